Source: an optimization exercise on an open RTL-to-GDS flow (aim: small area, a short achievable clock period and few clock cycles per item). Production flows keep margins and buffers that such runs may drop.
Where RTL was checked, it was by simulation tests only, not by an equivalence proof against the original.
Runs are listed by start time; runs that overlapped did not see each other's results, and the first one shown may already differ from the original design.
Not every run is shown, and edits may drop behaviour that the tests do not exercise.
Only the layout flow was run in runs 6 and 12 to 14; the RTL was not checked for function there.
The flow treats the clock pin as an ideal source, which a real chip does not have.
Power and IR drop assume default switching activity.

==> run.sh <==
#!/bin/bash
# synth_recipe.tcl (not shown) runs the flow's synth.tcl, then flattens the netlist and writes it again
# the make line also repeats each setting of config.mk as NAME=value (left out here)
make -C /OpenROAD-flow-scripts/flow DESIGN_CONFIG=/design/flow/config.mk WORK_HOME=/design/flow/orfs CLKGATE_MAP_FILE= SYNTH_SCRIPT=/design/flow/synth_recipe.tcl finish
==> config.mk <==
export PLATFORM = sky130hd
export DESIGN_NAME = sobel_gx_gy
export DESIGN_NICKNAME = sobel_gx_gy
export VERILOG_FILES = /design/flow/design.v
export SDC_FILE = /design/flow/constraint.sdc
export NUM_CORES = 4
export LEC_CHECK = 0
export CAP_MARGIN = 20
export CORE_MARGIN = 2
export CORE_UTILIZATION = 40
export SLEW_MARGIN = 20
==> constraint.sdc <==
create_clock -name core_clock -period 4.2 [get_ports {i_clk}]
set_input_delay 0.8400 -clock core_clock [delete_from_list [all_inputs] [get_ports {i_clk}]]
set_output_delay 0.8400 -clock core_clock [all_outputs]
set_load 0.01 [all_outputs]
==> design.v <==
module sobel_gx_gy#(
    parameter p_data_bits = 8
) (
    input wire i_clk,
    input wire i_rst,
    output wire busy_out,
    input wire valid_in,
    input wire [9*p_data_bits-1:0] data_in,
    output reg valid_out,
    output reg [p_data_bits-1:0] data_out_gx,
    output reg [p_data_bits-1:0] data_out_gy
);
wire [7:0] a00 = data_in[71:64];
wire [7:0] a10 = data_in[63:56];
wire [7:0] a20 = data_in[55:48];
wire [7:0] a01 = data_in[47:40];
wire [7:0] a21 = data_in[31:24];
wire [7:0] a02 = data_in[23:16];
wire [7:0] a12 = data_in[15:8];
wire [7:0] a22 = data_in[7:0];
wire [10:0] sx = a00 + a02 + {3'b000, ~a20} + {3'b000, ~a22} + {2'b00, a01, 1'b0} + {2'b00, ~a21, 1'b0};
wire [10:0] sy = a00 + a20 + {3'b000, ~a02} + {3'b000, ~a22} + {2'b00, a10, 1'b0} + {2'b00, ~a12, 1'b0};
assign busy_out = 1'b0;
always @(posedge i_clk) begin
    valid_out   <= valid_in & ~i_rst;
    data_out_gx <= sx[10:3];
    data_out_gy <= sy[10:3];
end
endmodule
==> results of run 1 <==
[cells by family (layout without fill, tap and decap cells)]
family / Yosys count / count (layout) / synth area share [%]
other: 1 / 1 / 0.129
flip-flops: 17 / 17 / 11.7
XOR/XNOR: 12 / 12 / 3.60
AND/OR/NAND/NOR: 24 / 24 / 5.92
AO/OA/AOI/OAI: 30 / 30 / 7.59
adder cells (fa/ha/maj): 82 / 82 / 51.1
buffers and inverters: 154 / 266 / 19.9
[how the worst min path moves through the flow]
stage	to	slack, ns	cells after the start
floorplan	valid_out$_DFF_P_	0.91	1
global placement	valid_out$_DFF_P_	1.36	2
detailed placement	valid_out$_DFF_P_	1.37	2
CTS	valid_out$_DFF_P_	1.11	2
global route	valid_out$_DFF_P_	1.14	2
finish	valid_out$_DFF_P_	1.11	2
[worst max-delay path, cell delays in order]
cell	delay, ns
clkdlybuf4s50_1	0.45
inv_1	0.07
fa_1	0.54
inv_1	0.06
fa_1	0.49
fa_1	0.51
and4bb_2	0.27
fa_2	0.22
a21oi_2	0.06
o21a_1	0.19
or4_1	0.52
nand3_1	0.08
[metal layers]
| layer | part of all wire, % | vias to the layer above | GRT usage [%] | wire length [um] |
|---|---|---|---|---|
| met5 | 0 | - | 0 | 0 |
| met4 | 1.9 | 0 | 4.21 | 100 |
| met3 | 4.2 | 8 | 1.29 | 221 |
| met2 | 54 | 61 | 29.1 | 2830 |
| met1 | 40 | 1064 | 16.8 | 2110 |
| li1 | - | 1121 | - | - |
[final cells by class]
cell class / count / area (um2)
sequential: 17 / 340
fill: 659 / 2930
clock buffer: 3 / 41.3
clock inverter: 1 / 5.00
timing repair buffer: 109 / 1030
multi-input combinational: 149 / 2100
inverter: 153 / 574
tap: 99 / 124
[registers in the layout (all words and copies together) (netlist names)]
register,count
data_out_gx,8
data_out_gy,8
valid_out,1
[through the flow]
stage | std cells | utilization, %
CTS | 528 | 57.6
detailed placement | 524 | 56.6
global placement | 524 | 56.6
floorplan | 320 | -
global route | 531 | 59.0
finish | 531 | 59.0
[synth_stat cells (2+ instances only)]
cell type	n	share of area, %
fa_1	62	43
or3_1	2	0.43
o21ai_0	7	1.2
and4_1	2	0.60
nand3b_1	2	0.51
o21a_1	2	0.51
inv_1	153	20
a211o_1	2	0.60
ha_1	20	8.6
nand2_1	2	0.26
nor2b_1	2	0.43
a21o_1	3	0.77
a21oi_1	5	0.86
dfxtp_1	17	12
nor2_1	3	0.39
xor2_1	5	1.5
and3_1	2	0.43
xnor2_1	7	2.1
a311oi_1	2	0.60
o21bai_1	2	0.51
[power by group through the flow]
stage / clock network [W] / logic [W] / registers [W]
floorplan: 0 / 0.000927 / 0.000330
global placement: 0 / 0.00153 / 0.000290
detailed placement: 0 / 0.00155 / 0.000290
CTS: 0.000128 / 0.00159 / 0.000287
global route: 0.000130 / 0.00193 / 0.000294
finish: 0.000123 / 0.00169 / 0.000285
[what timing repair did]
| action | 4_1_cts | 5_1_grt |
|---|---|---|
| pin swaps | 1 | 21 |
| hold buffers | 0 | 0 |
| resized for setup | 4 | 16 |
| endpoints found under the setup margin | 3 | 8 |
| setup buffers | 0 | 3 |
==> impl_metrics.csv, run 1 <==
group,metric,value,unit
setup_path,cp.required,4.40,ns
finish,final_common_cell,"inv_1",
synthesis,syn_area_per_cell,9.11,um2
floorplan,ioPinCount,93,
timing,setup_viol,0,
floorplan,dieArea,7990,um2
clocking,clkTransAtPathRegs,0.07,ns
routing,avgRoutedWirePerCell,9.92,um
synthesis,synth-edff-count,0,
power,power_leakage,2.23,nW
grt,track_usage,14.8,%
finish,drive_above_1_share,12.5,%
synthesis,yosysSeqAreaShare,11.7,%
setup_path,critPathCapture,"data_out_gx[7]$_DFF_P_",
routing,final_antenna_net_count,0,
setup_path,cp-start-kind,"input port",
finish,nets,590,
power,powerDensity,498,nW/um2
power,clkPwrFrac,5.8,%
placed_design,post-place-ws,-0.362,ns
finish,synthToLayoutAreaGrowth,44.4,%
setup_path,criticalPathCategory,"input port to flop",
routing,drt_iter0_drc,35,
grt,grt_pass1_vias,2438,
run,maxCapViolations,0,
synthesis,synthCells,320,
timing,hold_violations,0,
placed_design,gp_congestion,0.812,
floorplan,core.rowCount,31,
power,seq_power_share,13.6,%
synthesis,synth_area,2920,um2
floorplan,core,7140,um2
timing,post-route-period-util,97.7,%
setup_path,critPathCaptureType,"flop",
power,internal-power,0.00123,W
finish,final_cell_mix,"inv_1, clkdlybuf4s50_1, fa_1, buf_4, dfxtp_1",
setup_path,startpoint,"data_in[18]",
clocking,cts.htree.levels,1,
placed_design,place_area,4040,um2
synthesis,synth_cell_types,38,
routing,vias,2254,
timing,post-route-worst-setup-slack,0.0951,ns
clocking,clockRootBuffer,"clkbuf_8",
placed_design,dp_hpwl,4830,um
synthesis,synth-main-ff-cell,"dfxtp_1",
setup_path,worstPathArrival,4.30,ns
timing,fmax,244,MHz
finish,diodes,0,
grt,grt-ovfl-total,0,
clocking,cts_tree,"yes",
grt,grt_max_degree,11,
power,vdd_drop_max,0.000235,V
grt,antenna_found_initial,0,
synthesis,syn_nets,477,
routing,remaining_drc_errors,0,
routing,routed_wirelength,5270,um
power,total_power,0.00210,W
power,combPwrFrac,80.5,%
clocking,clockBufferDepth,2,
synthesis,ys_ff_latch,17,
min_path,hold_path.startpoint,"i_rst",
timing,slew_violations,0,
clocking,clock_sinks,17,
finish,design_area,4210,um2
status,outcome,"no timing/DRC/antenna violations",
timing,finalSetupTns,0,ns
power,p_sw_share,41.4,%
clocking,cts_buffers,3,
synthesis,yosysWarningCount,1,
setup_path,crit_fanout,3,
routing,dr.pass1.iters,4,
floorplan,start_util,40.9,%
timing,min_period,4.10,ns
floorplan,die_w,89.4,um
floorplan,die_h,89.4,um
placed_design,port_buffers,83,
power,power.switching,0.000868,W
grt,grt_pass1_wl,9460,um
timing,hold-worst-slack,1.11,ns
routing,routed_via_density,4.24,
min_path,hold_path.class,"input port to flop",
synthesis,postSynth.asyncResetShare,0,%
Testbench counts, summed over its fixed seeds: cycles 3,208, items 3,200.
==> run 2: changes to the inputs <==
--- a/design.v
+++ b/design.v
@@ -19,9 +19,18 @@
 wire [7:0] a12 = data_in[15:8];
 wire [7:0] a22 = data_in[7:0];
-wire [10:0] sx = a00 + a02 + {3'b000, ~a20} + {3'b000, ~a22} + {2'b00, a01, 1'b0} + {2'b00, ~a21, 1'b0};
-wire [10:0] sy = a00 + a20 + {3'b000, ~a02} + {3'b000, ~a22} + {2'b00, a10, 1'b0} + {2'b00, ~a12, 1'b0};
 assign busy_out = 1'b0;
+reg [8:0] e_r, f_r, g_r, h_r;
+reg       valid_r;
 always @(posedge i_clk) begin
-    valid_out   <= valid_in & ~i_rst;
+    e_r     <= a00 + {1'b0, ~a22};
+    f_r     <= a02 + {1'b0, ~a20};
+    g_r     <= a01 + {1'b0, ~a21};
+    h_r     <= a10 + {1'b0, ~a12};
+    valid_r <= valid_in & ~i_rst;
+end
+wire [10:0] sx = e_r + f_r + {g_r, 1'b0};
+wire [10:0] sy = e_r + {2'b00, ~f_r} + {h_r, 1'b0} - 11'd1;
+always @(posedge i_clk) begin
+    valid_out   <= valid_r & ~i_rst;
     data_out_gx <= sx[10:3];
     data_out_gy <= sy[10:3];
--- a/config.mk
+++ b/config.mk
@@ -9,3 +9,4 @@
 export CORE_MARGIN = 2
 export CORE_UTILIZATION = 40
+export SETUP_SLACK_MARGIN = 2.4
 export SLEW_MARGIN = 20
==> run 2 against run 1 <==
- fmax increased by 62%
- cell count increased by 24%
- synthesized area increased by 29%
- highest routed layer unchanged
- worst setup slack improved by 1.6 ns
- core utilization increased by 9.1 points
- first-iteration DRC count increased by 29%
- sequential share of layout area increased by 9.5 points
- critical path depth decreased by 3
- clock-buffer cell count increased by 3
- combinational power increased by 39%
- still clean
- non-clock buffer count increased by 37
==> impl_metrics.csv, run 2 <==
group,metric,value,unit
clocking,cts_buffers,5,
routing,routed_wirelength,8620,um
synthesis,synthCells,392,
setup_path,cp-start-kind,"flop",
routing,dr.pass1.iters,4,
floorplan,dieArea,10200,um2
finish,final_common_cell,"buf_4",
floorplan,start_util,41.0,%
grt,grt_pass1_vias,3297,
floorplan,die_w,101,um
synthesis,synth-main-ff-cell,"dfxtp_1",
synthesis,synth-edff-count,0,
timing,post-route-period-util,60.4,%
routing,final_antenna_net_count,0,
placed_design,gp_congestion,0.807,
finish,final_cell_mix,"buf_4, dlygate4sd2_1, dfxtp_1, inv_1, ha_4",
power,p_sw_share,37.6,%
floorplan,die_h,101,um
power,clkPwrFrac,11.9,%
setup_path,criticalPathCategory,"flop to flop",
finish,diodes,0,
synthesis,ys_top_cells_by_count,"inv_1, ha_1, dfxtp_1, fa_1, xnor2_1",
synthesis,ys_ff_latch,54,
clocking,clockBufferDepth,2,
grt,grt_max_degree,17,
synthesis,synth_cell_types,44,
grt,track_usage,17.1,%
setup_path,crit_chain,"inv_2, ha_4, fa_1, o21ba_4, fa_2, a21o_1, a221oi_4, nand3_1, o311ai_2",
clocking,hold_buffers,0,
timing,final.setup_skew,0.00390,ns
timing,finalSetupTns,0,ns
routing,routed_via_density,4.92,
synthesis,synth_area,3770,um2
synthesis,syn_area_per_cell,9.62,um2
run,maxCapViolations,0,
timing,rsz0062_at_grt,"true",
clocking,clockRootBuffer,"clkbuf_8",
clocking,clkTransAtPathRegs,0.09,ns
power,seq_power_share,21.2,%
synthesis,synth_area_leaders,"dfxtp_1, ha_1, fa_1",
routing,avgRoutedWirePerCell,13.1,um
finish,synthToLayoutAreaGrowth,66.1,%
timing,hold_violations,0,
synthesis,yosys.area.top_type_share,28.7,%
power,powerDensity,562,nW/um2
power,power.switching,0.00132,W
setup_path,critPathCaptureType,"flop",
status,outcome,"no timing/DRC/antenna violations",
clocking,clk_latency,0.29,ns
synthesis,yosysTopAreaCell,"dfxtp_1",
placed_design,dp_hpwl,6370,um
setup_path,cp.required,4.40,ns
synthesis,postSynth.asyncResetShare,0,%
synthesis,syn_nets,544,
finish,nets,696,
grt,grt-ovfl-total,0,
power,power_leakage,2.81,nW
power,internal-power,0.00220,W
routing,vias,3229,
synthesis,yosysWarningCount,1,
clocking,cts_tree,"yes",
floorplan,core.rowCount,35,
setup_path,worstPathArrival,2.74,ns
synthesis,yosysSeqAreaShare,28.7,%
setup_path,slowest_delay,0.49,ns
power,vdd_drop_max,0.000348,V
floorplan,ioPinCount,93,
timing,setup_viol,0,
clocking,cts.htree.levels,2,
min_path,hold_path.class,"flop to flop",
placed_design,port_buffers,83,
synthesis,synth.most_common_cell,"inv_1",
finish,drive_above_1_share,44.0,%
finish,finalNonFillerCells,656,
timing,slew_violations,0,
clocking,clock_sinks,54,
grt,antenna_found_initial,0,
placed_design,place_inst,585,
setup_path,critPathSlowestCell,"fa_1",
setup_path,crit_fanout,3,
power,combPwrFrac,66.9,%
floorplan,core,9200,um2
grt,grt_pass1_wl,14100,um
finish,design_area,6260,um2
routing,drt_iter0_drc,45,
finish,nFillCells,753,
placed_design,place_area,5200,um2
routing,remaining_drc_errors,0,
timing,min_period,2.54,ns
timing,fmax,394,MHz
==> run 2: final cells by class <==
class	count	area, um2	area share, %
timing repair buffer	146	1320	21.1
multi-input combinational	259	3220	51.4
inverter	78	342	5.45
sequential	54	1100	17.5
clock inverter	2	60.1	0.959
tap	111	139	2.22
clock buffer	6	82.6	1.32
==> run 2: worst max-delay path: cells and delay by family (launching register included) <==
kind,cells,cell delay (ns)
AOI/OAI and AO/OA,4,0.87
and+or+nand+nor,1,0.15
buffers and inverters,1,0.04
DFF,1,0.34
adders and majority gates,3,1.05
==> run 2: timing repair <==
action,4_1_cts,5_1_grt
gates resized for setup,211,36
endpoints found under the setup margin,64,36
setup buffers,43,20
pin swaps,77,47
==> run 2: cells by family after synthesis <==
| logic type | share of synthesized area (%) |
|---|---|
| xor+xnor | 6.50 |
| simple gates | 8.20 |
| other cells | 0.0994 |
| flops | 28.7 |
| fa+ha+maj | 29.5 |
| buf+inv | 7.96 |
| compound gates | 19.0 |
==> run 2: path summary, 6_finish.rpt <==
check | end | from | depth (start not counted) | slack, ns
setup / recovery | data_out_gy[7]$_DFF_P_ | h_r[1]$_DFF_P_ | 9 | 1.66
hold / removal | valid_out$_DFF_P_ | valid_r$_DFF_P_ | 1 | 0.46
setup reg to reg | data_out_gy[7]$_DFF_P_ | h_r[1]$_DFF_P_ | 9 | 1.66
hold reg to reg | valid_out$_DFF_P_ | valid_r$_DFF_P_ | 1 | 0.46
==> run 2: metrics by stage <==
| stage | setup WS, ns | utilization, % | hold WS, ns | total power [W] |
|---|---|---|---|---|
| after floorplan | 1.81 | - | 0.414 | 0.00218 |
| after global placement | 1.22 | 56.5 | 0.431 | 0.00265 |
| after detailed placement | 1.20 | 56.5 | 0.441 | 0.00270 |
| after CTS | 1.69 | 64.8 | 0.463 | 0.00333 |
| after global routing | 1.56 | 68.1 | 0.489 | 0.00384 |
| final | 1.66 | 68.1 | 0.462 | 0.00352 |
==> run 2: metal layers <==
| metal | wire [um] | vias to the layer above | share of wire (%) | track usage (%) |
|---|---|---|---|---|
| li1 | - | 1642 | - | - |
| met1 | 3760 | 1530 | 44 | 20.7 |
| met2 | 4500 | 49 | 52 | 31.9 |
| met3 | 263 | 8 | 3.1 | 2.84 |
| met4 | 93 | 0 | 1.1 | 3.12 |
| met5 | 0 | - | 0 | 0 |
==> run 2: power by group through the flow <==
stage	clock network (W)	logic [W]	registers, W
after floorplan	0	0.00138	0.000792
final	0.000418	0.00235	0.000747
after detailed placement	0	0.00193	0.000767
after CTS	0.000428	0.00215	0.000754
after global placement	0	0.00189	0.000766
after global routing	0.000451	0.00263	0.000761
Testbench counts for the RTL of run 2, summed over its fixed seeds: cycles 3,216, items 3,200.
==> run 3: changes to the inputs <==
--- a/config.mk
+++ b/config.mk
@@ -9,4 +9,3 @@
 export CORE_MARGIN = 2
 export CORE_UTILIZATION = 40
-export SETUP_SLACK_MARGIN = 2.4
 export SLEW_MARGIN = 20
==> run 3 against run 2 <==
- via count decreased by 9.5%
- worst setup slack got worse by 0.19 ns
- still clean on timing, DRC and antenna
- hold slack worse by 0.014 ns
- first-iteration DRC count grew 6.7%
- synthesized cell count is the same
- non-clock buffer count fell by 63
- clock-buffer cell count unchanged
- register-to-register slack worse by 0.15 ns
==> impl_metrics.csv, run 3 <==
group,metric,value,unit
clocking,clockRootBuffer,"clkbuf_8",
run,maxCapViolations,0,
synthesis,synth-main-ff-cell,"dfxtp_1",
synthesis,yosysTopAreaCell,"dfxtp_1",
synthesis,ys_top_cells_by_count,"inv_1, ha_1, dfxtp_1, fa_1, xnor2_1",
timing,final.setup_skew,0.0125,ns
setup_path,crit_fanout,4,
synthesis,synth_top_family_by_area,"adder cells",
floorplan,ioPinCount,93,
synthesis,synthCells,392,
routing,drt_iter0_drc,48,
grt,grt_pass1_vias,2842,
grt,antenna_found_initial,0,
grt,gr-usage-met3,2.64,%
setup_path,r2r_setup_slack,1.51,ns
setup_path,cp-start-kind,"input port",
timing,finalSetupTns,0,ns
finish,final_cell_mix,"clkdlybuf4s50_1, inv_1, ha_1, dfxtp_1, fa_1",
grt,grt_max_degree,18,
power,power_leakage,2.32,nW
grt,grt_pass1_wl,12400,um
finish,seqCellArea,1080,um2
clocking,clockBufferDepth,2,
clocking,cts_buffers,5,
finish,multiInputGateArea,2390,um2
synthesis,syn_area_per_cell,9.62,um2
grt,grt.busiest_layer,"met2",
timing,fmax,367,MHz
timing,post-route-period-util,64.9,%
floorplan,die_w,101,um
grt,use_met2,26.0,%
setup_path,worstRegToRegCells,9,
placed_design,gp_congestion,0.800,
finish,synthToLayoutAreaGrowth,28.2,%
timing,rsz0062_at_grt,"false",
setup_path,critPathCaptureType,"flop",
clocking,clk_latency,0.31,ns
routing,final_antenna_net_count,0,
finish,nets,633,
grt,grt-ovfl-total,0,
synthesis,postSynth.asyncResetShare,0,%
routing,avgRoutedWirePerCell,12.0,um
setup_path,cp.required,4.39,ns
synthesis,synth-edff-count,0,
placed_design,post-place-ws,1.13,ns
clocking,hold_buffers,0,
setup_path,worstPathArrival,2.92,ns
placed_design,dp_hpwl,6110,um
routing,dr.pass1.iters,4,
finish,diodes,0,
setup_path,criticalPathCategory,"input port to flop",
synthesis,ys_ff_latch,54,
synthesis,synth_xor_area_share,6.50,%
min_path,whs_path_depth,1,
grt,met1_usage,19.3,%
synthesis,yosys.area.top_type_share,28.7,%
clocking,ctsResizeCount,0,
timing,min_period,2.72,ns
min_path,hold_path.class,"flop to flop",
floorplan,dieArea,10200,um2
synthesis,synthMuxAreaShare,0,%
synthesis,syn_nets,544,
clocking,cts_tree,"yes",
synthesis,synth.most_common_cell,"inv_1",
routing,remaining_drc_errors,0,
floorplan,start_util,41.0,%
clocking,clkTransAtPathRegs,0.10,ns
synthesis,yosys.area_share.adder,29.5,%
routing,routed_wirelength,7140,um
placed_design,port_buffers,83,
synthesis,yosysSeqAreaShare,28.7,%
synthesis,yosysWarningCount,1,
grt,track_usage,15.1,%
routing,vias,2923,
power,vdd_drop_max,0.000236,V
finish,final_common_cell,"clkdlybuf4s50_1",
finish,drive_above_1_share,2.90,%
floorplan,core,9200,um2
timing,hold_violations,0,
clocking,cts_setup_buffers,0,
timing,post-route-worst-setup-slack,1.48,ns
power,powerDensity,564,nW/um2
timing,slew_violations,0,
floorplan,die_h,101,um
clocking,cts.htree.levels,2,
floorplan,core.rowCount,35,
synthesis,synth_area,3770,um2
synthesis,yosys.area_share.simple,8.20,%
synthesis,synth_cell_types,44,
timing,setup_viol,0,
status,outcome,"no timing/DRC/antenna violations",
synthesis,synth_compound_area_share,19.0,%
clocking,clock_sinks,54,
synthesis,synth_area_leaders,"dfxtp_1, ha_1, fa_1",
routing,routed_via_density,4.93,
finish,nFillCells,882,
power,total_power,0.00273,W
-- run 3: cell count changes in the layout (fill, tap and decap cells not counted), sizes merged, moves of 3 or more --
cell / previous run / this run
clkdlybuf4s15: 8 / 0
clkinvlp: 3 / 0
inv: 75 / 78
buf: 77 / 0
dlygate4sd2: 43 / 0
clkdlybuf4s50: 14 / 83
-- run 3: path summary, 6_finish.rpt --
kind	startpoint	end
worst max-delay path	data_in[24]	g_r[6]$_DFF_P_
worst min-delay path	valid_r$_DFF_P_	valid_out$_DFF_P_
worst max register to register	e_r[3]$_DFF_P_	data_out_gy[7]$_DFF_P_
worst min register to register	valid_r$_DFF_P_	valid_out$_DFF_P_
-- run 3: cell type report --
type,count,share of cell area (%)
inverter,78,6.06
timing repair buffer,83,17.2
clock inverter,2,0.362
sequential,54,22.4
multi-input combinational,259,49.4
clock buffer,6,1.71
tap,111,2.87
-- run 3: cell families (layout without fill, tap and decap cells) --
| kind of cell | Yosys count | in the layout |
|---|---|---|
| adders and majority gates | 77 | 77 |
| buffers and inverters | 79 | 169 |
| AOI/OAI and AO/OA | 96 | 96 |
| xor gates and xnor gates | 28 | 28 |
| other | 1 | 1 |
| DFF | 54 | 54 |
| and+or+nand+nor | 57 | 57 |
-- run 3: critical path, cell delays in order --
cell	delay (ns)
clkdlybuf4s50_1	0.45
inv_1	0.04
ha_1	0.23
fa_1	0.41
a21o_1	0.19
a21oi_1	0.31
nor4b_1	0.10
or3b_1	0.36
-- run 3: report_power, final --
part	switching (W)	internal [W]	leakage [nW]	total (W)
Clock	0.000171	0.000136	0.0514	0.000307
Sequential	0.0000687	0.000681	0.455	0.000750
Combinational	0.000830	0.000839	1.81	0.00167
Total	0.00107	0.00166	2.32	0.00273
-- run 3: routing by layer --
layer | vias to the layer above | routed length, um
met1 | 1322 | 3410
met5 | - | 0
met3 | 9 | 333
li1 | 1526 | -
met2 | 66 | 3310
met4 | 0 | 89
-- run 3: per-stage QoR --
stage / utilization (%) / area, um2 / std cells / hold WS (ns)
floorplan: - / 3770 / 392 / 0.414
global placement: 51.5 / 4730 / 585 / 0.424
detailed placement: 51.5 / 4730 / 585 / 0.433
CTS: 52.6 / 4830 / 593 / 0.457
global route: 52.6 / 4830 / 593 / 0.478
finish: 52.6 / 4830 / 593 / 0.447
==> run 4: changes to the inputs <==
==> flow/run.sh (new file) <==
#!/bin/bash
# Standard ORFS layout, except that the port buffers are plain buf_1 cells
# instead of the resizer's default pick (a 10 um2 delay buffer).
set -euo pipefail
export BUFFER_PORTS_ARGS="-buffer_cell sky130_fd_sc_hd__buf_1"
bash standard.sh finish > orfs_flow.log 2>&1
==> standard.sh (new file) <==
#!/bin/bash
# synth_recipe.tcl (not shown) runs the flow's synth.tcl, then flattens the netlist and writes it again
# the make line also repeats each setting of config.mk as NAME=value (left out here)
make -C /OpenROAD-flow-scripts/flow DESIGN_CONFIG=/design/flow/config.mk WORK_HOME=/design/flow/orfs CLKGATE_MAP_FILE= SYNTH_SCRIPT=/design/flow/synth_recipe.tcl "${@:-finish}"
removed: run.sh
==> run 4 against run 3 <==
- synthesized area unchanged
- largest cell class unchanged
- still clean on timing, DRC and antenna
- worst setup slack better by 0.041 ns
- global-route usage down 0.82 points
- combinational power down 9%
- largest power group unchanged
==> impl_metrics.csv, run 4 <==
group,metric,value,unit
finish,seqCellArea,1080,um2
synthesis,yosysTopAreaCell,"dfxtp_1",
finish,multiInputGateArea,2390,um2
finish,drive_above_1_share,2.90,%
timing,post-route-period-util,63.9,%
grt,gr-usage-met3,2.29,%
grt,grt_pass1_wl,11800,um
synthesis,synth_area,3770,um2
synthesis,yosys.area.top_type_share,28.7,%
routing,routed_via_density,4.80,
synthesis,yosysSeqAreaShare,28.7,%
min_path,hold_path.class,"flop to flop",
setup_path,path_buf_inv,2,
power,clkPwrFrac,12.8,%
setup_path,worstPathArrival,2.88,ns
setup_path,worstRegToRegCells,9,
min_path,hold_path.startpoint,"valid_r$_DFF_P_",
routing,dr.pass1.iters,4,
grt,grt_pass1_vias,2616,
clocking,ctsResizeCount,0,
clocking,clockRootBuffer,"clkbuf_8",
min_path,min_to,"valid_out$_DFF_P_",
synthesis,synth_area_leaders,"dfxtp_1, ha_1, fa_1",
routing,remaining_drc_errors,0,
synthesis,syn_nets,544,
timing,finalSetupTns,0,ns
floorplan,core.rowCount,35,
min_path,whs_path_depth,1,
setup_path,critPathSlowestCell,"fa_1",
finish,final_cell_mix,"buf_1, inv_1, ha_1, dfxtp_1, fa_1",
routing,routed_wirelength,6820,um
setup_path,crit_fanout,3,
setup_path,r2r_start,"e_r[3]$_DFF_P_",
synthesis,yosysWarningCount,1,
routing,final_antenna_net_count,0,
clocking,cts_buffers,5,
synthesis,synth-main-ff-cell,"dfxtp_1",
synthesis,synth-edff-count,0,
setup_path,crit_chain,"inv_1, ha_1, fa_1, inv_1, fa_1, a21o_1, a221oi_2, nand3_1, o311ai_1",
grt,grt_max_degree,17,
grt,use_met2,23.6,%
setup_path,cp-start-kind,"flop",
power,seq_power_share,28.7,%
synthesis,ys_ff_latch,54,
power,combPwrFrac,58.4,%
routing,drt_iter0_drc,68,
finish,nets,633,
synthesis,synth_cell_types,44,
grt,grt-ovfl-total,0,
timing,final.setup_skew,0.00360,ns
finish,fin_util,47.0,%
power,power_leakage,2.10,nW
finish,design_area,4320,um2
floorplan,die_h,101,um
setup_path,cp.required,4.40,ns
synthesis,ys_top_cells_by_count,"inv_1, ha_1, dfxtp_1, fa_1, xnor2_1",
placed_design,port_buffers,83,
setup_path,r2r_setup_slack,1.52,ns
setup_path,path_delay_family,"adder cells",
power,total_power,0.00260,W
timing,min_period,2.68,ns
floorplan,start_util,41.0,%
clocking,clkTransAtPathRegs,0.09,ns
floorplan,ioPinCount,93,
clocking,cts_setup_buffers,0,
timing,slew_violations,0,
synthesis,postSynth.asyncResetShare,0,%
setup_path,rr_endpoint,"data_out_gy[7]$_DFF_P_",
clocking,cts.htree.levels,2,
power,power.switching,0.00104,W
routing,vias,2847,
finish,final_common_cell,"buf_1",
grt,antenna_found_initial,0,
status,outcome,"no timing/DRC/antenna violations",
synthesis,syn_area_per_cell,9.62,um2
finish,diodes,0,
clocking,hold_buffers,0,
setup_path,criticalPathCategory,"flop to flop",
clocking,cts_tree,"yes",
placed_design,gp_congestion,0.803,
timing,fmax,373,MHz
setup_path,slowest_delay,0.53,ns
clocking,clockBufferDepth,2,
grt,track_usage,14.3,%
synthesis,synth.most_common_cell,"inv_1",
power,vdd_drop_max,0.000283,V
placed_design,place_area,4210,um2
timing,rsz0062_at_grt,"false",
timing,post-route-worst-setup-slack,1.52,ns
floorplan,die_w,101,um
setup_path,critPathCaptureType,"flop",
power,powerDensity,600,nW/um2
power,p_sw_share,40.1,%
grt,met1_usage,19.7,%
placed_design,post-place-ws,1.51,ns
clocking,clk_latency,0.29,ns
clocking,clock_sinks,54,
synthesis,synthCells,392,
floorplan,core,9200,um2
timing,setup_viol,0,
floorplan,dieArea,10200,um2
grt,grt.busiest_layer,"met2",
placed_design,dp_hpwl,5900,um
run,maxCapViolations,0,
timing,hold_violations,0,
routing,avgRoutedWirePerCell,11.5,um
finish,synthToLayoutAreaGrowth,14.6,%
power,internal-power,0.00155,W
finish,nFillCells,926,
==> run 4: cell counts after synthesis <==
Identical to the previous run, type by type.
==> run 4: cell type report <==
type	instances	area share, %
multi-input combinational	259	55.3
sequential	54	25.0
timing repair buffer	83	7.21
inverter	78	6.77
tap	111	3.21
clock buffer	5	1.59
clock inverter	3	0.926
==> run 4: per-layer routing <==
metal / wire length [um] / vias to the layer above
li1: - / 1517
met1: 3300 / 1269
met2: 3190 / 59
met3: 303 / 2
met4: 34 / 0
met5: 0 / -
==> run 4: through the flow <==
step,hold slack [ns],cells
after global routing,0.475,593
after global placement,0.425,585
final,0.449,593
after detailed placement,0.435,585
after floorplan,0.414,392
after CTS,0.458,593
==> run 4: power groups by stage <==
stage / clock network (W) / logic (W) / registers (W)
6_report: 0.000333 / 0.00152 / 0.000746
3_5_place_dp: 0 / 0.00152 / 0.000761
5_1_grt: 0.000369 / 0.00174 / 0.000760
3_3_place_gp: 0 / 0.00147 / 0.000765
4_1_cts: 0.000354 / 0.00153 / 0.000749
2_1_floorplan: 0 / 0.00116 / 0.000786
==> run 4: worst reg2reg max path: cells and delay by family (launching register included) <==
family,cells,cell delay (ns)
flops,1,0.38
fa+ha+maj,3,1.29
buf+inv,2,0.13
compound gates,3,0.66
simple gates,1,0.13
==> run 4: kinds of logic after synthesis <==
family,after synthesis,synth area share [%]
compound gates,96,19.0
xor+xnor,28,6.50
fa+ha+maj,77,29.5
buf+inv,79,7.96
flops,54,28.7
other cells,1,0.0994
simple gates,57,8.20
==> run 4: how the worst max path moves through the flow <==
stage,from,to,slack (ns),cells past startpoint
6_report,e_r[3]$_DFF_P_,data_out_gy[7]$_DFF_P_,1.52,9
5_1_grt,e_r[3]$_DFF_P_,data_out_gy[7]$_DFF_P_,1.32,9
4_1_cts,e_r[3]$_DFF_P_,data_out_gy[7]$_DFF_P_,1.47,9
3_5_place_dp,e_r[3]$_DFF_P_,data_out_gy[7]$_DFF_P_,1.51,9
3_3_place_gp,e_r[3]$_DFF_P_,data_out_gy[7]$_DFF_P_,1.53,9
2_1_floorplan,e_r[3]$_DFF_P_,data_out_gy[7]$_DFF_P_,1.70,9
==> run 5: changes to the inputs <==
--- a/config.mk
+++ b/config.mk
@@ -6,4 +6,5 @@
 export NUM_CORES = 4
 export LEC_CHECK = 0
+export ABC_AREA = 1
 export CAP_MARGIN = 20
 export CORE_MARGIN = 2
==> run 5 against run 4 <==
- critical endpoint unchanged
- final area shrank 0.12%
- clock power grew 4%
- first-iteration DRC count grew 8.8%
- largest cell class unchanged
- largest power group unchanged
==> impl_metrics.csv, run 5 <==
group,metric,value,unit
routing,routed_wirelength,6570,um
synthesis,synth-main-ff-cell,"dfxtp_1",
routing,final_antenna_net_count,0,
routing,remaining_drc_errors,0,
power,vdd_drop_max,0.000247,V
synthesis,syn_nets,627,
clocking,clk_latency,0.31,ns
timing,min_period,2.43,ns
clocking,ctsResizeCount,0,
floorplan,die_h,101,um
status,outcome,"no timing/DRC/antenna violations",
synthesis,ys_ff_latch,54,
synthesis,synth_area_leaders,"dfxtp_1, ha_1, inv_1",
setup_path,path_delay_family,"adder cells",
synthesis,synthCells,475,
grt,grt_pass1_vias,2886,
routing,drt_iter0_drc,74,
floorplan,core.rowCount,35,
min_path,min_to,"valid_out$_DFF_P_",
floorplan,dieArea,10200,um2
floorplan,core,9200,um2
setup_path,cp-start-kind,"flop",
grt,grt-ovfl-total,0,
synthesis,synth_area,3760,um2
timing,fmax,412,MHz
routing,dr.pass1.iters,4,
power,combPwrFrac,56.6,%
power,power_leakage,2.42,nW
clocking,clockRootBuffer,"clkbuf_8",
finish,fin_util,47.0,%
routing,avgRoutedWirePerCell,9.72,um
finish,drive_above_1_share,2.12,%
setup_path,r2r_setup_slack,1.77,ns
setup_path,crit_chain,"inv_1, ha_1, fa_1, inv_1, and2_1, fa_1, nand3_1, nand2_1, nand3_1, nand2_1, xor2_1",
floorplan,die_w,101,um
power,seq_power_share,29.6,%
run,maxCapViolations,0,
timing,hold_violations,0,
routing,vias,3001,
min_path,hold_path.class,"flop to flop",
setup_path,crit_fanout,3,
synthesis,yosysSeqAreaShare,28.7,%
setup_path,worstRegToRegCells,11,
clocking,hold_buffers,0,
clocking,cts_setup_buffers,0,
synthesis,synth-edff-count,0,
timing,rsz0062_at_grt,"false",
setup_path,cp.required,4.41,ns
finish,diodes,0,
setup_path,path_buf_inv,2,
synthesis,synth.most_common_cell,"inv_1",
placed_design,place_area,4210,um2
clocking,clockBufferDepth,2,
timing,setup_viol,0,
clocking,clock_sinks,54,
timing,finalSetupTns,0,ns
setup_path,r2r_start,"e_r[2]$_DFF_P_",
placed_design,gp_congestion,0.805,
synthesis,yosysTopAreaCell,"dfxtp_1",
power,power.switching,0.00109,W
setup_path,rr_endpoint,"data_out_gy[7]$_DFF_P_",
timing,final.setup_skew,0.00527,ns
timing,slew_violations,0,
setup_path,critPathSlowestCell,"fa_1",
grt,track_usage,14.4,%
finish,design_area,4320,um2
synthesis,ys_top_cells_by_count,"inv_1, nand2_1, ha_1, dfxtp_1, nand3_1",
clocking,cts_tree,"yes",
finish,final_common_cell,"inv_1",
placed_design,dp_hpwl,5730,um
placed_design,port_buffers,83,
grt,antenna_found_initial,0,
power,clkPwrFrac,13.8,%
setup_path,slowest_delay,0.50,ns
setup_path,critPathCaptureType,"flop",
timing,post-route-period-util,57.8,%
clocking,clkTransAtPathRegs,0.10,ns
clocking,cts.htree.levels,2,
synthesis,synth_cell_types,22,
floorplan,ioPinCount,93,
synthesis,syn_area_per_cell,7.92,um2
clocking,cts_buffers,5,
finish,synthToLayoutAreaGrowth,14.8,%
power,internal-power,0.00142,W
synthesis,yosysWarningCount,1,
setup_path,worstPathArrival,2.64,ns
grt,grt_pass1_wl,11800,um
min_path,whs_path_depth,2,
grt,grt_max_degree,18,
synthesis,postSynth.asyncResetShare,0,%
setup_path,criticalPathCategory,"flop to flop",
finish,nets,716,
power,powerDensity,581,nW/um2
min_path,hold_path.startpoint,"valid_r$_DFF_P_",
routing,routed_via_density,4.44,
power,p_sw_share,43.3,%
synthesis,yosys.area.top_type_share,28.7,%
finish,final_cell_mix,"inv_1, nand2_1, buf_1, ha_1, dfxtp_1",
floorplan,start_util,40.9,%
-- run 5: cell count changes in the layout (fill, tap and decap cells not counted), sizes merged, moves of 6 or more --
| cell | previous run | this run |
|---|---|---|
| a211oi | 7 | 0 |
| xor2 | 10 | 24 |
| a21o | 17 | 1 |
| nand2 | 10 | 106 |
| a21oi | 17 | 27 |
| xnor2 | 18 | 4 |
| nor2b | 10 | 0 |
| nand3 | 6 | 33 |
| inv | 78 | 122 |
| nand4 | 1 | 8 |
| o21a | 8 | 0 |
| o211ai | 6 | 0 |
-- run 5: power by group through the flow --
stage,clock (W),combinational (W),sequential [W]
after floorplan,0,0.00106,0.000785
after global placement,0,0.00138,0.000758
after detailed placement,0,0.00142,0.000761
after CTS,0.000356,0.00143,0.000748
after global routing,0.000379,0.00168,0.000761
final,0.000346,0.00142,0.000744
-- run 5: how the worst max path moves through the flow --
stage                         from                      to  cells past startpoint  slack (ns)
floorplan           e_r[2]$_DFF_P_  data_out_gy[7]$_DFF_P_                     11        1.94
global placement    e_r[2]$_DFF_P_  data_out_gy[7]$_DFF_P_                     11        1.81
detailed placement  e_r[2]$_DFF_P_  data_out_gy[7]$_DFF_P_                     11        1.79
CTS                 e_r[2]$_DFF_P_  data_out_gy[7]$_DFF_P_                     11        1.78
global route        e_r[8]$_DFF_P_  data_out_gy[6]$_DFF_P_                     11        1.60
finish              e_r[2]$_DFF_P_  data_out_gy[7]$_DFF_P_                     11        1.77
-- run 5: worst reg2reg max path, cell delays in order, from the launching register on --
cell     delay, ns
dfxtp_1       0.32
inv_1         0.06
ha_1          0.31
fa_1          0.50
inv_1         0.05
and2_1        0.16
fa_1          0.41
nand3_1       0.09
nand2_1       0.12
nand3_1       0.10
nand2_1       0.07
xor2_1        0.14
-- run 5: metal layers --
layer  vias to the layer above  track usage [%]  share of wire [%]
met5                         -                0                  0
met4                         0             5.61                2.3
met3                        12             1.66                3.7
met2                        65             25.3                 47
met1                      1293             17.8                 47
li1                       1631                -                  -
-- run 5: final cells by class --
class | count | area (um2)
Inverter | 121 | 454
Multi-Input combinational cell | 299 | 2220
Sequential cell | 54 | 1080
Clock inverter | 3 | 43.8
Timing Repair Buffer | 83 | 312
Clock buffer | 5 | 68.8
Fill cell | 953 | 4880
Tap cell | 111 | 139
-- run 5: kinds of logic (layout without fill, tap and decap cells) --
family	after synthesis	count (layout)	share of synthesized area, %
AOI/OAI and AO/OA	35	35	4.99
xor gates and xnor gates	28	28	6.52
adders and majority gates	77	77	29.6
buffers and inverters	122	212	12.3
DFF	54	54	28.7
other	1	1	0.0997
and+or+nand+nor	158	158	17.8
-- run 5: per-stage QoR --
stage	total power, W	std cells	hold slack (ns)	setup WS [ns]
after detailed placement	0.00218	668	0.413	1.79
after global placement	0.00213	668	0.396	1.81
final	0.00251	676	0.415	1.77
after CTS	0.00253	676	0.422	1.78
after global routing	0.00282	676	0.436	1.60
after floorplan	0.00184	475	0.388	1.94
==> run 6: changes to the inputs <==
--- a/design.v
+++ b/design.v
@@ -20,15 +20,218 @@
 wire [7:0] a22 = data_in[7:0];
 assign busy_out = 1'b0;
-reg [8:0] e_r, f_r, g_r, h_r;
-reg       valid_r;
+wire tx1_s1 = a00[1] ^ a02[1] ^ a01[0];
+wire tx1_c2 = (a00[1] & a02[1]) | (a00[1] & a01[0]) | (a02[1] & a01[0]);
+wire tx2_s3 = a00[2] ^ a02[2] ^ a01[1];
+wire tx2_c4 = (a00[2] & a02[2]) | (a00[2] & a01[1]) | (a02[2] & a01[1]);
+wire tx2_s5 = a20[2] ^ a22[2];
+wire tx2_c6 = a20[2] | a22[2];
+wire tx3_s7 = a00[3] ^ a02[3] ^ a01[2];
+wire tx3_c8 = (a00[3] & a02[3]) | (a00[3] & a01[2]) | (a02[3] & a01[2]);
+wire tx3_s9 = a20[3] ^ a22[3] ^ a21[2];
+wire tx3_c10 = (a20[3] & a22[3]) | (a20[3] & a21[2]) | (a22[3] & a21[2]);
+wire tx4_s11 = a00[4] ^ a02[4] ^ a01[3];
+wire tx4_c12 = (a00[4] & a02[4]) | (a00[4] & a01[3]) | (a02[4] & a01[3]);
+wire tx4_s13 = a20[4] ^ a22[4] ^ a21[3];
+wire tx4_c14 = (a20[4] & a22[4]) | (a20[4] & a21[3]) | (a22[4] & a21[3]);
+wire tx5_s15 = a00[5] ^ a02[5] ^ a01[4];
+wire tx5_c16 = (a00[5] & a02[5]) | (a00[5] & a01[4]) | (a02[5] & a01[4]);
+wire tx5_s17 = a20[5] ^ a22[5] ^ a21[4];
+wire tx5_c18 = (a20[5] & a22[5]) | (a20[5] & a21[4]) | (a22[5] & a21[4]);
+wire tx6_s19 = a00[6] ^ a02[6] ^ a01[5];
+wire tx6_c20 = (a00[6] & a02[6]) | (a00[6] & a01[5]) | (a02[6] & a01[5]);
+wire tx6_s21 = a20[6] ^ a22[6] ^ a21[5];
+wire tx6_c22 = (a20[6] & a22[6]) | (a20[6] & a21[5]) | (a22[6] & a21[5]);
+wire tx7_s23 = a00[7] ^ a02[7] ^ a01[6];
+wire tx7_c24 = (a00[7] & a02[7]) | (a00[7] & a01[6]) | (a02[7] & a01[6]);
+wire tx7_s25 = a20[7] ^ a22[7] ^ a21[6];
+wire tx7_c26 = (a20[7] & a22[7]) | (a20[7] & a21[6]) | (a22[7] & a21[6]);
+wire tx0_s27 = a00[0] ^ a02[0];
+wire tx0_c28 = a00[0] & a02[0];
+wire tx1_s29 = a20[1] ^ a22[1] ^ a21[0];
+wire tx1_c30 = (a20[1] & a22[1]) | (a20[1] & a21[0]) | (a22[1] & a21[0]);
+wire tx2_s31 = tx1_c2 ^ tx2_s3 ^ tx2_s5;
+wire tx2_c32 = (tx1_c2 & tx2_s3) | (tx1_c2 & tx2_s5) | (tx2_s3 & tx2_s5);
+wire tx3_s33 = tx2_c4 ^ tx3_s7 ^ ~tx2_c6;
+wire tx3_c34 = (tx2_c4 & tx3_s7) | (tx2_c4 & ~tx2_c6) | (tx3_s7 & ~tx2_c6);
+wire tx4_s35 = tx3_c8 ^ tx4_s11 ^ ~tx3_c10;
+wire tx4_c36 = (tx3_c8 & tx4_s11) | (tx3_c8 & ~tx3_c10) | (tx4_s11 & ~tx3_c10);
+wire tx5_s37 = tx4_c12 ^ tx5_s15 ^ ~tx4_c14;
+wire tx5_c38 = (tx4_c12 & tx5_s15) | (tx4_c12 & ~tx4_c14) | (tx5_s15 & ~tx4_c14);
+wire tx6_s39 = tx5_c16 ^ tx6_s19 ^ ~tx5_c18;
+wire tx6_c40 = (tx5_c16 & tx6_s19) | (tx5_c16 & ~tx5_c18) | (tx6_s19 & ~tx5_c18);
+wire tx7_s41 = tx6_c20 ^ tx7_s23 ^ ~tx6_c22;
+wire tx7_c42 = (tx6_c20 & tx7_s23) | (tx6_c20 & ~tx6_c22) | (tx7_s23 & ~tx6_c22);
+wire tx8_s43 = a01[7] ^ tx7_c24 ^ ~a21[7];
+wire tx8_c44 = (a01[7] & tx7_c24) | (a01[7] & ~a21[7]) | (tx7_c24 & ~a21[7]);
+wire tx0_s45 = a20[0] ^ a22[0];
+wire tx0_c46 = a20[0] | a22[0];
+wire tx1_s47 = tx1_s1 ^ tx0_c28 ^ ~tx1_s29;
+wire tx1_c48 = (tx1_s1 & tx0_c28) | (tx1_s1 & ~tx1_s29) | (tx0_c28 & ~tx1_s29);
+wire tx2_s49 = ~tx2_s31 ^ a21[1] ^ tx1_c30;
+wire tx2_c50 = (~tx2_s31 & a21[1]) | (~tx2_s31 & tx1_c30) | (a21[1] & tx1_c30);
+wire tx3_s51 = tx2_c32 ^ tx3_s33 ^ ~tx3_s9;
+wire tx3_c52 = (tx2_c32 & tx3_s33) | (tx2_c32 & ~tx3_s9) | (tx3_s33 & ~tx3_s9);
+wire tx4_s53 = tx3_c34 ^ tx4_s35 ^ ~tx4_s13;
+wire tx4_c54 = (tx3_c34 & tx4_s35) | (tx3_c34 & ~tx4_s13) | (tx4_s35 & ~tx4_s13);
+wire tx5_s55 = tx4_c36 ^ tx5_s37 ^ ~tx5_s17;
+wire tx5_c56 = (tx4_c36 & tx5_s37) | (tx4_c36 & ~tx5_s17) | (tx5_s37 & ~tx5_s17);
+wire tx6_s57 = tx5_c38 ^ tx6_s39 ^ ~tx6_s21;
+wire tx6_c58 = (tx5_c38 & tx6_s39) | (tx5_c38 & ~tx6_s21) | (tx6_s39 & ~tx6_s21);
+wire tx7_s59 = tx6_c40 ^ tx7_s41 ^ ~tx7_s25;
+wire tx7_c60 = (tx6_c40 & tx7_s41) | (tx6_c40 & ~tx7_s25) | (tx7_s41 & ~tx7_s25);
+wire tx8_s61 = tx7_c42 ^ tx8_s43 ^ ~tx7_c26;
+wire tx8_c62 = (tx7_c42 & tx8_s43) | (tx7_c42 & ~tx7_c26) | (tx8_s43 & ~tx7_c26);
+wire ty1_s63 = a00[1] ^ a20[1] ^ a10[0];
+wire ty1_c64 = (a00[1] & a20[1]) | (a00[1] & a10[0]) | (a20[1] & a10[0]);
+wire ty2_s65 = a00[2] ^ a20[2] ^ a10[1];
+wire ty2_c66 = (a00[2] & a20[2]) | (a00[2] & a10[1]) | (a20[2] & a10[1]);
+wire ty2_s67 = a02[2] ^ a22[2];
+wire ty2_c68 = a02[2] | a22[2];
+wire ty3_s69 = a00[3] ^ a20[3] ^ a10[2];
+wire ty3_c70 = (a00[3] & a20[3]) | (a00[3] & a10[2]) | (a20[3] & a10[2]);
+wire ty3_s71 = a02[3] ^ a22[3] ^ a12[2];
+wire ty3_c72 = (a02[3] & a22[3]) | (a02[3] & a12[2]) | (a22[3] & a12[2]);
+wire ty4_s73 = a00[4] ^ a20[4] ^ a10[3];
+wire ty4_c74 = (a00[4] & a20[4]) | (a00[4] & a10[3]) | (a20[4] & a10[3]);
+wire ty4_s75 = a02[4] ^ a22[4] ^ a12[3];
+wire ty4_c76 = (a02[4] & a22[4]) | (a02[4] & a12[3]) | (a22[4] & a12[3]);
+wire ty5_s77 = a00[5] ^ a20[5] ^ a10[4];
+wire ty5_c78 = (a00[5] & a20[5]) | (a00[5] & a10[4]) | (a20[5] & a10[4]);
+wire ty5_s79 = a02[5] ^ a22[5] ^ a12[4];
+wire ty5_c80 = (a02[5] & a22[5]) | (a02[5] & a12[4]) | (a22[5] & a12[4]);
+wire ty6_s81 = a00[6] ^ a20[6] ^ a10[5];
+wire ty6_c82 = (a00[6] & a20[6]) | (a00[6] & a10[5]) | (a20[6] & a10[5]);
+wire ty6_s83 = a02[6] ^ a22[6] ^ a12[5];
+wire ty6_c84 = (a02[6] & a22[6]) | (a02[6] & a12[5]) | (a22[6] & a12[5]);
+wire ty7_s85 = a00[7] ^ a20[7] ^ a10[6];
+wire ty7_c86 = (a00[7] & a20[7]) | (a00[7] & a10[6]) | (a20[7] & a10[6]);
+wire ty7_s87 = a02[7] ^ a22[7] ^ a12[6];
+wire ty7_c88 = (a02[7] & a22[7]) | (a02[7] & a12[6]) | (a22[7] & a12[6]);
+wire ty0_s89 = a00[0] ^ a20[0];
+wire ty0_c90 = a00[0] & a20[0];
+wire ty1_s91 = a02[1] ^ a22[1] ^ a12[0];
+wire ty1_c92 = (a02[1] & a22[1]) | (a02[1] & a12[0]) | (a22[1] & a12[0]);
+wire ty2_s93 = ty1_c64 ^ ty2_s65 ^ ty2_s67;
+wire ty2_c94 = (ty1_c64 & ty2_s65) | (ty1_c64 & ty2_s67) | (ty2_s65 & ty2_s67);
+wire ty3_s95 = ty2_c66 ^ ty3_s69 ^ ~ty2_c68;
+wire ty3_c96 = (ty2_c66 & ty3_s69) | (ty2_c66 & ~ty2_c68) | (ty3_s69 & ~ty2_c68);
+wire ty4_s97 = ty3_c70 ^ ty4_s73 ^ ~ty3_c72;
+wire ty4_c98 = (ty3_c70 & ty4_s73) | (ty3_c70 & ~ty3_c72) | (ty4_s73 & ~ty3_c72);
+wire ty5_s99 = ty4_c74 ^ ty5_s77 ^ ~ty4_c76;
+wire ty5_c100 = (ty4_c74 & ty5_s77) | (ty4_c74 & ~ty4_c76) | (ty5_s77 & ~ty4_c76);
+wire ty6_s101 = ty5_c78 ^ ty6_s81 ^ ~ty5_c80;
+wire ty6_c102 = (ty5_c78 & ty6_s81) | (ty5_c78 & ~ty5_c80) | (ty6_s81 & ~ty5_c80);
+wire ty7_s103 = ty6_c82 ^ ty7_s85 ^ ~ty6_c84;
+wire ty7_c104 = (ty6_c82 & ty7_s85) | (ty6_c82 & ~ty6_c84) | (ty7_s85 & ~ty6_c84);
+wire ty8_s105 = a10[7] ^ ty7_c86 ^ ~a12[7];
+wire ty8_c106 = (a10[7] & ty7_c86) | (a10[7] & ~a12[7]) | (ty7_c86 & ~a12[7]);
+wire ty0_s107 = a02[0] ^ a22[0];
+wire ty0_c108 = a02[0] | a22[0];
+wire ty1_s109 = ty1_s63 ^ ty0_c90 ^ ~ty1_s91;
+wire ty1_c110 = (ty1_s63 & ty0_c90) | (ty1_s63 & ~ty1_s91) | (ty0_c90 & ~ty1_s91);
+wire ty2_s111 = ~ty2_s93 ^ a12[1] ^ ty1_c92;
+wire ty2_c112 = (~ty2_s93 & a12[1]) | (~ty2_s93 & ty1_c92) | (a12[1] & ty1_c92);
+wire ty3_s113 = ty2_c94 ^ ty3_s95 ^ ~ty3_s71;
+wire ty3_c114 = (ty2_c94 & ty3_s95) | (ty2_c94 & ~ty3_s71) | (ty3_s95 & ~ty3_s71);
+wire ty4_s115 = ty3_c96 ^ ty4_s97 ^ ~ty4_s75;
+wire ty4_c116 = (ty3_c96 & ty4_s97) | (ty3_c96 & ~ty4_s75) | (ty4_s97 & ~ty4_s75);
+wire ty5_s117 = ty4_c98 ^ ty5_s99 ^ ~ty5_s79;
+wire ty5_c118 = (ty4_c98 & ty5_s99) | (ty4_c98 & ~ty5_s79) | (ty5_s99 & ~ty5_s79);
+wire ty6_s119 = ty5_c100 ^ ty6_s101 ^ ~ty6_s83;
+wire ty6_c120 = (ty5_c100 & ty6_s101) | (ty5_c100 & ~ty6_s83) | (ty6_s101 & ~ty6_s83);
+wire ty7_s121 = ty6_c102 ^ ty7_s103 ^ ~ty7_s87;
+wire ty7_c122 = (ty6_c102 & ty7_s103) | (ty6_c102 & ~ty7_s87) | (ty7_s103 & ~ty7_s87);
+wire ty8_s123 = ty7_c104 ^ ty8_s105 ^ ~ty7_c88;
+wire ty8_c124 = (ty7_c104 & ty8_s105) | (ty7_c104 & ~ty7_c88) | (ty8_s105 & ~ty7_c88);
+reg valid_r;
+reg rx_0_0;
+reg rx_0_1;
+reg rx_1_0;
+reg rx_1_1;
+reg rx_2_0;
+reg rx_2_1;
+reg rx_3_0;
+reg rx_3_1;
+reg rx_4_0;
+reg rx_4_1;
+reg rx_5_0;
+reg rx_5_1;
+reg rx_6_0;
+reg rx_6_1;
+reg rx_7_0;
+reg rx_7_1;
+reg rx_8_0;
+reg rx_8_1;
+reg rx_9_0;
+reg rx_9_1;
+reg ry_0_0;
+reg ry_0_1;
+reg ry_1_0;
+reg ry_1_1;
+reg ry_2_0;
+reg ry_2_1;
+reg ry_3_0;
+reg ry_3_1;
+reg ry_4_0;
+reg ry_4_1;
+reg ry_5_0;
+reg ry_5_1;
+reg ry_6_0;
+reg ry_6_1;
+reg ry_7_0;
+reg ry_7_1;
+reg ry_8_0;
+reg ry_8_1;
+reg ry_9_0;
+reg ry_9_1;
 always @(posedge i_clk) begin
-    e_r     <= a00 + {1'b0, ~a22};
-    f_r     <= a02 + {1'b0, ~a20};
-    g_r     <= a01 + {1'b0, ~a21};
-    h_r     <= a10 + {1'b0, ~a12};
     valid_r <= valid_in & ~i_rst;
+    rx_0_0 <= tx0_s45;
+    rx_0_1 <= tx0_s27;
+    rx_1_0 <= tx0_c46;
+    rx_1_1 <= tx1_s47;
+    rx_2_0 <= tx1_c48;
+    rx_2_1 <= tx2_s49;
+    rx_3_0 <= tx2_c50;
+    rx_3_1 <= tx3_s51;
+    rx_4_0 <= tx3_c52;
+    rx_4_1 <= tx4_s53;
+    rx_5_0 <= tx4_c54;
+    rx_5_1 <= tx5_s55;
+    rx_6_0 <= tx5_c56;
+    rx_6_1 <= tx6_s57;
+    rx_7_0 <= tx6_c58;
+    rx_7_1 <= tx7_s59;
+    rx_8_0 <= tx7_c60;
+    rx_8_1 <= tx8_s61;
+    rx_9_0 <= tx8_c62;
+    rx_9_1 <= tx8_c44;
+    ry_0_0 <= ty0_s107;
+    ry_0_1 <= ty0_s89;
+    ry_1_0 <= ty0_c108;
+    ry_1_1 <= ty1_s109;
+    ry_2_0 <= ty1_c110;
+    ry_2_1 <= ty2_s111;
+    ry_3_0 <= ty2_c112;
+    ry_3_1 <= ty3_s113;
+    ry_4_0 <= ty3_c114;
+    ry_4_1 <= ty4_s115;
+    ry_5_0 <= ty4_c116;
+    ry_5_1 <= ty5_s117;
+    ry_6_0 <= ty5_c118;
+    ry_6_1 <= ty6_s119;
+    ry_7_0 <= ty6_c120;
+    ry_7_1 <= ty7_s121;
+    ry_8_0 <= ty7_c122;
+    ry_8_1 <= ty8_s123;
+    ry_9_0 <= ty8_c124;
+    ry_9_1 <= ty8_c106;
 end
-wire [10:0] sx = e_r + f_r + {g_r, 1'b0};
-wire [10:0] sy = e_r + {2'b00, ~f_r} + {h_r, 1'b0} - 11'd1;
+wire [10:0] fx0 = {1'b0, rx_9_0, rx_8_0, rx_7_0, rx_6_0, rx_5_0, rx_4_0, ~rx_3_0, rx_2_0, ~rx_1_0, rx_0_0};
+wire [10:0] fx1 = {1'b0, rx_9_1, rx_8_1, rx_7_1, rx_6_1, rx_5_1, rx_4_1, rx_3_1, ~rx_2_1, rx_1_1, rx_0_1};
+wire [10:0] sx = fx0 + fx1;
+wire [10:0] fy0 = {1'b0, ry_9_0, ry_8_0, ry_7_0, ry_6_0, ry_5_0, ry_4_0, ~ry_3_0, ry_2_0, ~ry_1_0, ry_0_0};
+wire [10:0] fy1 = {1'b0, ry_9_1, ry_8_1, ry_7_1, ry_6_1, ry_5_1, ry_4_1, ry_3_1, ~ry_2_1, ry_1_1, ry_0_1};
+wire [10:0] sy = fy0 + fy1;
 always @(posedge i_clk) begin
     valid_out   <= valid_r & ~i_rst;
==> run 6 against run 5 <==
- still clean on timing, DRC and antenna
- non-clock buffer count unchanged
- hold slack worse by 0.012 ns
- sequential power up 11%
- fmax up 2.5%
- critical path depth down 5
- routed wire length up 2.0%
- clock-buffer cell count up 7
- worst setup slack better by 0.059 ns
- critical path type is now input port to flop
- largest cell class unchanged
- highest routed layer unchanged
==> impl_metrics.csv, run 6 <==
group,metric,value,unit
floorplan,start_util,40.7,%
power,powerDensity,583,nW/um2
timing,rsz0062_at_grt,"false",
min_path,hold_path.startpoint,"valid_r$_DFF_P_",
synthesis,postSynth.asyncResetShare,0,%
power,power_leakage,2.33,nW
grt,grt.busiest_layer,"met2",
clocking,cts_tree,"yes",
timing,finalSetupTns,0,ns
floorplan,die_h,100,um
synthesis,syn_nets,566,
timing,fmax,422,MHz
grt,antenna_found_initial,0,
timing,final.setup_skew,0.00619,ns
finish,top_regs,"data_out_gx: 8 flops, data_out_gy: 8 flops",
routing,dr.pass1.iters,5,
timing,post-route-period-util,56.4,%
status,outcome,"no timing/DRC/antenna violations",
synthesis,synth.most_common_cell,"inv_1",
placed_design,dp_hpwl,5940,um
clocking,clockRootBuffer,"clkbuf_8",
finish,drive_above_1_share,4.53,%
finish,diodes,0,
synthesis,yosysWarningCount,1,
finish,design_area,4330,um2
finish,final_common_cell,"inv_1",
floorplan,dieArea,10100,um2
routing,remaining_drc_errors,0,
clocking,cts_buffers,9,
synthesis,yosys.area.top_type_share,31.2,%
synthesis,synth_area,3720,um2
setup_path,worstPathArrival,2.58,ns
synthesis,synth-edff-count,0,
grt,grt_pass1_wl,11800,um
synthesis,ys_top_cells_by_count,"inv_1, nand2_1, dfxtp_1, fa_1, ha_1",
setup_path,startpoint,"data_in[19]",
run,maxCapViolations,0,
clocking,cts_setup_buffers,0,
synthesis,synthCells,411,
placed_design,port_buffers,83,
timing,slew_violations,0,
clocking,hold_buffers,0,
routing,routed_wirelength,6710,um
synthesis,yosysSeqAreaShare,31.2,%
grt,grt_max_degree,10,
clocking,cts.htree.levels,3,
clocking,clock_sinks,58,
routing,avgRoutedWirePerCell,10.8,um
setup_path,r2r_setup_slack,2.81,ns
grt,grt_pass1_vias,2792,
setup_path,worstRegToRegCells,8,
setup_path,critPathCapture,"rx_3_1$_DFF_P_",
floorplan,core.rowCount,35,
synthesis,synth_area_leaders,"dfxtp_1, fa_1, inv_1",
grt,met1_usage,17.6,%
power,vdd_drop_max,0.000210,V
setup_path,cp.required,4.41,ns
setup_path,cp-start-kind,"input port",
synthesis,syn_area_per_cell,9.05,um2
clocking,clkTransAtPathRegs,0.07,ns
placed_design,place_area,4160,um2
grt,grt-ovfl-total,0,
clocking,ctsResizeCount,0,
timing,setup_viol,0,
timing,hold_violations,0,
routing,drt_iter0_drc,123,
floorplan,core,9150,um2
floorplan,die_w,100,um
routing,final_antenna_net_count,0,
finish,synthToLayoutAreaGrowth,16.5,%
grt,gr-usage-met3,6.03,%
finish,final_cell_mix,"inv_1, buf_1, nand2_1, dfxtp_1, fa_1",
clocking,clockBufferDepth,2,
routing,vias,2644,
setup_path,rr_endpoint,"data_out_gx[7]$_DFF_P_",
setup_path,criticalPathCategory,"input port to flop",
timing,min_period,2.37,ns
placed_design,gp_congestion,0.845,
routing,routed_via_density,4.27,
synthesis,yosysTopAreaCell,"dfxtp_1",
min_path,hold_path.class,"flop to flop",
synthesis,synth_cell_types,18,
setup_path,crit_fanout,2,
grt,track_usage,15.4,%
clocking,clk_latency,0.33,ns
setup_path,r2r_start,"rx_3_0$_DFF_P_",
synthesis,synth-main-ff-cell,"dfxtp_1",
finish,nets,659,
synthesis,ys_ff_latch,58,
floorplan,ioPinCount,93,
setup_path,critPathCaptureType,"flop",
grt,use_met2,26.4,%
[run 6: cell types whose count changed in the layout (fill, tap and decap cells not counted), sizes merged, moves of 8 or more]
cell   before  now
nand2     106   84
ha         57   24
inv       122  135
nor2        6   14
a21oi      27   10
nand3      33   12
xor2       24    4
fa         20   56
[run 6: final cells by class]
class	instances	area, um2
clock buffers	12	155
fillers	920	4820
clock inverters	3	15.0
repair buffers	83	312
inverters	135	507
multi-input cells	217	2050
flip-flops and latches	58	1160
well taps	111	139
[run 6: where the power goes]
group | leakage (nW) | switching [W] | internal, W
clock network | 0.0920 | 0.000204 | 0.000240
logic | 1.75 | 0.000772 | 0.000482
registers | 0.489 | 0.0000558 | 0.000772
total | 2.33 | 0.00103 | 0.00149
[run 6: stage by stage]
stage	instances	hold WS, ns	util [%]	worst slack (ns)	total power [W]
global route	619	0.446	47.4	1.79	0.00283
global placement	604	0.396	45.5	1.48	0.00207
finish	619	0.403	47.4	1.83	0.00253
detailed placement	604	0.397	45.5	1.47	0.00211
CTS	619	0.405	47.4	1.83	0.00257
floorplan	411	0.388	-	1.70	0.00179
[run 6: per-layer routing]
layer	vias up	wire (um)	part of all wire, %
li1	1346	-	-
met1	1207	2920	44
met2	85	3190	48
met3	6	504	7.5
met4	0	88	1.3
met5	-	0	0
[run 6: kinds of logic (layout without fill, tap and decap cells)]
kind of cell / after synthesis / in the layout / synth area share (%)
other cells: 1 / 1 / 0.101
fa+ha+maj: 80 / 80 / 38.2
flops: 58 / 58 / 31.2
simple gates: 116 / 116 / 13.0
xor+xnor: 4 / 4 / 0.941
buf+inv: 136 / 233 / 13.8
compound gates: 16 / 16 / 2.76
[run 6: how the worst min path moves through the flow]
| stage | end | slack, ns | depth (start not counted) |
|---|---|---|---|
| 2_1_floorplan | valid_out$_DFF_P_ | 0.39 | 2 |
| 3_3_place_gp | valid_out$_DFF_P_ | 0.40 | 2 |
| 3_5_place_dp | valid_out$_DFF_P_ | 0.40 | 2 |
| 4_1_cts | valid_out$_DFF_P_ | 0.40 | 2 |
| 5_1_grt | valid_out$_DFF_P_ | 0.45 | 2 |
| 6_report | valid_out$_DFF_P_ | 0.40 | 2 |
[run 6: worst max-delay path, stage by stage]
cell	delay, ns
buf_1	0.15
inv_1	0.08
fa_1	0.50
fa_1	0.52
inv_1	0.05
fa_1	0.43
==> run 7: changes to the inputs <==
--- a/design.v
+++ b/design.v
@@ -64,22 +64,22 @@
 wire tx8_s43 = a01[7] ^ tx7_c24 ^ ~a21[7];
 wire tx8_c44 = (a01[7] & tx7_c24) | (a01[7] & ~a21[7]) | (tx7_c24 & ~a21[7]);
-wire tx0_s45 = a20[0] ^ a22[0];
-wire tx0_c46 = a20[0] | a22[0];
-wire tx1_s47 = tx1_s1 ^ tx0_c28 ^ ~tx1_s29;
-wire tx1_c48 = (tx1_s1 & tx0_c28) | (tx1_s1 & ~tx1_s29) | (tx0_c28 & ~tx1_s29);
-wire tx2_s49 = ~tx2_s31 ^ a21[1] ^ tx1_c30;
-wire tx2_c50 = (~tx2_s31 & a21[1]) | (~tx2_s31 & tx1_c30) | (a21[1] & tx1_c30);
-wire tx3_s51 = tx2_c32 ^ tx3_s33 ^ ~tx3_s9;
-wire tx3_c52 = (tx2_c32 & tx3_s33) | (tx2_c32 & ~tx3_s9) | (tx3_s33 & ~tx3_s9);
-wire tx4_s53 = tx3_c34 ^ tx4_s35 ^ ~tx4_s13;
-wire tx4_c54 = (tx3_c34 & tx4_s35) | (tx3_c34 & ~tx4_s13) | (tx4_s35 & ~tx4_s13);
-wire tx5_s55 = tx4_c36 ^ tx5_s37 ^ ~tx5_s17;
-wire tx5_c56 = (tx4_c36 & tx5_s37) | (tx4_c36 & ~tx5_s17) | (tx5_s37 & ~tx5_s17);
-wire tx6_s57 = tx5_c38 ^ tx6_s39 ^ ~tx6_s21;
-wire tx6_c58 = (tx5_c38 & tx6_s39) | (tx5_c38 & ~tx6_s21) | (tx6_s39 & ~tx6_s21);
-wire tx7_s59 = tx6_c40 ^ tx7_s41 ^ ~tx7_s25;
-wire tx7_c60 = (tx6_c40 & tx7_s41) | (tx6_c40 & ~tx7_s25) | (tx7_s41 & ~tx7_s25);
-wire tx8_s61 = tx7_c42 ^ tx8_s43 ^ ~tx7_c26;
-wire tx8_c62 = (tx7_c42 & tx8_s43) | (tx7_c42 & ~tx7_c26) | (tx8_s43 & ~tx7_c26);
+wire ux0_s45 = rx_0_1 ^ rx_0_2;
+wire ux0_c46 = rx_0_1 | rx_0_2;
+wire ux1_s47 = rx_1_0 ^ rx_1_2 ^ ~rx_1_1;
+wire ux1_c48 = (rx_1_0 & rx_1_2) | (rx_1_0 & ~rx_1_1) | (rx_1_2 & ~rx_1_1);
+wire ux2_s49 = ~rx_2_1 ^ rx_2_0 ^ rx_2_2;
+wire ux2_c50 = (~rx_2_1 & rx_2_0) | (~rx_2_1 & rx_2_2) | (rx_2_0 & rx_2_2);
+wire ux3_s51 = rx_3_0 ^ rx_3_1 ^ ~rx_3_2;
+wire ux3_c52 = (rx_3_0 & rx_3_1) | (rx_3_0 & ~rx_3_2) | (rx_3_1 & ~rx_3_2);
+wire ux4_s53 = rx_4_0 ^ rx_4_1 ^ ~rx_4_2;
+wire ux4_c54 = (rx_4_0 & rx_4_1) | (rx_4_0 & ~rx_4_2) | (rx_4_1 & ~rx_4_2);
+wire ux5_s55 = rx_5_0 ^ rx_5_1 ^ ~rx_5_2;
+wire ux5_c56 = (rx_5_0 & rx_5_1) | (rx_5_0 & ~rx_5_2) | (rx_5_1 & ~rx_5_2);
+wire ux6_s57 = rx_6_0 ^ rx_6_1 ^ ~rx_6_2;
+wire ux6_c58 = (rx_6_0 & rx_6_1) | (rx_6_0 & ~rx_6_2) | (rx_6_1 & ~rx_6_2);
+wire ux7_s59 = rx_7_0 ^ rx_7_1 ^ ~rx_7_2;
+wire ux7_c60 = (rx_7_0 & rx_7_1) | (rx_7_0 & ~rx_7_2) | (rx_7_1 & ~rx_7_2);
+wire ux8_s61 = rx_8_0 ^ rx_8_1 ^ ~rx_8_2;
+wire ux8_c62 = (rx_8_0 & rx_8_1) | (rx_8_0 & ~rx_8_2) | (rx_8_1 & ~rx_8_2);
 wire ty1_s63 = a00[1] ^ a20[1] ^ a10[0];
 wire ty1_c64 = (a00[1] & a20[1]) | (a00[1] & a10[0]) | (a20[1] & a10[0]);
@@ -126,111 +126,143 @@
 wire ty8_s105 = a10[7] ^ ty7_c86 ^ ~a12[7];
 wire ty8_c106 = (a10[7] & ty7_c86) | (a10[7] & ~a12[7]) | (ty7_c86 & ~a12[7]);
-wire ty0_s107 = a02[0] ^ a22[0];
-wire ty0_c108 = a02[0] | a22[0];
-wire ty1_s109 = ty1_s63 ^ ty0_c90 ^ ~ty1_s91;
-wire ty1_c110 = (ty1_s63 & ty0_c90) | (ty1_s63 & ~ty1_s91) | (ty0_c90 & ~ty1_s91);
-wire ty2_s111 = ~ty2_s93 ^ a12[1] ^ ty1_c92;
-wire ty2_c112 = (~ty2_s93 & a12[1]) | (~ty2_s93 & ty1_c92) | (a12[1] & ty1_c92);
-wire ty3_s113 = ty2_c94 ^ ty3_s95 ^ ~ty3_s71;
-wire ty3_c114 = (ty2_c94 & ty3_s95) | (ty2_c94 & ~ty3_s71) | (ty3_s95 & ~ty3_s71);
-wire ty4_s115 = ty3_c96 ^ ty4_s97 ^ ~ty4_s75;
-wire ty4_c116 = (ty3_c96 & ty4_s97) | (ty3_c96 & ~ty4_s75) | (ty4_s97 & ~ty4_s75);
-wire ty5_s117 = ty4_c98 ^ ty5_s99 ^ ~ty5_s79;
-wire ty5_c118 = (ty4_c98 & ty5_s99) | (ty4_c98 & ~ty5_s79) | (ty5_s99 & ~ty5_s79);
-wire ty6_s119 = ty5_c100 ^ ty6_s101 ^ ~ty6_s83;
-wire ty6_c120 = (ty5_c100 & ty6_s101) | (ty5_c100 & ~ty6_s83) | (ty6_s101 & ~ty6_s83);
-wire ty7_s121 = ty6_c102 ^ ty7_s103 ^ ~ty7_s87;
-wire ty7_c122 = (ty6_c102 & ty7_s103) | (ty6_c102 & ~ty7_s87) | (ty7_s103 & ~ty7_s87);
-wire ty8_s123 = ty7_c104 ^ ty8_s105 ^ ~ty7_c88;
-wire ty8_c124 = (ty7_c104 & ty8_s105) | (ty7_c104 & ~ty7_c88) | (ty8_s105 & ~ty7_c88);
+wire uy0_s107 = ry_0_1 ^ ry_0_2;
+wire uy0_c108 = ry_0_1 | ry_0_2;
+wire uy1_s109 = ry_1_0 ^ ry_1_2 ^ ~ry_1_1;
+wire uy1_c110 = (ry_1_0 & ry_1_2) | (ry_1_0 & ~ry_1_1) | (ry_1_2 & ~ry_1_1);
+wire uy2_s111 = ~ry_2_1 ^ ry_2_0 ^ ry_2_2;
+wire uy2_c112 = (~ry_2_1 & ry_2_0) | (~ry_2_1 & ry_2_2) | (ry_2_0 & ry_2_2);
+wire uy3_s113 = ry_3_0 ^ ry_3_1 ^ ~ry_3_2;
+wire uy3_c114 = (ry_3_0 & ry_3_1) | (ry_3_0 & ~ry_3_2) | (ry_3_1 & ~ry_3_2);
+wire uy4_s115 = ry_4_0 ^ ry_4_1 ^ ~ry_4_2;
+wire uy4_c116 = (ry_4_0 & ry_4_1) | (ry_4_0 & ~ry_4_2) | (ry_4_1 & ~ry_4_2);
+wire uy5_s117 = ry_5_0 ^ ry_5_1 ^ ~ry_5_2;
+wire uy5_c118 = (ry_5_0 & ry_5_1) | (ry_5_0 & ~ry_5_2) | (ry_5_1 & ~ry_5_2);
+wire uy6_s119 = ry_6_0 ^ ry_6_1 ^ ~ry_6_2;
+wire uy6_c120 = (ry_6_0 & ry_6_1) | (ry_6_0 & ~ry_6_2) | (ry_6_1 & ~ry_6_2);
+wire uy7_s121 = ry_7_0 ^ ry_7_1 ^ ~ry_7_2;
+wire uy7_c122 = (ry_7_0 & ry_7_1) | (ry_7_0 & ~ry_7_2) | (ry_7_1 & ~ry_7_2);
+wire uy8_s123 = ry_8_0 ^ ry_8_1 ^ ~ry_8_2;
+wire uy8_c124 = (ry_8_0 & ry_8_1) | (ry_8_0 & ~ry_8_2) | (ry_8_1 & ~ry_8_2);
 reg valid_r;
 reg rx_0_0;
 reg rx_0_1;
+reg rx_0_2;
 reg rx_1_0;
 reg rx_1_1;
+reg rx_1_2;
 reg rx_2_0;
 reg rx_2_1;
+reg rx_2_2;
 reg rx_3_0;
 reg rx_3_1;
+reg rx_3_2;
 reg rx_4_0;
 reg rx_4_1;
+reg rx_4_2;
 reg rx_5_0;
 reg rx_5_1;
+reg rx_5_2;
 reg rx_6_0;
 reg rx_6_1;
+reg rx_6_2;
 reg rx_7_0;
 reg rx_7_1;
+reg rx_7_2;
 reg rx_8_0;
 reg rx_8_1;
+reg rx_8_2;
 reg rx_9_0;
-reg rx_9_1;
 reg ry_0_0;
 reg ry_0_1;
+reg ry_0_2;
 reg ry_1_0;
 reg ry_1_1;
+reg ry_1_2;
 reg ry_2_0;
 reg ry_2_1;
+reg ry_2_2;
 reg ry_3_0;
 reg ry_3_1;
+reg ry_3_2;
 reg ry_4_0;
 reg ry_4_1;
+reg ry_4_2;
 reg ry_5_0;
 reg ry_5_1;
+reg ry_5_2;
 reg ry_6_0;
 reg ry_6_1;
+reg ry_6_2;
 reg ry_7_0;
 reg ry_7_1;
+reg ry_7_2;
 reg ry_8_0;
 reg ry_8_1;
+reg ry_8_2;
 reg ry_9_0;
-reg ry_9_1;
 always @(posedge i_clk) begin
     valid_r <= valid_in & ~i_rst;
-    rx_0_0 <= tx0_s45;
-    rx_0_1 <= tx0_s27;
-    rx_1_0 <= tx0_c46;
-    rx_1_1 <= tx1_s47;
-    rx_2_0 <= tx1_c48;
-    rx_2_1 <= tx2_s49;
-    rx_3_0 <= tx2_c50;
-    rx_3_1 <= tx3_s51;
-    rx_4_0 <= tx3_c52;
-    rx_4_1 <= tx4_s53;
-    rx_5_0 <= tx4_c54;
-    rx_5_1 <= tx5_s55;
-    rx_6_0 <= tx5_c56;
-    rx_6_1 <= tx6_s57;
-    rx_7_0 <= tx6_c58;
-    rx_7_1 <= tx7_s59;
-    rx_8_0 <= tx7_c60;
-    rx_8_1 <= tx8_s61;
-    rx_9_0 <= tx8_c62;
-    rx_9_1 <= tx8_c44;
-    ry_0_0 <= ty0_s107;
-    ry_0_1 <= ty0_s89;
-    ry_1_0 <= ty0_c108;
-    ry_1_1 <= ty1_s109;
-    ry_2_0 <= ty1_c110;
-    ry_2_1 <= ty2_s111;
-    ry_3_0 <= ty2_c112;
-    ry_3_1 <= ty3_s113;
-    ry_4_0 <= ty3_c114;
-    ry_4_1 <= ty4_s115;
-    ry_5_0 <= ty4_c116;
-    ry_5_1 <= ty5_s117;
-    ry_6_0 <= ty5_c118;
-    ry_6_1 <= ty6_s119;
-    ry_7_0 <= ty6_c120;
-    ry_7_1 <= ty7_s121;
-    ry_8_0 <= ty7_c122;
-    ry_8_1 <= ty8_s123;
-    ry_9_0 <= ty8_c124;
-    ry_9_1 <= ty8_c106;
+    rx_0_0 <= tx0_s27;
+    rx_0_1 <= a20[0];
+    rx_0_2 <= a22[0];
+    rx_1_0 <= tx0_c28;
+    rx_1_1 <= tx1_s29;
+    rx_1_2 <= tx1_s1;
+    rx_2_0 <= tx1_c30;
+    rx_2_1 <= tx2_s31;
+    rx_2_2 <= a21[1];
+    rx_3_0 <= tx2_c32;
+    rx_3_1 <= tx3_s33;
+    rx_3_2 <= tx3_s9;
+    rx_4_0 <= tx3_c34;
+    rx_4_1 <= tx4_s35;
+    rx_4_2 <= tx4_s13;
+    rx_5_0 <= tx4_c36;
+    rx_5_1 <= tx5_s37;
+    rx_5_2 <= tx5_s17;
+    rx_6_0 <= tx5_c38;
+    rx_6_1 <= tx6_s39;
+    rx_6_2 <= tx6_s21;
+    rx_7_0 <= tx6_c40;
+    rx_7_1 <= tx7_s41;
+    rx_7_2 <= tx7_s25;
+    rx_8_0 <= tx7_c42;
+    rx_8_1 <= tx8_s43;
+    rx_8_2 <= tx7_c26;
+    rx_9_0 <= tx8_c44;
+    ry_0_0 <= ty0_s89;
+    ry_0_1 <= a02[0];
+    ry_0_2 <= a22[0];
+    ry_1_0 <= ty0_c90;
+    ry_1_1 <= ty1_s91;
+    ry_1_2 <= ty1_s63;
+    ry_2_0 <= ty1_c92;
+    ry_2_1 <= ty2_s93;
+    ry_2_2 <= a12[1];
+    ry_3_0 <= ty2_c94;
+    ry_3_1 <= ty3_s95;
+    ry_3_2 <= ty3_s71;
+    ry_4_0 <= ty3_c96;
+    ry_4_1 <= ty4_s97;
+    ry_4_2 <= ty4_s75;
+    ry_5_0 <= ty4_c98;
+    ry_5_1 <= ty5_s99;
+    ry_5_2 <= ty5_s79;
+    ry_6_0 <= ty5_c100;
+    ry_6_1 <= ty6_s101;
+    ry_6_2 <= ty6_s83;
+    ry_7_0 <= ty6_c102;
+    ry_7_1 <= ty7_s103;
+    ry_7_2 <= ty7_s87;
+    ry_8_0 <= ty7_c104;
+    ry_8_1 <= ty8_s105;
+    ry_8_2 <= ty7_c88;
+    ry_9_0 <= ty8_c106;
 end
-wire [10:0] fx0 = {1'b0, rx_9_0, rx_8_0, rx_7_0, rx_6_0, rx_5_0, rx_4_0, ~rx_3_0, rx_2_0, ~rx_1_0, rx_0_0};
-wire [10:0] fx1 = {1'b0, rx_9_1, rx_8_1, rx_7_1, rx_6_1, rx_5_1, rx_4_1, rx_3_1, ~rx_2_1, rx_1_1, rx_0_1};
+wire [10:0] fx0 = {1'b0, ux8_c62, ux7_c60, ux6_c58, ux5_c56, ux4_c54, ux3_c52, ~ux2_c50, ux1_c48, ~ux0_c46, ux0_s45};
+wire [10:0] fx1 = {1'b0, rx_9_0, ux8_s61, ux7_s59, ux6_s57, ux5_s55, ux4_s53, ux3_s51, ~ux2_s49, ux1_s47, rx_0_0};
 wire [10:0] sx = fx0 + fx1;
-wire [10:0] fy0 = {1'b0, ry_9_0, ry_8_0, ry_7_0, ry_6_0, ry_5_0, ry_4_0, ~ry_3_0, ry_2_0, ~ry_1_0, ry_0_0};
-wire [10:0] fy1 = {1'b0, ry_9_1, ry_8_1, ry_7_1, ry_6_1, ry_5_1, ry_4_1, ry_3_1, ~ry_2_1, ry_1_1, ry_0_1};
+wire [10:0] fy0 = {1'b0, uy8_c124, uy7_c122, uy6_c120, uy5_c118, uy4_c116, uy3_c114, ~uy2_c112, uy1_c110, ~uy0_c108, uy0_s107};
+wire [10:0] fy1 = {1'b0, ry_9_0, uy8_s123, uy7_s121, uy6_s119, uy5_s117, uy4_s115, uy3_s113, ~uy2_s111, uy1_s109, ry_0_0};
 wire [10:0] sy = fy0 + fy1;
 always @(posedge i_clk) begin
==> run 7 against run 6 <==
- worst setup slack improved by 0.38 ns
- routed wire length up 3.0%
- hold slack improved by 0.0042 ns
- still clean on timing, DRC and antenna
- final area up 10%
==> impl_metrics.csv, run 7 <==
group,metric,value,unit
finish,diodes,0,
grt,grt.busiest_layer,"met2",
synthesis,synthCells,443,
setup_path,path_delay_family,"adder cells",
power,power_leakage,2.56,nW
setup_path,critPathSlowestCell,"fa_1",
setup_path,criticalPathCategory,"flop to flop",
synthesis,synth-edff-count,0,
floorplan,core.rowCount,36,
run,maxCapViolations,0,
synthesis,syn_nets,598,
routing,vias,2737,
setup_path,critPathCaptureType,"flop",
clocking,clockRootBuffer,"clkbuf_8",
floorplan,start_util,41.4,%
floorplan,die_h,105,um
grt,grt_pass1_wl,12500,um
grt,gr-usage-met3,3.18,%
synthesis,synth_xor_area_share,0.858,%
synthesis,syn_area_per_cell,9.22,um2
clocking,ctsResizeCount,0,
finish,finalNonFillerCells,674,
power,seq_power_share,32.2,%
clocking,cts_buffers,9,
setup_path,path_buf_inv,2,
setup_path,crit_fanout,4,
routing,dr.pass1.iters,4,
synthesis,synth_cell_types,18,
clocking,clockBufferDepth,2,
finish,nets,691,
synthesis,yosysTopAreaCell,"dfxtp_1",
power,powerDensity,607,nW/um2
finish,top_regs,"data_out_gx: 8 flops, data_out_gy: 8 flops",
timing,fmax,502,MHz
clocking,clk_latency,0.34,ns
synthesis,synth_compound_area_share,2.51,%
grt,use_met2,24.0,%
grt,grt_max_degree,13,
min_path,hold_path.class,"flop to flop",
timing,final.setup_skew,0.0103,ns
clocking,cts_tree,"yes",
finish,final_cell_mix,"inv_1, buf_1, nand2_1, dfxtp_1, fa_1",
setup_path,slowest_delay,0.55,ns
status,outcome,"no timing/DRC/antenna violations",
routing,routed_via_density,4.06,
timing,hold_violations,0,
routing,avgRoutedWirePerCell,10.2,um
synthesis,synth_area,4090,um2
clocking,hold_buffers,0,
synthesis,synth-main-ff-cell,"dfxtp_1",
finish,multiInputGateArea,2050,um2
finish,nFillCells,994,
routing,remaining_drc_errors,0,
synthesis,ys_top_cells_by_count,"inv_1, nand2_1, dfxtp_1, fa_1, ha_1",
clocking,clock_sinks,73,
floorplan,die_w,105,um
setup_path,crit_chain,"inv_1, fa_1, inv_1, ha_1, a21oi_2, nor2_1, nor2_1, nand2_1, nand2_1, nand2_1",
finish,synthToLayoutAreaGrowth,16.7,%
synthesis,yosysWarningCount,1,
synthesis,synth.most_common_cell,"inv_1",
synthesis,synth_top_family_by_area,"adder cells",
finish,seqCellArea,1460,um2
grt,grt_pass1_vias,2993,
routing,final_antenna_net_count,0,
floorplan,ioPinCount,93,
timing,min_period,1.99,ns
power,internal-power,0.00173,W
routing,routed_wirelength,6910,um
synthesis,synthMuxAreaShare,0,%
setup_path,cp_common_cell,"nand2_1",
placed_design,port_buffers,83,
setup_path,worstPathArrival,2.23,ns
grt,antenna_found_initial,0,
placed_design,dp_hpwl,5930,um
finish,fin_util,48.3,%
power,vdd_drop_max,0.000199,V
routing,drt_iter0_drc,64,
setup_path,cp.required,4.44,ns
setup_path,cp-start-kind,"flop",
timing,rsz0062_at_grt,"false",
clocking,clkTransAtPathRegs,0.07,ns
synthesis,yosysSeqAreaShare,35.8,%
synthesis,yosys.area.top_type_share,35.8,%
finish,drive_above_1_share,4.44,%
synthesis,yosys.area_share.adder,34.8,%
timing,slew_violations,0,
power,power.switching,0.00116,W
timing,finalSetupTns,0,ns
clocking,cts_setup_buffers,0,
floorplan,dieArea,11000,um2
placed_design,place_inst,658,
grt,grt-ovfl-total,0,
floorplan,core,9860,um2
synthesis,postSynth.asyncResetShare,0,%
grt,met1_usage,17.3,%
grt,track_usage,14.2,%
power,combPwrFrac,47.5,%
power,p_sw_share,40.1,%
synthesis,yosys.area_share.simple,11.8,%
synthesis,synth_area_leaders,"dfxtp_1, fa_1, inv_1",
timing,post-route-period-util,47.4,%
clocking,cts.htree.levels,3,
finish,final_common_cell,"inv_1",
placed_design,gp_congestion,0.781,
synthesis,ys_ff_latch,73,
power,clkPwrFrac,20.3,%
timing,setup_viol,0,
## run 7: cell types whose count changed in the layout (fill, tap and decap cells not counted), sizes merged
cell      change
clkinvlp      +1
clkbuf        -2
inv          +17
dfxtp        +15
bufinv        +2
## run 7: path summary, 6_finish.rpt
| kind | end | cells after the start | slack (ns) | from |
|---|---|---|---|---|
| hold / removal | valid_out$_DFF_P_ | 2 | 0.41 | valid_r$_DFF_P_ |
| setup reg to reg | data_out_gy[4]$_DFF_P_ | 10 | 2.21 | ry_4_0$_DFF_P_ |
| setup / recovery | data_out_gy[4]$_DFF_P_ | 10 | 2.21 | ry_4_0$_DFF_P_ |
| hold reg to reg | valid_out$_DFF_P_ | 2 | 0.41 | valid_r$_DFF_P_ |
## run 7: kinds of logic after synthesis
kind of cell	after synthesis
AOI/OAI and AO/OA	16
xor gates and xnor gates	4
adders and majority gates	80
buffers and inverters	153
DFF	73
other	1
and+or+nand+nor	116
## run 7: through the flow
stage	hold WS, ns	power, W	setup WS (ns)	cell area [um2]
finish	0.408	0.00289	2.21	4770
global route	0.440	0.00321	2.07	4770
CTS	0.413	0.00294	2.18	4770
detailed placement	0.400	0.00234	1.97	4560
global placement	0.394	0.00232	2.01	4560
floorplan	0.388	0.00198	2.19	4090
## run 7: area by class of cell
cell class / count / area share (%)
Clock buffer: 10 / 2.68
Clock inverter: 6 / 1.73
Inverter: 152 / 12.0
Multi-Input combinational cell: 217 / 42.9
Sequential cell: 73 / 30.7
Tap cell: 133 / 3.49
Timing Repair Buffer: 83 / 6.54
## run 7: worst min-delay path, delay by kind of cell, from the launching register on
family | cells | cell delay [ns]
and+or+nand+nor | 1 | 0.03
DFF | 1 | 0.30
buffers and inverters | 1 | 0.04
## run 7: layer usage
layer	vias up	share of wire, %
li1	1428	-
met1	1228	47
met2	66	46
met3	15	4.6
met4	0	2.3
met5	-	0
## run 7: power by group through the flow
| stage | sequential (W) | combinational, W | clock, W |
|---|---|---|---|
| floorplan | 0.000979 | 0.00100 | 0 |
| global placement | 0.000947 | 0.00137 | 0 |
| detailed placement | 0.000951 | 0.00139 | 0 |
| CTS | 0.000934 | 0.00140 | 0.000604 |
| global route | 0.000949 | 0.00163 | 0.000631 |
| finish | 0.000932 | 0.00137 | 0.000587 |
Testbench counts for the RTL of run 7, summed over its fixed seeds: cycles 3,216, items 3,200.
==> run 8: changes to the inputs <==
--- a/config.mk
+++ b/config.mk
@@ -10,3 +10,5 @@
 export CORE_MARGIN = 2
 export CORE_UTILIZATION = 40
+export CTS_CLUSTER_DIAMETER = 200
+export CTS_CLUSTER_SIZE = 40
 export SLEW_MARGIN = 20
==> run 8 against run 7 <==
- still clean on timing, DRC and antenna
- worst setup slack is the same
- core utilization did not move
- clock-buffer cell count unchanged
- via count did not move
- die area stayed put
- global-route usage unchanged
- combinational power about the same
- flip-flop and latch count did not move
- critical endpoint unchanged
- largest power group unchanged
- highest routed layer unchanged
==> impl_metrics.csv, run 8 <==
group,metric,value,unit
status,outcome,"no timing/DRC/antenna violations",
grt,grt_pass1_wl,12500,um
setup_path,r2r_setup_slack,2.21,ns
min_path,hold_path.class,"flop to flop",
finish,top_regs,"data_out_gx: 8 flops, data_out_gy: 8 flops",
clocking,cts.htree.levels,3,
run,maxCapViolations,0,
synthesis,synth.most_common_cell,"inv_1",
finish,drive_above_1_share,4.44,%
setup_path,r2r_start,"ry_4_0$_DFF_P_",
power,seq_power_share,32.2,%
synthesis,postSynth.asyncResetShare,0,%
power,combPwrFrac,47.5,%
placed_design,gp_congestion,0.781,
grt,grt-ovfl-total,0,
routing,final_antenna_net_count,0,
placed_design,place_inst,658,
power,power.switching,0.00116,W
clocking,clk_latency,0.34,ns
setup_path,critPathSlowestCell,"fa_1",
timing,post-route-worst-setup-slack,2.21,ns
clocking,clockRootBuffer,"clkbuf_8",
setup_path,startpoint,"ry_4_0$_DFF_P_",
power,power_leakage,2.56,nW
timing,rsz0062_at_grt,"false",
timing,final.setup_skew,0.0103,ns
setup_path,slowest_delay,0.55,ns
synthesis,syn_area_per_cell,9.22,um2
synthesis,synthCells,443,
synthesis,synth_area_leaders,"dfxtp_1, fa_1, inv_1",
timing,post-route-period-util,47.4,%
finish,fin_util,48.3,%
setup_path,crit_fanout,4,
grt,grt_max_degree,13,
timing,slew_violations,0,
finish,synthToLayoutAreaGrowth,16.7,%
floorplan,core,9860,um2
finish,final_common_cell,"inv_1",
clocking,clkTransAtPathRegs,0.07,ns
synthesis,yosys.area.top_type_share,35.8,%
routing,dr.pass1.iters,4,
synthesis,yosysSeqAreaShare,35.8,%
routing,remaining_drc_errors,0,
timing,min_period,1.99,ns
setup_path,cp.required,4.44,ns
placed_design,dp_hpwl,5930,um
synthesis,synth-edff-count,0,
setup_path,crit_chain,"inv_1, fa_1, inv_1, ha_1, a21oi_2, nor2_1, nor2_1, nand2_1, nand2_1, nand2_1",
grt,track_usage,14.2,%
grt,grt_pass1_vias,2993,
finish,final_cell_mix,"inv_1, buf_1, nand2_1, dfxtp_1, fa_1",
power,vdd_drop_max,0.000199,V
setup_path,cp-start-kind,"flop",
routing,avgRoutedWirePerCell,10.2,um
floorplan,start_util,41.4,%
setup_path,critPathCapture,"data_out_gy[4]$_DFF_P_",
floorplan,dieArea,11000,um2
grt,antenna_found_initial,0,
floorplan,ioPinCount,93,
clocking,clockBufferDepth,2,
floorplan,die_w,105,um
synthesis,syn_nets,598,
floorplan,core.rowCount,36,
placed_design,post-place-ws,1.97,ns
power,clkPwrFrac,20.3,%
setup_path,cp_common_cell,"nand2_1",
placed_design,port_buffers,83,
power,p_sw_share,40.1,%
synthesis,synth-main-ff-cell,"dfxtp_1",
setup_path,worstRegToRegCells,10,
synthesis,ys_top_cells_by_count,"inv_1, nand2_1, dfxtp_1, fa_1, ha_1",
finish,diodes,0,
timing,hold_violations,0,
setup_path,criticalPathCategory,"flop to flop",
clocking,cts_tree,"yes",
power,powerDensity,607,nW/um2
clocking,clock_sinks,73,
synthesis,synth_area,4090,um2
timing,fmax,502,MHz
synthesis,yosysWarningCount,1,
synthesis,ys_ff_latch,73,
routing,routed_via_density,4.06,
clocking,cts_buffers,9,
timing,setup_viol,0,
clocking,cts_setup_buffers,0,
synthesis,yosysTopAreaCell,"dfxtp_1",
power,internal-power,0.00173,W
finish,nets,691,
synthesis,synth_cell_types,18,
setup_path,rr_endpoint,"data_out_gy[4]$_DFF_P_",
finish,finalNonFillerCells,674,
routing,vias,2737,
floorplan,die_h,105,um
setup_path,worstPathArrival,2.23,ns
routing,drt_iter0_drc,64,
clocking,ctsResizeCount,0,
timing,finalSetupTns,0,ns
routing,routed_wirelength,6910,um
setup_path,critPathCaptureType,"flop",
finish,nFillCells,994,
clocking,hold_buffers,0,
run 8: cell counts in the layout (fill, tap and decap cells not counted):
Identical to the previous run, type by type.
run 8: final cells by class:
class / instances / area [um2] / share of cell area [%]
multi-input combinational: 217 / 2050 / 42.9
sequential: 73 / 1460 / 30.7
inverter: 152 / 571 / 12.0
timing repair buffer: 83 / 312 / 6.54
tap: 133 / 166 / 3.49
clock buffer: 10 / 128 / 2.68
clock inverter: 6 / 82.6 / 1.73
run 8: cells by family after synthesis:
logic type / count (synthesis) / share of synthesized area (%)
adder cells (fa/ha/maj): 80 / 34.8
XOR/XNOR: 4 / 0.857
buffers and inverters: 153 / 14.2
AO/OA/AOI/OAI: 16 / 2.51
flip-flops: 73 / 35.8
other: 1 / 0.0918
AND/OR/NAND/NOR: 116 / 11.8
run 8: per-layer routing:
layer	track usage [%]	wire, um
met3	3.18	318
met2	24.0	3210
met1	17.3	3220
met4	6.19	157
met5	0	0
run 8: per-stage QoR:
stage / power, W / hold WS [ns] / instance area (um2)
floorplan: 0.00198 / 0.388 / 4090
global placement: 0.00232 / 0.394 / 4560
detailed placement: 0.00234 / 0.400 / 4560
CTS: 0.00294 / 0.413 / 4770
global route: 0.00321 / 0.440 / 4770
finish: 0.00289 / 0.408 / 4770
run 8: power groups by stage:
stage / clock (W) / sequential (W) / combinational (W)
2_1_floorplan: 0 / 0.000979 / 0.00100
3_3_place_gp: 0 / 0.000947 / 0.00137
3_5_place_dp: 0 / 0.000951 / 0.00139
4_1_cts: 0.000604 / 0.000934 / 0.00140
5_1_grt: 0.000631 / 0.000949 / 0.00163
6_report: 0.000587 / 0.000932 / 0.00137
run 8: worst min-delay path by stage:
stage | startpoint | to | slack, ns | cells past startpoint
after floorplan | valid_r$_DFF_P_ | valid_out$_DFF_P_ | 0.39 | 2
after global placement | valid_r$_DFF_P_ | valid_out$_DFF_P_ | 0.39 | 2
after detailed placement | valid_r$_DFF_P_ | valid_out$_DFF_P_ | 0.40 | 2
after CTS | valid_r$_DFF_P_ | valid_out$_DFF_P_ | 0.41 | 2
after global routing | valid_r$_DFF_P_ | valid_out$_DFF_P_ | 0.44 | 2
final | valid_r$_DFF_P_ | valid_out$_DFF_P_ | 0.41 | 2
run 8: critical path, delay by kind of cell, from the launching register on:
kind / cells / cell delay, ns
AOI/OAI and AO/OA: 1 / 0.23
and+or+nand+nor: 5 / 0.35
DFF: 1 / 0.32
adders and majority gates: 2 / 0.91
buffers and inverters: 2 / 0.09
==> run 9: changes to the inputs <==
--- a/config.mk
+++ b/config.mk
@@ -6,9 +6,6 @@
 export NUM_CORES = 4
 export LEC_CHECK = 0
-export ABC_AREA = 1
 export CAP_MARGIN = 20
 export CORE_MARGIN = 2
 export CORE_UTILIZATION = 40
-export CTS_CLUSTER_DIAMETER = 200
-export CTS_CLUSTER_SIZE = 40
 export SLEW_MARGIN = 20
==> run 9 against run 8 <==
- total power fell by 8.7%
- final area fell by 5.9%
- flip-flop and latch count did not move
- register-to-register slack got worse by 0.31 ns
- fmax fell by 13%
- non-clock buffer count did not move
==> impl_metrics.csv, run 9 <==
group,metric,value,unit
timing,rsz0062_at_grt,"false",
floorplan,start_util,41.5,%
floorplan,die_w,102,um
timing,finalSetupTns,0,ns
finish,diodes,0,
floorplan,dieArea,10500,um2
timing,post-route-period-util,54.7,%
run,maxCapViolations,0,
clocking,clock_sinks,73,
routing,remaining_drc_errors,0,
setup_path,cp-start-kind,"flop",
clocking,clkTransAtPathRegs,0.07,ns
finish,drive_above_1_share,5.17,%
routing,final_antenna_net_count,0,
timing,final.setup_skew,0.00675,ns
floorplan,core.rowCount,35,
timing,hold_violations,0,
power,powerDensity,589,nW/um2
grt,grt-ovfl-total,0,
synthesis,postSynth.asyncResetShare,0,%
synthesis,synth_area,3870,um2
synthesis,yosysWarningCount,1,
floorplan,die_h,102,um
synthesis,synth.most_common_cell,"inv_1",
timing,min_period,2.30,ns
setup_path,r2r_start,"ry_4_0$_DFF_P_",
clocking,ctsResizeCount,0,
min_path,hold_path.startpoint,"valid_r$_DFF_P_",
power,vdd_drop_max,0.000194,V
grt,track_usage,12.9,%
synthesis,synth_cell_types,41,
clocking,cts_setup_buffers,0,
grt,grt_pass1_wl,10300,um
grt,grt_max_degree,12,
finish,synthToLayoutAreaGrowth,16.0,%
timing,fmax,435,MHz
routing,routed_via_density,4.13,
synthesis,syn_area_per_cell,11.0,um2
synthesis,ys_top_cells_by_count,"inv_1, dfxtp_1, fa_1, ha_1, nor2_1",
placed_design,port_buffers,83,
routing,dr.pass1.iters,4,
synthesis,synth_area_leaders,"dfxtp_1, fa_1, inv_1",
synthesis,synth-main-ff-cell,"dfxtp_1",
finish,nets,598,
routing,drt_iter0_drc,39,
timing,post-route-worst-setup-slack,1.90,ns
routing,routed_wirelength,6030,um
finish,final_common_cell,"inv_1",
placed_design,post-place-ws,1.90,ns
finish,finalNonFillerCells,574,
synthesis,synthCells,351,
finish,final_cell_mix,"inv_1, buf_1, dfxtp_1, fa_1, ha_1",
placed_design,gp_congestion,0.775,
routing,vias,2370,
grt,grt_pass1_vias,2411,
synthesis,yosysSeqAreaShare,37.8,%
floorplan,ioPinCount,93,
synthesis,yosys.area.top_type_share,37.8,%
placed_design,dp_hpwl,5160,um
synthesis,syn_nets,506,
power,power_leakage,2.24,nW
clocking,hold_buffers,0,
setup_path,startpoint,"ry_4_0$_DFF_P_",
clocking,cts_buffers,9,
synthesis,synth-edff-count,0,
timing,slew_violations,0,
setup_path,critPathCaptureType,"flop",
status,outcome,"no timing/DRC/antenna violations",
synthesis,yosysTopAreaCell,"dfxtp_1",
floorplan,core,9330,um2
setup_path,cp.required,4.43,ns
clocking,clockBufferDepth,2,
grt,antenna_found_initial,0,
setup_path,worstPathArrival,2.53,ns
min_path,hold_path.class,"flop to flop",
timing,setup_viol,0,
setup_path,criticalPathCategory,"flop to flop",
placed_design,place_inst,561,
finish,nFillCells,914,
synthesis,ys_ff_latch,73,
clocking,cts.htree.levels,3,
clocking,clk_latency,0.34,ns
clocking,cts_tree,"yes",
setup_path,crit_fanout,4,
routing,avgRoutedWirePerCell,10.5,um
finish,top_regs,"data_out_gx: 8 flops, data_out_gy: 8 flops",
clocking,clockRootBuffer,"clkbuf_8",
-- run 9: cell types whose count changed after synthesis, moves of 5 or more --
cell     delta
a21o_1      +6
nand2_2     -5
xnor2_1     +6
nand3_1    -11
nand2_1    -72
inv_1      -31
-- run 9: final timing paths --
path / to / slack (ns) / cells after the start
setup / recovery: data_out_gy[7]$_DFF_P_ / 1.90 / 8
hold / removal: valid_out$_DFF_P_ / 0.44 / 1
setup reg to reg: data_out_gy[7]$_DFF_P_ / 1.90 / 8
hold reg to reg: valid_out$_DFF_P_ / 0.44 / 1
-- run 9: final cells by class --
| cell class | count | area (um2) | area share, % |
|---|---|---|---|
| Tap cell | 129 | 161 | 3.60 |
| Sequential cell | 73 | 1460 | 32.6 |
| Multi-Input combinational cell | 155 | 1940 | 43.3 |
| Inverter | 121 | 454 | 10.1 |
| Clock inverter | 3 | 20.0 | 0.446 |
| Timing Repair Buffer | 83 | 312 | 6.94 |
| Clock buffer | 10 | 138 | 3.07 |
-- run 9: routing by layer --
metal,part of all wire (%),up-vias,wire [um],GRT usage [%]
met5,0,-,0,0
met2,47,60,2830,21.4
li1,-,1212,-,-
met1,46,1089,2770,15.8
met4,1.5,0,92,5.54
met3,5.7,9,341,3.42
-- run 9: cells by family after synthesis --
group	share of synthesized area, %
buffers and inverters	12.0
other	0.0970
AOI/OAI and AO/OA	7.60
xor gates and xnor gates	2.04
and+or+nand+nor	3.69
adders and majority gates	36.8
DFF	37.8
-- run 9: through the flow --
stage / hold slack [ns] / cell area [um2] / power (W) / util (%)
final: 0.438 / 4490 / 0.00264 / 48.1
after global routing: 0.459 / 4490 / 0.00292 / 48.1
after CTS: 0.441 / 4490 / 0.00269 / 48.1
after detailed placement: 0.423 / 4330 / 0.00222 / 46.4
after global placement: 0.427 / 4330 / 0.00221 / 46.4
after floorplan: 0.414 / 3870 / 0.00190 / -
-- run 9: worst max-delay path, cell delays in order (launching register included) --
cell	delay, ns
dfxtp_1	0.31
inv_1	0.05
fa_1	0.54
inv_1	0.04
ha_1	0.33
a21o_1	0.21
a21o_1	0.21
or2_4	0.26
a211o_1	0.25
-- run 9: where the power goes --
group          switching [W]  internal [W]  total, W
Sequential         0.0000518      0.000882  0.000934
Clock               0.000232      0.000219  0.000451
Combinational       0.000699      0.000558   0.00126
Total               0.000983       0.00166   0.00264
==> run 10: changes to the inputs <==
--- a/config.mk
+++ b/config.mk
@@ -6,6 +6,7 @@
 export NUM_CORES = 4
 export LEC_CHECK = 0
+export ABC_AREA = 1
 export CAP_MARGIN = 20
 export CORE_MARGIN = 2
-export CORE_UTILIZATION = 40
+export CORE_UTILIZATION = 65
 export SLEW_MARGIN = 20
==> run 10 against run 9 <==
- global-route usage is 10 points higher
- routed wire length increased by 18%
- critical path type unchanged
- sequential power barely moved
- hold slack worse by 0.022 ns
- critical endpoint is now data_out_gy[4]$_DFF_P_
- largest power group unchanged
- sequential share of layout area shrank 1.1 points
- core utilization is 29 points higher
==> impl_metrics.csv, run 10 <==
group,metric,value,unit
placed_design,port_buffers,83,
setup_path,worstPathArrival,2.23,ns
clocking,clockRootBuffer,"clkbuf_8",
finish,synthToLayoutAreaGrowth,13.7,%
synthesis,yosysWarningCount,1,
floorplan,die_h,83.3,um
synthesis,yosysTopAreaCell,"dfxtp_1",
run,maxCapViolations,0,
timing,slew_violations,0,
synthesis,synth.most_common_cell,"inv_1",
finish,drive_above_1_share,4.07,%
setup_path,startpoint,"ry_4_0$_DFF_P_",
timing,fmax,502,MHz
finish,top_regs,"data_out_gx: 8 flops, data_out_gy: 8 flops",
clocking,clk_latency,0.35,ns
synthesis,synth_cell_types,18,
finish,fin_util,77.5,%
synthesis,yosys.area.top_type_share,35.8,%
setup_path,r2r_setup_slack,2.21,ns
grt,grt_pass1_wl,12600,um
routing,vias,2766,
finish,final_common_cell,"inv_1",
synthesis,yosysSeqAreaShare,35.8,%
setup_path,cp-start-kind,"flop",
floorplan,start_util,68.2,%
clocking,cts_buffers,9,
routing,routed_wirelength,7120,um
routing,final_antenna_net_count,0,
clocking,ctsResizeCount,0,
timing,final.setup_skew,0.00889,ns
clocking,cts.htree.levels,3,
clocking,clockBufferDepth,2,
grt,track_usage,23.2,%
routing,drt_iter0_drc,91,
routing,routed_via_density,4.50,
clocking,hold_buffers,0,
timing,finalSetupTns,0,ns
setup_path,critPathCaptureType,"flop",
synthesis,syn_area_per_cell,9.22,um2
grt,antenna_found_initial,0,
synthesis,syn_nets,598,
power,powerDensity,602,nW/um2
power,power_leakage,2.54,nW
placed_design,gp_congestion,0.807,
timing,post-route-period-util,47.4,%
finish,final_cell_mix,"inv_1, buf_1, nand2_1, dfxtp_1, fa_1",
clocking,cts_tree,"yes",
placed_design,dp_hpwl,5900,um
floorplan,core,5990,um2
setup_path,criticalPathCategory,"flop to flop",
clocking,cts_setup_buffers,0,
finish,nets,691,
timing,rsz0062_at_grt,"false",
grt,grt_max_degree,12,
floorplan,core.rowCount,28,
floorplan,dieArea,6930,um2
power,vdd_drop_max,0.000391,V
setup_path,r2r_start,"ry_4_0$_DFF_P_",
floorplan,die_w,83.3,um
timing,hold_violations,0,
synthesis,ys_top_cells_by_count,"inv_1, nand2_1, dfxtp_1, fa_1, ha_1",
synthesis,postSynth.asyncResetShare,0,%
setup_path,crit_fanout,4,
floorplan,ioPinCount,93,
synthesis,ys_ff_latch,73,
status,outcome,"no timing/DRC/antenna violations",
min_path,hold_path.startpoint,"valid_r$_DFF_P_",
timing,setup_viol,0,
routing,remaining_drc_errors,0,
synthesis,synthCells,443,
routing,avgRoutedWirePerCell,11.6,um
synthesis,synth_area,4090,um2
timing,min_period,1.99,ns
grt,grt-ovfl-total,0,
clocking,clkTransAtPathRegs,0.07,ns
synthesis,synth-edff-count,0,
min_path,hold_path.class,"flop to flop",
finish,diodes,0,
synthesis,synth-main-ff-cell,"dfxtp_1",
synthesis,synth_area_leaders,"dfxtp_1, fa_1, inv_1",
grt,grt_pass1_vias,2974,
routing,dr.pass1.iters,4,
clocking,clock_sinks,73,
setup_path,cp.required,4.44,ns
==> run 10: changes by cell type after synthesis, sizes merged, moves of 4 or more <==
cell	previous run	this run
o21bai	2	6
o21ai	4	0
nor2	9	14
a21o	8	0
inv	121	152
xnor2	6	0
nand3	1	12
nand2	7	84
==> run 10: critical path, cell delays in order (launching register included) <==
cell     delay, ns
dfxtp_1       0.32
inv_1         0.05
fa_1          0.54
inv_1         0.05
ha_1          0.35
a21oi_2       0.23
nor2_1        0.06
nor2_1        0.12
nand2_1       0.06
nand2_1       0.05
nand2_1       0.05
==> run 10: kinds of logic (layout without fill, tap and decap cells) <==
group	Yosys count	after routing	synth area share, %
buffers and inverters	153	250	14.2
AND/OR/NAND/NOR	116	116	11.8
flip-flops	73	73	35.8
AO/OA/AOI/OAI	16	16	2.51
XOR/XNOR	4	4	0.857
adder cells (fa/ha/maj)	80	80	34.8
other	1	1	0.0918
==> run 10: power breakdown <==
| part | internal [W] | switching (W) | total [W] |
|---|---|---|---|
| Sequential | 0.000879 | 0.0000554 | 0.000935 |
| Combinational | 0.000528 | 0.000863 | 0.00139 |
| Clock | 0.000226 | 0.000243 | 0.000469 |
==> run 10: path summary, 6_finish.rpt <==
check,to,cells past startpoint
worst max-delay path,data_out_gy[4]$_DFF_P_,10
worst min-delay path,valid_out$_DFF_P_,2
worst max register to register,data_out_gy[4]$_DFF_P_,10
worst min register to register,valid_out$_DFF_P_,2
==> run 10: cell type report <==
class	count	area (um2)
well taps	75	93.8
clock inverters	3	17.5
inverters	152	571
repair buffers	83	312
flip-flops and latches	73	1460
multi-input cells	217	2050
clock buffers	12	145
fillers	434	1350
==> run 10: stage by stage <==
step	std cells	power (W)	setup WS (ns)	area, um2	hold WS (ns)
final	615	0.00279	2.21	4650	0.416
after global placement	600	0.00228	2.02	4480	0.397
after detailed placement	600	0.00233	1.98	4480	0.410
after CTS	615	0.00281	2.21	4650	0.422
after global routing	615	0.00306	2.07	4650	0.449
after floorplan	443	0.00198	2.19	4090	0.388
==> run 10: layer usage <==
layer | up-vias | track usage (%) | share of wire [%]
li1 | 1429 | - | -
met1 | 1267 | 26.2 | 41
met2 | 63 | 43.0 | 54
met3 | 7 | 6.46 | 3.9
met4 | 0 | 5.96 | 1.5
met5 | - | 0 | 0
==> run 11: changes to the inputs <==
==> flow/run.sh (replaced) <==
#!/bin/bash
# Standard ORFS layout with two changes:
#  - the port buffers are plain buf_1 cells instead of the resizer's default
#    pick (a 10 um2 delay buffer);
#  - after clock tree synthesis, flow/skew.tcl puts a clock buffer in front of
#    the output registers, so their clock arrives a little later.  This gives
#    the register-to-register paths that end there more time; the input paths
#    are untouched, and the output paths only lose slack.
set -euo pipefail
export BUFFER_PORTS_ARGS="-buffer_cell sky130_fd_sc_hd__buf_1"
R=orfs/results/sky130hd/sobel_gx_gy/base
bash standard.sh cts > orfs_to_cts.log 2>&1
SKEW_IN=$R/4_cts.odb SKEW_OUT=$R/4_cts_skew.odb SKEW_CELL=sky130_fd_sc_hd__clkbuf_2 \
  openroad -no_init -exit flow/skew.tcl > skew.log 2>&1
mv -f $R/4_cts_skew.odb $R/4_cts.odb
bash standard.sh finish > orfs_finish.log 2>&1
==> flow/skew.tcl (new file) <==
# Delay the clock of the output registers (data_out_*, valid_out) by putting
# one clock buffer between each leaf clock net and the output registers on it.
# These registers end the pipeline's internal register-to-register paths; the
# later clock gives those paths more time and leaves the input paths alone.
set odb_in  $::env(SKEW_IN)
set odb_out $::env(SKEW_OUT)
set cell    $::env(SKEW_CELL)
read_db $odb_in
set db [ord::get_db]
set block [ord::get_db_block]
set master [$db findMaster $cell]
set groups [dict create]
foreach inst [$block getInsts] {
  set n [$inst getName]
  if {[string match {data_out_g*} $n] || [string match {valid_out*} $n]} {
    set it [$inst findITerm CLK]
    if {$it eq "NULL" || $it eq ""} { continue }
    set net [$it getNet]
    dict lappend groups [$net getName] $it
  }
}
set k 0
dict for {netname iterms} $groups {
  set net [$block findNet $netname]
  set nn [odb::dbNet_create $block "skewnet_$k"]
  $nn setSigType CLOCK
  set buf [odb::dbInst_create $block $master "skewbuf_$k"]
  # place at the centroid of the sinks
  set sx 0; set sy 0
  foreach it $iterms {
    set inst [$it getInst]
    set bb [$inst getBBox]
    set sx [expr {$sx + [$bb xMin]}]; set sy [expr {$sy + [$bb yMin]}]
    $it disconnect
    $it connect $nn
  }
  set cnt [llength $iterms]
  $buf setLocation [expr {$sx / $cnt}] [expr {$sy / $cnt}]
  $buf setPlacementStatus PLACED
  [$buf findITerm A] connect $net
  [$buf findITerm X] connect $nn
  puts "skew: buffer skewbuf_$k on $netname drives $cnt output registers"
  incr k
}
detailed_placement
check_placement
write_db $odb_out
--- a/config.mk
+++ b/config.mk
@@ -9,4 +9,4 @@
 export CAP_MARGIN = 20
 export CORE_MARGIN = 2
-export CORE_UTILIZATION = 65
+export CORE_UTILIZATION = 40
 export SLEW_MARGIN = 20
==> run 11 against run 10 <==
- non-clock buffer count is 5 higher
- die area up 59%
- sequential share of layout area down 0.95 points
- critical endpoint is now ry_4_1$_DFF_P_
- cell count increased by 10%
- fmax increased by 6.6%
- routed wire length fell by 1.9%
==> impl_metrics.csv, run 11 <==
group,metric,value,unit
placed_design,dp_hpwl,5930,um
floorplan,core.rowCount,36,
timing,post-route-period-util,44.4,%
grt,track_usage,14.4,%
floorplan,ioPinCount,93,
synthesis,postSynth.asyncResetShare,0,%
grt,antenna_found_initial,0,
routing,drt_iter0_drc,61,
synthesis,syn_area_per_cell,9.22,um2
routing,highest_layer,"met4",
routing,dr_wl_met3,324,um
placed_design,gp_congestion,0.781,
synthesis,ys_top_cells_by_count,"inv_1, nand2_1, dfxtp_1, fa_1, ha_1",
run,maxCapViolations,0,
routing,vias,2754,
timing,rsz0062_at_grt,"false",
floorplan,start_util,41.4,%
setup_path,criticalPathCategory,"input port to flop",
routing,met2WireLength,3230,um
setup_path,crit_chain,"buf_1, inv_1, fa_1, inv_1, fa_1",
clocking,cts_tree,"yes",
setup_path,slowest_delay,0.54,ns
synthesis,synth-main-ff-cell,"dfxtp_1",
setup_path,cp-start-kind,"input port",
synthesis,synth_area_leaders,"dfxtp_1, fa_1, inv_1",
routing,routed_wirelength,6980,um
synthesis,yosysWarningCount,1,
clocking,cts_buffers,9,
clocking,hold_buffers,0,
setup_path,crit_fanout,2,
timing,hold-worst-slack,0.287,ns
setup_path,worstPathArrival,2.08,ns
routing,remaining_drc_errors,0,
synthesis,synth_area,4090,um2
synthesis,synthCells,443,
synthesis,yosys.area.top_type_share,35.8,%
synthesis,ys_ff_latch,73,
synthesis,synth.most_common_cell,"inv_1",
timing,finalSetupTns,0,ns
clocking,clock_sinks,73,
grt,grt_pass1_wl,12700,um
clocking,clk_latency,0.48,ns
finish,nets,696,
clocking,cts.htree.levels,3,
floorplan,die_w,105,um
clocking,ctsResizeCount,0,
finish,final_common_cell,"inv_1",
clocking,clkTransAtPathRegs,0.07,ns
clocking,clockBufferDepth,2,
timing,hold_violations,0,
finish,drive_above_1_share,5.31,%
clocking,cts_setup_buffers,0,
floorplan,dieArea,11000,um2
floorplan,die_h,105,um
routing,final_antenna_net_count,0,
grt,grt-ovfl-total,0,
placed_design,place_area,4560,um2
finish,final_cell_mix,"inv_1, buf_1, nand2_1, dfxtp_1, fa_1",
setup_path,path_buf_inv,3,
routing,routed_via_density,4.06,
status,outcome,"no timing/DRC/antenna violations",
finish,top_regs,"data_out_gx: 8 flops, data_out_gy: 8 flops",
min_path,hold_path.class,"flop to flop",
setup_path,critPathSlowestCell,"fa_1",
routing,avgRoutedWirePerCell,10.3,um
timing,min_period,1.87,ns
synthesis,yosysSeqAreaShare,35.8,%
floorplan,core,9860,um2
grt,grt_pass1_vias,3032,
placed_design,port_buffers,83,
synthesis,synth_cell_types,18,
finish,diodes,0,
setup_path,path_delay_family,"adder cells",
timing,fmax,536,MHz
synthesis,syn_nets,598,
timing,slew_violations,0,
synthesis,yosysTopAreaCell,"dfxtp_1",
grt,grt_max_degree,13,
power,powerDensity,615,nW/um2
synthesis,synth-edff-count,0,
power,vdd_drop_max,0.000199,V
timing,setup_viol,0,
setup_path,r2r_setup_slack,2.35,ns
finish,design_area,4790,um2
clocking,clockRootBuffer,"clkbuf_8",
timing,final.setup_skew,0.145,ns
setup_path,critPathCaptureType,"flop",
setup_path,cp.required,4.41,ns
routing,dr.pass1.iters,4,
routing,met1_length,3270,um
finish,synthToLayoutAreaGrowth,17.3,%
power,power_leakage,2.58,nW
## run 11: cell counts after synthesis
Identical to the previous run, type by type.
## run 11: layout make-up
cell class	instances	area [um2]
well taps	133	166
repair buffers	83	312
fillers	994	5070
clock inverters	6	82.6
flip-flops and latches	73	1460
plain buffers	5	25.0
multi-input cells	217	2050
clock buffers	10	128
inverters	152	571
## run 11: cell families (layout without fill, tap and decap cells)
family | Yosys count | in the layout | synth area share (%)
xor+xnor | 4 | 4 | 0.857
compound gates | 16 | 16 | 2.51
fa+ha+maj | 80 | 80 | 34.8
other cells | 1 | 1 | 0.0918
simple gates | 116 | 116 | 11.8
flops | 73 | 73 | 35.8
buf+inv | 153 | 256 | 14.2
## run 11: path summary, 6_finish.rpt
check,from,end,cells past startpoint
worst max-delay path,data_in[52],ry_4_1$_DFF_P_,5
worst min-delay path,valid_r$_DFF_P_,valid_out$_DFF_P_,2
worst max register to register,rx_3_0$_DFF_P_,data_out_gx[7]$_DFF_P_,10
worst min register to register,valid_r$_DFF_P_,valid_out$_DFF_P_,2
## run 11: power by group
group	internal (W)	switching, W
sequential	0.000879	0.0000536
clock	0.000362	0.000275
combinational	0.000523	0.000852
total	0.00176	0.00118
## run 11: per-layer routing
layer | up-vias | track usage, %
li1 | 1441 | -
met1 | 1230 | 17.6
met2 | 68 | 24.1
met3 | 15 | 3.18
met4 | 0 | 6.57
met5 | - | 0
## run 11: through the flow
| step | power, W | setup slack, ns | instances | utilization, % |
|---|---|---|---|---|
| 4_1_cts | 0.00294 | 2.18 | 674 | 48.3 |
| 5_1_grt | 0.00327 | 2.22 | 679 | 48.6 |
| 2_1_floorplan | 0.00198 | 2.19 | 443 | - |
| 3_3_place_gp | 0.00232 | 2.01 | 658 | 46.2 |
| 6_report | 0.00294 | 2.33 | 679 | 48.6 |
| 3_5_place_dp | 0.00234 | 1.97 | 658 | 46.2 |
## run 11: worst register-to-register path: cells and delay by family (launching register included)
kind,cells,cell delay [ns]
flip-flops,1,0.31
adder cells (fa/ha/maj),2,0.86
AO/OA/AOI/OAI,1,0.18
buffers and inverters,2,0.10
AND/OR/NAND/NOR,5,0.40
==> run 12: changes to the inputs <==
==> design.v (replaced) <==
module sobel_gx_gy#(
    parameter p_data_bits = 8
) (
    input wire i_clk,
    input wire i_rst,
    output wire busy_out,
    input wire valid_in,
    input wire [9*p_data_bits-1:0] data_in,
    output reg valid_out,
    output reg [p_data_bits-1:0] data_out_gx,
    output reg [p_data_bits-1:0] data_out_gy
);
wire [7:0] a00 = data_in[71:64];
wire [7:0] a10 = data_in[63:56];
wire [7:0] a20 = data_in[55:48];
wire [7:0] a01 = data_in[47:40];
wire [7:0] a21 = data_in[31:24];
wire [7:0] a02 = data_in[23:16];
wire [7:0] a12 = data_in[15:8];
wire [7:0] a22 = data_in[7:0];
wire [7:0] n20 = ~a20;
wire [7:0] n21 = ~a21;
wire [7:0] n22 = ~a22;
wire [7:0] n02 = ~a02;
wire [7:0] n12 = ~a12;
assign busy_out = 1'b0;
wire tx1_s1 = a00[1] ^ a02[1] ^ a01[0];
wire tx1_c2 = (a00[1] & a02[1]) | (a00[1] & a01[0]) | (a02[1] & a01[0]);
wire tx2_s3 = a00[2] ^ a02[2] ^ a01[1];
wire tx2_c4 = (a00[2] & a02[2]) | (a00[2] & a01[1]) | (a02[2] & a01[1]);
wire tx2_s5 = n20[2] ^ n22[2];
wire tx2_c6 = n20[2] & n22[2];
wire tx3_s7 = a00[3] ^ a02[3] ^ a01[2];
wire tx3_c8 = (a00[3] & a02[3]) | (a00[3] & a01[2]) | (a02[3] & a01[2]);
wire tx3_s9 = n20[3] ^ n22[3] ^ n21[2];
wire tx3_c10 = (n20[3] & n22[3]) | (n20[3] & n21[2]) | (n22[3] & n21[2]);
wire tx4_s11 = a00[4] ^ a02[4] ^ a01[3];
wire tx4_c12 = (a00[4] & a02[4]) | (a00[4] & a01[3]) | (a02[4] & a01[3]);
wire tx4_s13 = n20[4] ^ n22[4] ^ n21[3];
wire tx4_c14 = (n20[4] & n22[4]) | (n20[4] & n21[3]) | (n22[4] & n21[3]);
wire tx5_s15 = a00[5] ^ a02[5] ^ a01[4];
wire tx5_c16 = (a00[5] & a02[5]) | (a00[5] & a01[4]) | (a02[5] & a01[4]);
wire tx5_s17 = n20[5] ^ n22[5] ^ n21[4];
wire tx5_c18 = (n20[5] & n22[5]) | (n20[5] & n21[4]) | (n22[5] & n21[4]);
wire tx6_s19 = a00[6] ^ a02[6] ^ a01[5];
wire tx6_c20 = (a00[6] & a02[6]) | (a00[6] & a01[5]) | (a02[6] & a01[5]);
wire tx6_s21 = n20[6] ^ n22[6] ^ n21[5];
wire tx6_c22 = (n20[6] & n22[6]) | (n20[6] & n21[5]) | (n22[6] & n21[5]);
wire tx7_s23 = a00[7] ^ a02[7] ^ a01[6];
wire tx7_c24 = (a00[7] & a02[7]) | (a00[7] & a01[6]) | (a02[7] & a01[6]);
wire tx7_s25 = n20[7] ^ n22[7] ^ n21[6];
wire tx7_c26 = (n20[7] & n22[7]) | (n20[7] & n21[6]) | (n22[7] & n21[6]);
wire tx0_s27 = a00[0] ^ a02[0];
wire tx0_c28 = a00[0] & a02[0];
wire tx1_s29 = n20[1] ^ n22[1] ^ n21[0];
wire tx1_c30 = (n20[1] & n22[1]) | (n20[1] & n21[0]) | (n22[1] & n21[0]);
wire tx2_s31 = n21[1] ^ tx1_c2 ^ tx2_s3;
wire tx2_c32 = (n21[1] & tx1_c2) | (n21[1] & tx2_s3) | (tx1_c2 & tx2_s3);
wire tx3_s33 = tx2_c4 ^ tx2_c6 ^ tx3_s7;
wire tx3_c34 = (tx2_c4 & tx2_c6) | (tx2_c4 & tx3_s7) | (tx2_c6 & tx3_s7);
wire tx4_s35 = tx3_c8 ^ tx3_c10 ^ tx4_s11;
wire tx4_c36 = (tx3_c8 & tx3_c10) | (tx3_c8 & tx4_s11) | (tx3_c10 & tx4_s11);
wire tx5_s37 = tx4_c12 ^ tx4_c14 ^ tx5_s15;
wire tx5_c38 = (tx4_c12 & tx4_c14) | (tx4_c12 & tx5_s15) | (tx4_c14 & tx5_s15);
wire tx6_s39 = tx5_c16 ^ tx5_c18 ^ tx6_s19;
wire tx6_c40 = (tx5_c16 & tx5_c18) | (tx5_c16 & tx6_s19) | (tx5_c18 & tx6_s19);
wire tx7_s41 = tx6_c20 ^ tx6_c22 ^ tx7_s23;
wire tx7_c42 = (tx6_c20 & tx6_c22) | (tx6_c20 & tx7_s23) | (tx6_c22 & tx7_s23);
wire tx8_s43 = a01[7] ^ n21[7] ^ tx7_c24;
wire tx8_c44 = (a01[7] & n21[7]) | (a01[7] & tx7_c24) | (n21[7] & tx7_c24);
wire ux0_s45 = rx_0_0 ^ rx_0_1;
wire ux0_c46 = rx_0_0 & rx_0_1;
wire ux1_s47 = rx_1_0 ^ rx_1_1 ^ rx_1_2;
wire ux1_c48 = (rx_1_0 & rx_1_1) | (rx_1_0 & rx_1_2) | (rx_1_1 & rx_1_2);
wire ux2_s49 = rx_2_0 ^ rx_2_1 ^ rx_2_2;
wire ux2_c50 = (rx_2_0 & rx_2_1) | (rx_2_0 & rx_2_2) | (rx_2_1 & rx_2_2);
wire ux3_s51 = rx_3_0 ^ rx_3_1 ^ rx_3_2;
wire ux3_c52 = (rx_3_0 & rx_3_1) | (rx_3_0 & rx_3_2) | (rx_3_1 & rx_3_2);
wire ux4_s53 = rx_4_0 ^ rx_4_1 ^ rx_4_2;
wire ux4_c54 = (rx_4_0 & rx_4_1) | (rx_4_0 & rx_4_2) | (rx_4_1 & rx_4_2);
wire ux5_s55 = rx_5_0 ^ rx_5_1 ^ rx_5_2;
wire ux5_c56 = (rx_5_0 & rx_5_1) | (rx_5_0 & rx_5_2) | (rx_5_1 & rx_5_2);
wire ux6_s57 = rx_6_0 ^ rx_6_1 ^ rx_6_2;
wire ux6_c58 = (rx_6_0 & rx_6_1) | (rx_6_0 & rx_6_2) | (rx_6_1 & rx_6_2);
wire ux7_s59 = rx_7_0 ^ rx_7_1 ^ rx_7_2;
wire ux7_c60 = (rx_7_0 & rx_7_1) | (rx_7_0 & rx_7_2) | (rx_7_1 & rx_7_2);
wire ux8_s61 = rx_8_0 ^ rx_8_1 ^ rx_8_2;
wire ux8_c62 = (rx_8_0 & rx_8_1) | (rx_8_0 & rx_8_2) | (rx_8_1 & rx_8_2);
wire ty1_s63 = a00[1] ^ a20[1] ^ a10[0];
wire ty1_c64 = (a00[1] & a20[1]) | (a00[1] & a10[0]) | (a20[1] & a10[0]);
wire ty2_s65 = a00[2] ^ a20[2] ^ a10[1];
wire ty2_c66 = (a00[2] & a20[2]) | (a00[2] & a10[1]) | (a20[2] & a10[1]);
wire ty2_s67 = n02[2] ^ n22[2];
wire ty2_c68 = n02[2] & n22[2];
wire ty3_s69 = a00[3] ^ a20[3] ^ a10[2];
wire ty3_c70 = (a00[3] & a20[3]) | (a00[3] & a10[2]) | (a20[3] & a10[2]);
wire ty3_s71 = n02[3] ^ n22[3] ^ n12[2];
wire ty3_c72 = (n02[3] & n22[3]) | (n02[3] & n12[2]) | (n22[3] & n12[2]);
wire ty4_s73 = a00[4] ^ a20[4] ^ a10[3];
wire ty4_c74 = (a00[4] & a20[4]) | (a00[4] & a10[3]) | (a20[4] & a10[3]);
wire ty4_s75 = n02[4] ^ n22[4] ^ n12[3];
wire ty4_c76 = (n02[4] & n22[4]) | (n02[4] & n12[3]) | (n22[4] & n12[3]);
wire ty5_s77 = a00[5] ^ a20[5] ^ a10[4];
wire ty5_c78 = (a00[5] & a20[5]) | (a00[5] & a10[4]) | (a20[5] & a10[4]);
wire ty5_s79 = n02[5] ^ n22[5] ^ n12[4];
wire ty5_c80 = (n02[5] & n22[5]) | (n02[5] & n12[4]) | (n22[5] & n12[4]);
wire ty6_s81 = a00[6] ^ a20[6] ^ a10[5];
wire ty6_c82 = (a00[6] & a20[6]) | (a00[6] & a10[5]) | (a20[6] & a10[5]);
wire ty6_s83 = n02[6] ^ n22[6] ^ n12[5];
wire ty6_c84 = (n02[6] & n22[6]) | (n02[6] & n12[5]) | (n22[6] & n12[5]);
wire ty7_s85 = a00[7] ^ a20[7] ^ a10[6];
wire ty7_c86 = (a00[7] & a20[7]) | (a00[7] & a10[6]) | (a20[7] & a10[6]);
wire ty7_s87 = n02[7] ^ n22[7] ^ n12[6];
wire ty7_c88 = (n02[7] & n22[7]) | (n02[7] & n12[6]) | (n22[7] & n12[6]);
wire ty0_s89 = a00[0] ^ a20[0];
wire ty0_c90 = a00[0] & a20[0];
wire ty1_s91 = n02[1] ^ n22[1] ^ n12[0];
wire ty1_c92 = (n02[1] & n22[1]) | (n02[1] & n12[0]) | (n22[1] & n12[0]);
wire ty2_s93 = n12[1] ^ ty1_c64 ^ ty2_s65;
wire ty2_c94 = (n12[1] & ty1_c64) | (n12[1] & ty2_s65) | (ty1_c64 & ty2_s65);
wire ty3_s95 = ty2_c66 ^ ty2_c68 ^ ty3_s69;
wire ty3_c96 = (ty2_c66 & ty2_c68) | (ty2_c66 & ty3_s69) | (ty2_c68 & ty3_s69);
wire ty4_s97 = ty3_c70 ^ ty3_c72 ^ ty4_s73;
wire ty4_c98 = (ty3_c70 & ty3_c72) | (ty3_c70 & ty4_s73) | (ty3_c72 & ty4_s73);
wire ty5_s99 = ty4_c74 ^ ty4_c76 ^ ty5_s77;
wire ty5_c100 = (ty4_c74 & ty4_c76) | (ty4_c74 & ty5_s77) | (ty4_c76 & ty5_s77);
wire ty6_s101 = ty5_c78 ^ ty5_c80 ^ ty6_s81;
wire ty6_c102 = (ty5_c78 & ty5_c80) | (ty5_c78 & ty6_s81) | (ty5_c80 & ty6_s81);
wire ty7_s103 = ty6_c82 ^ ty6_c84 ^ ty7_s85;
wire ty7_c104 = (ty6_c82 & ty6_c84) | (ty6_c82 & ty7_s85) | (ty6_c84 & ty7_s85);
wire ty8_s105 = a10[7] ^ n12[7] ^ ty7_c86;
wire ty8_c106 = (a10[7] & n12[7]) | (a10[7] & ty7_c86) | (n12[7] & ty7_c86);
wire uy0_s107 = ry_0_0 ^ ry_0_1;
wire uy0_c108 = ry_0_0 & ry_0_1;
wire uy1_s109 = ry_1_0 ^ ry_1_1 ^ ry_1_2;
wire uy1_c110 = (ry_1_0 & ry_1_1) | (ry_1_0 & ry_1_2) | (ry_1_1 & ry_1_2);
wire uy2_s111 = ry_2_0 ^ ry_2_1 ^ ry_2_2;
wire uy2_c112 = (ry_2_0 & ry_2_1) | (ry_2_0 & ry_2_2) | (ry_2_1 & ry_2_2);
wire uy3_s113 = ry_3_0 ^ ry_3_1 ^ ry_3_2;
wire uy3_c114 = (ry_3_0 & ry_3_1) | (ry_3_0 & ry_3_2) | (ry_3_1 & ry_3_2);
wire uy4_s115 = ry_4_0 ^ ry_4_1 ^ ry_4_2;
wire uy4_c116 = (ry_4_0 & ry_4_1) | (ry_4_0 & ry_4_2) | (ry_4_1 & ry_4_2);
wire uy5_s117 = ry_5_0 ^ ry_5_1 ^ ry_5_2;
wire uy5_c118 = (ry_5_0 & ry_5_1) | (ry_5_0 & ry_5_2) | (ry_5_1 & ry_5_2);
wire uy6_s119 = ry_6_0 ^ ry_6_1 ^ ry_6_2;
wire uy6_c120 = (ry_6_0 & ry_6_1) | (ry_6_0 & ry_6_2) | (ry_6_1 & ry_6_2);
wire uy7_s121 = ry_7_0 ^ ry_7_1 ^ ry_7_2;
wire uy7_c122 = (ry_7_0 & ry_7_1) | (ry_7_0 & ry_7_2) | (ry_7_1 & ry_7_2);
wire uy8_s123 = ry_8_0 ^ ry_8_1 ^ ry_8_2;
wire uy8_c124 = (ry_8_0 & ry_8_1) | (ry_8_0 & ry_8_2) | (ry_8_1 & ry_8_2);
reg valid_r;
reg rx_0_0;
reg rx_0_1;
reg rx_0_2;
reg rx_1_0;
reg rx_1_1;
reg rx_1_2;
reg rx_2_0;
reg rx_2_1;
reg rx_2_2;
reg rx_3_0;
reg rx_3_1;
reg rx_3_2;
reg rx_4_0;
reg rx_4_1;
reg rx_4_2;
reg rx_5_0;
reg rx_5_1;
reg rx_5_2;
reg rx_6_0;
reg rx_6_1;
reg rx_6_2;
reg rx_7_0;
reg rx_7_1;
reg rx_7_2;
reg rx_8_0;
reg rx_8_1;
reg rx_8_2;
reg rx_9_0;
reg ry_0_0;
reg ry_0_1;
reg ry_0_2;
reg ry_1_0;
reg ry_1_1;
reg ry_1_2;
reg ry_2_0;
reg ry_2_1;
reg ry_2_2;
reg ry_3_0;
reg ry_3_1;
reg ry_3_2;
reg ry_4_0;
reg ry_4_1;
reg ry_4_2;
reg ry_5_0;
reg ry_5_1;
reg ry_5_2;
reg ry_6_0;
reg ry_6_1;
reg ry_6_2;
reg ry_7_0;
reg ry_7_1;
reg ry_7_2;
reg ry_8_0;
reg ry_8_1;
reg ry_8_2;
reg ry_9_0;
always @(posedge i_clk) begin
    valid_r <= valid_in & ~i_rst;
    rx_0_0 <= tx0_s27;
    rx_0_1 <= n20[0];
    rx_0_2 <= n22[0];
    rx_1_0 <= tx0_c28;
    rx_1_1 <= tx1_s29;
    rx_1_2 <= tx1_s1;
    rx_2_0 <= tx1_c30;
    rx_2_1 <= tx2_s31;
    rx_2_2 <= tx2_s5;
    rx_3_0 <= tx2_c32;
    rx_3_1 <= tx3_s33;
    rx_3_2 <= tx3_s9;
    rx_4_0 <= tx3_c34;
    rx_4_1 <= tx4_s35;
    rx_4_2 <= tx4_s13;
    rx_5_0 <= tx4_c36;
    rx_5_1 <= tx5_s37;
    rx_5_2 <= tx5_s17;
    rx_6_0 <= tx5_c38;
    rx_6_1 <= tx6_s39;
    rx_6_2 <= tx6_s21;
    rx_7_0 <= tx6_c40;
    rx_7_1 <= tx7_s41;
    rx_7_2 <= tx7_s25;
    rx_8_0 <= tx7_c42;
    rx_8_1 <= tx8_s43;
    rx_8_2 <= tx7_c26;
    rx_9_0 <= tx8_c44;
    ry_0_0 <= ty0_s89;
    ry_0_1 <= n02[0];
    ry_0_2 <= n22[0];
    ry_1_0 <= ty0_c90;
    ry_1_1 <= ty1_s91;
    ry_1_2 <= ty1_s63;
    ry_2_0 <= ty1_c92;
    ry_2_1 <= ty2_s93;
    ry_2_2 <= ty2_s67;
    ry_3_0 <= ty2_c94;
    ry_3_1 <= ty3_s95;
    ry_3_2 <= ty3_s71;
    ry_4_0 <= ty3_c96;
    ry_4_1 <= ty4_s97;
    ry_4_2 <= ty4_s75;
    ry_5_0 <= ty4_c98;
    ry_5_1 <= ty5_s99;
    ry_5_2 <= ty5_s79;
    ry_6_0 <= ty5_c100;
    ry_6_1 <= ty6_s101;
    ry_6_2 <= ty6_s83;
    ry_7_0 <= ty6_c102;
    ry_7_1 <= ty7_s103;
    ry_7_2 <= ty7_s87;
    ry_8_0 <= ty7_c104;
    ry_8_1 <= ty8_s105;
    ry_8_2 <= ty7_c88;
    ry_9_0 <= ty8_c106;
end
wire [10:0] fx0 = {1'b0, ux8_c62, ux7_c60, ux6_c58, ux5_c56, ux4_c54, ux3_c52, ux2_c50, ux1_c48, ux0_c46, ux0_s45};
wire [10:0] fx1 = {1'b0, rx_9_0, ux8_s61, ux7_s59, ux6_s57, ux5_s55, ux4_s53, ux3_s51, ux2_s49, ux1_s47, rx_0_2};
wire [10:0] sx = fx0 + fx1;
wire [10:0] fy0 = {1'b0, uy8_c124, uy7_c122, uy6_c120, uy5_c118, uy4_c116, uy3_c114, uy2_c112, uy1_c110, uy0_c108, uy0_s107};
wire [10:0] fy1 = {1'b0, ry_9_0, uy8_s123, uy7_s121, uy6_s119, uy5_s117, uy4_s115, uy3_s113, uy2_s111, uy1_s109, ry_0_2};
wire [10:0] sy = fy0 + fy1;
always @(posedge i_clk) begin
    valid_out   <= valid_r & ~i_rst;
    data_out_gx <= sx[10:3];
    data_out_gy <= sy[10:3];
end
endmodule
--- a/flow/run.sh
+++ b/flow/run.sh
@@ -11,5 +11,5 @@
 R=orfs/results/sky130hd/sobel_gx_gy/base
 bash standard.sh cts > orfs_to_cts.log 2>&1
-SKEW_IN=$R/4_cts.odb SKEW_OUT=$R/4_cts_skew.odb SKEW_CELL=sky130_fd_sc_hd__clkbuf_2 \
+SKEW_IN=$R/4_cts.odb SKEW_OUT=$R/4_cts_skew.odb SKEW_CELL=sky130_fd_sc_hd__clkbuf_4 \
   openroad -no_init -exit flow/skew.tcl > skew.log 2>&1
 mv -f $R/4_cts_skew.odb $R/4_cts.odb
--- a/config.mk
+++ b/config.mk
@@ -9,4 +9,4 @@
 export CAP_MARGIN = 20
 export CORE_MARGIN = 2
-export CORE_UTILIZATION = 40
+export CORE_UTILIZATION = 65
 export SLEW_MARGIN = 20
==> run 12 against run 11 <==
- die area down 39%
- total power down 0.33%
- hold slack worse by 0.039 ns
- critical endpoint is now ry_2_1$_DFF_P_
- core utilization up 30 points
- sequential power up 1%
- still clean
- non-clock buffer count unchanged
- combinational power down 5%
- flip-flop and latch count unchanged
- synthesized cell count down 9.3%
- routed wire length down 2.6%
- highest routed layer unchanged
- register-to-register slack better by 0.11 ns
==> impl_metrics.csv, run 12 <==
group,metric,value,unit
floorplan,die_w,81.8,um
setup_path,critPathSlowestCell,"fa_1",
finish,nets,655,
timing,min_period,1.84,ns
grt,track_usage,23.1,%
synthesis,ys_top_cells_by_count,"inv_1, nand2_1, dfxtp_1, fa_1, ha_1",
grt,grt_max_degree,12,
power,powerDensity,638,nW/um2
timing,rsz0062_at_grt,"false",
synthesis,synth_area,3940,um2
power,seq_power_share,32.2,%
routing,vias,2684,
placed_design,place_inst,559,
setup_path,crit_fanout,2,
setup_path,criticalPathCategory,"input port to flop",
setup_path,worstRegToRegCells,8,
timing,slew_violations,0,
synthesis,yosys.area.top_type_share,37.1,%
floorplan,core,5890,um2
grt,grt_pass1_vias,2755,
setup_path,startpoint,"data_in[50]",
routing,remaining_drc_errors,0,
routing,avgRoutedWirePerCell,11.7,um
setup_path,slowest_delay,0.55,ns
synthesis,synth.most_common_cell,"inv_1",
synthesis,synthCells,402,
timing,post-route-period-util,43.7,%
synthesis,syn_area_per_cell,9.80,um2
clocking,cts_tree,"yes",
routing,final_antenna_net_count,0,
synthesis,syn_nets,557,
power,internal-power,0.00181,W
power,total_power,0.00294,W
clocking,clockBufferDepth,2,
power,p_sw_share,38.5,%
synthesis,yosysSeqAreaShare,37.1,%
setup_path,r2r_setup_slack,2.46,ns
synthesis,synth-edff-count,0,
synthesis,yosysWarningCount,1,
floorplan,die_h,81.8,um
min_path,hold_path.class,"flop to flop",
timing,post-route-worst-setup-slack,2.36,ns
clocking,clkTransAtPathRegs,0.07,ns
grt,grt_pass1_wl,11400,um
finish,synthToLayoutAreaGrowth,16.9,%
clocking,ctsResizeCount,0,
finish,final_common_cell,"inv_1",
timing,fmax,544,MHz
routing,routed_via_density,4.63,
finish,finalNonFillerCells,580,
synthesis,synth-main-ff-cell,"dfxtp_1",
setup_path,r2r_start,"rx_6_0$_DFF_P_",
power,vdd_drop_max,0.000442,V
clocking,cts.htree.levels,3,
grt,grt-ovfl-total,0,
setup_path,worstPathArrival,2.08,ns
finish,diodes,0,
placed_design,gp_congestion,0.872,
routing,drt_iter0_drc,75,
setup_path,critPathCapture,"ry_2_1$_DFF_P_",
setup_path,crit_chain,"buf_1, fa_1, inv_1, fa_1, inv_1",
placed_design,port_buffers,83,
power,clkPwrFrac,23.3,%
floorplan,dieArea,6700,um2
power,power.switching,0.00113,W
floorplan,core.rowCount,28,
synthesis,synth_cell_types,19,
setup_path,cp-start-kind,"input port",
setup_path,rr_endpoint,"data_out_gx[6]$_DFF_P_",
floorplan,start_util,66.9,%
power,power_leakage,2.39,nW
run,maxCapViolations,0,
setup_path,cp.required,4.44,ns
status,outcome,"no timing/DRC/antenna violations",
floorplan,ioPinCount,93,
setup_path,critPathCaptureType,"flop",
clocking,clk_latency,0.47,ns
finish,fin_util,78.2,%
finish,top_regs,"data_out_gx: 8 flops, data_out_gy: 8 flops",
synthesis,postSynth.asyncResetShare,0,%
synthesis,ys_ff_latch,73,
routing,dr.pass1.iters,4,
timing,finalSetupTns,0,ns
grt,antenna_found_initial,0,
clocking,hold_buffers,0,
synthesis,yosysTopAreaCell,"dfxtp_1",
timing,hold_violations,0,
routing,routed_wirelength,6800,um
clocking,cts_buffers,9,
timing,setup_viol,0,
finish,drive_above_1_share,6.34,%
finish,final_cell_mix,"inv_1, buf_1, nand2_1, dfxtp_1, fa_1",
power,combPwrFrac,44.5,%
timing,final.setup_skew,0.156,ns
clocking,clockRootBuffer,"clkbuf_8",
clocking,clock_sinks,73,
synthesis,synth_area_leaders,"dfxtp_1, fa_1, inv_1",
placed_design,dp_hpwl,5730,um
clocking,cts_setup_buffers,0,
placed_design,post-place-ws,2.01,ns
[run 12: cell count changes after synthesis]
| cell | previous run | this run |
|---|---|---|
| nor2_1 | 12 | 13 |
| inv_1 | 152 | 111 |
| nand2_1 | 79 | 78 |
| o21bai_2 | 0 | 2 |
| nand2_2 | 5 | 6 |
| nor2_2 | 2 | 1 |
| o21bai_1 | 6 | 4 |
[run 12: metrics by stage]
| stage | hold slack (ns) | instance area, um2 |
|---|---|---|
| after detailed placement | 0.409 | 4340 |
| after CTS | 0.419 | 4570 |
| after floorplan | 0.388 | 3940 |
| after global routing | 0.252 | 4600 |
| after global placement | 0.400 | 4340 |
| final | 0.248 | 4600 |
[run 12: cells by family (layout without fill, tap and decap cells)]
group / Yosys count / in the layout / synth area share [%]
AO/OA/AOI/OAI: 16 / 16 / 2.80
adder cells (fa/ha/maj): 80 / 80 / 36.1
XOR/XNOR: 4 / 4 / 0.889
flip-flops: 73 / 73 / 37.1
buffers and inverters: 112 / 215 / 10.8
other: 1 / 1 / 0.0952
AND/OR/NAND/NOR: 116 / 116 / 12.3
[run 12: power groups by stage]
stage | clock network, W | registers, W | logic [W]
final | 0.000683 | 0.000945 | 0.00131
after detailed placement | 0 | 0.000964 | 0.00130
after CTS | 0.000630 | 0.000948 | 0.00131
after global placement | 0 | 0.000958 | 0.00126
after floorplan | 0 | 0.000999 | 0.000946
after global routing | 0.000723 | 0.000965 | 0.00153
[run 12: routing by layer]
layer | global-route usage, % | part of all wire (%) | vias up
li1 | - | - | 1362
met1 | 27.9 | 43 | 1216
met2 | 40.3 | 49 | 90
met3 | 4.07 | 5.8 | 16
met4 | 10.5 | 2.1 | 0
met5 | 0 | 0 | -
[run 12: how the worst min path moves through the flow]
| stage | startpoint | endpoint | slack (ns) | cells after the start |
|---|---|---|---|---|
| floorplan | valid_r$_DFF_P_ | valid_out$_DFF_P_ | 0.39 | 2 |
| global placement | valid_r$_DFF_P_ | valid_out$_DFF_P_ | 0.40 | 2 |
| detailed placement | valid_r$_DFF_P_ | valid_out$_DFF_P_ | 0.41 | 2 |
| CTS | valid_r$_DFF_P_ | valid_out$_DFF_P_ | 0.42 | 2 |
| global route | valid_r$_DFF_P_ | valid_out$_DFF_P_ | 0.25 | 2 |
| finish | valid_r$_DFF_P_ | valid_out$_DFF_P_ | 0.25 | 2 |
[run 12: cell type report]
class,count,area (um2)
timing repair buffer,83,312
multi-input combinational,217,2050
clock buffer,11,151
sequential,73,1460
fill,413,1280
tap,75,93.8
clock inverter,5,77.6
buffer,5,37.5
inverter,111,417
[run 12: critical path, delay by kind of cell]
family | cells | cell delay (ns)
adder cells (fa/ha/maj) | 2 | 1.03
buffers and inverters | 3 | 0.21
==> run 13: changes to the inputs <==
--- a/flow/run.sh
+++ b/flow/run.sh
@@ -9,4 +9,6 @@
 set -euo pipefail
 export BUFFER_PORTS_ARGS="-buffer_cell sky130_fd_sc_hd__buf_1"
+# ORFS cts.tcl arguments, plus -dont_use_dummy_load (no dummy clock loads)
+export CTS_ARGS="-sink_clustering_enable -repair_clock_nets -dont_use_dummy_load"
 R=orfs/results/sky130hd/sobel_gx_gy/base
 bash standard.sh cts > orfs_to_cts.log 2>&1
==> run 13 against run 12 <==
- still clean
- worst setup slack got worse by 0.013 ns
- die area did not move
- cell count fell by 1.2%
- register-to-register slack barely moved
- synthesized cell count did not move
- clock skew fell by 0.0053 ns
- critical path depth did not move
- critical path type unchanged
- largest cell class unchanged
==> impl_metrics.csv, run 13 <==
group,metric,value,unit
setup_path,critPathSlowestCell,"fa_1",
synthesis,yosysWarningCount,1,
floorplan,ioPinCount,93,
timing,rsz0062_at_grt,"false",
setup_path,crit_chain,"buf_1, fa_1, inv_1, fa_1, inv_1",
setup_path,cp-start-kind,"input port",
timing,final.setup_skew,0.151,ns
floorplan,start_util,66.9,%
timing,min_period,1.85,ns
synthesis,yosys.area_share.simple,12.3,%
placed_design,dp_hpwl,5730,um
synthesis,synth_top_family_by_area,"adder cells",
setup_path,criticalPathCategory,"input port to flop",
finish,nets,655,
clocking,clockBufferDepth,2,
synthesis,synthMuxAreaShare,0,%
routing,routed_wirelength,6710,um
power,power_leakage,2.34,nW
routing,met1_length,2910,um
grt,grt_max_degree,12,
placed_design,place_area,4340,um2
synthesis,synth.most_common_cell,"inv_1",
finish,drive_above_1_share,5.02,%
routing,vias,2675,
synthesis,ys_top_cells_by_count,"inv_1, nand2_1, dfxtp_1, fa_1, ha_1",
routing,routed_via_density,4.67,
min_path,hold_path.class,"flop to flop",
run,maxCapViolations,0,
floorplan,die_h,81.8,um
clocking,cts_buffers,9,
power,vdd_drop_max,0.000436,V
setup_path,r2r_setup_slack,2.47,ns
grt,grt_pass1_wl,11200,um
setup_path,cp.required,4.43,ns
clocking,clkTransAtPathRegs,0.07,ns
synthesis,yosysTopAreaCell,"dfxtp_1",
timing,fmax,541,MHz
placed_design,gp_congestion,0.872,
timing,post-route-period-util,44.0,%
setup_path,worstPathArrival,2.08,ns
routing,final_antenna_net_count,0,
timing,setup_viol,0,
routing,drt_iter0_drc,69,
setup_path,slowest_delay,0.55,ns
routing,dr_wl_met3,376,um
setup_path,crit_fanout,2,
clocking,cts_setup_buffers,0,
status,outcome,"no timing/DRC/antenna violations",
finish,top_regs,"data_out_gx: 8 flops, data_out_gy: 8 flops",
routing,avgRoutedWirePerCell,11.7,um
timing,finalSetupTns,0,ns
clocking,clock_sinks,73,
synthesis,syn_nets,557,
finish,design_area,4500,um2
setup_path,path_delay_family,"adder cells",
finish,diodes,0,
grt,grt_pass1_vias,2685,
synthesis,synth-edff-count,0,
synthesis,synth_xor_area_share,0.889,%
clocking,clk_latency,0.45,ns
synthesis,synth_area,3940,um2
routing,met2WireLength,3300,um
synthesis,synth_area_leaders,"dfxtp_1, fa_1, inv_1",
synthesis,ys_ff_latch,73,
finish,nFillCells,431,
synthesis,postSynth.asyncResetShare,0,%
finish,synthToLayoutAreaGrowth,14.2,%
timing,hold_violations,0,
timing,slew_violations,0,
finish,final_cell_mix,"inv_1, buf_1, nand2_1, dfxtp_1, fa_1",
grt,antenna_found_initial,0,
floorplan,core.rowCount,28,
routing,highest_layer,"met4",
synthesis,synthCells,402,
routing,dr.pass1.iters,4,
synthesis,syn_area_per_cell,9.80,um2
setup_path,path_buf_inv,3,
clocking,cts.htree.levels,3,
clocking,ctsResizeCount,0,
synthesis,yosys.area.top_type_share,37.1,%
floorplan,die_w,81.8,um
floorplan,dieArea,6700,um2
finish,final_common_cell,"inv_1",
clocking,cts_tree,"yes",
grt,grt-ovfl-total,0,
floorplan,core,5890,um2
clocking,clockRootBuffer,"clkbuf_8",
routing,remaining_drc_errors,0,
placed_design,port_buffers,83,
synthesis,synth-main-ff-cell,"dfxtp_1",
power,powerDensity,605,nW/um2
setup_path,critPathCaptureType,"flop",
clocking,hold_buffers,0,
grt,track_usage,22.8,%
synthesis,yosysSeqAreaShare,37.1,%
synthesis,yosys.area_share.adder,36.1,%
synthesis,synth_compound_area_share,2.80,%
synthesis,synth_cell_types,19,
==> run 13: cells by family (layout without fill, tap and decap cells) <==
family                   after synthesis  count (layout)
AO/OA/AOI/OAI                         16              16
buffers and inverters                112             208
flip-flops                            73              73
other                                  1               1
XOR/XNOR                               4               4
adder cells (fa/ha/maj)               80              80
AND/OR/NAND/NOR                      116             116
==> run 13: worst reg2reg max path, delay by kind of cell (launching register included) <==
| family | cells | cell delay [ns] |
|---|---|---|
| adder cells (fa/ha/maj) | 2 | 0.86 |
| AND/OR/NAND/NOR | 4 | 0.33 |
| flip-flops | 1 | 0.31 |
| AO/OA/AOI/OAI | 1 | 0.21 |
| buffers and inverters | 1 | 0.05 |
==> run 13: layer usage <==
metal  up-vias  GRT usage (%)
met3        12           4.29
met1      1226           27.9
met4         0           8.17
met5         -              0
li1       1352              -
met2        85           40.2
==> run 13: final cells by class <==
cell class | instances | area, um2 | area share [%]
inverter | 111 | 417 | 9.26
timing repair buffer | 83 | 312 | 6.93
sequential | 73 | 1460 | 32.5
tap | 75 | 93.8 | 2.09
clock buffer | 9 | 124 | 2.75
buffer | 5 | 37.5 | 0.834
multi-input combinational | 217 | 2050 | 45.6
==> run 13: power breakdown <==
group | total [W] | internal, W | switching, W
registers | 0.000946 | 0.000880 | 0.0000660
logic | 0.00130 | 0.000509 | 0.000793
clock network | 0.000473 | 0.000243 | 0.000230
total | 0.00272 | 0.00163 | 0.00109
==> run 13: path summary, 6_finish.rpt <==
kind	start	to	cells past startpoint
worst max-delay path	data_in[50]	ry_2_1$_DFF_P_	5
worst min-delay path	valid_r$_DFF_P_	valid_out$_DFF_P_	2
worst max register to register	ry_6_0$_DFF_P_	data_out_gy[5]$_DFF_P_	8
worst min register to register	valid_r$_DFF_P_	valid_out$_DFF_P_	2
==> run 13: stage by stage <==
step                utilization [%]  setup WS (ns)  instances  total power, W  hold slack (ns)
global route                   76.4           2.29        573         0.00300            0.255
finish                         76.4           2.35        573         0.00272            0.249
detailed placement             73.7           2.01        559         0.00226            0.409
global placement               73.7           2.03        559         0.00222            0.400
CTS                            75.8           2.34        568         0.00268            0.417
floorplan                         -           2.20        402         0.00194            0.388
==> run 14: changes to the inputs <==
==> design.v (replaced) <==
module sobel_gx_gy#(
    parameter p_data_bits = 8
) (
    input wire i_clk,
    input wire i_rst,
    output wire busy_out,
    input wire valid_in,
    input wire [9*p_data_bits-1:0] data_in,
    output reg valid_out,
    output reg [p_data_bits-1:0] data_out_gx,
    output reg [p_data_bits-1:0] data_out_gy
);
wire [7:0] a00 = data_in[71:64];
wire [7:0] a10 = data_in[63:56];
wire [7:0] a20 = data_in[55:48];
wire [7:0] a01 = data_in[47:40];
wire [7:0] a21 = data_in[31:24];
wire [7:0] a02 = data_in[23:16];
wire [7:0] a12 = data_in[15:8];
wire [7:0] a22 = data_in[7:0];
wire [7:0] n20 = ~a20;
wire [7:0] n21 = ~a21;
wire [7:0] n22 = ~a22;
wire [7:0] n02 = ~a02;
wire [7:0] n12 = ~a12;
assign busy_out = 1'b0;
wire tx0_0__s1 = a00[0] ^ a02[0] ^ n20[0];
wire tx0_0__c2 = (a00[0] & a02[0]) | (a00[0] & n20[0]) | (a02[0] & n20[0]);
wire tx0_1__s3 = a00[1] ^ a02[1] ^ a01[0];
wire tx0_1__c4 = (a00[1] & a02[1]) | (a00[1] & a01[0]) | (a02[1] & a01[0]);
wire tx0_1__s5 = n20[1] ^ n22[1] ^ n21[0];
wire tx0_1__c6 = (n20[1] & n22[1]) | (n20[1] & n21[0]) | (n22[1] & n21[0]);
wire tx0_2__s7 = a00[2] ^ a02[2] ^ a01[1];
wire tx0_2__c8 = (a00[2] & a02[2]) | (a00[2] & a01[1]) | (a02[2] & a01[1]);
wire tx0_2__s9 = n20[2] ^ n22[2] ^ n21[1];
wire tx0_2__c10 = (n20[2] & n22[2]) | (n20[2] & n21[1]) | (n22[2] & n21[1]);
wire tx0_3__s11 = a00[3] ^ a02[3] ^ a01[2];
wire tx0_3__c12 = (a00[3] & a02[3]) | (a00[3] & a01[2]) | (a02[3] & a01[2]);
wire tx0_3__s13 = n20[3] ^ n22[3] ^ n21[2];
wire tx0_3__c14 = (n20[3] & n22[3]) | (n20[3] & n21[2]) | (n22[3] & n21[2]);
wire tx0_4__s15 = a00[4] ^ a02[4] ^ a01[3];
wire tx0_4__c16 = (a00[4] & a02[4]) | (a00[4] & a01[3]) | (a02[4] & a01[3]);
wire tx0_4__s17 = n20[4] ^ n22[4] ^ n21[3];
wire tx0_4__c18 = (n20[4] & n22[4]) | (n20[4] & n21[3]) | (n22[4] & n21[3]);
wire tx0_5__s19 = a00[5] ^ a02[5] ^ a01[4];
wire tx0_5__c20 = (a00[5] & a02[5]) | (a00[5] & a01[4]) | (a02[5] & a01[4]);
wire tx0_5__s21 = n20[5] ^ n22[5] ^ n21[4];
wire tx0_5__c22 = (n20[5] & n22[5]) | (n20[5] & n21[4]) | (n22[5] & n21[4]);
wire tx0_6__s23 = a00[6] ^ a02[6] ^ a01[5];
wire tx0_6__c24 = (a00[6] & a02[6]) | (a00[6] & a01[5]) | (a02[6] & a01[5]);
wire tx0_6__s25 = n20[6] ^ n22[6] ^ n21[5];
wire tx0_6__c26 = (n20[6] & n22[6]) | (n20[6] & n21[5]) | (n22[6] & n21[5]);
wire tx0_7__s27 = a00[7] ^ a02[7] ^ a01[6];
wire tx0_7__c28 = (a00[7] & a02[7]) | (a00[7] & a01[6]) | (a02[7] & a01[6]);
wire tx0_7__s29 = n20[7] ^ n22[7] ^ n21[6];
wire tx0_7__c30 = (n20[7] & n22[7]) | (n20[7] & n21[6]) | (n22[7] & n21[6]);
wire tx1_1__s31 = tx0_0__c2 ^ tx0_1__s3 ^ tx0_1__s5;
wire tx1_1__c32 = (tx0_0__c2 & tx0_1__s3) | (tx0_0__c2 & tx0_1__s5) | (tx0_1__s3 & tx0_1__s5);
wire tx1_2__s33 = tx0_1__c4 ^ tx0_1__c6 ^ tx0_2__s7;
wire tx1_2__c34 = (tx0_1__c4 & tx0_1__c6) | (tx0_1__c4 & tx0_2__s7) | (tx0_1__c6 & tx0_2__s7);
wire tx1_3__s35 = tx0_2__c8 ^ tx0_2__c10 ^ tx0_3__s11;
wire tx1_3__c36 = (tx0_2__c8 & tx0_2__c10) | (tx0_2__c8 & tx0_3__s11) | (tx0_2__c10 & tx0_3__s11);
wire tx1_4__s37 = tx0_3__c12 ^ tx0_3__c14 ^ tx0_4__s15;
wire tx1_4__c38 = (tx0_3__c12 & tx0_3__c14) | (tx0_3__c12 & tx0_4__s15) | (tx0_3__c14 & tx0_4__s15);
wire tx1_5__s39 = tx0_4__c16 ^ tx0_4__c18 ^ tx0_5__s19;
wire tx1_5__c40 = (tx0_4__c16 & tx0_4__c18) | (tx0_4__c16 & tx0_5__s19) | (tx0_4__c18 & tx0_5__s19);
wire tx1_6__s41 = tx0_5__c20 ^ tx0_5__c22 ^ tx0_6__s23;
wire tx1_6__c42 = (tx0_5__c20 & tx0_5__c22) | (tx0_5__c20 & tx0_6__s23) | (tx0_5__c22 & tx0_6__s23);
wire tx1_7__s43 = tx0_6__c24 ^ tx0_6__c26 ^ tx0_7__s27;
wire tx1_7__c44 = (tx0_6__c24 & tx0_6__c26) | (tx0_6__c24 & tx0_7__s27) | (tx0_6__c26 & tx0_7__s27);
wire tx1_8__s45 = tx0_7__c28 ^ tx0_7__c30 ^ a01[7];
wire tx1_8__c46 = (tx0_7__c28 & tx0_7__c30) | (tx0_7__c28 & a01[7]) | (tx0_7__c30 & a01[7]);
wire ux2_s47 = rx_2_0 ^ rx_2_1;
wire ux2_c48 = rx_2_0 & rx_2_1;
wire ux3_s49 = rx_3_0 ^ rx_3_1 ^ rx_3_2;
wire ux3_c50 = (rx_3_0 & rx_3_1) | (rx_3_0 & rx_3_2) | (rx_3_1 & rx_3_2);
wire ux4_s51 = rx_4_0 ^ rx_4_1 ^ rx_4_2;
wire ux4_c52 = (rx_4_0 & rx_4_1) | (rx_4_0 & rx_4_2) | (rx_4_1 & rx_4_2);
wire ux5_s53 = rx_5_0 ^ rx_5_1 ^ rx_5_2;
wire ux5_c54 = (rx_5_0 & rx_5_1) | (rx_5_0 & rx_5_2) | (rx_5_1 & rx_5_2);
wire ux6_s55 = rx_6_0 ^ rx_6_1 ^ rx_6_2;
wire ux6_c56 = (rx_6_0 & rx_6_1) | (rx_6_0 & rx_6_2) | (rx_6_1 & rx_6_2);
wire ux7_s57 = rx_7_0 ^ rx_7_1 ^ rx_7_2;
wire ux7_c58 = (rx_7_0 & rx_7_1) | (rx_7_0 & rx_7_2) | (rx_7_1 & rx_7_2);
wire ux8_s59 = rx_8_0 ^ rx_8_1 ^ rx_8_2;
wire ux8_c60 = (rx_8_0 & rx_8_1) | (rx_8_0 & rx_8_2) | (rx_8_1 & rx_8_2);
wire ty0_0__s61 = a00[0] ^ a20[0] ^ n02[0];
wire ty0_0__c62 = (a00[0] & a20[0]) | (a00[0] & n02[0]) | (a20[0] & n02[0]);
wire ty0_1__s63 = a00[1] ^ a20[1] ^ a10[0];
wire ty0_1__c64 = (a00[1] & a20[1]) | (a00[1] & a10[0]) | (a20[1] & a10[0]);
wire ty0_1__s65 = n02[1] ^ n22[1] ^ n12[0];
wire ty0_1__c66 = (n02[1] & n22[1]) | (n02[1] & n12[0]) | (n22[1] & n12[0]);
wire ty0_2__s67 = a00[2] ^ a20[2] ^ a10[1];
wire ty0_2__c68 = (a00[2] & a20[2]) | (a00[2] & a10[1]) | (a20[2] & a10[1]);
wire ty0_2__s69 = n02[2] ^ n22[2] ^ n12[1];
wire ty0_2__c70 = (n02[2] & n22[2]) | (n02[2] & n12[1]) | (n22[2] & n12[1]);
wire ty0_3__s71 = a00[3] ^ a20[3] ^ a10[2];
wire ty0_3__c72 = (a00[3] & a20[3]) | (a00[3] & a10[2]) | (a20[3] & a10[2]);
wire ty0_3__s73 = n02[3] ^ n22[3] ^ n12[2];
wire ty0_3__c74 = (n02[3] & n22[3]) | (n02[3] & n12[2]) | (n22[3] & n12[2]);
wire ty0_4__s75 = a00[4] ^ a20[4] ^ a10[3];
wire ty0_4__c76 = (a00[4] & a20[4]) | (a00[4] & a10[3]) | (a20[4] & a10[3]);
wire ty0_4__s77 = n02[4] ^ n22[4] ^ n12[3];
wire ty0_4__c78 = (n02[4] & n22[4]) | (n02[4] & n12[3]) | (n22[4] & n12[3]);
wire ty0_5__s79 = a00[5] ^ a20[5] ^ a10[4];
wire ty0_5__c80 = (a00[5] & a20[5]) | (a00[5] & a10[4]) | (a20[5] & a10[4]);
wire ty0_5__s81 = n02[5] ^ n22[5] ^ n12[4];
wire ty0_5__c82 = (n02[5] & n22[5]) | (n02[5] & n12[4]) | (n22[5] & n12[4]);
wire ty0_6__s83 = a00[6] ^ a20[6] ^ a10[5];
wire ty0_6__c84 = (a00[6] & a20[6]) | (a00[6] & a10[5]) | (a20[6] & a10[5]);
wire ty0_6__s85 = n02[6] ^ n22[6] ^ n12[5];
wire ty0_6__c86 = (n02[6] & n22[6]) | (n02[6] & n12[5]) | (n22[6] & n12[5]);
wire ty0_7__s87 = a00[7] ^ a20[7] ^ a10[6];
wire ty0_7__c88 = (a00[7] & a20[7]) | (a00[7] & a10[6]) | (a20[7] & a10[6]);
wire ty0_7__s89 = n02[7] ^ n22[7] ^ n12[6];
wire ty0_7__c90 = (n02[7] & n22[7]) | (n02[7] & n12[6]) | (n22[7] & n12[6]);
wire ty1_1__s91 = ty0_0__c62 ^ ty0_1__s63 ^ ty0_1__s65;
wire ty1_1__c92 = (ty0_0__c62 & ty0_1__s63) | (ty0_0__c62 & ty0_1__s65) | (ty0_1__s63 & ty0_1__s65);
wire ty1_2__s93 = ty0_1__c64 ^ ty0_1__c66 ^ ty0_2__s67;
wire ty1_2__c94 = (ty0_1__c64 & ty0_1__c66) | (ty0_1__c64 & ty0_2__s67) | (ty0_1__c66 & ty0_2__s67);
wire ty1_3__s95 = ty0_2__c68 ^ ty0_2__c70 ^ ty0_3__s71;
wire ty1_3__c96 = (ty0_2__c68 & ty0_2__c70) | (ty0_2__c68 & ty0_3__s71) | (ty0_2__c70 & ty0_3__s71);
wire ty1_4__s97 = ty0_3__c72 ^ ty0_3__c74 ^ ty0_4__s75;
wire ty1_4__c98 = (ty0_3__c72 & ty0_3__c74) | (ty0_3__c72 & ty0_4__s75) | (ty0_3__c74 & ty0_4__s75);
wire ty1_5__s99 = ty0_4__c76 ^ ty0_4__c78 ^ ty0_5__s79;
wire ty1_5__c100 = (ty0_4__c76 & ty0_4__c78) | (ty0_4__c76 & ty0_5__s79) | (ty0_4__c78 & ty0_5__s79);
wire ty1_6__s101 = ty0_5__c80 ^ ty0_5__c82 ^ ty0_6__s83;
wire ty1_6__c102 = (ty0_5__c80 & ty0_5__c82) | (ty0_5__c80 & ty0_6__s83) | (ty0_5__c82 & ty0_6__s83);
wire ty1_7__s103 = ty0_6__c84 ^ ty0_6__c86 ^ ty0_7__s87;
wire ty1_7__c104 = (ty0_6__c84 & ty0_6__c86) | (ty0_6__c84 & ty0_7__s87) | (ty0_6__c86 & ty0_7__s87);
wire ty1_8__s105 = ty0_7__c88 ^ ty0_7__c90 ^ a10[7];
wire ty1_8__c106 = (ty0_7__c88 & ty0_7__c90) | (ty0_7__c88 & a10[7]) | (ty0_7__c90 & a10[7]);
wire uy2_s107 = ry_2_0 ^ ry_2_1;
wire uy2_c108 = ry_2_0 & ry_2_1;
wire uy3_s109 = ry_3_0 ^ ry_3_1 ^ ry_3_2;
wire uy3_c110 = (ry_3_0 & ry_3_1) | (ry_3_0 & ry_3_2) | (ry_3_1 & ry_3_2);
wire uy4_s111 = ry_4_0 ^ ry_4_1 ^ ry_4_2;
wire uy4_c112 = (ry_4_0 & ry_4_1) | (ry_4_0 & ry_4_2) | (ry_4_1 & ry_4_2);
wire uy5_s113 = ry_5_0 ^ ry_5_1 ^ ry_5_2;
wire uy5_c114 = (ry_5_0 & ry_5_1) | (ry_5_0 & ry_5_2) | (ry_5_1 & ry_5_2);
wire uy6_s115 = ry_6_0 ^ ry_6_1 ^ ry_6_2;
wire uy6_c116 = (ry_6_0 & ry_6_1) | (ry_6_0 & ry_6_2) | (ry_6_1 & ry_6_2);
wire uy7_s117 = ry_7_0 ^ ry_7_1 ^ ry_7_2;
wire uy7_c118 = (ry_7_0 & ry_7_1) | (ry_7_0 & ry_7_2) | (ry_7_1 & ry_7_2);
wire uy8_s119 = ry_8_0 ^ ry_8_1 ^ ry_8_2;
wire uy8_c120 = (ry_8_0 & ry_8_1) | (ry_8_0 & ry_8_2) | (ry_8_1 & ry_8_2);
reg valid_r;
reg rx_0_0;
reg rx_0_1;
reg rx_1_0;
reg rx_2_0;
reg rx_2_1;
reg rx_2_2;
reg rx_3_0;
reg rx_3_1;
reg rx_3_2;
reg rx_4_0;
reg rx_4_1;
reg rx_4_2;
reg rx_5_0;
reg rx_5_1;
reg rx_5_2;
reg rx_6_0;
reg rx_6_1;
reg rx_6_2;
reg rx_7_0;
reg rx_7_1;
reg rx_7_2;
reg rx_8_0;
reg rx_8_1;
reg rx_8_2;
reg rx_9_0;
reg ry_0_0;
reg ry_0_1;
reg ry_1_0;
reg ry_2_0;
reg ry_2_1;
reg ry_2_2;
reg ry_3_0;
reg ry_3_1;
reg ry_3_2;
reg ry_4_0;
reg ry_4_1;
reg ry_4_2;
reg ry_5_0;
reg ry_5_1;
reg ry_5_2;
reg ry_6_0;
reg ry_6_1;
reg ry_6_2;
reg ry_7_0;
reg ry_7_1;
reg ry_7_2;
reg ry_8_0;
reg ry_8_1;
reg ry_8_2;
reg ry_9_0;
always @(posedge i_clk) begin
    valid_r <= valid_in & ~i_rst;
    rx_0_0 <= tx0_0__s1;
    rx_0_1 <= n22[0];
    rx_1_0 <= tx1_1__s31;
    rx_2_0 <= tx1_1__c32;
    rx_2_1 <= tx1_2__s33;
    rx_2_2 <= tx0_2__s9;
    rx_3_0 <= tx1_2__c34;
    rx_3_1 <= tx1_3__s35;
    rx_3_2 <= tx0_3__s13;
    rx_4_0 <= tx1_3__c36;
    rx_4_1 <= tx1_4__s37;
    rx_4_2 <= tx0_4__s17;
    rx_5_0 <= tx1_4__c38;
    rx_5_1 <= tx1_5__s39;
    rx_5_2 <= tx0_5__s21;
    rx_6_0 <= tx1_5__c40;
    rx_6_1 <= tx1_6__s41;
    rx_6_2 <= tx0_6__s25;
    rx_7_0 <= tx1_6__c42;
    rx_7_1 <= tx1_7__s43;
    rx_7_2 <= tx0_7__s29;
    rx_8_0 <= tx1_7__c44;
    rx_8_1 <= tx1_8__s45;
    rx_8_2 <= n21[7];
    rx_9_0 <= tx1_8__c46;
    ry_0_0 <= ty0_0__s61;
    ry_0_1 <= n22[0];
    ry_1_0 <= ty1_1__s91;
    ry_2_0 <= ty1_1__c92;
    ry_2_1 <= ty1_2__s93;
    ry_2_2 <= ty0_2__s69;
    ry_3_0 <= ty1_2__c94;
    ry_3_1 <= ty1_3__s95;
    ry_3_2 <= ty0_3__s73;
    ry_4_0 <= ty1_3__c96;
    ry_4_1 <= ty1_4__s97;
    ry_4_2 <= ty0_4__s77;
    ry_5_0 <= ty1_4__c98;
    ry_5_1 <= ty1_5__s99;
    ry_5_2 <= ty0_5__s81;
    ry_6_0 <= ty1_5__c100;
    ry_6_1 <= ty1_6__s101;
    ry_6_2 <= ty0_6__s85;
    ry_7_0 <= ty1_6__c102;
    ry_7_1 <= ty1_7__s103;
    ry_7_2 <= ty0_7__s89;
    ry_8_0 <= ty1_7__c104;
    ry_8_1 <= ty1_8__s105;
    ry_8_2 <= n12[7];
    ry_9_0 <= ty1_8__c106;
end
wire [10:0] fx0 = {1'b0, ux8_c60, ux7_c58, ux6_c56, ux5_c54, ux4_c52, ux3_c50, ux2_c48, ux2_s47, rx_1_0, rx_0_0};
wire [10:0] fx1 = {1'b0, rx_9_0, ux8_s59, ux7_s57, ux6_s55, ux5_s53, ux4_s51, ux3_s49, rx_2_2, 1'b0, rx_0_1};
wire [10:0] sx = fx0 + fx1;
wire [10:0] fy0 = {1'b0, uy8_c120, uy7_c118, uy6_c116, uy5_c114, uy4_c112, uy3_c110, uy2_c108, uy2_s107, ry_1_0, ry_0_0};
wire [10:0] fy1 = {1'b0, ry_9_0, uy8_s119, uy7_s117, uy6_s115, uy5_s113, uy4_s111, uy3_s109, ry_2_2, 1'b0, ry_0_1};
wire [10:0] sy = fy0 + fy1;
always @(posedge i_clk) begin
    valid_out   <= valid_r & ~i_rst;
    data_out_gx <= sx[10:3];
    data_out_gy <= sy[10:3];
end
endmodule
==> run 14 against run 13 <==
- critical path depth did not move
- clock skew rose by 0.0027 ns
- flip-flop and latch count fell by 7
- largest power group unchanged
- highest routed layer unchanged
==> impl_metrics.csv, run 14 <==
group,metric,value,unit
floorplan,dieArea,6400,um2
timing,setup_viol,0,
setup_path,crit_fanout,2,
timing,slew_violations,0,
routing,routed_wirelength,6530,um
timing,fmax,529,MHz
synthesis,yosysTopAreaCell,"dfxtp_1",
synthesis,synth-main-ff-cell,"dfxtp_1",
min_path,hold_path.class,"flop to flop",
setup_path,rr_endpoint,"data_out_gx[6]$_DFF_P_",
setup_path,worstRegToRegCells,9,
clocking,clockRootBuffer,"clkbuf_8",
power,total_power,0.00266,W
grt,grt-ovfl-total,0,
setup_path,r2r_setup_slack,2.39,ns
synthesis,synthCells,393,
placed_design,gp_congestion,0.869,
floorplan,die_w,80.0,um
synthesis,synth.most_common_cell,"inv_1",
floorplan,die_h,80.0,um
timing,hold-worst-slack,0.242,ns
grt,grt_pass1_wl,11000,um
clocking,clock_sinks,66,
routing,remaining_drc_errors,0,
synthesis,synth-edff-count,0,
timing,post-route-period-util,45.0,%
synthesis,yosysWarningCount,1,
timing,min_period,1.89,ns
routing,avgRoutedWirePerCell,11.6,um
finish,final_cell_mix,"inv_1, buf_1, nand2_1, dfxtp_1, fa_1",
synthesis,synth_area,3760,um2
clocking,clockBufferDepth,2,
routing,final_antenna_net_count,0,
routing,routed_via_density,4.62,
floorplan,core.rowCount,27,
routing,drt_iter0_drc,63,
floorplan,start_util,67.8,%
synthesis,synth_area_leaders,"dfxtp_1, fa_1, inv_1",
clocking,hold_buffers,0,
finish,synthToLayoutAreaGrowth,15.2,%
grt,track_usage,23.6,%
floorplan,core,5540,um2
synthesis,syn_nets,544,
finish,nets,644,
clocking,cts_buffers,9,
setup_path,criticalPathCategory,"input port to flop",
setup_path,worstPathArrival,2.10,ns
grt,grt_max_degree,11,
clocking,ctsResizeCount,0,
status,outcome,"no timing/DRC/antenna violations",
routing,vias,2602,
finish,top_regs,"data_out_gx: 8 flops, data_out_gy: 8 flops",
synthesis,postSynth.asyncResetShare,0,%
power,power_leakage,2.25,nW
synthesis,yosys.area.top_type_share,35.2,%
clocking,clkTransAtPathRegs,0.08,ns
clocking,cts.htree.levels,3,
timing,hold_violations,0,
synthesis,ys_ff_latch,66,
synthesis,ys_top_cells_by_count,"inv_1, nand2_1, dfxtp_1, fa_1",
placed_design,dp_hpwl,5550,um
setup_path,critPathCaptureType,"flop",
setup_path,r2r_start,"rx_4_0$_DFF_P_",
clocking,clk_latency,0.46,ns
floorplan,ioPinCount,93,
grt,grt_pass1_vias,2600,
clocking,cts_setup_buffers,0,
power,powerDensity,614,nW/um2
finish,drive_above_1_share,4.48,%
routing,dr.pass1.iters,4,
placed_design,post-place-ws,1.96,ns
placed_design,port_buffers,83,
synthesis,syn_area_per_cell,9.56,um2
power,vdd_drop_max,0.000400,V
finish,diodes,0,
timing,post-route-worst-setup-slack,2.31,ns
run,maxCapViolations,0,
finish,final_common_cell,"inv_1",
grt,antenna_found_initial,0,
setup_path,cp-start-kind,"input port",
synthesis,synth_cell_types,20,
min_path,hold_path.startpoint,"valid_r$_DFF_P_",
synthesis,yosysSeqAreaShare,35.2,%
timing,rsz0062_at_grt,"false",
min_path,min_to,"valid_out$_DFF_P_",
clocking,cts_tree,"yes",
setup_path,cp.required,4.41,ns
timing,final.setup_skew,0.154,ns
timing,finalSetupTns,0,ns
min_path,whs_path_depth,2,
==> run 14: changes by cell type in the layout (fill, tap and decap cells not counted), moves of 3 or more <==
cell and delta:
nand2_2 -3, dfxtp_1 -7, nand2_1 -8, nor2_1 +3, ha_1 -6, inv_1 +6
nand3_1 +6
==> run 14: final cells by class <==
| cell class | instances | area (um2) |
|---|---|---|
| plain buffers | 7 | 52.6 |
| clock buffers | 9 | 124 |
| fillers | 373 | 1210 |
| inverters | 117 | 439 |
| multi-input cells | 209 | 1990 |
| flip-flops and latches | 66 | 1320 |
| well taps | 72 | 90.1 |
| repair buffers | 83 | 312 |
==> run 14: through the flow <==
| stage | cell area [um2] | instances | util (%) |
|---|---|---|---|
| final | 4330 | 563 | 78.1 |
| after global routing | 4330 | 563 | 78.1 |
| after CTS | 4270 | 556 | 77.1 |
| after detailed placement | 4150 | 547 | 74.9 |
| after global placement | 4150 | 547 | 74.9 |
| after floorplan | 3760 | 393 | - |
==> run 14: worst max path at each step <==
stage / start / endpoint / slack (ns)
CTS: rx_4_0$_DFF_P_ / data_out_gx[6]$_DFF_P_ / 2.28
global placement: data_in[49] / ry_1_0$_DFF_P_ / 2.00
global route: data_in[49] / ry_1_0$_DFF_P_ / 2.28
finish: data_in[49] / ry_1_0$_DFF_P_ / 2.31
detailed placement: data_in[49] / ry_1_0$_DFF_P_ / 1.96
floorplan: data_in[17] / rx_1_0$_DFF_P_ / 2.20
==> run 14: logic make-up after synthesis <==
group | after synthesis | share of synthesized area (%)
DFF | 66 | 35.2
and+or+nand+nor | 110 | 12.0
xor gates and xnor gates | 6 | 1.40
buffers and inverters | 118 | 11.9
adders and majority gates | 76 | 36.9
AOI/OAI and AO/OA | 16 | 2.57
other | 1 | 0.0998
==> run 14: per-layer routing <==
layer	up-vias	part of all wire, %	GRT usage (%)
met4	0	2.2	9.83
met1	1200	42	27.6
met5	-	0	0
met2	75	50	40.1
li1	1313	-	-
met3	14	5.6	7.35
==> run 14: worst max-delay path, cell delays in order <==
cell   delay, ns
buf_1       0.13
inv_1       0.08
fa_1        0.55
inv_1       0.06
fa_1        0.44
==> run 14: report_power, final <==
part / internal [W] / total (W) / switching [W]
sequential: 0.000820 / 0.000893 / 0.0000730
clock: 0.000263 / 0.000476 / 0.000213
combinational: 0.000497 / 0.00129 / 0.000794
==> run 15: changes to the inputs <==
--- a/design.v
+++ b/design.v
@@ -85,5 +85,4 @@
 wire ux8_s59 = rx_8_0 ^ rx_8_1 ^ rx_8_2;
 wire ux8_c60 = (rx_8_0 & rx_8_1) | (rx_8_0 & rx_8_2) | (rx_8_1 & rx_8_2);
-wire ty0_0__s61 = a00[0] ^ a20[0] ^ n02[0];
 wire ty0_0__c62 = (a00[0] & a20[0]) | (a00[0] & n02[0]) | (a20[0] & n02[0]);
 wire ty0_1__s63 = a00[1] ^ a20[1] ^ a10[0];
@@ -171,6 +170,4 @@
 reg rx_8_2;
 reg rx_9_0;
-reg ry_0_0;
-reg ry_0_1;
 reg ry_1_0;
 reg ry_2_0;
@@ -223,6 +220,4 @@
     rx_8_2 <= n21[7];
     rx_9_0 <= tx1_8__c46;
-    ry_0_0 <= ty0_0__s61;
-    ry_0_1 <= n22[0];
     ry_1_0 <= ty1_1__s91;
     ry_2_0 <= ty1_1__c92;
@@ -252,6 +247,6 @@
 wire [10:0] fx1 = {1'b0, rx_9_0, ux8_s59, ux7_s57, ux6_s55, ux5_s53, ux4_s51, ux3_s49, rx_2_2, 1'b0, rx_0_1};
 wire [10:0] sx = fx0 + fx1;
-wire [10:0] fy0 = {1'b0, uy8_c120, uy7_c118, uy6_c116, uy5_c114, uy4_c112, uy3_c110, uy2_c108, uy2_s107, ry_1_0, ry_0_0};
-wire [10:0] fy1 = {1'b0, ry_9_0, uy8_s119, uy7_s117, uy6_s115, uy5_s113, uy4_s111, uy3_s109, ry_2_2, 1'b0, ry_0_1};
+wire [10:0] fy0 = {1'b0, uy8_c120, uy7_c118, uy6_c116, uy5_c114, uy4_c112, uy3_c110, uy2_c108, uy2_s107, ry_1_0, rx_0_0};
+wire [10:0] fy1 = {1'b0, ry_9_0, uy8_s119, uy7_s117, uy6_s115, uy5_s113, uy4_s111, uy3_s109, ry_2_2, 1'b0, rx_0_1};
 wire [10:0] sy = fy0 + fy1;
 always @(posedge i_clk) begin
--- a/flow/run.sh
+++ b/flow/run.sh
@@ -1,4 +1,9 @@
 #!/bin/bash
-# Standard ORFS layout with two changes:
+# Standard ORFS layout with these changes:
+#  - Yosys's synth runs with -noabc, so its generic ABC pass does not
+#    restructure the written-out carry-save adders before extract_fa maps them
+#    to full-adder cells (the registers and the final ABC mapping are as in
+#    the standard synthesis);
+#  - clock tree synthesis adds no dummy loads;
 #  - the port buffers are plain buf_1 cells instead of the resizer's default
 #    pick (a 10 um2 delay buffer);
@@ -9,4 +14,5 @@
 set -euo pipefail
 export BUFFER_PORTS_ARGS="-buffer_cell sky130_fd_sc_hd__buf_1"
+export SYNTH_ARGS="-noabc"
 # ORFS cts.tcl arguments, plus -dont_use_dummy_load (no dummy clock loads)
 export CTS_ARGS="-sink_clustering_enable -repair_clock_nets -dont_use_dummy_load"
==> run 15 against run 14 <==
- still clean
- routed wire length fell by 6.7%
- combinational power about the same
- register-to-register slack better by 0.05 ns
- global-route usage about the same
- clock skew down 0.0031 ns
- total power fell by 1.5%
- sequential share of layout area increased by 1.4 points
- non-clock buffer count unchanged
- die area is 4.8% lower
- largest power group unchanged
- highest routed layer unchanged
==> impl_metrics.csv, run 15 <==
group,metric,value,unit
finish,diodes,0,
floorplan,ioPinCount,93,
setup_path,cp-start-kind,"input port",
grt,gr-usage-met3,6.55,%
synthesis,yosysTopAreaCell,"dfxtp_1",
placed_design,post-place-ws,2.08,ns
timing,post-route-worst-setup-slack,2.40,ns
grt,grt_pass1_vias,2627,
setup_path,criticalPathCategory,"input port to flop",
grt,grt_pass1_wl,11000,um
synthesis,synth.most_common_cell,"nand2_1",
placed_design,place_inst,494,
routing,remaining_drc_errors,0,
routing,avgRoutedWirePerCell,12.0,um
synthesis,yosys.area_share.adder,38.9,%
timing,rsz0062_at_grt,"false",
synthesis,syn_nets,493,
synthesis,yosys.area_share.simple,12.8,%
grt,antenna_found_initial,0,
synthesis,yosysWarningCount,1,
synthesis,synth_area_leaders,"dfxtp_1, fa_1, nand2_1",
grt,track_usage,23.5,%
clocking,hold_buffers,0,
power,power.switching,0.00104,W
timing,hold_violations,0,
setup_path,cp.required,4.39,ns
timing,setup_viol,0,
synthesis,ys_ff_latch,66,
power,p_sw_share,39.6,%
grt,grt_max_degree,12,
grt,use_met2,42.0,%
finish,finalNonFillerCells,510,
synthesis,synth_compound_area_share,2.60,%
power,internal-power,0.00158,W
grt,grt-ovfl-total,0,
clocking,clkTransAtPathRegs,0.05,ns
min_path,hold_path.class,"flop to flop",
floorplan,dieArea,6090,um2
power,clkPwrFrac,18.1,%
floorplan,core,5200,um2
grt,met1_usage,29.0,%
routing,vias,2393,
timing,slew_violations,0,
clocking,clockBufferDepth,2,
finish,drive_above_1_share,5.23,%
setup_path,startpoint,"data_in[17]",
floorplan,die_w,78.1,um
clocking,ctsResizeCount,0,
finish,final_common_cell,"buf_1",
synthesis,synthMuxAreaShare,0,%
run,maxCapViolations,0,
routing,dr.pass1.iters,6,
clocking,cts_tree,"yes",
clocking,clockRootBuffer,"clkbuf_8",
power,vdd_drop_max,0.000492,V
clocking,cts_buffers,9,
finish,nets,593,
synthesis,postSynth.asyncResetShare,0,%
finish,top_regs,"data_out_gx: 8 flops, data_out_gy: 8 flops",
floorplan,start_util,68.5,%
power,combPwrFrac,48.1,%
synthesis,yosysSeqAreaShare,37.1,%
synthesis,synth_cell_types,18,
timing,finalSetupTns,0,ns
power,powerDensity,633,nW/um2
power,seq_power_share,33.8,%
clocking,clock_sinks,66,
grt,grt.busiest_layer,"met2",
synthesis,ys_top_cells_by_count,"nand2_1, dfxtp_1, inv_1, fa_1",
synthesis,syn_area_per_cell,10.4,um2
synthesis,synth_top_family_by_area,"adder cells",
floorplan,die_h,78.1,um
synthesis,synthCells,342,
routing,drt_iter0_drc,95,
setup_path,r2r_start,"rx_4_0$_DFF_P_",
status,outcome,"no timing/DRC/antenna violations",
power,power_leakage,1.98,nW
routing,routed_wirelength,6100,um
synthesis,synth-main-ff-cell,"dfxtp_1",
placed_design,dp_hpwl,5180,um
setup_path,crit_fanout,2,
routing,final_antenna_net_count,0,
timing,fmax,557,MHz
placed_design,gp_congestion,0.821,
floorplan,core.rowCount,26,
clocking,cts.htree.levels,3,
clocking,cts_setup_buffers,0,
min_path,hold_path.startpoint,"valid_r$_DFF_P_",
timing,post-route-period-util,42.7,%
timing,min_period,1.80,ns
synthesis,synth_area,3560,um2
finish,final_cell_mix,"buf_1, nand2_1, dfxtp_1, inv_1, fa_1",
timing,final.setup_skew,0.151,ns
synthesis,synth-edff-count,0,
placed_design,port_buffers,83,
synthesis,synth_xor_area_share,1.47,%
setup_path,critPathCaptureType,"flop",
routing,routed_via_density,4.69,
clocking,clk_latency,0.46,ns
finish,synthToLayoutAreaGrowth,15.9,%
synthesis,yosys.area.top_type_share,37.1,%
setup_path,worstPathArrival,1.98,ns
run 15: changes by cell type after synthesis:
cell,before,now
nand2_1,70,73
inv_1,117,65
and2_4,0,1
o21bai_1,2,0
o21ai_1,0,2
a21oi_1,8,10
o21a_1,1,2
o21ai_0,2,0
a31oi_1,1,0
nor2_1,16,14
nor3_1,1,0
nand2_2,3,2
nor2_2,1,2
run 15: stage by stage:
stage / hold slack (ns) / total power (W) / util, % / instance area, um2
6_report: 0.284 / 0.00262 / 79.4 / 4130
5_1_grt: 0.322 / 0.00291 / 79.4 / 4130
4_1_cts: 0.420 / 0.00255 / 78.4 / 4080
3_5_place_dp: 0.410 / 0.00216 / 76.0 / 3960
3_3_place_gp: 0.392 / 0.00212 / 76.0 / 3960
2_1_floorplan: 0.388 / 0.00184 / - / 3560
run 15: cell families (layout without fill, tap and decap cells):
| kind of cell | Yosys count | after routing |
|---|---|---|
| buffers and inverters | 66 | 164 |
| xor gates and xnor gates | 6 | 6 |
| and+or+nand+nor | 111 | 111 |
| adders and majority gates | 76 | 76 |
| AOI/OAI and AO/OA | 16 | 16 |
| other | 1 | 1 |
| DFF | 66 | 66 |
run 15: metal layers:
layer	vias up	part of all wire (%)
met5	-	0
met4	0	1.3
li1	1215	-
met1	1081	43
met2	87	49
met3	10	6.7
run 15: final timing paths:
| check | end | slack, ns | cells past startpoint |
|---|---|---|---|
| max | ry_1_0$_DFF_P_ | 2.40 | 4 |
| min | valid_out$_DFF_P_ | 0.28 | 2 |
| min reg2reg | valid_out$_DFF_P_ | 0.28 | 2 |
| max reg2reg | data_out_gx[6]$_DFF_P_ | 2.44 | 9 |
run 15: cell type report:
| class | instances | area (um2) |
|---|---|---|
| multi-input cells | 210 | 1990 |
| flip-flops and latches | 66 | 1320 |
| fillers | 360 | 1070 |
| repair buffers | 83 | 312 |
| inverters | 65 | 244 |
| clock buffers | 9 | 124 |
| well taps | 70 | 87.6 |
| plain buffers | 7 | 52.6 |
run 15: critical path, cell delays in order:
cell and delay, ns:
buf_1 0.12, fa_1 0.54, inv_1 0.05, fa_1 0.44
run 15: power groups by stage:
stage                     Clock, W  Sequential (W)  Combinational, W
after global placement           0        0.000896           0.00122
after global routing      0.000515        0.000905           0.00149
after detailed placement         0        0.000901           0.00125
final                     0.000474        0.000886           0.00126
after CTS                 0.000397        0.000888           0.00126
after floorplan                  0        0.000935          0.000909
Testbench counts for the RTL of run 15, summed over its fixed seeds: cycles 3,216, items 3,200.
==> run 16: changes to the inputs <==
--- a/config.mk
+++ b/config.mk
@@ -10,3 +10,4 @@
 export CORE_MARGIN = 2
 export CORE_UTILIZATION = 65
+export SETUP_SLACK_MARGIN = 2.45
 export SLEW_MARGIN = 20
==> run 16 against run 15 <==
- still clean on timing, DRC and antenna
- sequential power is 2.6% higher
- clock-buffer cell count did not move
- non-clock buffer count up 2
- worst setup slack got worse by 0.0026 ns
- flip-flop and latch count stayed put
- sequential share of layout area is 2.9 points lower
- largest cell class unchanged
- largest power group unchanged
==> impl_metrics.csv, run 16 <==
group,metric,value,unit
grt,grt_max_degree,12,
status,outcome,"no timing/DRC/antenna violations",
floorplan,dieArea,6090,um2
power,power.switching,0.00132,W
clocking,cts.htree.levels,3,
timing,final.setup_skew,0.148,ns
clocking,clockRootBuffer,"clkbuf_8",
routing,drt_iter0_drc,120,
synthesis,synth_compound_area_share,2.60,%
grt,grt-ovfl-total,0,
synthesis,synth_top_family_by_area,"adder cells",
power,p_sw_share,40.9,%
finish,top_regs,"data_out_gx: 8 flops, data_out_gy: 8 flops",
timing,min_period,1.80,ns
synthesis,synth_xor_area_share,1.47,%
setup_path,crit_chain,"buf_8, fa_1, inv_2, fa_1",
floorplan,die_h,78.1,um
timing,rsz0062_at_grt,"true",
synthesis,synth_cell_types,18,
grt,track_usage,26.6,%
routing,remaining_drc_errors,0,
setup_path,cp-start-kind,"input port",
synthesis,ys_top_cells_by_count,"nand2_1, dfxtp_1, inv_1, fa_1",
floorplan,core,5200,um2
finish,final_cell_mix,"inv_1, nand2_1, dfxtp_1, buf_1, fa_1",
synthesis,yosys.area_share.adder,38.9,%
clocking,hold_buffers,0,
clocking,clockBufferDepth,2,
timing,finalSetupTns,0,ns
grt,grt_pass1_vias,2767,
routing,routed_wirelength,7540,um
setup_path,worstPathArrival,1.99,ns
synthesis,synthCells,342,
timing,setup_viol,0,
placed_design,port_buffers,83,
timing,fmax,556,MHz
clocking,clk_latency,0.47,ns
setup_path,critPathSlowestCell,"fa_1",
synthesis,postSynth.asyncResetShare,0,%
routing,routed_via_density,4.96,
synthesis,synth_area_leaders,"dfxtp_1, fa_1, nand2_1",
grt,antenna_found_initial,0,
finish,diodes,0,
grt,grt_pass1_wl,12200,um
clocking,cts_tree,"yes",
placed_design,dp_hpwl,5200,um
routing,avgRoutedWirePerCell,14.7,um
power,powerDensity,706,nW/um2
timing,slew_violations,0,
setup_path,cp.required,4.40,ns
synthesis,synth-edff-count,0,
clocking,clkTransAtPathRegs,0.07,ns
synthesis,yosysSeqAreaShare,37.1,%
placed_design,place_inst,494,
power,vdd_drop_max,0.000397,V
synthesis,yosys.area_share.simple,12.8,%
setup_path,path_delay_family,"adder cells",
synthesis,synth.most_common_cell,"nand2_1",
clocking,cts_buffers,9,
power,combPwrFrac,57.5,%
routing,vias,2538,
clocking,clock_sinks,66,
power,internal-power,0.00191,W
finish,synthToLayoutAreaGrowth,28.4,%
setup_path,r2r_setup_slack,2.46,ns
synthesis,syn_area_per_cell,10.4,um2
floorplan,ioPinCount,93,
floorplan,die_w,78.1,um
synthesis,yosys.area.top_type_share,37.1,%
setup_path,crit_fanout,2,
synthesis,syn_nets,493,
floorplan,core.rowCount,26,
synthesis,synth-main-ff-cell,"dfxtp_1",
finish,nFillCells,259,
finish,nets,595,
finish,finalNonFillerCells,512,
setup_path,cp_common_cell,"fa_1",
finish,final_common_cell,"inv_1",
timing,hold_violations,0,
power,seq_power_share,28.2,%
floorplan,start_util,68.5,%
setup_path,critPathCaptureType,"flop",
synthesis,ys_ff_latch,66,
setup_path,slowest_delay,0.55,ns
finish,drive_above_1_share,29.9,%
setup_path,path_buf_inv,2,
timing,post-route-period-util,42.8,%
min_path,hold_path.class,"flop to flop",
placed_design,gp_congestion,0.857,
synthesis,yosysTopAreaCell,"dfxtp_1",
setup_path,criticalPathCategory,"input port to flop",
synthesis,yosysWarningCount,1,
routing,dr.pass1.iters,4,
power,power_leakage,2.09,nW
synthesis,synth_area,3560,um2
power,clkPwrFrac,14.3,%
synthesis,synthMuxAreaShare,0,%
routing,final_antenna_net_count,0,
run,maxCapViolations,0,
-- run 16: changes by cell type in the layout (fill, tap and decap cells not counted), sizes merged --
cell and change:
clkbuf +11, buf -9
-- run 16: cells by family (layout without fill, tap and decap cells) --
kind of cell / after synthesis / in the layout
flip-flops: 66 / 66
AO/OA/AOI/OAI: 16 / 16
other: 1 / 1
buffers and inverters: 66 / 166
adder cells (fa/ha/maj): 76 / 76
AND/OR/NAND/NOR: 111 / 111
XOR/XNOR: 6 / 6
-- run 16: power groups by stage --
stage | Sequential [W] | Clock (W) | Combinational, W
after detailed placement | 0.000907 | 0 | 0.00128
after global routing | 0.000924 | 0.000501 | 0.00205
final | 0.000909 | 0.000463 | 0.00186
after CTS | 0.000896 | 0.000393 | 0.00164
after floorplan | 0.000935 | 0 | 0.000916
after global placement | 0.000904 | 0 | 0.00125
-- run 16: path summary, 6_finish.rpt --
check | cells past startpoint | from | endpoint
max | 4 | data_in[49] | rx_1_0$_DFF_P_
min | 2 | valid_r$_DFF_P_ | valid_out$_DFF_P_
max reg2reg | 9 | rx_4_0$_DFF_P_ | data_out_gx[6]$_DFF_P_
min reg2reg | 2 | valid_r$_DFF_P_ | valid_out$_DFF_P_
-- run 16: worst reg2reg max path, delay by kind of cell, from the launching register on --
kind / cells / cell delay, ns
adder cells (fa/ha/maj): 2 / 0.84
AND/OR/NAND/NOR: 7 / 0.56
flip-flops: 1 / 0.33
-- run 16: final cells by class --
class                      count  area (um2)  area share [%]
multi-input combinational    210        2320            50.6
sequential                    66        1330            29.1
timing repair buffer          87         435            9.51
inverter                      65         244            5.33
clock buffer                   9         124            2.71
tap                           70        87.6            1.91
buffer                         5        37.5           0.820
-- run 16: metrics by stage --
step	setup WS, ns	hold WS [ns]	util, %	instance area [um2]	total power [W]
finish	2.40	0.270	87.9	4580	0.00323
global route	2.40	0.282	87.9	4580	0.00348
global placement	2.07	0.392	77.4	4030	0.00216
floorplan	2.26	0.388	-	3630	0.00185
detailed placement	2.06	0.422	77.4	4030	0.00219
CTS	2.41	0.430	84.8	4410	0.00293
-- run 16: layer usage --
layer	part of all wire (%)	global-route usage (%)	wire (um)	vias to the layer above
met5	0	0	0	-
met4	1.5	9.65	113	0
met3	5.5	6.44	412	18
met2	54	49.1	4100	99
met1	39	30.0	2910	1202
li1	-	-	-	1219
-- run 16: repair_timing --
action / 4_1_cts / 5_1_grt
pin swaps: 37 / 19
buffers inserted: 2 / 2
endpoints found under the setup margin: 23 / 34
resized for setup: 45 / 65
==> run 17: changes to the inputs <==
--- a/config.mk
+++ b/config.mk
@@ -10,4 +10,4 @@
 export CORE_MARGIN = 2
 export CORE_UTILIZATION = 65
-export SETUP_SLACK_MARGIN = 2.45
+export SETUP_SLACK_MARGIN = 2.6
 export SLEW_MARGIN = 20
==> run 17 against run 16 <==
- flip-flop and latch count did not move
- sequential power barely moved
- via count rose by 20%
- first-iteration DRC count rose by 73%
- hold slack improved by 0.011 ns
- core utilization rose by 7.3 points
- clock-buffer cell count did not move
==> impl_metrics.csv, run 17 <==
group,metric,value,unit
finish,finalNonFillerCells,518,
finish,top_regs,"data_out_gx: 8 flops, data_out_gy: 8 flops",
finish,multiInputGateArea,2460,um2
setup_path,slowest_delay,0.55,ns
routing,routed_wirelength,12100,um
placed_design,gp_congestion,0.845,
clocking,cts_buffers,9,
finish,final_cell_mix,"dfxtp_1, inv_1, nand2_1, fa_2, buf_1",
synthesis,synth-edff-count,0,
timing,hold-worst-slack,0.281,ns
placed_design,place_inst,494,
floorplan,core.rowCount,26,
synthesis,synth-main-ff-cell,"dfxtp_1",
synthesis,ys_top_cells_by_count,"nand2_1, dfxtp_1, inv_1, fa_1",
synthesis,yosysWarningCount,1,
clocking,cts.htree.levels,3,
synthesis,yosys.area.top_type_share,37.1,%
run,maxCapViolations,0,
routing,remaining_drc_errors,0,
setup_path,cp.required,4.53,ns
synthesis,synth.most_common_cell,"nand2_1",
synthesis,yosysTopAreaCell,"dfxtp_1",
routing,final_antenna_net_count,0,
power,power_leakage,2.24,nW
placed_design,port_buffers,83,
grt,gr-usage-met3,7.93,%
setup_path,crit_fanout,5,
synthesis,postSynth.asyncResetShare,0,%
power,vdd_drop_max,0.000536,V
setup_path,path_delay_family,"adder cells",
clocking,clkTransAtPathRegs,0.06,ns
finish,nets,601,
timing,post-route-period-util,44.2,%
timing,finalSetupTns,0,ns
grt,grt_pass1_wl,14700,um
clocking,clock_sinks,66,
routing,routed_via_density,5.86,
grt,antenna_found_initial,0,
synthesis,synth_area,3560,um2
synthesis,ys_ff_latch,66,
clocking,clk_latency,0.47,ns
floorplan,ioPinCount,93,
grt,use_met2,62.4,%
synthesis,syn_nets,493,
floorplan,core,5200,um2
grt,grt.busiest_layer,"met2",
power,total_power,0.00377,W
floorplan,dieArea,6090,um2
synthesis,syn_area_per_cell,10.4,um2
timing,rsz0062_at_grt,"true",
routing,dr.pass1.iters,5,
finish,diodes,0,
min_path,hold_path.class,"flop to flop",
finish,synthToLayoutAreaGrowth,39.1,%
grt,grt_max_degree,12,
floorplan,die_h,78.1,um
clocking,hold_buffers,0,
grt,met1_usage,33.2,%
synthesis,synth_area_leaders,"dfxtp_1, fa_1, nand2_1",
placed_design,dp_hpwl,6040,um
clocking,cts_tree,"yes",
finish,drive_above_1_share,44.4,%
clocking,clockBufferDepth,2,
finish,final_common_cell,"dfxtp_1",
setup_path,worstPathArrival,2.19,ns
grt,grt-ovfl-total,0,
timing,fmax,538,MHz
timing,min_period,1.86,ns
grt,track_usage,33.6,%
finish,fin_util,95.2,%
synthesis,synthCells,342,
setup_path,critPathCaptureType,"flop",
power,powerDensity,760,nW/um2
setup_path,path_buf_inv,0,
routing,avgRoutedWirePerCell,23.3,um
status,outcome,"no timing/DRC/antenna violations",
finish,seqCellArea,1340,um2
timing,final.setup_skew,0.155,ns
timing,slew_violations,0,
setup_path,criticalPathCategory,"flop to flop",
floorplan,die_w,78.1,um
timing,hold_violations,0,
grt,grt_pass1_vias,3089,
floorplan,start_util,68.5,%
clocking,clockRootBuffer,"clkbuf_8",
setup_path,crit_chain,"fa_1, ha_4, nand2_4, nor2_2, nor2_2, nand2_2, nand2_1, nand3_1, nand2_1",
routing,vias,3035,
setup_path,critPathSlowestCell,"fa_1",
synthesis,yosysSeqAreaShare,37.1,%
setup_path,cp-start-kind,"flop",
finish,nFillCells,133,
timing,setup_viol,0,
synthesis,synth_cell_types,18,
routing,drt_iter0_drc,208,
run 17: cell counts after synthesis:
Identical to the previous run, type by type.
run 17: area by class of cell:
type,instances,share of cell area (%)
plain buffers,8,1.21
clock buffers,9,2.50
inverters,65,4.92
multi-input cells,210,49.6
flip-flops and latches,66,26.9
well taps,70,1.77
repair buffers,90,13.0
run 17: path summary, 6_finish.rpt:
kind,cells after the start,start,endpoint,slack [ns]
worst min-delay path,2,valid_r$_DFF_P_,valid_out$_DFF_P_,0.28
worst min register to register,2,valid_r$_DFF_P_,valid_out$_DFF_P_,0.28
worst max register to register,9,rx_3_0$_DFF_P_,data_out_gx[6]$_DFF_P_,2.34
worst max-delay path,9,rx_3_0$_DFF_P_,data_out_gx[6]$_DFF_P_,2.34
run 17: cell families (layout without fill, tap and decap cells):
group / after synthesis / in the layout / synth area share (%)
buffers and inverters: 66 / 172 / 7.06
adder cells (fa/ha/maj): 76 / 76 / 38.9
AND/OR/NAND/NOR: 111 / 111 / 12.8
other: 1 / 1 / 0.105
AO/OA/AOI/OAI: 16 / 16 / 2.60
flip-flops: 66 / 66 / 37.1
XOR/XNOR: 6 / 6 / 1.47
run 17: repair_timing:
item                       CTS  global route
resized for setup          109            85
buffers inserted             4             3
pin swaps                   40            56
setup endpoints to repair   58            51
run 17: per-stage QoR:
step           instance area, um2  setup WS [ns]
6_report                     4960           2.34
5_1_grt                      4960           2.32
4_1_cts                      4640           2.43
3_5_place_dp                 4220           2.06
3_3_place_gp                 4220           2.07
2_1_floorplan                3820           2.26
run 17: power by group:
part	leakage [nW]	switching (W)	internal, W	total [W]
sequential	0.557	0.0000820	0.000826	0.000908
combinational	1.58	0.00135	0.00100	0.00235
clock	0.102	0.000237	0.000274	0.000512
run 17: tightest hold or removal path: cells and delay by family (launching register included):
family / cells / cell delay (ns)
AND/OR/NAND/NOR: 1 / 0.03
flip-flops: 1 / 0.29
buffers and inverters: 1 / 0.05
run 17: metal layers:
metal / routed length [um] / up-vias
li1: - / 1231
met1: 3780 / 1408
met2: 6150 / 286
met5: 0 / -
met3: 1090 / 110
met4: 1070 / 0
==> run 18: changes to the inputs <==
==> design.v (replaced) <==
module sobel_gx_gy#(
    parameter p_data_bits = 8
) (
    input wire i_clk,
    input wire i_rst,
    output wire busy_out,
    input wire valid_in,
    input wire [9*p_data_bits-1:0] data_in,
    output reg valid_out,
    output reg [p_data_bits-1:0] data_out_gx,
    output reg [p_data_bits-1:0] data_out_gy
);
wire [7:0] a00 = data_in[71:64];
wire [7:0] a10 = data_in[63:56];
wire [7:0] a20 = data_in[55:48];
wire [7:0] a01 = data_in[47:40];
wire [7:0] a21 = data_in[31:24];
wire [7:0] a02 = data_in[23:16];
wire [7:0] a12 = data_in[15:8];
wire [7:0] a22 = data_in[7:0];
wire [7:0] n20 = ~a20;
wire [7:0] n21 = ~a21;
wire [7:0] n22 = ~a22;
wire [7:0] n02 = ~a02;
wire [7:0] n12 = ~a12;
assign busy_out = 1'b0;
wire tx0_0__s1 = a00[0] ^ a02[0] ^ n20[0];
wire tx0_0__c2 = (a00[0] & a02[0]) | (a00[0] & n20[0]) | (a02[0] & n20[0]);
wire tx0_1__s3 = a00[1] ^ a02[1] ^ a01[0];
wire tx0_1__c4 = (a00[1] & a02[1]) | (a00[1] & a01[0]) | (a02[1] & a01[0]);
wire tx0_1__s5 = n20[1] ^ n22[1] ^ n21[0];
wire tx0_1__c6 = (n20[1] & n22[1]) | (n20[1] & n21[0]) | (n22[1] & n21[0]);
wire tx0_2__s7 = a00[2] ^ a02[2] ^ a01[1];
wire tx0_2__c8 = (a00[2] & a02[2]) | (a00[2] & a01[1]) | (a02[2] & a01[1]);
wire tx0_2__s9 = n20[2] ^ n22[2] ^ n21[1];
wire tx0_2__c10 = (n20[2] & n22[2]) | (n20[2] & n21[1]) | (n22[2] & n21[1]);
wire tx0_3__s11 = a00[3] ^ a02[3] ^ a01[2];
wire tx0_3__c12 = (a00[3] & a02[3]) | (a00[3] & a01[2]) | (a02[3] & a01[2]);
wire tx0_3__s13 = n20[3] ^ n22[3] ^ n21[2];
wire tx0_3__c14 = (n20[3] & n22[3]) | (n20[3] & n21[2]) | (n22[3] & n21[2]);
wire tx0_4__s15 = a00[4] ^ a02[4] ^ a01[3];
wire tx0_4__c16 = (a00[4] & a02[4]) | (a00[4] & a01[3]) | (a02[4] & a01[3]);
wire tx0_4__s17 = n20[4] ^ n22[4] ^ n21[3];
wire tx0_4__c18 = (n20[4] & n22[4]) | (n20[4] & n21[3]) | (n22[4] & n21[3]);
wire tx0_5__s19 = a00[5] ^ a02[5] ^ a01[4];
wire tx0_5__c20 = (a00[5] & a02[5]) | (a00[5] & a01[4]) | (a02[5] & a01[4]);
wire tx0_5__s21 = n20[5] ^ n22[5] ^ n21[4];
wire tx0_5__c22 = (n20[5] & n22[5]) | (n20[5] & n21[4]) | (n22[5] & n21[4]);
wire tx0_6__s23 = a00[6] ^ a02[6] ^ a01[5];
wire tx0_6__c24 = (a00[6] & a02[6]) | (a00[6] & a01[5]) | (a02[6] & a01[5]);
wire tx0_6__s25 = n20[6] ^ n22[6] ^ n21[5];
wire tx0_6__c26 = (n20[6] & n22[6]) | (n20[6] & n21[5]) | (n22[6] & n21[5]);
wire tx0_7__s27 = a00[7] ^ a02[7] ^ a01[6];
wire tx0_7__c28 = (a00[7] & a02[7]) | (a00[7] & a01[6]) | (a02[7] & a01[6]);
wire tx0_7__s29 = n20[7] ^ n22[7] ^ n21[6];
wire tx0_7__c30 = (n20[7] & n22[7]) | (n20[7] & n21[6]) | (n22[7] & n21[6]);
wire tx1_1__s31 = tx0_0__c2 ^ tx0_1__s3 ^ tx0_1__s5;
wire tx1_1__c32 = (tx0_0__c2 & tx0_1__s3) | (tx0_0__c2 & tx0_1__s5) | (tx0_1__s3 & tx0_1__s5);
wire tx1_2__s33 = tx0_1__c4 ^ tx0_1__c6 ^ tx0_2__s7;
wire tx1_2__c34 = (tx0_1__c4 & tx0_1__c6) | (tx0_1__c4 & tx0_2__s7) | (tx0_1__c6 & tx0_2__s7);
wire tx1_3__s35 = tx0_2__c8 ^ tx0_2__c10 ^ tx0_3__s11;
wire tx1_3__c36 = (tx0_2__c8 & tx0_2__c10) | (tx0_2__c8 & tx0_3__s11) | (tx0_2__c10 & tx0_3__s11);
wire tx1_4__s37 = tx0_3__c12 ^ tx0_3__c14 ^ tx0_4__s15;
wire tx1_4__c38 = (tx0_3__c12 & tx0_3__c14) | (tx0_3__c12 & tx0_4__s15) | (tx0_3__c14 & tx0_4__s15);
wire tx1_5__s39 = tx0_4__c16 ^ tx0_4__c18 ^ tx0_5__s19;
wire tx1_5__c40 = (tx0_4__c16 & tx0_4__c18) | (tx0_4__c16 & tx0_5__s19) | (tx0_4__c18 & tx0_5__s19);
wire tx1_6__s41 = tx0_5__c20 ^ tx0_5__c22 ^ tx0_6__s23;
wire tx1_6__c42 = (tx0_5__c20 & tx0_5__c22) | (tx0_5__c20 & tx0_6__s23) | (tx0_5__c22 & tx0_6__s23);
wire tx1_7__s43 = tx0_6__c24 ^ tx0_6__c26 ^ tx0_7__s27;
wire tx1_7__c44 = (tx0_6__c24 & tx0_6__c26) | (tx0_6__c24 & tx0_7__s27) | (tx0_6__c26 & tx0_7__s27);
wire tx1_8__s45 = tx0_7__c28 ^ tx0_7__c30 ^ a01[7];
wire tx1_8__c46 = (tx0_7__c28 & tx0_7__c30) | (tx0_7__c28 & a01[7]) | (tx0_7__c30 & a01[7]);
wire c0_47 = n22[0] & tx0_0__s1;
wire ux2_s48 = rx_2_0 ^ rx_2_1;
wire ux2_c49 = rx_2_0 & rx_2_1;
wire ux3_s50 = rx_3_0 ^ rx_3_1 ^ rx_3_2;
wire ux3_c51 = (rx_3_0 & rx_3_1) | (rx_3_0 & rx_3_2) | (rx_3_1 & rx_3_2);
wire ux4_s52 = rx_4_0 ^ rx_4_1 ^ rx_4_2;
wire ux4_c53 = (rx_4_0 & rx_4_1) | (rx_4_0 & rx_4_2) | (rx_4_1 & rx_4_2);
wire ux5_s54 = rx_5_0 ^ rx_5_1 ^ rx_5_2;
wire ux5_c55 = (rx_5_0 & rx_5_1) | (rx_5_0 & rx_5_2) | (rx_5_1 & rx_5_2);
wire ux6_s56 = rx_6_0 ^ rx_6_1 ^ rx_6_2;
wire ux6_c57 = (rx_6_0 & rx_6_1) | (rx_6_0 & rx_6_2) | (rx_6_1 & rx_6_2);
wire ux7_s58 = rx_7_0 ^ rx_7_1 ^ rx_7_2;
wire ux7_c59 = (rx_7_0 & rx_7_1) | (rx_7_0 & rx_7_2) | (rx_7_1 & rx_7_2);
wire ux8_s60 = rx_8_0 ^ rx_8_1 ^ rx_8_2;
wire ux8_c61 = (rx_8_0 & rx_8_1) | (rx_8_0 & rx_8_2) | (rx_8_1 & rx_8_2);
wire ty0_0__c63 = (a00[0] & a20[0]) | (a00[0] & n02[0]) | (a20[0] & n02[0]);
wire ty0_1__s64 = a00[1] ^ a20[1] ^ a10[0];
wire ty0_1__c65 = (a00[1] & a20[1]) | (a00[1] & a10[0]) | (a20[1] & a10[0]);
wire ty0_1__s66 = n02[1] ^ n22[1] ^ n12[0];
wire ty0_1__c67 = (n02[1] & n22[1]) | (n02[1] & n12[0]) | (n22[1] & n12[0]);
wire ty0_2__s68 = a00[2] ^ a20[2] ^ a10[1];
wire ty0_2__c69 = (a00[2] & a20[2]) | (a00[2] & a10[1]) | (a20[2] & a10[1]);
wire ty0_2__s70 = n02[2] ^ n22[2] ^ n12[1];
wire ty0_2__c71 = (n02[2] & n22[2]) | (n02[2] & n12[1]) | (n22[2] & n12[1]);
wire ty0_3__s72 = a00[3] ^ a20[3] ^ a10[2];
wire ty0_3__c73 = (a00[3] & a20[3]) | (a00[3] & a10[2]) | (a20[3] & a10[2]);
wire ty0_3__s74 = n02[3] ^ n22[3] ^ n12[2];
wire ty0_3__c75 = (n02[3] & n22[3]) | (n02[3] & n12[2]) | (n22[3] & n12[2]);
wire ty0_4__s76 = a00[4] ^ a20[4] ^ a10[3];
wire ty0_4__c77 = (a00[4] & a20[4]) | (a00[4] & a10[3]) | (a20[4] & a10[3]);
wire ty0_4__s78 = n02[4] ^ n22[4] ^ n12[3];
wire ty0_4__c79 = (n02[4] & n22[4]) | (n02[4] & n12[3]) | (n22[4] & n12[3]);
wire ty0_5__s80 = a00[5] ^ a20[5] ^ a10[4];
wire ty0_5__c81 = (a00[5] & a20[5]) | (a00[5] & a10[4]) | (a20[5] & a10[4]);
wire ty0_5__s82 = n02[5] ^ n22[5] ^ n12[4];
wire ty0_5__c83 = (n02[5] & n22[5]) | (n02[5] & n12[4]) | (n22[5] & n12[4]);
wire ty0_6__s84 = a00[6] ^ a20[6] ^ a10[5];
wire ty0_6__c85 = (a00[6] & a20[6]) | (a00[6] & a10[5]) | (a20[6] & a10[5]);
wire ty0_6__s86 = n02[6] ^ n22[6] ^ n12[5];
wire ty0_6__c87 = (n02[6] & n22[6]) | (n02[6] & n12[5]) | (n22[6] & n12[5]);
wire ty0_7__s88 = a00[7] ^ a20[7] ^ a10[6];
wire ty0_7__c89 = (a00[7] & a20[7]) | (a00[7] & a10[6]) | (a20[7] & a10[6]);
wire ty0_7__s90 = n02[7] ^ n22[7] ^ n12[6];
wire ty0_7__c91 = (n02[7] & n22[7]) | (n02[7] & n12[6]) | (n22[7] & n12[6]);
wire ty1_1__s92 = ty0_0__c63 ^ ty0_1__s64 ^ ty0_1__s66;
wire ty1_1__c93 = (ty0_0__c63 & ty0_1__s64) | (ty0_0__c63 & ty0_1__s66) | (ty0_1__s64 & ty0_1__s66);
wire ty1_2__s94 = ty0_1__c65 ^ ty0_1__c67 ^ ty0_2__s68;
wire ty1_2__c95 = (ty0_1__c65 & ty0_1__c67) | (ty0_1__c65 & ty0_2__s68) | (ty0_1__c67 & ty0_2__s68);
wire ty1_3__s96 = ty0_2__c69 ^ ty0_2__c71 ^ ty0_3__s72;
wire ty1_3__c97 = (ty0_2__c69 & ty0_2__c71) | (ty0_2__c69 & ty0_3__s72) | (ty0_2__c71 & ty0_3__s72);
wire ty1_4__s98 = ty0_3__c73 ^ ty0_3__c75 ^ ty0_4__s76;
wire ty1_4__c99 = (ty0_3__c73 & ty0_3__c75) | (ty0_3__c73 & ty0_4__s76) | (ty0_3__c75 & ty0_4__s76);
wire ty1_5__s100 = ty0_4__c77 ^ ty0_4__c79 ^ ty0_5__s80;
wire ty1_5__c101 = (ty0_4__c77 & ty0_4__c79) | (ty0_4__c77 & ty0_5__s80) | (ty0_4__c79 & ty0_5__s80);
wire ty1_6__s102 = ty0_5__c81 ^ ty0_5__c83 ^ ty0_6__s84;
wire ty1_6__c103 = (ty0_5__c81 & ty0_5__c83) | (ty0_5__c81 & ty0_6__s84) | (ty0_5__c83 & ty0_6__s84);
wire ty1_7__s104 = ty0_6__c85 ^ ty0_6__c87 ^ ty0_7__s88;
wire ty1_7__c105 = (ty0_6__c85 & ty0_6__c87) | (ty0_6__c85 & ty0_7__s88) | (ty0_6__c87 & ty0_7__s88);
wire ty1_8__s106 = ty0_7__c89 ^ ty0_7__c91 ^ a10[7];
wire ty1_8__c107 = (ty0_7__c89 & ty0_7__c91) | (ty0_7__c89 & a10[7]) | (ty0_7__c91 & a10[7]);
wire uy2_s108 = ry_2_0 ^ ry_2_1;
wire uy2_c109 = ry_2_0 & ry_2_1;
wire uy3_s110 = ry_3_0 ^ ry_3_1 ^ ry_3_2;
wire uy3_c111 = (ry_3_0 & ry_3_1) | (ry_3_0 & ry_3_2) | (ry_3_1 & ry_3_2);
wire uy4_s112 = ry_4_0 ^ ry_4_1 ^ ry_4_2;
wire uy4_c113 = (ry_4_0 & ry_4_1) | (ry_4_0 & ry_4_2) | (ry_4_1 & ry_4_2);
wire uy5_s114 = ry_5_0 ^ ry_5_1 ^ ry_5_2;
wire uy5_c115 = (ry_5_0 & ry_5_1) | (ry_5_0 & ry_5_2) | (ry_5_1 & ry_5_2);
wire uy6_s116 = ry_6_0 ^ ry_6_1 ^ ry_6_2;
wire uy6_c117 = (ry_6_0 & ry_6_1) | (ry_6_0 & ry_6_2) | (ry_6_1 & ry_6_2);
wire uy7_s118 = ry_7_0 ^ ry_7_1 ^ ry_7_2;
wire uy7_c119 = (ry_7_0 & ry_7_1) | (ry_7_0 & ry_7_2) | (ry_7_1 & ry_7_2);
wire uy8_s120 = ry_8_0 ^ ry_8_1 ^ ry_8_2;
wire uy8_c121 = (ry_8_0 & ry_8_1) | (ry_8_0 & ry_8_2) | (ry_8_1 & ry_8_2);
reg valid_r;
reg rx_1_0;
reg rx_1_1;
reg rx_2_0;
reg rx_2_1;
reg rx_2_2;
reg rx_3_0;
reg rx_3_1;
reg rx_3_2;
reg rx_4_0;
reg rx_4_1;
reg rx_4_2;
reg rx_5_0;
reg rx_5_1;
reg rx_5_2;
reg rx_6_0;
reg rx_6_1;
reg rx_6_2;
reg rx_7_0;
reg rx_7_1;
reg rx_7_2;
reg rx_8_0;
reg rx_8_1;
reg rx_8_2;
reg rx_9_0;
reg ry_1_0;
reg ry_2_0;
reg ry_2_1;
reg ry_2_2;
reg ry_3_0;
reg ry_3_1;
reg ry_3_2;
reg ry_4_0;
reg ry_4_1;
reg ry_4_2;
reg ry_5_0;
reg ry_5_1;
reg ry_5_2;
reg ry_6_0;
reg ry_6_1;
reg ry_6_2;
reg ry_7_0;
reg ry_7_1;
reg ry_7_2;
reg ry_8_0;
reg ry_8_1;
reg ry_8_2;
reg ry_9_0;
always @(posedge i_clk) begin
    valid_r <= valid_in & ~i_rst;
    rx_1_0 <= tx1_1__s31;
    rx_1_1 <= c0_47;
    rx_2_0 <= tx1_1__c32;
    rx_2_1 <= tx1_2__s33;
    rx_2_2 <= tx0_2__s9;
    rx_3_0 <= tx1_2__c34;
    rx_3_1 <= tx1_3__s35;
    rx_3_2 <= tx0_3__s13;
    rx_4_0 <= tx1_3__c36;
    rx_4_1 <= tx1_4__s37;
    rx_4_2 <= tx0_4__s17;
    rx_5_0 <= tx1_4__c38;
    rx_5_1 <= tx1_5__s39;
    rx_5_2 <= tx0_5__s21;
    rx_6_0 <= tx1_5__c40;
    rx_6_1 <= tx1_6__s41;
    rx_6_2 <= tx0_6__s25;
    rx_7_0 <= tx1_6__c42;
    rx_7_1 <= tx1_7__s43;
    rx_7_2 <= tx0_7__s29;
    rx_8_0 <= tx1_7__c44;
    rx_8_1 <= tx1_8__s45;
    rx_8_2 <= n21[7];
    rx_9_0 <= tx1_8__c46;
    ry_1_0 <= ty1_1__s92;
    ry_2_0 <= ty1_1__c93;
    ry_2_1 <= ty1_2__s94;
    ry_2_2 <= ty0_2__s70;
    ry_3_0 <= ty1_2__c95;
    ry_3_1 <= ty1_3__s96;
    ry_3_2 <= ty0_3__s74;
    ry_4_0 <= ty1_3__c97;
    ry_4_1 <= ty1_4__s98;
    ry_4_2 <= ty0_4__s78;
    ry_5_0 <= ty1_4__c99;
    ry_5_1 <= ty1_5__s100;
    ry_5_2 <= ty0_5__s82;
    ry_6_0 <= ty1_5__c101;
    ry_6_1 <= ty1_6__s102;
    ry_6_2 <= ty0_6__s86;
    ry_7_0 <= ty1_6__c103;
    ry_7_1 <= ty1_7__s104;
    ry_7_2 <= ty0_7__s90;
    ry_8_0 <= ty1_7__c105;
    ry_8_1 <= ty1_8__s106;
    ry_8_2 <= n12[7];
    ry_9_0 <= ty1_8__c107;
end
wire [10:0] fx0 = {1'b0, ux8_c61, ux7_c59, ux6_c57, ux5_c55, ux4_c53, ux3_c51, ux2_c49, ux2_s48, rx_1_0, 1'b0};
wire [10:0] fx1 = {1'b0, rx_9_0, ux8_s60, ux7_s58, ux6_s56, ux5_s54, ux4_s52, ux3_s50, rx_2_2, rx_1_1, 1'b0};
wire [10:0] sx = fx0 + fx1;
wire [10:0] fy0 = {1'b0, uy8_c121, uy7_c119, uy6_c117, uy5_c115, uy4_c113, uy3_c111, uy2_c109, uy2_s108, ry_1_0, 1'b0};
wire [10:0] fy1 = {1'b0, ry_9_0, uy8_s120, uy7_s118, uy6_s116, uy5_s114, uy4_s112, uy3_s110, ry_2_2, rx_1_1, 1'b0};
wire [10:0] sy = fy0 + fy1;
always @(posedge i_clk) begin
    valid_out   <= valid_r & ~i_rst;
    data_out_gx <= sx[10:3];
    data_out_gy <= sy[10:3];
end
endmodule
--- a/config.mk
+++ b/config.mk
@@ -10,4 +10,3 @@
 export CORE_MARGIN = 2
 export CORE_UTILIZATION = 65
-export SETUP_SLACK_MARGIN = 2.6
 export SLEW_MARGIN = 20
==> run 18 against run 17 <==
- still clean
- clock power fell by 14%
- clock-buffer cell count did not move
- sequential share of layout area rose by 5.7 points
- critical path type is now input port to flop
- largest power group unchanged
- highest routed layer unchanged
==> impl_metrics.csv, run 18 <==
group,metric,value,unit
timing,final.setup_skew,0.157,ns
setup_path,crit_fanout,2,
routing,avgRoutedWirePerCell,12.8,um
setup_path,worstPathArrival,2.01,ns
placed_design,gp_congestion,0.865,
status,outcome,"no timing/DRC/antenna violations",
timing,setup_viol,0,
timing,post-route-worst-setup-slack,2.38,ns
routing,dr.pass1.iters,4,
finish,nets,558,
floorplan,dieArea,5890,um2
synthesis,postSynth.asyncResetShare,0,%
min_path,hold_path.class,"flop to flop",
synthesis,ys_top_cells_by_count,"dfxtp_1, inv_1, fa_1, nand2_1, ha_1",
setup_path,cp.required,4.39,ns
power,powerDensity,620,nW/um2
finish,diodes,0,
synthesis,syn_area_per_cell,11.1,um2
synthesis,ys_ff_latch,65,
routing,final_antenna_net_count,0,
timing,finalSetupTns,0,ns
power,power_leakage,1.89,nW
setup_path,worstRegToRegCells,10,
timing,hold_violations,0,
routing,routed_via_density,4.80,
routing,dr_wl_met3,404,um
synthesis,yosysWarningCount,1,
timing,slew_violations,0,
synthesis,synth_cell_types,21,
clocking,clockRootBuffer,"clkbuf_8",
routing,met2WireLength,3080,um
setup_path,slowest_delay,0.55,ns
finish,fin_util,78.1,%
finish,top_regs,"data_out_gx: 8 flops, data_out_gy: 8 flops",
synthesis,synth_area_leaders,"dfxtp_1, fa_1, inv_1",
synthesis,yosysSeqAreaShare,37.8,%
synthesis,synth-edff-count,0,
synthesis,yosysTopAreaCell,"dfxtp_1",
floorplan,die_w,76.8,um
grt,grt_pass1_wl,10400,um
placed_design,dp_hpwl,5220,um
setup_path,cp-start-kind,"input port",
clocking,clk_latency,0.45,ns
grt,grt-ovfl-total,0,
timing,rsz0062_at_grt,"false",
setup_path,cp_common_cell,"fa_1",
synthesis,synth_area,3440,um2
timing,fmax,549,MHz
clocking,ctsResizeCount,0,
synthesis,synthCells,310,
finish,final_cell_mix,"buf_1, dfxtp_1, inv_1, fa_1, nand2_1",
finish,synthToLayoutAreaGrowth,15.8,%
setup_path,crit_chain,"buf_1, fa_1, inv_1, fa_1",
grt,track_usage,23.1,%
placed_design,port_buffers,83,
run,maxCapViolations,0,
power,vdd_drop_max,0.000443,V
clocking,hold_buffers,0,
floorplan,core.rowCount,26,
clocking,cts_tree,"yes",
min_path,whs_path_depth,2,
setup_path,critPathSlowestCell,"fa_1",
routing,met1_length,2450,um
grt,grt_pass1_vias,2493,
synthesis,synth-main-ff-cell,"dfxtp_1",
clocking,clock_sinks,65,
finish,finalNonFillerCells,475,
clocking,cts_buffers,9,
routing,routed_wirelength,6070,um
floorplan,core,5110,um2
routing,highest_layer,"met4",
synthesis,synth.most_common_cell,"dfxtp_1",
clocking,cts_setup_buffers,0,
timing,min_period,1.82,ns
clocking,clkTransAtPathRegs,0.08,ns
placed_design,post-place-ws,2.06,ns
timing,post-route-period-util,43.4,%
setup_path,critPathCaptureType,"flop",
setup_path,criticalPathCategory,"input port to flop",
floorplan,ioPinCount,93,
grt,grt_max_degree,10,
grt,antenna_found_initial,0,
placed_design,place_inst,462,
synthesis,yosys.area.top_type_share,37.8,%
finish,final_common_cell,"buf_1",
floorplan,die_h,76.8,um
routing,remaining_drc_errors,0,
clocking,clockBufferDepth,2,
routing,drt_iter0_drc,74,
floorplan,start_util,67.4,%
routing,vias,2280,
clocking,cts.htree.levels,3,
synthesis,syn_nets,461,
finish,drive_above_1_share,7.16,%
## run 18: cell count changes after synthesis, sizes merged, moves of 2 or more
cell and change:
nand2 -17, and2 -2, nand3 -7, nor2 -6, a21oi -2, nand4 +2
o21a -2
## run 18: path summary, 6_finish.rpt
check | start | end | slack (ns)
worst min-delay path | valid_r$_DFF_P_ | valid_out$_DFF_P_ | 0.23
worst min register to register | valid_r$_DFF_P_ | valid_out$_DFF_P_ | 0.23
worst max-delay path | data_in[17] | ry_1_0$_DFF_P_ | 2.38
worst max register to register | ry_5_0$_DFF_P_ | data_out_gy[5]$_DFF_P_ | 2.53
## run 18: metrics by stage
step / power [W] / hold slack [ns] / instance area [um2]
after global placement: 0.00200 / 0.392 / 3830
after CTS: 0.00244 / 0.406 / 3960
after floorplan: 0.00175 / 0.388 / 3440
after global routing: 0.00272 / 0.251 / 3990
after detailed placement: 0.00205 / 0.397 / 3830
final: 0.00247 / 0.235 / 3990
## run 18: report_power, final
| part | switching [W] | internal [W] | total, W | leakage, nW |
|---|---|---|---|---|
| Sequential | 0.0000676 | 0.000808 | 0.000876 | 0.548 |
| Combinational | 0.000699 | 0.000460 | 0.00116 | 1.26 |
| Clock | 0.000206 | 0.000232 | 0.000438 | 0.0831 |
## run 18: worst max-delay path, delay by kind of cell
kind	cells	cell delay (ns)
fa+ha+maj	2	0.98
buf+inv	2	0.18
## run 18: layer usage
metal | up-vias | track usage (%)
met3 | 12 | 5.65
met1 | 1080 | 27.1
met2 | 87 | 41.3
met5 | - | 0
li1 | 1101 | -
met4 | 0 | 8.36
## run 18: area by class of cell
type                            instances  area [um2]
Buffer                                  4        30.0
Sequential cell                        65        1300
Fill cell                             358        1120
Timing Repair Buffer                   83         312
Clock buffer                            9         124
Inverter                               65         244
Tap cell                               70        87.6
Multi-Input combinational cell        179        1890
## run 18: cells by family after synthesis
family	after synthesis	share of synthesized area [%]
compound gates	14	2.22
simple gates	82	10.8
fa+ha+maj	76	40.3
flops	65	37.8
xor+xnor	6	1.53
buf+inv	66	7.31
other cells	1	0.109
Testbench counts for the RTL of run 18, summed over its fixed seeds: cycles 3,216, items 3,200.
==> run 19: changes to the inputs <==
--- a/flow/run.sh
+++ b/flow/run.sh
@@ -11,5 +11,7 @@
 #    the output registers, so their clock arrives a little later.  This gives
 #    the register-to-register paths that end there more time; the input paths
-#    are untouched, and the output paths only lose slack.
+#    are untouched, and the output paths only lose slack;
+#  - then flow/swap.tcl lets the resizer swap equivalent input pins (only that)
+#    aiming at a period of about 1.6 ns.
 set -euo pipefail
 export BUFFER_PORTS_ARGS="-buffer_cell sky130_fd_sc_hd__buf_1"
@@ -21,4 +23,7 @@
 SKEW_IN=$R/4_cts.odb SKEW_OUT=$R/4_cts_skew.odb SKEW_CELL=sky130_fd_sc_hd__clkbuf_4 \
   openroad -no_init -exit flow/skew.tcl > skew.log 2>&1
-mv -f $R/4_cts_skew.odb $R/4_cts.odb
+SWAP_IN=$R/4_cts_skew.odb SWAP_SDC=$R/4_cts.sdc SWAP_OUT=$R/4_cts_swap.odb SWAP_MARGIN=2.6 \
+  openroad -no_init -exit flow/swap.tcl > swap.log 2>&1
+mv -f $R/4_cts_swap.odb $R/4_cts.odb
+rm -f $R/4_cts_skew.odb
 bash standard.sh finish > orfs_finish.log 2>&1
==> flow/swap.tcl (new file) <==
# Pin swapping only: let the resizer move critical signals onto the faster
# of a cell's equivalent input pins (no cell is added, removed or resized).
read_liberty $::env(FLOW_HOME)/platforms/sky130hd/lib/sky130_fd_sc_hd__tt_025C_1v80.lib
read_db $::env(SWAP_IN)
read_sdc $::env(SWAP_SDC)
source $::env(FLOW_HOME)/platforms/sky130hd/setRC.tcl
set_propagated_clock [all_clocks]
estimate_parasitics -placement
report_worst_slack -max
repair_timing -setup -setup_margin $::env(SWAP_MARGIN) -sequence swap -skip_last_gasp
report_worst_slack -max
write_db $::env(SWAP_OUT)
==> run 19 against run 18 <==
- fmax is 2.1% higher
- clock power hardly changed
- final area stayed put
- global-route usage hardly changed
- sequential share of layout area stayed put
- clock-buffer cell count stayed put
- flip-flop and latch count stayed put
- register-to-register slack hardly changed
- hold slack hardly changed
- critical path depth stayed put
- critical path type unchanged
- largest cell class unchanged
==> impl_metrics.csv, run 19 <==
group,metric,value,unit
timing,post-route-worst-setup-slack,2.42,ns
clocking,clkTransAtPathRegs,0.08,ns
routing,dr.pass1.iters,6,
power,powerDensity,620,nW/um2
grt,antenna_found_initial,0,
min_path,hold_path.class,"flop to flop",
min_path,min_to,"valid_out$_DFF_P_",
timing,hold-worst-slack,0.235,ns
synthesis,postSynth.asyncResetShare,0,%
floorplan,core.rowCount,26,
floorplan,die_w,76.8,um
timing,final.setup_skew,0.157,ns
synthesis,ys_top_cells_by_count,"dfxtp_1, inv_1, fa_1, nand2_1, ha_1",
setup_path,rr_endpoint,"data_out_gy[5]$_DFF_P_",
run,maxCapViolations,0,
clocking,clk_latency,0.45,ns
setup_path,worstRegToRegCells,10,
synthesis,yosys.area.top_type_share,37.8,%
clocking,clock_sinks,65,
setup_path,r2r_start,"ry_5_0$_DFF_P_",
clocking,cts_buffers,9,
floorplan,ioPinCount,93,
finish,final_common_cell,"buf_1",
grt,grt-ovfl-total,0,
synthesis,synth_area,3440,um2
setup_path,startpoint,"data_in[49]",
setup_path,worstPathArrival,1.97,ns
power,clkPwrFrac,17.7,%
timing,rsz0062_at_grt,"false",
grt,grt_max_degree,10,
finish,final_cell_mix,"buf_1, dfxtp_1, inv_1, fa_1, nand2_1",
finish,synthToLayoutAreaGrowth,15.8,%
timing,finalSetupTns,0,ns
synthesis,syn_area_per_cell,11.1,um2
power,power_leakage,1.89,nW
grt,track_usage,23.2,%
synthesis,syn_nets,461,
synthesis,synthCells,310,
synthesis,yosysWarningCount,1,
synthesis,yosysSeqAreaShare,37.8,%
routing,routed_via_density,4.81,
power,p_sw_share,39.3,%
setup_path,r2r_setup_slack,2.53,ns
finish,drive_above_1_share,7.16,%
clocking,hold_buffers,0,
setup_path,cp.required,4.39,ns
synthesis,yosysTopAreaCell,"dfxtp_1",
clocking,clockRootBuffer,"clkbuf_8",
clocking,ctsResizeCount,0,
floorplan,die_h,76.8,um
grt,grt_pass1_wl,10400,um
routing,drt_iter0_drc,80,
floorplan,start_util,67.4,%
timing,hold_violations,0,
setup_path,cp-start-kind,"input port",
min_path,hold_path.startpoint,"valid_r$_DFF_P_",
routing,avgRoutedWirePerCell,12.8,um
synthesis,synth-edff-count,0,
routing,vias,2283,
placed_design,place_area,3830,um2
timing,fmax,561,MHz
power,seq_power_share,35.4,%
routing,routed_wirelength,6070,um
power,power.switching,0.000973,W
synthesis,synth-main-ff-cell,"dfxtp_1",
finish,nFillCells,358,
timing,setup_viol,0,
min_path,whs_path_depth,2,
floorplan,core,5110,um2
placed_design,post-place-ws,2.06,ns
power,vdd_drop_max,0.000443,V
timing,slew_violations,0,
setup_path,critPathCaptureType,"flop",
power,combPwrFrac,46.9,%
finish,diodes,0,
placed_design,dp_hpwl,5220,um
timing,post-route-period-util,42.5,%
status,outcome,"no timing/DRC/antenna violations",
clocking,cts.htree.levels,3,
synthesis,synth.most_common_cell,"dfxtp_1",
clocking,cts_tree,"yes",
finish,top_regs,"data_out_gx: 8 flops, data_out_gy: 8 flops",
power,internal-power,0.00150,W
placed_design,port_buffers,83,
placed_design,gp_congestion,0.865,
routing,remaining_drc_errors,0,
routing,final_antenna_net_count,0,
grt,grt_pass1_vias,2486,
finish,design_area,3990,um2
synthesis,synth_cell_types,21,
setup_path,criticalPathCategory,"input port to flop",
timing,min_period,1.78,ns
finish,nets,558,
clocking,clockBufferDepth,2,
setup_path,crit_fanout,2,
finish,seqCellArea,1300,um2
synthesis,ys_ff_latch,65,
floorplan,dieArea,5890,um2
finish,multiInputGateArea,1890,um2
clocking,cts_setup_buffers,0,
synthesis,synth_area_leaders,"dfxtp_1, fa_1, inv_1",
==> run 19: cell counts in the layout (fill, tap and decap cells not counted) <==
Identical to the previous run, type by type.
==> run 19: power groups by stage <==
| stage | clock network [W] | registers, W | logic [W] |
|---|---|---|---|
| floorplan | 0 | 0.000924 | 0.000828 |
| global placement | 0 | 0.000884 | 0.00112 |
| detailed placement | 0 | 0.000891 | 0.00116 |
| CTS | 0.000395 | 0.000878 | 0.00117 |
| global route | 0.000478 | 0.000894 | 0.00135 |
| finish | 0.000438 | 0.000876 | 0.00116 |
==> run 19: worst max-delay path: stages <==
cell and delay, ns:
buf_1 0.12, fa_1 0.51, inv_1 0.06, fa_1 0.45
==> run 19: cell type report <==
class | count | area share [%]
repair buffers | 83 | 7.81
clock buffers | 9 | 3.11
multi-input cells | 179 | 47.4
flip-flops and latches | 65 | 32.6
plain buffers | 4 | 0.753
well taps | 70 | 2.20
inverters | 65 | 6.12
==> run 19: how the worst max path moves through the flow <==
stage / endpoint / slack [ns] / cells after the start
3_3_place_gp: rx_1_0$_DFF_P_ / 2.08 / 4
4_1_cts: data_out_gy[5]$_DFF_P_ / 2.39 / 10
3_5_place_dp: ry_1_0$_DFF_P_ / 2.06 / 4
5_1_grt: data_out_gy[3] / 2.38 / 1
6_report: rx_1_0$_DFF_P_ / 2.42 / 4
2_1_floorplan: rx_1_0$_DFF_P_ / 2.26 / 3
==> run 19: cell families after synthesis <==
logic type,Yosys count,synth area share (%)
xor+xnor,6,1.53
buf+inv,66,7.31
flops,65,37.8
simple gates,82,10.8
compound gates,14,2.22
fa+ha+maj,76,40.3
other cells,1,0.109
==> run 19: through the flow <==
stage | util, % | std cells | total power (W)
5_1_grt | 78.1 | 475 | 0.00272
2_1_floorplan | - | 310 | 0.00175
3_3_place_gp | 75.1 | 462 | 0.00200
6_report | 78.1 | 475 | 0.00247
4_1_cts | 77.5 | 471 | 0.00244
3_5_place_dp | 75.1 | 462 | 0.00205
==> run 19: layer usage <==
| metal | vias up | wire length (um) | GRT usage [%] |
|---|---|---|---|
| met5 | - | 0 | 0 |
| met4 | 0 | 138 | 8.36 |
| met3 | 14 | 457 | 5.65 |
| met2 | 93 | 3060 | 41.3 |
| met1 | 1075 | 2410 | 27.2 |
| li1 | 1101 | - | - |
==> run 20: changes to the inputs <==
--- a/flow/run.sh
+++ b/flow/run.sh
@@ -9,5 +9,6 @@
 #    pick (a 10 um2 delay buffer);
 #  - after clock tree synthesis, flow/skew.tcl puts a clock buffer in front of
-#    the output registers, so their clock arrives a little later.  This gives
+#    the output registers (clkbuf_1, _2 or _4 by load), so their clock arrives
+#    a little later.  This gives
 #    the register-to-register paths that end there more time; the input paths
 #    are untouched, and the output paths only lose slack;
@@ -21,5 +22,5 @@
 R=orfs/results/sky130hd/sobel_gx_gy/base
 bash standard.sh cts > orfs_to_cts.log 2>&1
-SKEW_IN=$R/4_cts.odb SKEW_OUT=$R/4_cts_skew.odb SKEW_CELL=sky130_fd_sc_hd__clkbuf_4 \
+SKEW_SMALL=1 SKEW_IN=$R/4_cts.odb SKEW_OUT=$R/4_cts_skew.odb SKEW_CELL=sky130_fd_sc_hd__clkbuf_4 \
   openroad -no_init -exit flow/skew.tcl > skew.log 2>&1
 SWAP_IN=$R/4_cts_skew.odb SWAP_SDC=$R/4_cts.sdc SWAP_OUT=$R/4_cts_swap.odb SWAP_MARGIN=2.6 \
--- a/flow/skew.tcl
+++ b/flow/skew.tcl
@@ -21,9 +21,24 @@
 }
 set k 0
+if {[info exists ::env(SKEW_SINGLE)]} {
+  # one buffer for all output registers, fed from the leaf net that has most of them
+  set best ""; set bn 0; set all {}
+  dict for {netname iterms} $groups {
+    set all [concat $all $iterms]
+    if {[llength $iterms] > $bn} { set bn [llength $iterms]; set best $netname }
+  }
+  set groups [dict create $best $all]
+}
 dict for {netname iterms} $groups {
   set net [$block findNet $netname]
   set nn [odb::dbNet_create $block "skewnet_$k"]
   $nn setSigType CLOCK
-  set buf [odb::dbInst_create $block $master "skewbuf_$k"]
+  set cnt [llength $iterms]
+  set m $master
+  if {[info exists ::env(SKEW_SMALL)]} {
+    # smaller buffers for the small groups
+    if {$cnt <= 2} { set m [$db findMaster sky130_fd_sc_hd__clkbuf_1] } elseif {$cnt <= 5} { set m [$db findMaster sky130_fd_sc_hd__clkbuf_2] }
+  }
+  set buf [odb::dbInst_create $block $m "skewbuf_$k"]
   # place at the centroid of the sinks
   set sx 0; set sy 0
--- a/config.mk
+++ b/config.mk
@@ -9,4 +9,4 @@
 export CAP_MARGIN = 20
 export CORE_MARGIN = 2
-export CORE_UTILIZATION = 65
+export CORE_UTILIZATION = 55
 export SLEW_MARGIN = 20
==> run 20 against run 19 <==
- final area hardly changed
- cell count is 1.3% higher
- worst setup slack better by 0.0090 ns
- synthesized area stayed put
- clock-buffer cell count stayed put
- clock skew is 0.0020 ns lower
- non-clock buffer count is 1 higher
- hold slack worse by 0.0026 ns
- global-route usage is 4.0 points lower
- synthesized cell count stayed put
- combinational power hardly changed
==> impl_metrics.csv, run 20 <==
group,metric,value,unit
status,outcome,"no timing/DRC/antenna violations",
floorplan,core.rowCount,28,
routing,drt_iter0_drc,73,
setup_path,worstPathArrival,1.97,ns
timing,post-route-period-util,42.3,%
setup_path,cp-start-kind,"input port",
setup_path,r2r_start,"ry_8_0$_DFF_P_",
setup_path,rr_endpoint,"data_out_gy[6]$_DFF_P_",
timing,setup_viol,0,
placed_design,post-place-ws,2.08,ns
synthesis,synth_area,3440,um2
timing,slew_violations,0,
floorplan,die_h,83.1,um
power,combPwrFrac,46.5,%
floorplan,start_util,57.5,%
routing,remaining_drc_errors,0,
synthesis,synth_top_family_by_area,"adder cells",
synthesis,synth_compound_area_share,2.22,%
routing,avgRoutedWirePerCell,11.8,um
synthesis,postSynth.asyncResetShare,0,%
timing,min_period,1.77,ns
timing,fmax,563,MHz
routing,routed_via_density,4.58,
routing,routed_wirelength,5670,um
synthesis,yosys.area_share.adder,40.3,%
clocking,clockRootBuffer,"clkbuf_8",
grt,grt_max_degree,11,
placed_design,port_buffers,83,
floorplan,ioPinCount,93,
grt,grt_pass1_wl,10200,um
power,seq_power_share,35.7,%
synthesis,yosys.area.top_type_share,37.8,%
clocking,hold_buffers,0,
power,internal-power,0.00148,W
timing,rsz0062_at_grt,"false",
power,vdd_drop_max,0.000403,V
power,clkPwrFrac,17.8,%
min_path,whs_path_depth,2,
grt,track_usage,19.1,%
grt,antenna_found_initial,0,
synthesis,synth.most_common_cell,"dfxtp_1",
timing,final.setup_skew,0.155,ns
power,p_sw_share,39.3,%
clocking,clockBufferDepth,2,
clocking,cts_buffers,9,
synthesis,synth-main-ff-cell,"dfxtp_1",
power,power.switching,0.000961,W
synthesis,synth_cell_types,21,
synthesis,synthCells,310,
synthesis,ys_top_cells_by_count,"dfxtp_1, inv_1, fa_1, nand2_1, ha_1",
placed_design,gp_congestion,0.868,
grt,grt-ovfl-total,0,
routing,vias,2205,
finish,final_cell_mix,"buf_1, dfxtp_1, inv_1, fa_1, nand2_1",
synthesis,synth_xor_area_share,1.53,%
setup_path,criticalPathCategory,"input port to flop",
clocking,cts.htree.levels,3,
timing,hold_violations,0,
power,powerDensity,613,nW/um2
synthesis,ys_ff_latch,65,
synthesis,yosys.area_share.simple,10.8,%
setup_path,r2r_setup_slack,2.50,ns
run,maxCapViolations,0,
synthesis,synthMuxAreaShare,0,%
clocking,cts_tree,"yes",
finish,nFillCells,501,
timing,post-route-worst-setup-slack,2.43,ns
finish,top_regs,"data_out_gx: 8 flops, data_out_gy: 8 flops",
min_path,hold_path.startpoint,"valid_r$_DFF_P_",
floorplan,core,5990,um2
setup_path,worstRegToRegCells,8,
clocking,clkTransAtPathRegs,0.08,ns
timing,finalSetupTns,0,ns
synthesis,syn_nets,461,
clocking,cts_setup_buffers,0,
setup_path,critPathCaptureType,"flop",
min_path,hold_path.class,"flop to flop",
floorplan,dieArea,6910,um2
finish,nets,559,
grt,grt_pass1_vias,2317,
routing,final_antenna_net_count,0,
floorplan,die_w,83.1,um
routing,dr.pass1.iters,4,
finish,synthToLayoutAreaGrowth,15.9,%
finish,seqCellArea,1300,um2
placed_design,dp_hpwl,4860,um
clocking,clock_sinks,65,
synthesis,yosysTopAreaCell,"dfxtp_1",
synthesis,yosysWarningCount,1,
finish,multiInputGateArea,1890,um2
finish,diodes,0,
clocking,clk_latency,0.45,ns
finish,final_common_cell,"buf_1",
clocking,ctsResizeCount,0,
power,power_leakage,1.89,nW
synthesis,synth-edff-count,0,
setup_path,crit_fanout,2,
setup_path,cp.required,4.39,ns
min_path,min_to,"valid_out$_DFF_P_",
synthesis,yosysSeqAreaShare,37.8,%
finish,drive_above_1_share,6.90,%
synthesis,syn_area_per_cell,11.1,um2
synthesis,synth_area_leaders,"dfxtp_1, fa_1, inv_1",
## run 20: kinds of logic (layout without fill, tap and decap cells)
kind of cell               after synthesis  count (layout)
and+or+nand+nor                         82              82
adders and majority gates               76              76
buffers and inverters                   66             162
DFF                                     65              65
AOI/OAI and AO/OA                       14              14
xor gates and xnor gates                 6               6
other                                    1               1
## run 20: worst max-delay path by stage
stage / slack (ns) / from / to
2_1_floorplan: 2.26 / data_in[1] / rx_1_0$_DFF_P_
3_5_place_dp: 2.08 / data_in[1] / rx_1_0$_DFF_P_
3_3_place_gp: 2.07 / data_in[1] / rx_1_0$_DFF_P_
4_1_cts: 2.37 / rx_3_0$_DFF_P_ / data_out_gx[7]$_DFF_P_
5_1_grt: 2.35 / rx_3_0$_DFF_P_ / data_out_gx[7]$_DFF_P_
6_report: 2.43 / data_in[49] / rx_1_0$_DFF_P_
## run 20: power by group through the flow
stage	combinational (W)	sequential [W]	clock, W
after floorplan	0.000828	0.000924	0
final	0.00114	0.000873	0.000434
after global routing	0.00135	0.000890	0.000485
after detailed placement	0.00115	0.000890	0
after global placement	0.00112	0.000885	0
after CTS	0.00116	0.000877	0.000402
## run 20: through the flow
stage	hold slack [ns]	cell area (um2)	std cells	total power, W	utilization, %
2_1_floorplan	0.388	3440	310	0.00175	-
3_3_place_gp	0.391	3840	467	0.00201	64.1
3_5_place_dp	0.396	3840	467	0.00204	64.1
4_1_cts	0.405	3960	476	0.00243	66.2
5_1_grt	0.244	3990	481	0.00273	66.6
6_report	0.232	3990	481	0.00244	66.6
## run 20: cell type report
cell class	instances	share of cell area, %
multi-input combinational	179	47.4
sequential	65	32.6
timing repair buffer	83	7.81
inverter	65	6.12
clock buffer	9	3.11
tap	75	2.35
buffer	5	0.627
## run 20: routing by layer
layer  global-route usage, %  part of all wire (%)
met1                    25.4                    45
met2                    29.0                    45
met3                    6.16                   7.8
met4                    8.49                   2.1
met5                       0                     0
## run 20: worst max-delay path, cell delays in order
cell and delay [ns]:
buf_1 0.12, fa_1 0.52, inv_1 0.05, fa_1 0.43
==> run 21: changes to the inputs <==
--- a/config.mk
+++ b/config.mk
@@ -9,4 +9,4 @@
 export CAP_MARGIN = 20
 export CORE_MARGIN = 2
-export CORE_UTILIZATION = 55
+export CORE_UTILIZATION = 72
 export SLEW_MARGIN = 20
==> run 21 against run 20 <==
- register-to-register slack got worse by 0.03 ns
- via count increased by 2.3%
- sequential share of layout area increased by 0.13 points
- critical path type unchanged
- critical endpoint unchanged
- largest cell class unchanged
==> impl_metrics.csv, run 21 <==
group,metric,value,unit
finish,synthToLayoutAreaGrowth,15.4,%
synthesis,synth.most_common_cell,"dfxtp_1",
clocking,cts_tree,"yes",
synthesis,yosysTopAreaCell,"dfxtp_1",
grt,antenna_found_initial,0,
synthesis,synth_top_family_by_area,"adder cells",
setup_path,r2r_setup_slack,2.47,ns
grt,grt_pass1_wl,9800,um
grt,grt-ovfl-total,0,
floorplan,start_util,73.9,%
synthesis,synth_area_leaders,"dfxtp_1, fa_1, inv_1",
synthesis,syn_area_per_cell,11.1,um2
setup_path,worstPathArrival,2.00,ns
floorplan,core.rowCount,25,
run,maxCapViolations,0,
routing,final_antenna_net_count,0,
setup_path,cp.required,4.39,ns
floorplan,core,4660,um2
grt,track_usage,25.3,%
clocking,clkTransAtPathRegs,0.07,ns
timing,fmax,553,MHz
timing,hold-worst-slack,0.272,ns
synthesis,postSynth.asyncResetShare,0,%
grt,grt_pass1_vias,2280,
clocking,cts_setup_buffers,0,
routing,avgRoutedWirePerCell,12.6,um
placed_design,dp_hpwl,4940,um
clocking,clockBufferDepth,2,
synthesis,synth_area,3440,um2
setup_path,r2r_start,"ry_6_0$_DFF_P_",
synthesis,synth_xor_area_share,1.53,%
setup_path,critPathCaptureType,"flop",
power,power_leakage,1.89,nW
power,total_power,0.00248,W
timing,setup_viol,0,
min_path,min_to,"valid_out$_DFF_P_",
routing,dr.pass1.iters,4,
timing,post-route-period-util,43.1,%
min_path,hold_path.startpoint,"valid_r$_DFF_P_",
placed_design,port_buffers,83,
timing,hold_violations,0,
synthesis,synthMuxAreaShare,0,%
setup_path,rr_endpoint,"data_out_gy[6]$_DFF_P_",
timing,min_period,1.81,ns
routing,routed_via_density,4.87,
synthesis,yosys.area_share.adder,40.3,%
synthesis,ys_top_cells_by_count,"dfxtp_1, inv_1, fa_1, nand2_1, ha_1",
finish,final_cell_mix,"buf_1, dfxtp_1, inv_1, fa_1, nand2_1",
finish,drive_above_1_share,7.09,%
routing,vias,2256,
placed_design,place_area,3810,um2
timing,slew_violations,0,
finish,top_regs,"data_out_gx: 8 flops, data_out_gy: 8 flops",
timing,finalSetupTns,0,ns
setup_path,cp-start-kind,"input port",
clocking,ctsResizeCount,0,
clocking,clk_latency,0.44,ns
routing,drt_iter0_drc,72,
setup_path,worstRegToRegCells,8,
synthesis,yosysSeqAreaShare,37.8,%
routing,remaining_drc_errors,0,
timing,final.setup_skew,0.139,ns
setup_path,crit_fanout,2,
setup_path,criticalPathCategory,"input port to flop",
finish,diodes,0,
timing,rsz0062_at_grt,"false",
synthesis,synth_compound_area_share,2.22,%
clocking,clockRootBuffer,"clkbuf_8",
finish,nFillCells,268,
routing,routed_wirelength,5840,um
finish,fin_util,85.2,%
synthesis,syn_nets,461,
synthesis,synth-main-ff-cell,"dfxtp_1",
finish,final_common_cell,"buf_1",
clocking,cts.htree.levels,3,
synthesis,ys_ff_latch,65,
floorplan,dieArea,5350,um2
synthesis,synthCells,310,
synthesis,yosys.area.top_type_share,37.8,%
clocking,cts_buffers,9,
finish,nets,562,
floorplan,die_h,73.1,um
synthesis,yosys.area_share.simple,10.8,%
status,outcome,"no timing/DRC/antenna violations",
synthesis,synth_cell_types,21,
finish,design_area,3970,um2
min_path,hold_path.class,"flop to flop",
grt,grt_max_degree,11,
synthesis,yosysWarningCount,1,
placed_design,gp_congestion,0.902,
min_path,whs_path_depth,2,
power,powerDensity,625,nW/um2
floorplan,ioPinCount,93,
clocking,hold_buffers,0,
power,vdd_drop_max,0.000489,V
floorplan,die_w,73.1,um
synthesis,synth-edff-count,0,
clocking,clock_sinks,65,
[run 21: cell counts after synthesis]
Identical to the previous run, type by type.
[run 21: worst max path at each step]
| stage | startpoint | to | slack [ns] | depth (start not counted) |
|---|---|---|---|---|
| 3_5_place_dp | data_in[1] | rx_1_0$_DFF_P_ | 2.04 | 4 |
| 6_report | data_in[49] | rx_1_0$_DFF_P_ | 2.39 | 4 |
| 2_1_floorplan | data_in[1] | rx_1_0$_DFF_P_ | 2.26 | 3 |
| 4_1_cts | data_in[1] | rx_1_0$_DFF_P_ | 2.36 | 4 |
| 5_1_grt | ry_6_0$_DFF_P_ | data_out_gy[6]$_DFF_P_ | 2.35 | 8 |
| 3_3_place_gp | data_in[1] | rx_1_0$_DFF_P_ | 2.06 | 4 |
[run 21: cells by family after synthesis]
family,Yosys count
other,1
AO/OA/AOI/OAI,14
flip-flops,65
XOR/XNOR,6
buffers and inverters,66
adder cells (fa/ha/maj),76
AND/OR/NAND/NOR,82
[run 21: metrics by stage]
step                      std cells  worst slack [ns]
after global routing            463              2.35
after CTS                       455              2.36
after global placement          446              2.06
after detailed placement        446              2.04
after floorplan                 310              2.26
final                           463              2.39
[run 21: report_power, final]
group          leakage (nW)  internal [W]  total [W]  switching [W]
logic                  1.26      0.000459    0.00116       0.000706
clock network        0.0860      0.000230   0.000443       0.000213
registers             0.548      0.000809   0.000874      0.0000650
total                  1.89       0.00150    0.00248       0.000984
[run 21: layout make-up]
| type | count | area (um2) | share of cell area (%) |
|---|---|---|---|
| Buffer | 8 | 35.0 | 0.882 |
| Clock buffer | 9 | 124 | 3.12 |
| Inverter | 65 | 244 | 6.14 |
| Multi-Input combinational cell | 179 | 1890 | 47.6 |
| Sequential cell | 65 | 1300 | 32.8 |
| Tap cell | 54 | 67.6 | 1.70 |
| Timing Repair Buffer | 83 | 312 | 7.84 |
[run 21: critical path: stages]
cell and delay, ns:
buf_1 0.12, fa_1 0.54, inv_1 0.06, fa_1 0.45
[run 21: routing by layer]
layer  global-route usage (%)  vias up  wire length, um
met2                     41.3      100             2900
met4                     10.5        0              127
met3                     7.04       14              450
met1                     31.9     1030             2360
li1                         -     1112                -
met5                        0        -                0
==> run 22: changes to the inputs <==
==> design.v (replaced) <==
module sobel_gx_gy#(
    parameter p_data_bits = 8
) (
    input wire i_clk,
    input wire i_rst,
    output wire busy_out,
    input wire valid_in,
    input wire [9*p_data_bits-1:0] data_in,
    output reg valid_out,
    output reg [p_data_bits-1:0] data_out_gx,
    output reg [p_data_bits-1:0] data_out_gy
);
wire [7:0] a00 = data_in[71:64];
wire [7:0] a10 = data_in[63:56];
wire [7:0] a20 = data_in[55:48];
wire [7:0] a01 = data_in[47:40];
wire [7:0] a21 = data_in[31:24];
wire [7:0] a02 = data_in[23:16];
wire [7:0] a12 = data_in[15:8];
wire [7:0] a22 = data_in[7:0];
wire [7:0] n20 = ~a20;
wire [7:0] n21 = ~a21;
wire [7:0] n22 = ~a22;
wire [7:0] n02 = ~a02;
wire [7:0] n12 = ~a12;
assign busy_out = 1'b0;
wire tx0_0__s1 = a00[0] ^ a02[0] ^ n20[0];
wire tx0_0__c2 = (a00[0] & a02[0]) | (a00[0] & n20[0]) | (a02[0] & n20[0]);
wire tx0_1__s3 = a00[1] ^ a02[1] ^ a01[0];
wire tx0_1__c4 = (a00[1] & a02[1]) | (a00[1] & a01[0]) | (a02[1] & a01[0]);
wire tx0_1__s5 = n20[1] ^ n22[1] ^ n21[0];
wire tx0_1__c6 = (n20[1] & n22[1]) | (n20[1] & n21[0]) | (n22[1] & n21[0]);
wire tx0_2__s7 = a00[2] ^ a02[2] ^ a01[1];
wire tx0_2__c8 = (a00[2] & a02[2]) | (a00[2] & a01[1]) | (a02[2] & a01[1]);
wire tx0_2__s9 = n20[2] ^ n22[2] ^ n21[1];
wire tx0_2__c10 = (n20[2] & n22[2]) | (n20[2] & n21[1]) | (n22[2] & n21[1]);
wire tx0_3__s11 = a00[3] ^ a02[3] ^ a01[2];
wire tx0_3__c12 = (a00[3] & a02[3]) | (a00[3] & a01[2]) | (a02[3] & a01[2]);
wire tx0_3__s13 = n20[3] ^ n22[3] ^ n21[2];
wire tx0_3__c14 = (n20[3] & n22[3]) | (n20[3] & n21[2]) | (n22[3] & n21[2]);
wire tx0_4__s15 = a00[4] ^ a02[4] ^ a01[3];
wire tx0_4__c16 = (a00[4] & a02[4]) | (a00[4] & a01[3]) | (a02[4] & a01[3]);
wire tx0_4__s17 = n20[4] ^ n22[4] ^ n21[3];
wire tx0_4__c18 = (n20[4] & n22[4]) | (n20[4] & n21[3]) | (n22[4] & n21[3]);
wire tx0_5__s19 = a00[5] ^ a02[5] ^ a01[4];
wire tx0_5__c20 = (a00[5] & a02[5]) | (a00[5] & a01[4]) | (a02[5] & a01[4]);
wire tx0_5__s21 = n20[5] ^ n22[5] ^ n21[4];
wire tx0_5__c22 = (n20[5] & n22[5]) | (n20[5] & n21[4]) | (n22[5] & n21[4]);
wire tx0_6__s23 = a00[6] ^ a02[6] ^ a01[5];
wire tx0_6__c24 = (a00[6] & a02[6]) | (a00[6] & a01[5]) | (a02[6] & a01[5]);
wire tx0_6__s25 = n20[6] ^ n22[6] ^ n21[5];
wire tx0_6__c26 = (n20[6] & n22[6]) | (n20[6] & n21[5]) | (n22[6] & n21[5]);
wire tx0_7__s27 = a00[7] ^ a02[7] ^ a01[6];
wire tx0_7__c28 = (a00[7] & a02[7]) | (a00[7] & a01[6]) | (a02[7] & a01[6]);
wire tx0_7__s29 = n20[7] ^ n22[7] ^ n21[6];
wire tx0_7__c30 = (n20[7] & n22[7]) | (n20[7] & n21[6]) | (n22[7] & n21[6]);
wire tx1_1__s31 = tx0_0__c2 ^ tx0_1__s3 ^ tx0_1__s5;
wire tx1_1__c32 = (tx0_0__c2 & tx0_1__s3) | (tx0_0__c2 & tx0_1__s5) | (tx0_1__s3 & tx0_1__s5);
wire tx1_2__s33 = tx0_1__c4 ^ tx0_1__c6 ^ tx0_2__s7;
wire tx1_2__c34 = (tx0_1__c4 & tx0_1__c6) | (tx0_1__c4 & tx0_2__s7) | (tx0_1__c6 & tx0_2__s7);
wire tx1_3__s35 = tx0_2__c8 ^ tx0_2__c10 ^ tx0_3__s11;
wire tx1_3__c36 = (tx0_2__c8 & tx0_2__c10) | (tx0_2__c8 & tx0_3__s11) | (tx0_2__c10 & tx0_3__s11);
wire tx1_4__s37 = tx0_3__c12 ^ tx0_3__c14 ^ tx0_4__s15;
wire tx1_4__c38 = (tx0_3__c12 & tx0_3__c14) | (tx0_3__c12 & tx0_4__s15) | (tx0_3__c14 & tx0_4__s15);
wire tx1_5__s39 = tx0_4__c16 ^ tx0_4__c18 ^ tx0_5__s19;
wire tx1_5__c40 = (tx0_4__c16 & tx0_4__c18) | (tx0_4__c16 & tx0_5__s19) | (tx0_4__c18 & tx0_5__s19);
wire tx1_6__s41 = tx0_5__c20 ^ tx0_5__c22 ^ tx0_6__s23;
wire tx1_6__c42 = (tx0_5__c20 & tx0_5__c22) | (tx0_5__c20 & tx0_6__s23) | (tx0_5__c22 & tx0_6__s23);
wire tx1_7__s43 = tx0_6__c24 ^ tx0_6__c26 ^ tx0_7__s27;
wire tx1_7__c44 = (tx0_6__c24 & tx0_6__c26) | (tx0_6__c24 & tx0_7__s27) | (tx0_6__c26 & tx0_7__s27);
wire tx1_8__s45 = tx0_7__c28 ^ tx0_7__c30 ^ a01[7];
wire tx1_8__c46 = (tx0_7__c28 & tx0_7__c30) | (tx0_7__c28 & a01[7]) | (tx0_7__c30 & a01[7]);
wire c0_47 = n22[0] & tx0_0__s1;
wire ty0_0__c49 = (a00[0] & a20[0]) | (a00[0] & n02[0]) | (a20[0] & n02[0]);
wire ty0_1__s50 = a00[1] ^ a20[1] ^ a10[0];
wire ty0_1__c51 = (a00[1] & a20[1]) | (a00[1] & a10[0]) | (a20[1] & a10[0]);
wire ty0_1__s52 = n02[1] ^ n22[1] ^ n12[0];
wire ty0_1__c53 = (n02[1] & n22[1]) | (n02[1] & n12[0]) | (n22[1] & n12[0]);
wire ty0_2__s54 = a00[2] ^ a20[2] ^ a10[1];
wire ty0_2__c55 = (a00[2] & a20[2]) | (a00[2] & a10[1]) | (a20[2] & a10[1]);
wire ty0_2__s56 = n02[2] ^ n22[2] ^ n12[1];
wire ty0_2__c57 = (n02[2] & n22[2]) | (n02[2] & n12[1]) | (n22[2] & n12[1]);
wire ty0_3__s58 = a00[3] ^ a20[3] ^ a10[2];
wire ty0_3__c59 = (a00[3] & a20[3]) | (a00[3] & a10[2]) | (a20[3] & a10[2]);
wire ty0_3__s60 = n02[3] ^ n22[3] ^ n12[2];
wire ty0_3__c61 = (n02[3] & n22[3]) | (n02[3] & n12[2]) | (n22[3] & n12[2]);
wire ty0_4__s62 = a00[4] ^ a20[4] ^ a10[3];
wire ty0_4__c63 = (a00[4] & a20[4]) | (a00[4] & a10[3]) | (a20[4] & a10[3]);
wire ty0_4__s64 = n02[4] ^ n22[4] ^ n12[3];
wire ty0_4__c65 = (n02[4] & n22[4]) | (n02[4] & n12[3]) | (n22[4] & n12[3]);
wire ty0_5__s66 = a00[5] ^ a20[5] ^ a10[4];
wire ty0_5__c67 = (a00[5] & a20[5]) | (a00[5] & a10[4]) | (a20[5] & a10[4]);
wire ty0_5__s68 = n02[5] ^ n22[5] ^ n12[4];
wire ty0_5__c69 = (n02[5] & n22[5]) | (n02[5] & n12[4]) | (n22[5] & n12[4]);
wire ty0_6__s70 = a00[6] ^ a20[6] ^ a10[5];
wire ty0_6__c71 = (a00[6] & a20[6]) | (a00[6] & a10[5]) | (a20[6] & a10[5]);
wire ty0_6__s72 = n02[6] ^ n22[6] ^ n12[5];
wire ty0_6__c73 = (n02[6] & n22[6]) | (n02[6] & n12[5]) | (n22[6] & n12[5]);
wire ty0_7__s74 = a00[7] ^ a20[7] ^ a10[6];
wire ty0_7__c75 = (a00[7] & a20[7]) | (a00[7] & a10[6]) | (a20[7] & a10[6]);
wire ty0_7__s76 = n02[7] ^ n22[7] ^ n12[6];
wire ty0_7__c77 = (n02[7] & n22[7]) | (n02[7] & n12[6]) | (n22[7] & n12[6]);
wire ty1_1__s78 = ty0_0__c49 ^ ty0_1__s50 ^ ty0_1__s52;
wire ty1_1__c79 = (ty0_0__c49 & ty0_1__s50) | (ty0_0__c49 & ty0_1__s52) | (ty0_1__s50 & ty0_1__s52);
wire ty1_2__s80 = ty0_1__c51 ^ ty0_1__c53 ^ ty0_2__s54;
wire ty1_2__c81 = (ty0_1__c51 & ty0_1__c53) | (ty0_1__c51 & ty0_2__s54) | (ty0_1__c53 & ty0_2__s54);
wire ty1_3__s82 = ty0_2__c55 ^ ty0_2__c57 ^ ty0_3__s58;
wire ty1_3__c83 = (ty0_2__c55 & ty0_2__c57) | (ty0_2__c55 & ty0_3__s58) | (ty0_2__c57 & ty0_3__s58);
wire ty1_4__s84 = ty0_3__c59 ^ ty0_3__c61 ^ ty0_4__s62;
wire ty1_4__c85 = (ty0_3__c59 & ty0_3__c61) | (ty0_3__c59 & ty0_4__s62) | (ty0_3__c61 & ty0_4__s62);
wire ty1_5__s86 = ty0_4__c63 ^ ty0_4__c65 ^ ty0_5__s66;
wire ty1_5__c87 = (ty0_4__c63 & ty0_4__c65) | (ty0_4__c63 & ty0_5__s66) | (ty0_4__c65 & ty0_5__s66);
wire ty1_6__s88 = ty0_5__c67 ^ ty0_5__c69 ^ ty0_6__s70;
wire ty1_6__c89 = (ty0_5__c67 & ty0_5__c69) | (ty0_5__c67 & ty0_6__s70) | (ty0_5__c69 & ty0_6__s70);
wire ty1_7__s90 = ty0_6__c71 ^ ty0_6__c73 ^ ty0_7__s74;
wire ty1_7__c91 = (ty0_6__c71 & ty0_6__c73) | (ty0_6__c71 & ty0_7__s74) | (ty0_6__c73 & ty0_7__s74);
wire ty1_8__s92 = ty0_7__c75 ^ ty0_7__c77 ^ a10[7];
wire ty1_8__c93 = (ty0_7__c75 & ty0_7__c77) | (ty0_7__c75 & a10[7]) | (ty0_7__c77 & a10[7]);
reg valid_r;
reg rx_1_0;
reg rx_1_1;
reg rx_2_0;
reg rx_2_1;
reg rx_2_2;
reg rx_3_0;
reg rx_3_1;
reg rx_3_2;
reg rx_4_0;
reg rx_4_1;
reg rx_4_2;
reg rx_5_0;
reg rx_5_1;
reg rx_5_2;
reg rx_6_0;
reg rx_6_1;
reg rx_6_2;
reg rx_7_0;
reg rx_7_1;
reg rx_7_2;
reg rx_8_0;
reg rx_8_1;
reg rx_8_2;
reg rx_9_0;
reg ry_1_0;
reg ry_2_0;
reg ry_2_1;
reg ry_2_2;
reg ry_3_0;
reg ry_3_1;
reg ry_3_2;
reg ry_4_0;
reg ry_4_1;
reg ry_4_2;
reg ry_5_0;
reg ry_5_1;
reg ry_5_2;
reg ry_6_0;
reg ry_6_1;
reg ry_6_2;
reg ry_7_0;
reg ry_7_1;
reg ry_7_2;
reg ry_8_0;
reg ry_8_1;
reg ry_8_2;
reg ry_9_0;
always @(posedge i_clk) begin
    valid_r <= valid_in & ~i_rst;
    rx_1_0 <= tx1_1__s31;
    rx_1_1 <= c0_47;
    rx_2_0 <= tx1_1__c32;
    rx_2_1 <= tx1_2__s33;
    rx_2_2 <= tx0_2__s9;
    rx_3_0 <= tx1_2__c34;
    rx_3_1 <= tx1_3__s35;
    rx_3_2 <= tx0_3__s13;
    rx_4_0 <= tx1_3__c36;
    rx_4_1 <= tx1_4__s37;
    rx_4_2 <= tx0_4__s17;
    rx_5_0 <= tx1_4__c38;
    rx_5_1 <= tx1_5__s39;
    rx_5_2 <= tx0_5__s21;
    rx_6_0 <= tx1_5__c40;
    rx_6_1 <= tx1_6__s41;
    rx_6_2 <= tx0_6__s25;
    rx_7_0 <= tx1_6__c42;
    rx_7_1 <= tx1_7__s43;
    rx_7_2 <= tx0_7__s29;
    rx_8_0 <= tx1_7__c44;
    rx_8_1 <= tx1_8__s45;
    rx_8_2 <= n21[7];
    rx_9_0 <= tx1_8__c46;
    ry_1_0 <= ty1_1__s78;
    ry_2_0 <= ty1_1__c79;
    ry_2_1 <= ty1_2__s80;
    ry_2_2 <= ty0_2__s56;
    ry_3_0 <= ty1_2__c81;
    ry_3_1 <= ty1_3__s82;
    ry_3_2 <= ty0_3__s60;
    ry_4_0 <= ty1_3__c83;
    ry_4_1 <= ty1_4__s84;
    ry_4_2 <= ty0_4__s64;
    ry_5_0 <= ty1_4__c85;
    ry_5_1 <= ty1_5__s86;
    ry_5_2 <= ty0_5__s68;
    ry_6_0 <= ty1_5__c87;
    ry_6_1 <= ty1_6__s88;
    ry_6_2 <= ty0_6__s72;
    ry_7_0 <= ty1_6__c89;
    ry_7_1 <= ty1_7__s90;
    ry_7_2 <= ty0_7__s76;
    ry_8_0 <= ty1_7__c91;
    ry_8_1 <= ty1_8__s92;
    ry_8_2 <= n12[7];
    ry_9_0 <= ty1_8__c93;
end
wire [10:0] fx0 = {1'b0, rx_9_0, rx_8_0, rx_7_0, rx_6_0, rx_5_0, rx_4_0, rx_3_0, rx_2_0, rx_1_0, 1'b0};
wire [10:0] fx1 = {1'b0, 1'b0, rx_8_1, rx_7_1, rx_6_1, rx_5_1, rx_4_1, rx_3_1, rx_2_1, rx_1_1, 1'b0};
wire [10:0] fx2 = {1'b0, 1'b0, rx_8_2, rx_7_2, rx_6_2, rx_5_2, rx_4_2, rx_3_2, rx_2_2, 1'b0, 1'b0};
wire [10:0] sx = fx0 + fx1 + fx2;
wire [10:0] fy0 = {1'b0, ry_9_0, ry_8_0, ry_7_0, ry_6_0, ry_5_0, ry_4_0, ry_3_0, ry_2_0, ry_1_0, 1'b0};
wire [10:0] fy1 = {1'b0, 1'b0, ry_8_1, ry_7_1, ry_6_1, ry_5_1, ry_4_1, ry_3_1, ry_2_1, rx_1_1, 1'b0};
wire [10:0] fy2 = {1'b0, 1'b0, ry_8_2, ry_7_2, ry_6_2, ry_5_2, ry_4_2, ry_3_2, ry_2_2, 1'b0, 1'b0};
wire [10:0] sy = fy0 + fy1 + fy2;
always @(posedge i_clk) begin
    valid_out   <= valid_r & ~i_rst;
    data_out_gx <= sx[10:3];
    data_out_gy <= sy[10:3];
end
endmodule
--- a/config.mk
+++ b/config.mk
@@ -9,4 +9,4 @@
 export CAP_MARGIN = 20
 export CORE_MARGIN = 2
-export CORE_UTILIZATION = 72
+export CORE_UTILIZATION = 65
 export SLEW_MARGIN = 20
==> run 22 against run 21 <==
- critical path type is now flop to flop
- flip-flop and latch count stayed put
- core utilization down 8.1 points
- still clean
- combinational power fell by about 10%
==> impl_metrics.csv, run 22 <==
group,metric,value,unit
power,power_leakage,1.82,nW
grt,grt_pass1_wl,8680,um
min_path,min_to,"valid_out$_DFF_P_",
routing,remaining_drc_errors,0,
placed_design,gp_congestion,0.810,
timing,hold_violations,0,
timing,rsz0062_at_grt,"false",
power,power.switching,0.000895,W
synthesis,yosys.area.top_type_share,39.1,%
routing,drt_iter0_drc,71,
timing,finalSetupTns,0,ns
clocking,cts_setup_buffers,0,
grt,grt-ovfl-total,0,
routing,routed_via_density,4.68,
floorplan,dieArea,5700,um2
routing,dr.pass1.iters,4,
power,combPwrFrac,44.4,%
placed_design,dp_hpwl,4630,um
clocking,cts_tree,"yes",
setup_path,startpoint,"ry_2_0$_DFF_P_",
synthesis,ys_top_cells_by_count,"dfxtp_1, fa_1, inv_1, nand2_1, ha_1",
synthesis,synthMuxAreaShare,0,%
status,outcome,"no timing/DRC/antenna violations",
min_path,whs_path_depth,2,
power,internal-power,0.00145,W
synthesis,synth_area_leaders,"dfxtp_1, fa_1, inv_1",
synthesis,ys_ff_latch,65,
finish,diodes,0,
synthesis,synthCells,277,
floorplan,core.rowCount,26,
clocking,ctsResizeCount,0,
clocking,clockBufferDepth,2,
synthesis,synth_top_family_by_area,"adder cells",
power,seq_power_share,37.2,%
synthesis,yosysWarningCount,1,
synthesis,yosys.area_share.adder,42.6,%
power,p_sw_share,38.1,%
finish,nets,526,
synthesis,synth.most_common_cell,"dfxtp_1",
synthesis,syn_area_per_cell,12.0,um2
setup_path,critPathCaptureType,"flop",
synthesis,synth-edff-count,0,
setup_path,crit_chain,"fa_1, nand3_1, inv_1, fa_1, nand3_1, nand2_1, nand2_1, nand2_1, nand2_1, nand2_1",
grt,grt_max_degree,9,
timing,post-route-period-util,43.8,%
finish,final_cell_mix,"buf_1, dfxtp_1, fa_1, inv_1, nand2_1",
synthesis,synth_compound_area_share,2.71,%
power,powerDensity,608,nW/um2
clocking,clock_sinks,65,
setup_path,cp.required,4.53,ns
floorplan,start_util,66.4,%
setup_path,critPathSlowestCell,"fa_1",
routing,routed_wirelength,5460,um
setup_path,r2r_setup_slack,2.36,ns
timing,min_period,1.84,ns
finish,synthToLayoutAreaGrowth,16.2,%
setup_path,criticalPathCategory,"flop to flop",
timing,final.setup_skew,0.154,ns
clocking,clockRootBuffer,"clkbuf_8",
power,clkPwrFrac,18.4,%
setup_path,worstRegToRegCells,10,
floorplan,ioPinCount,93,
clocking,clkTransAtPathRegs,0.11,ns
timing,post-route-worst-setup-slack,2.36,ns
synthesis,postSynth.asyncResetShare,0,%
finish,drive_above_1_share,4.83,%
routing,avgRoutedWirePerCell,12.3,um
setup_path,cp-start-kind,"flop",
synthesis,yosysTopAreaCell,"dfxtp_1",
setup_path,slowest_delay,0.46,ns
min_path,hold_path.startpoint,"valid_r$_DFF_P_",
synthesis,synth-main-ff-cell,"dfxtp_1",
synthesis,yosys.area_share.simple,7.41,%
grt,grt_pass1_vias,2087,
synthesis,synth_xor_area_share,1.58,%
setup_path,r2r_start,"ry_2_0$_DFF_P_",
power,vdd_drop_max,0.000399,V
synthesis,synth_area,3320,um2
clocking,hold_buffers,0,
clocking,cts.htree.levels,3,
finish,nFillCells,341,
synthesis,yosysSeqAreaShare,39.1,%
finish,top_regs,"data_out_gx: 8 flops, data_out_gy: 8 flops",
setup_path,rr_endpoint,"data_out_gy[7]$_DFF_P_",
timing,slew_violations,0,
run,maxCapViolations,0,
finish,multiInputGateArea,1810,um2
synthesis,syn_nets,428,
clocking,clk_latency,0.47,ns
min_path,hold_path.class,"flop to flop",
clocking,cts_buffers,9,
finish,final_common_cell,"buf_1",
floorplan,die_h,75.5,um
setup_path,cp_common_cell,"nand2_1",
setup_path,worstPathArrival,2.16,ns
finish,seqCellArea,1300,um2
timing,setup_viol,0,
floorplan,core,5010,um2
routing,vias,2073,
placed_design,port_buffers,83,
synthesis,synth_cell_types,17,
grt,track_usage,21.7,%
setup_path,crit_fanout,2,
timing,fmax,544,MHz
floorplan,die_w,75.5,um
placed_design,post-place-ws,2.06,ns
routing,final_antenna_net_count,0,
grt,antenna_found_initial,0,
## run 22: worst max path at each step
stage,to,slack [ns],cells past startpoint
floorplan,rx_1_0$_DFF_P_,2.26,3
global placement,ry_1_0$_DFF_P_,2.08,4
detailed placement,rx_1_0$_DFF_P_,2.06,4
CTS,data_out_gx[5]$_DFF_P_,2.24,10
global route,data_out_gy[5]$_DFF_P_,2.25,10
finish,data_out_gy[7]$_DFF_P_,2.36,10
## run 22: power groups by stage
stage / sequential (W) / combinational (W) / clock, W
6_report: 0.000874 / 0.00104 / 0.000431
5_1_grt: 0.000897 / 0.00122 / 0.000471
4_1_cts: 0.000877 / 0.00105 / 0.000395
3_5_place_dp: 0.000891 / 0.00104 / 0
3_3_place_gp: 0.000883 / 0.00101 / 0
2_1_floorplan: 0.000926 / 0.000736 / 0
## run 22: critical path: cells and delay by family (launching register included)
family / cells / cell delay [ns]
buffers and inverters: 1 / 0.07
DFF: 1 / 0.32
and+or+nand+nor: 7 / 0.60
adders and majority gates: 2 / 0.86
## run 22: stage by stage
step	std cells	hold slack (ns)	instance area [um2]	utilization [%]	power, W
global route	443	0.261	3860	77.1	0.00259
CTS	438	0.411	3840	76.6	0.00232
floorplan	277	0.388	3320	-	0.00166
global placement	429	0.390	3720	74.2	0.00189
finish	443	0.237	3860	77.1	0.00235
detailed placement	429	0.401	3720	74.2	0.00193
## run 22: final cells by class
class	instances	share of cell area [%]
multi-input combinational	156	46.8
sequential	65	33.7
timing repair buffer	83	8.07
inverter	55	5.35
clock buffer	9	3.21
tap	70	2.27
buffer	5	0.583
## run 22: cells by family (layout without fill, tap and decap cells)
kind of cell	Yosys count	count (layout)
AOI/OAI and AO/OA	14	14
xor gates and xnor gates	6	6
adders and majority gates	76	76
buffers and inverters	56	152
DFF	65	65
other	1	1
and+or+nand+nor	59	59
## run 22: routing by layer
layer  global-route usage, %  part of all wire, %
met2                    36.2                   49
met1                    25.9                   41
met3                    6.35                  8.7
met4                    10.5                  1.9
met5                       0                    0
Testbench counts for the RTL of run 22, summed over its fixed seeds: cycles 3,216, items 3,200.
==> run 23: changes to the inputs <==
--- a/config.mk
+++ b/config.mk
@@ -9,4 +9,4 @@
 export CAP_MARGIN = 20
 export CORE_MARGIN = 2
-export CORE_UTILIZATION = 65
+export CORE_UTILIZATION = 55
 export SLEW_MARGIN = 20
==> run 23 against run 22 <==
- critical path type unchanged
- synthesized cell count stayed put
- still clean
- highest routed layer unchanged
- combinational power hardly changed
- fmax is 1.1% higher
- first-iteration DRC count is 31% lower
- total power is 1.0% lower
==> impl_metrics.csv, run 23 <==
group,metric,value,unit
status,outcome,"no timing/DRC/antenna violations",
setup_path,worstRegToRegCells,10,
finish,drive_above_1_share,4.83,%
min_path,min_to,"valid_out$_DFF_P_",
finish,synthToLayoutAreaGrowth,16.4,%
min_path,hold_path.startpoint,"valid_r$_DFF_P_",
floorplan,core.rowCount,28,
setup_path,crit_chain,"fa_1, nand3_1, inv_1, fa_1, nand3_1, nand2_1, nand2_1, nand2_1, nand2_1, nand2_1",
setup_path,cp.required,4.54,ns
placed_design,dp_hpwl,4710,um
setup_path,crit_cells,10,
synthesis,ys_top_cells_by_count,"dfxtp_1, fa_1, inv_1, nand2_1, ha_1",
clocking,clk_latency,0.47,ns
power,total_power,0.00232,W
setup_path,rr_endpoint,"data_out_gy[7]$_DFF_P_",
synthesis,postSynth.asyncResetShare,0,%
grt,grt-ovfl-total,0,
grt,grt_max_degree,10,
floorplan,ioPinCount,93,
setup_path,critPathCaptureType,"flop",
setup_path,criticalPathCategory,"flop to flop",
routing,vias,2025,
synthesis,yosysWarningCount,1,
power,internal-power,0.00146,W
synthesis,synth_area_leaders,"dfxtp_1, fa_1, inv_1",
setup_path,path_buf_inv,1,
routing,drt_iter0_drc,49,
synthesis,syn_nets,428,
finish,diodes,0,
clocking,clkTransAtPathRegs,0.07,ns
timing,rsz0062_at_grt,"false",
placed_design,port_buffers,83,
power,power_leakage,1.82,nW
routing,routed_via_density,4.52,
synthesis,synthCells,277,
min_path,whs_path_depth,2,
clocking,hold_buffers,0,
floorplan,core,5890,um2
power,clkPwrFrac,18.4,%
clocking,cts_buffers,9,
setup_path,critPathSlowestCell,"fa_1",
power,powerDensity,600,nW/um2
setup_path,cp-start-kind,"flop",
routing,dr.pass1.iters,4,
synthesis,yosysTopAreaCell,"dfxtp_1",
finish,nets,526,
clocking,clock_sinks,65,
timing,slew_violations,0,
setup_path,worstPathArrival,2.16,ns
timing,post-route-period-util,43.3,%
clocking,ctsResizeCount,0,
clocking,cts.htree.levels,3,
clocking,clockBufferDepth,2,
placed_design,gp_congestion,0.783,
grt,grt_pass1_wl,9050,um
setup_path,crit_fanout,2,
finish,final_common_cell,"buf_1",
setup_path,path_delay_family,"adder cells",
placed_design,place_inst,434,
finish,finalNonFillerCells,448,
synthesis,yosysSeqAreaShare,39.1,%
synthesis,synth.most_common_cell,"dfxtp_1",
power,power.switching,0.000867,W
clocking,cts_tree,"yes",
timing,finalSetupTns,0,ns
finish,multiInputGateArea,1810,um2
routing,final_antenna_net_count,0,
floorplan,start_util,56.5,%
setup_path,r2r_start,"ry_2_0$_DFF_P_",
clocking,cts_setup_buffers,0,
finish,final_cell_mix,"buf_1, dfxtp_1, fa_1, inv_1, nand2_1",
synthesis,yosys.area.top_type_share,39.1,%
synthesis,synth-main-ff-cell,"dfxtp_1",
setup_path,cp_common_cell,"nand2_1",
grt,grt_pass1_vias,2168,
clocking,clockRootBuffer,"clkbuf_8",
power,combPwrFrac,44.1,%
routing,remaining_drc_errors,0,
timing,fmax,550,MHz
synthesis,synth_area,3320,um2
run,maxCapViolations,0,
setup_path,slowest_delay,0.46,ns
routing,routed_wirelength,5390,um
timing,setup_viol,0,
power,seq_power_share,37.5,%
synthesis,synth_cell_types,17,
power,vdd_drop_max,0.000326,V
min_path,hold_path.class,"flop to flop",
timing,final.setup_skew,0.159,ns
floorplan,die_w,81.7,um
finish,nFillCells,501,
synthesis,ys_ff_latch,65,
synthesis,synth-edff-count,0,
grt,antenna_found_initial,0,
synthesis,syn_area_per_cell,12.0,um2
finish,seqCellArea,1300,um2
floorplan,dieArea,6680,um2
timing,hold_violations,0,
grt,track_usage,19.0,%
finish,top_regs,"data_out_gx: 8 flops, data_out_gy: 8 flops",
floorplan,die_h,81.7,um
timing,min_period,1.82,ns
setup_path,r2r_setup_slack,2.38,ns
routing,avgRoutedWirePerCell,12.0,um
power,p_sw_share,37.3,%
## run 23: cell counts after synthesis
No cell type changed its count.
## run 23: through the flow
| step | hold WS [ns] | instance area, um2 | setup slack (ns) | util, % |
|---|---|---|---|---|
| 2_1_floorplan | 0.388 | 3320 | 2.26 | - |
| 3_3_place_gp | 0.391 | 3720 | 2.06 | 63.2 |
| 3_5_place_dp | 0.408 | 3720 | 2.03 | 63.2 |
| 4_1_cts | 0.418 | 3850 | 2.24 | 65.3 |
| 5_1_grt | 0.265 | 3870 | 2.20 | 65.8 |
| 6_report | 0.248 | 3870 | 2.38 | 65.8 |
## run 23: worst max path at each step
stage | startpoint | to
after floorplan | data_in[1] | rx_1_0$_DFF_P_
after global routing | ry_2_0$_DFF_P_ | data_out_gy[7]$_DFF_P_
after global placement | data_in[17] | ry_1_0$_DFF_P_
final | ry_2_0$_DFF_P_ | data_out_gy[7]$_DFF_P_
after detailed placement | data_in[17] | ry_1_0$_DFF_P_
after CTS | ry_2_0$_DFF_P_ | data_out_gy[7]$_DFF_P_
## run 23: kinds of logic after synthesis
logic type | after synthesis | synth area share, %
xor gates and xnor gates | 6 | 1.58
DFF | 65 | 39.1
other | 1 | 0.113
and+or+nand+nor | 59 | 7.41
adders and majority gates | 76 | 42.6
AOI/OAI and AO/OA | 14 | 2.71
buffers and inverters | 56 | 6.44
## run 23: power by group through the flow
stage | Clock (W) | Combinational [W] | Sequential (W)
after floorplan | 0 | 0.000736 | 0.000926
final | 0.000427 | 0.00102 | 0.000872
after detailed placement | 0 | 0.00104 | 0.000889
after global placement | 0 | 0.00102 | 0.000885
after CTS | 0.000398 | 0.00105 | 0.000876
after global routing | 0.000473 | 0.00122 | 0.000895
## run 23: tightest hold or removal path, stage by stage, from the launching register on
cell and delay [ns]:
dfxtp_1 0.29, inv_1 0.04, nor2_1 0.03
## run 23: metal layers
metal | global-route usage (%) | up-vias | share of wire [%]
met5 | 0 | - | 0
met4 | 8.50 | 0 | 1.9
met3 | 8.35 | 11 | 12
met2 | 31.9 | 78 | 48
met1 | 20.9 | 924 | 39
li1 | - | 1012 | -
## run 23: area by class of cell
class / count / area share (%)
Multi-Input combinational cell: 156 / 46.7
Clock buffer: 9 / 3.20
Buffer: 5 / 0.646
Inverter: 55 / 5.33
Timing Repair Buffer: 83 / 8.05
Tap cell: 75 / 2.42
Sequential cell: 65 / 33.6
==> run 24: changes to the inputs <==
--- a/flow/run.sh
+++ b/flow/run.sh
@@ -9,10 +9,10 @@
 #    pick (a 10 um2 delay buffer);
 #  - after clock tree synthesis, flow/skew.tcl puts a clock buffer in front of
-#    the output registers (clkbuf_1, _2 or _4 by load), so their clock arrives
-#    a little later.  This gives
+#    the output registers, so their clock arrives a little later.  This gives
 #    the register-to-register paths that end there more time; the input paths
 #    are untouched, and the output paths only lose slack;
 #  - then flow/swap.tcl lets the resizer swap equivalent input pins (only that)
 #    aiming at a period of about 1.6 ns.
+# Each tool's output goes to a log file of its own in this folder.
 set -euo pipefail
 export BUFFER_PORTS_ARGS="-buffer_cell sky130_fd_sc_hd__buf_1"
@@ -22,5 +22,5 @@
 R=orfs/results/sky130hd/sobel_gx_gy/base
 bash standard.sh cts > orfs_to_cts.log 2>&1
-SKEW_SMALL=1 SKEW_IN=$R/4_cts.odb SKEW_OUT=$R/4_cts_skew.odb SKEW_CELL=sky130_fd_sc_hd__clkbuf_4 \
+SKEW_IN=$R/4_cts.odb SKEW_OUT=$R/4_cts_skew.odb SKEW_CELL=sky130_fd_sc_hd__clkbuf_4 \
   openroad -no_init -exit flow/skew.tcl > skew.log 2>&1
 SWAP_IN=$R/4_cts_skew.odb SWAP_SDC=$R/4_cts.sdc SWAP_OUT=$R/4_cts_swap.odb SWAP_MARGIN=2.6 \
==> flow/skew.tcl (replaced) <==
# Delay the clock of the output registers (data_out_*, valid_out) by putting
# one clock buffer between each leaf clock net and the output registers on it
# (clkbuf_2, or SKEW_CELL for more than five registers).  These registers end
# the pipeline's internal register-to-register paths; the later clock gives
# those paths more time and leaves the input paths alone.
set odb_in  $::env(SKEW_IN)
set odb_out $::env(SKEW_OUT)
read_db $odb_in
set db [ord::get_db]
set block [ord::get_db_block]
set big   [$db findMaster $::env(SKEW_CELL)]
set small [$db findMaster sky130_fd_sc_hd__clkbuf_2]
set groups [dict create]
foreach inst [$block getInsts] {
  set n [$inst getName]
  if {[string match {data_out_g*} $n] || [string match {valid_out*} $n]} {
    set it [$inst findITerm CLK]
    if {$it eq "NULL" || $it eq ""} { continue }
    set net [$it getNet]
    dict lappend groups [$net getName] $it
  }
}
set k 0
dict for {netname iterms} $groups {
  set net [$block findNet $netname]
  set nn [odb::dbNet_create $block "skewnet_$k"]
  $nn setSigType CLOCK
  set cnt [llength $iterms]
  set m [expr {$cnt <= 5 ? $small : $big}]
  set buf [odb::dbInst_create $block $m "skewbuf_$k"]
  # place at the centroid of the sinks
  set sx 0; set sy 0
  foreach it $iterms {
    set bb [[$it getInst] getBBox]
    set sx [expr {$sx + [$bb xMin]}]; set sy [expr {$sy + [$bb yMin]}]
    $it disconnect
    $it connect $nn
  }
  $buf setLocation [expr {$sx / $cnt}] [expr {$sy / $cnt}]
  $buf setPlacementStatus PLACED
  [$buf findITerm A] connect $net
  [$buf findITerm X] connect $nn
  puts "skew: [$m getName] skewbuf_$k on $netname drives $cnt output registers"
  incr k
}
detailed_placement
check_placement
write_db $odb_out
--- a/config.mk
+++ b/config.mk
@@ -9,4 +9,4 @@
 export CAP_MARGIN = 20
 export CORE_MARGIN = 2
-export CORE_UTILIZATION = 55
+export CORE_UTILIZATION = 65
 export SLEW_MARGIN = 20
==> run 24 against run 23 <==
- synthesized cell count did not move
- sequential power barely moved
- synthesized area did not move
- total power rose by 1.2%
- cell count fell by 1.1%
- clock skew fell by 0.0046 ns
- combinational power barely moved
- first-iteration DRC count rose by 57%
- sequential share of layout area rose by 0.054 points
- largest cell class unchanged
==> impl_metrics.csv, run 24 <==
group,metric,value,unit
routing,remaining_drc_errors,0,
synthesis,synth.most_common_cell,"dfxtp_1",
finish,final_cell_mix,"buf_1, dfxtp_1, fa_1, inv_1, nand2_1",
floorplan,die_h,75.5,um
setup_path,criticalPathCategory,"flop to flop",
finish,diodes,0,
placed_design,port_buffers,83,
clocking,cts_setup_buffers,0,
routing,dr.pass1.iters,4,
timing,post-route-period-util,43.9,%
timing,final.setup_skew,0.154,ns
grt,grt_max_degree,9,
status,outcome,"no timing/DRC/antenna violations",
placed_design,gp_congestion,0.810,
routing,routed_via_density,4.69,
finish,final_common_cell,"buf_1",
grt,grt_pass1_vias,2083,
setup_path,cp.required,4.52,ns
timing,min_period,1.84,ns
synthesis,syn_nets,428,
run,maxCapViolations,0,
power,powerDensity,609,nW/um2
grt,track_usage,21.7,%
clocking,ctsResizeCount,0,
placed_design,dp_hpwl,4630,um
synthesis,synth-main-ff-cell,"dfxtp_1",
floorplan,core,5010,um2
routing,drt_iter0_drc,77,
synthesis,synth_cell_types,17,
timing,slew_violations,0,
clocking,clkTransAtPathRegs,0.11,ns
grt,antenna_found_initial,0,
synthesis,ys_top_cells_by_count,"dfxtp_1, fa_1, inv_1, nand2_1, ha_1",
synthesis,synthCells,277,
finish,drive_above_1_share,5.36,%
clocking,cts.htree.levels,3,
routing,final_antenna_net_count,0,
floorplan,start_util,66.4,%
setup_path,cp_common_cell,"nand2_1",
timing,finalSetupTns,0,ns
synthesis,syn_area_per_cell,12.0,um2
setup_path,worstPathArrival,2.16,ns
timing,setup_viol,0,
finish,nets,526,
finish,fin_util,77.1,%
synthesis,synth-edff-count,0,
setup_path,path_buf_inv,1,
placed_design,post-place-ws,2.06,ns
synthesis,yosysTopAreaCell,"dfxtp_1",
setup_path,path_delay_family,"adder cells",
synthesis,yosys.area.top_type_share,39.1,%
clocking,hold_buffers,0,
timing,hold_violations,0,
timing,post-route-worst-setup-slack,2.36,ns
finish,multiInputGateArea,1810,um2
setup_path,crit_fanout,2,
finish,nFillCells,342,
routing,routed_wirelength,5470,um
setup_path,slowest_delay,0.46,ns
clocking,clockRootBuffer,"clkbuf_8",
setup_path,crit_chain,"fa_1, nand3_1, inv_1, fa_1, nand3_1, nand2_1, nand2_1, nand2_1, nand2_1, nand2_1",
synthesis,yosysWarningCount,1,
grt,grt_pass1_wl,8710,um
synthesis,synth_area,3320,um2
synthesis,yosysSeqAreaShare,39.1,%
setup_path,cp-start-kind,"flop",
floorplan,ioPinCount,93,
finish,seqCellArea,1300,um2
finish,top_regs,"data_out_gx: 8 flops, data_out_gy: 8 flops",
power,power_leakage,1.82,nW
clocking,clk_latency,0.47,ns
clocking,clockBufferDepth,2,
setup_path,critPathCaptureType,"flop",
min_path,hold_path.class,"flop to flop",
setup_path,critPathSlowestCell,"fa_1",
floorplan,core.rowCount,26,
grt,grt-ovfl-total,0,
power,vdd_drop_max,0.000399,V
timing,rsz0062_at_grt,"false",
synthesis,synth_area_leaders,"dfxtp_1, fa_1, inv_1",
routing,vias,2076,
finish,synthToLayoutAreaGrowth,16.3,%
floorplan,dieArea,5700,um2
floorplan,die_w,75.5,um
timing,fmax,542,MHz
synthesis,ys_ff_latch,65,
clocking,clock_sinks,65,
synthesis,postSynth.asyncResetShare,0,%
routing,avgRoutedWirePerCell,12.3,um
clocking,cts_tree,"yes",
clocking,cts_buffers,9,
## run 24: changes by cell type in the layout (fill, tap and decap cells not counted)
cell,delta
clkbuf_4,-1
clkbuf_1,-2
clkbuf_2,+3
## run 24: worst reg2reg max path, delay by kind of cell (launching register included)
kind | cells | cell delay [ns]
flops | 1 | 0.32
buf+inv | 1 | 0.07
fa+ha+maj | 2 | 0.86
simple gates | 7 | 0.60
## run 24: final timing paths
kind                   start                endpoint  slack [ns]  depth (start not counted)
min reg2reg  valid_r$_DFF_P_       valid_out$_DFF_P_        0.24                          2
max reg2reg   ry_2_0$_DFF_P_  data_out_gy[7]$_DFF_P_        2.36                         10
max           ry_2_0$_DFF_P_  data_out_gy[7]$_DFF_P_        2.36                         10
min          valid_r$_DFF_P_       valid_out$_DFF_P_        0.24                          2
## run 24: cell type report
type                            instances  share of cell area [%]
Tap cell                               70                    2.27
Clock buffer                            9                    3.20
Multi-Input combinational cell        156                    46.8
Timing Repair Buffer                   83                    8.06
Buffer                                  5                   0.647
Inverter                               55                    5.34
Sequential cell                        65                    33.7
## run 24: metrics by stage
stage               area [um2]  cells  hold WS [ns]  power [W]
finish                    3860    443         0.237    0.00235
global route              3860    443         0.261    0.00259
CTS                       3840    438         0.411    0.00232
detailed placement        3720    429         0.401    0.00193
global placement          3720    429         0.390    0.00189
floorplan                 3320    277         0.388    0.00166
## run 24: metal layers
metal | GRT usage (%) | part of all wire (%) | vias up
met2 | 36.2 | 48 | 81
met1 | 26.0 | 41 | 974
met4 | 10.5 | 1.9 | 0
li1 | - | - | 1012
met5 | 0 | 0 | -
met3 | 6.35 | 8.8 | 9
## run 24: cell families after synthesis
logic type	after synthesis	share of synthesized area, %
flops	65	39.1
compound gates	14	2.71
simple gates	59	7.41
xor+xnor	6	1.58
other cells	1	0.113
fa+ha+maj	76	42.6
buf+inv	56	6.44
## run 24: report_power, final
part | switching (W) | internal [W] | total (W)
registers | 0.0000655 | 0.000809 | 0.000874
clock network | 0.000215 | 0.000221 | 0.000436
logic | 0.000614 | 0.000429 | 0.00104
==> run 25: changes to the inputs <==
--- a/config.mk
+++ b/config.mk
@@ -9,4 +9,4 @@
 export CAP_MARGIN = 20
 export CORE_MARGIN = 2
-export CORE_UTILIZATION = 65
+export CORE_UTILIZATION = 55
 export SLEW_MARGIN = 20
==> run 25 against run 24 <==
- still clean
- fmax grew 1.6%
- synthesized area stayed put
- worst setup slack better by 0.029 ns
==> impl_metrics.csv, run 25 <==
group,metric,value,unit
clocking,ctsResizeCount,0,
timing,final.setup_skew,0.159,ns
grt,grt-ovfl-total,0,
setup_path,critPathCaptureType,"flop",
grt,grt_pass1_wl,9040,um
synthesis,synthMuxAreaShare,0,%
finish,final_cell_mix,"buf_1, dfxtp_1, fa_1, inv_1, nand2_1",
synthesis,synthCells,277,
clocking,clockBufferDepth,2,
floorplan,die_h,81.7,um
clocking,cts.htree.levels,3,
power,power_leakage,1.82,nW
synthesis,synth_area,3320,um2
placed_design,port_buffers,83,
clocking,cts_buffers,9,
setup_path,slowest_delay,0.47,ns
routing,vias,2026,
timing,fmax,551,MHz
finish,multiInputGateArea,1810,um2
routing,drt_iter0_drc,49,
timing,rsz0062_at_grt,"false",
routing,routed_via_density,4.52,
grt,grt_max_degree,10,
finish,synthToLayoutAreaGrowth,16.5,%
synthesis,synth_cell_types,17,
setup_path,critPathSlowestCell,"fa_1",
clocking,clock_sinks,65,
status,outcome,"no timing/DRC/antenna violations",
setup_path,r2r_setup_slack,2.38,ns
clocking,clkTransAtPathRegs,0.07,ns
clocking,clockRootBuffer,"clkbuf_8",
floorplan,dieArea,6680,um2
synthesis,ys_top_cells_by_count,"dfxtp_1, fa_1, inv_1, nand2_1, ha_1",
finish,nFillCells,499,
setup_path,crit_fanout,3,
routing,final_antenna_net_count,0,
finish,nets,526,
placed_design,gp_congestion,0.783,
finish,drive_above_1_share,5.36,%
synthesis,synth_top_family_by_area,"adder cells",
timing,hold_violations,0,
synthesis,yosys.area_share.simple,7.41,%
clocking,clk_latency,0.47,ns
routing,avgRoutedWirePerCell,12.0,um
routing,routed_wirelength,5380,um
grt,antenna_found_initial,0,
finish,seqCellArea,1300,um2
finish,top_regs,"data_out_gx: 8 flops, data_out_gy: 8 flops",
grt,track_usage,19.0,%
floorplan,ioPinCount,93,
synthesis,synth_xor_area_share,1.58,%
placed_design,place_area,3720,um2
synthesis,synth_compound_area_share,2.71,%
power,powerDensity,601,nW/um2
synthesis,synth.most_common_cell,"dfxtp_1",
setup_path,criticalPathCategory,"flop to flop",
synthesis,yosysTopAreaCell,"dfxtp_1",
finish,diodes,0,
clocking,hold_buffers,0,
finish,design_area,3870,um2
routing,remaining_drc_errors,0,
setup_path,cp-start-kind,"flop",
synthesis,yosys.area.top_type_share,39.1,%
setup_path,cp.required,4.53,ns
synthesis,yosys.area_share.adder,42.6,%
timing,post-route-period-util,43.2,%
synthesis,syn_area_per_cell,12.0,um2
min_path,hold_path.class,"flop to flop",
synthesis,yosysSeqAreaShare,39.1,%
floorplan,core,5890,um2
synthesis,synth-main-ff-cell,"dfxtp_1",
synthesis,synth-edff-count,0,
floorplan,die_w,81.7,um
finish,final_common_cell,"buf_1",
synthesis,yosysWarningCount,1,
timing,min_period,1.82,ns
power,vdd_drop_max,0.000326,V
setup_path,cp_common_cell,"nand2_1",
synthesis,syn_nets,428,
routing,dr.pass1.iters,4,
placed_design,dp_hpwl,4710,um
clocking,cts_setup_buffers,0,
timing,slew_violations,0,
floorplan,start_util,56.5,%
timing,setup_viol,0,
run,maxCapViolations,0,
setup_path,crit_chain,"fa_1, nand3_1, inv_1, fa_1, nand3_1, nand2_1, nand2_1, nand2_1, nand2_1, nand2_1",
setup_path,worstPathArrival,2.15,ns
synthesis,postSynth.asyncResetShare,0,%
clocking,cts_tree,"yes",
timing,finalSetupTns,0,ns
grt,grt_pass1_vias,2170,
synthesis,synth_area_leaders,"dfxtp_1, fa_1, inv_1",
floorplan,core.rowCount,28,
synthesis,ys_ff_latch,65,
## run 25: final cells by class
cell class | count | share of cell area [%]
Buffer | 5 | 0.711
Inverter | 55 | 5.33
Clock buffer | 9 | 3.20
Sequential cell | 65 | 33.6
Timing Repair Buffer | 83 | 8.04
Multi-Input combinational cell | 156 | 46.7
Tap cell | 75 | 2.42
## run 25: critical path, delay by kind of cell, from the launching register on
family	cells	cell delay [ns]
buf+inv	1	0.07
fa+ha+maj	2	0.87
flops	1	0.31
simple gates	7	0.58
## run 25: per-stage QoR
step                      setup WS, ns  util, %  instances  power (W)  hold WS [ns]
final                             2.38     65.8        448    0.00233         0.248
after floorplan                   2.26        -        277    0.00166         0.388
after global placement            2.06     63.2        434    0.00191         0.391
after CTS                         2.24     65.3        443    0.00232         0.418
after detailed placement          2.03     63.2        434    0.00193         0.408
after global routing              2.19     65.8        448    0.00259         0.265
## run 25: kinds of logic (layout without fill, tap and decap cells)
group / Yosys count / after routing
fa+ha+maj: 76 / 76
flops: 65 / 65
simple gates: 59 / 59
buf+inv: 56 / 152
compound gates: 14 / 14
xor+xnor: 6 / 6
other cells: 1 / 1
## run 25: worst paths after layout
path | from | end | cells after the start
worst min-delay path | valid_r$_DFF_P_ | valid_out$_DFF_P_ | 2
worst max-delay path | rx_2_0$_DFF_P_ | data_out_gx[5]$_DFF_P_ | 10
worst min register to register | valid_r$_DFF_P_ | valid_out$_DFF_P_ | 2
worst max register to register | rx_2_0$_DFF_P_ | data_out_gx[5]$_DFF_P_ | 10
## run 25: report_power, final
part | total (W) | leakage, nW | switching (W) | internal (W)
sequential | 0.000872 | 0.548 | 0.0000633 | 0.000809
combinational | 0.00102 | 1.19 | 0.000597 | 0.000428
clock | 0.000432 | 0.0859 | 0.000207 | 0.000225
total | 0.00233 | 1.82 | 0.000868 | 0.00146
## run 25: routing by layer
layer | part of all wire, % | GRT usage, %
met5 | 0 | 0
met3 | 12 | 8.35
met4 | 2.0 | 8.50
met2 | 48 | 31.9
met1 | 38 | 20.9
==> run 26: changes to the inputs <==
--- a/flow/run.sh
+++ b/flow/run.sh
@@ -9,5 +9,6 @@
 #    pick (a 10 um2 delay buffer);
 #  - after clock tree synthesis, flow/skew.tcl puts a clock buffer in front of
-#    the output registers, so their clock arrives a little later.  This gives
+#    the output registers (grouped by position, at most nine a buffer), so
+#    their clock arrives a little later.  This gives
 #    the register-to-register paths that end there more time; the input paths
 #    are untouched, and the output paths only lose slack;
@@ -22,5 +23,5 @@
 R=orfs/results/sky130hd/sobel_gx_gy/base
 bash standard.sh cts > orfs_to_cts.log 2>&1
-SKEW_IN=$R/4_cts.odb SKEW_OUT=$R/4_cts_skew.odb SKEW_CELL=sky130_fd_sc_hd__clkbuf_4 \
+SKEW_GROUP=9 SKEW_IN=$R/4_cts.odb SKEW_OUT=$R/4_cts_skew.odb SKEW_CELL=sky130_fd_sc_hd__clkbuf_4 \
   openroad -no_init -exit flow/skew.tcl > skew.log 2>&1
 SWAP_IN=$R/4_cts_skew.odb SWAP_SDC=$R/4_cts.sdc SWAP_OUT=$R/4_cts_swap.odb SWAP_MARGIN=2.6 \
==> flow/skew.tcl (replaced) <==
# Delay the clock of the output registers (data_out_*, valid_out): the
# registers are split by position into groups of at most SKEW_GROUP, and each
# group gets one SKEW_CELL clock buffer, fed from the leaf clock net that
# most of the group was on.  These registers end the pipeline's internal
# register-to-register paths; the later clock gives those paths more time and
# leaves the input paths alone.
set odb_in  $::env(SKEW_IN)
set odb_out $::env(SKEW_OUT)
set gmax    $::env(SKEW_GROUP)
read_db $odb_in
set db [ord::get_db]
set block [ord::get_db_block]
set master [$db findMaster $::env(SKEW_CELL)]
set its {}
foreach inst [$block getInsts] {
  set n [$inst getName]
  if {[string match {data_out_g*} $n] || [string match {valid_out*} $n]} {
    set it [$inst findITerm CLK]
    if {$it eq "NULL" || $it eq ""} { continue }
    lappend its $it
  }
}
proc pos {it} {
  set bb [[$it getInst] getBBox]
  return [list [expr {([$bb xMin] + [$bb xMax]) / 2.0}] [expr {([$bb yMin] + [$bb yMax]) / 2.0}]]
}
# k-means on the register positions, k = ceil(n / gmax), seeded along x
set n [llength $its]
set k [expr {($n + $gmax - 1) / $gmax}]
set sorted [lsort -real -index 1 [lmap it $its {list $it {*}[pos $it]}]]
set cent {}
for {set i 0} {$i < $k} {incr i} {
  set e [lindex $sorted [expr {int(($i + 0.5) * $n / $k)}]]
  lappend cent [list [lindex $e 1] [lindex $e 2]]
}
for {set iter 0} {$iter < 20} {incr iter} {
  # balanced assignment: nearest centre that still has room
  set cnt [lrepeat $k 0]
  set asg [dict create]
  set pairs {}
  foreach e $sorted {
    for {set c 0} {$c < $k} {incr c} {
      set d [expr {hypot([lindex $e 1] - [lindex $cent $c 0], [lindex $e 2] - [lindex $cent $c 1])}]
      lappend pairs [list $d [lindex $e 0] $c]
    }
  }
  foreach p [lsort -real -index 0 $pairs] {
    lassign $p d it c
    if {[dict exists $asg $it]} { continue }
    if {[lindex $cnt $c] >= $gmax} { continue }
    dict set asg $it $c
    lset cnt $c [expr {[lindex $cnt $c] + 1}]
  }
  set new {}
  for {set c 0} {$c < $k} {incr c} {
    set sx 0.0; set sy 0.0; set m 0
    dict for {it cc} $asg { if {$cc == $c} { lassign [pos $it] x y; set sx [expr {$sx + $x}]; set sy [expr {$sy + $y}]; incr m } }
    if {$m > 0} { lappend new [list [expr {$sx / $m}] [expr {$sy / $m}]] } else { lappend new [lindex $cent $c] }
  }
  set cent $new
}
for {set c 0} {$c < $k} {incr c} {
  set members {}
  set nets [dict create]
  dict for {it cc} $asg { if {$cc == $c} { lappend members $it; dict incr nets [[$it getNet] getName] } }
  if {[llength $members] == 0} { continue }
  set src ""; set best 0
  dict for {nm v} $nets { if {$v > $best} { set best $v; set src $nm } }
  set net [$block findNet $src]
  set nn [odb::dbNet_create $block "skewnet_$c"]
  $nn setSigType CLOCK
  set buf [odb::dbInst_create $block $master "skewbuf_$c"]
  foreach it $members { $it disconnect; $it connect $nn }
  lassign [lindex $cent $c] cx cy
  $buf setLocation [expr {int($cx)}] [expr {int($cy)}]
  $buf setPlacementStatus PLACED
  [$buf findITerm A] connect $net
  [$buf findITerm X] connect $nn
  puts "skew: skewbuf_$c ([$master getName]) on $src drives [llength $members] output registers"
}
detailed_placement
check_placement
write_db $odb_out
==> run 26 against run 25 <==
- critical path depth decreased by 9
- core utilization decreased by 0.21 points
- clock-buffer cell count is the same
- first-iteration DRC count down 4.1%
- critical endpoint is now data_out_gx[6]
- largest cell class unchanged
- combinational power barely moved
- flip-flop and latch count did not move
- fmax down 0.22%
- routed wire length grew 0.84%
- still clean
- register-to-register slack improved by 0.04 ns
- non-clock buffer count decreased by 3
- cell count is 0.67% lower
- sequential power about the same
==> impl_metrics.csv, run 26 <==
group,metric,value,unit
status,outcome,"no timing/DRC/antenna violations",
setup_path,r2r_setup_slack,2.42,ns
setup_path,slowest_delay,0.34,ns
grt,grt_max_degree,10,
floorplan,dieArea,6680,um2
timing,slew_violations,0,
synthesis,synth_cell_types,17,
synthesis,syn_nets,428,
synthesis,yosysTopAreaCell,"dfxtp_1",
setup_path,r2r_start,"ry_2_0$_DFF_P_",
synthesis,synth-edff-count,0,
synthesis,yosysWarningCount,1,
min_path,hold_path.startpoint,"valid_r$_DFF_P_",
grt,grt_pass1_vias,2159,
setup_path,worstPathArrival,0.98,ns
clocking,cts.htree.levels,3,
clocking,clockRootBuffer,"clkbuf_8",
routing,avgRoutedWirePerCell,12.2,um
clocking,clkTransAtPathRegs,0.10,ns
routing,highest_layer,"met4",
timing,rsz0062_at_grt,"false",
setup_path,worstRegToRegCells,10,
finish,drive_above_1_share,4.59,%
finish,synthToLayoutAreaGrowth,16.1,%
grt,antenna_found_initial,0,
power,power_leakage,1.81,nW
timing,hold-worst-slack,0.220,ns
synthesis,synth_area_leaders,"dfxtp_1, fa_1, inv_1",
routing,met2WireLength,2590,um
setup_path,crit_fanout,1,
finish,final_cell_mix,"buf_1, dfxtp_1, fa_1, inv_1, nand2_1",
synthesis,synthCells,277,
routing,met1_length,2120,um
min_path,hold_path.class,"flop to flop",
power,vdd_drop_max,0.000326,V
setup_path,criticalPathCategory,"flop to output port",
synthesis,ys_top_cells_by_count,"dfxtp_1, fa_1, inv_1, nand2_1, ha_1",
timing,hold_violations,0,
clocking,clock_sinks,65,
power,powerDensity,599,nW/um2
timing,min_period,1.82,ns
clocking,cts_tree,"yes",
routing,remaining_drc_errors,0,
placed_design,gp_congestion,0.783,
routing,dr.pass1.iters,4,
setup_path,crit_chain,"buf_1",
setup_path,cp.required,3.36,ns
floorplan,start_util,56.5,%
routing,dr_wl_met3,604,um
setup_path,path_buf_inv,1,
synthesis,ys_ff_latch,65,
setup_path,path_delay_family,"flip-flops",
routing,final_antenna_net_count,0,
synthesis,synth-main-ff-cell,"dfxtp_1",
timing,final.setup_skew,0.181,ns
min_path,min_to,"valid_out$_DFF_P_",
routing,routed_via_density,4.54,
grt,grt-ovfl-total,0,
grt,grt_pass1_wl,9150,um
timing,post-route-period-util,43.3,%
finish,final_common_cell,"buf_1",
floorplan,die_w,81.7,um
clocking,ctsResizeCount,0,
floorplan,ioPinCount,93,
routing,drt_iter0_drc,47,
floorplan,die_h,81.7,um
setup_path,rr_endpoint,"data_out_gy[7]$_DFF_P_",
finish,top_regs,"data_out_gx: 8 flops, data_out_gy: 8 flops",
synthesis,yosysSeqAreaShare,39.1,%
clocking,clockBufferDepth,2,
clocking,hold_buffers,0,
floorplan,core,5890,um2
finish,nets,523,
timing,finalSetupTns,0,ns
timing,fmax,550,MHz
synthesis,postSynth.asyncResetShare,0,%
placed_design,port_buffers,83,
setup_path,cp-start-kind,"flop",
timing,setup_viol,0,
placed_design,dp_hpwl,4710,um
synthesis,yosys.area.top_type_share,39.1,%
clocking,clk_latency,0.49,ns
grt,track_usage,19.2,%
run,maxCapViolations,0,
setup_path,critPathCaptureType,"output port",
clocking,cts_buffers,9,
synthesis,synth.most_common_cell,"dfxtp_1",
clocking,cts_setup_buffers,0,
routing,vias,2019,
setup_path,critPathSlowestCell,"dfxtp_1",
synthesis,syn_area_per_cell,12.0,um2
synthesis,synth_area,3320,um2
finish,diodes,0,
routing,routed_wirelength,5430,um
floorplan,core.rowCount,28,
min_path,whs_path_depth,2,
-- run 26: per-stage QoR --
step | cells | total power, W | area [um2] | setup WS, ns | util (%)
floorplan | 277 | 0.00166 | 3320 | 2.26 | -
CTS | 443 | 0.00232 | 3850 | 2.24 | 65.3
global placement | 434 | 0.00191 | 3720 | 2.06 | 63.2
detailed placement | 434 | 0.00193 | 3720 | 2.03 | 63.2
global route | 445 | 0.00258 | 3860 | 2.25 | 65.6
finish | 445 | 0.00231 | 3860 | 2.38 | 65.6
-- run 26: logic make-up (layout without fill, tap and decap cells) --
| kind of cell | Yosys count | after routing | share of synthesized area (%) |
|---|---|---|---|
| buffers and inverters | 56 | 149 | 6.44 |
| and+or+nand+nor | 59 | 59 | 7.41 |
| other | 1 | 1 | 0.113 |
| adders and majority gates | 76 | 76 | 42.6 |
| AOI/OAI and AO/OA | 14 | 14 | 2.71 |
| DFF | 65 | 65 | 39.1 |
| xor gates and xnor gates | 6 | 6 | 1.58 |
-- run 26: report_power, final --
group	switching [W]	total, W	internal (W)
clock network	0.000206	0.000417	0.000211
logic	0.000598	0.00103	0.000428
registers	0.0000632	0.000872	0.000809
total	0.000867	0.00231	0.00145
-- run 26: metal layers --
metal  vias to the layer above  track usage, %
li1                       1007               -
met1                       925            21.7
met2                        76            31.7
met3                        11            8.35
met4                         0            8.50
met5                         -               0
-- run 26: worst max path at each step --
| stage | from | to | depth (start not counted) |
|---|---|---|---|
| floorplan | data_in[1] | rx_1_0$_DFF_P_ | 3 |
| global placement | data_in[17] | ry_1_0$_DFF_P_ | 4 |
| detailed placement | data_in[17] | ry_1_0$_DFF_P_ | 4 |
| CTS | ry_2_0$_DFF_P_ | data_out_gy[7]$_DFF_P_ | 10 |
| global route | ry_2_0$_DFF_P_ | data_out_gy[7]$_DFF_P_ | 10 |
| finish | data_out_gx[6]$_DFF_P_ | data_out_gx[6] | 1 |
-- run 26: layout make-up --
cell class              instances  area, um2
inverters                      55        206
plain buffers                   2       15.0
well taps                      75       93.8
fillers                       502       2020
clock buffers                   9        124
multi-input cells             156       1810
repair buffers                 83        312
flip-flops and latches         65       1300
==> run 27: changes to the inputs <==
--- a/config.mk
+++ b/config.mk
@@ -9,4 +9,4 @@
 export CAP_MARGIN = 20
 export CORE_MARGIN = 2
-export CORE_UTILIZATION = 55
+export CORE_UTILIZATION = 65
 export SLEW_MARGIN = 20
==> run 27 against run 26 <==
- cell count is 1.1% lower
- fmax increased by 0.39%
- flip-flop and latch count is the same
- critical path type unchanged
- critical path depth unchanged
==> impl_metrics.csv, run 27 <==
group,metric,value,unit
synthesis,yosys.area.top_type_share,39.1,%
synthesis,syn_area_per_cell,12.0,um2
finish,top_regs,"data_out_gx: 8 flops, data_out_gy: 8 flops",
finish,diodes,0,
routing,routed_via_density,4.67,
clocking,clockBufferDepth,2,
routing,final_antenna_net_count,0,
synthesis,syn_nets,428,
min_path,hold_path.class,"flop to flop",
finish,final_cell_mix,"buf_1, dfxtp_1, fa_1, inv_1, nand2_1",
timing,final.setup_skew,0.181,ns
setup_path,path_buf_inv,1,
setup_path,criticalPathCategory,"flop to output port",
timing,rsz0062_at_grt,"false",
clocking,cts.htree.levels,3,
grt,grt_pass1_vias,2072,
synthesis,synth_xor_area_share,1.58,%
synthesis,yosysWarningCount,1,
placed_design,port_buffers,83,
timing,min_period,1.81,ns
setup_path,critPathSlowestCell,"dfxtp_1",
setup_path,slowest_delay,0.33,ns
synthesis,yosysTopAreaCell,"dfxtp_1",
floorplan,dieArea,5700,um2
floorplan,start_util,66.4,%
setup_path,r2r_setup_slack,2.41,ns
routing,drt_iter0_drc,62,
grt,grt_pass1_wl,8660,um
finish,finalNonFillerCells,440,
routing,vias,2053,
synthesis,synth_top_family_by_area,"adder cells",
finish,drive_above_1_share,4.59,%
grt,antenna_found_initial,0,
clocking,cts_buffers,9,
power,vdd_drop_max,0.000393,V
floorplan,ioPinCount,93,
grt,grt_max_degree,10,
clocking,cts_setup_buffers,0,
synthesis,synthMuxAreaShare,0,%
status,outcome,"no timing/DRC/antenna violations",
setup_path,path_delay_family,"flip-flops",
synthesis,synth_compound_area_share,2.71,%
power,power_leakage,1.81,nW
setup_path,crit_chain,"buf_1",
routing,routed_wirelength,5440,um
synthesis,yosys.area_share.simple,7.41,%
clocking,clk_latency,0.49,ns
synthesis,synthCells,277,
clocking,ctsResizeCount,0,
timing,hold_violations,0,
grt,grt.busiest_layer,"met2",
grt,use_met2,35.8,%
setup_path,cp.required,3.36,ns
synthesis,synth-edff-count,0,
grt,track_usage,21.7,%
run,maxCapViolations,0,
routing,dr.pass1.iters,4,
placed_design,gp_congestion,0.810,
clocking,clockRootBuffer,"clkbuf_8",
synthesis,synth_area_leaders,"dfxtp_1, fa_1, inv_1",
synthesis,synth_cell_types,17,
clocking,clock_sinks,65,
finish,nets,523,
grt,met1_usage,26.1,%
routing,avgRoutedWirePerCell,12.4,um
floorplan,core.rowCount,26,
floorplan,die_h,75.5,um
grt,gr-usage-met3,6.35,%
floorplan,die_w,75.5,um
routing,remaining_drc_errors,0,
synthesis,synth_area,3320,um2
synthesis,postSynth.asyncResetShare,0,%
timing,setup_viol,0,
placed_design,post-place-ws,2.06,ns
setup_path,crit_fanout,1,
timing,post-route-period-util,43.2,%
synthesis,synth-main-ff-cell,"dfxtp_1",
grt,grt-ovfl-total,0,
finish,synthToLayoutAreaGrowth,16.0,%
timing,hold-worst-slack,0.211,ns
placed_design,dp_hpwl,4630,um
setup_path,worstPathArrival,0.97,ns
timing,post-route-worst-setup-slack,2.39,ns
clocking,cts_tree,"yes",
finish,nFillCells,344,
timing,slew_violations,0,
synthesis,synth.most_common_cell,"dfxtp_1",
timing,finalSetupTns,0,ns
timing,fmax,552,MHz
finish,final_common_cell,"buf_1",
setup_path,cp-start-kind,"flop",
synthesis,yosys.area_share.adder,42.6,%
floorplan,core,5010,um2
synthesis,yosysSeqAreaShare,39.1,%
placed_design,place_inst,429,
synthesis,ys_ff_latch,65,
clocking,hold_buffers,0,
power,powerDensity,604,nW/um2
setup_path,critPathCaptureType,"output port",
synthesis,ys_top_cells_by_count,"dfxtp_1, fa_1, inv_1, nand2_1, ha_1",
clocking,clkTransAtPathRegs,0.10,ns
==> run 27: power breakdown <==
group,switching (W),internal (W),total (W)
Combinational,0.000614,0.000428,0.00104
Clock,0.000202,0.000211,0.000413
Sequential,0.0000658,0.000809,0.000874
==> run 27: cells by family (layout without fill, tap and decap cells) <==
kind of cell / after synthesis / after routing
fa+ha+maj: 76 / 76
flops: 65 / 65
simple gates: 59 / 59
buf+inv: 56 / 149
compound gates: 14 / 14
xor+xnor: 6 / 6
other cells: 1 / 1
==> run 27: per-stage QoR <==
stage	total power, W	utilization [%]	cell area, um2
6_report	0.00233	76.9	3850
5_1_grt	0.00257	76.9	3850
4_1_cts	0.00232	76.6	3840
3_5_place_dp	0.00193	74.2	3720
3_3_place_gp	0.00189	74.2	3720
2_1_floorplan	0.00166	-	3320
==> run 27: cell type report <==
type | count | area [um2] | share of cell area [%]
Sequential cell | 65 | 1300 | 33.8
Clock buffer | 9 | 124 | 3.21
Tap cell | 70 | 87.6 | 2.27
Multi-Input combinational cell | 156 | 1810 | 46.9
Inverter | 55 | 206 | 5.36
Buffer | 2 | 15.0 | 0.389
Timing Repair Buffer | 83 | 312 | 8.08
==> run 27: path summary, 6_finish.rpt <==
kind | from | to | cells past startpoint
worst max register to register | rx_2_0$_DFF_P_ | data_out_gx[5]$_DFF_P_ | 10
worst max-delay path | data_out_gx[7]$_DFF_P_ | data_out_gx[7] | 1
worst min register to register | valid_r$_DFF_P_ | valid_out$_DFF_P_ | 2
worst min-delay path | valid_r$_DFF_P_ | valid_out$_DFF_P_ | 2
==> run 27: per-layer routing <==
| layer | share of wire, % | routed length [um] | up-vias |
|---|---|---|---|
| met2 | 48 | 2630 | 73 |
| li1 | - | - | 1005 |
| met3 | 8.3 | 450 | 7 |
| met5 | 0 | 0 | - |
| met4 | 1.5 | 84 | 0 |
| met1 | 42 | 2270 | 968 |
==> run 28: changes to the inputs <==
--- a/flow/run.sh
+++ b/flow/run.sh
@@ -5,5 +5,5 @@
 #    to full-adder cells (the registers and the final ABC mapping are as in
 #    the standard synthesis);
-#  - clock tree synthesis adds no dummy loads;
+#  - clock tree synthesis uses clkbuf_4 and adds no dummy loads;
 #  - the port buffers are plain buf_1 cells instead of the resizer's default
 #    pick (a 10 um2 delay buffer);
@@ -19,6 +19,7 @@
 export BUFFER_PORTS_ARGS="-buffer_cell sky130_fd_sc_hd__buf_1"
 export SYNTH_ARGS="-noabc"
-# ORFS cts.tcl arguments, plus -dont_use_dummy_load (no dummy clock loads)
-export CTS_ARGS="-sink_clustering_enable -repair_clock_nets -dont_use_dummy_load"
+# ORFS cts.tcl arguments, plus -dont_use_dummy_load (no dummy clock loads),
+# with clkbuf_4 as the clock tree's buffer (as CTS_BUF_LIST would set it)
+export CTS_ARGS="-sink_clustering_enable -repair_clock_nets -dont_use_dummy_load -buf_list sky130_fd_sc_hd__clkbuf_4 -root_buf sky130_fd_sc_hd__clkbuf_4"
 R=orfs/results/sky130hd/sobel_gx_gy/base
 bash standard.sh cts > orfs_to_cts.log 2>&1
==> run 28 against run 27 <==
- first-iteration DRC count increased by 9.7%
- critical path depth unchanged
- flip-flop and latch count unchanged
- fmax decreased by 3.1%
- register-to-register slack about the same
- synthesized cell count unchanged
- sequential share of layout area increased by 0.50 points
- core utilization decreased by 1.1 points
- clock power decreased by 24%
- critical path type unchanged
- critical endpoint unchanged
- largest cell class unchanged
- highest routed layer unchanged
==> impl_metrics.csv, run 28 <==
group,metric,value,unit
floorplan,ioPinCount,93,
synthesis,synthCells,277,
grt,grt_pass1_vias,2071,
clocking,cts_buffers,9,
clocking,clock_sinks,65,
setup_path,r2r_start,"rx_2_0$_DFF_P_",
synthesis,synth-main-ff-cell,"dfxtp_1",
setup_path,critPathCaptureType,"output port",
grt,grt_pass1_wl,8600,um
setup_path,slowest_delay,0.33,ns
grt,grt-ovfl-total,0,
synthesis,synth-edff-count,0,
grt,antenna_found_initial,0,
finish,nFillCells,353,
synthesis,synth.most_common_cell,"dfxtp_1",
synthesis,synth_area_leaders,"dfxtp_1, fa_1, inv_1",
power,total_power,0.00222,W
synthesis,synth_cell_types,17,
finish,diodes,0,
setup_path,crit_chain,"buf_1",
timing,final.setup_skew,0.190,ns
power,powerDensity,585,nW/um2
placed_design,dp_hpwl,4630,um
min_path,hold_path.class,"flop to flop",
finish,synthToLayoutAreaGrowth,14.3,%
synthesis,ys_top_cells_by_count,"dfxtp_1, fa_1, inv_1, nand2_1, ha_1",
synthesis,synth_area,3320,um2
routing,vias,2052,
grt,grt_max_degree,10,
synthesis,syn_area_per_cell,12.0,um2
min_path,min_to,"valid_out$_DFF_P_",
finish,final_cell_mix,"buf_1, dfxtp_1, fa_1, inv_1, nand2_1",
timing,hold_violations,0,
setup_path,critPathSlowestCell,"dfxtp_1",
power,power_leakage,1.79,nW
min_path,hold_path.startpoint,"valid_r$_DFF_P_",
clocking,cts_tree,"yes",
setup_path,cp-start-kind,"flop",
setup_path,rr_endpoint,"data_out_gx[5]$_DFF_P_",
timing,fmax,535,MHz
finish,final_common_cell,"buf_1",
floorplan,die_w,75.5,um
power,vdd_drop_max,0.000368,V
timing,setup_viol,0,
synthesis,ys_ff_latch,65,
finish,drive_above_1_share,4.59,%
floorplan,dieArea,5700,um2
routing,routed_via_density,4.66,
setup_path,cp.required,3.36,ns
routing,routed_wirelength,5340,um
routing,avgRoutedWirePerCell,12.1,um
setup_path,r2r_setup_slack,2.42,ns
timing,min_period,1.87,ns
synthesis,yosysSeqAreaShare,39.1,%
timing,finalSetupTns,0,ns
floorplan,start_util,66.4,%
setup_path,criticalPathCategory,"flop to output port",
finish,nets,523,
clocking,cts.htree.levels,3,
routing,dr.pass1.iters,4,
placed_design,port_buffers,83,
routing,remaining_drc_errors,0,
routing,final_antenna_net_count,0,
timing,slew_violations,0,
timing,post-route-period-util,44.5,%
clocking,clockRootBuffer,"clkbuf_4",
synthesis,yosysWarningCount,1,
setup_path,worstRegToRegCells,10,
setup_path,crit_fanout,1,
synthesis,syn_nets,428,
clocking,clk_latency,0.55,ns
synthesis,yosys.area.top_type_share,39.1,%
synthesis,yosysTopAreaCell,"dfxtp_1",
clocking,hold_buffers,0,
clocking,ctsResizeCount,0,
clocking,clkTransAtPathRegs,0.10,ns
clocking,clockBufferDepth,2,
setup_path,path_buf_inv,1,
timing,rsz0062_at_grt,"false",
setup_path,path_delay_family,"flip-flops",
routing,drt_iter0_drc,68,
floorplan,die_h,75.5,um
status,outcome,"no timing/DRC/antenna violations",
grt,track_usage,21.6,%
setup_path,worstPathArrival,1.03,ns
min_path,whs_path_depth,2,
floorplan,core.rowCount,26,
finish,top_regs,"data_out_gx: 8 flops, data_out_gy: 8 flops",
floorplan,core,5010,um2
run,maxCapViolations,0,
clocking,cts_setup_buffers,0,
synthesis,postSynth.asyncResetShare,0,%
placed_design,gp_congestion,0.810,
==> run 28: metal layers <==
| metal | vias up | global-route usage, % | share of wire (%) |
|---|---|---|---|
| met4 | 0 | 11.1 | 1.9 |
| li1 | 1009 | - | - |
| met5 | - | 0 | 0 |
| met1 | 954 | 26.0 | 42 |
| met2 | 79 | 35.3 | 48 |
| met3 | 10 | 6.75 | 8.4 |
==> run 28: cell families (layout without fill, tap and decap cells) <==
kind of cell               Yosys count  in the layout  synth area share, %
buffers and inverters               56            149                 6.44
xor gates and xnor gates             6              6                 1.58
other                                1              1                0.113
adders and majority gates           76             76                 42.6
DFF                                 65             65                 39.1
AOI/OAI and AO/OA                   14             14                 2.71
and+or+nand+nor                     59             59                 7.41
==> run 28: final cells by class <==
type / instances / area [um2] / area share [%]
Multi-Input combinational cell: 156 / 1810 / 47.6
Timing Repair Buffer: 83 / 312 / 8.20
Tap cell: 70 / 87.6 / 2.31
Buffer: 2 / 15.0 / 0.395
Clock buffer: 9 / 67.6 / 1.78
Inverter: 55 / 206 / 5.43
Sequential cell: 65 / 1300 / 34.3
==> run 28: worst max-delay path by stage <==
stage | end | start | cells past startpoint | slack (ns)
after CTS | data_out_gx[5]$_DFF_P_ | rx_2_1$_DFF_P_ | 10 | 2.24
after detailed placement | rx_1_0$_DFF_P_ | data_in[1] | 4 | 2.06
after floorplan | rx_1_0$_DFF_P_ | data_in[1] | 3 | 2.26
final | data_out_gx[7] | data_out_gx[7]$_DFF_P_ | 1 | 2.33
after global routing | data_out_gx[3] | data_out_gx[3]$_DFF_P_ | 1 | 2.22
after global placement | ry_1_0$_DFF_P_ | data_in[17] | 4 | 2.08
==> run 28: power breakdown <==
| part | leakage (nW) | switching, W | internal, W |
|---|---|---|---|
| combinational | 1.19 | 0.000612 | 0.000428 |
| clock | 0.0506 | 0.000191 | 0.000121 |
| sequential | 0.548 | 0.0000654 | 0.000807 |
| total | 1.79 | 0.000868 | 0.00136 |
==> run 28: metrics by stage <==
step,hold slack (ns),util (%),setup slack (ns),cells,instance area (um2)
after global routing,0.235,75.8,2.22,440,3800
after global placement,0.390,74.2,2.08,429,3720
final,0.212,75.8,2.33,440,3800
after CTS,0.417,75.5,2.24,438,3780
after detailed placement,0.401,74.2,2.06,429,3720
after floorplan,0.388,-,2.26,277,3320
==> run 29: changes to the inputs <==
--- a/flow/run.sh
+++ b/flow/run.sh
@@ -5,5 +5,5 @@
 #    to full-adder cells (the registers and the final ABC mapping are as in
 #    the standard synthesis);
-#  - clock tree synthesis uses clkbuf_4 and adds no dummy loads;
+#  - clock tree synthesis adds no dummy loads;
 #  - the port buffers are plain buf_1 cells instead of the resizer's default
 #    pick (a 10 um2 delay buffer);
@@ -19,7 +19,6 @@
 export BUFFER_PORTS_ARGS="-buffer_cell sky130_fd_sc_hd__buf_1"
 export SYNTH_ARGS="-noabc"
-# ORFS cts.tcl arguments, plus -dont_use_dummy_load (no dummy clock loads),
-# with clkbuf_4 as the clock tree's buffer (as CTS_BUF_LIST would set it)
-export CTS_ARGS="-sink_clustering_enable -repair_clock_nets -dont_use_dummy_load -buf_list sky130_fd_sc_hd__clkbuf_4 -root_buf sky130_fd_sc_hd__clkbuf_4"
+# ORFS cts.tcl arguments, plus -dont_use_dummy_load (no dummy clock loads)
+export CTS_ARGS="-sink_clustering_enable -repair_clock_nets -dont_use_dummy_load"
 R=orfs/results/sky130hd/sobel_gx_gy/base
 bash standard.sh cts > orfs_to_cts.log 2>&1
--- a/config.mk
+++ b/config.mk
@@ -9,4 +9,5 @@
 export CAP_MARGIN = 20
 export CORE_MARGIN = 2
-export CORE_UTILIZATION = 65
+export CORE_UTILIZATION = 55
+export PLACE_DENSITY = 0.9
 export SLEW_MARGIN = 20
==> run 29 against run 28 <==
- clock power increased by 35%
- global-route usage decreased by 0.79 points
- first-iteration DRC count decreased by 29%
- die area increased by 17%
- synthesized cell count unchanged
- via count increased by 2.2%
- non-clock buffer count unchanged
- combinational power about the same
- clock-buffer cell count unchanged
- sequential power increased by 0.5%
- worst setup slack improved by 0.045 ns
- core utilization decreased by 10 points
- critical path type is now flop to flop
- largest cell class unchanged
==> impl_metrics.csv, run 29 <==
group,metric,value,unit
synthesis,synth.most_common_cell,"dfxtp_1",
power,total_power,0.00235,W
synthesis,synth_xor_area_share,1.58,%
synthesis,syn_area_per_cell,12.0,um2
routing,vias,2098,
timing,final.setup_skew,0.180,ns
floorplan,die_w,81.7,um
synthesis,synth_area_leaders,"dfxtp_1, fa_1, inv_1",
synthesis,ys_top_cells_by_count,"dfxtp_1, fa_1, inv_1, nand2_1, ha_1",
setup_path,crit_fanout,2,
setup_path,slowest_delay,0.46,ns
clocking,cts_buffers,9,
clocking,cts_tree,"yes",
clocking,hold_buffers,0,
routing,drt_iter0_drc,48,
power,powerDensity,608,nW/um2
grt,met1_usage,23.0,%
floorplan,die_h,81.7,um
grt,grt_pass1_wl,10100,um
synthesis,postSynth.asyncResetShare,0,%
setup_path,critPathCaptureType,"flop",
synthesis,synth_cell_types,17,
finish,fin_util,65.6,%
synthesis,synth_area,3320,um2
power,combPwrFrac,44.8,%
placed_design,dp_hpwl,5160,um
synthesis,yosys.area_share.simple,7.41,%
setup_path,cp_common_cell,"nand2_1",
setup_path,criticalPathCategory,"flop to flop",
clocking,ctsResizeCount,0,
synthesis,synthCells,277,
power,power_leakage,1.81,nW
routing,routed_wirelength,5980,um
timing,slew_violations,0,
floorplan,core,5890,um2
grt,grt_pass1_vias,2319,
routing,final_antenna_net_count,0,
synthesis,yosysWarningCount,1,
floorplan,ioPinCount,93,
synthesis,syn_nets,428,
clocking,clockBufferDepth,2,
power,vdd_drop_max,0.000346,V
finish,diodes,0,
grt,grt.busiest_layer,"met2",
synthesis,yosysTopAreaCell,"dfxtp_1",
floorplan,dieArea,6680,um2
timing,fmax,548,MHz
clocking,cts.htree.levels,3,
timing,min_period,1.83,ns
synthesis,yosys.area_share.adder,42.6,%
grt,gr-usage-met3,8.02,%
routing,avgRoutedWirePerCell,13.4,um
timing,hold_violations,0,
finish,final_common_cell,"buf_1",
finish,drive_above_1_share,4.59,%
floorplan,start_util,56.5,%
grt,antenna_found_initial,0,
routing,routed_via_density,4.71,
routing,dr.pass1.iters,4,
synthesis,synth_top_family_by_area,"adder cells",
timing,rsz0062_at_grt,"false",
clocking,clkTransAtPathRegs,0.09,ns
routing,remaining_drc_errors,0,
synthesis,ys_ff_latch,65,
grt,grt-ovfl-total,0,
grt,use_met2,37.8,%
placed_design,port_buffers,83,
synthesis,synth_compound_area_share,2.71,%
power,p_sw_share,38.2,%
finish,top_regs,"data_out_gx: 8 flops, data_out_gy: 8 flops",
timing,hold-worst-slack,0.229,ns
grt,grt_max_degree,11,
timing,finalSetupTns,0,ns
finish,nets,523,
grt,track_usage,20.8,%
power,internal-power,0.00145,W
timing,post-route-period-util,43.5,%
floorplan,core.rowCount,28,
setup_path,path_delay_family,"adder cells",
synthesis,synthMuxAreaShare,0,%
power,seq_power_share,37.3,%
finish,nFillCells,459,
finish,synthToLayoutAreaGrowth,16.1,%
setup_path,worstPathArrival,2.20,ns
finish,finalNonFillerCells,445,
synthesis,synth-main-ff-cell,"dfxtp_1",
placed_design,place_inst,434,
setup_path,cp-start-kind,"flop",
clocking,cts_setup_buffers,0,
clocking,clockRootBuffer,"clkbuf_8",
run,maxCapViolations,0,
setup_path,path_buf_inv,1,
setup_path,critPathSlowestCell,"fa_1",
synthesis,yosysSeqAreaShare,39.1,%
clocking,clock_sinks,65,
synthesis,yosys.area.top_type_share,39.1,%
setup_path,crit_chain,"fa_1, nand3_1, inv_1, fa_1, nand3_1, nand2_1, nand2_1, nand2_1, nand2_1, nand2_1",
clocking,clk_latency,0.49,ns
synthesis,synth-edff-count,0,
finish,final_cell_mix,"buf_1, dfxtp_1, fa_1, inv_1, nand2_1",
setup_path,cp.required,4.58,ns
placed_design,gp_congestion,0.825,
timing,setup_viol,0,
power,clkPwrFrac,17.9,%
power,power.switching,0.000897,W
status,outcome,"no timing/DRC/antenna violations",
min_path,hold_path.class,"flop to flop",
## run 29: area by class of cell
class	instances	area (um2)	share of cell area [%]
Multi-Input combinational cell	156	1810	46.9
Sequential cell	65	1300	33.7
Timing Repair Buffer	83	312	8.07
Inverter	55	206	5.35
Clock buffer	9	124	3.21
Tap cell	75	93.8	2.43
Buffer	2	15.0	0.389
## run 29: metrics by stage
| step | area (um2) | setup WS (ns) |
|---|---|---|
| final | 3860 | 2.37 |
| after global routing | 3860 | 2.26 |
| after CTS | 3850 | 2.21 |
| after detailed placement | 3720 | 2.06 |
| after global placement | 3720 | 2.09 |
| after floorplan | 3320 | 2.26 |
## run 29: kinds of logic after synthesis
family                     count (synthesis)
DFF                                       65
buffers and inverters                     56
xor gates and xnor gates                   6
other                                      1
adders and majority gates                 76
and+or+nand+nor                           59
AOI/OAI and AO/OA                         14
## run 29: final timing paths
| path | slack (ns) | cells after the start | to | start |
|---|---|---|---|---|
| worst max-delay path | 2.37 | 10 | data_out_gy[7]$_DFF_P_ | ry_2_0$_DFF_P_ |
| worst min-delay path | 0.23 | 2 | valid_out$_DFF_P_ | valid_r$_DFF_P_ |
| worst max register to register | 2.37 | 10 | data_out_gy[7]$_DFF_P_ | ry_2_0$_DFF_P_ |
| worst min register to register | 0.23 | 2 | valid_out$_DFF_P_ | valid_r$_DFF_P_ |
## run 29: layer usage
metal,vias to the layer above,part of all wire [%]
met5,-,0
li1,1009,-
met2,92,52
met1,992,37
met4,0,0.89
met3,5,10
## run 29: power groups by stage
stage | logic (W) | registers [W] | clock network, W
floorplan | 0.000736 | 0.000926 | 0
global placement | 0.000996 | 0.000888 | 0
detailed placement | 0.00106 | 0.000894 | 0
CTS | 0.00107 | 0.000881 | 0.000399
global route | 0.00124 | 0.000896 | 0.000462
finish | 0.00105 | 0.000876 | 0.000421
## run 29: tightest hold or removal path, cell delays in order, from the launching register on
cell and delay [ns]:
dfxtp_1 0.30, inv_1 0.04, nor2_1 0.03
==> run 30: changes to the inputs <==
--- a/config.mk
+++ b/config.mk
@@ -9,5 +9,5 @@
 export CAP_MARGIN = 20
 export CORE_MARGIN = 2
-export CORE_UTILIZATION = 55
+export CORE_UTILIZATION = 65
 export PLACE_DENSITY = 0.9
 export SLEW_MARGIN = 20
==> run 30 against run 29 <==
- via count fell by 0.38%
- clock skew rose by 0.0039 ns
- combinational power barely moved
- sequential share of layout area rose by 0.055 points
- sequential power barely moved
- register-to-register slack barely moved
- non-clock buffer count did not move
- core utilization rose by 11 points
- clock power fell by 1%
- highest routed layer unchanged
==> impl_metrics.csv, run 30 <==
group,metric,value,unit
status,outcome,"no timing/DRC/antenna violations",
setup_path,cp-start-kind,"flop",
synthesis,synthMuxAreaShare,0,%
clocking,clk_latency,0.49,ns
clocking,cts_buffers,9,
floorplan,die_w,75.5,um
finish,final_common_cell,"buf_1",
synthesis,syn_area_per_cell,12.0,um2
floorplan,core.rowCount,26,
floorplan,dieArea,5700,um2
synthesis,synth_top_family_by_area,"adder cells",
synthesis,synth-edff-count,0,
setup_path,r2r_start,"ry_2_0$_DFF_P_",
synthesis,synth_area_leaders,"dfxtp_1, fa_1, inv_1",
min_path,hold_path.class,"flop to flop",
grt,grt_pass1_wl,9370,um
finish,design_area,3850,um2
routing,dr.pass1.iters,4,
synthesis,synth_compound_area_share,2.71,%
clocking,clkTransAtPathRegs,0.10,ns
timing,finalSetupTns,0,ns
synthesis,yosys.area_share.adder,42.6,%
synthesis,synth_xor_area_share,1.58,%
synthesis,syn_nets,428,
synthesis,synthCells,277,
placed_design,dp_hpwl,4920,um
floorplan,start_util,66.4,%
routing,routed_via_density,4.75,
power,vdd_drop_max,0.000422,V
finish,nFillCells,338,
synthesis,synth-main-ff-cell,"dfxtp_1",
routing,drt_iter0_drc,49,
synthesis,yosys.area_share.simple,7.41,%
clocking,cts.htree.levels,3,
finish,diodes,0,
finish,top_regs,"data_out_gx: 8 flops, data_out_gy: 8 flops",
clocking,ctsResizeCount,0,
routing,routed_wirelength,5680,um
finish,synthToLayoutAreaGrowth,16.0,%
placed_design,place_area,3720,um2
floorplan,core,5010,um2
timing,setup_viol,0,
routing,vias,2090,
setup_path,rr_endpoint,"data_out_gy[7]$_DFF_P_",
setup_path,startpoint,"ry_2_0$_DFF_P_",
floorplan,die_h,75.5,um
timing,slew_violations,0,
synthesis,synth_area,3320,um2
finish,fin_util,76.9,%
clocking,clockBufferDepth,2,
synthesis,ys_ff_latch,65,
timing,hold-worst-slack,0.222,ns
setup_path,critPathCapture,"data_out_gy[7]$_DFF_P_",
grt,grt_pass1_vias,2256,
synthesis,postSynth.asyncResetShare,0,%
routing,avgRoutedWirePerCell,12.9,um
run,maxCapViolations,0,
power,total_power,0.00233,W
grt,antenna_found_initial,0,
clocking,clockRootBuffer,"clkbuf_8",
timing,hold_violations,0,
power,combPwrFrac,44.6,%
setup_path,cp.required,4.59,ns
timing,rsz0062_at_grt,"false",
power,power_leakage,1.81,nW
power,powerDensity,606,nW/um2
placed_design,gp_congestion,0.849,
clocking,clock_sinks,65,
timing,min_period,1.83,ns
synthesis,ys_top_cells_by_count,"dfxtp_1, fa_1, inv_1, nand2_1, ha_1",
synthesis,yosysTopAreaCell,"dfxtp_1",
setup_path,crit_fanout,2,
finish,multiInputGateArea,1810,um2
clocking,cts_setup_buffers,0,
routing,final_antenna_net_count,0,
synthesis,synth.most_common_cell,"dfxtp_1",
clocking,hold_buffers,0,
power,power.switching,0.000885,W
timing,fmax,547,MHz
setup_path,worstRegToRegCells,10,
finish,nets,523,
finish,final_cell_mix,"buf_1, dfxtp_1, fa_1, inv_1, nand2_1",
power,internal-power,0.00145,W
routing,remaining_drc_errors,0,
grt,grt-ovfl-total,0,
synthesis,yosys.area.top_type_share,39.1,%
synthesis,synth_cell_types,17,
setup_path,critPathCaptureType,"flop",
power,seq_power_share,37.6,%
finish,seqCellArea,1300,um2
power,p_sw_share,37.9,%
grt,grt_max_degree,10,
placed_design,port_buffers,83,
grt,track_usage,23.7,%
synthesis,yosysSeqAreaShare,39.1,%
synthesis,yosysWarningCount,1,
setup_path,worstPathArrival,2.21,ns
timing,post-route-period-util,43.5,%
power,clkPwrFrac,17.8,%
floorplan,ioPinCount,93,
finish,drive_above_1_share,4.59,%
timing,final.setup_skew,0.184,ns
clocking,cts_tree,"yes",
setup_path,r2r_setup_slack,2.37,ns
setup_path,criticalPathCategory,"flop to flop",
## run 30: cell type report
| type | count | area share, % |
|---|---|---|
| Multi-Input combinational cell | 156 | 46.9 |
| Sequential cell | 65 | 33.8 |
| Timing Repair Buffer | 83 | 8.08 |
| Inverter | 55 | 5.36 |
| Clock buffer | 9 | 3.21 |
| Tap cell | 70 | 2.27 |
| Buffer | 2 | 0.389 |
## run 30: power groups by stage
stage | sequential [W] | combinational, W | clock, W
finish | 0.000878 | 0.00104 | 0.000416
global route | 0.000901 | 0.00122 | 0.000458
CTS | 0.000880 | 0.00106 | 0.000404
detailed placement | 0.000893 | 0.00105 | 0
global placement | 0.000885 | 0.000993 | 0
floorplan | 0.000926 | 0.000736 | 0
## run 30: logic make-up (layout without fill, tap and decap cells)
kind of cell | Yosys count | after routing
adder cells (fa/ha/maj) | 76 | 76
AND/OR/NAND/NOR | 59 | 59
other | 1 | 1
AO/OA/AOI/OAI | 14 | 14
flip-flops | 65 | 65
buffers and inverters | 56 | 149
XOR/XNOR | 6 | 6
## run 30: worst min-delay path by stage
stage	cells after the start	slack, ns	to	startpoint
final	2	0.22	valid_out$_DFF_P_	valid_r$_DFF_P_
after global routing	2	0.24	valid_out$_DFF_P_	valid_r$_DFF_P_
after floorplan	2	0.39	valid_out$_DFF_P_	valid_r$_DFF_P_
after detailed placement	2	0.41	valid_out$_DFF_P_	valid_r$_DFF_P_
after global placement	2	0.40	valid_out$_DFF_P_	valid_r$_DFF_P_
after CTS	2	0.42	valid_out$_DFF_P_	valid_r$_DFF_P_
## run 30: metrics by stage
stage | setup WS [ns] | instances
4_1_cts | 2.21 | 438
3_5_place_dp | 2.07 | 429
6_report | 2.37 | 440
5_1_grt | 2.28 | 440
2_1_floorplan | 2.26 | 277
3_3_place_gp | 2.08 | 429
## run 30: per-layer routing
| metal | global-route usage (%) | vias to the layer above | wire length, um |
|---|---|---|---|
| met1 | 24.2 | 991 | 2180 |
| li1 | - | 1005 | - |
| met4 | 9.16 | 0 | 70 |
| met2 | 42.0 | 85 | 2970 |
| met3 | 11.0 | 9 | 463 |
| met5 | 0 | - | 0 |
## run 30: worst max-delay path, cell delays in order (launching register included)
cell and delay (ns):
dfxtp_1 0.32, fa_1 0.47, nand3_1 0.15, inv_1 0.07, fa_1 0.41, nand3_1 0.09
nand2_1 0.08, nand2_1 0.10, nand2_1 0.09, nand2_1 0.08, nand2_1 0.04

## separate check: timing with driven ports
The flow's constraints put no driver on any port. The routed layouts listed below were extracted and timed again, unchanged, in two steps.
Step 1 (the two cells are an assumption about what drives the block):
set clk [get_ports {i_clk}]
set_driving_cell -lib_cell sky130_fd_sc_hd__clkbuf_16 $clk
set_driving_cell -lib_cell sky130_fd_sc_hd__buf_2 [delete_from_list [all_inputs] $clk]
Step 2 also shifts input and output timing later by t, the mid clock arrival at the registers, as if the neighbouring blocks saw the same clock.
Three values: ideal, step 1, step 2; two values: the first two.
run | t (ns) | setup WS [ns] | slew at the worst register clock pin (ns) | worst slew at a driven data input, ns
run 1 | 0.273 | 0.095 / 0.087 / -0.186 | 0.07 / 0.07 | 0.04
run 2 | 0.323 | 1.664 / 1.664 / 1.664 | 0.10 / 0.10 | 0.06
run 3 | 0.333 | 1.476 / 1.486 / 1.153 | 0.10 / 0.10 | 0.05
run 4 | 0.322 | 1.517 / 1.517 / 1.517 | 0.09 / 0.09 | 0.03
run 5 | 0.340 | 1.773 / 1.773 / 1.773 | 0.10 / 0.10 | 0.03
run 6 | 0.360 | 1.832 / 1.842 / 1.481 | 0.07 / 0.07 | 0.05
run 7 | 0.368 | 2.207 / 2.207 / 1.971 | 0.08 / 0.08 | 0.04
run 8 | 0.368 | 2.207 / 2.207 / 1.971 | 0.08 / 0.08 | 0.04
run 9 | 0.362 | 1.901 / 1.901 / 1.901 | 0.07 / 0.07 | 0.03
run 10 | 0.371 | 2.210 / 2.210 / 1.954 | 0.07 / 0.07 | 0.05
run 11 | 0.435 | 2.333 / 2.340 / 1.904 | 0.12 / 0.12 | 0.04
run 12 | 0.416 | 2.363 / 2.366 / 1.950 | 0.07 / 0.07 | 0.03
run 13 | 0.407 | 2.351 / 2.352 / 1.945 | 0.07 / 0.07 | 0.03
run 14 | 0.413 | 2.310 / 2.319 / 1.905 | 0.08 / 0.08 | 0.03
run 15 | 0.405 | 2.405 / 2.407 / 2.001 | 0.07 / 0.07 | 0.05
run 16 | 0.412 | 2.402 / 2.392 / 1.980 | 0.07 / 0.07 | 0.05
run 17 | 0.423 | 2.343 / 2.343 / 1.957 | 0.08 / 0.08 | 0.07
run 18 | 0.402 | 2.378 / 2.386 / 1.983 | 0.08 / 0.08 | 0.05
run 19 | 0.402 | 2.416 / 2.418 / 2.019 | 0.08 / 0.08 | 0.05
run 20 | 0.405 | 2.425 / 2.418 / 2.025 | 0.09 / 0.09 | 0.05
run 21 | 0.405 | 2.391 / 2.396 / 1.991 | 0.07 / 0.07 | 0.05
run 22 | 0.414 | 2.362 / 2.362 / 2.013 | 0.11 / 0.11 | 0.05
run 23 | 0.421 | 2.382 / 2.382 / 2.005 | 0.08 / 0.08 | 0.05
run 24 | 0.414 | 2.355 / 2.355 / 2.017 | 0.11 / 0.11 | 0.05
run 25 | 0.421 | 2.385 / 2.385 / 2.005 | 0.08 / 0.08 | 0.05
run 26 | 0.430 | 2.381 / 2.352 / 1.993 | 0.10 / 0.10 | 0.05
run 27 | 0.426 | 2.388 / 2.360 / 2.004 | 0.10 / 0.10 | 0.05
run 28 | 0.479 | 2.330 / 2.303 / 2.012 | 0.10 / 0.10 | 0.05
run 29 | 0.418 | 2.374 / 2.374 / 2.010 | 0.09 / 0.09 | 0.06
run 30 | 0.430 | 2.373 / 2.355 / 2.017 | 0.10 / 0.10 | 0.05
With both steps, setup timing fails in run 1, where it was met with ideal ports. The setup slack of run 11, which loses most, moves by +0.007 ns with the drivers and by -0.429 ns with both steps.
